Context: an optimization exercise on an open-source flow, tuned for small area and a short achievable clock period. The choices shown serve that exercise and are no tape-out recipe. At most, simulation tests tie the RTL to the original design; equivalence was not proved. The runs stand in the order in which they began. Some may have run side by side, so a run need not build on the results above it, and the first need not be the original design. Some runs may be left out. An edit can pass the tests and still lose a function that they never use. Only the layout flow was run in runs 2 to 5, 9, 11 to 14, 18, 22, 25, 45, 49 and 50; the RTL was not checked for function there.

==> flow/run.sh <==
#!/bin/bash
# synth_recipe.tcl (not shown) runs the flow's synth.tcl, then flattens the netlist and writes it again
# the make line also repeats each setting of config.mk as NAME=value (left out here)
make -C /OpenROAD-flow-scripts/flow DESIGN_CONFIG=/design/flow/config.mk WORK_HOME=/design/flow/orfs CLKGATE_MAP_FILE= SYNTH_SCRIPT=/design/flow/synth_recipe.tcl finish
==> flow/config.mk <==
export PLATFORM = sky130hd
export DESIGN_NAME = hybrid_pwm_sd_2ndorder
export DESIGN_NICKNAME = hybrid_pwm_sd_2ndorder
export VERILOG_FILES = /design/flow/design.v
export SDC_FILE = /design/flow/constraint.sdc
export NUM_CORES = 4
export LEC_CHECK = 0
export CAP_MARGIN = 20
export CORE_MARGIN = 2
export CORE_UTILIZATION = 40
export SLEW_MARGIN = 20
==> flow/constraint.sdc <==
create_clock -name core_clock -period 11.0 [get_ports {clk}]
set_input_delay 2.2000 -clock core_clock [delete_from_list [all_inputs] [get_ports {clk}]]
set_output_delay 2.2000 -clock core_clock [all_outputs]
set_load 0.01 [all_outputs]
==> flow/design.v <==
module hybrid_pwm_sd_2ndorder #(parameter signalwidth=16)
(
	input clk,
	input reset_n,
	input [signalwidth-1:0] d,
	output q
);
reg q_reg;
wire [signalwidth-1:0] infiltered;
reg infilterena;
iirfilter # (.signalwidth(signalwidth),.cbits(2)) inputfilter
(
	.clk(clk),
	.reset_n(reset_n),
	.ena(infilterena),
	.d(d),
	.q(infiltered)
);
wire [signalwidth-1:0] outfiltered;
reg outfilterena;
iirfilter # (.signalwidth(signalwidth),.cbits(7),.immediate(1)) outputfilter
(
	.clk(clk),
	.reset_n(reset_n),
	.ena(1'b1),
	.d(q_comb ? {signalwidth{1'b1}} : {signalwidth{1'b0}}),
	.q(outfiltered)
);
reg [signalwidth-1:0] inprev;
reg [signalwidth+1:0] sigma;
reg [signalwidth+1:0] sigma2;
wire [signalwidth+1:0] sigmanext;
assign sigmanext = sigma + {2'b0,infiltered} - {2'b0,outfiltered};
reg [6:0] pwmcounter;
wire [6:0] pwmthreshold;
assign pwmthreshold = sigma2[signalwidth+1:signalwidth-5];
wire q_comb;
assign q_comb = pwmthreshold[6] ? infiltered[signalwidth-1] : (pwmcounter<pwmthreshold ? 1'b1 : 1'b0);
assign q=q_comb;
always @(posedge clk,negedge reset_n)
begin
	if(!reset_n) begin
		sigma<={signalwidth+2{1'b0}};
		sigma2<={signalwidth+2{1'b0}};
		pwmcounter<=7'b111110;
		infilterena<=1'b0;
	end else begin
		infilterena<=1'b0;
		if(pwmcounter==pwmthreshold)
			q_reg<=1'b0;
		if(pwmcounter==7'b11111)  
		begin
			inprev<=infiltered;
			infilterena<=1'b1;
			sigma<=sigmanext;
			sigma2<=sigmanext+{7'b0010000,sigma2[signalwidth-6:0]};
			if(sigma2[signalwidth+1]==1'b1)
				q_reg<=1'b0;
			else
				q_reg<=1'b1;
		end
		pwmcounter[6:5]<=2'b0;
		pwmcounter[4:0]<=pwmcounter[4:0]+5'b1;
	end
end
endmodule
module iirfilter # 
(
	parameter signalwidth = 16,
	parameter cbits = 5,	 
	parameter immediate = 0
)
(
	input clk,
	input reset_n,
	input ena,
	input [signalwidth-1:0] d,
	output [signalwidth-1:0] q
);
reg [signalwidth+cbits-1:0] acc;
wire [signalwidth+cbits-1:0] acc_new;
wire [signalwidth+cbits:0] delta = {d,{cbits{1'b0}}} - acc;
assign acc_new = acc + {{cbits{delta[signalwidth+cbits]}},delta[signalwidth+cbits-1:cbits]};
always @(posedge clk, negedge reset_n)
begin
	if(!reset_n)
	begin
		acc[signalwidth+cbits-1:0]<={{signalwidth{1'b1}},{cbits{1'b0}}};  
	end
	else if(ena)
		acc <= acc_new;  
end
assign q=immediate ? acc_new[signalwidth+cbits-1:cbits] : acc[signalwidth+cbits-1:cbits];
endmodule
==> impl_metrics.py, run 1 <==
metrics = {
    "logic_synthesis": {
        "synth_cell_type_count": 67,
        "ys_ff_latch": 84,
        "synth_top_cell_by_area": "ha_1",
        "synthTopCellsByArea": "ha_1 (17%), dfrtp_1 (15%), dfstp_2 (12%)",
        "syn_inst": 896,
        "synth.avg_cell_area_um2": 8.75,
        "yosysMostFrequentCell": "ha_1",
        "synth_common_cells": "ha_1 (107), inv_1 (101), nand2_1 (78)",
        "synth-edff-count": 0,
        "ys_seq_area_share_pct": 27.4,
        "synth_warnings": 3,
        "syn_area_mm2": 0.00784,
        "synthArstFlopShare_pct": 100,
        "netlist.area_leader.share_pct": 17.1,
        "synth_nets": 1040,
        "synth_ff_type": "dfrtp_1",
    },
    "clock_tree": {
        "clock_sinks": 84,
        "h-tree-depth": 3,
        "cts.clk_slew.worst_paths_ns": 0.06,
        "ctsResizeCount": 0,
        "cts_tree": "done",
        "clkLatencyLatePin_ns": 0.35,
        "cts-root-buf": "clkbuf_16",
        "cts_buffers": 9,
        "clockBufferDepth": 2,
        "postCtsSetupBuffers": 0,
        "ctsHoldBuffers": 0,
    },
    "timing": {
        "worstMarginPinSlew_ns": 0.974,
        "tns_ns": 0,
        "finalMaxSlewViolations": 0,
        "maxSlewHeadroom_pct": 35.1,
        "setup_viol": 0,
        "clock_skew_ns": 0.00853,
        "finalHoldViolations": 0,
        "period_share_pct": 84.4,
        "rsz0062_at_grt": "false",
        "fmax_mhz": 108,
        "period_needed_ns": 9.29,
    },
    "worst_setup_path": {
        "critical_path.slowest_cell": "a22o_1",
        "rr_worst_depth": 36,
        "critPathMostFrequentCell": "o21ai_0",
        "reg2reg_from": "pwmcounter[1]",
        "r2r_slack_ns": 1.71,
        "crit_start": "pwmcounter[1]",
        "arrival_ns": 9.50,
        "crit_path_end_kind": "flop",
        "crit_required_ns": 11.21,
        "worst_path_largest_cell_delay_ns": 0.57,
        "crit_fanout": 17,
        "reg2reg_to": "sigma2[17]",
        "crit_path_start_kind": "flop",
        "criticalPathCategory": "reg2reg",
    },
    "routing": {
        "drt-total-wl_um": 16700,
        "ant_nets": 0,
        "vias": 6108,
        "viasPerCell": 5.15,
        "drc": 0,
        "dr.pass1.iters": 4,
        "wl_per_cell_um": 14.1,
        "drt_iter0_markers": 219,
    },
    "global_routing": {
        "grt_pass1_wl_um": 29400,
        "gr-usage-all-layers_pct": 18.0,
        "antenna_found_initial": 0,
        "overflow": 0,
        "grt_max_degree": 45,
        "grt_pass1_vias": 6095,
    },
    "floorplan": {
        "coreArea_mm2": 0.0193,
        "die_x_um": 144,
        "start_util_pct": 40.5,
        "dieArea_mm2": 0.0207,
        "io_pins": 19,
        "rows": 51,
        "die_height_um": 144,
    },
    "worst_hold_path": {
        "whs_endpoint": "pwmcounter[0]",
        "holdPathStages": 1,
        "hold_start": "pwmcounter[0]",
        "hold_path_class": "reg2reg",
    },
    "final_layout": {
        "final_nets": 1060,
        "drive_above_1_share_pct": 8.58,
        "n_antenna_cell": 0,
        "areaGrowthSynthToFinish_pct": 10.2,
    },
    "placed_design": {
        "dpl.hpwl_um": 13500,
        "routabilityCongestion": 0.861,
        "portBuffers": 18,
    },
    "run_status": {
        "status": "finished clean",
    },
    "run": {
        "drv_cap": 0,
    },
}
==> worst max path at each step <==
| stage | endpoint | slack [ns] | depth (start not counted) |
|---|---|---|---|
| floorplan | sigma2[17] | 2.66 | 36 |
| global placement | sigma2[17] | 1.92 | 36 |
| detailed placement | sigma2[17] | 1.72 | 36 |
| CTS | sigma2[17] | 1.70 | 36 |
| global route | sigma2[17] | 0.83 | 37 |
| finish | sigma2[17] | 1.71 | 36 |
==> through the flow <==
stage	area [um^2]	std cells	setup WS, ns	util [%]	hold slack, ns
3_5_place_dp	8340	1170	1.72	43.2	0.472
4_1_cts	8640	1186	1.70	44.7	0.486
6_report	8640	1186	1.71	44.7	0.474
5_1_grt	8640	1186	0.834	44.7	0.517
2_1_floorplan	7840	896	2.66	-	0.434
3_3_place_gp	8320	1169	1.92	43.0	0.464
==> flip-flops by register name, summed over array words and instances, names as in the netlist <==
name,flops
sigma2,18
inputfilter.acc,18
outputfilter.acc,23
infilterena,1
pwmcounter,6
sigma,18
==> area by class of cell <==
class | count | area (um^2)
clock buffers | 12 | 246
clock inverters | 4 | 48.8
fillers | 1930 | 10700
inverters | 101 | 379
multi-input cells | 699 | 5260
flip-flops and latches | 84 | 2150
well taps | 265 | 332
repair buffers | 21 | 220
==> cell families (layout without fill, tap and decap cells) <==
kind of cell / count (synthesis) / in the layout / share of synthesized area, %
AO/OA/AOI/OAI: 248 / 248 / 20.4
XOR/XNOR: 91 / 91 / 10.2
adder cells (fa/ha/maj): 126 / 126 / 21.9
buffers and inverters: 113 / 138 / 5.41
flip-flops: 84 / 84 / 27.4
multiplexers: 4 / 4 / 0.543
other: 1 / 1 / 0.0479
AND/OR/NAND/NOR: 229 / 229 / 14.1
==> routing by layer <==
layer	up-vias	share of wire [%]	GRT usage [%]	wire [um]
met1	2861	51	25.0	8590
li1	3176	-	-	-
met3	15	2.1	2.73	348
met2	56	45	29.3	7570
met5	-	0	0	0
met4	0	1.3	4.70	222
==> worst max-delay path, delay by kind of cell (launching register included) <==
kind	cells	cell delay, ns
buffers and inverters	1	0.05
flip-flops	1	0.54
XOR/XNOR	2	0.34
AND/OR/NAND/NOR	9	1.39
adder cells (fa/ha/maj)	5	1.65
AO/OA/AOI/OAI	19	5.18
==> cells in the final DEF, fill, tap and decap left out, types with 11 or more instances in the layout <==
cell type	count
clkdlybuf4s50_1	17
xnor2_1	67
a21oi_1	66
a21o_1	21
inv_1	101
nor2b_1	12
o21bai_1	12
nand2b_1	13
o21ai_0	75
xor2_1	24
dfrtp_1	47
o21a_1	11
nand3_1	15
fa_1	19
nor3_1	19
nor2_1	50
a211oi_1	11
dfstp_2	37
ha_1	107
nand2_1	78
Power of run 1 is not shown: default switching activity piles up to over one toggle a cycle in this logic, so the estimate is an artifact.
==> run 2, diff against run 1 <==
==> flow/design.v (replaced) <==
module hybrid_pwm_sd_2ndorder #(parameter signalwidth=16)
(
	input clk,
	input reset_n,
	input [signalwidth-1:0] d,
	output q
);
reg [4:0]  pc;        
reg        q_r;       
reg [22:0] r;         
reg [17:0] acc1;      
reg [17:0] sigma;
reg [17:0] sigma2;
wire [17:0] acc1_base = acc1 - {2'b0, acc1[17:2]} - {17'b0, |acc1[1:0]};
wire [17:0] acc1_new  = acc1_base + {2'b0, d};
wire [15:0] an_hi = r[22:7] + (q_r ? ((r[6:0] == 7'd0) ? 16'd511 : 16'd512) : 16'd0);
wire [17:0] sigma_new  = sigma + {2'b0, acc1[17:2]} - {2'b0, an_hi};
wire [17:0] sigma2_new = sigma_new + {7'b0010000, sigma2[10:0]};
wire last  = (pc == 5'd31);
wire first = (pc == 5'd0);
wire [6:0] th_next  = last ? sigma2_new[17:11] : sigma2[17:11];
wire       msb_next = first ? acc1_new[17] : acc1[17];
wire [4:0] pc_next  = pc + 5'd1;
wire       q_next   = th_next[6] ? msb_next : ({1'b0, pc_next} < th_next[5:0]);
wire [22:0] r_next = r + {7'h7f, ~r[22:7]} + (q_r ? 23'h00fdff : 23'h0)
                       + {22'b0, (r[6:0] < {6'b0, 1'b1} + {6'b0, q_r})};
always @(posedge clk, negedge reset_n)
begin
	if (!reset_n) begin
		pc     <= 5'd30;
		q_r    <= 1'b0;
		r      <= 23'h7eff81;
		acc1   <= 18'h3fffc;
		sigma  <= 18'd0;
		sigma2 <= 18'd0;
	end else begin
		pc  <= pc_next;
		q_r <= q_next;
		r   <= r_next;
		if (first)
			acc1 <= acc1_new;
		if (last) begin
			sigma  <= sigma_new;
			sigma2 <= sigma2_new;
		end
	end
end
assign q = q_r;
endmodule
==> run 2 against run 1 <==
Against the previous run: non-clock buffer count down 1; worst setup slack better by 1.7 ns; die area unchanged; final area up 0.16%; clock-buffer cell count down 2; register-to-register slack better by 1.7 ns; critical endpoint is now q_r; sequential share of layout area down 0.34 points.
==> impl_metrics.py, run 2 <==
metrics = {
    "run_status": {
        "status": "finished clean",
    },
    "logic_synthesis": {
        "synth_cell_type_count": 65,
        "synth_top_cell_by_area": "ha_1",
        "netlist.area_leader.share_pct": 16.0,
        "syn_inst": 813,
        "synth_common_cells": "inv_1 (109), ha_1 (100), nand2_1 (52)",
        "synth-edff-count": 0,
        "synth.avg_cell_area_um2": 9.64,
        "synth_warnings": 1,
        "syn_area_mm2": 0.00784,
        "yosysMostFrequentCell": "inv_1",
        "synthTopCellsByArea": "ha_1 (16%), dfrtp_1 (15%), fa_1 (13%)",
        "synthArstFlopShare_pct": 100,
        "ys_seq_area_share_pct": 27.1,
        "synth_ff_type": "dfrtp_1",
        "ys_ff_latch": 83,
        "synth_nets": 981,
    },
    "worst_setup_path": {
        "critPathMostFrequentCell": "ha_1",
        "crit_fanout": 12,
        "crit_required_ns": 11.23,
        "worst_path_largest_cell_delay_ns": 0.72,
        "reg2reg_to": "q_r",
        "criticalPathCategory": "reg2reg",
        "r2r_slack_ns": 3.45,
        "rr_worst_depth": 25,
        "arrival_ns": 7.78,
        "crit_path_end_kind": "flop",
        "crit_path_start_kind": "flop",
        "reg2reg_from": "r[5]",
        "critical_path.slowest_cell": "or4b_1",
    },
    "routing": {
        "drc": 0,
        "viasPerCell": 5.03,
        "vias": 5549,
        "drt-total-wl_um": 15600,
        "dr.pass1.iters": 5,
        "wl_per_cell_um": 14.2,
        "drt_iter0_markers": 239,
        "ant_nets": 0,
    },
    "final_layout": {
        "mostFrequentLayoutCells": "inv_1 (109), ha_1 (99), nand2_1 (52)",
        "areaGrowthSynthToFinish_pct": 10.4,
        "drive_above_1_share_pct": 11.7,
        "largest_reg_flops": 23,
        "n_antenna_cell": 0,
        "final_nets": 1003,
        "layout_commonest_cell": "inv_1",
        "top_register": "r",
    },
    "floorplan": {
        "die_x_um": 144,
        "start_util_pct": 40.5,
        "coreArea_mm2": 0.0193,
        "die_height_um": 144,
        "io_pins": 19,
        "rows": 51,
        "dieArea_mm2": 0.0207,
    },
    "global_routing": {
        "antenna_found_initial": 0,
        "gr-usage-all-layers_pct": 16.6,
        "use_met2_pct": 26.7,
        "grt_max_degree": 54,
        "busiest_layer": "met2",
        "grt_pass1_wl_um": 27300,
        "grt_pass1_vias": 5554,
        "met3_usage_pct": 3.10,
        "grt_use_met1_pct": 22.9,
        "overflow": 0,
    },
    "timing": {
        "maxSlewHeadroom_pct": 29.8,
        "finalMaxSlewViolations": 0,
        "rsz0062_at_grt": "false",
        "period_share_pct": 68.6,
        "worstMarginPinSlew_ns": 1.05,
        "finalHoldViolations": 0,
        "clock_skew_ns": 0.00628,
        "setup_slack_ns": 3.45,
        "fmax_mhz": 132,
        "tns_ns": 0,
        "setup_viol": 0,
        "period_needed_ns": 7.55,
    },
    "worst_hold_path": {
        "hold_start": "sigma2[11]",
        "hold_path_class": "reg2reg",
        "whs_endpoint": "sigma2[11]",
        "holdPathStages": 2,
    },
    "run": {
        "drv_cap": 0,
    },
    "placed_design": {
        "dpl.hpwl_um": 12300,
        "routabilityCongestion": 0.825,
        "portBuffers": 18,
        "place_ws_ns": 3.53,
    },
    "clock_tree": {
        "clockBufferDepth": 2,
        "cts.clk_slew.worst_paths_ns": 0.06,
        "clkLatencyLatePin_ns": 0.35,
        "ctsResizeCount": 0,
        "clock_sinks": 83,
        "ctsHoldBuffers": 0,
        "h-tree-depth": 3,
        "cts-root-buf": "clkbuf_16",
        "cts_tree": "done",
        "postCtsSetupBuffers": 0,
        "cts_buffers": 9,
    },
}
[run 2: cell types whose count changed after synthesis, moves of 7 or more]
cell | before | now
nand2_1 | 78 | 52
inv_1 | 101 | 109
o21ai_0 | 75 | 43
mux2_2 | 2 | 20
fa_1 | 19 | 50
a21oi_1 | 66 | 50
nand2b_1 | 13 | 4
ha_1 | 107 | 100
nor2_1 | 50 | 43
xnor2_1 | 67 | 51
[run 2: critical path: cells and delay by family, from the launching register on]
| kind | cells | cell delay [ns] |
|---|---|---|
| AOI/OAI and AO/OA | 6 | 0.95 |
| xor gates and xnor gates | 4 | 0.68 |
| adders and majority gates | 5 | 1.71 |
| DFF | 1 | 0.39 |
| muxes | 1 | 0.28 |
| and+or+nand+nor | 9 | 3.38 |
[run 2: kinds of logic (layout without fill, tap and decap cells)]
logic type	after synthesis	in the layout	share of synthesized area, %
adders and majority gates	150	150	28.7
and+or+nand+nor	177	177	11.1
buffers and inverters	118	144	5.65
xor gates and xnor gates	76	76	8.88
AOI/OAI and AO/OA	185	185	15.2
DFF	83	83	27.1
muxes	24	24	3.40
[run 2: layer usage]
layer,vias up,part of all wire [%]
li1,2833,-
met2,54,46
met4,0,1.7
met5,-,0
met1,2644,50
met3,18,2.7
[run 2: cell type report]
class                           instances  area (um^2)
Sequential cell                        83         2120
Clock buffer                           10          239
Inverter                              109          409
Multi-Input combinational cell        612         5280
Fill cell                            1876        10700
Tap cell                              265          332
Clock inverter                          5         77.6
Timing Repair Buffer                   20          193
[run 2: metrics by stage]
stage / std cells / instance area, um^2 / util [%] / hold WS [ns]
CTS: 1104 / 8650 / 44.7 / 0.491
detailed placement: 1089 / 8330 / 43.1 / 0.482
global placement: 1089 / 8330 / 43.1 / 0.477
floorplan: 813 / 7840 / - / 0.437
finish: 1104 / 8650 / 44.7 / 0.490
global route: 1104 / 8650 / 44.7 / 0.516
[run 2: worst max-delay path by stage]
| stage | slack [ns] | end | from | depth (start not counted) |
|---|---|---|---|---|
| 2_1_floorplan | 3.63 | q_r | q_r | 28 |
| 3_3_place_gp | 3.63 | q_r | r[5] | 27 |
| 3_5_place_dp | 3.53 | q_r | r[5] | 25 |
| 4_1_cts | 3.46 | q_r | r[5] | 25 |
| 5_1_grt | 2.91 | q_r | r[5] | 27 |
| 6_report | 3.45 | q_r | r[5] | 25 |
Power of run 2 is left out for the same reason.
==> run 3, diff against run 2 <==
==> flow/design.v (replaced) <==
module hybrid_pwm_sd_2ndorder #(parameter signalwidth=16)
(
	input clk,
	input reset_n,
	input [signalwidth-1:0] d,
	output q
);
reg [4:0]  pc;        
reg        q_r;       
reg [22:0] r;         
reg [17:0] acc1;      
reg        m;         
reg [15:0] dreg;      
reg [6:0]  th;        
reg [17:0] s2;        
reg [10:0] ep;        
wire last  = (pc == 5'd31);
wire first = (pc == 5'd0);
wire pre   = (pc == 5'd30);
wire st1   = (pc == 5'd1);
wire st2   = (pc == 5'd2);
wire st3   = (pc == 5'd3);
wire st4   = (pc == 5'd4);
wire [16:0] lo_sum = {1'b0, acc1[15:0]} + {1'b0, d};
wire m_new = acc1[17] ^ (acc1[16] & lo_sum[16]);
wire [17:0] a_op  = st1 ? {2'b0, dreg} : ~{2'b0, acc1[17:2]};
wire        a_cin = ~st1 & ~|acc1[1:0];
wire [17:0] acc1_sum = acc1 + a_op + {17'b0, a_cin};
wire [17:0] s_op = last ? ~{2'b0, r[22:7]} :
                   st1  ? ~{7'b0, ep} :
                   st2  ?  {7'b0, ep} :
                           {2'b0, acc1[17:2]};
wire        s_cin = last | st1;
wire [17:0] s2_sum = s2 + s_op + {17'b0, s_cin};
wire [4:0] pc_next = pc + 5'd1;
wire       q_gen   = th[6] ? m : ({1'b0, pc_next} < th[5:0]);
wire       q_last  = s2_sum[17] ? m : (s2_sum[16:11] != 6'd0);
wire       q_first = th[6] ? m_new : (th[5:1] != 5'd0);
wire       q_next  = last ? q_last : first ? q_first : q_gen;
wire f = q_r & ~last;
wire p = q_gen & pre;
wire [22:0] r_next = r + {7'h7f, ~r[22:7]} + (f ? 23'h00fdff : 23'h0) + (p ? 23'h00ffff : 23'h0)
                       + {22'b0, (r[6:0] < {6'b0, 1'b1} + {6'b0, f})};
always @(posedge clk)
	dreg <= d;
always @(posedge clk, negedge reset_n)
begin
	if (!reset_n) begin
		pc   <= 5'd30;
		q_r  <= 1'b0;
		r    <= 23'h7eff81;
		acc1 <= 18'h2fffd;
		m    <= 1'b1;
		th   <= 7'd0;
		s2   <= 18'h17fff;
		ep   <= 11'd0;
	end else begin
		pc  <= pc_next;
		q_r <= q_next;
		r   <= r_next;
		if (first)
			m <= m_new;
		if (st1 | st4)
			acc1 <= acc1_sum;
		if (last | st1 | st2 | st3)
			s2 <= s2_sum;
		if (last)
			th <= s2_sum[17:11];
		if (st1)
			ep <= s2[10:0];
	end
end
assign q = q_r;
endmodule
==> run 3 against run 2 <==
Against the previous run: still clean; maximum frequency up 27%; register-to-register slack gained 1.6 ns; final cell count rose by 1.4%; synthesized cell count increased by 3.3%; critical endpoint is now r[21].
==> impl_metrics.py, run 3 <==
metrics = {
    "routing": {
        "routedLengthMet1_um": 8200,
        "wl_per_cell_um": 14.7,
        "ant_nets": 0,
        "dr.max_layer_used": "met4",
        "viasPerCell": 5.14,
        "drt_iter0_markers": 236,
        "dr_wl_met2_um": 7750,
        "dr.pass1.iters": 4,
        "vias": 5757,
        "wl_met3_um": 348,
        "drt-total-wl_um": 16500,
        "drc": 0,
    },
    "final_layout": {
        "drive_above_1_share_pct": 12.5,
        "mostFrequentLayoutCells": "a21oi_1 (87), ha_1 (85), inv_1 (79)",
        "final_cell_area_mm2": 0.00852,
        "layout_commonest_cell": "a21oi_1",
        "num-fill-cells": 1878,
        "top_regs": "r: 23 flops, acc1: 18 flops, s2: 18 flops",
        "largest_reg_flops": 23,
        "n_antenna_cell": 0,
        "final_util_pct": 45.1,
        "multiInputGateArea_mm2": 0.00489,
        "final_nets": 993,
        "areaGrowthSynthToFinish_pct": 9.79,
        "top_register": "r",
        "regArea_mm2": 0.00249,
    },
    "logic_synthesis": {
        "synth_cell_type_count": 65,
        "synth_nets": 979,
        "syn_area_mm2": 0.00776,
        "yosysMostFrequentCell": "a21oi_1",
        "synth_ff_type": "dfstp_2",
        "syn_inst": 840,
        "synthArstFlopShare_pct": 84.0,
        "ys_ff_latch": 100,
        "synth_common_cells": "a21oi_1 (87), ha_1 (85), inv_1 (79)",
        "synth_warnings": 1,
        "synthTopCellsByArea": "dfstp_2 (18%), ha_1 (14%), dfrtp_1 (10%)",
        "netlist.area_leader.share_pct": 17.9,
        "synth_top_cell_by_area": "dfstp_2",
        "ys_seq_area_share_pct": 32.1,
        "synth.avg_cell_area_um2": 9.24,
        "synth-edff-count": 0,
    },
    "placed_design": {
        "routabilityCongestion": 0.840,
        "portBuffers": 18,
        "postPlaceCellArea_mm2": 0.00823,
        "dpl.hpwl_um": 12500,
    },
    "clock_tree": {
        "cts.clk_slew.worst_paths_ns": 0.07,
        "h-tree-depth": 3,
        "ctsResizeCount": 0,
        "cts_buffers": 9,
        "clockBufferDepth": 2,
        "clkLatencyLatePin_ns": 0.37,
        "cts_tree": "done",
        "postCtsSetupBuffers": 0,
        "ctsHoldBuffers": 0,
        "clock_sinks": 100,
        "cts-root-buf": "clkbuf_16",
    },
    "timing": {
        "hold_slack_ns": 0.481,
        "finalMaxSlewViolations": 0,
        "clock_skew_ns": 0.00997,
        "maxSlewHeadroom_pct": 36.1,
        "fmax_mhz": 168,
        "rsz0062_at_grt": "false",
        "setup_viol": 0,
        "finalHoldViolations": 0,
        "period_needed_ns": 5.96,
        "worstMarginPinSlew_ns": 0.957,
        "tns_ns": 0,
        "period_share_pct": 54.2,
    },
    "worst_setup_path": {
        "criticalPathCategory": "reg2reg",
        "reg2reg_from": "pc[1]",
        "endpoint": "r[21]",
        "rr_worst_depth": 23,
        "crit_path_start_kind": "flop",
        "crit_required_ns": 11.29,
        "reg2reg_to": "r[21]",
        "r2r_slack_ns": 5.04,
        "crit_start": "pc[1]",
        "crit_path_end_kind": "flop",
        "crit_fanout": 15,
        "arrival_ns": 6.25,
    },
    "global_routing": {
        "grt_pass1_vias": 5769,
        "overflow": 0,
        "gr-usage-all-layers_pct": 17.5,
        "grt_max_degree": 60,
        "grt_pass1_wl_um": 28500,
        "antenna_found_initial": 0,
    },
    "floorplan": {
        "io_pins": 19,
        "die_x_um": 143,
        "start_util_pct": 41.1,
        "coreArea_mm2": 0.0189,
        "dieArea_mm2": 0.0205,
        "rows": 50,
        "die_height_um": 143,
    },
    "run_status": {
        "status": "finished clean",
    },
    "run": {
        "drv_cap": 0,
    },
    "worst_hold_path": {
        "hold_path_class": "reg2reg",
    },
}
[run 3: cell count changes after synthesis, sizes merged, moves of 13 or more]
cell	delta
a211oi	+13
clkbuf	+13
a21oi	+35
nand2	+24
dfrtp	-16
and3	+17
inv	-29
fa	-14
dfxtp	+16
nor2	+19
ha	-15
dfstp	+17
xnor2	-22
[run 3: routing by layer]
metal | vias up | global-route usage (%)
met5 | - | 0
met4 | 0 | 3.97
met3 | 9 | 3.62
met2 | 47 | 28.9
met1 | 2723 | 23.6
li1 | 2978 | -
[run 3: area by class of cell]
class / instances / share of cell area [%]
repair buffers: 24 / 2.61
clock inverters: 7 / 0.764
well taps: 260 / 3.82
multi-input cells: 639 / 57.4
inverters: 80 / 3.52
clock buffers: 9 / 2.64
flip-flops and latches: 100 / 29.2
[run 3: how the worst min path moves through the flow]
stage	startpoint	endpoint	slack, ns	cells after the start
after global placement	s2[14]	s2[14]	0.46	2
after detailed placement	s2[14]	s2[14]	0.47	2
after floorplan	s2[14]	s2[14]	0.45	2
after global routing	m	m	0.52	2
final	s2[14]	s2[14]	0.48	2
after CTS	s2[14]	s2[14]	0.49	2
[run 3: critical path, cell delays in order, from the launching register on]
cell and delay (ns):
dfstp_2 0.56, inv_1 0.07, ha_1 0.29, ha_1 0.27
a21boi_0 0.12, o21a_1 0.18, o21ai_0 0.15, nand2b_1 0.07
a21oi_1 0.15, o31a_1 0.15, nand3_1 0.19, inv_1 0.79
fa_1 0.55, ha_1 0.25, fa_1 0.41, a21oi_1 0.22
o211ai_1 0.16, a31oi_1 0.21, a21oi_1 0.18, a41o_1 0.30
nor3_1 0.20, o21bai_1 0.11, a21oi_1 0.18, xnor2_1 0.13
[run 3: cell families after synthesis]
| family | after synthesis | share of synthesized area (%) |
|---|---|---|
| xor gates and xnor gates | 45 | 5.27 |
| DFF | 100 | 32.1 |
| and+or+nand+nor | 228 | 13.9 |
| muxes | 16 | 2.24 |
| buffers and inverters | 101 | 4.95 |
| AOI/OAI and AO/OA | 229 | 18.6 |
| adders and majority gates | 121 | 23.0 |
[run 3: through the flow]
stage	setup WS, ns	instances
2_1_floorplan	5.79	840
3_3_place_gp	5.13	1103
3_5_place_dp	5.00	1103
4_1_cts	4.95	1119
5_1_grt	4.55	1119
6_report	5.04	1119
Power of run 3 is left out for the same reason.
==> run 4, diff against run 3 <==
==> flow/design.v (replaced) <==
module hybrid_pwm_sd_2ndorder #(parameter signalwidth=16)
(
	input clk,
	input reset_n,
	input [signalwidth-1:0] d,
	output q
);
reg [4:0]  pc;        
reg        q_r;       
reg [22:0] w;         
reg [17:0] acc1;      
reg        m;         
reg [15:0] dreg;      
reg [6:0]  th;        
reg [17:0] s2;        
reg [10:0] ep;        
wire st30 = (pc == 5'd30);
wire st31 = (pc == 5'd31);
wire st0  = (pc == 5'd0);
wire st1  = (pc == 5'd1);
wire st2  = (pc == 5'd2);
wire st3  = (pc == 5'd3);
wire st4  = (pc == 5'd4);
wire st5  = (pc == 5'd5);
wire [16:0] lo_sum = {1'b0, acc1[15:0]} + {1'b0, d};
wire m_new = acc1[17] ^ (acc1[16] & lo_sum[16]);
wire q31 = th[6] ? m : th[5];
wire use_acc = st1 | st5;
wire inv = st31 | st2 | st5;
wire [17:0] b_sel = st31 ? {2'b0, w[22:7]} :
                    st30 ? {{9{q31}}, 9'b0} :
                    st1  ? {2'b0, dreg} :
                    (st2 | st3) ? {7'b0, ep} :
                    {2'b0, acc1[17:2]};
wire [17:0] b_op = b_sel ^ {18{inv}};
wire [17:0] a_op = use_acc ? acc1 : s2;
wire cin = st30 | st2 | (st31 & (q_r | ~&w[6:0])) | (st5 & ~|acc1[1:0]);
wire [17:0] sum = a_op + b_op + {17'b0, cin};
wire [4:0] pc_next = pc + 5'd1;
wire q_gen   = th[6] ? m : ({1'b0, pc_next} < th[5:0]);
wire q_last  = sum[17] ? m : (sum[16:11] != 6'd0);
wire q_first = th[6] ? m_new : (th[5:1] != 5'd0);
wire q_next  = st31 ? q_last : st0 ? q_first : q_gen;
wire [22:0] w_next = w + {7'h7f, ~w[22:7]} + (q_r ? 23'h00fe00 : 23'h0)
                       + {22'b0, q_r ? (w[6:0] == 7'd0) : 1'b1};
always @(posedge clk)
	dreg <= d;
always @(posedge clk, negedge reset_n)
begin
	if (!reset_n) begin
		pc   <= 5'd30;
		q_r  <= 1'b0;
		w    <= 23'h7f0000;
		acc1 <= 18'h2fffd;
		m    <= 1'b1;
		th   <= 7'd0;
		s2   <= 18'h17fff;
		ep   <= 11'd0;
	end else begin
		pc  <= pc_next;
		q_r <= q_next;
		w   <= w_next;
		if (st0)
			m <= m_new;
		if (use_acc)
			acc1 <= sum;
		if (st30 | st31 | st2 | st3 | st4)
			s2 <= sum;
		if (st31)
			th <= sum[17:11];
		if (st2)
			ep <= s2[10:0];
	end
end
assign q = q_r;
endmodule
==> run 4 against run 3 <==
Against the previous run: sequential share of layout area is 4.0 points higher; final area decreased by 13%; clock skew decreased by 0.0030 ns.
==> impl_metrics.py, run 4 <==
metrics = {
    "run_status": {
        "status": "finished clean",
    },
    "worst_setup_path": {
        "crit_fanout": 53,
        "criticalPathCategory": "reg2reg",
        "crit_required_ns": 11.23,
        "path_cells": "inv_1 -> ha_1 -> or3b_2 -> buf_4 -> nor2_2 -> o21ai_0 -> a22oi_1 -> xnor2_1 -> fa_1 -> inv_1 -> fa_1 -> nor2b_1 -> o31ai_1 -> a211o_1 -> a21oi_1 -> o21a_1 -> o22ai_1 -> nor4_1 -> a211oi_2",
        "arrival_ns": 5.63,
        "critical_path.slowest_cell": "nor2_2",
        "crit_path_start_kind": "flop",
        "worst_path_largest_cell_delay_ns": 0.81,
        "crit_path_end_kind": "flop",
    },
    "floorplan": {
        "start_util_pct": 40.9,
        "coreArea_mm2": 0.0165,
        "dieArea_mm2": 0.0179,
        "rows": 47,
        "die_height_um": 134,
        "die_x_um": 134,
        "io_pins": 19,
    },
    "timing": {
        "rsz0062_at_grt": "false",
        "maxSlewHeadroom_pct": 34.5,
        "setup_viol": 0,
        "worstMarginPinSlew_ns": 0.982,
        "finalHoldViolations": 0,
        "period_share_pct": 49.1,
        "setup_slack_ns": 5.59,
        "tns_ns": 0,
        "finalMaxSlewViolations": 0,
        "fmax_mhz": 185,
        "clock_skew_ns": 0.00701,
        "period_needed_ns": 5.41,
    },
    "routing": {
        "drt_iter0_markers": 167,
        "drc": 0,
        "vias": 4986,
        "ant_nets": 0,
        "wl_per_cell_um": 17.1,
        "viasPerCell": 5.46,
        "drt-total-wl_um": 15600,
        "dr.pass1.iters": 4,
    },
    "logic_synthesis": {
        "synth-edff-count": 0,
        "syn_area_mm2": 0.00675,
        "synth_cell_type_count": 59,
        "synth_common_cells": "ha_1 (69), nand2_1 (52), o21ai_0 (51)",
        "synthTopCellsByArea": "dfstp_2 (17%), dfrtp_1 (15%), ha_1 (13%)",
        "synth_ff_type": "dfstp_2",
        "synthArstFlopShare_pct": 84.0,
        "synth.avg_cell_area_um2": 10.0,
        "synth_warnings": 1,
        "synth_top_cell_by_area": "dfstp_2",
        "synth_nets": 773,
        "ys_seq_area_share_pct": 36.7,
        "netlist.area_leader.share_pct": 17.1,
        "yosysMostFrequentCell": "ha_1",
        "ys_ff_latch": 100,
        "syn_inst": 675,
    },
    "final_layout": {
        "final_cell_area_mm2": 0.00745,
        "n_antenna_cell": 0,
        "layout_commonest_cell": "ha_1",
        "top_register": "w",
        "drive_above_1_share_pct": 16.6,
        "top_regs": "w: 23 flops, acc1: 18 flops, s2: 18 flops",
        "mostFrequentLayoutCells": "ha_1 (69), nand2_1 (52), o21ai_0 (51)",
        "largest_reg_flops": 23,
        "final_nets": 786,
        "areaGrowthSynthToFinish_pct": 10.4,
    },
    "global_routing": {
        "grt_use_met1_pct": 24.9,
        "grt_pass1_wl_um": 26000,
        "busiest_layer": "met2",
        "grt_max_degree": 54,
        "met3_usage_pct": 2.57,
        "gr-usage-all-layers_pct": 18.5,
        "use_met2_pct": 30.4,
        "grt_pass1_vias": 5026,
        "antenna_found_initial": 0,
        "overflow": 0,
    },
    "clock_tree": {
        "ctsResizeCount": 0,
        "cts_tree": "done",
        "cts_buffers": 9,
        "cts.clk_slew.worst_paths_ns": 0.06,
        "clockBufferDepth": 2,
        "postCtsSetupBuffers": 0,
        "clock_sinks": 100,
        "h-tree-depth": 3,
        "clkLatencyLatePin_ns": 0.35,
        "cts-root-buf": "clkbuf_16",
        "ctsHoldBuffers": 0,
    },
    "placed_design": {
        "place_ws_ns": 5.51,
        "postPlaceCellArea_mm2": 0.00717,
        "dpl.hpwl_um": 11700,
        "portBuffers": 18,
        "routabilityCongestion": 0.831,
    },
    "run": {
        "drv_cap": 0,
    },
    "worst_hold_path": {
        "hold_path_class": "reg2reg",
    },
}
==> run 4: changes by cell type after synthesis, moves of 12 or more <==
cell,before,now
ha_1,85,69
nor2_1,62,28
nand2_1,76,52
fa_1,36,11
a211oi_1,24,12
mux2_2,11,42
inv_1,79,40
and3_1,22,8
a22oi_1,0,12
a21oi_1,87,36
==> run 4: stage by stage <==
| step | hold WS [ns] | std cells | util [%] |
|---|---|---|---|
| 4_1_cts | 0.482 | 913 | 45.1 |
| 3_5_place_dp | 0.472 | 897 | 43.4 |
| 5_1_grt | 0.499 | 913 | 45.1 |
| 6_report | 0.477 | 913 | 45.1 |
| 2_1_floorplan | 0.452 | 675 | - |
| 3_3_place_gp | 0.468 | 897 | 43.4 |
==> run 4: kinds of logic (layout without fill, tap and decap cells) <==
| group | Yosys count | count (layout) | synth area share (%) |
|---|---|---|---|
| AO/OA/AOI/OAI | 181 | 181 | 17.3 |
| XOR/XNOR | 50 | 50 | 6.69 |
| AND/OR/NAND/NOR | 146 | 146 | 10.4 |
| multiplexers | 58 | 58 | 9.37 |
| adder cells (fa/ha/maj) | 80 | 80 | 16.0 |
| buffers and inverters | 60 | 78 | 3.50 |
| flip-flops | 100 | 100 | 36.7 |
==> run 4: worst paths after layout <==
check | startpoint | endpoint | slack [ns] | cells after the start
worst min register to register | s2[12] | s2[12] | 0.48 | 2
worst max-delay path | pc[1] | q_r | 5.59 | 19
min in group asynchronous | reset_n | s2[15] | 1.82 | 1
worst min-delay path | s2[12] | s2[12] | 0.48 | 2
worst max register to register | pc[1] | q_r | 5.59 | 19
max in group asynchronous | reset_n | ep[0] | 8.18 | 2
==> run 4: metal layers <==
metal / part of all wire (%) / vias up
met5: 0 / -
met4: 2.6 / 0
li1: - / 2469
met3: 2.9 / 21
met2: 47 / 98
met1: 48 / 2398
==> run 4: worst max-delay path, delay by kind of cell, from the launching register on <==
| family | cells | cell delay [ns] |
|---|---|---|
| AOI/OAI and AO/OA | 8 | 1.63 |
| xor gates and xnor gates | 1 | 0.18 |
| adders and majority gates | 3 | 0.77 |
| buffers and inverters | 3 | 0.45 |
| DFF | 1 | 0.38 |
| and+or+nand+nor | 4 | 1.85 |
==> run 4: cell type report <==
| class | instances | area [um^2] |
|---|---|---|
| fill | 1522 | 9070 |
| multi-input combinational | 515 | 4060 |
| sequential | 100 | 2480 |
| clock buffer | 15 | 278 |
| tap | 220 | 275 |
| timing repair buffer | 22 | 208 |
| inverter | 40 | 150 |
| clock inverter | 1 | 5.00 |
Power of run 4 is not shown: the default activity estimate is doubtful for this run.
==> run 5, diff against run 4 <==
==> flow/flow/run.sh (new file) <==
#!/bin/bash
# Standard ORFS layout (standard.sh), with timing repair asked to leave
# extra setup margin so that the layout runs well faster than the clock.
set -euo pipefail
bash standard.sh SETUP_SLACK_MARGIN=7.5 finish > flow_make.log 2>&1
==> flow/standard.sh (new file) <==
#!/bin/bash
# synth_recipe.tcl (not shown) runs the flow's synth.tcl, then flattens the netlist and writes it again
# the make line also repeats each setting of config.mk as NAME=value (left out here)
make -C /OpenROAD-flow-scripts/flow DESIGN_CONFIG=/design/flow/config.mk WORK_HOME=/design/flow/orfs CLKGATE_MAP_FILE= SYNTH_SCRIPT=/design/flow/synth_recipe.tcl "${@:-finish}"
removed: flow/run.sh
==> run 5 against run 4 <==
Against the previous run: still clean; first-iteration DRC count grew 63%; final area rose by 13%; highest routed layer unchanged; largest cell class unchanged; core utilization up 6.0 points; final cell count is 4.5% higher; critical endpoint is now acc1[16].
==> impl_metrics.py, run 5 <==
metrics = {
    "final_layout": {
        "top_register": "w",
        "num-fill-cells": 1433,
        "areaGrowthSynthToFinish_pct": 25.0,
        "largest_reg_flops": 23,
        "stdcell_count": 954,
        "final_nets": 827,
        "n_antenna_cell": 0,
        "drive_above_1_share_pct": 33.1,
        "mostFrequentLayoutCells": "nand2_1 (52), ha_1 (52), dfstp_2 (43)",
        "top_regs": "w: 23 flops, acc1: 18 flops, s2: 18 flops",
    },
    "floorplan": {
        "die_x_um": 134,
        "io_pins": 19,
        "coreArea_mm2": 0.0165,
        "dieArea_mm2": 0.0179,
        "rows": 47,
        "die_height_um": 134,
        "start_util_pct": 40.9,
    },
    "clock_tree": {
        "ctsHoldBuffers": 0,
        "cts.clk_slew.worst_paths_ns": 0.07,
        "clockBufferDepth": 2,
        "clock_sinks": 100,
        "clkLatencyLatePin_ns": 0.37,
        "cts_tree": "done",
        "cts-root-buf": "clkbuf_16",
        "h-tree-depth": 3,
        "cts_buffers": 9,
    },
    "logic_synthesis": {
        "yosysMostFrequentCell": "ha_1",
        "netlist.area_leader.share_pct": 17.1,
        "synth_top_cell_by_area": "dfstp_2",
        "synthTopCellsByArea": "dfstp_2 (17%), dfrtp_1 (15%), ha_1 (13%)",
        "synth.avg_cell_area_um2": 10.0,
        "synth_cell_type_count": 59,
        "syn_area_mm2": 0.00675,
        "synthArstFlopShare_pct": 84.0,
        "synth-edff-count": 0,
        "synth_common_cells": "ha_1 (69), nand2_1 (52), o21ai_0 (51)",
        "synth_nets": 773,
        "ys_seq_area_share_pct": 36.7,
        "synth_ff_type": "dfstp_2",
        "synth_warnings": 1,
        "ys_ff_latch": 100,
        "syn_inst": 675,
    },
    "routing": {
        "wl_per_cell_um": 18.5,
        "drt_iter0_markers": 273,
        "dr.pass1.iters": 4,
        "vias": 5301,
        "ant_nets": 0,
        "viasPerCell": 5.56,
        "drc": 0,
        "drt-total-wl_um": 17700,
    },
    "worst_hold_path": {
        "hold_start": "s2[13]",
        "hold_path_class": "reg2reg",
    },
    "timing": {
        "maxSlewHeadroom_pct": 53.4,
        "setup_viol": 0,
        "finalMaxSlewViolations": 0,
        "rsz0062_at_grt": "true",
        "clock_skew_ns": 0.0146,
        "tns_ns": 0,
        "finalHoldViolations": 0,
        "setup_slack_ns": 6.94,
        "period_share_pct": 37.0,
        "period_needed_ns": 4.06,
        "fmax_mhz": 246,
        "hold_slack_ns": 0.465,
        "worstMarginPinSlew_ns": 0.700,
    },
    "placed_design": {
        "portBuffers": 18,
        "place_inst": 897,
        "dpl.hpwl_um": 12100,
        "routabilityCongestion": 0.839,
        "place_ws_ns": 5.93,
    },
    "worst_setup_path": {
        "criticalPathCategory": "reg2reg",
        "worst_path_largest_cell_delay_ns": 0.39,
        "crit_required_ns": 11.26,
        "crit_fanout": 6,
        "arrival_ns": 4.32,
        "crit_start": "pc[1]",
        "path_cells": "inv_2 -> ha_2 -> or3b_4 -> buf_12 -> nor2_4 -> buf_4 -> nand2_1 -> o21ai_1 -> a22oi_1 -> xnor2_1 -> ha_1 -> o21a_1 -> o31ai_4 -> a211o_1 -> a21oi_2 -> o21a_1 -> o211ai_1 -> buf_4 -> mux2_2",
        "critical_path.slowest_cell": "dfstp_2",
        "reg2reg_from": "pc[1]",
        "crit_path_end_kind": "flop",
        "crit_path_start_kind": "flop",
    },
    "global_routing": {
        "grt_max_degree": 53,
        "overflow": 0,
        "grt_pass1_wl_um": 28700,
        "gr-usage-all-layers_pct": 20.7,
        "grt_pass1_vias": 5553,
        "antenna_found_initial": 0,
    },
    "run": {
        "drv_cap": 0,
    },
    "run_status": {
        "status": "finished clean",
    },
}
## run 5: final cells by class
| class | count | area (um^2) | share of cell area [%] |
|---|---|---|---|
| Clock inverter | 6 | 61.3 | 0.726 |
| Multi-Input combinational cell | 516 | 4610 | 54.6 |
| Clock buffer | 10 | 250 | 2.96 |
| Inverter | 40 | 150 | 1.78 |
| Sequential cell | 100 | 2480 | 29.4 |
| Timing Repair Buffer | 62 | 612 | 7.25 |
| Tap cell | 220 | 275 | 3.26 |
## run 5: layer usage
layer  part of all wire, %  global-route usage [%]
met1                    45                    26.4
met2                    47                    33.5
met3                   3.1                    2.91
met4                   4.3                    12.4
met5                     0                       0
## run 5: critical path: cells and delay by family (launching register included)
family / cells / cell delay (ns)
xor gates and xnor gates: 1 / 0.20
buffers and inverters: 4 / 0.59
DFF: 1 / 0.39
muxes: 1 / 0.25
adders and majority gates: 2 / 0.48
and+or+nand+nor: 3 / 0.60
AOI/OAI and AO/OA: 8 / 1.44
## run 5: final timing paths
check,depth (start not counted),endpoint,slack [ns]
min in group asynchronous,1,acc1[16],1.78
max in group asynchronous,2,ep[2],8.18
setup / recovery,19,acc1[16],6.94
setup reg to reg,19,acc1[16],6.94
hold reg to reg,2,s2[13],0.47
hold / removal,2,s2[13],0.47
## run 5: cells by family (layout without fill, tap and decap cells)
logic type,count (synthesis),count (layout),synth area share [%]
AOI/OAI and AO/OA,181,181,17.3
adders and majority gates,80,80,16.0
xor gates and xnor gates,50,50,6.69
and+or+nand+nor,146,147,10.4
muxes,58,58,9.37
buffers and inverters,60,118,3.50
DFF,100,100,36.7
## run 5: through the flow
| step | cell area, um^2 | utilization [%] |
|---|---|---|
| 2_1_floorplan | 6910 | - |
| 3_3_place_gp | 7290 | 44.1 |
| 3_5_place_dp | 7290 | 44.1 |
| 4_1_cts | 8360 | 50.6 |
| 5_1_grt | 8440 | 51.1 |
| 6_report | 8440 | 51.1 |
## run 5: what timing repair did
item,CTS,global route
endpoints found under the setup margin,52,38
buffers inserted,35,2
cloned,4,0
pin swaps,41,19
gates resized for setup,104,37
Power of run 5 is not shown: the default activity estimate is doubtful for this run.
==> run 6, diff against run 5 <==
==> flow/design.v (replaced) <==
module hybrid_pwm_sd_2ndorder #(parameter signalwidth=16)
(
	input clk,
	input reset_n,
	input [signalwidth-1:0] d,
	output q
);
reg [4:0]  pc;        
reg        q_r;       
reg [22:0] w;         
reg [17:0] acc1;      
reg        m;         
reg [15:0] dreg;      
reg [6:0]  th;        
reg [17:0] s2;        
reg [10:0] ep;        
reg        f30, f31, f0, f1, f2, f3, f4, f5;    
wire [16:0] lo_sum = {1'b0, acc1[15:0]} + {1'b0, d};
wire c16 = lo_sum[16];
wire q31 = th[6] ? m : th[5];
wire [17:0] b_oth = ({18{f30}} & {{9{q31}}, 9'b0})
                  | ({18{f1}} & {2'b0, dreg})
                  | ({18{f2 | f3}} & ({7'b0, ep} ^ {18{f2}}))
                  | ({18{f4 | f5}} & ({2'b0, acc1[17:2]} ^ {18{f5}}));
wire [17:0] b_op = f31 ? ~{2'b0, w[22:7]} : b_oth;
wire [17:0] a_op = (f1 | f5) ? acc1 : s2;
wire cin = f30 | f2 | (f31 & (q_r | ~&w[6:0])) | (f5 & ~|acc1[1:0]);
wire [17:0] sum = a_op + b_op + {17'b0, cin};
wire [4:0] pc_next = pc + 5'd1;
wire q_gen   = th[6] ? m : ({1'b0, pc_next} < th[5:0]);
wire q_last  = sum[17] ? m : (sum[16:11] != 6'd0);
wire q_oth   = f31 ? q_last : f0 ? (th[5:1] != 5'd0) : q_gen;
wire sel_m   = f0 & th[6];
wire q_c1    = sel_m ? (acc1[17] ^ acc1[16]) : q_oth;
wire q_c0    = sel_m ? acc1[17] : q_oth;
wire q_next  = c16 ? q_c1 : q_c0;
wire m_new   = c16 ? (acc1[17] ^ acc1[16]) : acc1[17];
wire [22:0] w_next = w + {7'h7f, ~w[22:7]} + (q_r ? 23'h00fe00 : 23'h0)
                       + {22'b0, q_r ? (w[6:0] == 7'd0) : 1'b1};
always @(posedge clk)
	dreg <= d;
always @(posedge clk, negedge reset_n)
begin
	if (!reset_n) begin
		pc   <= 5'd30;
		q_r  <= 1'b0;
		w    <= 23'h7f0000;
		acc1 <= 18'h2fffd;
		m    <= 1'b1;
		th   <= 7'd0;
		s2   <= 18'h17fff;
		ep   <= 11'd0;
		{f30, f31, f0, f1, f2, f3, f4, f5} <= 8'b10000000;
	end else begin
		pc  <= pc_next;
		q_r <= q_next;
		w   <= w_next;
		{f30, f31, f0, f1, f2, f3, f4, f5} <= {pc == 5'd29, f30, f31, f0, f1, f2, f3, f4};
		if (f0)
			m <= m_new;
		if (f1 | f5)
			acc1 <= sum;
		if (f30 | f31 | f2 | f3 | f4)
			s2 <= sum;
		if (f31)
			th <= sum[17:11];
		if (f2)
			ep <= s2[10:0];
	end
end
assign q = q_r;
endmodule
==> flow/run.sh (new file) <==
#!/bin/bash
# synth_recipe.tcl (not shown) runs the flow's synth.tcl, then flattens the netlist and writes it again
# the make line also repeats each setting of config.mk as NAME=value (left out here)
make -C /OpenROAD-flow-scripts/flow DESIGN_CONFIG=/design/flow/config.mk WORK_HOME=/design/flow/orfs CLKGATE_MAP_FILE= SYNTH_SCRIPT=/design/flow/synth_recipe.tcl finish
removed: flow/flow/run.sh
removed: flow/standard.sh
==> run 6 against run 5 <==
Against the previous run: non-clock buffer count decreased by 40; die area increased by 3.8%; clock-buffer cell count increased by 1; first-iteration DRC count increased by 1.8%; via count increased by 0.47%; core utilization decreased by 6.3 points; register-to-register slack got worse by 0.85 ns; hold slack got worse by 0.036 ns; critical path type unchanged; critical endpoint is now q_r.
==> impl_metrics.py, run 6 <==
metrics = {
    "clock_tree": {
        "h-tree-depth": 3,
        "ctsHoldBuffers": 0,
        "cts-root-buf": "clkbuf_16",
        "clock_sinks": 108,
        "ctsResizeCount": 0,
        "postCtsSetupBuffers": 0,
        "clkLatencyLatePin_ns": 0.36,
        "clockBufferDepth": 2,
        "cts.clk_slew.worst_paths_ns": 0.07,
        "cts_buffers": 9,
        "cts_tree": "done",
    },
    "final_layout": {
        "multiInputGateArea_mm2": 0.00404,
        "areaGrowthSynthToFinish_pct": 9.98,
        "regArea_mm2": 0.00268,
        "final_nets": 826,
        "num-fill-cells": 1631,
        "mostFrequentLayoutCells": "ha_1 (66), a21oi_1 (64), inv_1 (58), nor2_1 (58), mux2_2 (50)",
        "drive_above_1_share_pct": 17.3,
        "largest_reg_flops": 23,
        "top_regs": "w: 23 flops, acc1: 18 flops, s2: 18 flops",
        "n_antenna_cell": 0,
        "top_register": "w",
        "final_cell_area_mm2": 0.00772,
        "layout_commonest_cell": "ha_1",
    },
    "timing": {
        "finalHoldViolations": 0,
        "setup_slack_ns": 6.09,
        "clock_skew_ns": 0.00558,
        "period_share_pct": 44.6,
        "worstMarginPinSlew_ns": 0.967,
        "finalMaxSlewViolations": 0,
        "rsz0062_at_grt": "false",
        "tns_ns": 0,
        "fmax_mhz": 204,
        "maxSlewHeadroom_pct": 35.5,
        "period_needed_ns": 4.91,
        "setup_viol": 0,
    },
    "floorplan": {
        "die_x_um": 136,
        "die_height_um": 136,
        "rows": 48,
        "io_pins": 19,
        "dieArea_mm2": 0.0186,
        "start_util_pct": 40.7,
        "coreArea_mm2": 0.0172,
    },
    "worst_setup_path": {
        "crit_path_start_kind": "flop",
        "criticalPathCategory": "reg2reg",
        "arrival_ns": 5.13,
        "worst_path_largest_cell_delay_ns": 0.78,
        "crit_fanout": 22,
        "critical_path.slowest_cell": "dfrtp_1",
        "crit_start": "f5",
        "path_cells": "nand2b_1 -> a21oi_1 -> a2111oi_0 -> a21oi_1 -> fa_1 -> inv_1 -> fa_1 -> nor2b_1 -> o31a_1 -> o21bai_1 -> a2111oi_0 -> a311oi_1 -> nand3_1 -> nor4_1 -> a31oi_1",
        "crit_path_end_kind": "flop",
        "reg2reg_from": "f5",
        "crit_required_ns": 11.22,
    },
    "logic_synthesis": {
        "synth_warnings": 1,
        "synthXorXnorAreaFrac_pct": 3.87,
        "ys_seq_area_share_pct": 38.2,
        "synthArstFlopShare_pct": 85.2,
        "synth_top_family_by_area": "compound AO/OA/AOI/OAI gates",
        "synthMuxAreaShare_pct": 8.59,
        "synth_compound_area_share_pct": 18.6,
        "syn_area_mm2": 0.00702,
        "ys_ff_latch": 108,
        "yosys.area_share.simple_pct": 11.5,
        "yosysMostFrequentCell": "ha_1",
        "synth_common_cells": "ha_1 (66), a21oi_1 (64), nor2_1 (60)",
        "netlist.area_leader.share_pct": 16.8,
        "synthAdderAreaFrac_pct": 14.9,
        "syn_inst": 721,
        "synth_top_cell_by_area": "dfstp_2",
        "synth_ff_type": "dfrtp_1",
        "synth_cell_type_count": 66,
        "synth-edff-count": 0,
        "synthTopCellsByArea": "dfstp_2 (17%), dfrtp_1 (17%), ha_1 (12%)",
        "synth.avg_cell_area_um2": 9.74,
        "synth_nets": 816,
    },
    "placed_design": {
        "dpl.hpwl_um": 13000,
        "postPlaceCellArea_mm2": 0.00743,
        "routabilityCongestion": 0.903,
        "portBuffers": 18,
        "place_ws_ns": 6.20,
    },
    "run": {
        "drv_cap": 0,
    },
    "routing": {
        "wl_per_cell_um": 18.0,
        "drt_iter0_markers": 278,
        "drt-total-wl_um": 17300,
        "vias": 5326,
        "ant_nets": 0,
        "drc": 0,
        "viasPerCell": 5.54,
        "dr.pass1.iters": 5,
    },
    "global_routing": {
        "overflow": 0,
        "grt_pass1_wl_um": 28500,
        "gr-usage-all-layers_pct": 19.9,
        "grt_pass1_vias": 5420,
        "grt_max_degree": 63,
        "antenna_found_initial": 0,
    },
    "run_status": {
        "status": "finished clean",
    },
    "worst_hold_path": {
        "hold_start": "f3",
        "hold_path_class": "reg2reg",
    },
}
## run 6: changes by cell type after synthesis, moves of 7 or more
cell	previous run	this run
a21oi_1	36	64
a221oi_1	7	0
dfrtp_1	40	47
inv_1	40	58
mux2_2	42	50
mux2i_1	16	4
nand2_1	52	37
nand3_1	7	14
nor2_1	28	60
o21ai_0	51	41
xnor2_1	32	22
xor2_1	17	9
## run 6: metrics by stage
step | hold WS [ns] | cells | utilization [%]
6_report | 0.429 | 961 | 44.8
3_3_place_gp | 0.418 | 945 | 43.1
5_1_grt | 0.447 | 961 | 44.8
2_1_floorplan | 0.349 | 721 | -
3_5_place_dp | 0.412 | 945 | 43.1
4_1_cts | 0.431 | 961 | 44.8
## run 6: routing by layer
| metal | part of all wire [%] | vias to the layer above | track usage (%) | routed length (um) |
|---|---|---|---|---|
| met5 | 0 | - | 0 | 0 |
| met4 | 1.4 | 0 | 5.32 | 240 |
| met3 | 5.2 | 20 | 4.15 | 891 |
| met2 | 47 | 127 | 32.1 | 8110 |
| met1 | 46 | 2587 | 27.1 | 8010 |
| li1 | - | 2592 | - | - |
## run 6: path summary, 6_finish.rpt
kind / cells after the start / to / slack (ns)
worst min register to register: 0 / f4 / 0.43
worst max register to register: 15 / q_r / 6.09
min in group asynchronous: 1 / acc1[1] / 1.76
worst max-delay path: 15 / q_r / 6.09
worst min-delay path: 0 / f4 / 0.43
max in group asynchronous: 2 / s2[15] / 8.10
## run 6: area by class of cell
| class | instances | share of cell area [%] |
|---|---|---|
| multi-input cells | 532 | 52.3 |
| inverters | 58 | 2.82 |
| repair buffers | 22 | 2.69 |
| clock inverters | 5 | 0.551 |
| clock buffers | 11 | 3.27 |
| well taps | 225 | 3.65 |
| flip-flops and latches | 108 | 34.7 |
## run 6: cell families (layout without fill, tap and decap cells)
| logic type | after synthesis | count (layout) |
|---|---|---|
| AND/OR/NAND/NOR | 169 | 169 |
| buffers and inverters | 81 | 96 |
| flip-flops | 108 | 108 |
| multiplexers | 54 | 54 |
| AO/OA/AOI/OAI | 201 | 201 |
| adder cells (fa/ha/maj) | 77 | 77 |
| XOR/XNOR | 31 | 31 |
## run 6: worst max-delay path: cells and delay by family (launching register included)
kind,cells,cell delay [ns]
compound gates,8,2.22
simple gates,4,0.99
flops,1,0.78
fa+ha+maj,2,0.70
buf+inv,1,0.09
Power of run 6 is not shown: the default activity estimate is doubtful for this run.
==> run 7, diff against run 6 <==
==> flow/flow/run.sh (new file) <==
#!/bin/bash
# Standard ORFS layout (standard.sh), with timing repair asked to leave
# extra setup margin so that the layout runs well faster than the clock.
set -euo pipefail
bash standard.sh SETUP_SLACK_MARGIN=7.0 finish > flow_make.log 2>&1
==> flow/standard.sh (new file) <==
#!/bin/bash
# synth_recipe.tcl (not shown) runs the flow's synth.tcl, then flattens the netlist and writes it again
# the make line also repeats each setting of config.mk as NAME=value (left out here)
make -C /OpenROAD-flow-scripts/flow DESIGN_CONFIG=/design/flow/config.mk WORK_HOME=/design/flow/orfs CLKGATE_MAP_FILE= SYNTH_SCRIPT=/design/flow/synth_recipe.tcl "${@:-finish}"
removed: flow/run.sh
==> run 7 against run 6 <==
Against the previous run: clock-buffer cell count did not move; area after synthesis did not move; critical path depth fell by 6; core utilization rose by 0.94 points; final area rose by 2.1%; final cell count rose by 0.94%.
==> impl_metrics.py, run 7 <==
metrics = {
    "logic_synthesis": {
        "ys_seq_area_share_pct": 38.2,
        "ys_ff_latch": 108,
        "synthTopCellsByArea": "dfstp_2 (17%), dfrtp_1 (17%), ha_1 (12%)",
        "synth_top_cell_by_area": "dfstp_2",
        "synth_cell_type_count": 66,
        "synth_nets": 816,
        "synth.avg_cell_area_um2": 9.74,
        "synth_ff_type": "dfrtp_1",
        "syn_inst": 721,
        "synth_common_cells": "ha_1 (66), a21oi_1 (64), nor2_1 (60)",
        "syn_area_mm2": 0.00702,
        "netlist.area_leader.share_pct": 16.8,
        "synth-edff-count": 0,
        "synthArstFlopShare_pct": 85.2,
        "yosysMostFrequentCell": "ha_1",
        "synth_warnings": 1,
    },
    "final_layout": {
        "multiInputGateArea_mm2": 0.00412,
        "final_nets": 835,
        "n_antenna_cell": 0,
        "drive_above_1_share_pct": 20.5,
        "mostFrequentLayoutCells": "ha_1 (65), a21oi_1 (63), nor2_1 (58)",
        "regArea_mm2": 0.00269,
        "largest_reg_flops": 23,
        "layout_commonest_cell": "ha_1",
        "final_util_pct": 45.7,
        "top_regs": "w: 23 flops, acc1: 18 flops, s2: 18 flops",
        "num-fill-cells": 1612,
        "top_register": "w",
        "areaGrowthSynthToFinish_pct": 12.3,
    },
    "routing": {
        "drt_iter0_markers": 324,
        "dr_wl_met2_um": 8310,
        "dr.pass1.iters": 4,
        "wl_per_cell_um": 18.1,
        "vias": 5356,
        "dr.max_layer_used": "met4",
        "drt-total-wl_um": 17500,
        "drc": 0,
        "wl_met3_um": 823,
        "viasPerCell": 5.52,
        "routedLengthMet1_um": 8080,
        "ant_nets": 0,
    },
    "placed_design": {
        "dpl.hpwl_um": 13000,
        "routabilityCongestion": 0.903,
        "place_ws_ns": 6.20,
        "portBuffers": 18,
    },
    "worst_setup_path": {
        "criticalPathCategory": "in2reg",
        "crit_fanout": 2,
        "critical_path.slowest_cell": "clkdlybuf4s50_1",
        "crit_required_ns": 11.28,
        "path_cells": "clkdlybuf4s50_1 -> ha_1 -> or3_1 -> a211oi_2 -> o21bai_1 -> a22oi_2 -> xnor2_1 -> o221ai_1 -> a31oi_1",
        "crit_path_end_kind": "flop",
        "worst_path_largest_cell_delay_ns": 0.48,
        "crit_path_start_kind": "input port",
        "arrival_ns": 4.23,
    },
    "timing": {
        "tns_ns": 0,
        "worstMarginPinSlew_ns": 0.799,
        "period_needed_ns": 3.95,
        "rsz0062_at_grt": "true",
        "fmax_mhz": 253,
        "maxSlewHeadroom_pct": 46.7,
        "setup_slack_ns": 7.05,
        "finalMaxSlewViolations": 0,
        "finalHoldViolations": 0,
        "setup_viol": 0,
        "clock_skew_ns": 0.00594,
        "period_share_pct": 35.9,
    },
    "floorplan": {
        "die_height_um": 136,
        "start_util_pct": 40.7,
        "coreArea_mm2": 0.0172,
        "dieArea_mm2": 0.0186,
        "die_x_um": 136,
        "io_pins": 19,
        "rows": 48,
    },
    "clock_tree": {
        "clock_sinks": 108,
        "cts_buffers": 9,
        "cts-root-buf": "clkbuf_16",
        "ctsHoldBuffers": 0,
        "cts_tree": "done",
        "cts.clk_slew.worst_paths_ns": 0.08,
        "h-tree-depth": 3,
        "clkLatencyLatePin_ns": 0.36,
        "clockBufferDepth": 2,
    },
    "global_routing": {
        "overflow": 0,
        "grt_pass1_vias": 5467,
        "gr-usage-all-layers_pct": 20.0,
        "grt_pass1_wl_um": 28700,
        "grt_max_degree": 63,
        "antenna_found_initial": 0,
    },
    "worst_hold_path": {
        "hold_path_class": "reg2reg",
    },
    "run_status": {
        "status": "finished clean",
    },
    "run": {
        "drv_cap": 0,
    },
}
## run 7: worst max-delay path: cells and delay by family
family | cells | cell delay, ns
AOI/OAI and AO/OA | 5 | 0.82
adders and majority gates | 1 | 0.22
and+or+nand+nor | 1 | 0.34
xor gates and xnor gates | 1 | 0.16
buffers and inverters | 1 | 0.48
## run 7: cell families (layout without fill, tap and decap cells)
family	count (synthesis)	count (layout)	share of synthesized area (%)
buffers and inverters	81	105	4.37
DFF	108	108	38.2
and+or+nand+nor	169	169	11.5
xor gates and xnor gates	31	31	3.87
muxes	54	54	8.59
AOI/OAI and AO/OA	201	201	18.6
adders and majority gates	77	77	14.9
## run 7: final cells by class
cell class,instances,share of cell area [%]
clock buffers,11,3.21
clock inverters,5,0.540
inverters,58,2.81
multi-input cells,532,52.2
flip-flops and latches,108,34.1
well taps,225,3.57
repair buffers,31,3.57
## run 7: through the flow
step / hold WS (ns) / area (um^2) / std cells
final: 0.444 / 7880 / 970
after global routing: 0.452 / 7880 / 970
after CTS: 0.447 / 7800 / 964
after detailed placement: 0.412 / 7430 / 945
after global placement: 0.418 / 7430 / 945
after floorplan: 0.349 / 7020 / 721
## run 7: metal layers
metal  track usage (%)  up-vias
met5                 0        -
met2              32.3      108
li1                  -     2616
met3              4.15       22
met4              5.73        0
met1              27.1     2610
## run 7: worst paths after layout
path	start	to	slack, ns	cells after the start
max in group asynchronous	reset_n	f5	8.02	2
worst max register to register	f5	q_r	7.14	16
worst max-delay path	d[12]	q_r	7.05	9
worst min-delay path	f30	f31	0.44	0
min in group asynchronous	reset_n	acc1[1]	1.76	1
worst min register to register	f30	f31	0.44	0
## run 7: repair_timing
item | 4_1_cts | 5_1_grt
resized for setup | 17 | 9
endpoints found under the setup margin | 28 | 12
buffers inserted | 3 | 6
cloned | 0 | 0
pin swaps | 6 | 5
Power of run 7 is not shown: the default activity estimate is doubtful for this run.
==> run 8, diff against run 7 <==
==> flow/flow/run.sh (replaced) <==
#!/bin/bash
# Standard ORFS layout (standard.sh), with timing repair asked to leave
# extra setup margin so that the layout runs well faster than the clock.
set -euo pipefail
bash standard.sh SETUP_SLACK_MARGIN=8.0 finish > flow_make.log 2>&1
==> run 8 against run 7 <==
Against the previous run: still clean on timing, DRC and antenna; flip-flop and latch count did not move; final area up 18%; synthesized cell count unchanged; sequential share of layout area down 5.3 points; register-to-register slack improved by 0.34 ns; non-clock buffer count increased by 54; first-iteration DRC count increased by 21%; clock skew increased by 0.0076 ns; critical path type unchanged.
==> impl_metrics.py, run 8 <==
metrics = {
    "placed_design": {
        "dpl.hpwl_um": 13000,
        "portBuffers": 18,
        "routabilityCongestion": 0.902,
    },
    "routing": {
        "vias": 5801,
        "drt-total-wl_um": 20000,
        "dr.pass1.iters": 5,
        "ant_nets": 0,
        "wl_per_cell_um": 19.5,
        "viasPerCell": 5.66,
        "drt_iter0_markers": 392,
        "drc": 0,
    },
    "worst_setup_path": {
        "criticalPathCategory": "in2reg",
        "r2r_slack_ns": 7.48,
        "crit_path_start_kind": "input port",
        "crit_required_ns": 11.28,
        "arrival_ns": 3.91,
        "crit_path_end_kind": "flop",
        "crit_fanout": 2,
    },
    "global_routing": {
        "grt_pass1_vias": 5912,
        "grt_pass1_wl_um": 31100,
        "met3_usage_pct": 3.63,
        "grt_max_degree": 49,
        "overflow": 0,
        "antenna_found_initial": 0,
        "grt_use_met1_pct": 29.1,
        "use_met2_pct": 34.9,
        "gr-usage-all-layers_pct": 22.0,
        "busiest_layer": "met2",
    },
    "clock_tree": {
        "cts.clk_slew.worst_paths_ns": 0.07,
        "cts_buffers": 9,
        "cts-root-buf": "clkbuf_16",
        "cts_tree": "done",
        "ctsHoldBuffers": 0,
        "clkLatencyLatePin_ns": 0.36,
        "h-tree-depth": 3,
        "clock_sinks": 108,
        "clockBufferDepth": 2,
    },
    "final_layout": {
        "top_regs": "w: 23 flops, acc1: 18 flops, s2: 18 flops",
        "mostFrequentLayoutCells": "inv_1 (55), nor2_1 (49), dfstp_2 (45)",
        "num-fill-cells": 1443,
        "final_nets": 890,
        "regArea_mm2": 0.00269,
        "areaGrowthSynthToFinish_pct": 32.8,
        "multiInputGateArea_mm2": 0.00502,
        "layout_commonest_cell": "inv_1",
        "top_register": "w",
        "n_antenna_cell": 0,
        "largest_reg_flops": 23,
        "drive_above_1_share_pct": 41.4,
    },
    "floorplan": {
        "io_pins": 19,
        "coreArea_mm2": 0.0172,
        "rows": 48,
        "die_x_um": 136,
        "die_height_um": 136,
        "dieArea_mm2": 0.0186,
        "start_util_pct": 40.7,
    },
    "timing": {
        "worstMarginPinSlew_ns": 0.632,
        "rsz0062_at_grt": "true",
        "clock_skew_ns": 0.0135,
        "period_needed_ns": 3.62,
        "finalMaxSlewViolations": 0,
        "tns_ns": 0,
        "period_share_pct": 33.0,
        "maxSlewHeadroom_pct": 57.8,
        "fmax_mhz": 276,
        "finalHoldViolations": 0,
        "setup_viol": 0,
    },
    "run_status": {
        "status": "finished clean",
    },
    "logic_synthesis": {
        "ys_seq_area_share_pct": 38.2,
        "synth_warnings": 1,
        "synthTopCellsByArea": "dfstp_2 (17%), dfrtp_1 (17%), ha_1 (12%)",
        "yosysMostFrequentCell": "ha_1",
        "ys_ff_latch": 108,
        "synth_cell_type_count": 66,
        "synth_top_cell_by_area": "dfstp_2",
        "synth_common_cells": "ha_1 (66), a21oi_1 (64), nor2_1 (60)",
        "synth_nets": 816,
        "synth_ff_type": "dfrtp_1",
        "synth-edff-count": 0,
        "netlist.area_leader.share_pct": 16.8,
        "syn_inst": 721,
        "syn_area_mm2": 0.00702,
        "synthArstFlopShare_pct": 85.2,
        "synth.avg_cell_area_um2": 9.74,
    },
    "worst_hold_path": {
        "hold_path_class": "reg2reg",
    },
    "run": {
        "drv_cap": 0,
    },
}
## run 8: layer usage
metal	wire length (um)	vias up	share of wire [%]
met5	0	-	0
met1	8760	2856	44
met2	9520	161	48
met3	951	49	4.8
li1	-	2735	-
met4	784	0	3.9
## run 8: logic make-up (layout without fill, tap and decap cells)
| group | after synthesis | in the layout | share of synthesized area (%) |
|---|---|---|---|
| XOR/XNOR | 31 | 31 | 3.87 |
| buffers and inverters | 81 | 159 | 4.37 |
| multiplexers | 54 | 54 | 8.59 |
| AND/OR/NAND/NOR | 169 | 170 | 11.5 |
| adder cells (fa/ha/maj) | 77 | 77 | 14.9 |
| flip-flops | 108 | 108 | 38.2 |
| AO/OA/AOI/OAI | 201 | 201 | 18.6 |
## run 8: worst max-delay path: stages
cell      delay (ns)
buf_6           0.10
ha_4            0.21
a21o_1          0.19
a21o_1          0.18
a211oi_2        0.23
o21bai_2        0.14
a22oi_2         0.20
xnor2_2         0.16
o221ai_1        0.14
a31oi_1         0.15
## run 8: area by class of cell
type	instances	share of cell area [%]
multi-input combinational	533	53.9
sequential	108	28.8
timing repair buffer	85	8.72
tap	225	3.02
clock buffer	12	2.64
inverter	58	2.38
clock inverter	4	0.523
## run 8: through the flow
step                setup slack (ns)  cell area [um^2]  hold slack (ns)  std cells  util [%]
floorplan                       7.36              7280            0.349        721         -
global placement                6.44              7620            0.426        945      44.2
detailed placement              6.45              7620            0.397        945      44.2
CTS                             7.43              8880            0.475       1009      51.5
global route                    7.29              9320            0.494       1025      54.1
finish                          7.38              9320            0.476       1025      54.1
## run 8: final timing paths
| kind | startpoint | to | cells after the start |
|---|---|---|---|
| max in group asynchronous | reset_n | f1 | 2 |
| min in group asynchronous | reset_n | acc1[1] | 1 |
| setup reg to reg | w[4] | q_r | 14 |
| hold reg to reg | s2[16] | s2[16] | 2 |
| hold / removal | s2[16] | s2[16] | 2 |
| setup / recovery | d[9] | q_r | 10 |
## run 8: repair_timing
item / in CTS / in global routing
gates cloned: 2 / 0
resized for setup: 155 / 74
setup endpoints to repair: 56 / 95
pin swaps: 44 / 44
buffers inserted: 46 / 16
Power of run 8 is not shown: the default activity estimate is doubtful for this run.
==> run 9, diff against run 8 <==
--- a/flow/design.v
+++ b/flow/design.v
@@ -15,8 +15,8 @@
 reg [17:0] s2;        
 reg [10:0] ep;        
 reg        f30, f31, f0, f1, f2, f3, f4, f5;    
-wire [16:0] lo_sum = {1'b0, acc1[15:0]} + {1'b0, d};
-wire c16 = lo_sum[16];
+wire c16;
+carry16 u_c16 (.a(acc1[15:0]), .b(d), .c(c16));
 wire q31 = th[6] ? m : th[5];
 wire [17:0] b_oth = ({18{f30}} & {{9{q31}}, 9'b0})
                   | ({18{f1}} & {2'b0, dreg})
@@ -33,8 +33,9 @@
 wire sel_m   = f0 & th[6];
 wire q_c1    = sel_m ? (acc1[17] ^ acc1[16]) : q_oth;
 wire q_c0    = sel_m ? acc1[17] : q_oth;
-wire q_next  = c16 ? q_c1 : q_c0;
-wire m_new   = c16 ? (acc1[17] ^ acc1[16]) : acc1[17];
+wire q_next, m_new;
+mux2x u_qsel (.s(c16), .a1(q_c1), .a0(q_c0), .y(q_next));
+mux2x u_msel (.s(c16), .a1(acc1[17] ^ acc1[16]), .a0(acc1[17]), .y(m_new));
 wire [22:0] w_next = w + {7'h7f, ~w[22:7]} + (q_r ? 23'h00fe00 : 23'h0)
                        + {22'b0, q_r ? (w[6:0] == 7'd0) : 1'b1};
 always @(posedge clk)
@@ -70,3 +71,29 @@
 end
 assign q = q_r;
 endmodule
+module carry16 (input [15:0] a, input [15:0] b, output c);
+wire [15:0] g0 = a & b;
+wire [15:0] p0 = a | b;
+wire [7:0] g1, p1;
+wire [3:0] g2, p2;
+wire [1:0] g3, p3;
+genvar i;
+generate
+	for (i = 0; i < 8; i = i + 1) begin : l1
+		assign g1[i] = g0[2*i+1] | (p0[2*i+1] & g0[2*i]);
+		assign p1[i] = p0[2*i+1] & p0[2*i];
+	end
+	for (i = 0; i < 4; i = i + 1) begin : l2
+		assign g2[i] = g1[2*i+1] | (p1[2*i+1] & g1[2*i]);
+		assign p2[i] = p1[2*i+1] & p1[2*i];
+	end
+	for (i = 0; i < 2; i = i + 1) begin : l3
+		assign g3[i] = g2[2*i+1] | (p2[2*i+1] & g2[2*i]);
+		assign p3[i] = p2[2*i+1] & p2[2*i];
+	end
+endgenerate
+assign c = g3[1] | (p3[1] & g3[0]);
+endmodule
+module mux2x (input s, input a1, input a0, output y);
+assign y = s ? a1 : a0;
+endmodule
==> flow/flow/run.sh (replaced) <==
#!/bin/bash
# Standard ORFS layout (standard.sh), with timing repair asked to leave
# extra setup margin so that the layout runs well faster than the clock.
set -euo pipefail
bash standard.sh SETUP_SLACK_MARGIN=7.5 finish > flow_make.log 2>&1
--- a/flow/config.mk
+++ b/flow/config.mk
@@ -9,3 +9,4 @@
 export CORE_MARGIN = 2
 export CORE_UTILIZATION = 40
 export SLEW_MARGIN = 20
+export SYNTH_HIERARCHICAL = 1
==> run 9 against run 8 <==
Against the previous run: critical path depth grew 6; register-to-register slack lost 0.24 ns; core utilization shrank 2.9 points; sequential share of layout area grew 2.6 points; final area shrank 8.3%; final cell count shrank 3.2%; synthesized cell count shrank 3.1%; hold slack gained 0.0071 ns; largest cell class unchanged; critical path type is now reg2reg; clock skew shrank 0.0069 ns.
==> impl_metrics.py, run 9 <==
metrics = {
    "run_status": {
        "status": "finished clean",
    },
    "worst_setup_path": {
        "crit_path_end_kind": "flop",
        "crit_required_ns": 11.24,
        "critPathMostFrequentCell": "fa_2",
        "crit_buf_inv": 2,
        "crit_path_start_kind": "flop",
        "path_cells": "nor2b_1 -> buf_6 -> a2111oi_4 -> a21oi_2 -> fa_2 -> inv_2 -> fa_2 -> nor2b_2 -> o31a_1 -> o21ai_2 -> nand2_2 -> a31oi_1 -> xor2_1 -> nor4b_4 -> a211oi_2 -> mux2_4",
        "critical_path.slowest_cell": "fa_2",
        "critPathTopFamily": "compound AO/OA/AOI/OAI gates",
        "crit_fanout": 10,
        "arrival_ns": 4.00,
        "criticalPathCategory": "reg2reg",
        "worst_path_largest_cell_delay_ns": 0.41,
    },
    "timing": {
        "rsz0062_at_grt": "true",
        "period_share_pct": 34.2,
        "clock_skew_ns": 0.00657,
        "tns_ns": 0,
        "finalMaxSlewViolations": 0,
        "worstMarginPinSlew_ns": 0.628,
        "period_needed_ns": 3.76,
        "maxSlewHeadroom_pct": 58.1,
        "fmax_mhz": 266,
        "setup_viol": 0,
        "hold_slack_ns": 0.483,
        "finalHoldViolations": 0,
    },
    "final_layout": {
        "top_register": "w",
        "n_antenna_cell": 0,
        "areaGrowthSynthToFinish_pct": 24.5,
        "mostFrequentLayoutCells": "nand2_1 (52), buf_4 (52), inv_1 (51)",
        "top_regs": "w: 23 flops, acc1: 18 flops, s2: 18 flops",
        "num-fill-cells": 1484,
        "largest_reg_flops": 23,
        "final_cell_area_mm2": 0.00855,
        "stdcell_count": 992,
        "final_nets": 847,
        "drive_above_1_share_pct": 35.9,
    },
    "clock_tree": {
        "clkLatencyLatePin_ns": 0.36,
        "cts_tree": "done",
        "cts.clk_slew.worst_paths_ns": 0.08,
        "clock_sinks": 108,
        "cts-root-buf": "clkbuf_16",
        "cts_buffers": 9,
        "ctsHoldBuffers": 0,
        "h-tree-depth": 3,
        "clockBufferDepth": 2,
    },
    "global_routing": {
        "grt_pass1_vias": 5899,
        "grt_max_degree": 48,
        "grt_pass1_wl_um": 29900,
        "overflow": 0,
        "gr-usage-all-layers_pct": 21.0,
        "antenna_found_initial": 0,
    },
    "floorplan": {
        "die_height_um": 135,
        "io_pins": 19,
        "die_x_um": 135,
        "coreArea_mm2": 0.0167,
        "start_util_pct": 41.1,
        "dieArea_mm2": 0.0182,
        "rows": 47,
    },
    "logic_synthesis": {
        "synth_cell_type_count": 71,
        "synth_common_cells": "a21oi_1 (61), nand2_1 (55), inv_1 (54), o21ai_0 (54), ha_1 (51)",
        "synth_warnings": 7,
        "synth_ff_type": "dfrtp_1",
        "synth_nets": 779,
        "syn_area_mm2": 0.00687,
        "ys_ff_latch": 108,
        "synth-edff-count": 0,
        "ys_seq_area_share_pct": 39.0,
        "syn_inst": 699,
        "netlist.area_leader.share_pct": 17.2,
        "synthArstFlopShare_pct": 85.2,
        "synth.avg_cell_area_um2": 9.82,
        "yosysMostFrequentCell": "a21oi_1",
        "synth_top_cell_by_area": "dfstp_2",
        "synthTopCellsByArea": "dfstp_2 (17%), dfrtp_1 (17%), ha_1 (9.3%)",
    },
    "routing": {
        "vias": 5695,
        "dr.pass1.iters": 5,
        "drc": 0,
        "viasPerCell": 5.74,
        "wl_per_cell_um": 18.9,
        "ant_nets": 0,
        "drt-total-wl_um": 18800,
        "drt_iter0_markers": 418,
    },
    "placed_design": {
        "postPlaceCellArea_mm2": 0.00726,
        "portBuffers": 18,
        "place_inst": 921,
        "dpl.hpwl_um": 12500,
        "routabilityCongestion": 0.873,
    },
    "run": {
        "drv_cap": 0,
    },
    "worst_hold_path": {
        "hold_path_class": "reg2reg",
    },
}
## run 9: changes by cell type after synthesis, moves of 5 or more
cell / previous run / this run
a21o_1: 18 / 7
ha_1: 66 / 51
nand2_1: 37 / 55
nand2b_1: 10 / 3
nand3_1: 14 / 9
nor2_1: 60 / 43
o21ai_0: 41 / 54
o22ai_1: 0 / 7
## run 9: metrics by stage
stage / worst slack (ns) / utilization [%]
finish: 7.24 / 51.2
global route: 7.15 / 51.2
CTS: 7.35 / 49.1
detailed placement: 6.02 / 43.5
global placement: 6.27 / 43.5
floorplan: 7.31 / -
## run 9: layer usage
layer	routed length (um)	vias to the layer above	track usage, %
met3	834	39	3.57
met1	8350	2808	27.4
met4	537	0	8.22
met2	9040	173	34.9
li1	-	2675	-
met5	0	-	0
## run 9: final timing paths
check | startpoint | slack (ns) | end | depth (start not counted)
worst max-delay path | f4 | 7.24 | q_r | 16
worst min-delay path | s2[15] | 0.48 | s2[15] | 2
worst max register to register | f4 | 7.24 | q_r | 16
worst min register to register | s2[15] | 0.48 | s2[15] | 2
max in group asynchronous | reset_n | 8.09 | th[0] | 2
min in group asynchronous | reset_n | 1.84 | ep[1] | 1
## run 9: final cells by class
class                   count  area, um^2  share of cell area, %
well taps                 220         275                   3.22
flip-flops and latches    108        2690                   31.5
multi-input cells         516        4370                   51.1
clock inverters             7        82.6                  0.966
inverters                  54         211                   2.47
repair buffers             78         693                   8.11
clock buffers               9         225                   2.63
## run 9: worst register-to-register path, cell delays in order (launching register included)
cell and delay, ns:
dfrtp_1 0.38, nor2b_1 0.15, buf_6 0.16, a2111oi_4 0.39, a21oi_2 0.08, fa_2 0.42, inv_2 0.07, fa_2 0.21
nor2b_2 0.05, o31a_1 0.31, o21ai_2 0.18, nand2_2 0.12, a31oi_1 0.19, xor2_1 0.22, nor4b_4 0.32, a211oi_2 0.13
mux2_4 0.28
## run 9: logic make-up after synthesis
logic type	Yosys count	synth area share (%)
flip-flops	108	39.0
buffers and inverters	75	4.56
AO/OA/AOI/OAI	214	20.2
adder cells (fa/ha/maj)	63	12.7
XOR/XNOR	32	4.08
multiplexers	54	8.97
AND/OR/NAND/NOR	153	10.6
## run 9: what timing repair did
| action | 4_1_cts | 5_1_grt |
|---|---|---|
| setup buffers | 32 | 21 |
| setup endpoints to repair | 42 | 13 |
| pin swaps | 35 | 36 |
| gates resized for setup | 104 | 63 |
| cloned | 2 | 0 |
## run 9: per-module statistics from Yosys (local to each module, per instance)
module | times used | flops+latches
mux2x | 2 | 0
carry16 | 1 | 0
hybrid_pwm_sd_2ndorder | 1 | 108
Power of run 9 is not shown: the default activity estimate is doubtful for this run.
==> run 10, diff against run 9 <==
--- a/flow/design.v
+++ b/flow/design.v
@@ -15,8 +15,8 @@
 reg [17:0] s2;        
 reg [10:0] ep;        
 reg        f30, f31, f0, f1, f2, f3, f4, f5;    
-wire c16;
-carry16 u_c16 (.a(acc1[15:0]), .b(d), .c(c16));
+wire [16:0] lo_sum = {1'b0, acc1[15:0]} + {1'b0, d};
+wire c16 = lo_sum[16];
 wire q31 = th[6] ? m : th[5];
 wire [17:0] b_oth = ({18{f30}} & {{9{q31}}, 9'b0})
                   | ({18{f1}} & {2'b0, dreg})
@@ -33,9 +33,8 @@
 wire sel_m   = f0 & th[6];
 wire q_c1    = sel_m ? (acc1[17] ^ acc1[16]) : q_oth;
 wire q_c0    = sel_m ? acc1[17] : q_oth;
-wire q_next, m_new;
-mux2x u_qsel (.s(c16), .a1(q_c1), .a0(q_c0), .y(q_next));
-mux2x u_msel (.s(c16), .a1(acc1[17] ^ acc1[16]), .a0(acc1[17]), .y(m_new));
+wire q_next  = c16 ? q_c1 : q_c0;
+wire m_new   = c16 ? (acc1[17] ^ acc1[16]) : acc1[17];
 wire [22:0] w_next = w + {7'h7f, ~w[22:7]} + (q_r ? 23'h00fe00 : 23'h0)
                        + {22'b0, q_r ? (w[6:0] == 7'd0) : 1'b1};
 always @(posedge clk)
@@ -71,29 +70,3 @@
 end
 assign q = q_r;
 endmodule
-module carry16 (input [15:0] a, input [15:0] b, output c);
-wire [15:0] g0 = a & b;
-wire [15:0] p0 = a | b;
-wire [7:0] g1, p1;
-wire [3:0] g2, p2;
-wire [1:0] g3, p3;
-genvar i;
-generate
-	for (i = 0; i < 8; i = i + 1) begin : l1
-		assign g1[i] = g0[2*i+1] | (p0[2*i+1] & g0[2*i]);
-		assign p1[i] = p0[2*i+1] & p0[2*i];
-	end
-	for (i = 0; i < 4; i = i + 1) begin : l2
-		assign g2[i] = g1[2*i+1] | (p1[2*i+1] & g1[2*i]);
-		assign p2[i] = p1[2*i+1] & p1[2*i];
-	end
-	for (i = 0; i < 2; i = i + 1) begin : l3
-		assign g3[i] = g2[2*i+1] | (p2[2*i+1] & g2[2*i]);
-		assign p3[i] = p2[2*i+1] & p2[2*i];
-	end
-endgenerate
-assign c = g3[1] | (p3[1] & g3[0]);
-endmodule
-module mux2x (input s, input a1, input a0, output y);
-assign y = s ? a1 : a0;
-endmodule
--- a/flow/config.mk
+++ b/flow/config.mk
@@ -9,4 +9,3 @@
 export CORE_MARGIN = 2
 export CORE_UTILIZATION = 40
 export SLEW_MARGIN = 20
-export SYNTH_HIERARCHICAL = 1
==> run 10 against run 9 <==
Against the previous run: still clean on timing, DRC and antenna; first-iteration DRC count up 5.0%; maximum frequency up 4.8%; core utilization down 2.3 points; non-clock buffer count down 25; register-to-register slack better by 0.27 ns; die area up 2.2%; final cell count unchanged; sequential share of layout area up 0.47 points; critical path depth down 6; critical endpoint unchanged; highest routed layer unchanged.
==> impl_metrics.py, run 10 <==
metrics = {
    "timing": {
        "maxSlewHeadroom_pct": 55.7,
        "finalMaxSlewViolations": 0,
        "period_share_pct": 32.6,
        "setup_viol": 0,
        "clock_skew_ns": 0.00965,
        "period_needed_ns": 3.59,
        "tns_ns": 0,
        "finalHoldViolations": 0,
        "fmax_mhz": 279,
        "rsz0062_at_grt": "true",
        "worstMarginPinSlew_ns": 0.664,
    },
    "routing": {
        "ant_nets": 0,
        "vias": 5579,
        "drc": 0,
        "drt-total-wl_um": 18400,
        "drt_iter0_markers": 439,
        "wl_per_cell_um": 18.5,
        "viasPerCell": 5.62,
        "dr.pass1.iters": 6,
    },
    "logic_synthesis": {
        "synth_compound_area_share_pct": 18.6,
        "synth-edff-count": 0,
        "ys_ff_latch": 108,
        "synth.avg_cell_area_um2": 9.74,
        "synthTopCellsByArea": "dfstp_2 (17%), dfrtp_1 (17%), ha_1 (12%)",
        "synth_top_family_by_area": "compound AO/OA/AOI/OAI gates",
        "yosys.area_share.simple_pct": 11.5,
        "yosysMostFrequentCell": "ha_1",
        "synth_common_cells": "ha_1 (66), a21oi_1 (64), nor2_1 (60)",
        "synth_top_cell_by_area": "dfstp_2",
        "synth_warnings": 1,
        "syn_area_mm2": 0.00702,
        "ys_seq_area_share_pct": 38.2,
        "synthAdderAreaFrac_pct": 14.9,
        "netlist.area_leader.share_pct": 16.8,
        "synthMuxAreaShare_pct": 8.59,
        "synth_ff_type": "dfrtp_1",
        "synth_nets": 816,
        "synthArstFlopShare_pct": 85.2,
        "syn_inst": 721,
        "synthXorXnorAreaFrac_pct": 3.87,
        "synth_cell_type_count": 66,
    },
    "worst_setup_path": {
        "reg2reg_to": "q_r",
        "path_cells": "buf_4 -> ha_4 -> a31o_4 -> a21o_1 -> a21oi_2 -> o21ai_2 -> a22oi_2 -> xnor2_2 -> o221ai_2 -> a31oi_1",
        "crit_fanout": 2,
        "crit_path_start_kind": "input port",
        "crit_path_end_kind": "flop",
        "critical_path.slowest_cell": "a22oi_2",
        "crit_required_ns": 11.28,
        "critPathTopFamily": "compound AO/OA/AOI/OAI gates",
        "reg2reg_from": "f1",
        "crit_start": "d[1]",
        "criticalPathCategory": "in2reg",
        "r2r_slack_ns": 7.51,
        "crit_buf_inv": 1,
        "worst_path_largest_cell_delay_ns": 0.25,
        "path_depth": 10,
        "rr_worst_depth": 12,
        "endpoint": "q_r",
        "arrival_ns": 3.86,
    },
    "final_layout": {
        "drive_above_1_share_pct": 30.5,
        "top_register": "w",
        "num-fill-cells": 1561,
        "mostFrequentLayoutCells": "inv_1 (57), nor2_1 (57), a21oi_1 (57)",
        "multiInputGateArea_mm2": 0.00452,
        "n_antenna_cell": 0,
        "final_nets": 857,
        "regArea_mm2": 0.00269,
        "final_cell_area_mm2": 0.00843,
        "top_regs": "w: 23 flops, acc1: 18 flops, s2: 18 flops",
        "largest_reg_flops": 23,
        "areaGrowthSynthToFinish_pct": 20.0,
    },
    "run_status": {
        "status": "finished clean",
    },
    "floorplan": {
        "die_x_um": 136,
        "die_height_um": 136,
        "io_pins": 19,
        "rows": 48,
        "start_util_pct": 40.7,
        "dieArea_mm2": 0.0186,
        "coreArea_mm2": 0.0172,
    },
    "clock_tree": {
        "ctsHoldBuffers": 0,
        "cts-root-buf": "clkbuf_16",
        "clock_sinks": 108,
        "clockBufferDepth": 2,
        "cts_tree": "done",
        "cts_buffers": 9,
        "cts.clk_slew.worst_paths_ns": 0.08,
        "h-tree-depth": 3,
        "clkLatencyLatePin_ns": 0.36,
    },
    "worst_hold_path": {
        "holdPathStages": 0,
        "hold_path_class": "reg2reg",
    },
    "placed_design": {
        "postPlaceCellArea_mm2": 0.00749,
        "routabilityCongestion": 0.883,
        "portBuffers": 18,
        "dpl.hpwl_um": 12700,
    },
    "global_routing": {
        "grt_pass1_wl_um": 29500,
        "grt_pass1_vias": 5491,
        "antenna_found_initial": 0,
        "gr-usage-all-layers_pct": 20.5,
        "overflow": 0,
        "grt_max_degree": 48,
    },
    "run": {
        "drv_cap": 0,
    },
}
-- run 10: changes by cell type in the layout (fill, tap and decap cells not counted), moves of 6 or more --
cell,before,now
o22ai_1,6,0
buf_4,52,32
nand2_1,52,37
nor2_1,40,57
a21o_1,7,18
xnor2_1,23,17
ha_1,40,48
a21oi_1,50,57
ha_4,4,11
nand2b_1,2,8
inv_1,51,57
o21ai_0,45,35
-- run 10: how the worst min path moves through the flow --
stage,startpoint,endpoint,slack [ns]
CTS,f30,f31,0.46
detailed placement,f4,f5,0.42
floorplan,f1,f2,0.35
global route,f30,f31,0.46
finish,f30,f31,0.46
global placement,f4,f5,0.41
-- run 10: layout make-up --
cell class,count,share of cell area [%]
repair buffers,53,5.15
flip-flops and latches,108,31.9
multi-input cells,532,53.7
inverters,58,2.63
well taps,225,3.34
clock inverters,5,0.520
clock buffers,11,2.76
-- run 10: cells by family after synthesis --
logic type,count (synthesis)
AOI/OAI and AO/OA,201
and+or+nand+nor,169
DFF,108
buffers and inverters,81
adders and majority gates,77
muxes,54
xor gates and xnor gates,31
-- run 10: worst register-to-register path, cell delays in order (launching register included) --
cell	delay (ns)
dfrtp_4	0.61
nor2_4	0.20
buf_12	0.17
mux2_2	0.38
ha_1	0.37
a21o_1	0.20
a21oi_1	0.21
o21ai_0	0.19
a211o_1	0.33
a21oi_2	0.18
xnor2_2	0.13
nor4_2	0.28
a31oi_1	0.12
-- run 10: routing by layer --
metal	part of all wire [%]	GRT usage [%]	up-vias
met2	48	32.4	171
li1	-	-	2667
met1	46	29.4	2721
met3	5.1	2.96	20
met5	0	0	-
met4	1.4	5.79	0
-- run 10: per-stage QoR --
step | std cells | setup slack [ns] | util [%] | hold WS [ns]
after global routing | 992 | 7.34 | 48.9 | 0.464
after global placement | 945 | 6.52 | 43.5 | 0.410
after detailed placement | 945 | 6.43 | 43.5 | 0.421
final | 992 | 7.41 | 48.9 | 0.461
after CTS | 982 | 7.40 | 47.2 | 0.459
after floorplan | 721 | 7.36 | - | 0.349
-- run 10: what timing repair did --
action / CTS / global route
pin swaps: 25 / 37
resized for setup: 85 / 54
setup buffers: 21 / 9
gates cloned: 0 / 1
setup endpoints to repair: 41 / 29
Power of run 10 is not shown: the default activity estimate is doubtful for this run.
==> run 11, diff against run 10 <==
==> flow/design.v (replaced) <==
module hybrid_pwm_sd_2ndorder #(parameter signalwidth=16)
(
	input clk,
	input reset_n,
	input [signalwidth-1:0] d,
	output q
);
reg [4:0]  pc;        
reg        q_r;       
reg [22:0] w;         
reg [17:0] acc1;      
reg        m;         
reg [15:0] dreg;      
reg [6:0]  th;        
reg [17:0] s2;        
reg [10:0] ep;        
reg        f31, f0, f1, f2, f3, f4, f5;    
reg        fa;        
wire c16;
carry16 u_c16 (.a(acc1[15:0]), .b(d), .c(c16));
wire [17:0] b_oth = ({18{f1}} & {2'b0, dreg})
                  | ({18{f2 | f3}} & ({7'b0, ep} ^ {18{f2}}))
                  | ({18{f4 | f5}} & ({2'b0, acc1[17:2]} ^ {18{f5}}));
wire [7:0] wu;
wire [17:0] b_op = f31 ? ~{1'b0, wu, w[15:7]} : b_oth;
wire [17:0] a_op = fa ? acc1 : s2;
wire cin = f2 | f4 | (f31 & (q_r | ~&w[6:0])) | (f5 & ~|acc1[1:0]);
wire [17:0] sum;
add18 u_sadd (.a(a_op), .b(b_op), .ci(cin), .s(sum));
wire [4:0] pc_next = pc + 5'd1;
wire q_gen   = th[6] ? m : ({1'b0, pc_next} < th[5:0]);
wire q_last  = sum[17] ? m : (sum[16:11] != 6'd0);
wire q_oth   = f31 ? q_last : f0 ? (th[5:1] != 5'd0) : q_gen;
wire sel_m   = f0 & th[6];
wire q_c1    = sel_m ? (acc1[17] ^ acc1[16]) : q_oth;
wire q_c0    = sel_m ? acc1[17] : q_oth;
wire q_next, m_new;
mux2x u_qsel (.s(c16), .a1(q_c1), .a0(q_c0), .y(q_next));
mux2x u_msel (.s(c16), .a1(f0 ? acc1[17] ^ acc1[16] : m), .a0(f0 ? acc1[17] : m), .y(m_new));
wire [22:0] w_next;
radd u_radd (.w(w), .f(q_r), .y(w_next), .u(wu));
always @(posedge clk)
	dreg <= d;
always @(posedge clk, negedge reset_n)
begin
	if (!reset_n) begin
		pc   <= 5'd30;
		q_r  <= 1'b0;
		w    <= 23'h7f0000;
		acc1 <= 18'h2fffd;
		m    <= 1'b1;
		th   <= 7'd0;
		s2   <= 18'h18000;
		ep   <= 11'd0;
		{f31, f0, f1, f2, f3, f4, f5} <= 7'b0000000;
		fa   <= 1'b0;
	end else begin
		pc  <= pc_next;
		q_r <= q_next;
		w   <= w_next;
		{f31, f0, f1, f2, f3, f4, f5} <= {pc == 5'd30, f31, f0, f1, f2, f3, f4};
		fa  <= f0 | f4;
		m   <= m_new;
		if (fa)
			acc1 <= sum;
		if (f31 | f2 | f3 | f4)
			s2 <= sum;
		if (f31)
			th <= sum[17:11];
		if (f2)
			ep <= s2[10:0];
	end
end
assign q = q_r;
endmodule
module carry16 (input [15:0] a, input [15:0] b, output c);
wire [15:0] g0 = a & b;
wire [15:0] p0 = a | b;
wire [7:0] g1, p1;
wire [3:0] g2, p2;
wire [1:0] g3, p3;
genvar i;
generate
	for (i = 0; i < 8; i = i + 1) begin : l1
		assign g1[i] = g0[2*i+1] | (p0[2*i+1] & g0[2*i]);
		assign p1[i] = p0[2*i+1] & p0[2*i];
	end
	for (i = 0; i < 4; i = i + 1) begin : l2
		assign g2[i] = g1[2*i+1] | (p1[2*i+1] & g1[2*i]);
		assign p2[i] = p1[2*i+1] & p1[2*i];
	end
	for (i = 0; i < 2; i = i + 1) begin : l3
		assign g3[i] = g2[2*i+1] | (p2[2*i+1] & g2[2*i]);
		assign p3[i] = p2[2*i+1] & p2[2*i];
	end
endgenerate
assign c = g3[1] | (p3[1] & g3[0]);
endmodule
module mux2x (input s, input a1, input a0, output y);
assign y = s ? a1 : a0;
endmodule
module add18 (input [17:0] a, input [17:0] b, input ci, output [17:0] s);
assign s = a + b + {17'b0, ci};
endmodule
module radd (input [22:0] w, input f, output [22:0] y, output [7:0] u);
assign u = {1'b0, w[22:16]} + {7'b0, f};
wire [22:0] b = {{7{~f | u[7]}}, ~u[6:0], ~w[15:7]};
wire ci = f ? (w[6:0] == 7'd0) : 1'b1;
assign y = w + b + {22'b0, ci};
endmodule
--- a/flow/config.mk
+++ b/flow/config.mk
@@ -9,3 +9,4 @@
 export CORE_MARGIN = 2
 export CORE_UTILIZATION = 40
 export SLEW_MARGIN = 20
+export SYNTH_HIERARCHICAL = 1
==> run 11 against run 10 <==
Against the previous run: still clean; first-iteration DRC count up 0.23%; global-route usage grew 0.88 points; area after synthesis increased by 0.57%; final cell count shrank 2.4%; hold slack gained 0.022 ns; die area increased by 0.56%; sequential share of layout area shrank 0.99 points; clock skew about the same; maximum frequency down 10%.
==> impl_metrics.py, run 11 <==
metrics = {
    "run_status": {
        "status": "finished clean",
    },
    "timing": {
        "hold_slack_ns": 0.482,
        "rsz0062_at_grt": "true",
        "fmax_mhz": 251,
        "tns_ns": 0,
        "maxSlewHeadroom_pct": 37.1,
        "setup_viol": 0,
        "finalMaxSlewViolations": 0,
        "finalHoldViolations": 0,
        "period_needed_ns": 3.99,
        "worstMarginPinSlew_ns": 0.937,
        "clock_skew_ns": 0.0101,
        "period_share_pct": 36.3,
    },
    "routing": {
        "vias": 5706,
        "dr.pass1.iters": 5,
        "drc": 0,
        "drt-total-wl_um": 19400,
        "drt_iter0_markers": 440,
        "viasPerCell": 5.89,
        "wl_per_cell_um": 20.1,
        "ant_nets": 0,
    },
    "worst_setup_path": {
        "crit_fanout": 8,
        "r2r_slack_ns": 7.01,
        "crit_start": "f2",
        "crit_required_ns": 11.25,
        "arrival_ns": 4.24,
        "rr_worst_depth": 18,
        "reg2reg_from": "f2",
        "critical_path.slowest_cell": "dfrtp_2",
        "crit_path_end_kind": "flop",
        "reg2reg_to": "q_r",
        "critPathTopFamily": "compound AO/OA/AOI/OAI gates",
        "crit_buf_inv": 2,
        "criticalPathCategory": "reg2reg",
        "crit_path_start_kind": "flop",
        "worst_path_largest_cell_delay_ns": 0.46,
        "path_cells": "buf_12 -> nor2b_4 -> mux2_2 -> a2111oi_0 -> a21oi_1 -> inv_1 -> fa_2 -> fa_2 -> nand2b_4 -> a21oi_4 -> a21oi_4 -> o211ai_1 -> xor2_2 -> nor4_2 -> a21oi_1 -> a221oi_2 -> a32oi_1 -> mux2_4",
    },
    "global_routing": {
        "grt_pass1_vias": 5824,
        "overflow": 0,
        "gr-usage-all-layers_pct": 21.4,
        "grt_pass1_wl_um": 30800,
        "grt_max_degree": 52,
        "antenna_found_initial": 0,
    },
    "clock_tree": {
        "clockBufferDepth": 2,
        "cts-root-buf": "clkbuf_16",
        "ctsHoldBuffers": 0,
        "cts_tree": "done",
        "h-tree-depth": 3,
        "clock_sinks": 108,
        "cts_buffers": 9,
        "clkLatencyLatePin_ns": 0.37,
        "cts.clk_slew.worst_paths_ns": 0.08,
    },
    "floorplan": {
        "rows": 48,
        "start_util_pct": 40.8,
        "die_x_um": 137,
        "die_height_um": 137,
        "coreArea_mm2": 0.0173,
        "io_pins": 19,
        "dieArea_mm2": 0.0187,
    },
    "final_layout": {
        "final_nets": 803,
        "n_antenna_cell": 0,
        "top_register": "w",
        "layout_commonest_cell": "mux2_2",
        "top_regs": "w: 23 flops, acc1: 18 flops, s2: 18 flops",
        "drive_above_1_share_pct": 37.1,
        "num-fill-cells": 1522,
        "largest_reg_flops": 23,
        "areaGrowthSynthToFinish_pct": 22.0,
        "mostFrequentLayoutCells": "mux2_2 (70), a21oi_1 (59), dfrtp_1 (56)",
    },
    "logic_synthesis": {
        "synthArstFlopShare_pct": 85.2,
        "synth_cell_type_count": 84,
        "synth_ff_type": "dfrtp_1",
        "synth-edff-count": 0,
        "synth.avg_cell_area_um2": 10.2,
        "netlist.area_leader.share_pct": 22.0,
        "ys_seq_area_share_pct": 37.7,
        "synth_common_cells": "mux2_2 (70), a21oi_1 (68), dfrtp_1 (62)",
        "synthTopCellsByArea": "dfrtp_1 (22%), dfstp_2 (11%), mux2_2 (11%)",
        "ys_ff_latch": 108,
        "syn_area_mm2": 0.00706,
        "synth_nets": 758,
        "synth_top_cell_by_area": "dfrtp_1",
        "syn_inst": 693,
        "synth_warnings": 7,
        "yosysMostFrequentCell": "mux2_2",
    },
    "run": {
        "drv_cap": 0,
    },
    "worst_hold_path": {
        "holdPathStages": 0,
        "hold_start": "f3",
        "hold_path_class": "reg2reg",
        "whs_endpoint": "f4",
    },
    "placed_design": {
        "portBuffers": 18,
        "routabilityCongestion": 0.915,
        "dpl.hpwl_um": 13200,
    },
}
run 11: changes by cell type after synthesis, moves of 10 or more:
cell / change
ha_1: -23
inv_1: -22
mux2_2: +20
o21ai_0: -18
dfrtp_1: +15
dfstp_2: -15
nor2_1: -15
mux2_4: +12
o21ai_1: +12
a21o_1: -10
run 11: kinds of logic (layout without fill, tap and decap cells):
group	after synthesis	count (layout)	share of synthesized area, %
mux	84	84	14.0
fa+ha+maj	49	49	9.05
flops	108	108	37.7
xor+xnor	38	38	4.82
simple gates	140	141	9.92
compound gates	214	214	20.9
buf+inv	60	109	3.60
run 11: metal layers:
| layer | GRT usage, % | part of all wire (%) | vias up |
|---|---|---|---|
| met2 | 34.1 | 47 | 154 |
| met3 | 4.22 | 5.0 | 34 |
| li1 | - | - | 2680 |
| met1 | 29.1 | 46 | 2838 |
| met5 | 0 | 0 | - |
| met4 | 7.39 | 2.6 | 0 |
run 11: per-stage QoR:
stage	std cells	utilization [%]	setup WS [ns]	cell area (um^2)
2_1_floorplan	693	-	7.37	7080
3_3_place_gp	918	43.1	6.17	7460
3_5_place_dp	918	43.1	6.21	7460
4_1_cts	956	48.2	7.11	8350
5_1_grt	968	49.8	6.89	8620
6_report	968	49.8	7.01	8620
run 11: how the worst max path moves through the flow:
stage | end | slack (ns) | depth (start not counted)
after floorplan | q_r | 7.37 | 6
after global placement | q_r | 6.17 | 15
after detailed placement | q_r | 6.21 | 18
after CTS | q_r | 7.11 | 19
after global routing | q_r | 6.89 | 18
final | q_r | 7.01 | 18
run 11: Yosys stat by module (local to each module, per instance):
module	cells inside	copies in the design
mux2x	1	2
hybrid_pwm_sd_2ndorder	331	1
carry16	34	1
add18	134	1
radd	192	1
run 11: worst register-to-register path: cells and delay by family (launching register included):
family                     cells  cell delay (ns)
buffers and inverters          2             0.23
DFF                            1             0.46
xor gates and xnor gates       1             0.13
AOI/OAI and AO/OA              8             1.24
muxes                          2             0.47
and+or+nand+nor                3             0.63
adders and majority gates      2             0.74
run 11: repair_timing:
item | in CTS | in global routing
gates resized for setup | 110 | 44
pin swaps | 25 | 24
cloned | 2 | 1
setup buffers | 20 | 11
endpoints found under the setup margin | 36 | 9
run 11: layout make-up:
type	instances	area, um^2	share of cell area [%]
Clock inverter	5	66.3	0.770
Sequential cell	108	2670	31.0
Multi-Input combinational cell	526	4700	54.5
Clock buffer	11	243	2.82
Tap cell	225	282	3.27
Inverter	37	139	1.61
Timing Repair Buffer	56	523	6.07
Power of run 11 is not shown: the default activity estimate is doubtful for this run.
==> run 12, diff against run 11 <==
--- a/flow/config.mk
+++ b/flow/config.mk
@@ -5,8 +5,8 @@
 export SDC_FILE = /design/flow/constraint.sdc
 export NUM_CORES = 4
 export LEC_CHECK = 0
+export ABC_AREA = 1
 export CAP_MARGIN = 20
 export CORE_MARGIN = 2
 export CORE_UTILIZATION = 40
 export SLEW_MARGIN = 20
-export SYNTH_HIERARCHICAL = 1
==> run 12 against run 11 <==
Against the previous run: still clean; wire length shrank 1.4%; flip-flop and latch count unchanged; non-clock buffer count is 25 lower; die area decreased by 0.10%; core utilization down 3.9 points; via count grew 5.3%; area after synthesis is 0.11% lower; clock skew down 0.0018 ns; maximum frequency is 16% higher; global-route usage is 0.40 points lower; critical path type is now in2reg.
==> impl_metrics.py, run 12 <==
metrics = {
    "final_layout": {
        "n_antenna_cell": 0,
        "num-fill-cells": 1711,
        "multiInputGateArea_mm2": 0.00391,
        "top_regs": "w: 23 flops, acc1: 18 flops, s2: 18 flops",
        "stdcell_count": 1162,
        "areaGrowthSynthToFinish_pct": 12.5,
        "layout_commonest_cell": "nand2_1",
        "mostFrequentLayoutCells": "nand2_1 (219), inv_1 (102), o21ai_0 (90)",
        "final_nets": 999,
        "drive_above_1_share_pct": 15.6,
        "largest_reg_flops": 23,
        "regArea_mm2": 0.00266,
        "final_util_pct": 45.9,
        "top_register": "w",
    },
    "global_routing": {
        "gr-usage-all-layers_pct": 21.0,
        "overflow": 0,
        "grt_pass1_vias": 5457,
        "grt_max_degree": 63,
        "antenna_found_initial": 0,
        "grt_pass1_wl_um": 29800,
    },
    "logic_synthesis": {
        "netlist.area_leader.share_pct": 22.0,
        "ys_seq_area_share_pct": 37.7,
        "syn_area_mm2": 0.00705,
        "synth_common_cells": "nand2_1 (221), inv_1 (109), o21ai_0 (91)",
        "synth-edff-count": 0,
        "syn_inst": 909,
        "yosysMostFrequentCell": "nand2_1",
        "synth_warnings": 1,
        "synth_ff_type": "dfrtp_1",
        "synthArstFlopShare_pct": 85.2,
        "synth_cell_type_count": 55,
        "synthTopCellsByArea": "dfrtp_1 (22%), nand2_1 (12%), dfstp_2 (11%)",
        "synth.avg_cell_area_um2": 7.76,
        "ys_ff_latch": 108,
        "synth_top_cell_by_area": "dfrtp_1",
        "synth_nets": 976,
    },
    "placed_design": {
        "routabilityCongestion": 0.867,
        "portBuffers": 18,
        "place_ws_ns": 7.18,
        "dpl.hpwl_um": 13900,
        "place_inst": 1133,
    },
    "worst_hold_path": {
        "hold_start": "f4",
        "whs_endpoint": "f5",
        "hold_path_class": "reg2reg",
        "holdPathStages": 0,
    },
    "floorplan": {
        "rows": 48,
        "coreArea_mm2": 0.0173,
        "die_x_um": 137,
        "die_height_um": 137,
        "io_pins": 19,
        "dieArea_mm2": 0.0187,
        "start_util_pct": 40.8,
    },
    "timing": {
        "maxSlewHeadroom_pct": 44.5,
        "finalHoldViolations": 0,
        "period_needed_ns": 3.43,
        "worstMarginPinSlew_ns": 0.832,
        "fmax_mhz": 292,
        "setup_slack_ns": 7.57,
        "tns_ns": 0,
        "period_share_pct": 31.2,
        "rsz0062_at_grt": "false",
        "finalMaxSlewViolations": 0,
        "clock_skew_ns": 0.00828,
        "setup_viol": 0,
    },
    "clock_tree": {
        "cts_tree": "done",
        "cts.clk_slew.worst_paths_ns": 0.08,
        "clockBufferDepth": 2,
        "cts-root-buf": "clkbuf_16",
        "clkLatencyLatePin_ns": 0.36,
        "clock_sinks": 108,
        "h-tree-depth": 3,
        "cts_buffers": 9,
    },
    "routing": {
        "drt-total-wl_um": 19200,
        "vias": 6007,
        "ant_nets": 0,
        "wl_met3_um": 1200,
        "drt_iter0_markers": 507,
        "wl_per_cell_um": 16.5,
        "dr.pass1.iters": 5,
        "dr_wl_met2_um": 8370,
        "dr.max_layer_used": "met4",
        "viasPerCell": 5.17,
        "drc": 0,
        "routedLengthMet1_um": 9290,
    },
    "worst_setup_path": {
        "arrival_ns": 3.68,
        "reg2reg_to": "q_r",
        "rr_worst_depth": 19,
        "crit_fanout": 3,
        "reg2reg_from": "q_r",
        "r2r_slack_ns": 7.73,
        "crit_required_ns": 11.25,
        "criticalPathCategory": "in2reg",
        "crit_path_start_kind": "input port",
        "crit_path_end_kind": "flop",
    },
    "run_status": {
        "status": "finished clean",
    },
    "run": {
        "drv_cap": 0,
    },
}
run 12: cell types whose count changed after synthesis, moves of 16 or more:
| cell | delta |
|---|---|
| o21ai_0 | +68 |
| mux2_2 | -70 |
| inv_1 | +73 |
| nand2_1 | +192 |
| nand2_2 | +21 |
| a2111oi_0 | -16 |
| nand3_1 | +20 |
| a21oi_1 | -23 |
run 12: how the worst max path moves through the flow:
stage                     startpoint  endpoint  slack (ns)  cells past startpoint
after floorplan                d[15]       q_r        7.74                      8
after global placement         d[15]       q_r        7.21                      9
after detailed placement       d[15]       q_r        7.18                      9
after CTS                         f2       q_r        7.46                     19
after global routing             f31       q_r        7.48                     20
final                           d[3]       q_r        7.57                     12
run 12: kinds of logic after synthesis:
family	Yosys count	synth area share, %
simple gates	374	23.7
flops	108	37.7
fa+ha+maj	49	9.12
xor+xnor	40	5.07
compound gates	197	16.8
buf+inv	141	7.68
run 12: stage by stage:
stage	cell area [um^2]	hold slack (ns)
finish	7940	0.428
global placement	7440	0.360
floorplan	7050	0.352
detailed placement	7440	0.368
global route	7940	0.439
CTS	7780	0.382
run 12: critical path, cell delays in order:
cell,delay (ns)
clkdlybuf4s50_1,0.52
nor2_2,0.06
a21oi_1,0.11
o211ai_1,0.10
nand2_1,0.13
nand2_1,0.08
nand2_2,0.08
nand2_1,0.08
nand2_1,0.07
nand2_1,0.07
a21oi_2,0.14
a21oi_2,0.04
run 12: cell type report:
type | instances | area share (%)
flip-flops and latches | 108 | 33.6
inverters | 119 | 5.91
clock inverters | 6 | 0.993
well taps | 225 | 3.55
repair inverters | 3 | 0.221
clock buffers | 10 | 2.88
repair buffers | 31 | 3.64
multi-input cells | 660 | 49.2
run 12: metal layers:
layer | vias to the layer above | global-route usage (%)
met5 | - | 0
met2 | 161 | 31.4
met3 | 17 | 3.26
met1 | 2779 | 31.0
li1 | 3050 | -
met4 | 0 | 6.82
run 12: timing repair:
item | 4_1_cts | 5_1_grt
gates cloned | 2 | 1
hold buffers | 0 | 0
resized for setup | 5 | 21
setup endpoints to repair | 7 | 14
setup buffers | 1 | 9
pin swaps | 0 | 3
Power of run 12 is not shown: the default activity estimate is doubtful for this run.
==> run 13, diff against run 12 <==
--- a/flow/config.mk
+++ b/flow/config.mk
@@ -9,4 +9,6 @@
 export CAP_MARGIN = 20
 export CORE_MARGIN = 2
 export CORE_UTILIZATION = 40
+export CTS_BUF_LIST = sky130_fd_sc_hd__clkbuf_4 sky130_fd_sc_hd__clkbuf_8
+export CTS_CLUSTER_SIZE = 30
 export SLEW_MARGIN = 20
==> run 13 against run 12 <==
Against the previous run: wire length down 0.21%; final cell count increased by 0.26%; core utilization shrank 0.61 points; final area is 1.3% lower; first-iteration DRC count up 5.3%; flip-flop and latch count did not move; die area did not move; critical endpoint is now q.
==> impl_metrics.py, run 13 <==
metrics = {
    "logic_synthesis": {
        "synthXorXnorAreaFrac_pct": 5.07,
        "netlist.area_leader.share_pct": 22.0,
        "ys_seq_area_share_pct": 37.7,
        "synth_cell_type_count": 55,
        "ys_ff_latch": 108,
        "synth_top_cell_by_area": "dfrtp_1",
        "yosysMostFrequentCell": "nand2_1",
        "synthMuxAreaShare_pct": 0,
        "synthTopCellsByArea": "dfrtp_1 (22%), nand2_1 (12%), dfstp_2 (11%)",
        "syn_area_mm2": 0.00705,
        "synth_ff_type": "dfrtp_1",
        "synth_nets": 976,
        "synth_common_cells": "nand2_1 (221), inv_1 (109), o21ai_0 (91)",
        "synth_top_family_by_area": "simple AND/OR/NAND/NOR gates",
        "syn_inst": 909,
        "synthArstFlopShare_pct": 85.2,
        "synthAdderAreaFrac_pct": 9.12,
        "synth_warnings": 1,
        "synth-edff-count": 0,
        "yosys.area_share.simple_pct": 23.7,
        "synth_compound_area_share_pct": 16.8,
        "synth.avg_cell_area_um2": 7.76,
    },
    "routing": {
        "viasPerCell": 5.18,
        "drt_iter0_markers": 534,
        "drt-total-wl_um": 19100,
        "wl_per_cell_um": 16.4,
        "ant_nets": 0,
        "vias": 6032,
        "dr.pass1.iters": 5,
        "drc": 0,
    },
    "clock_tree": {
        "clockBufferDepth": 2,
        "cts-root-buf": "clkbuf_8",
        "h-tree-depth": 3,
        "cts.clk_slew.worst_paths_ns": 0.12,
        "clkLatencyLatePin_ns": 0.41,
        "ctsHoldBuffers": 0,
        "clock_sinks": 108,
        "cts_tree": "done",
        "cts_buffers": 9,
    },
    "final_layout": {
        "layout_commonest_cell": "nand2_1",
        "areaGrowthSynthToFinish_pct": 11.0,
        "num-fill-cells": 1728,
        "largest_reg_flops": 23,
        "drive_above_1_share_pct": 15.4,
        "multiInputGateArea_mm2": 0.00389,
        "top_regs": "w: 23 flops, acc1: 18 flops, s2: 18 flops",
        "final_util_pct": 45.3,
        "mostFrequentLayoutCells": "nand2_1 (220), inv_1 (103), o21ai_0 (90)",
        "n_antenna_cell": 0,
        "final_nets": 1002,
        "regArea_mm2": 0.00266,
        "top_register": "w",
    },
    "worst_setup_path": {
        "arrival_ns": 1.17,
        "critical_path.slowest_cell": "dfrtp_2",
        "crit_required_ns": 8.80,
        "worst_path_largest_cell_delay_ns": 0.47,
        "crit_path_end_kind": "output pin",
        "r2r_slack_ns": 7.76,
        "crit_path_start_kind": "flop",
        "critPathTopFamily": "flip-flops",
        "criticalPathCategory": "reg2out",
        "crit_fanout": 2,
        "crit_buf_inv": 1,
        "path_cells": "dlygate4sd2_1",
    },
    "global_routing": {
        "grt_max_degree": 63,
        "antenna_found_initial": 0,
        "gr-usage-all-layers_pct": 20.7,
        "grt_pass1_vias": 5387,
        "grt_pass1_wl_um": 29400,
        "overflow": 0,
    },
    "timing": {
        "finalHoldViolations": 0,
        "clock_skew_ns": 0.0188,
        "period_share_pct": 30.6,
        "fmax_mhz": 297,
        "finalMaxSlewViolations": 0,
        "period_needed_ns": 3.37,
        "maxSlewHeadroom_pct": 44.7,
        "rsz0062_at_grt": "false",
        "setup_viol": 0,
        "hold_slack_ns": 0.431,
        "worstMarginPinSlew_ns": 0.829,
        "tns_ns": 0,
    },
    "floorplan": {
        "io_pins": 19,
        "dieArea_mm2": 0.0187,
        "rows": 48,
        "start_util_pct": 40.8,
        "die_x_um": 137,
        "die_height_um": 137,
        "coreArea_mm2": 0.0173,
    },
    "placed_design": {
        "portBuffers": 18,
        "dpl.hpwl_um": 13900,
        "routabilityCongestion": 0.867,
    },
    "run_status": {
        "status": "finished clean",
    },
    "run": {
        "drv_cap": 0,
    },
    "worst_hold_path": {
        "hold_path_class": "reg2reg",
    },
}
[run 13: cell counts after synthesis]
No cell type changed its count.
[run 13: logic make-up (layout without fill, tap and decap cells)]
group / Yosys count / count (layout)
adder cells (fa/ha/maj): 49 / 49
XOR/XNOR: 40 / 40
buffers and inverters: 141 / 172
AND/OR/NAND/NOR: 374 / 374
AO/OA/AOI/OAI: 197 / 197
flip-flops: 108 / 108
[run 13: final timing paths]
| path | start | to | cells after the start |
|---|---|---|---|
| min reg2reg | f4 | f5 | 0 |
| min | f4 | f5 | 0 |
| min in group asynchronous | reset_n | w[12] | 1 |
| max in group asynchronous | reset_n | f1 | 2 |
| max reg2reg | q_r | q_r | 19 |
| max | q_r | q | 1 |
[run 13: per-layer routing]
metal	routed length (um)	vias up	track usage, %	share of wire, %
li1	-	3052	-	-
met1	9490	2809	30.4	50
met2	8360	153	31.0	44
met3	934	18	3.37	4.9
met4	341	0	7.04	1.8
met5	0	-	0	0
[run 13: through the flow]
step | cell area, um^2 | cells | setup slack, ns
floorplan | 7050 | 909 | 7.74
global placement | 7440 | 1133 | 7.21
detailed placement | 7440 | 1133 | 7.18
CTS | 7670 | 1150 | 7.38
global route | 7830 | 1165 | 7.47
finish | 7830 | 1165 | 7.63
[run 13: what timing repair did]
item                                    CTS  global route
endpoints found under the setup margin    8            23
setup buffers                             1            12
cloned                                    0             3
gates resized for setup                   5            15
pin swaps                                 0             1
[run 13: final cells by class]
| class | count | area share, % |
|---|---|---|
| timing repair buffer | 34 | 3.79 |
| multi-input combinational | 660 | 49.7 |
| clock buffer | 10 | 1.68 |
| clock inverter | 6 | 1.01 |
| inverter | 119 | 5.99 |
| sequential | 108 | 34.0 |
| tap | 225 | 3.59 |
| timing repair inverter | 3 | 0.224 |
Power of run 13 is not shown: the default activity estimate is doubtful for this run.
==> run 14, diff against run 13 <==
--- a/flow/config.mk
+++ b/flow/config.mk
@@ -8,7 +8,5 @@
 export ABC_AREA = 1
 export CAP_MARGIN = 20
 export CORE_MARGIN = 2
-export CORE_UTILIZATION = 40
-export CTS_BUF_LIST = sky130_fd_sc_hd__clkbuf_4 sky130_fd_sc_hd__clkbuf_8
-export CTS_CLUSTER_SIZE = 30
+export CORE_UTILIZATION = 65
 export SLEW_MARGIN = 20
==> run 14 against run 13 <==
Against the previous run: still clean on timing, DRC and antenna; first-iteration DRC count increased by 7.3%; area after synthesis unchanged; non-clock buffer count decreased by 1; core utilization increased by 27 points; final area decreased by 1.2%; critical path type is now in2reg; critical endpoint is now q_r; largest cell class unchanged.
==> impl_metrics.py, run 14 <==
metrics = {
    "routing": {
        "viasPerCell": 5.82,
        "drt-total-wl_um": 18600,
        "ant_nets": 0,
        "dr.pass1.iters": 7,
        "wl_per_cell_um": 17.2,
        "drt_iter0_markers": 573,
        "vias": 6279,
        "drc": 0,
    },
    "logic_synthesis": {
        "syn_inst": 909,
        "synthXorXnorAreaFrac_pct": 5.07,
        "synthArstFlopShare_pct": 85.2,
        "synthMuxAreaShare_pct": 0,
        "ys_seq_area_share_pct": 37.7,
        "syn_area_mm2": 0.00705,
        "synth_compound_area_share_pct": 16.8,
        "synth_common_cells": "nand2_1 (221), inv_1 (109), o21ai_0 (91)",
        "synth_cell_type_count": 55,
        "yosysMostFrequentCell": "nand2_1",
        "synth.avg_cell_area_um2": 7.76,
        "synth_nets": 976,
        "synth_top_cell_by_area": "dfrtp_1",
        "synth_warnings": 1,
        "synth_ff_type": "dfrtp_1",
        "netlist.area_leader.share_pct": 22.0,
        "yosys.area_share.simple_pct": 23.7,
        "synthAdderAreaFrac_pct": 9.12,
        "synth_top_family_by_area": "simple AND/OR/NAND/NOR gates",
        "synthTopCellsByArea": "dfrtp_1 (22%), nand2_1 (12%), dfstp_2 (11%)",
        "ys_ff_latch": 108,
        "synth-edff-count": 0,
    },
    "timing": {
        "worstMarginPinSlew_ns": 0.779,
        "maxSlewHeadroom_pct": 48.0,
        "period_needed_ns": 3.47,
        "finalHoldViolations": 0,
        "period_share_pct": 31.5,
        "clock_skew_ns": 0.00983,
        "finalMaxSlewViolations": 0,
        "setup_viol": 0,
        "fmax_mhz": 288,
        "tns_ns": 0,
        "rsz0062_at_grt": "false",
    },
    "floorplan": {
        "rows": 38,
        "dieArea_mm2": 0.0117,
        "coreArea_mm2": 0.0107,
        "io_pins": 19,
        "die_height_um": 108,
        "start_util_pct": 65.9,
        "die_x_um": 108,
    },
    "final_layout": {
        "top_regs": "w: 23 flops, acc1: 18 flops, s2: 18 flops",
        "areaGrowthSynthToFinish_pct": 9.72,
        "drive_above_1_share_pct": 14.9,
        "mostFrequentLayoutCells": "nand2_1 (221), inv_1 (104), o21ai_0 (90)",
        "layout_commonest_cell": "nand2_1",
        "largest_reg_flops": 23,
        "num-fill-cells": 817,
        "n_antenna_cell": 0,
        "final_nets": 1001,
        "multiInputGateArea_mm2": 0.00388,
        "regArea_mm2": 0.00266,
        "top_register": "w",
    },
    "clock_tree": {
        "cts.clk_slew.worst_paths_ns": 0.10,
        "cts-root-buf": "clkbuf_8",
        "ctsHoldBuffers": 0,
        "h-tree-depth": 3,
        "clockBufferDepth": 2,
        "clkLatencyLatePin_ns": 0.39,
        "clock_sinks": 108,
        "cts_tree": "done",
        "cts_buffers": 9,
    },
    "worst_setup_path": {
        "crit_required_ns": 11.28,
        "crit_path_end_kind": "flop",
        "crit_fanout": 2,
        "crit_path_start_kind": "input port",
        "criticalPathCategory": "in2reg",
        "arrival_ns": 3.75,
    },
    "placed_design": {
        "dpl.hpwl_um": 13400,
        "routabilityCongestion": 0.988,
        "portBuffers": 18,
    },
    "global_routing": {
        "grt_pass1_vias": 6021,
        "grt_max_degree": 58,
        "overflow": 0,
        "gr-usage-all-layers_pct": 33.2,
        "antenna_found_initial": 0,
        "grt_pass1_wl_um": 29700,
    },
    "worst_hold_path": {
        "hold_path_class": "reg2reg",
    },
    "run_status": {
        "status": "finished clean",
    },
    "run": {
        "drv_cap": 0,
    },
}
==> run 14: cell counts after synthesis <==
Identical to the previous run, type by type.
==> run 14: worst paths after layout <==
| check | slack [ns] | depth (start not counted) | to | start |
|---|---|---|---|---|
| worst max-delay path | 7.53 | 11 | q_r | d[5] |
| worst min-delay path | 0.40 | 0 | f4 | f3 |
| worst max register to register | 7.72 | 21 | q_r | f4 |
| worst min register to register | 0.40 | 0 | f4 | f3 |
| max in group asynchronous | 8.11 | 2 | q_r | reset_n |
| min in group asynchronous | 1.75 | 1 | ep[1] | reset_n |
==> run 14: area by class of cell <==
| cell class | count | share of cell area (%) |
|---|---|---|
| clock inverters | 6 | 1.12 |
| repair buffers | 33 | 4.09 |
| flip-flops and latches | 108 | 34.4 |
| clock buffers | 10 | 1.78 |
| multi-input cells | 660 | 50.1 |
| repair inverters | 3 | 0.226 |
| well taps | 140 | 2.26 |
| inverters | 119 | 6.01 |
==> run 14: kinds of logic (layout without fill, tap and decap cells) <==
group,count (synthesis),count (layout)
AOI/OAI and AO/OA,197,197
xor gates and xnor gates,40,40
adders and majority gates,49,49
buffers and inverters,141,171
DFF,108,108
and+or+nand+nor,374,374
==> run 14: metrics by stage <==
| stage | area (um^2) | setup WS, ns | hold slack [ns] | utilization (%) | std cells |
|---|---|---|---|---|---|
| after floorplan | 7050 | 7.74 | 0.352 | - | 909 |
| after global placement | 7330 | 7.24 | 0.370 | 68.6 | 1048 |
| after detailed placement | 7330 | 7.19 | 0.381 | 68.6 | 1048 |
| after CTS | 7590 | 7.42 | 0.405 | 70.9 | 1067 |
| after global routing | 7740 | 7.49 | 0.426 | 72.4 | 1079 |
| final | 7740 | 7.53 | 0.396 | 72.4 | 1079 |
==> run 14: repair_timing <==
| action | 4_1_cts | 5_1_grt |
|---|---|---|
| setup endpoints to repair | 12 | 15 |
| endpoints found under the hold margin | 0 | 0 |
| resized for setup | 5 | 16 |
| setup buffers | 1 | 11 |
| pin swaps | 0 | 2 |
| cloned | 2 | 1 |
==> run 14: critical path: stages <==
cell             delay [ns]
clkdlybuf4s50_1        0.45
inv_1                  0.09
nand2_1                0.08
nand3_1                0.08
o21ai_0                0.09
a21oi_1                0.19
nand2_1                0.13
nand2_1                0.11
nand3_1                0.12
a21oi_2                0.16
a21oi_2                0.04
==> run 14: layer usage <==
metal / GRT usage, % / up-vias / routed length, um
li1: - / 3051 / -
met1: 42.7 / 2937 / 8030
met2: 53.4 / 231 / 8500
met3: 7.59 / 60 / 1340
met4: 15.1 / 0 / 732
met5: 0 / - / 0
Power of run 14 is not shown: the default activity estimate is doubtful for this run.
==> run 15, diff against run 14 <==
--- a/flow/design.v
+++ b/flow/design.v
@@ -100,11 +100,200 @@
 assign y = s ? a1 : a0;
 endmodule
 module add18 (input [17:0] a, input [17:0] b, input ci, output [17:0] s);
-assign s = a + b + {17'b0, ci};
+add_bk18 u_add (.a(a), .b(b), .cin(ci), .s(s));
 endmodule
 module radd (input [22:0] w, input f, output [22:0] y, output [7:0] u);
 assign u = {1'b0, w[22:16]} + {7'b0, f};
 wire [22:0] b = {{7{~f | u[7]}}, ~u[6:0], ~w[15:7]};
 wire ci = f ? (w[6:0] == 7'd0) : 1'b1;
-assign y = w + b + {22'b0, ci};
-endmodule
+add_bk23 u_add (.a(w), .b(b), .cin(ci), .s(y));
+endmodule
+module add_bk23 (input [22:0] a, input [22:0] b, input cin, output [22:0] s);
+wire [22:0] p = a ^ b;
+wire g1 = (a[0] & b[0]) | (p[0] & cin);
+wire p1 = p[0] & 1'b0;
+wire g2 = (a[2] & b[2]) | (p[2] & (a[1] & b[1]));
+wire p2 = p[2] & p[1];
+wire g3 = (a[4] & b[4]) | (p[4] & (a[3] & b[3]));
+wire p3 = p[4] & p[3];
+wire g4 = (a[6] & b[6]) | (p[6] & (a[5] & b[5]));
+wire p4 = p[6] & p[5];
+wire g5 = (a[8] & b[8]) | (p[8] & (a[7] & b[7]));
+wire p5 = p[8] & p[7];
+wire g6 = (a[10] & b[10]) | (p[10] & (a[9] & b[9]));
+wire p6 = p[10] & p[9];
+wire g7 = (a[12] & b[12]) | (p[12] & (a[11] & b[11]));
+wire p7 = p[12] & p[11];
+wire g8 = (a[14] & b[14]) | (p[14] & (a[13] & b[13]));
+wire p8 = p[14] & p[13];
+wire g9 = (a[16] & b[16]) | (p[16] & (a[15] & b[15]));
+wire p9 = p[16] & p[15];
+wire g10 = (a[18] & b[18]) | (p[18] & (a[17] & b[17]));
+wire p10 = p[18] & p[17];
+wire g11 = (a[20] & b[20]) | (p[20] & (a[19] & b[19]));
+wire p11 = p[20] & p[19];
+wire g12 = (a[22] & b[22]) | (p[22] & (a[21] & b[21]));
+wire p12 = p[22] & p[21];
+wire g13 = g2 | (p2 & g1);
+wire p13 = p2 & p1;
+wire g14 = g4 | (p4 & g3);
+wire p14 = p4 & p3;
+wire g15 = g6 | (p6 & g5);
+wire p15 = p6 & p5;
+wire g16 = g8 | (p8 & g7);
+wire p16 = p8 & p7;
+wire g17 = g10 | (p10 & g9);
+wire p17 = p10 & p9;
+wire g18 = g12 | (p12 & g11);
+wire p18 = p12 & p11;
+wire g19 = g14 | (p14 & g13);
+wire p19 = p14 & p13;
+wire g20 = g16 | (p16 & g15);
+wire p20 = p16 & p15;
+wire g21 = g18 | (p18 & g17);
+wire p21 = p18 & p17;
+wire g22 = g20 | (p20 & g19);
+wire p22 = p20 & p19;
+wire g23 = g21 | (p21 & g22);
+wire p23 = p21 & p22;
+wire g24 = g15 | (p15 & g19);
+wire p24 = p15 & p19;
+wire g25 = g17 | (p17 & g22);
+wire p25 = p17 & p22;
+wire g26 = g3 | (p3 & g13);
+wire p26 = p3 & p13;
+wire g27 = g5 | (p5 & g19);
+wire p27 = p5 & p19;
+wire g28 = g7 | (p7 & g24);
+wire p28 = p7 & p24;
+wire g29 = g9 | (p9 & g22);
+wire p29 = p9 & p22;
+wire g30 = g11 | (p11 & g25);
+wire p30 = p11 & p25;
+wire g31 = (a[1] & b[1]) | (p[1] & g1);
+wire p31 = p[1] & p1;
+wire g32 = (a[3] & b[3]) | (p[3] & g13);
+wire p32 = p[3] & p13;
+wire g33 = (a[5] & b[5]) | (p[5] & g26);
+wire p33 = p[5] & p26;
+wire g34 = (a[7] & b[7]) | (p[7] & g19);
+wire p34 = p[7] & p19;
+wire g35 = (a[9] & b[9]) | (p[9] & g27);
+wire p35 = p[9] & p27;
+wire g36 = (a[11] & b[11]) | (p[11] & g24);
+wire p36 = p[11] & p24;
+wire g37 = (a[13] & b[13]) | (p[13] & g28);
+wire p37 = p[13] & p28;
+wire g38 = (a[15] & b[15]) | (p[15] & g22);
+wire p38 = p[15] & p22;
+wire g39 = (a[17] & b[17]) | (p[17] & g29);
+wire p39 = p[17] & p29;
+wire g40 = (a[19] & b[19]) | (p[19] & g25);
+wire p40 = p[19] & p25;
+wire g41 = (a[21] & b[21]) | (p[21] & g30);
+wire p41 = p[21] & p30;
+assign s[0] = p[0] ^ cin;
+assign s[1] = p[1] ^ g1;
+assign s[2] = p[2] ^ g31;
+assign s[3] = p[3] ^ g13;
+assign s[4] = p[4] ^ g32;
+assign s[5] = p[5] ^ g26;
+assign s[6] = p[6] ^ g33;
+assign s[7] = p[7] ^ g19;
+assign s[8] = p[8] ^ g34;
+assign s[9] = p[9] ^ g27;
+assign s[10] = p[10] ^ g35;
+assign s[11] = p[11] ^ g24;
+assign s[12] = p[12] ^ g36;
+assign s[13] = p[13] ^ g28;
+assign s[14] = p[14] ^ g37;
+assign s[15] = p[15] ^ g22;
+assign s[16] = p[16] ^ g38;
+assign s[17] = p[17] ^ g29;
+assign s[18] = p[18] ^ g39;
+assign s[19] = p[19] ^ g25;
+assign s[20] = p[20] ^ g40;
+assign s[21] = p[21] ^ g30;
+assign s[22] = p[22] ^ g41;
+endmodule
+module add_bk18 (input [17:0] a, input [17:0] b, input cin, output [17:0] s);
+wire [17:0] p = a ^ b;
+wire g1 = (a[0] & b[0]) | (p[0] & cin);
+wire p1 = p[0] & 1'b0;
+wire g2 = (a[2] & b[2]) | (p[2] & (a[1] & b[1]));
+wire p2 = p[2] & p[1];
+wire g3 = (a[4] & b[4]) | (p[4] & (a[3] & b[3]));
+wire p3 = p[4] & p[3];
+wire g4 = (a[6] & b[6]) | (p[6] & (a[5] & b[5]));
+wire p4 = p[6] & p[5];
+wire g5 = (a[8] & b[8]) | (p[8] & (a[7] & b[7]));
+wire p5 = p[8] & p[7];
+wire g6 = (a[10] & b[10]) | (p[10] & (a[9] & b[9]));
+wire p6 = p[10] & p[9];
+wire g7 = (a[12] & b[12]) | (p[12] & (a[11] & b[11]));
+wire p7 = p[12] & p[11];
+wire g8 = (a[14] & b[14]) | (p[14] & (a[13] & b[13]));
+wire p8 = p[14] & p[13];
+wire g9 = (a[16] & b[16]) | (p[16] & (a[15] & b[15]));
+wire p9 = p[16] & p[15];
+wire g10 = g2 | (p2 & g1);
+wire p10 = p2 & p1;
+wire g11 = g4 | (p4 & g3);
+wire p11 = p4 & p3;
+wire g12 = g6 | (p6 & g5);
+wire p12 = p6 & p5;
+wire g13 = g8 | (p8 & g7);
+wire p13 = p8 & p7;
+wire g14 = g11 | (p11 & g10);
+wire p14 = p11 & p10;
+wire g15 = g13 | (p13 & g12);
+wire p15 = p13 & p12;
+wire g16 = g15 | (p15 & g14);
+wire p16 = p15 & p14;
+wire g17 = g12 | (p12 & g14);
+wire p17 = p12 & p14;
+wire g18 = g3 | (p3 & g10);
+wire p18 = p3 & p10;
+wire g19 = g5 | (p5 & g14);
+wire p19 = p5 & p14;
+wire g20 = g7 | (p7 & g17);
+wire p20 = p7 & p17;
+wire g21 = g9 | (p9 & g16);
+wire p21 = p9 & p16;
+wire g22 = (a[1] & b[1]) | (p[1] & g1);
+wire p22 = p[1] & p1;
+wire g23 = (a[3] & b[3]) | (p[3] & g10);
+wire p23 = p[3] & p10;
+wire g24 = (a[5] & b[5]) | (p[5] & g18);
+wire p24 = p[5] & p18;
+wire g25 = (a[7] & b[7]) | (p[7] & g14);
+wire p25 = p[7] & p14;
+wire g26 = (a[9] & b[9]) | (p[9] & g19);
+wire p26 = p[9] & p19;
+wire g27 = (a[11] & b[11]) | (p[11] & g17);
+wire p27 = p[11] & p17;
+wire g28 = (a[13] & b[13]) | (p[13] & g20);
+wire p28 = p[13] & p20;
+wire g29 = (a[15] & b[15]) | (p[15] & g16);
+wire p29 = p[15] & p16;
+wire g30 = (a[17] & b[17]) | (p[17] & g21);
+wire p30 = p[17] & p21;
+assign s[0] = p[0] ^ cin;
+assign s[1] = p[1] ^ g1;
+assign s[2] = p[2] ^ g22;
+assign s[3] = p[3] ^ g10;
+assign s[4] = p[4] ^ g23;
+assign s[5] = p[5] ^ g18;
+assign s[6] = p[6] ^ g24;
+assign s[7] = p[7] ^ g14;
+assign s[8] = p[8] ^ g25;
+assign s[9] = p[9] ^ g19;
+assign s[10] = p[10] ^ g26;
+assign s[11] = p[11] ^ g17;
+assign s[12] = p[12] ^ g27;
+assign s[13] = p[13] ^ g20;
+assign s[14] = p[14] ^ g28;
+assign s[15] = p[15] ^ g16;
+assign s[16] = p[16] ^ g29;
+assign s[17] = p[17] ^ g21;
+endmodule
--- a/flow/config.mk
+++ b/flow/config.mk
@@ -8,5 +8,6 @@
 export ABC_AREA = 1
 export CAP_MARGIN = 20
 export CORE_MARGIN = 2
-export CORE_UTILIZATION = 65
+export CORE_UTILIZATION = 40
+export CTS_BUF_LIST = sky130_fd_sc_hd__clkbuf_8
 export SLEW_MARGIN = 20
==> run 15 against run 14 <==
Against the previous run: critical path type unchanged; synthesized cell count shrank 18%; first-iteration DRC count shrank 19%; register-to-register slack lost 0.11 ns; hold slack gained 0.056 ns; area after synthesis shrank 8.6%; core utilization shrank 25 points; clock skew grew 0.010 ns; clock-buffer cell count grew 1; worst setup slack gained 0.0069 ns; maximum frequency grew 0.20%; critical endpoint unchanged; flip-flop and latch count is the same; still clean.
==> impl_metrics.py, run 15 <==
metrics = {
    "floorplan": {
        "start_util_pct": 40.7,
        "die_x_um": 131,
        "dieArea_mm2": 0.0171,
        "io_pins": 19,
        "die_height_um": 131,
        "rows": 46,
        "coreArea_mm2": 0.0158,
    },
    "timing": {
        "tns_ns": 0,
        "period_needed_ns": 3.46,
        "finalHoldViolations": 0,
        "finalMaxSlewViolations": 0,
        "setup_viol": 0,
        "clock_skew_ns": 0.0199,
        "rsz0062_at_grt": "true",
        "period_share_pct": 31.5,
        "maxSlewHeadroom_pct": 45.1,
        "worstMarginPinSlew_ns": 0.823,
        "fmax_mhz": 289,
        "setup_slack_ns": 7.54,
    },
    "worst_hold_path": {
        "holdPathStages": 0,
        "hold_start": "f0",
        "whs_endpoint": "f1",
        "hold_path_class": "reg2reg",
    },
    "final_layout": {
        "largest_reg_flops": 23,
        "top_register": "w",
        "final_nets": 875,
        "n_antenna_cell": 0,
        "layout_commonest_cell": "nand2_1",
        "top_regs": "w: 23 flops, acc1: 18 flops, s2: 18 flops",
        "mostFrequentLayoutCells": "nand2_1 (161), inv_1 (100), o21ai_0 (66)",
        "areaGrowthSynthToFinish_pct": 17.2,
        "drive_above_1_share_pct": 18.4,
    },
    "clock_tree": {
        "cts.clk_slew.worst_paths_ns": 0.10,
        "clockBufferDepth": 2,
        "cts_tree": "done",
        "clock_sinks": 108,
        "h-tree-depth": 3,
        "clkLatencyLatePin_ns": 0.39,
        "cts_buffers": 9,
        "cts-root-buf": "clkbuf_8",
        "ctsHoldBuffers": 0,
    },
    "global_routing": {
        "antenna_found_initial": 0,
        "overflow": 0,
        "grt_pass1_wl_um": 26200,
        "grt_max_degree": 65,
        "grt_pass1_vias": 5166,
        "gr-usage-all-layers_pct": 20.1,
    },
    "logic_synthesis": {
        "synth_cell_type_count": 52,
        "synthAdderAreaFrac_pct": 15.1,
        "ys_seq_area_share_pct": 41.3,
        "synth_nets": 830,
        "ys_ff_latch": 108,
        "synth_warnings": 1,
        "synth_ff_type": "dfrtp_1",
        "yosys.area_share.simple_pct": 16.6,
        "synth-edff-count": 0,
        "synthXorXnorAreaFrac_pct": 3.92,
        "synth.avg_cell_area_um2": 8.63,
        "synth_common_cells": "nand2_1 (167), inv_1 (101), o21ai_0 (66)",
        "syn_inst": 747,
        "yosysMostFrequentCell": "nand2_1",
        "synthTopCellsByArea": "dfrtp_1 (24%), dfstp_2 (12%), nand2_1 (9.7%)",
        "synth_compound_area_share_pct": 15.4,
        "synth_top_cell_by_area": "dfrtp_1",
        "synth_top_family_by_area": "simple AND/OR/NAND/NOR gates",
        "synthArstFlopShare_pct": 85.2,
        "synthMuxAreaShare_pct": 0,
        "netlist.area_leader.share_pct": 24.1,
        "syn_area_mm2": 0.00645,
    },
    "placed_design": {
        "portBuffers": 18,
        "dpl.hpwl_um": 11800,
        "place_ws_ns": 6.77,
        "routabilityCongestion": 0.873,
    },
    "routing": {
        "vias": 5322,
        "ant_nets": 0,
        "drt_iter0_markers": 463,
        "wl_per_cell_um": 16.7,
        "viasPerCell": 5.25,
        "drc": 0,
        "drt-total-wl_um": 16900,
        "dr.pass1.iters": 5,
    },
    "run_status": {
        "status": "finished clean",
    },
    "worst_setup_path": {
        "rr_worst_depth": 21,
        "reg2reg_to": "q_r",
        "r2r_slack_ns": 7.61,
        "crit_path_start_kind": "input port",
        "crit_required_ns": 11.28,
        "crit_path_end_kind": "flop",
        "reg2reg_from": "w[16]",
        "crit_fanout": 3,
        "criticalPathCategory": "in2reg",
        "crit_start": "d[13]",
        "arrival_ns": 3.74,
    },
    "run": {
        "drv_cap": 0,
    },
}
## run 15: cell type report
| class | instances | area, um^2 |
|---|---|---|
| Sequential cell | 108 | 2670 |
| Inverter | 106 | 425 |
| Tap cell | 216 | 270 |
| Clock buffer | 11 | 151 |
| Clock inverter | 5 | 45.0 |
| Fill cell | 1513 | 8280 |
| Timing Repair Buffer | 54 | 475 |
| Timing Repair inverter | 2 | 21.3 |
| Multi-Input combinational cell | 511 | 3500 |
## run 15: repair_timing
action,4_1_cts,5_1_grt
gates cloned,1,1
gates resized for setup,10,56
endpoints found under the setup margin,30,10
pin swaps,0,18
setup buffers,1,32
## run 15: how the worst max path moves through the flow
stage / slack, ns / endpoint / cells past startpoint
floorplan: 7.78 / q_r / 21
global placement: 6.87 / q_r / 18
detailed placement: 6.77 / q_r / 17
CTS: 7.40 / q_r / 18
global route: 7.39 / q_r / 21
finish: 7.54 / q_r / 10
## run 15: layer usage
metal | up-vias | part of all wire [%] | track usage, %
met5 | - | 0 | 0
met4 | 0 | 2.9 | 7.88
met3 | 31 | 5.0 | 4.15
met2 | 178 | 47 | 32.5
met1 | 2574 | 45 | 26.6
li1 | 2539 | - | -
## run 15: critical path, cell delays in order
cell	delay [ns]
clkdlybuf4s50_1	0.57
nor2_1	0.08
nor3_2	0.13
o21ai_1	0.15
nor2_1	0.16
nand2_2	0.10
nand3_1	0.08
nand2_1	0.10
nor2_1	0.13
a21oi_2	0.04
## run 15: cells by family after synthesis
logic type / Yosys count
compound gates: 164
xor+xnor: 28
fa+ha+maj: 65
buf+inv: 128
flops: 108
simple gates: 254
## run 15: stage by stage
step	std cells	area (um^2)	utilization (%)	hold slack, ns
after floorplan	747	6450	-	0.352
after global placement	962	6820	43.1	0.365
after detailed placement	962	6820	43.1	0.372
after CTS	980	7050	44.6	0.396
after global routing	1013	7550	47.7	0.457
final	1013	7550	47.7	0.452
Power of run 15 is not shown: the default activity estimate is doubtful for this run.
==> run 16, diff against run 15 <==
==> flow/flow/run.sh (replaced) <==
#!/bin/bash
# Standard ORFS layout (standard.sh), with timing repair asked to leave
# extra setup margin so that the layout runs well faster than the clock,
# and small port buffers.
set -euo pipefail
bash standard.sh SETUP_SLACK_MARGIN=7.5 "BUFFER_PORTS_ARGS=-buffer_cell sky130_fd_sc_hd__buf_2" finish > flow_make.log 2>&1
==> run 16 against run 15 <==
Against the previous run: still clean on timing, DRC and antenna; final area decreased by 0.93%; clock-buffer cell count increased by 2; die area unchanged; first-iteration DRC count down 0.65%; flip-flop and latch count unchanged; hold slack worse by 0.0089 ns; clock skew shrank 0.0090 ns; sequential share of layout area grew 0.33 points; critical path depth is 11 higher; final cell count increased by 0.30%; critical path type is now reg2reg; critical endpoint unchanged.
==> impl_metrics.py, run 16 <==
metrics = {
    "logic_synthesis": {
        "netlist.area_leader.share_pct": 24.1,
        "ys_ff_latch": 108,
        "synth_nets": 830,
        "synthArstFlopShare_pct": 85.2,
        "yosysMostFrequentCell": "nand2_1",
        "synth_warnings": 1,
        "synth-edff-count": 0,
        "syn_inst": 747,
        "syn_area_mm2": 0.00645,
        "synth_ff_type": "dfrtp_1",
        "synthTopCellsByArea": "dfrtp_1 (24%), dfstp_2 (12%), nand2_1 (9.7%)",
        "synth_cell_type_count": 52,
        "ys_seq_area_share_pct": 41.3,
        "synth.avg_cell_area_um2": 8.63,
        "synth_top_cell_by_area": "dfrtp_1",
        "synth_common_cells": "nand2_1 (167), inv_1 (101), o21ai_0 (66)",
    },
    "final_layout": {
        "layout_commonest_cell": "nand2_1",
        "top_regs": "w: 23 flops, acc1: 18 flops, s2: 18 flops",
        "largest_reg_flops": 23,
        "areaGrowthSynthToFinish_pct": 16.1,
        "drive_above_1_share_pct": 20.6,
        "n_antenna_cell": 0,
        "top_register": "w",
        "mostFrequentLayoutCells": "nand2_1 (163), inv_1 (98), o21ai_0 (66)",
        "final_nets": 878,
    },
    "timing": {
        "tns_ns": 0,
        "maxSlewHeadroom_pct": 47.5,
        "fmax_mhz": 293,
        "rsz0062_at_grt": "true",
        "clock_skew_ns": 0.0109,
        "worstMarginPinSlew_ns": 0.788,
        "finalHoldViolations": 0,
        "setup_viol": 0,
        "period_needed_ns": 3.42,
        "hold_slack_ns": 0.443,
        "period_share_pct": 31.1,
        "finalMaxSlewViolations": 0,
    },
    "worst_setup_path": {
        "crit_path_start_kind": "flop",
        "crit_buf_inv": 3,
        "rr_worst_depth": 21,
        "crit_path_end_kind": "flop",
        "criticalPathCategory": "reg2reg",
        "critPathTopFamily": "simple AND/OR/NAND/NOR gates",
        "crit_fanout": 3,
        "path_depth": 21,
        "critical_path.slowest_cell": "dfstp_2",
        "worst_path_largest_cell_delay_ns": 0.57,
        "arrival_ns": 3.69,
        "path_cells": "ha_4 -> nand3_4 -> nor2_4 -> nand2_2 -> xor2_4 -> o22ai_2 -> inv_2 -> ha_4 -> nand2_4 -> nor2_4 -> inv_1 -> nor2_1 -> nand2_1 -> nand2_2 -> inv_2 -> fa_2 -> nand4_1 -> nor3_2 -> nand3_2 -> nand3_2 -> a21oi_2",
        "crit_required_ns": 11.28,
    },
    "placed_design": {
        "routabilityCongestion": 0.863,
        "dpl.hpwl_um": 11800,
        "portBuffers": 18,
    },
    "global_routing": {
        "antenna_found_initial": 0,
        "grt_max_degree": 64,
        "grt_pass1_vias": 5091,
        "gr-usage-all-layers_pct": 20.4,
        "overflow": 0,
        "grt_pass1_wl_um": 26500,
    },
    "floorplan": {
        "rows": 46,
        "die_x_um": 131,
        "coreArea_mm2": 0.0158,
        "start_util_pct": 40.7,
        "io_pins": 19,
        "dieArea_mm2": 0.0171,
        "die_height_um": 131,
    },
    "routing": {
        "viasPerCell": 5.22,
        "drt-total-wl_um": 16700,
        "drt_iter0_markers": 460,
        "ant_nets": 0,
        "wl_per_cell_um": 16.5,
        "dr.pass1.iters": 5,
        "vias": 5301,
        "drc": 0,
    },
    "clock_tree": {
        "ctsHoldBuffers": 0,
        "cts.clk_slew.worst_paths_ns": 0.10,
        "cts_tree": "done",
        "clockBufferDepth": 2,
        "h-tree-depth": 3,
        "clkLatencyLatePin_ns": 0.39,
        "clock_sinks": 108,
        "cts_buffers": 9,
        "cts-root-buf": "clkbuf_8",
    },
    "run": {
        "drv_cap": 0,
    },
    "run_status": {
        "status": "finished clean",
    },
    "worst_hold_path": {
        "hold_path_class": "reg2reg",
        "holdPathStages": 0,
    },
}
run 16: timing repair:
action	4_1_cts	5_1_grt
cloned	2	1
setup buffers	1	34
pin swaps	0	17
setup endpoints to repair	31	8
gates resized for setup	13	44
run 16: layout make-up:
class	instances	area [um^2]
fill	1520	8350
multi-input combinational	511	3500
clock buffer	13	179
clock inverter	3	12.5
timing repair inverter	3	16.3
sequential	108	2670
inverter	106	420
timing repair buffer	56	417
tap	216	270
run 16: layer usage:
layer | GRT usage (%) | share of wire [%] | vias up
met4 | 6.57 | 2.8 | 0
met2 | 33.5 | 48 | 137
met3 | 3.75 | 4.0 | 35
li1 | - | - | 2549
met1 | 27.3 | 45 | 2580
met5 | 0 | 0 | -
run 16: worst paths after layout:
kind,slack [ns],endpoint,start
max,7.58,q_r,w[16]
min,0.44,f4,f3
max reg2reg,7.58,q_r,w[16]
min reg2reg,0.44,f4,f3
max in group asynchronous,8.07,f31,reset_n
min in group asynchronous,1.73,ep[8],reset_n
run 16: cell families after synthesis:
family / share of synthesized area [%]
xor gates and xnor gates: 3.92
adders and majority gates: 15.1
buffers and inverters: 7.69
and+or+nand+nor: 16.6
AOI/OAI and AO/OA: 15.4
DFF: 41.3
run 16: metrics by stage:
stage	util (%)	setup WS (ns)	instances	cell area, um^2
global route	47.3	7.40	1016	7480
detailed placement	42.5	6.75	962	6730
finish	47.3	7.58	1016	7480
floorplan	-	7.78	747	6450
global placement	42.5	6.83	962	6730
CTS	44.3	7.50	981	7010
run 16: worst register-to-register path, cell delays in order, from the launching register on:
cell and delay [ns]:
dfstp_2 0.57, ha_4 0.16, nand3_4 0.10, nor2_4 0.14
nand2_2 0.09, xor2_4 0.17, o22ai_2 0.16, inv_2 0.07
ha_4 0.29, nand2_4 0.06, nor2_4 0.10, inv_1 0.04
nor2_1 0.07, nand2_1 0.07, nand2_2 0.09, inv_2 0.04
fa_2 0.55, nand4_1 0.11, nor3_2 0.20, nand3_2 0.09
nand3_2 0.07, a21oi_2 0.05
Power of run 16 is not shown: the default activity estimate is doubtful for this run.
==> run 17, diff against run 16 <==
--- a/flow/design.v
+++ b/flow/design.v
@@ -8,67 +8,63 @@
 reg [4:0]  pc;        
 reg        q_r;       
 reg [22:0] w;         
-reg [17:0] acc1;      
+reg [17:0] p;
+reg [17:0] r;
 reg        m;         
 reg [15:0] dreg;      
 reg [6:0]  th;        
-reg [17:0] s2;        
 reg [10:0] ep;        
-reg        f31, f0, f1, f2, f3, f4, f5;    
-reg        fa;        
+reg        f31, f0, f2, f3, f5, f7, f8;    
 wire c16;
-carry16 u_c16 (.a(acc1[15:0]), .b(d), .c(c16));
-wire [17:0] b_oth = ({18{f1}} & {2'b0, dreg})
-                  | ({18{f2 | f3}} & ({7'b0, ep} ^ {18{f2}}))
-                  | ({18{f4 | f5}} & ({2'b0, acc1[17:2]} ^ {18{f5}}));
+carry16 u_c16 (.a(p[15:0]), .b(d), .c(c16));
+wire [17:0] b_oth = ({18{f2}} & {2'b0, dreg})
+                  | ({18{f3 | f5}} & ({7'b0, ep} ^ {18{f3}}))
+                  | ({18{f7}} & {2'b0, r[17:2]})
+                  | ({18{f8}} & ~{2'b0, p[17:2]});
 wire [7:0] wu;
 wire [17:0] b_op = f31 ? ~{1'b0, wu, w[15:7]} : b_oth;
-wire [17:0] a_op = fa ? acc1 : s2;
-wire cin = f2 | f4 | (f31 & (q_r | ~&w[6:0])) | (f5 & ~|acc1[1:0]);
+wire cin = f3 | f7 | (f31 & (q_r | ~&w[6:0])) | (f8 & ~|p[1:0]);
 wire [17:0] sum;
-add18 u_sadd (.a(a_op), .b(b_op), .ci(cin), .s(sum));
+add18 u_sadd (.a(p), .b(b_op), .ci(cin), .s(sum));
 wire [4:0] pc_next = pc + 5'd1;
 wire q_gen   = th[6] ? m : ({1'b0, pc_next} < th[5:0]);
 wire q_last  = sum[17] ? m : (sum[16:11] != 6'd0);
 wire q_oth   = f31 ? q_last : f0 ? (th[5:1] != 5'd0) : q_gen;
 wire sel_m   = f0 & th[6];
-wire q_c1    = sel_m ? (acc1[17] ^ acc1[16]) : q_oth;
-wire q_c0    = sel_m ? acc1[17] : q_oth;
+wire q_c1    = sel_m ? (p[17] ^ p[16]) : q_oth;
+wire q_c0    = sel_m ? p[17] : q_oth;
 wire q_next, m_new;
 mux2x u_qsel (.s(c16), .a1(q_c1), .a0(q_c0), .y(q_next));
-mux2x u_msel (.s(c16), .a1(f0 ? acc1[17] ^ acc1[16] : m), .a0(f0 ? acc1[17] : m), .y(m_new));
+mux2x u_msel (.s(c16), .a1(f0 ? p[17] ^ p[16] : m), .a0(f0 ? p[17] : m), .y(m_new));
 wire [22:0] w_next;
 radd u_radd (.w(w), .f(q_r), .y(w_next), .u(wu));
 always @(posedge clk)
-	dreg <= d;
+	if (f0)
+		dreg <= d;
 always @(posedge clk, negedge reset_n)
 begin
 	if (!reset_n) begin
 		pc   <= 5'd30;
 		q_r  <= 1'b0;
 		w    <= 23'h7f0000;
-		acc1 <= 18'h2fffd;
+		p    <= 18'h2fffd;
+		r    <= 18'h18000;
 		m    <= 1'b1;
 		th   <= 7'd0;
-		s2   <= 18'h18000;
 		ep   <= 11'd0;
-		{f31, f0, f1, f2, f3, f4, f5} <= 7'b0000000;
-		fa   <= 1'b0;
+		{f31, f0, f2, f3, f5, f7, f8} <= 7'b0000000;
 	end else begin
 		pc  <= pc_next;
 		q_r <= q_next;
 		w   <= w_next;
-		{f31, f0, f1, f2, f3, f4, f5} <= {pc == 5'd30, f31, f0, f1, f2, f3, f4};
-		fa  <= f0 | f4;
+		p   <= r;
+		r   <= sum;
+		{f31, f0, f2, f3, f5, f7, f8} <= {pc == 5'd30, f31, pc == 5'd1, f2, pc == 5'd4, pc == 5'd6, f7};
 		m   <= m_new;
-		if (fa)
-			acc1 <= sum;
-		if (f31 | f2 | f3 | f4)
-			s2 <= sum;
 		if (f31)
 			th <= sum[17:11];
-		if (f2)
-			ep <= s2[10:0];
+		if (f3)
+			ep <= p[10:0];
 	end
 end
 assign q = q_r;
==> run 17 against run 16 <==
Against the previous run: still clean on timing, DRC and antenna; hold slack got worse by 0.080 ns; final area decreased by 8.7%; synthesized cell count decreased by 15%; critical path depth decreased by 2; via count decreased by 15%; global-route usage decreased by 1.7 points; maximum frequency decreased by 3.6%; area after synthesis decreased by 5.7%; first-iteration DRC count decreased by 30%; critical endpoint unchanged.
==> impl_metrics.py, run 17 <==
metrics = {
    "worst_setup_path": {
        "reg2reg_from": "q_r",
        "crit_path_end_kind": "flop",
        "crit_required_ns": 11.30,
        "worst_path_largest_cell_delay_ns": 0.47,
        "crit_start": "q_r",
        "reg2reg_to": "q_r",
        "criticalPathCategory": "reg2reg",
        "crit_path_start_kind": "flop",
        "r2r_slack_ns": 7.45,
        "endpoint": "q_r",
        "critical_path.slowest_cell": "dfrtp_2",
        "rr_worst_depth": 19,
        "arrival_ns": 3.84,
        "path_cells": "ha_1 -> ha_1 -> xnor2_2 -> o22ai_2 -> inv_1 -> ha_1 -> nand2_2 -> nor2_2 -> inv_1 -> nor2_1 -> nand2_1 -> nand2_2 -> inv_1 -> fa_1 -> xnor2_2 -> nor4_2 -> nand3_1 -> nand3_2 -> a21oi_2",
        "crit_fanout": 4,
    },
    "floorplan": {
        "die_height_um": 127,
        "dieArea_mm2": 0.0162,
        "die_x_um": 127,
        "io_pins": 19,
        "start_util_pct": 40.4,
        "coreArea_mm2": 0.0150,
        "rows": 45,
    },
    "run": {
        "drv_cap": 0,
    },
    "placed_design": {
        "dpl.hpwl_um": 9970,
        "portBuffers": 18,
        "postPlaceCellArea_mm2": 0.00636,
        "routabilityCongestion": 0.895,
    },
    "timing": {
        "setup_viol": 0,
        "worstMarginPinSlew_ns": 0.999,
        "period_share_pct": 32.2,
        "rsz0062_at_grt": "true",
        "finalMaxSlewViolations": 0,
        "tns_ns": 0,
        "maxSlewHeadroom_pct": 33.4,
        "period_needed_ns": 3.55,
        "fmax_mhz": 282,
        "finalHoldViolations": 0,
        "clock_skew_ns": 0.0140,
    },
    "global_routing": {
        "grt_max_degree": 47,
        "grt_pass1_vias": 4576,
        "overflow": 0,
        "antenna_found_initial": 0,
        "grt_pass1_wl_um": 23400,
        "gr-usage-all-layers_pct": 18.7,
    },
    "final_layout": {
        "n_antenna_cell": 0,
        "areaGrowthSynthToFinish_pct": 12.3,
        "top_register": "w",
        "top_regs": "w: 23 flops, p: 18 flops, r: 18 flops",
        "regArea_mm2": 0.00280,
        "largest_reg_flops": 23,
        "num-fill-cells": 1416,
        "drive_above_1_share_pct": 19.7,
        "layout_commonest_cell": "nand2_1",
        "final_nets": 756,
        "multiInputGateArea_mm2": 0.00294,
        "final_cell_area_mm2": 0.00683,
        "mostFrequentLayoutCells": "nand2_1 (110), inv_1 (92), dfrtp_1 (57)",
    },
    "clock_tree": {
        "cts_tree": "done",
        "cts_buffers": 9,
        "h-tree-depth": 3,
        "clkLatencyLatePin_ns": 0.40,
        "clockBufferDepth": 2,
        "cts.clk_slew.worst_paths_ns": 0.11,
        "cts-root-buf": "clkbuf_8",
        "clock_sinks": 107,
        "ctsHoldBuffers": 0,
    },
    "logic_synthesis": {
        "synth_warnings": 1,
        "synthArstFlopShare_pct": 85.0,
        "synth_top_cell_by_area": "dfrtp_1",
        "synth_ff_type": "dfrtp_1",
        "yosysMostFrequentCell": "nand2_1",
        "ys_ff_latch": 107,
        "synth_common_cells": "nand2_1 (111), inv_1 (94), dfrtp_1 (61)",
        "synth-edff-count": 16,
        "synth.avg_cell_area_um2": 9.61,
        "synth_nets": 718,
        "syn_area_mm2": 0.00608,
        "synth_cell_type_count": 46,
        "synthTopCellsByArea": "dfrtp_1 (25%), dfstp_2 (13%), ha_1 (9.5%)",
        "netlist.area_leader.share_pct": 25.1,
        "syn_inst": 633,
        "ys_seq_area_share_pct": 46.0,
    },
    "routing": {
        "viasPerCell": 5.19,
        "drt_iter0_markers": 323,
        "vias": 4488,
        "drt-total-wl_um": 14000,
        "ant_nets": 0,
        "drc": 0,
        "dr.pass1.iters": 5,
        "wl_per_cell_um": 16.2,
    },
    "worst_hold_path": {
        "hold_path_class": "reg2reg",
    },
    "run_status": {
        "status": "finished clean",
    },
}
run 17: logic make-up (layout without fill, tap and decap cells):
family          after synthesis  count (layout)  synth area share (%)
simple gates                202             202                  14.3
buf+inv                     109             152                  6.91
compound gates              122             122                  12.5
flops                       107             107                  46.0
fa+ha+maj                    67              67                  16.4
xor+xnor                     26              26                  3.87
run 17: how the worst min path moves through the flow:
stage	cells after the start	slack (ns)	from	end
after floorplan	0	0.33	r[1]	p[1]
after global placement	0	0.34	r[0]	p[0]
after detailed placement	0	0.34	r[1]	p[1]
after CTS	0	0.37	r[1]	p[1]
after global routing	0	0.37	r[1]	p[1]
final	0	0.36	r[1]	p[1]
run 17: final cells by class:
class	instances	share of cell area, %
inverter	96	5.51
multi-input combinational	417	43.1
tap	188	3.44
timing repair inverter	1	0.110
sequential	107	41.0
timing repair buffer	39	4.27
clock inverter	7	0.733
clock buffer	9	1.81
run 17: layer usage:
layer  vias to the layer above  track usage [%]  wire length, um
met1                      2214             25.5             6470
li1                       2162                -                -
met5                         -                0                0
met3                        19             4.44              542
met2                        93             30.0             6700
met4                         0             5.56              267
run 17: stage by stage:
step | utilization (%) | worst slack, ns | instances | hold slack [ns]
2_1_floorplan | - | 7.62 | 633 | 0.331
3_3_place_gp | 42.3 | 6.95 | 828 | 0.343
3_5_place_dp | 42.3 | 6.87 | 828 | 0.343
4_1_cts | 45.0 | 7.51 | 862 | 0.367
5_1_grt | 45.4 | 7.27 | 864 | 0.370
6_report | 45.4 | 7.45 | 864 | 0.362
run 17: what timing repair did:
| action | CTS | global route |
|---|---|---|
| gates resized for setup | 19 | 15 |
| endpoints found under the setup margin | 10 | 12 |
| gates cloned | 2 | 0 |
| pin swaps | 9 | 2 |
| setup buffers | 16 | 2 |
run 17: critical path: cells and delay by family (launching register included):
family | cells | cell delay (ns)
AOI/OAI and AO/OA | 2 | 0.33
xor gates and xnor gates | 2 | 0.39
adders and majority gates | 4 | 1.19
buffers and inverters | 3 | 0.17
DFF | 1 | 0.47
and+or+nand+nor | 8 | 0.86
Power of run 17 is not shown: the default activity estimate is doubtful for this run.
==> run 18, diff against run 17 <==
--- a/flow/design.v
+++ b/flow/design.v
@@ -14,15 +14,16 @@
 reg [15:0] dreg;      
 reg [6:0]  th;        
 reg [10:0] ep;        
-reg        f31, f0, f2, f3, f5, f7, f8;    
+reg        f31, f0, f2, f3, f5, f7, f8, f9;    
 wire c16;
 carry16 u_c16 (.a(p[15:0]), .b(d), .c(c16));
+wire q31 = th[6] ? m : th[5];
 wire [17:0] b_oth = ({18{f2}} & {2'b0, dreg})
                   | ({18{f3 | f5}} & ({7'b0, ep} ^ {18{f3}}))
                   | ({18{f7}} & {2'b0, r[17:2]})
-                  | ({18{f8}} & ~{2'b0, p[17:2]});
-wire [7:0] wu;
-wire [17:0] b_op = f31 ? ~{1'b0, wu, w[15:7]} : b_oth;
+                  | ({18{f8}} & ~{2'b0, p[17:2]})
+                  | ({18{f9 & q31}} & {9'h1ff, 9'b0});
+wire [17:0] b_op = f31 ? ~{2'b0, w[22:7]} : b_oth;
 wire cin = f3 | f7 | (f31 & (q_r | ~&w[6:0])) | (f8 & ~|p[1:0]);
 wire [17:0] sum;
 add18 u_sadd (.a(p), .b(b_op), .ci(cin), .s(sum));
@@ -37,7 +38,7 @@
 mux2x u_qsel (.s(c16), .a1(q_c1), .a0(q_c0), .y(q_next));
 mux2x u_msel (.s(c16), .a1(f0 ? p[17] ^ p[16] : m), .a0(f0 ? p[17] : m), .y(m_new));
 wire [22:0] w_next;
-radd u_radd (.w(w), .f(q_r), .y(w_next), .u(wu));
+radd u_radd (.w(w), .f(q_r), .y(w_next));
 always @(posedge clk)
 	if (f0)
 		dreg <= d;
@@ -52,14 +53,14 @@
 		m    <= 1'b1;
 		th   <= 7'd0;
 		ep   <= 11'd0;
-		{f31, f0, f2, f3, f5, f7, f8} <= 7'b0000000;
+		{f31, f0, f2, f3, f5, f7, f8, f9} <= 8'b00000000;
 	end else begin
 		pc  <= pc_next;
 		q_r <= q_next;
 		w   <= w_next;
 		p   <= r;
 		r   <= sum;
-		{f31, f0, f2, f3, f5, f7, f8} <= {pc == 5'd30, f31, pc == 5'd1, f2, pc == 5'd4, pc == 5'd6, f7};
+		{f31, f0, f2, f3, f5, f7, f8, f9} <= {pc == 5'd30, f31, pc == 5'd1, f2, pc == 5'd4, pc == 5'd6, f7, f8};
 		m   <= m_new;
 		if (f31)
 			th <= sum[17:11];
@@ -98,8 +99,8 @@
 module add18 (input [17:0] a, input [17:0] b, input ci, output [17:0] s);
 add_bk18 u_add (.a(a), .b(b), .cin(ci), .s(s));
 endmodule
-module radd (input [22:0] w, input f, output [22:0] y, output [7:0] u);
-assign u = {1'b0, w[22:16]} + {7'b0, f};
+module radd (input [22:0] w, input f, output [22:0] y);
+wire [7:0] u = {1'b0, w[22:16]} + {7'b0, f};
 wire [22:0] b = {{7{~f | u[7]}}, ~u[6:0], ~w[15:7]};
 wire ci = f ? (w[6:0] == 7'd0) : 1'b1;
 add_bk23 u_add (.a(w), .b(b), .cin(ci), .s(y));
==> run 18 against run 17 <==
Against the previous run: critical path type unchanged; still clean on timing, DRC and antenna; flip-flop and latch count is 1 higher; worst setup slack gained 0.038 ns; final area up 4.5%; global-route usage up 0.39 points; wire length grew 5.7%; core utilization up 1.9 points; final cell count rose by 1.3%; area after synthesis grew 0.49%; highest routed layer unchanged; maximum frequency increased by 1.1%; clock skew is 0.0015 ns lower; die area up 0.48%.
==> impl_metrics.py, run 18 <==
metrics = {
    "final_layout": {
        "areaGrowthSynthToFinish_pct": 16.8,
        "top_regs": "w: 23 flops, p: 18 flops, r: 18 flops",
        "drive_above_1_share_pct": 23.9,
        "final_nets": 767,
        "final_cell_area_mm2": 0.00714,
        "mostFrequentLayoutCells": "nand2_1 (121), inv_1 (82), dfrtp_1 (59)",
        "n_antenna_cell": 0,
        "top_register": "w",
        "num-fill-cells": 1419,
        "largest_reg_flops": 23,
        "layout_commonest_cell": "nand2_1",
    },
    "worst_setup_path": {
        "crit_fanout": 6,
        "critical_path.slowest_cell": "fa_2",
        "reg2reg_from": "f3",
        "rr_worst_depth": 18,
        "criticalPathCategory": "reg2reg",
        "crit_required_ns": 11.30,
        "crit_path_start_kind": "flop",
        "reg2reg_to": "q_r",
        "path_cells": "clkinv_4 -> o21ai_1 -> a2111oi_2 -> a21oi_2 -> ha_1 -> nand2_1 -> nor2_2 -> nand2_1 -> nand2_2 -> inv_2 -> o21bai_4 -> a31oi_4 -> fa_2 -> nand3b_1 -> nor4_2 -> nand3_1 -> nand3_2 -> a21oi_2",
        "r2r_slack_ns": 7.49,
        "crit_path_end_kind": "flop",
        "arrival_ns": 3.81,
        "worst_path_largest_cell_delay_ns": 0.55,
    },
    "logic_synthesis": {
        "synthArstFlopShare_pct": 85.2,
        "synthTopCellsByArea": "dfrtp_1 (25%), dfstp_2 (13%), ha_1 (9.4%)",
        "netlist.area_leader.share_pct": 25.4,
        "syn_inst": 636,
        "synth_top_cell_by_area": "dfrtp_1",
        "yosysMostFrequentCell": "nand2_1",
        "synth-edff-count": 16,
        "syn_area_mm2": 0.00611,
        "ys_ff_latch": 108,
        "synth.avg_cell_area_um2": 9.61,
        "synth_nets": 721,
        "synth_common_cells": "nand2_1 (126), inv_1 (84), dfrtp_1 (62)",
        "synth_ff_type": "dfrtp_1",
        "synth_cell_type_count": 49,
        "synth_warnings": 1,
        "ys_seq_area_share_pct": 46.2,
    },
    "clock_tree": {
        "clkLatencyLatePin_ns": 0.40,
        "cts-root-buf": "clkbuf_8",
        "cts_buffers": 9,
        "cts.clk_slew.worst_paths_ns": 0.12,
        "h-tree-depth": 3,
        "clock_sinks": 108,
        "cts_tree": "done",
        "ctsHoldBuffers": 0,
        "clockBufferDepth": 2,
    },
    "routing": {
        "ant_nets": 0,
        "viasPerCell": 5.21,
        "wl_per_cell_um": 16.9,
        "vias": 4563,
        "drc": 0,
        "drt_iter0_markers": 247,
        "dr.pass1.iters": 4,
        "drt-total-wl_um": 14800,
    },
    "floorplan": {
        "die_height_um": 128,
        "die_x_um": 128,
        "io_pins": 19,
        "start_util_pct": 40.5,
        "dieArea_mm2": 0.0163,
        "rows": 45,
        "coreArea_mm2": 0.0151,
    },
    "placed_design": {
        "routabilityCongestion": 0.907,
        "postPlaceCellArea_mm2": 0.00639,
        "dpl.hpwl_um": 10300,
        "portBuffers": 18,
    },
    "timing": {
        "tns_ns": 0,
        "setup_viol": 0,
        "worstMarginPinSlew_ns": 0.894,
        "maxSlewHeadroom_pct": 40.4,
        "period_needed_ns": 3.51,
        "period_share_pct": 31.9,
        "finalHoldViolations": 0,
        "finalMaxSlewViolations": 0,
        "fmax_mhz": 285,
        "clock_skew_ns": 0.0125,
        "rsz0062_at_grt": "true",
    },
    "global_routing": {
        "grt_pass1_vias": 4855,
        "overflow": 0,
        "gr-usage-all-layers_pct": 19.1,
        "grt_max_degree": 63,
        "grt_pass1_wl_um": 23900,
        "antenna_found_initial": 0,
    },
    "worst_hold_path": {
        "hold_start": "r[1]",
        "holdPathStages": 0,
        "hold_path_class": "reg2reg",
        "whs_endpoint": "p[1]",
    },
    "run": {
        "drv_cap": 0,
    },
    "run_status": {
        "status": "finished clean",
    },
}
==> run 18: cell types whose count changed in the layout (fill, tap and decap cells not counted), moves of 6 or more <==
cell | before | now
inv_1 | 92 | 82
nand3_1 | 26 | 17
o21ai_0 | 41 | 32
nand2_1 | 110 | 121
a21oi_1 | 31 | 25
==> run 18: kinds of logic (layout without fill, tap and decap cells) <==
family	count (synthesis)	in the layout	synth area share (%)
AOI/OAI and AO/OA	114	114	11.7
xor gates and xnor gates	27	27	3.87
adders and majority gates	67	67	16.3
buffers and inverters	102	153	6.49
DFF	108	108	46.2
and+or+nand+nor	218	218	15.5
==> run 18: final cells by class <==
cell class | count | area (um^2) | share of cell area (%)
Timing Repair inverter | 2 | 17.5 | 0.245
Sequential cell | 108 | 2830 | 39.6
Clock buffer | 9 | 124 | 1.74
Tap cell | 188 | 235 | 3.30
Inverter | 90 | 362 | 5.07
Multi-Input combinational cell | 426 | 3120 | 43.8
Timing Repair Buffer | 45 | 319 | 4.47
Clock inverter | 7 | 128 | 1.79
==> run 18: worst max path at each step <==
stage | start | to | cells after the start
global route | f3 | q_r | 19
finish | f3 | q_r | 18
floorplan | f3 | q_r | 23
detailed placement | f8 | q_r | 18
global placement | f31 | q_r | 18
CTS | f2 | q_r | 19
==> run 18: worst max-delay path, delay by kind of cell, from the launching register on <==
kind            cells  cell delay [ns]
compound gates      6             0.92
fa+ha+maj           2             0.87
buf+inv             2             0.17
flops               1             0.52
simple gates        8             0.93
==> run 18: layer usage <==
layer,track usage [%],share of wire (%)
met5,0,0
met4,7.43,2.8
met3,4.40,3.9
met2,31.2,48
met1,24.8,45
==> run 18: repair_timing <==
action | in CTS | in global routing
setup endpoints to repair | 4 | 6
buffers inserted | 10 | 15
pin swaps | 9 | 27
gates resized for setup | 21 | 58
gates cloned | 0 | 2
==> run 18: metrics by stage <==
step / cells / setup slack [ns] / utilization (%) / hold WS [ns]
2_1_floorplan: 636 / 7.63 / - / 0.331
3_3_place_gp: 832 / 7.16 / 42.4 / 0.335
3_5_place_dp: 832 / 7.04 / 42.4 / 0.335
4_1_cts: 858 / 7.51 / 45.0 / 0.360
5_1_grt: 875 / 7.31 / 47.3 / 0.385
6_report: 875 / 7.49 / 47.3 / 0.357
Power of run 18 is not shown: the default activity estimate is doubtful for this run.
==> run 19, diff against run 18 <==
--- a/flow/design.v
+++ b/flow/design.v
@@ -14,16 +14,15 @@
 reg [15:0] dreg;      
 reg [6:0]  th;        
 reg [10:0] ep;        
-reg        f31, f0, f2, f3, f5, f7, f8, f9;    
+reg        f31, f0, f2, f3, f5, f7, f8;    
 wire c16;
 carry16 u_c16 (.a(p[15:0]), .b(d), .c(c16));
-wire q31 = th[6] ? m : th[5];
 wire [17:0] b_oth = ({18{f2}} & {2'b0, dreg})
                   | ({18{f3 | f5}} & ({7'b0, ep} ^ {18{f3}}))
                   | ({18{f7}} & {2'b0, r[17:2]})
-                  | ({18{f8}} & ~{2'b0, p[17:2]})
-                  | ({18{f9 & q31}} & {9'h1ff, 9'b0});
-wire [17:0] b_op = f31 ? ~{2'b0, w[22:7]} : b_oth;
+                  | ({18{f8}} & ~{2'b0, p[17:2]});
+wire [7:0] wu;
+wire [17:0] b_op = f31 ? ~{1'b0, wu, w[15:7]} : b_oth;
 wire cin = f3 | f7 | (f31 & (q_r | ~&w[6:0])) | (f8 & ~|p[1:0]);
 wire [17:0] sum;
 add18 u_sadd (.a(p), .b(b_op), .ci(cin), .s(sum));
@@ -38,7 +37,7 @@
 mux2x u_qsel (.s(c16), .a1(q_c1), .a0(q_c0), .y(q_next));
 mux2x u_msel (.s(c16), .a1(f0 ? p[17] ^ p[16] : m), .a0(f0 ? p[17] : m), .y(m_new));
 wire [22:0] w_next;
-radd u_radd (.w(w), .f(q_r), .y(w_next));
+radd u_radd (.w(w), .f(q_r), .y(w_next), .u(wu));
 always @(posedge clk)
 	if (f0)
 		dreg <= d;
@@ -53,14 +52,14 @@
 		m    <= 1'b1;
 		th   <= 7'd0;
 		ep   <= 11'd0;
-		{f31, f0, f2, f3, f5, f7, f8, f9} <= 8'b00000000;
+		{f31, f0, f2, f3, f5, f7, f8} <= 7'b0000000;
 	end else begin
 		pc  <= pc_next;
 		q_r <= q_next;
 		w   <= w_next;
 		p   <= r;
 		r   <= sum;
-		{f31, f0, f2, f3, f5, f7, f8, f9} <= {pc == 5'd30, f31, pc == 5'd1, f2, pc == 5'd4, pc == 5'd6, f7, f8};
+		{f31, f0, f2, f3, f5, f7, f8} <= {pc == 5'd30, f31, pc == 5'd1, f2, pc == 5'd4, pc == 5'd6, f7};
 		m   <= m_new;
 		if (f31)
 			th <= sum[17:11];
@@ -99,8 +98,8 @@
 module add18 (input [17:0] a, input [17:0] b, input ci, output [17:0] s);
 add_bk18 u_add (.a(a), .b(b), .cin(ci), .s(s));
 endmodule
-module radd (input [22:0] w, input f, output [22:0] y);
-wire [7:0] u = {1'b0, w[22:16]} + {7'b0, f};
+module radd (input [22:0] w, input f, output [22:0] y, output [7:0] u);
+assign u = {1'b0, w[22:16]} + {7'b0, f};
 wire [22:0] b = {{7{~f | u[7]}}, ~u[6:0], ~w[15:7]};
 wire ci = f ? (w[6:0] == 7'd0) : 1'b1;
 add_bk23 u_add (.a(w), .b(b), .cin(ci), .s(y));
==> flow/flow/run.sh (replaced) <==
#!/bin/bash
# Standard ORFS layout (standard.sh), with timing repair asked to leave
# extra setup margin so that the layout runs well faster than the clock,
# and small port buffers.
set -euo pipefail
bash standard.sh SETUP_SLACK_MARGIN=7.2 "BUFFER_PORTS_ARGS=-buffer_cell sky130_fd_sc_hd__buf_2" finish > flow_make.log 2>&1
==> run 19 against run 18 <==
Against the previous run: still clean; clock-buffer cell count stayed put; non-clock buffer count decreased by 6; first-iteration DRC count up 4.5%; hold slack improved by 0.0057 ns; synthesized cell count decreased by 0.47%; highest routed layer unchanged.
==> impl_metrics.py, run 19 <==
metrics = {
    "clock_tree": {
        "cts_buffers": 9,
        "h-tree-depth": 3,
        "cts.clk_slew.worst_paths_ns": 0.11,
        "ctsHoldBuffers": 0,
        "clockBufferDepth": 2,
        "clkLatencyLatePin_ns": 0.40,
        "cts-root-buf": "clkbuf_8",
        "clock_sinks": 107,
        "cts_tree": "done",
    },
    "floorplan": {
        "coreArea_mm2": 0.0150,
        "rows": 45,
        "die_height_um": 127,
        "start_util_pct": 40.4,
        "dieArea_mm2": 0.0162,
        "io_pins": 19,
        "die_x_um": 127,
    },
    "routing": {
        "dr.pass1.iters": 5,
        "vias": 4460,
        "ant_nets": 0,
        "viasPerCell": 5.16,
        "wl_per_cell_um": 16.1,
        "drt_iter0_markers": 258,
        "drt-total-wl_um": 13900,
        "drc": 0,
    },
    "logic_synthesis": {
        "synthTopCellsByArea": "dfrtp_1 (25%), dfstp_2 (13%), ha_1 (9.5%)",
        "netlist.area_leader.share_pct": 25.1,
        "ys_seq_area_share_pct": 46.0,
        "synth_top_cell_by_area": "dfrtp_1",
        "synth_common_cells": "nand2_1 (111), inv_1 (94), dfrtp_1 (61)",
        "synth_ff_type": "dfrtp_1",
        "synth.avg_cell_area_um2": 9.61,
        "synth-edff-count": 16,
        "synth_cell_type_count": 46,
        "synth_warnings": 1,
        "yosysMostFrequentCell": "nand2_1",
        "synthArstFlopShare_pct": 85.0,
        "ys_ff_latch": 107,
        "synth_nets": 718,
        "syn_inst": 633,
        "syn_area_mm2": 0.00608,
    },
    "final_layout": {
        "layout_commonest_cell": "nand2_1",
        "areaGrowthSynthToFinish_pct": 11.8,
        "n_antenna_cell": 0,
        "largest_reg_flops": 23,
        "top_regs": "w: 23 flops, p: 18 flops, r: 18 flops",
        "stdcell_count": 864,
        "drive_above_1_share_pct": 19.1,
        "top_register": "w",
        "final_nets": 756,
        "mostFrequentLayoutCells": "nand2_1 (110), inv_1 (92), dfrtp_1 (57)",
    },
    "worst_setup_path": {
        "critPathTopFamily": "simple AND/OR/NAND/NOR gates",
        "crit_fanout": 7,
        "criticalPathCategory": "reg2reg",
        "worst_path_largest_cell_delay_ns": 0.58,
        "critPathMostFrequentCell": "nor2_2",
        "crit_required_ns": 11.29,
        "crit_buf_inv": 4,
        "rr_worst_depth": 22,
        "arrival_ns": 3.90,
        "crit_path_end_kind": "flop",
        "path_cells": "buf_12 -> clkinvlp_4 -> buf_6 -> o21ai_0 -> a2111oi_1 -> a21oi_1 -> ha_1 -> nand2_2 -> nor2_2 -> nand2_2 -> nand2_4 -> inv_2 -> nor2_2 -> nor2_2 -> nor2_1 -> nor2_2 -> fa_2 -> nand3_1 -> nor4_2 -> nand3_1 -> nand3_2 -> a21oi_2",
        "path_depth": 22,
        "crit_path_start_kind": "flop",
        "critical_path.slowest_cell": "fa_2",
    },
    "run": {
        "drv_cap": 0,
    },
    "timing": {
        "finalHoldViolations": 0,
        "period_needed_ns": 3.61,
        "setup_viol": 0,
        "clock_skew_ns": 0.0160,
        "maxSlewHeadroom_pct": 32.8,
        "period_share_pct": 32.8,
        "finalMaxSlewViolations": 0,
        "rsz0062_at_grt": "false",
        "tns_ns": 0,
        "worstMarginPinSlew_ns": 1.01,
        "fmax_mhz": 277,
    },
    "placed_design": {
        "routabilityCongestion": 0.895,
        "place_inst": 828,
        "portBuffers": 18,
        "dpl.hpwl_um": 9970,
    },
    "global_routing": {
        "gr-usage-all-layers_pct": 18.2,
        "grt_pass1_vias": 4433,
        "overflow": 0,
        "antenna_found_initial": 0,
        "grt_max_degree": 47,
        "grt_pass1_wl_um": 22800,
    },
    "worst_hold_path": {
        "hold_path_class": "reg2reg",
        "holdPathStages": 0,
    },
    "run_status": {
        "status": "finished clean",
    },
}
[run 19: cell types whose count changed after synthesis, sizes merged, moves of 3 or more]
cell and change:
a21oi +4, a22oi -3, clkbuf +3, inv +8
nand2 -13, nand3 +4, nor2 -4, o21ai +5
o22ai +3
[run 19: cell type report]
class	instances	area, um^2
fillers	1411	8240
well taps	188	235
flip-flops and latches	107	2800
clock buffers	9	124
multi-input cells	417	2920
repair buffers	39	284
repair inverters	1	7.51
clock inverters	7	50.0
inverters	96	373
[run 19: what timing repair did]
item                                    4_1_cts  5_1_grt
buffers inserted                              3       15
gates resized for setup                       4       25
endpoints found under the setup margin        2        3
pin swaps                                     0        8
cloned                                        1        1
[run 19: layer usage]
| layer | up-vias | part of all wire [%] | track usage, % |
|---|---|---|---|
| li1 | 2164 | - | - |
| met3 | 17 | 4.5 | 4.15 |
| met4 | 0 | 1.5 | 4.85 |
| met5 | - | 0 | 0 |
| met2 | 98 | 48 | 29.3 |
| met1 | 2181 | 46 | 25.0 |
[run 19: cell families after synthesis]
kind of cell               Yosys count  share of synthesized area, %
adders and majority gates           67                          16.4
buffers and inverters              109                          6.91
AOI/OAI and AO/OA                  122                          12.5
xor gates and xnor gates            26                          3.87
and+or+nand+nor                    202                          14.3
DFF                                107                          46.0
[run 19: worst paths after layout]
check | start | end | slack [ns]
max in group asynchronous | reset_n | f2 | 8.08
hold reg to reg | r[1] | p[1] | 0.36
setup reg to reg | f31 | q_r | 7.39
hold / removal | r[1] | p[1] | 0.36
min in group asynchronous | reset_n | w[1] | 1.80
setup / recovery | f31 | q_r | 7.39
[run 19: stage by stage]
stage / util (%) / area [um^2] / setup slack (ns) / hold slack, ns
2_1_floorplan: - / 6080 / 7.62 / 0.331
3_3_place_gp: 42.3 / 6360 / 6.95 / 0.343
3_5_place_dp: 42.3 / 6360 / 6.87 / 0.343
4_1_cts: 43.7 / 6580 / 7.23 / 0.367
5_1_grt: 45.2 / 6800 / 7.21 / 0.370
6_report: 45.2 / 6800 / 7.39 / 0.363
[run 19: worst reg2reg max path, stage by stage (launching register included)]
cell	delay [ns]
dfrtp_2	0.43
buf_12	0.14
clkinvlp_4	0.14
buf_6	0.12
o21ai_0	0.08
a2111oi_1	0.42
a21oi_1	0.08
ha_1	0.35
nand2_2	0.07
nor2_2	0.09
nand2_2	0.07
nand2_4	0.07
inv_2	0.05
nor2_2	0.10
nor2_2	0.05
nor2_1	0.13
nor2_2	0.06
fa_2	0.58
nand3_1	0.09
nor4_2	0.15
nand3_1	0.11
nand3_2	0.08
a21oi_2	0.05
Power of run 19 is not shown: the default activity estimate is doubtful for this run.
==> run 20, diff against run 19 <==
==> flow/flow/run.sh (replaced) <==
#!/bin/bash
# Standard ORFS layout (standard.sh), with timing repair asked to leave
# extra setup margin so that the layout runs well faster than the clock,
# and small port buffers.
set -euo pipefail
bash standard.sh SETUP_SLACK_MARGIN=7.8 "BUFFER_PORTS_ARGS=-buffer_cell sky130_fd_sc_hd__buf_2" finish > flow_make.log 2>&1
==> run 20 against run 19 <==
Against the previous run: still clean on timing, DRC and antenna; clock skew shrank 0.0063 ns; die area is the same; sequential share of layout area shrank 4.5 points; highest routed layer unchanged.
==> impl_metrics.py, run 20 <==
metrics = {
    "run": {
        "drv_cap": 0,
    },
    "logic_synthesis": {
        "synth_top_family_by_area": "adder cells",
        "synth_nets": 718,
        "synth_top_cell_by_area": "dfrtp_1",
        "yosysMostFrequentCell": "nand2_1",
        "synth_cell_type_count": 46,
        "ys_seq_area_share_pct": 46.0,
        "syn_area_mm2": 0.00608,
        "syn_inst": 633,
        "synthTopCellsByArea": "dfrtp_1 (25%), dfstp_2 (13%), ha_1 (9.5%)",
        "synth.avg_cell_area_um2": 9.61,
        "synth-edff-count": 16,
        "ys_ff_latch": 107,
        "synth_warnings": 1,
        "yosys.area_share.simple_pct": 14.3,
        "netlist.area_leader.share_pct": 25.1,
        "synthAdderAreaFrac_pct": 16.4,
        "synthMuxAreaShare_pct": 0,
        "synthXorXnorAreaFrac_pct": 3.87,
        "synthArstFlopShare_pct": 85.0,
        "synth_common_cells": "nand2_1 (111), inv_1 (94), dfrtp_1 (61)",
        "synth_ff_type": "dfrtp_1",
        "synth_compound_area_share_pct": 12.5,
    },
    "routing": {
        "viasPerCell": 5.35,
        "routedLengthMet1_um": 6910,
        "dr.max_layer_used": "met4",
        "wl_met3_um": 634,
        "dr.pass1.iters": 5,
        "dr_wl_met2_um": 7900,
        "drt_iter0_markers": 310,
        "wl_per_cell_um": 17.6,
        "drc": 0,
        "vias": 4823,
        "drt-total-wl_um": 15800,
        "ant_nets": 0,
    },
    "clock_tree": {
        "clockBufferDepth": 2,
        "cts.clk_slew.worst_paths_ns": 0.09,
        "clock_sinks": 107,
        "clkLatencyLatePin_ns": 0.39,
        "cts_buffers": 9,
        "cts-root-buf": "clkbuf_8",
        "ctsHoldBuffers": 0,
        "h-tree-depth": 3,
        "cts_tree": "done",
    },
    "placed_design": {
        "routabilityCongestion": 0.849,
        "place_inst": 828,
        "dpl.hpwl_um": 10300,
        "portBuffers": 18,
        "place_ws_ns": 7.11,
    },
    "worst_setup_path": {
        "crit_fanout": 8,
        "arrival_ns": 3.86,
        "crit_path_start_kind": "flop",
        "crit_required_ns": 11.28,
        "crit_path_end_kind": "flop",
        "criticalPathCategory": "reg2reg",
    },
    "final_layout": {
        "layout_commonest_cell": "nand2_1",
        "drive_above_1_share_pct": 32.5,
        "n_antenna_cell": 0,
        "final_util_pct": 50.8,
        "final_nets": 794,
        "top_register": "w",
        "stdcell_count": 902,
        "mostFrequentLayoutCells": "nand2_1 (100), inv_1 (85), dfrtp_1 (56)",
        "top_regs": "w: 23 flops, p: 18 flops, r: 18 flops",
        "areaGrowthSynthToFinish_pct": 25.7,
        "largest_reg_flops": 23,
    },
    "global_routing": {
        "grt_pass1_wl_um": 23300,
        "grt_pass1_vias": 4623,
        "antenna_found_initial": 0,
        "overflow": 0,
        "gr-usage-all-layers_pct": 18.6,
        "grt_max_degree": 48,
    },
    "floorplan": {
        "rows": 45,
        "die_x_um": 127,
        "dieArea_mm2": 0.0162,
        "io_pins": 19,
        "start_util_pct": 40.4,
        "coreArea_mm2": 0.0150,
        "die_height_um": 127,
    },
    "timing": {
        "worstMarginPinSlew_ns": 0.973,
        "fmax_mhz": 280,
        "tns_ns": 0,
        "period_needed_ns": 3.58,
        "rsz0062_at_grt": "true",
        "maxSlewHeadroom_pct": 35.2,
        "clock_skew_ns": 0.00969,
        "setup_viol": 0,
        "period_share_pct": 32.5,
        "setup_slack_ns": 7.42,
        "finalHoldViolations": 0,
        "finalMaxSlewViolations": 0,
    },
    "run_status": {
        "status": "finished clean",
    },
    "worst_hold_path": {
        "hold_path_class": "reg2reg",
    },
}
-- run 20: cell counts after synthesis --
No cell type changed its count.
-- run 20: kinds of logic after synthesis --
group | after synthesis
adder cells (fa/ha/maj) | 67
flip-flops | 107
AO/OA/AOI/OAI | 122
buffers and inverters | 109
AND/OR/NAND/NOR | 202
XOR/XNOR | 26
-- run 20: metal layers --
metal / up-vias / GRT usage, %
met5: - / 0
met2: 114 / 30.5
met3: 29 / 2.35
met1: 2423 / 25.0
met4: 0 / 7.89
li1: 2257 / -
-- run 20: worst max-delay path, stage by stage (launching register included) --
cell and delay, ns:
dfrtp_4 0.55, buf_6 0.17, buf_4 0.16, a22o_1 0.20
o22ai_1 0.18, inv_1 0.10, ha_4 0.29, nand2_2 0.07
nor2_2 0.12, inv_1 0.07, nor2_2 0.11, nand2_2 0.08
nand2_4 0.09, inv_2 0.04, fa_2 0.61, nand3_2 0.10
nor4_2 0.25, nand3_1 0.13, nand3_2 0.09, a21oi_2 0.05
-- run 20: final timing paths --
path	start	to	slack, ns	cells past startpoint
setup / recovery	f2	q_r	7.42	19
hold / removal	r[0]	p[0]	0.36	0
setup reg to reg	f2	q_r	7.42	19
hold reg to reg	r[0]	p[0]	0.36	0
max in group asynchronous	reset_n	f3	8.16	2
min in group asynchronous	reset_n	f8	1.81	1
-- run 20: metrics by stage --
stage | cell area (um^2) | hold WS [ns]
4_1_cts | 6700 | 0.361
3_5_place_dp | 6390 | 0.339
2_1_floorplan | 6130 | 0.331
6_report | 7640 | 0.364
5_1_grt | 7640 | 0.365
3_3_place_gp | 6390 | 0.342
-- run 20: final cells by class --
| cell class | instances | area (um^2) |
|---|---|---|
| clock buffer | 12 | 165 |
| clock inverter | 4 | 23.8 |
| fill | 1315 | 7390 |
| inverter | 96 | 397 |
| multi-input combinational | 417 | 3320 |
| sequential | 107 | 2810 |
| tap | 188 | 235 |
| timing repair buffer | 74 | 649 |
| timing repair inverter | 4 | 40.0 |
-- run 20: timing repair --
action                                  CTS  global route
buffers inserted                          7            45
hold endpoints to repair                  0             0
gates resized for setup                  19           119
gates cloned                              1             5
pin swaps                                 3            55
endpoints found under the setup margin   20            17
Power of run 20 is not shown: the default activity estimate is doubtful for this run.
==> run 21, diff against run 20 <==
==> flow/flow/run.sh (replaced) <==
#!/bin/bash
# Standard ORFS layout (standard.sh), with timing repair asked to leave
# extra setup margin so that the layout runs well faster than the clock,
# and small port buffers.
set -euo pipefail
bash standard.sh SETUP_SLACK_MARGIN=7.5 "BUFFER_PORTS_ARGS=-buffer_cell sky130_fd_sc_hd__buf_2" finish > flow_make.log 2>&1
--- a/flow/config.mk
+++ b/flow/config.mk
@@ -10,4 +10,5 @@
 export CORE_MARGIN = 2
 export CORE_UTILIZATION = 40
 export CTS_BUF_LIST = sky130_fd_sc_hd__clkbuf_8
+export PLACE_DENSITY = 0.8
 export SLEW_MARGIN = 20
==> run 21 against run 20 <==
Against the previous run: wire length fell by 13%; hold slack about the same; via count is 4.2% lower; global-route usage down 1.4 points; register-to-register slack about the same; synthesized cell count did not move; first-iteration DRC count fell by 0.97%; maximum frequency is 0.37% higher; largest cell class unchanged; non-clock buffer count decreased by 31; highest routed layer unchanged; die area unchanged.
==> impl_metrics.py, run 21 <==
metrics = {
    "logic_synthesis": {
        "synthArstFlopShare_pct": 85.0,
        "netlist.area_leader.share_pct": 25.1,
        "synthTopCellsByArea": "dfrtp_1 (25%), dfstp_2 (13%), ha_1 (9.5%)",
        "syn_area_mm2": 0.00608,
        "synth_cell_type_count": 46,
        "synth_common_cells": "nand2_1 (111), inv_1 (94), dfrtp_1 (61)",
        "synth_top_cell_by_area": "dfrtp_1",
        "yosysMostFrequentCell": "nand2_1",
        "synth_ff_type": "dfrtp_1",
        "ys_seq_area_share_pct": 46.0,
        "synth_nets": 718,
        "syn_inst": 633,
        "synth.avg_cell_area_um2": 9.61,
        "ys_ff_latch": 107,
        "synth_warnings": 1,
        "synth-edff-count": 16,
    },
    "timing": {
        "setup_viol": 0,
        "clock_skew_ns": 0.00800,
        "finalHoldViolations": 0,
        "fmax_mhz": 281,
        "worstMarginPinSlew_ns": 1.02,
        "period_share_pct": 32.4,
        "finalMaxSlewViolations": 0,
        "hold_slack_ns": 0.364,
        "rsz0062_at_grt": "true",
        "tns_ns": 0,
        "maxSlewHeadroom_pct": 31.8,
        "period_needed_ns": 3.56,
    },
    "final_layout": {
        "layout_commonest_cell": "nand2_1",
        "mostFrequentLayoutCells": "nand2_1 (105), inv_1 (88), dfrtp_1 (58)",
        "n_antenna_cell": 0,
        "largest_reg_flops": 23,
        "drive_above_1_share_pct": 23.7,
        "top_register": "w",
        "top_regs": "w: 23 flops, p: 18 flops, r: 18 flops",
        "stdcell_count": 868,
        "final_nets": 760,
        "areaGrowthSynthToFinish_pct": 15.7,
    },
    "routing": {
        "drt_iter0_markers": 307,
        "wl_per_cell_um": 16.0,
        "dr.pass1.iters": 5,
        "vias": 4620,
        "ant_nets": 0,
        "drt-total-wl_um": 13900,
        "drc": 0,
        "viasPerCell": 5.32,
    },
    "global_routing": {
        "gr-usage-all-layers_pct": 17.3,
        "met3_usage_pct": 2.30,
        "overflow": 0,
        "grt_max_degree": 51,
        "antenna_found_initial": 0,
        "busiest_layer": "met2",
        "use_met2_pct": 27.6,
        "grt_pass1_wl_um": 22000,
        "grt_use_met1_pct": 23.5,
        "grt_pass1_vias": 4458,
    },
    "worst_setup_path": {
        "critical_path.slowest_cell": "fa_2",
        "criticalPathCategory": "reg2reg",
        "crit_path_end_kind": "flop",
        "path_cells": "buf_12 -> clkinvlp_4 -> buf_12 -> o21ai_0 -> a2111oi_1 -> a21oi_1 -> ha_1 -> nand2_2 -> nor2_2 -> nand2_2 -> nand2_2 -> inv_2 -> nor2_2 -> nor2_2 -> nor2_1 -> nor2_1 -> fa_2 -> nand3_2 -> nor4_4 -> nand3_1 -> nand3_2 -> a21oi_2",
        "arrival_ns": 3.85,
        "crit_path_start_kind": "flop",
        "crit_buf_inv": 4,
        "critPathTopFamily": "simple AND/OR/NAND/NOR gates",
        "crit_required_ns": 11.28,
        "worst_path_largest_cell_delay_ns": 0.54,
        "crit_fanout": 6,
    },
    "floorplan": {
        "die_x_um": 127,
        "io_pins": 19,
        "dieArea_mm2": 0.0162,
        "coreArea_mm2": 0.0150,
        "start_util_pct": 40.4,
        "die_height_um": 127,
        "rows": 45,
    },
    "placed_design": {
        "portBuffers": 18,
        "dpl.hpwl_um": 9400,
        "routabilityCongestion": 0.903,
        "place_inst": 828,
    },
    "run_status": {
        "status": "finished clean",
    },
    "clock_tree": {
        "cts-root-buf": "clkbuf_8",
        "cts.clk_slew.worst_paths_ns": 0.10,
        "clockBufferDepth": 2,
        "clkLatencyLatePin_ns": 0.39,
        "h-tree-depth": 3,
        "cts_tree": "done",
        "ctsHoldBuffers": 0,
        "cts_buffers": 9,
        "clock_sinks": 107,
    },
    "run": {
        "drv_cap": 0,
    },
    "worst_hold_path": {
        "hold_path_class": "reg2reg",
    },
}
-- run 21: cell type report --
cell class | count | area [um^2]
Clock inverter | 6 | 50.0
Timing Repair Buffer | 43 | 338
Clock buffer | 10 | 138
Sequential cell | 107 | 2800
Multi-Input combinational cell | 417 | 3100
Fill cell | 1315 | 8000
Inverter | 96 | 373
Tap cell | 188 | 235
Timing Repair inverter | 1 | 7.51
-- run 21: metal layers --
| metal | share of wire [%] | up-vias |
|---|---|---|
| met3 | 5.2 | 28 |
| met1 | 44 | 2266 |
| met4 | 2.7 | 0 |
| met5 | 0 | - |
| met2 | 48 | 147 |
| li1 | - | 2179 |
-- run 21: worst paths after layout --
check / depth (start not counted) / slack, ns / from / end
max in group asynchronous: 2 / 8.19 / reset_n / f2
max reg2reg: 22 / 7.44 / f31 / q_r
min reg2reg: 0 / 0.36 / r[1] / p[1]
min: 0 / 0.36 / r[1] / p[1]
max: 22 / 7.44 / f31 / q_r
min in group asynchronous: 1 / 1.78 / reset_n / w[3]
-- run 21: logic make-up (layout without fill, tap and decap cells) --
logic type	count (synthesis)	in the layout	synth area share, %
simple gates	202	202	14.3
flops	107	107	46.0
xor+xnor	26	26	3.87
fa+ha+maj	67	67	16.4
buf+inv	109	156	6.91
compound gates	122	122	12.5
-- run 21: stage by stage --
step | setup WS, ns | utilization (%) | area (um^2)
2_1_floorplan | 7.62 | - | 6080
3_3_place_gp | 7.10 | 42.3 | 6360
3_5_place_dp | 6.92 | 42.3 | 6360
4_1_cts | 7.50 | 45.0 | 6770
5_1_grt | 7.26 | 46.8 | 7040
6_report | 7.44 | 46.8 | 7040
-- run 21: timing repair --
item	4_1_cts	5_1_grt
resized for setup	21	47
pin swaps	13	25
setup buffers	13	9
cloned	2	0
endpoints found under the setup margin	8	8
Power of run 21 is not shown: the default activity estimate is doubtful for this run.
==> run 22, diff against run 21 <==
--- a/flow/design.v
+++ b/flow/design.v
@@ -11,10 +11,11 @@
 reg [17:0] p;
 reg [17:0] r;
 reg        m;         
+reg        c16_r;     
 reg [15:0] dreg;      
 reg [6:0]  th;        
 reg [10:0] ep;        
-reg        f31, f0, f2, f3, f5, f7, f8;    
+reg        f31, f0, f1, f2, f3, f5, f7, f8;    
 wire c16;
 carry16 u_c16 (.a(p[15:0]), .b(d), .c(c16));
 wire [17:0] b_oth = ({18{f2}} & {2'b0, dreg})
@@ -27,21 +28,25 @@
 wire [17:0] sum;
 add18 u_sadd (.a(p), .b(b_op), .ci(cin), .s(sum));
 wire [4:0] pc_next = pc + 5'd1;
-wire q_gen   = th[6] ? m : ({1'b0, pc_next} < th[5:0]);
+wire m_new   = r[17] ^ (r[16] & c16_r);
+wire m_eff   = f1 ? m_new : m;
+wire q_gen   = th[6] ? m_eff : ({1'b0, pc_next} < th[5:0]);
 wire q_last  = sum[17] ? m : (sum[16:11] != 6'd0);
 wire q_oth   = f31 ? q_last : f0 ? (th[5:1] != 5'd0) : q_gen;
 wire sel_m   = f0 & th[6];
 wire q_c1    = sel_m ? (p[17] ^ p[16]) : q_oth;
 wire q_c0    = sel_m ? p[17] : q_oth;
-wire q_next, m_new;
+wire q_next;
 mux2x u_qsel (.s(c16), .a1(q_c1), .a0(q_c0), .y(q_next));
-mux2x u_msel (.s(c16), .a1(f0 ? p[17] ^ p[16] : m), .a0(f0 ? p[17] : m), .y(m_new));
 wire [22:0] w_next;
 radd u_radd (.w(w), .f(q_r), .y(w_next), .u(wu));
 always @(posedge clk)
+begin
+	c16_r <= c16;
 	if (f0)
 		dreg <= d;
-always @(posedge clk, negedge reset_n)
+end
+always @(posedge clk)
 begin
 	if (!reset_n) begin
 		pc   <= 5'd30;
@@ -52,15 +57,16 @@
 		m    <= 1'b1;
 		th   <= 7'd0;
 		ep   <= 11'd0;
-		{f31, f0, f2, f3, f5, f7, f8} <= 7'b0000000;
+		{f31, f0, f1, f2, f3, f5, f7, f8} <= 8'b00000000;
 	end else begin
 		pc  <= pc_next;
 		q_r <= q_next;
 		w   <= w_next;
 		p   <= r;
 		r   <= sum;
-		{f31, f0, f2, f3, f5, f7, f8} <= {pc == 5'd30, f31, pc == 5'd1, f2, pc == 5'd4, pc == 5'd6, f7};
-		m   <= m_new;
+		{f31, f0, f1, f2, f3, f5, f7, f8} <= {pc == 5'd30, f31, f0, f1, f2, pc == 5'd4, pc == 5'd6, f7};
+		if (f1)
+			m <= m_new;
 		if (f31)
 			th <= sum[17:11];
 		if (f3)
==> flow/flow/run.sh (replaced) <==
#!/bin/bash
# Standard ORFS layout (standard.sh) with three changes: timing repair is
# asked to leave extra setup margin so that the layout runs well faster than
# the clock, the ports get small buffers, and adders are left to ABC instead
# of being mapped to full/half-adder cells (registers are unchanged).
set -euo pipefail
bash standard.sh SETUP_SLACK_MARGIN=7.5 "BUFFER_PORTS_ARGS=-buffer_cell sky130_fd_sc_hd__buf_2" ADDER_MAP_FILE= finish > flow_make.log 2>&1
--- a/flow/config.mk
+++ b/flow/config.mk
@@ -10,5 +10,4 @@
 export CORE_MARGIN = 2
 export CORE_UTILIZATION = 40
 export CTS_BUF_LIST = sky130_fd_sc_hd__clkbuf_8
-export PLACE_DENSITY = 0.8
 export SLEW_MARGIN = 20
==> run 22 against run 21 <==
Against the previous run: worst setup slack better by 0.12 ns; critical endpoint is now q_r; die area up 2.0%; sequential share of layout area down 4.6 points; hold slack better by 0.060 ns; core utilization down 3.0 points; non-clock buffer count down 23; flip-flop and latch count up 2; final area down 5.3%; maximum frequency up 3.4%; area after synthesis up 2.0%; register-to-register slack better by 0.53 ns; first-iteration DRC count up 18%.
==> impl_metrics.py, run 22 <==
metrics = {
    "routing": {
        "drt-total-wl_um": 15300,
        "wl_met3_um": 591,
        "drc": 0,
        "vias": 5590,
        "ant_nets": 0,
        "dr.max_layer_used": "met4",
        "dr.pass1.iters": 6,
        "routedLengthMet1_um": 7300,
        "viasPerCell": 4.91,
        "dr_wl_met2_um": 7250,
        "drt_iter0_markers": 361,
        "wl_per_cell_um": 13.4,
    },
    "timing": {
        "period_needed_ns": 3.44,
        "finalMaxSlewViolations": 0,
        "rsz0062_at_grt": "true",
        "maxSlewHeadroom_pct": 44.4,
        "fmax_mhz": 290,
        "setup_viol": 0,
        "finalHoldViolations": 0,
        "tns_ns": 0,
        "period_share_pct": 31.3,
        "setup_slack_ns": 7.56,
        "clock_skew_ns": 0.0145,
        "worstMarginPinSlew_ns": 0.832,
    },
    "worst_hold_path": {
        "whs_endpoint": "p[0]",
        "hold_start": "r[0]",
        "holdPathStages": 1,
        "hold_path_class": "reg2reg",
    },
    "logic_synthesis": {
        "synth_common_cells": "nand2_1 (287), inv_1 (121), nor2_1 (101)",
        "yosysMostFrequentCell": "nand2_1",
        "syn_inst": 941,
        "synthArstFlopShare_pct": 0,
        "synth_cell_type_count": 53,
        "synth.avg_cell_area_um2": 6.59,
        "synth_ff_type": "dfxtp_1",
        "syn_area_mm2": 0.00620,
        "synthTopCellsByArea": "dfxtp_1 (30%), nand2_1 (17%), edfxtp_1 (7.7%)",
        "ys_seq_area_share_pct": 37.7,
        "synth_warnings": 1,
        "synth_nets": 959,
        "ys_ff_latch": 109,
        "synth_top_cell_by_area": "dfxtp_1",
        "synth-edff-count": 16,
        "netlist.area_leader.share_pct": 30.0,
    },
    "placed_design": {
        "dpl.hpwl_um": 11000,
        "place_ws_ns": 6.98,
        "postPlaceCellArea_mm2": 0.00640,
        "portBuffers": 18,
        "routabilityCongestion": 0.837,
    },
    "clock_tree": {
        "cts-root-buf": "clkbuf_8",
        "ctsHoldBuffers": 0,
        "cts_tree": "done",
        "h-tree-depth": 3,
        "clockBufferDepth": 2,
        "cts_buffers": 9,
        "cts.clk_slew.worst_paths_ns": 0.11,
        "clock_sinks": 109,
        "clkLatencyLatePin_ns": 0.40,
        "postCtsSetupBuffers": 0,
    },
    "final_layout": {
        "final_cell_area_mm2": 0.00666,
        "layout_commonest_cell": "nand2_1",
        "areaGrowthSynthToFinish_pct": 7.40,
        "top_regs": "w: 23 flops, p: 18 flops, r: 18 flops",
        "num-fill-cells": 1627,
        "mostFrequentLayoutCells": "nand2_1 (286), inv_1 (121), nor2_1 (100)",
        "drive_above_1_share_pct": 11.9,
        "largest_reg_flops": 23,
        "n_antenna_cell": 0,
        "multiInputGateArea_mm2": 0.00324,
        "final_util_pct": 43.8,
        "final_nets": 964,
        "top_register": "w",
        "regArea_mm2": 0.00234,
    },
    "worst_setup_path": {
        "reg2reg_to": "q_r",
        "crit_buf_inv": 1,
        "r2r_slack_ns": 7.97,
        "crit_path_end_kind": "flop",
        "critPathTopFamily": "compound AO/OA/AOI/OAI gates",
        "crit_required_ns": 11.34,
        "crit_path_start_kind": "input port",
        "criticalPathCategory": "in2reg",
        "reg2reg_from": "f31",
        "worst_path_largest_cell_delay_ns": 0.26,
        "path_cells": "buf_8 -> nor2_4 -> o211ai_1 -> o221ai_1 -> nand2_1 -> a21oi_2 -> o31ai_4 -> nand2_1 -> nand2_1 -> nand2_1 -> nand2_1 -> nand2_1 -> xor2_1 -> nand3_1 -> nand2_1 -> a21oi_1",
        "rr_worst_depth": 22,
        "arrival_ns": 3.78,
        "crit_fanout": 3,
        "critPathMostFrequentCell": "nand2_1",
        "critical_path.slowest_cell": "o31ai_4",
    },
    "global_routing": {
        "gr-usage-all-layers_pct": 19.5,
        "grt_pass1_wl_um": 25300,
        "overflow": 0,
        "grt_max_degree": 55,
        "grt_pass1_vias": 5220,
        "antenna_found_initial": 0,
    },
    "run": {
        "drv_cap": 0,
    },
    "run_status": {
        "status": "finished clean",
    },
    "floorplan": {
        "dieArea_mm2": 0.0165,
        "start_util_pct": 40.8,
        "die_x_um": 129,
        "coreArea_mm2": 0.0152,
        "rows": 45,
        "io_pins": 19,
        "die_height_um": 129,
    },
}
## run 22: changes by cell type in the layout (fill, tap and decap cells not counted), sizes merged, moves of 9 or more
cell / before / now
a2111oi: 9 / 0
a21oi: 34 / 54
buf: 42 / 19
dfrtp: 61 / 0
dfstp: 30 / 0
dfxtp: 0 / 93
fa: 21 / 0
ha: 46 / 0
inv: 94 / 133
nand2: 122 / 310
nand3: 28 / 66
nor2: 39 / 106
or2: 0 / 18
## run 22: cell families after synthesis
kind of cell | after synthesis | share of synthesized area, %
and+or+nand+nor | 525 | 37.1
AOI/OAI and AO/OA | 138 | 13.0
DFF | 109 | 37.7
buffers and inverters | 157 | 10.4
xor gates and xnor gates | 12 | 1.69
## run 22: stage by stage
step / std cells / hold WS (ns)
final: 1138 / 0.424
after global routing: 1138 / 0.448
after CTS: 1138 / 0.425
after detailed placement: 1123 / 0.400
after global placement: 1123 / 0.400
after floorplan: 941 / 0.390
## run 22: final cells by class
cell class,count,share of cell area [%]
flip-flops and latches,109,35.2
inverters,131,7.49
repair buffers,20,1.86
clock buffers,9,1.86
well taps,188,3.53
multi-input cells,675,48.6
clock inverters,6,1.43
## run 22: per-layer routing
metal  vias to the layer above  GRT usage, %
met5                         -             0
met4                         0          4.16
met3                         7          3.99
met2                        80          33.7
met1                      2507          25.2
li1                       2996             -
## run 22: how the worst max path moves through the flow
stage | start | endpoint | slack (ns) | cells after the start
floorplan | d[0] | q_r | 7.51 | 15
global placement | d[0] | q_r | 6.98 | 16
detailed placement | d[0] | q_r | 6.98 | 16
CTS | d[0] | q_r | 7.51 | 16
global route | d[1] | q_r | 7.41 | 16
finish | d[1] | q_r | 7.56 | 16
## run 22: repair_timing
| item | CTS | global route |
|---|---|---|
| gates cloned | 0 | 0 |
| resized for setup | 1 | 10 |
| endpoints found under the hold margin | 0 | 0 |
| pin swaps | 0 | 5 |
| setup endpoints to repair | 1 | 20 |
## run 22: worst register-to-register path, cell delays in order, from the launching register on
cell     delay (ns)
dfxtp_1        0.33
buf_4          0.36
inv_1          0.36
nand2_1        0.16
nor2_1         0.05
nand2_1        0.07
nand3_1        0.16
nand3_2        0.14
nand2_1        0.07
nand2_1        0.08
nand2_1        0.08
nand2_1        0.08
nand2_2        0.09
nand2_1        0.10
nand2_1        0.07
nand2_1        0.09
nand2_1        0.05
nand2_1        0.07
nand2_1        0.09
nor3_1         0.19
nand4_1        0.10
nand3_1        0.08
a21oi_1        0.06
Power of run 22 is not shown: the default activity estimate is doubtful for this run.
==> run 23, diff against run 22 <==
--- a/flow/design.v
+++ b/flow/design.v
@@ -11,11 +11,10 @@
 reg [17:0] p;
 reg [17:0] r;
 reg        m;         
-reg        c16_r;     
 reg [15:0] dreg;      
 reg [6:0]  th;        
 reg [10:0] ep;        
-reg        f31, f0, f1, f2, f3, f5, f7, f8;    
+reg        f31, f0, f2, f3, f5, f7, f8;    
 wire c16;
 carry16 u_c16 (.a(p[15:0]), .b(d), .c(c16));
 wire [17:0] b_oth = ({18{f2}} & {2'b0, dreg})
@@ -28,24 +27,20 @@
 wire [17:0] sum;
 add18 u_sadd (.a(p), .b(b_op), .ci(cin), .s(sum));
 wire [4:0] pc_next = pc + 5'd1;
-wire m_new   = r[17] ^ (r[16] & c16_r);
-wire m_eff   = f1 ? m_new : m;
-wire q_gen   = th[6] ? m_eff : ({1'b0, pc_next} < th[5:0]);
+wire q_gen   = th[6] ? m : ({1'b0, pc_next} < th[5:0]);
 wire q_last  = sum[17] ? m : (sum[16:11] != 6'd0);
 wire q_oth   = f31 ? q_last : f0 ? (th[5:1] != 5'd0) : q_gen;
 wire sel_m   = f0 & th[6];
 wire q_c1    = sel_m ? (p[17] ^ p[16]) : q_oth;
 wire q_c0    = sel_m ? p[17] : q_oth;
-wire q_next;
+wire q_next, m_new;
 mux2x u_qsel (.s(c16), .a1(q_c1), .a0(q_c0), .y(q_next));
+mux2x u_msel (.s(c16), .a1(f0 ? p[17] ^ p[16] : m), .a0(f0 ? p[17] : m), .y(m_new));
 wire [22:0] w_next;
 radd u_radd (.w(w), .f(q_r), .y(w_next), .u(wu));
 always @(posedge clk)
-begin
-	c16_r <= c16;
 	if (f0)
 		dreg <= d;
-end
 always @(posedge clk)
 begin
 	if (!reset_n) begin
@@ -57,16 +52,15 @@
 		m    <= 1'b1;
 		th   <= 7'd0;
 		ep   <= 11'd0;
-		{f31, f0, f1, f2, f3, f5, f7, f8} <= 8'b00000000;
+		{f31, f0, f2, f3, f5, f7, f8} <= 7'b0000000;
 	end else begin
 		pc  <= pc_next;
 		q_r <= q_next;
 		w   <= w_next;
 		p   <= r;
 		r   <= sum;
-		{f31, f0, f1, f2, f3, f5, f7, f8} <= {pc == 5'd30, f31, f0, f1, f2, pc == 5'd4, pc == 5'd6, f7};
-		if (f1)
-			m <= m_new;
+		{f31, f0, f2, f3, f5, f7, f8} <= {pc == 5'd30, f31, pc == 5'd1, f2, pc == 5'd4, pc == 5'd6, f7};
+		m   <= m_new;
 		if (f31)
 			th <= sum[17:11];
 		if (f3)
==> flow/flow/run.sh (replaced) <==
#!/bin/bash
# Standard ORFS layout (standard.sh), with timing repair asked to leave
# extra setup margin so that the layout runs well faster than the clock,
# and small port buffers.
set -euo pipefail
bash standard.sh SETUP_SLACK_MARGIN=7.5 "BUFFER_PORTS_ARGS=-buffer_cell sky130_fd_sc_hd__buf_2" finish > flow_make.log 2>&1
==> run 23 against run 22 <==
Against the previous run: critical endpoint is now r[16]; register-to-register slack got worse by 0.32 ns; maximum frequency rose by 2.4%; clock-buffer cell count rose by 3; core utilization rose by 2.5 points; flip-flop and latch count fell by 2.
==> impl_metrics.py, run 23 <==
metrics = {
    "run_status": {
        "status": "finished clean",
    },
    "logic_synthesis": {
        "synthTopCellsByArea": "dfxtp_1 (30%), ha_1 (9.5%), nand2_1 (8.2%)",
        "ys_ff_latch": 107,
        "synth_common_cells": "nand2_1 (132), inv_1 (97), dfxtp_1 (91)",
        "synth.avg_cell_area_um2": 8.27,
        "synthArstFlopShare_pct": 0,
        "syn_area_mm2": 0.00603,
        "syn_inst": 729,
        "synth-edff-count": 16,
        "netlist.area_leader.share_pct": 30.2,
        "synth_cell_type_count": 44,
        "synth_ff_type": "dfxtp_1",
        "synth_nets": 814,
        "ys_seq_area_share_pct": 38.2,
        "synth_warnings": 1,
        "synth_top_cell_by_area": "dfxtp_1",
        "yosysMostFrequentCell": "nand2_1",
    },
    "routing": {
        "dr.pass1.iters": 4,
        "viasPerCell": 5.16,
        "drt-total-wl_um": 14600,
        "vias": 4840,
        "drt_iter0_markers": 290,
        "wl_per_cell_um": 15.6,
        "drc": 0,
        "ant_nets": 0,
    },
    "placed_design": {
        "routabilityCongestion": 0.860,
        "dpl.hpwl_um": 10400,
        "portBuffers": 18,
    },
    "final_layout": {
        "final_nets": 834,
        "n_antenna_cell": 0,
        "top_regs": "w: 23 flops, p: 18 flops, r: 18 flops",
        "top_register": "w",
        "largest_reg_flops": 23,
        "mostFrequentLayoutCells": "nand2_1 (130), inv_1 (95), dfxtp_1 (83)",
        "layout_commonest_cell": "nand2_1",
        "areaGrowthSynthToFinish_pct": 12.5,
        "drive_above_1_share_pct": 17.8,
    },
    "worst_setup_path": {
        "criticalPathCategory": "in2reg",
        "crit_fanout": 33,
        "critPathTopFamily": "buffers and inverters",
        "worst_path_largest_cell_delay_ns": 0.39,
        "crit_path_start_kind": "input port",
        "arrival_ns": 3.64,
        "rr_worst_depth": 19,
        "crit_required_ns": 11.28,
        "crit_path_end_kind": "flop",
        "reg2reg_to": "q_r",
        "critical_path.slowest_cell": "clkinvlp_4",
        "r2r_slack_ns": 7.65,
        "critPathMostFrequentCell": "buf_4",
        "path_cells": "buf_4 -> clkinvlp_4 -> buf_4 -> or2_2",
        "crit_buf_inv": 3,
        "reg2reg_from": "q_r",
    },
    "clock_tree": {
        "ctsHoldBuffers": 0,
        "h-tree-depth": 3,
        "cts_buffers": 9,
        "cts.clk_slew.worst_paths_ns": 0.10,
        "clockBufferDepth": 2,
        "cts-root-buf": "clkbuf_8",
        "cts_tree": "done",
        "clock_sinks": 107,
        "clkLatencyLatePin_ns": 0.39,
    },
    "floorplan": {
        "die_x_um": 127,
        "coreArea_mm2": 0.0146,
        "die_height_um": 127,
        "io_pins": 19,
        "rows": 44,
        "start_util_pct": 41.2,
        "dieArea_mm2": 0.0161,
    },
    "global_routing": {
        "gr-usage-all-layers_pct": 19.1,
        "antenna_found_initial": 0,
        "grt_max_degree": 34,
        "overflow": 0,
        "grt_pass1_wl_um": 24400,
        "grt_pass1_vias": 4859,
    },
    "timing": {
        "period_needed_ns": 3.36,
        "clock_skew_ns": 0.00564,
        "fmax_mhz": 297,
        "finalMaxSlewViolations": 0,
        "setup_viol": 0,
        "tns_ns": 0,
        "worstMarginPinSlew_ns": 1.04,
        "period_share_pct": 30.6,
        "maxSlewHeadroom_pct": 30.8,
        "rsz0062_at_grt": "true",
        "finalHoldViolations": 0,
    },
    "worst_hold_path": {
        "hold_path_class": "reg2reg",
        "whs_endpoint": "p[0]",
        "holdPathStages": 1,
        "hold_start": "r[0]",
    },
    "run": {
        "drv_cap": 0,
    },
}
[run 23: cell count changes after synthesis, sizes merged, moves of 8 or more]
| cell | delta |
|---|---|
| clkbuf | +8 |
| inv | -29 |
| xnor2 | +10 |
| nand2 | -167 |
| nor2 | -47 |
| fa | +21 |
| o211ai | +10 |
| ha | +46 |
| nand3 | -22 |
| buf | -11 |
| o21ai | -29 |
[run 23: kinds of logic after synthesis]
| kind of cell | after synthesis | synth area share, % |
|---|---|---|
| AO/OA/AOI/OAI | 129 | 13.2 |
| XOR/XNOR | 24 | 3.80 |
| adder cells (fa/ha/maj) | 67 | 16.5 |
| buffers and inverters | 126 | 8.05 |
| flip-flops | 107 | 38.2 |
| AND/OR/NAND/NOR | 276 | 20.2 |
[run 23: worst register-to-register path, delay by kind of cell, from the launching register on]
kind            cells  cell delay (ns)
fa+ha+maj           4             1.26
simple gates        9             0.93
flops               1             0.38
compound gates      2             0.28
buf+inv             3             0.20
xor+xnor            1             0.18
[run 23: timing repair]
action / CTS / global route
buffers inserted: 0 / 8
resized for setup: 10 / 50
endpoints found under the setup margin: 40 / 10
pin swaps: 0 / 11
cloned: 1 / 1
[run 23: routing by layer]
metal / global-route usage, % / vias to the layer above / routed length, um
met5: 0 / - / 0
met4: 5.69 / 0 / 297
met3: 4.39 / 21 / 514
met2: 32.0 / 69 / 7120
met1: 24.9 / 2318 / 6690
li1: - / 2432 / -
[run 23: worst max path at each step]
| stage | start | endpoint | slack [ns] | cells after the start |
|---|---|---|---|---|
| 6_report | reset_n | r[16] | 7.64 | 4 |
| 5_1_grt | w[16] | q_r | 7.42 | 22 |
| 4_1_cts | f8 | q_r | 7.38 | 22 |
| 3_5_place_dp | reset_n | pc[3] | 6.76 | 4 |
| 3_3_place_gp | reset_n | pc[3] | 6.81 | 4 |
| 2_1_floorplan | f31 | q_r | 7.73 | 21 |
[run 23: area by class of cell]
| cell class | count | area [um^2] |
|---|---|---|
| fill | 1465 | 7860 |
| multi-input combinational | 496 | 3390 |
| sequential | 107 | 2320 |
| inverter | 103 | 417 |
| tap | 184 | 230 |
| timing repair buffer | 31 | 224 |
| clock buffer | 12 | 165 |
| clock inverter | 4 | 32.5 |
| timing repair inverter | 1 | 5.00 |
[run 23: metrics by stage]
step	std cells	cell area [um^2]	util, %	setup slack (ns)	hold WS, ns
6_report	938	6780	46.3	7.64	0.425
4_1_cts	929	6520	44.5	7.38	0.427
3_5_place_dp	912	6280	42.9	6.76	0.398
5_1_grt	938	6780	46.3	7.42	0.450
3_3_place_gp	912	6280	42.9	6.81	0.397
2_1_floorplan	729	6030	-	7.73	0.388
Power of run 23 is not shown: the default activity estimate is doubtful for this run.
==> run 24, diff against run 23 <==
==> flow/design.v (replaced) <==
module hybrid_pwm_sd_2ndorder #(parameter signalwidth=16)
(
	input clk,
	input reset_n,
	input [signalwidth-1:0] d,
	output q
);
reg [4:0]  pc;        
reg        q_r;       
reg [22:0] w;         
reg [17:0] p;
reg [17:0] r;
reg        m;         
reg        c16_r;     
reg [15:0] dreg;      
reg [6:0]  th;        
reg [10:0] ep;        
reg        f31, f0, f1, f2, f3, f5, f7, f8;    
wire c16;
carry16 u_c16 (.a(p[15:0]), .b(d), .c(c16));
wire [17:0] b_oth = ({18{f2}} & {2'b0, dreg})
                  | ({18{f3 | f5}} & ({7'b0, ep} ^ {18{f3}}))
                  | ({18{f7}} & {2'b0, r[17:2]})
                  | ({18{f8}} & ~{2'b0, p[17:2]});
wire [7:0] wu;
wire [17:0] b_op = f31 ? ~{1'b0, wu, w[15:7]} : b_oth;
wire cin = f3 | f7 | (f31 & (q_r | ~&w[6:0])) | (f8 & ~|p[1:0]);
wire [17:0] sum;
wire [17:0] sa_p = p ^ b_op;
wire [17:0] sa_g = p & b_op;
wire sa_g1 = sa_g[0] | (sa_p[0] & cin);
wire sa_p1 = sa_p[0] & 1'b0;
wire sa_g2 = sa_g[2] | (sa_p[2] & sa_g[1]);
wire sa_p2 = sa_p[2] & sa_p[1];
wire sa_g3 = sa_g[4] | (sa_p[4] & sa_g[3]);
wire sa_p3 = sa_p[4] & sa_p[3];
wire sa_g4 = sa_g[6] | (sa_p[6] & sa_g[5]);
wire sa_p4 = sa_p[6] & sa_p[5];
wire sa_g5 = sa_g[8] | (sa_p[8] & sa_g[7]);
wire sa_p5 = sa_p[8] & sa_p[7];
wire sa_g6 = sa_g[10] | (sa_p[10] & sa_g[9]);
wire sa_p6 = sa_p[10] & sa_p[9];
wire sa_g7 = sa_g[12] | (sa_p[12] & sa_g[11]);
wire sa_p7 = sa_p[12] & sa_p[11];
wire sa_g8 = sa_g[14] | (sa_p[14] & sa_g[13]);
wire sa_p8 = sa_p[14] & sa_p[13];
wire sa_g9 = sa_g[16] | (sa_p[16] & sa_g[15]);
wire sa_p9 = sa_p[16] & sa_p[15];
wire sa_g10 = sa_g2 | (sa_p2 & sa_g1);
wire sa_p10 = sa_p2 & sa_p1;
wire sa_g11 = sa_g4 | (sa_p4 & sa_g3);
wire sa_p11 = sa_p4 & sa_p3;
wire sa_g12 = sa_g6 | (sa_p6 & sa_g5);
wire sa_p12 = sa_p6 & sa_p5;
wire sa_g13 = sa_g8 | (sa_p8 & sa_g7);
wire sa_p13 = sa_p8 & sa_p7;
wire sa_g14 = sa_g11 | (sa_p11 & sa_g10);
wire sa_p14 = sa_p11 & sa_p10;
wire sa_g15 = sa_g13 | (sa_p13 & sa_g12);
wire sa_p15 = sa_p13 & sa_p12;
wire sa_g16 = sa_g15 | (sa_p15 & sa_g14);
wire sa_p16 = sa_p15 & sa_p14;
wire sa_g17 = sa_g12 | (sa_p12 & sa_g14);
wire sa_p17 = sa_p12 & sa_p14;
wire sa_g18 = sa_g3 | (sa_p3 & sa_g10);
wire sa_p18 = sa_p3 & sa_p10;
wire sa_g19 = sa_g5 | (sa_p5 & sa_g14);
wire sa_p19 = sa_p5 & sa_p14;
wire sa_g20 = sa_g7 | (sa_p7 & sa_g17);
wire sa_p20 = sa_p7 & sa_p17;
wire sa_g21 = sa_g9 | (sa_p9 & sa_g16);
wire sa_p21 = sa_p9 & sa_p16;
wire sa_g22 = sa_g[1] | (sa_p[1] & sa_g1);
wire sa_p22 = sa_p[1] & sa_p1;
wire sa_g23 = sa_g[3] | (sa_p[3] & sa_g10);
wire sa_p23 = sa_p[3] & sa_p10;
wire sa_g24 = sa_g[5] | (sa_p[5] & sa_g18);
wire sa_p24 = sa_p[5] & sa_p18;
wire sa_g25 = sa_g[7] | (sa_p[7] & sa_g14);
wire sa_p25 = sa_p[7] & sa_p14;
wire sa_g26 = sa_g[9] | (sa_p[9] & sa_g19);
wire sa_p26 = sa_p[9] & sa_p19;
wire sa_g27 = sa_g[11] | (sa_p[11] & sa_g17);
wire sa_p27 = sa_p[11] & sa_p17;
wire sa_g28 = sa_g[13] | (sa_p[13] & sa_g20);
wire sa_p28 = sa_p[13] & sa_p20;
wire sa_g29 = sa_g[15] | (sa_p[15] & sa_g16);
wire sa_p29 = sa_p[15] & sa_p16;
wire sa_g30 = sa_g[17] | (sa_p[17] & sa_g21);
wire sa_p30 = sa_p[17] & sa_p21;
assign sum = sa_p ^ {sa_g21, sa_g29, sa_g16, sa_g28, sa_g20, sa_g27, sa_g17, sa_g26, sa_g19, sa_g25, sa_g14, sa_g24, sa_g18, sa_g23, sa_g10, sa_g22, sa_g1, cin};
wire [4:0] pc_next = pc + 5'd1;
wire m_new   = r[17] ^ (r[16] & c16_r);
wire m_eff   = f1 ? m_new : m;
wire q_gen   = th[6] ? m_eff : ({1'b0, pc_next} < th[5:0]);
wire q_last  = sum[17] ? m : (sum[16:11] != 6'd0);
wire q_oth   = f31 ? q_last : f0 ? (th[5:1] != 5'd0) : q_gen;
wire sel_m   = f0 & th[6];
wire q_c1    = sel_m ? (p[17] ^ p[16]) : q_oth;
wire q_c0    = sel_m ? p[17] : q_oth;
wire q_next;
mux2x u_qsel (.s(c16), .a1(q_c1), .a0(q_c0), .y(q_next));
wire [22:0] w_next;
assign wu = {1'b0, w[22:16]} + {7'b0, q_r};
wire [22:0] wb = {{7{~q_r | wu[7]}}, ~wu[6:0], ~w[15:7]};
wire wci = q_r ? (w[6:0] == 7'd0) : 1'b1;
wire [22:0] wa_p = w ^ wb;
wire [22:0] wa_g = w & wb;
wire wa_g1 = wa_g[0] | (wa_p[0] & wci);
wire wa_p1 = wa_p[0] & 1'b0;
wire wa_g2 = wa_g[2] | (wa_p[2] & wa_g[1]);
wire wa_p2 = wa_p[2] & wa_p[1];
wire wa_g3 = wa_g[4] | (wa_p[4] & wa_g[3]);
wire wa_p3 = wa_p[4] & wa_p[3];
wire wa_g4 = wa_g[6] | (wa_p[6] & wa_g[5]);
wire wa_p4 = wa_p[6] & wa_p[5];
wire wa_g5 = wa_g[8] | (wa_p[8] & wa_g[7]);
wire wa_p5 = wa_p[8] & wa_p[7];
wire wa_g6 = wa_g[10] | (wa_p[10] & wa_g[9]);
wire wa_p6 = wa_p[10] & wa_p[9];
wire wa_g7 = wa_g[12] | (wa_p[12] & wa_g[11]);
wire wa_p7 = wa_p[12] & wa_p[11];
wire wa_g8 = wa_g[14] | (wa_p[14] & wa_g[13]);
wire wa_p8 = wa_p[14] & wa_p[13];
wire wa_g9 = wa_g[16] | (wa_p[16] & wa_g[15]);
wire wa_p9 = wa_p[16] & wa_p[15];
wire wa_g10 = wa_g[18] | (wa_p[18] & wa_g[17]);
wire wa_p10 = wa_p[18] & wa_p[17];
wire wa_g11 = wa_g[20] | (wa_p[20] & wa_g[19]);
wire wa_p11 = wa_p[20] & wa_p[19];
wire wa_g12 = wa_g[22] | (wa_p[22] & wa_g[21]);
wire wa_p12 = wa_p[22] & wa_p[21];
wire wa_g13 = wa_g2 | (wa_p2 & wa_g1);
wire wa_p13 = wa_p2 & wa_p1;
wire wa_g14 = wa_g4 | (wa_p4 & wa_g3);
wire wa_p14 = wa_p4 & wa_p3;
wire wa_g15 = wa_g6 | (wa_p6 & wa_g5);
wire wa_p15 = wa_p6 & wa_p5;
wire wa_g16 = wa_g8 | (wa_p8 & wa_g7);
wire wa_p16 = wa_p8 & wa_p7;
wire wa_g17 = wa_g10 | (wa_p10 & wa_g9);
wire wa_p17 = wa_p10 & wa_p9;
wire wa_g18 = wa_g12 | (wa_p12 & wa_g11);
wire wa_p18 = wa_p12 & wa_p11;
wire wa_g19 = wa_g14 | (wa_p14 & wa_g13);
wire wa_p19 = wa_p14 & wa_p13;
wire wa_g20 = wa_g16 | (wa_p16 & wa_g15);
wire wa_p20 = wa_p16 & wa_p15;
wire wa_g21 = wa_g18 | (wa_p18 & wa_g17);
wire wa_p21 = wa_p18 & wa_p17;
wire wa_g22 = wa_g20 | (wa_p20 & wa_g19);
wire wa_p22 = wa_p20 & wa_p19;
wire wa_g23 = wa_g21 | (wa_p21 & wa_g22);
wire wa_p23 = wa_p21 & wa_p22;
wire wa_g24 = wa_g15 | (wa_p15 & wa_g19);
wire wa_p24 = wa_p15 & wa_p19;
wire wa_g25 = wa_g17 | (wa_p17 & wa_g22);
wire wa_p25 = wa_p17 & wa_p22;
wire wa_g26 = wa_g3 | (wa_p3 & wa_g13);
wire wa_p26 = wa_p3 & wa_p13;
wire wa_g27 = wa_g5 | (wa_p5 & wa_g19);
wire wa_p27 = wa_p5 & wa_p19;
wire wa_g28 = wa_g7 | (wa_p7 & wa_g24);
wire wa_p28 = wa_p7 & wa_p24;
wire wa_g29 = wa_g9 | (wa_p9 & wa_g22);
wire wa_p29 = wa_p9 & wa_p22;
wire wa_g30 = wa_g11 | (wa_p11 & wa_g25);
wire wa_p30 = wa_p11 & wa_p25;
wire wa_g31 = wa_g[1] | (wa_p[1] & wa_g1);
wire wa_p31 = wa_p[1] & wa_p1;
wire wa_g32 = wa_g[3] | (wa_p[3] & wa_g13);
wire wa_p32 = wa_p[3] & wa_p13;
wire wa_g33 = wa_g[5] | (wa_p[5] & wa_g26);
wire wa_p33 = wa_p[5] & wa_p26;
wire wa_g34 = wa_g[7] | (wa_p[7] & wa_g19);
wire wa_p34 = wa_p[7] & wa_p19;
wire wa_g35 = wa_g[9] | (wa_p[9] & wa_g27);
wire wa_p35 = wa_p[9] & wa_p27;
wire wa_g36 = wa_g[11] | (wa_p[11] & wa_g24);
wire wa_p36 = wa_p[11] & wa_p24;
wire wa_g37 = wa_g[13] | (wa_p[13] & wa_g28);
wire wa_p37 = wa_p[13] & wa_p28;
wire wa_g38 = wa_g[15] | (wa_p[15] & wa_g22);
wire wa_p38 = wa_p[15] & wa_p22;
wire wa_g39 = wa_g[17] | (wa_p[17] & wa_g29);
wire wa_p39 = wa_p[17] & wa_p29;
wire wa_g40 = wa_g[19] | (wa_p[19] & wa_g25);
wire wa_p40 = wa_p[19] & wa_p25;
wire wa_g41 = wa_g[21] | (wa_p[21] & wa_g30);
wire wa_p41 = wa_p[21] & wa_p30;
assign w_next = wa_p ^ {wa_g41, wa_g30, wa_g40, wa_g25, wa_g39, wa_g29, wa_g38, wa_g22, wa_g37, wa_g28, wa_g36, wa_g24, wa_g35, wa_g27, wa_g34, wa_g19, wa_g33, wa_g26, wa_g32, wa_g13, wa_g31, wa_g1, wci};
always @(posedge clk)
begin
	c16_r <= c16;
	if (f0)
		dreg <= d;
end
always @(posedge clk)
begin
	if (!reset_n) begin
		pc   <= 5'd30;
		q_r  <= 1'b0;
		w    <= 23'h7f0000;
		p    <= 18'h2fffd;
		r    <= 18'h18000;
		m    <= 1'b1;
		th   <= 7'd0;
		ep   <= 11'd0;
		{f31, f0, f1, f2, f3, f5, f7, f8} <= 8'b00000000;
	end else begin
		pc  <= pc_next;
		q_r <= q_next;
		w   <= w_next;
		p   <= r;
		r   <= sum;
		{f31, f0, f1, f2, f3, f5, f7, f8} <= {pc == 5'd30, f31, f0, f1, f2, pc == 5'd4, pc == 5'd6, f7};
		if (f1)
			m <= m_new;
		if (f31)
			th <= sum[17:11];
		if (f3)
			ep <= p[10:0];
	end
end
assign q = q_r;
endmodule
module carry16 (input [15:0] a, input [15:0] b, output c);
wire [15:0] g0 = a & b;
wire [15:0] p0 = a | b;
wire [7:0] g1, p1;
wire [3:0] g2, p2;
wire [1:0] g3, p3;
genvar i;
generate
	for (i = 0; i < 8; i = i + 1) begin : l1
		assign g1[i] = g0[2*i+1] | (p0[2*i+1] & g0[2*i]);
		assign p1[i] = p0[2*i+1] & p0[2*i];
	end
	for (i = 0; i < 4; i = i + 1) begin : l2
		assign g2[i] = g1[2*i+1] | (p1[2*i+1] & g1[2*i]);
		assign p2[i] = p1[2*i+1] & p1[2*i];
	end
	for (i = 0; i < 2; i = i + 1) begin : l3
		assign g3[i] = g2[2*i+1] | (p2[2*i+1] & g2[2*i]);
		assign p3[i] = p2[2*i+1] & p2[2*i];
	end
endgenerate
assign c = g3[1] | (p3[1] & g3[0]);
endmodule
module mux2x (input s, input a1, input a0, output y);
assign y = s ? a1 : a0;
endmodule
==> flow/flow/run.sh (replaced) <==
#!/bin/bash
# Standard ORFS layout (standard.sh) with three changes: timing repair is
# asked to leave extra setup margin so that the layout runs well faster than
# the clock, the ports get small buffers, and adders are left to ABC instead
# of being mapped to full/half-adder cells (registers are unchanged).
set -euo pipefail
bash standard.sh SETUP_SLACK_MARGIN=7.5 "BUFFER_PORTS_ARGS=-buffer_cell sky130_fd_sc_hd__buf_2" ADDER_MAP_FILE= finish > flow_make.log 2>&1
--- a/flow/config.mk
+++ b/flow/config.mk
@@ -11,3 +11,4 @@
 export CORE_UTILIZATION = 40
 export CTS_BUF_LIST = sky130_fd_sc_hd__clkbuf_8
 export SLEW_MARGIN = 20
+export SYNTH_HIERARCHICAL = 1
==> run 24 against run 23 <==
Against the previous run: maximum frequency is 1.3% lower; non-clock buffer count is 8 lower; flip-flop and latch count is 2 higher; worst setup slack worse by 0.045 ns; largest cell class unchanged; sequential share of layout area is 0.34 points higher; clock-buffer cell count is 3 lower; first-iteration DRC count is 20% higher; die area is 4.6% higher; critical path type is now reg2out; synthesized cell count is 33% higher.
==> impl_metrics.py, run 24 <==
metrics = {
    "logic_synthesis": {
        "synth_nets": 987,
        "synthTopCellsByArea": "dfxtp_1 (29%), nand2_1 (18%), edfxtp_1 (7.6%)",
        "syn_area_mm2": 0.00632,
        "ys_seq_area_share_pct": 37.1,
        "synthArstFlopShare_pct": 0,
        "synth_top_family_by_area": "simple AND/OR/NAND/NOR gates",
        "ys_ff_latch": 109,
        "yosys.area_share.simple_pct": 39.2,
        "synth_warnings": 7,
        "netlist.area_leader.share_pct": 29.5,
        "synthXorXnorAreaFrac_pct": 1.37,
        "synth_cell_type_count": 52,
        "synth_compound_area_share_pct": 11.6,
        "syn_inst": 969,
        "synth_common_cells": "nand2_1 (301), inv_1 (126), nor2_1 (109)",
        "synth_ff_type": "dfxtp_1",
        "synthAdderAreaFrac_pct": 0,
        "yosysMostFrequentCell": "nand2_1",
        "synth-edff-count": 16,
        "synth.avg_cell_area_um2": 6.52,
        "synth_top_cell_by_area": "dfxtp_1",
        "synthMuxAreaShare_pct": 0,
    },
    "clock_tree": {
        "cts_tree": "done",
        "cts_buffers": 9,
        "clock_sinks": 109,
        "clkLatencyLatePin_ns": 0.40,
        "h-tree-depth": 3,
        "cts-root-buf": "clkbuf_8",
        "cts.clk_slew.worst_paths_ns": 0.10,
        "ctsHoldBuffers": 0,
        "ctsResizeCount": 0,
        "postCtsSetupBuffers": 0,
        "clockBufferDepth": 2,
    },
    "run_status": {
        "status": "finished clean",
    },
    "routing": {
        "wl_per_cell_um": 12.9,
        "drt-total-wl_um": 15500,
        "ant_nets": 0,
        "dr_wl_met2_um": 6780,
        "viasPerCell": 4.78,
        "drt_iter0_markers": 348,
        "routedLengthMet1_um": 7890,
        "dr.pass1.iters": 4,
        "drc": 0,
        "vias": 5712,
        "dr.max_layer_used": "met4",
        "wl_met3_um": 596,
    },
    "timing": {
        "finalHoldViolations": 0,
        "rsz0062_at_grt": "true",
        "worstMarginPinSlew_ns": 0.469,
        "finalMaxSlewViolations": 0,
        "setup_viol": 0,
        "period_needed_ns": 3.41,
        "fmax_mhz": 293,
        "period_share_pct": 31.0,
        "tns_ns": 0,
        "hold_slack_ns": 0.433,
        "clock_skew_ns": 0.0160,
        "maxSlewHeadroom_pct": 68.7,
    },
    "final_layout": {
        "num-fill-cells": 1673,
        "multiInputGateArea_mm2": 0.00329,
        "drive_above_1_share_pct": 12.0,
        "top_register": "w",
        "final_nets": 997,
        "layout_commonest_cell": "nand2_1",
        "final_util_pct": 44.3,
        "areaGrowthSynthToFinish_pct": 7.35,
        "top_regs": "w: 23 flops, p: 18 flops, r: 18 flops",
        "mostFrequentLayoutCells": "nand2_1 (301), inv_1 (127), nor2_1 (109)",
        "regArea_mm2": 0.00235,
        "n_antenna_cell": 0,
        "largest_reg_flops": 23,
    },
    "placed_design": {
        "routabilityCongestion": 0.818,
        "portBuffers": 18,
        "dpl.hpwl_um": 11200,
    },
    "worst_setup_path": {
        "crit_path_end_kind": "output pin",
        "criticalPathCategory": "reg2out",
        "crit_required_ns": 8.80,
        "critical_path.slowest_cell": "dfxtp_1",
        "crit_fanout": 7,
        "worst_path_largest_cell_delay_ns": 0.59,
        "critPathTopFamily": "flip-flops",
        "crit_buf_inv": 1,
        "crit_path_start_kind": "flop",
        "path_cells": "buf_2",
        "arrival_ns": 1.21,
    },
    "floorplan": {
        "die_height_um": 130,
        "io_pins": 19,
        "start_util_pct": 41.3,
        "dieArea_mm2": 0.0168,
        "coreArea_mm2": 0.0153,
        "rows": 45,
        "die_x_um": 130,
    },
    "global_routing": {
        "grt_max_degree": 53,
        "grt_pass1_vias": 5361,
        "antenna_found_initial": 0,
        "grt_pass1_wl_um": 25700,
        "overflow": 0,
        "gr-usage-all-layers_pct": 19.5,
    },
    "run": {
        "drv_cap": 0,
    },
    "worst_hold_path": {
        "hold_path_class": "reg2reg",
    },
}
-- run 24: cell count changes after synthesis, moves of 8 or more --
cell      delta
ha_1        -46
o211ai_1     -9
nand4_1     +10
clkbuf_1     -8
nand2_2     +13
o21ai_0     +12
nand3_1     +17
xnor2_1     -11
nand2_1    +169
inv_1       +29
nor3_1       +9
nor2_1      +52
fa_1        -21
-- run 24: kinds of logic after synthesis --
| group | after synthesis |
|---|---|
| AOI/OAI and AO/OA | 126 |
| xor gates and xnor gates | 9 |
| buffers and inverters | 163 |
| DFF | 109 |
| and+or+nand+nor | 562 |
-- run 24: worst paths after layout --
kind,cells past startpoint,slack [ns],end,startpoint
worst max-delay path,1,7.59,q,q_r
worst min-delay path,1,0.43,p[0],r[0]
worst max register to register,29,7.93,q_r,f3
worst min register to register,1,0.43,p[0],r[0]
-- run 24: metal layers --
layer / up-vias / track usage (%)
met5: - / 0
met4: 0 / 5.06
met3: 14 / 4.26
met2: 77 / 32.2
met1: 2524 / 25.9
li1: 3097 / -
-- run 24: modules after synthesis (local to each module, per instance) --
module                  copies in the design  area [um^2]  cells inside
hybrid_pwm_sd_2ndorder                     1         6030           904
mux2x                                      1         15.0             4
carry16                                    1          270            61
-- run 24: final cells by class --
type | instances | area share (%)
well taps | 211 | 3.89
clock inverters | 7 | 1.46
inverters | 139 | 7.75
repair buffers | 23 | 1.94
multi-input cells | 697 | 48.6
clock buffers | 9 | 1.83
flip-flops and latches | 109 | 34.6
-- run 24: per-stage QoR --
step	worst slack, ns	instance area (um^2)	std cells
floorplan	7.96	6320	969
global placement	7.14	6550	1179
detailed placement	7.09	6550	1179
CTS	7.52	6780	1195
global route	7.43	6780	1195
finish	7.59	6780	1195
Power of run 24 is not shown: the default activity estimate is doubtful for this run.
==> run 25, diff against run 24 <==
==> flow/design.v: back to that of run 22 <==
==> flow/flow/run.sh (replaced) <==
#!/bin/bash
# Standard ORFS layout (standard.sh) with three changes: timing repair after
# placement is asked to leave extra setup margin so that the layout runs well
# faster than the clock, the ports get small buffers, and adders are left to
# ABC instead of being mapped to full/half-adder cells (registers unchanged).
set -euo pipefail
opts=("BUFFER_PORTS_ARGS=-buffer_cell sky130_fd_sc_hd__buf_2" ADDER_MAP_FILE=)
bash standard.sh "${opts[@]}" floorplan > flow_make_fp.log 2>&1
bash standard.sh SETUP_SLACK_MARGIN=7.5 "${opts[@]}" finish > flow_make.log 2>&1
--- a/flow/config.mk
+++ b/flow/config.mk
@@ -11,4 +11,3 @@
 export CORE_UTILIZATION = 40
 export CTS_BUF_LIST = sky130_fd_sc_hd__clkbuf_8
 export SLEW_MARGIN = 20
-export SYNTH_HIERARCHICAL = 1
==> run 25 against run 24 <==
Against the previous run: still clean; clock skew down 0.0015 ns; sequential share of layout area grew 0.60 points; first-iteration DRC count increased by 3.7%; critical path type is now in2reg; highest routed layer unchanged.
==> impl_metrics.py, run 25 <==
metrics = {
    "run_status": {
        "status": "finished clean",
    },
    "logic_synthesis": {
        "synth-edff-count": 16,
        "synth_common_cells": "nand2_1 (287), inv_1 (121), nor2_1 (101)",
        "synthArstFlopShare_pct": 0,
        "yosysMostFrequentCell": "nand2_1",
        "synthTopCellsByArea": "dfxtp_1 (30%), nand2_1 (17%), edfxtp_1 (7.7%)",
        "netlist.area_leader.share_pct": 30.0,
        "ys_seq_area_share_pct": 37.7,
        "synth_top_cell_by_area": "dfxtp_1",
        "syn_inst": 941,
        "synth.avg_cell_area_um2": 6.59,
        "synth_cell_type_count": 53,
        "synth_ff_type": "dfxtp_1",
        "synth_nets": 959,
        "ys_ff_latch": 109,
        "synth_warnings": 1,
        "syn_area_mm2": 0.00620,
    },
    "timing": {
        "fmax_mhz": 290,
        "tns_ns": 0,
        "worstMarginPinSlew_ns": 0.832,
        "finalMaxSlewViolations": 0,
        "hold_slack_ns": 0.424,
        "setup_viol": 0,
        "period_share_pct": 31.3,
        "period_needed_ns": 3.44,
        "finalHoldViolations": 0,
        "setup_slack_ns": 7.56,
        "maxSlewHeadroom_pct": 44.4,
        "clock_skew_ns": 0.0145,
        "rsz0062_at_grt": "true",
    },
    "floorplan": {
        "start_util_pct": 40.8,
        "die_height_um": 129,
        "rows": 45,
        "coreArea_mm2": 0.0152,
        "die_x_um": 129,
        "dieArea_mm2": 0.0165,
        "io_pins": 19,
    },
    "final_layout": {
        "drive_above_1_share_pct": 11.9,
        "largest_reg_flops": 23,
        "final_util_pct": 43.8,
        "mostFrequentLayoutCells": "nand2_1 (286), inv_1 (121), nor2_1 (100)",
        "n_antenna_cell": 0,
        "layout_commonest_cell": "nand2_1",
        "top_register": "w",
        "areaGrowthSynthToFinish_pct": 7.40,
        "top_regs": "w: 23 flops, p: 18 flops, r: 18 flops",
        "final_nets": 964,
    },
    "placed_design": {
        "place_ws_ns": 6.98,
        "dpl.hpwl_um": 11000,
        "routabilityCongestion": 0.837,
        "portBuffers": 18,
    },
    "routing": {
        "dr.pass1.iters": 6,
        "wl_per_cell_um": 13.4,
        "viasPerCell": 4.91,
        "ant_nets": 0,
        "vias": 5590,
        "drt_iter0_markers": 361,
        "drc": 0,
        "drt-total-wl_um": 15300,
    },
    "worst_setup_path": {
        "critical_path.slowest_cell": "o31ai_4",
        "crit_fanout": 3,
        "crit_required_ns": 11.34,
        "path_cells": "buf_8 -> nor2_4 -> o211ai_1 -> o221ai_1 -> nand2_1 -> a21oi_2 -> o31ai_4 -> nand2_1 -> nand2_1 -> nand2_1 -> nand2_1 -> nand2_1 -> xor2_1 -> nand3_1 -> nand2_1 -> a21oi_1",
        "criticalPathCategory": "in2reg",
        "crit_path_start_kind": "input port",
        "critPathMostFrequentCell": "nand2_1",
        "worst_path_largest_cell_delay_ns": 0.26,
        "arrival_ns": 3.78,
        "critPathTopFamily": "compound AO/OA/AOI/OAI gates",
        "crit_buf_inv": 1,
        "crit_path_end_kind": "flop",
    },
    "global_routing": {
        "overflow": 0,
        "gr-usage-all-layers_pct": 19.5,
        "grt_pass1_vias": 5220,
        "grt_pass1_wl_um": 25300,
        "grt_max_degree": 55,
        "antenna_found_initial": 0,
    },
    "clock_tree": {
        "cts-root-buf": "clkbuf_8",
        "h-tree-depth": 3,
        "clkLatencyLatePin_ns": 0.40,
        "clock_sinks": 109,
        "cts_buffers": 9,
        "postCtsSetupBuffers": 0,
        "cts_tree": "done",
        "cts.clk_slew.worst_paths_ns": 0.11,
        "clockBufferDepth": 2,
        "ctsHoldBuffers": 0,
    },
    "run": {
        "drv_cap": 0,
    },
    "worst_hold_path": {
        "hold_path_class": "reg2reg",
    },
}
run 25: cell count changes in the layout (fill, tap and decap cells not counted), moves of 5 or more:
cell     delta
nand4_1     -5
nand2_1    -15
o21ai_0    +12
a21oi_1     +5
nor2_1      -9
inv_1       -6
run 25: stage by stage:
| step | area (um^2) | instances |
|---|---|---|
| floorplan | 6200 | 941 |
| global placement | 6400 | 1123 |
| detailed placement | 6400 | 1123 |
| CTS | 6620 | 1138 |
| global route | 6660 | 1138 |
| finish | 6660 | 1138 |
run 25: cell type report:
cell class	instances	area, um^2
Inverter	131	499
Timing Repair Buffer	20	124
Clock buffer	9	124
Sequential cell	109	2340
Multi-Input combinational cell	675	3240
Clock inverter	6	95.1
Fill cell	1627	8540
Tap cell	188	235
run 25: path summary, 6_finish.rpt:
kind	startpoint	end	slack [ns]	depth (start not counted)
setup / recovery	d[1]	q_r	7.56	16
hold / removal	r[0]	p[0]	0.42	1
setup reg to reg	f31	q_r	7.97	22
hold reg to reg	r[0]	p[0]	0.42	1
run 25: repair_timing:
item	CTS	global route
cloned	0	0
pin swaps	0	5
gates resized for setup	1	10
setup endpoints to repair	1	20
run 25: per-layer routing:
| layer | part of all wire [%] | up-vias | GRT usage [%] | wire length [um] |
|---|---|---|---|---|
| li1 | - | 2996 | - | - |
| met1 | 48 | 2507 | 25.2 | 7300 |
| met2 | 47 | 80 | 33.7 | 7250 |
| met3 | 3.9 | 7 | 3.99 | 591 |
| met4 | 0.79 | 0 | 4.16 | 121 |
| met5 | 0 | - | 0 | 0 |
run 25: logic make-up after synthesis:
kind of cell | Yosys count | synth area share (%)
and+or+nand+nor | 525 | 37.1
xor gates and xnor gates | 12 | 1.69
buffers and inverters | 157 | 10.4
DFF | 109 | 37.7
AOI/OAI and AO/OA | 138 | 13.0
Power of run 25 is not shown: the default activity estimate is doubtful for this run.
==> run 26, diff against run 25 <==
==> flow/design.v: back to that of run 24 <==
==> flow/flow/run.sh (replaced) <==
#!/bin/bash
# Standard ORFS layout (standard.sh) with three changes: timing repair is
# asked to leave extra setup margin so that the layout runs well faster than
# the clock, the ports get small buffers, and adders are left to ABC instead
# of being mapped to full/half-adder cells (registers are unchanged).
set -euo pipefail
bash standard.sh SETUP_SLACK_MARGIN=7.7 "BUFFER_PORTS_ARGS=-buffer_cell sky130_fd_sc_hd__buf_2" ADDER_MAP_FILE= finish > flow_make.log 2>&1
--- a/flow/config.mk
+++ b/flow/config.mk
@@ -11,3 +11,4 @@
 export CORE_UTILIZATION = 40
 export CTS_BUF_LIST = sky130_fd_sc_hd__clkbuf_8
 export SLEW_MARGIN = 20
+export SYNTH_HIERARCHICAL = 1
==> run 26 against run 25 <==
Against the previous run: still clean; final area up 3.2%; wire length up 1.6%; first-iteration DRC count down 6.9%; via count up 2.1%; global-route usage about the same.
==> impl_metrics.py, run 26 <==
metrics = {
    "clock_tree": {
        "cts.clk_slew.worst_paths_ns": 0.11,
        "ctsHoldBuffers": 0,
        "cts_buffers": 9,
        "clkLatencyLatePin_ns": 0.40,
        "clockBufferDepth": 2,
        "cts_tree": "done",
        "clock_sinks": 109,
        "cts-root-buf": "clkbuf_8",
        "h-tree-depth": 3,
    },
    "worst_setup_path": {
        "crit_required_ns": 8.80,
        "critical_path.slowest_cell": "dfxtp_2",
        "reg2reg_from": "q_r",
        "crit_path_start_kind": "flop",
        "crit_path_end_kind": "output pin",
        "criticalPathCategory": "reg2out",
        "worst_path_largest_cell_delay_ns": 0.48,
        "arrival_ns": 1.07,
        "path_depth": 1,
        "r2r_slack_ns": 8.08,
        "path_cells": "buf_2",
        "crit_start": "q_r",
        "endpoint": "q",
        "rr_worst_depth": 25,
        "crit_buf_inv": 1,
        "reg2reg_to": "q_r",
        "crit_fanout": 7,
        "critPathTopFamily": "flip-flops",
    },
    "run": {
        "drv_cap": 0,
    },
    "floorplan": {
        "dieArea_mm2": 0.0168,
        "die_height_um": 130,
        "io_pins": 19,
        "start_util_pct": 41.3,
        "coreArea_mm2": 0.0153,
        "rows": 45,
        "die_x_um": 130,
    },
    "timing": {
        "fmax_mhz": 306,
        "finalMaxSlewViolations": 0,
        "maxSlewHeadroom_pct": 70.3,
        "tns_ns": 0,
        "rsz0062_at_grt": "true",
        "period_share_pct": 29.7,
        "hold_slack_ns": 0.425,
        "setup_viol": 0,
        "period_needed_ns": 3.27,
        "worstMarginPinSlew_ns": 0.444,
        "clock_skew_ns": 0.0152,
        "finalHoldViolations": 0,
    },
    "logic_synthesis": {
        "synthArstFlopShare_pct": 0,
        "synth_top_cell_by_area": "dfxtp_1",
        "synthTopCellsByArea": "dfxtp_1 (29%), nand2_1 (18%), edfxtp_1 (7.6%)",
        "netlist.area_leader.share_pct": 29.5,
        "synth.avg_cell_area_um2": 6.52,
        "synth_warnings": 7,
        "synth_nets": 987,
        "ys_seq_area_share_pct": 37.1,
        "yosysMostFrequentCell": "nand2_1",
        "syn_area_mm2": 0.00632,
        "synth-edff-count": 16,
        "synth_cell_type_count": 52,
        "syn_inst": 969,
        "synth_common_cells": "nand2_1 (301), inv_1 (126), nor2_1 (109)",
        "ys_ff_latch": 109,
        "synth_ff_type": "dfxtp_1",
    },
    "routing": {
        "ant_nets": 0,
        "viasPerCell": 4.75,
        "drt_iter0_markers": 336,
        "dr.pass1.iters": 5,
        "vias": 5710,
        "drc": 0,
        "drt-total-wl_um": 15500,
        "wl_per_cell_um": 12.9,
    },
    "global_routing": {
        "grt_max_degree": 53,
        "grt_pass1_vias": 5365,
        "antenna_found_initial": 0,
        "overflow": 0,
        "grt_pass1_wl_um": 25700,
        "gr-usage-all-layers_pct": 19.5,
    },
    "final_layout": {
        "top_register": "w",
        "n_antenna_cell": 0,
        "layout_commonest_cell": "nand2_1",
        "drive_above_1_share_pct": 13.0,
        "final_util_pct": 44.9,
        "final_nets": 1003,
        "largest_reg_flops": 23,
        "mostFrequentLayoutCells": "nand2_1 (300), inv_1 (126), nor2_1 (109)",
        "top_regs": "w: 23 flops, p: 18 flops, r: 18 flops",
        "areaGrowthSynthToFinish_pct": 8.79,
    },
    "placed_design": {
        "routabilityCongestion": 0.818,
        "dpl.hpwl_um": 11200,
        "portBuffers": 18,
    },
    "worst_hold_path": {
        "hold_start": "r[0]",
        "hold_path_class": "reg2reg",
    },
    "run_status": {
        "status": "finished clean",
    },
}
run 26: cell types whose count changed after synthesis, moves of 4 or more:
cell / delta
a21oi_1: -6
buf_2: -4
inv_1: +5
nand2_1: +14
nand4_1: +5
nor2_1: +8
o21ai_0: -12
run 26: worst min-delay path by stage:
stage	end	slack, ns	cells past startpoint
final	p[0]	0.43	1
after global routing	p[0]	0.45	1
after CTS	p[0]	0.43	1
after detailed placement	p[0]	0.41	1
after global placement	p[0]	0.41	1
after floorplan	p[1]	0.39	2
run 26: cell families after synthesis:
| family | count (synthesis) | synth area share [%] |
|---|---|---|
| xor gates and xnor gates | 9 | 1.37 |
| DFF | 109 | 37.1 |
| buffers and inverters | 163 | 10.8 |
| AOI/OAI and AO/OA | 126 | 11.6 |
| and+or+nand+nor | 562 | 39.2 |
run 26: Yosys stat by module, one instance, submodules excluded:
module,copies in the design,cell area (um^2),flip-flops and latches
carry16,1,270,0
mux2x,1,15.0,0
hybrid_pwm_sd_2ndorder,1,6030,109
run 26: area by class of cell:
cell class                      instances  area, um^2
Multi-Input combinational cell        697        3300
Fill cell                            1663        8440
Clock inverter                          7        98.8
Tap cell                              211         264
Clock buffer                            9         124
Sequential cell                       109        2360
Inverter                              139         539
Timing Repair Buffer                   29         195
run 26: metal layers:
layer / vias up / wire (um) / GRT usage (%) / part of all wire, %
li1: 3105 / - / - / -
met1: 2516 / 7940 / 26.0 / 51
met2: 77 / 6880 / 32.1 / 44
met3: 12 / 510 / 4.26 / 3.3
met4: 0 / 187 / 5.06 / 1.2
met5: - / 0 / 0 / 0
run 26: timing repair:
| action | 4_1_cts | 5_1_grt |
|---|---|---|
| gates resized for setup | 2 | 18 |
| setup endpoints to repair | 16 | 15 |
| setup buffers | 0 | 6 |
run 26: through the flow:
stage / setup WS [ns] / std cells / area (um^2)
final: 7.73 / 1201 / 6880
after global routing: 7.69 / 1201 / 6880
after CTS: 7.70 / 1195 / 6780
after detailed placement: 7.09 / 1179 / 6550
after global placement: 7.14 / 1179 / 6550
after floorplan: 7.96 / 969 / 6320
Power of run 26 is not shown: the default activity estimate is doubtful for this run.
==> run 27, diff against run 26 <==
==> flow/flow/run.sh (replaced) <==
#!/bin/bash
# Standard ORFS layout (standard.sh) with three changes: timing repair is
# asked to leave extra setup margin so that the layout runs well faster than
# the clock, the ports get small buffers, and adders are left to ABC instead
# of being mapped to full/half-adder cells (registers are unchanged).
set -euo pipefail
bash standard.sh SETUP_SLACK_MARGIN=7.9 "BUFFER_PORTS_ARGS=-buffer_cell sky130_fd_sc_hd__buf_2" ADDER_MAP_FILE= finish > flow_make.log 2>&1
==> run 27 against run 26 <==
Against the previous run: maximum frequency grew 5.6%; clock skew shrank 0.0012 ns; area after synthesis is the same; non-clock buffer count grew 8; highest routed layer unchanged; synthesized cell count is the same; wire length grew 2.2%; final cell count grew 0.67%; first-iteration DRC count shrank 14%; worst setup slack gained 0.17 ns.
==> impl_metrics.py, run 27 <==
metrics = {
    "run_status": {
        "status": "finished clean",
    },
    "logic_synthesis": {
        "synth.avg_cell_area_um2": 6.52,
        "synthTopCellsByArea": "dfxtp_1 (29%), nand2_1 (18%), edfxtp_1 (7.6%)",
        "synth_warnings": 7,
        "yosysMostFrequentCell": "nand2_1",
        "syn_area_mm2": 0.00632,
        "synth_top_cell_by_area": "dfxtp_1",
        "synthArstFlopShare_pct": 0,
        "ys_seq_area_share_pct": 37.1,
        "synth_ff_type": "dfxtp_1",
        "synth_nets": 987,
        "synth-edff-count": 16,
        "synth_cell_type_count": 52,
        "netlist.area_leader.share_pct": 29.5,
        "ys_ff_latch": 109,
        "syn_inst": 969,
        "synth_common_cells": "nand2_1 (301), inv_1 (126), nor2_1 (109)",
    },
    "placed_design": {
        "portBuffers": 18,
        "dpl.hpwl_um": 11200,
        "routabilityCongestion": 0.818,
        "place_ws_ns": 7.09,
        "place_inst": 1179,
    },
    "floorplan": {
        "dieArea_mm2": 0.0168,
        "die_x_um": 130,
        "die_height_um": 130,
        "start_util_pct": 41.3,
        "rows": 45,
        "io_pins": 19,
        "coreArea_mm2": 0.0153,
    },
    "routing": {
        "drt_iter0_markers": 288,
        "drc": 0,
        "drt-total-wl_um": 15900,
        "vias": 5782,
        "ant_nets": 0,
        "viasPerCell": 4.78,
        "wl_per_cell_um": 13.1,
        "dr.pass1.iters": 5,
    },
    "timing": {
        "clock_skew_ns": 0.0140,
        "period_share_pct": 28.1,
        "worstMarginPinSlew_ns": 0.372,
        "setup_slack_ns": 7.91,
        "period_needed_ns": 3.09,
        "finalHoldViolations": 0,
        "hold_slack_ns": 0.426,
        "maxSlewHeadroom_pct": 75.0,
        "tns_ns": 0,
        "rsz0062_at_grt": "true",
        "finalMaxSlewViolations": 0,
        "fmax_mhz": 323,
        "setup_viol": 0,
    },
    "worst_setup_path": {
        "crit_fanout": 2,
        "rr_worst_depth": 26,
        "crit_path_start_kind": "flop",
        "crit_buf_inv": 1,
        "crit_path_end_kind": "output pin",
        "worst_path_largest_cell_delay_ns": 0.38,
        "crit_required_ns": 8.80,
        "arrival_ns": 0.89,
        "path_depth": 1,
        "critical_path.slowest_cell": "dfxtp_4",
        "critPathTopFamily": "flip-flops",
        "r2r_slack_ns": 8.15,
        "path_cells": "buf_6",
        "criticalPathCategory": "reg2out",
    },
    "clock_tree": {
        "cts_tree": "done",
        "cts_buffers": 9,
        "clockBufferDepth": 2,
        "h-tree-depth": 3,
        "cts.clk_slew.worst_paths_ns": 0.11,
        "clkLatencyLatePin_ns": 0.39,
        "ctsHoldBuffers": 0,
        "cts-root-buf": "clkbuf_8",
        "clock_sinks": 109,
    },
    "worst_hold_path": {
        "holdPathStages": 1,
        "hold_path_class": "reg2reg",
    },
    "final_layout": {
        "drive_above_1_share_pct": 16.9,
        "largest_reg_flops": 23,
        "top_regs": "w: 23 flops, p: 18 flops, r: 18 flops",
        "final_nets": 1011,
        "areaGrowthSynthToFinish_pct": 12.9,
        "num-fill-cells": 1641,
        "mostFrequentLayoutCells": "nand2_1 (282), inv_1 (124), nor2_1 (108)",
        "top_register": "w",
        "stdcell_count": 1209,
        "n_antenna_cell": 0,
        "layout_commonest_cell": "nand2_1",
    },
    "global_routing": {
        "gr-usage-all-layers_pct": 19.5,
        "grt_pass1_vias": 5389,
        "overflow": 0,
        "grt_pass1_wl_um": 25800,
        "antenna_found_initial": 0,
        "grt_max_degree": 53,
    },
    "run": {
        "drv_cap": 0,
    },
}
-- run 27: what timing repair did --
action | 4_1_cts | 5_1_grt
buffers inserted | 2 | 12
gates cloned | 0 | 0
resized for setup | 8 | 67
setup endpoints to repair | 34 | 17
pin swaps | 0 | 20
-- run 27: modules after synthesis (local to each module, per instance) --
module,cells,copies in the design
hybrid_pwm_sd_2ndorder,904,1
carry16,61,1
mux2x,4,1
-- run 27: cells by family after synthesis --
group | share of synthesized area [%]
compound gates | 11.6
xor+xnor | 1.37
buf+inv | 10.8
flops | 37.1
simple gates | 39.2
-- run 27: area by class of cell --
class                   instances  area [um^2]  area share [%]
clock buffers                   9          124            1.74
clock inverters                 7         98.8            1.39
multi-input cells             697         3450            48.4
well taps                     211          264            3.70
repair buffers                 37          284            3.98
inverters                     139          551            7.72
flip-flops and latches        109         2360            33.1
-- run 27: per-stage QoR --
stage / cell area [um^2] / util [%]
detailed placement: 6550 / 42.8
global route: 7130 / 46.6
CTS: 6810 / 44.5
floorplan: 6320 / -
finish: 7130 / 46.6
global placement: 6550 / 42.8
-- run 27: worst paths after layout --
check / start / end
max reg2reg: q_r / q_r
min: r[0] / p[0]
min reg2reg: r[0] / p[0]
max: q_r / q
-- run 27: routing by layer --
| metal | vias up | track usage [%] | routed length (um) |
|---|---|---|---|
| met2 | 73 | 32.4 | 7210 |
| met5 | - | 0 | 0 |
| met3 | 15 | 4.26 | 552 |
| met1 | 2575 | 25.9 | 7860 |
| li1 | 3119 | - | - |
| met4 | 0 | 5.06 | 235 |
Power of run 27 is not shown: the default activity estimate is doubtful for this run.
==> run 28, diff against run 27 <==
==> flow/flow/run.sh (replaced) <==
#!/bin/bash
# Standard ORFS layout (standard.sh) with these changes:
#  - synthesis is standard.sh's, except that ABC maps the top module with a
#    delay target (flow/synth.tcl, flow/abc_top.script); registers unchanged;
#  - adders are left to ABC instead of full/half-adder cells;
#  - timing repair is asked to leave extra setup margin, so that the layout
#    runs well faster than the clock;
#  - the ports get small buffers.
# make's output goes to flow_make.log; each step's log is under orfs/logs.
set -euo pipefail
export FLOW_FLOW_DIR="$(pwd)/flow"
bash standard.sh "SYNTH_SCRIPT=$FLOW_FLOW_DIR/synth.tcl" ADDER_MAP_FILE= \
  SETUP_SLACK_MARGIN=7.5 "BUFFER_PORTS_ARGS=-buffer_cell sky130_fd_sc_hd__buf_2" \
  finish > flow_make.log 2>&1
==> flow/flow/abc_top.script (new file) <==
strash
dch
map -D 2500
topo
stime -c
buffer -c
upsize -c
dnsize -c
==> flow/flow/synth.tcl (new file) <==
# synth_recipe.tcl (standard.sh's synthesis script) with one change: ABC maps
# the top module with abc_top.script (the flow's area script, given a delay
# target) and the input-side carry tree (carry16, mux2x) with the flow's own
# script. Registers and names are those of the standard synthesis.
proc synth {args} { yosys synth -nofsm -noshare {*}$args }
proc abc {args} {
  set i [lsearch -exact $args -script]
  set rest $args
  lset rest [expr {$i + 1}] $::env(FLOW_FLOW_DIR)/abc_top.script
  yosys abc {*}$args carry16 mux2x
  yosys abc {*}$rest hybrid_pwm_sd_2ndorder
}
source $::env(SCRIPTS_DIR)/synth.tcl
# left out here: clear keep_hierarchy, flatten, clean up, hide names made inside functions, write 1_2_yosys.v
==> run 28 against run 27 <==
Against the previous run: critical path type is now reg2reg; register-to-register slack worse by 0.57 ns; hold slack worse by 0.019 ns; die area is 7.4% lower; final cell count decreased by 14%; via count fell by 10%.
==> impl_metrics.py, run 28 <==
metrics = {
    "routing": {
        "wl_met3_um": 449,
        "dr_wl_met2_um": 6690,
        "wl_per_cell_um": 14.2,
        "drc": 0,
        "viasPerCell": 4.98,
        "ant_nets": 0,
        "routedLengthMet1_um": 7530,
        "vias": 5185,
        "drt_iter0_markers": 351,
        "dr.max_layer_used": "met4",
        "dr.pass1.iters": 4,
        "drt-total-wl_um": 14800,
    },
    "worst_setup_path": {
        "crit_start": "f3",
        "criticalPathCategory": "reg2reg",
        "crit_required_ns": 11.27,
        "critical_path.slowest_cell": "dfxtp_4",
        "crit_path_end_kind": "flop",
        "reg2reg_from": "f3",
        "path_cells": "clkinv_8 -> o2111ai_4 -> o21ai_4 -> xor2_2 -> nand2_1 -> o21ai_2 -> nand2_1 -> o21ai_2 -> a21oi_2 -> nor4_2 -> or2_4 -> nand2_2 -> nand2_4 -> nand2_2 -> a31oi_4 -> a21oi_2 -> xor2_1 -> nand4_1 -> a32oi_2 -> o21ai_1 -> nand2_1 -> nand2_1 -> inv_1 -> nor2_1",
        "worst_path_largest_cell_delay_ns": 0.44,
        "critPathMostFrequentCell": "nand2_1",
        "crit_path_start_kind": "flop",
        "crit_fanout": 13,
        "arrival_ns": 3.69,
    },
    "placed_design": {
        "dpl.hpwl_um": 10300,
        "postPlaceCellArea_mm2": 0.00607,
        "routabilityCongestion": 0.810,
        "portBuffers": 18,
    },
    "clock_tree": {
        "clock_sinks": 109,
        "cts_buffers": 9,
        "cts_tree": "done",
        "ctsHoldBuffers": 0,
        "h-tree-depth": 3,
        "cts.clk_slew.worst_paths_ns": 0.10,
        "clkLatencyLatePin_ns": 0.39,
        "clockBufferDepth": 2,
        "cts-root-buf": "clkbuf_8",
    },
    "timing": {
        "hold_slack_ns": 0.407,
        "rsz0062_at_grt": "true",
        "worstMarginPinSlew_ns": 1.02,
        "finalMaxSlewViolations": 0,
        "tns_ns": 0,
        "clock_skew_ns": 0.00807,
        "maxSlewHeadroom_pct": 31.6,
        "period_needed_ns": 3.42,
        "fmax_mhz": 292,
        "setup_viol": 0,
        "period_share_pct": 31.1,
        "finalHoldViolations": 0,
    },
    "final_layout": {
        "final_cell_area_mm2": 0.00660,
        "areaGrowthSynthToFinish_pct": 13.1,
        "layout_commonest_cell": "nor2_1",
        "drive_above_1_share_pct": 17.0,
        "n_antenna_cell": 0,
        "mostFrequentLayoutCells": "nor2_1 (143), nand2_1 (135), inv_1 (106)",
        "final_nets": 871,
        "top_regs": "w: 23 flops, p: 18 flops, r: 18 flops",
        "top_register": "w",
        "largest_reg_flops": 23,
    },
    "logic_synthesis": {
        "yosysMostFrequentCell": "nor2_1",
        "synthMuxAreaShare_pct": 0,
        "synthTopCellsByArea": "dfxtp_1 (32%), nor2_1 (9.5%), nand2_1 (8.7%)",
        "synth_compound_area_share_pct": 21.0,
        "synth_top_family_by_area": "simple AND/OR/NAND/NOR gates",
        "ys_ff_latch": 109,
        "synthArstFlopShare_pct": 0,
        "synth_nets": 843,
        "netlist.area_leader.share_pct": 31.9,
        "synthAdderAreaFrac_pct": 0,
        "synthXorXnorAreaFrac_pct": 3.28,
        "yosys.area_share.simple_pct": 26.3,
        "syn_inst": 825,
        "synth_common_cells": "nor2_1 (148), nand2_1 (136), inv_1 (107)",
        "syn_area_mm2": 0.00584,
        "synth_cell_type_count": 52,
        "synth_warnings": 7,
        "synth.avg_cell_area_um2": 7.08,
        "synth_top_cell_by_area": "dfxtp_1",
        "ys_seq_area_share_pct": 40.1,
        "synth_ff_type": "dfxtp_1",
        "synth-edff-count": 16,
    },
    "floorplan": {
        "coreArea_mm2": 0.0144,
        "start_util_pct": 40.6,
        "die_x_um": 125,
        "io_pins": 19,
        "rows": 44,
        "dieArea_mm2": 0.0156,
        "die_height_um": 125,
    },
    "run_status": {
        "status": "finished clean",
    },
    "worst_hold_path": {
        "hold_path_class": "reg2reg",
        "hold_start": "r[1]",
    },
    "global_routing": {
        "grt_max_degree": 44,
        "gr-usage-all-layers_pct": 18.8,
        "grt_pass1_wl_um": 23600,
        "antenna_found_initial": 0,
        "overflow": 0,
        "grt_pass1_vias": 4714,
    },
    "run": {
        "drv_cap": 0,
    },
}
## run 28: worst paths after layout
kind          end  slack (ns)  cells past startpoint
min reg2reg  p[1]        0.41                      2
min          p[1]        0.41                      2
max           q_r        7.58                     24
max reg2reg   q_r        7.58                     24
## run 28: modules after synthesis, one instance, submodules excluded
module | times used | flops+latches | cells
carry16 | 1 | 0 | 61
mux2x | 1 | 0 | 4
hybrid_pwm_sd_2ndorder | 1 | 109 | 760
## run 28: what timing repair did
action                     CTS  global route
pin swaps                    0            12
gates cloned                 1             2
setup endpoints to repair   15             3
gates resized for setup      8            36
buffers inserted             1            17
## run 28: layout make-up
class / instances / area [um^2]
well taps: 184 / 230
multi-input cells: 575 / 3050
clock buffers: 11 / 151
clock inverters: 5 / 57.6
repair buffers: 39 / 278
repair inverters: 2 / 16.3
inverters: 117 / 455
fillers: 1434 / 7770
flip-flops and latches: 109 / 2370
## run 28: kinds of logic (layout without fill, tap and decap cells)
kind of cell              Yosys count  in the layout
and+or+nand+nor                   360            360
AOI/OAI and AO/OA                 194            194
buffers and inverters             141            174
DFF                               109            109
xor gates and xnor gates           21             21
## run 28: critical path, delay by kind of cell (launching register included)
kind                   cells  cell delay [ns]
AND/OR/NAND/NOR           11             1.02
flip-flops                 1             0.44
buffers and inverters      2             0.16
AO/OA/AOI/OAI              9             1.20
XOR/XNOR                   2             0.45
## run 28: stage by stage
step / instances / utilization, % / worst slack (ns)
finish: 1042 / 45.9 / 7.58
global placement: 1005 / 42.2 / 7.04
detailed placement: 1005 / 42.2 / 7.00
floorplan: 825 / - / 7.95
global route: 1042 / 45.9 / 7.37
CTS: 1023 / 43.9 / 7.45
## run 28: metal layers
metal,vias up,global-route usage (%)
li1,2743,-
met1,2363,26.5
met2,73,29.4
met3,6,4.17
met4,0,4.58
met5,-,0
Power of run 28 is not shown: the default activity estimate is doubtful for this run.
==> run 29, diff against run 28 <==
--- a/flow/flow/run.sh
+++ b/flow/flow/run.sh
@@ -10,5 +10,5 @@
 set -euo pipefail
 export FLOW_FLOW_DIR="$(pwd)/flow"
 bash standard.sh "SYNTH_SCRIPT=$FLOW_FLOW_DIR/synth.tcl" ADDER_MAP_FILE= \
-  SETUP_SLACK_MARGIN=7.5 "BUFFER_PORTS_ARGS=-buffer_cell sky130_fd_sc_hd__buf_2" \
+  SETUP_SLACK_MARGIN=7.9 "BUFFER_PORTS_ARGS=-buffer_cell sky130_fd_sc_hd__buf_2" \
   finish > flow_make.log 2>&1
==> run 29 against run 28 <==
Against the previous run: core utilization grew 1.8 points; wire length increased by 2.6%; via count is 1.6% higher; clock-buffer cell count unchanged; non-clock buffer count up 19; critical path depth grew 2; final area up 3.9%; critical endpoint unchanged.
==> impl_metrics.py, run 29 <==
metrics = {
    "run_status": {
        "status": "finished clean",
    },
    "routing": {
        "drt-total-wl_um": 15200,
        "drt_iter0_markers": 412,
        "drc": 0,
        "vias": 5270,
        "viasPerCell": 4.97,
        "dr.max_layer_used": "met4",
        "wl_per_cell_um": 14.3,
        "wl_met3_um": 545,
        "routedLengthMet1_um": 7520,
        "dr.pass1.iters": 5,
        "ant_nets": 0,
        "dr_wl_met2_um": 6850,
    },
    "worst_setup_path": {
        "crit_required_ns": 11.28,
        "crit_path_start_kind": "flop",
        "crit_path_end_kind": "flop",
        "critical_path.slowest_cell": "dfxtp_2",
        "critPathMostFrequentCell": "nand2_1",
        "crit_fanout": 13,
        "reg2reg_from": "f31",
        "criticalPathCategory": "reg2reg",
        "arrival_ns": 3.56,
        "crit_start": "f31",
        "worst_path_largest_cell_delay_ns": 0.35,
    },
    "global_routing": {
        "grt_pass1_vias": 4910,
        "grt_pass1_wl_um": 24700,
        "antenna_found_initial": 0,
        "gr-usage-all-layers_pct": 19.8,
        "grt_max_degree": 44,
        "overflow": 0,
    },
    "timing": {
        "finalHoldViolations": 0,
        "hold_slack_ns": 0.407,
        "rsz0062_at_grt": "true",
        "period_share_pct": 29.8,
        "setup_slack_ns": 7.72,
        "period_needed_ns": 3.28,
        "fmax_mhz": 305,
        "clock_skew_ns": 0.0127,
        "worstMarginPinSlew_ns": 1.04,
        "finalMaxSlewViolations": 0,
        "setup_viol": 0,
        "maxSlewHeadroom_pct": 30.3,
        "tns_ns": 0,
    },
    "logic_synthesis": {
        "synth_ff_type": "dfxtp_1",
        "synth_nets": 843,
        "ys_ff_latch": 109,
        "synth-edff-count": 16,
        "netlist.area_leader.share_pct": 31.9,
        "synthTopCellsByArea": "dfxtp_1 (32%), nor2_1 (9.5%), nand2_1 (8.7%)",
        "synthMuxAreaShare_pct": 0,
        "syn_inst": 825,
        "synth.avg_cell_area_um2": 7.08,
        "synthXorXnorAreaFrac_pct": 3.28,
        "synthAdderAreaFrac_pct": 0,
        "synth_cell_type_count": 52,
        "yosys.area_share.simple_pct": 26.3,
        "synth_warnings": 7,
        "ys_seq_area_share_pct": 40.1,
        "synth_top_cell_by_area": "dfxtp_1",
        "yosysMostFrequentCell": "nor2_1",
        "syn_area_mm2": 0.00584,
        "synth_common_cells": "nor2_1 (148), nand2_1 (136), inv_1 (107)",
        "synth_compound_area_share_pct": 21.0,
        "synthArstFlopShare_pct": 0,
        "synth_top_family_by_area": "simple AND/OR/NAND/NOR gates",
    },
    "placed_design": {
        "routabilityCongestion": 0.810,
        "place_ws_ns": 7.00,
        "dpl.hpwl_um": 10300,
        "portBuffers": 18,
    },
    "final_layout": {
        "areaGrowthSynthToFinish_pct": 17.5,
        "top_regs": "w: 23 flops, p: 18 flops, r: 18 flops",
        "top_register": "w",
        "largest_reg_flops": 23,
        "drive_above_1_share_pct": 20.2,
        "mostFrequentLayoutCells": "nor2_1 (141), nand2_1 (134), inv_1 (106)",
        "final_util_pct": 47.8,
        "layout_commonest_cell": "nor2_1",
        "final_nets": 890,
        "num-fill-cells": 1414,
        "n_antenna_cell": 0,
    },
    "run": {
        "drv_cap": 0,
    },
    "floorplan": {
        "die_x_um": 125,
        "rows": 44,
        "die_height_um": 125,
        "dieArea_mm2": 0.0156,
        "io_pins": 19,
        "coreArea_mm2": 0.0144,
        "start_util_pct": 40.6,
    },
    "clock_tree": {
        "clock_sinks": 109,
        "cts_buffers": 9,
        "clockBufferDepth": 2,
        "clkLatencyLatePin_ns": 0.40,
        "cts-root-buf": "clkbuf_8",
        "cts_tree": "done",
        "cts.clk_slew.worst_paths_ns": 0.10,
        "ctsHoldBuffers": 0,
        "h-tree-depth": 3,
    },
    "worst_hold_path": {
        "hold_start": "r[1]",
        "hold_path_class": "reg2reg",
    },
}
run 29: cell counts after synthesis:
No cell type changed its count.
run 29: per-module statistics from Yosys, one instance, submodules excluded:
module	flops+latches	cells	times used	area (um^2)
mux2x	0	4	1	15.0
hybrid_pwm_sd_2ndorder	109	760	1	5550
carry16	0	61	1	270
run 29: area by class of cell:
| cell class | instances | area, um^2 | area share (%) |
|---|---|---|---|
| multi-input cells | 575 | 3120 | 45.4 |
| flip-flops and latches | 109 | 2370 | 34.6 |
| repair buffers | 58 | 460 | 6.71 |
| inverters | 117 | 455 | 6.64 |
| well taps | 184 | 230 | 3.36 |
| clock buffers | 11 | 151 | 2.21 |
| clock inverters | 5 | 57.6 | 0.839 |
| repair inverters | 2 | 16.3 | 0.237 |
run 29: worst max-delay path, delay by kind of cell, from the launching register on:
| family | cells | cell delay, ns |
|---|---|---|
| AO/OA/AOI/OAI | 10 | 1.16 |
| XOR/XNOR | 1 | 0.16 |
| buffers and inverters | 2 | 0.21 |
| flip-flops | 1 | 0.35 |
| AND/OR/NAND/NOR | 13 | 1.27 |
run 29: metrics by stage:
step | cell area (um^2) | cells
global route | 6860 | 1061
floorplan | 5840 | 825
finish | 6860 | 1061
global placement | 6070 | 1005
CTS | 6640 | 1044
detailed placement | 6070 | 1005
run 29: cell families after synthesis:
kind of cell           after synthesis
AO/OA/AOI/OAI                      194
XOR/XNOR                            21
buffers and inverters              141
flip-flops                         109
AND/OR/NAND/NOR                    360
run 29: worst paths after layout:
kind                to  slack (ns)  cells past startpoint
setup / recovery   q_r        7.72                     26
hold reg to reg   p[1]        0.41                      2
hold / removal    p[1]        0.41                      2
setup reg to reg   q_r        7.72                     26
run 29: timing repair:
action	CTS	global route
buffers inserted	20	17
gates resized for setup	42	26
endpoints found under the setup margin	57	21
pin swaps	10	11
cloned	3	0
run 29: per-layer routing:
layer / GRT usage, % / up-vias
met3: 4.68 / 19
met5: 0 / -
met4: 5.29 / 0
met2: 31.4 / 92
met1: 27.0 / 2383
li1: - / 2776
Power of run 29 is not shown: the default activity estimate is doubtful for this run.
==> run 30, diff against run 29 <==
==> flow/flow/run.sh (replaced) <==
#!/bin/bash
# Standard ORFS layout (standard.sh) with three changes: timing repair is
# asked to leave extra setup margin so that the layout runs well faster than
# the clock, the ports get small buffers, and adders are left to ABC instead
# of being mapped to full/half-adder cells (registers are unchanged).
set -euo pipefail
bash standard.sh SETUP_SLACK_MARGIN=8.3 "BUFFER_PORTS_ARGS=-buffer_cell sky130_fd_sc_hd__buf_2" ADDER_MAP_FILE= finish > flow_make.log 2>&1
removed: flow/flow/abc_top.script
removed: flow/flow/synth.tcl
==> run 30 against run 29 <==
Against the previous run: global-route usage decreased by 0.57 points; wire length increased by 5.3%; final area increased by 6.8%.
==> impl_metrics.py, run 30 <==
metrics = {
    "global_routing": {
        "gr-usage-all-layers_pct": 19.2,
        "antenna_found_initial": 0,
        "grt_max_degree": 53,
        "grt_pass1_wl_um": 25300,
        "overflow": 0,
        "grt_pass1_vias": 5203,
    },
    "final_layout": {
        "n_antenna_cell": 0,
        "largest_reg_flops": 23,
        "top_regs": "w: 23 flops, p: 18 flops, r: 18 flops",
        "drive_above_1_share_pct": 18.8,
        "final_nets": 1012,
        "layout_commonest_cell": "nand2_1",
        "mostFrequentLayoutCells": "nand2_1 (279), inv_1 (123), nor2_1 (104)",
        "top_register": "w",
        "areaGrowthSynthToFinish_pct": 16.0,
    },
    "placed_design": {
        "dpl.hpwl_um": 11100,
        "routabilityCongestion": 0.861,
        "portBuffers": 18,
    },
    "worst_setup_path": {
        "path_cells": "buf_6",
        "critical_path.slowest_cell": "dfxtp_4",
        "worst_path_largest_cell_delay_ns": 0.38,
        "crit_required_ns": 8.80,
        "crit_buf_inv": 1,
        "crit_path_start_kind": "flop",
        "crit_path_end_kind": "output pin",
        "arrival_ns": 0.89,
        "critPathTopFamily": "flip-flops",
        "crit_fanout": 2,
        "criticalPathCategory": "reg2out",
    },
    "logic_synthesis": {
        "synth_ff_type": "dfxtp_1",
        "synth_cell_type_count": 52,
        "synthArstFlopShare_pct": 0,
        "synthTopCellsByArea": "dfxtp_1 (29%), nand2_1 (18%), edfxtp_1 (7.6%)",
        "ys_ff_latch": 109,
        "yosysMostFrequentCell": "nand2_1",
        "syn_inst": 969,
        "synth_nets": 987,
        "synth_top_cell_by_area": "dfxtp_1",
        "syn_area_mm2": 0.00632,
        "synth.avg_cell_area_um2": 6.52,
        "synth_common_cells": "nand2_1 (301), inv_1 (126), nor2_1 (109)",
        "synth_warnings": 7,
        "synth-edff-count": 16,
        "ys_seq_area_share_pct": 37.1,
        "netlist.area_leader.share_pct": 29.5,
    },
    "timing": {
        "finalHoldViolations": 0,
        "setup_viol": 0,
        "worstMarginPinSlew_ns": 0.469,
        "tns_ns": 0,
        "maxSlewHeadroom_pct": 68.5,
        "period_needed_ns": 3.09,
        "rsz0062_at_grt": "true",
        "finalMaxSlewViolations": 0,
        "period_share_pct": 28.1,
        "fmax_mhz": 324,
        "clock_skew_ns": 0.0109,
    },
    "floorplan": {
        "start_util_pct": 41.3,
        "coreArea_mm2": 0.0153,
        "die_height_um": 130,
        "io_pins": 19,
        "dieArea_mm2": 0.0168,
        "die_x_um": 130,
        "rows": 45,
    },
    "clock_tree": {
        "cts_buffers": 9,
        "clkLatencyLatePin_ns": 0.40,
        "cts-root-buf": "clkbuf_8",
        "cts_tree": "done",
        "ctsHoldBuffers": 0,
        "h-tree-depth": 3,
        "clockBufferDepth": 2,
        "clock_sinks": 109,
        "cts.clk_slew.worst_paths_ns": 0.10,
    },
    "routing": {
        "drt_iter0_markers": 381,
        "drc": 0,
        "vias": 5861,
        "drt-total-wl_um": 16000,
        "wl_per_cell_um": 13.2,
        "ant_nets": 0,
        "dr.pass1.iters": 5,
        "viasPerCell": 4.84,
    },
    "run_status": {
        "status": "finished clean",
    },
    "worst_hold_path": {
        "hold_path_class": "reg2reg",
    },
    "run": {
        "drv_cap": 0,
    },
}
## run 30: cell count changes after synthesis, moves of 16 or more
cell and change:
nand2_1 +165, nor2_1 -39, nand3_1 +35, o21ai_0 -23
inv_1 +19, nand2_2 +17, a22oi_1 -16
## run 30: cell families (layout without fill, tap and decap cells)
kind of cell              Yosys count  in the layout  share of synthesized area (%)
AOI/OAI and AO/OA                 126            126                           11.6
and+or+nand+nor                   562            562                           39.2
buffers and inverters             163            193                           10.8
xor gates and xnor gates            9              9                           1.37
DFF                               109            109                           37.1
## run 30: routing by layer
layer  routed length (um)  GRT usage (%)
met5                    0              0
met4                  393           7.65
met3                  591           2.67
met2                 7050           30.2
met1                 7950           26.7
## run 30: through the flow
step / worst slack, ns / utilization [%] / instances / hold WS, ns / instance area (um^2)
2_1_floorplan: 8.00 / - / 969 / 0.390 / 6480
3_3_place_gp: 7.26 / 43.2 / 1178 / 0.404 / 6610
4_1_cts: 7.89 / 45.1 / 1196 / 0.430 / 6910
6_report: 7.91 / 47.9 / 1210 / 0.426 / 7330
3_5_place_dp: 7.24 / 43.2 / 1178 / 0.401 / 6610
5_1_grt: 7.89 / 47.9 / 1210 / 0.455 / 7330
## run 30: area by class of cell
type | instances | area (um^2)
Clock buffer | 10 | 138
Timing Repair Buffer | 38 | 333
Inverter | 139 | 543
Tap cell | 211 | 264
Clock inverter | 6 | 108
Multi-Input combinational cell | 697 | 3590
Sequential cell | 109 | 2360
Fill cell | 1576 | 7990
## run 30: timing repair
item                                    CTS  global route
pin swaps                                 0            21
resized for setup                        13            80
setup buffers                             2            13
hold endpoints to repair                  0             0
gates cloned                              0             1
endpoints found under the setup margin   94            37
## run 30: path summary, 6_finish.rpt
path	cells past startpoint	endpoint	slack [ns]	start
max	1	q	7.91	q_r
min	2	p[1]	0.43	r[1]
max reg2reg	27	q_r	8.14	q_r
min reg2reg	2	p[1]	0.43	r[1]
## run 30: per-module statistics from Yosys, one instance, submodules excluded
| module | cells | flip-flops and latches |
|---|---|---|
| hybrid_pwm_sd_2ndorder | 904 | 109 |
| carry16 | 61 | 0 |
| mux2x | 4 | 0 |
Power of run 30 is not shown: the default activity estimate is doubtful for this run.
==> run 31, diff against run 30 <==
==> flow/flow/run.sh (replaced) <==
#!/bin/bash
# Standard ORFS layout (standard.sh) with three changes: timing repair is
# asked to leave extra setup margin so that the layout runs well faster than
# the clock, the ports get small buffers, and adders are left to ABC instead
# of being mapped to full/half-adder cells (registers are unchanged).
set -euo pipefail
bash standard.sh SETUP_SLACK_MARGIN=8.1 "BUFFER_PORTS_ARGS=-buffer_cell sky130_fd_sc_hd__buf_2" ADDER_MAP_FILE= finish > flow_make.log 2>&1
==> run 31 against run 30 <==
Against the previous run: final cell count decreased by 0.41%; clock skew decreased by 0.00065 ns; non-clock buffer count is 6 lower; core utilization down 2.2 points; first-iteration DRC count up 2.6%; critical endpoint unchanged.
==> impl_metrics.py, run 31 <==
metrics = {
    "logic_synthesis": {
        "synth_cell_type_count": 52,
        "netlist.area_leader.share_pct": 29.5,
        "syn_area_mm2": 0.00632,
        "synthArstFlopShare_pct": 0,
        "synth_top_cell_by_area": "dfxtp_1",
        "synth.avg_cell_area_um2": 6.52,
        "synth_nets": 987,
        "ys_ff_latch": 109,
        "synth_ff_type": "dfxtp_1",
        "yosysMostFrequentCell": "nand2_1",
        "synth_warnings": 7,
        "syn_inst": 969,
        "ys_seq_area_share_pct": 37.1,
        "synth-edff-count": 16,
        "synthTopCellsByArea": "dfxtp_1 (29%), nand2_1 (18%), edfxtp_1 (7.6%)",
        "synth_common_cells": "nand2_1 (301), inv_1 (126), nor2_1 (109)",
    },
    "worst_setup_path": {
        "critical_path.slowest_cell": "dfxtp_4",
        "path_cells": "buf_6",
        "reg2reg_from": "q_r",
        "crit_fanout": 2,
        "crit_path_end_kind": "output pin",
        "crit_path_start_kind": "flop",
        "path_depth": 1,
        "crit_start": "q_r",
        "critPathTopFamily": "flip-flops",
        "r2r_slack_ns": 8.15,
        "rr_worst_depth": 23,
        "crit_buf_inv": 1,
        "arrival_ns": 0.90,
        "crit_required_ns": 8.80,
        "endpoint": "q",
        "reg2reg_to": "q_r",
        "criticalPathCategory": "reg2out",
        "worst_path_largest_cell_delay_ns": 0.38,
    },
    "worst_hold_path": {
        "hold_path_class": "reg2reg",
    },
    "placed_design": {
        "dpl.hpwl_um": 11000,
        "place_ws_ns": 7.26,
        "portBuffers": 18,
        "routabilityCongestion": 0.898,
    },
    "timing": {
        "period_needed_ns": 3.10,
        "tns_ns": 0,
        "fmax_mhz": 323,
        "worstMarginPinSlew_ns": 0.562,
        "maxSlewHeadroom_pct": 62.5,
        "finalHoldViolations": 0,
        "setup_viol": 0,
        "rsz0062_at_grt": "true",
        "period_share_pct": 28.2,
        "clock_skew_ns": 0.0103,
        "setup_slack_ns": 7.90,
        "finalMaxSlewViolations": 0,
    },
    "clock_tree": {
        "clkLatencyLatePin_ns": 0.40,
        "cts_tree": "done",
        "ctsHoldBuffers": 0,
        "cts.clk_slew.worst_paths_ns": 0.10,
        "cts_buffers": 9,
        "h-tree-depth": 3,
        "cts-root-buf": "clkbuf_8",
        "clockBufferDepth": 2,
        "clock_sinks": 109,
    },
    "run": {
        "drv_cap": 0,
    },
    "routing": {
        "drt_iter0_markers": 391,
        "viasPerCell": 4.85,
        "wl_per_cell_um": 13.0,
        "ant_nets": 0,
        "drt-total-wl_um": 15600,
        "dr.pass1.iters": 5,
        "vias": 5840,
        "drc": 0,
    },
    "floorplan": {
        "dieArea_mm2": 0.0168,
        "rows": 45,
        "io_pins": 19,
        "die_height_um": 130,
        "coreArea_mm2": 0.0153,
        "start_util_pct": 41.3,
        "die_x_um": 130,
    },
    "run_status": {
        "status": "finished clean",
    },
    "global_routing": {
        "grt_pass1_vias": 5081,
        "grt_max_degree": 53,
        "gr-usage-all-layers_pct": 19.1,
        "overflow": 0,
        "antenna_found_initial": 0,
        "grt_pass1_wl_um": 25200,
    },
    "final_layout": {
        "top_register": "w",
        "final_nets": 1007,
        "n_antenna_cell": 0,
        "layout_commonest_cell": "nand2_1",
        "drive_above_1_share_pct": 15.5,
        "areaGrowthSynthToFinish_pct": 10.6,
        "top_regs": "w: 23 flops, p: 18 flops, r: 18 flops",
        "largest_reg_flops": 23,
        "mostFrequentLayoutCells": "nand2_1 (291), inv_1 (125), nor2_1 (106)",
    },
}
==> run 31: cell counts after synthesis <==
Identical to the previous run, type by type.
==> run 31: worst min path at each step <==
stage	to	start	depth (start not counted)	slack (ns)
detailed placement	p[0]	r[0]	1	0.40
finish	p[0]	r[0]	1	0.42
CTS	p[0]	r[0]	1	0.43
global placement	p[0]	r[0]	1	0.39
global route	p[0]	r[0]	1	0.44
floorplan	p[1]	r[1]	2	0.39
==> run 31: logic make-up (layout without fill, tap and decap cells) <==
group / after synthesis / count (layout) / share of synthesized area (%)
and+or+nand+nor: 562 / 562 / 39.2
buffers and inverters: 163 / 188 / 10.8
AOI/OAI and AO/OA: 126 / 126 / 11.6
DFF: 109 / 109 / 37.1
xor gates and xnor gates: 9 / 9 / 1.37
==> run 31: modules after synthesis, one instance, submodules excluded <==
module	times used	cells	flops+latches	area (um^2)
hybrid_pwm_sd_2ndorder	1	904	109	6030
carry16	1	61	0	270
mux2x	1	4	0	15.0
==> run 31: timing repair <==
action | CTS | global route
endpoints found under the setup margin | 51 | 11
setup buffers | 1 | 8
resized for setup | 13 | 40
pin swaps | 0 | 2
cloned | 0 | 2
==> run 31: layout make-up <==
type	count	area (um^2)
Sequential cell	109	2370
Fill cell	1617	8330
Inverter	139	537
Clock inverter	6	38.8
Tap cell	211	264
Clock buffer	10	138
Timing Repair inverter	1	5.00
Multi-Input combinational cell	697	3370
Timing Repair Buffer	32	263
==> run 31: per-layer routing <==
| metal | up-vias | global-route usage, % | part of all wire (%) |
|---|---|---|---|
| met2 | 75 | 29.9 | 44 |
| met4 | 0 | 6.33 | 1.4 |
| met5 | - | 0 | 0 |
| met1 | 2619 | 27.0 | 51 |
| met3 | 18 | 3.08 | 3.1 |
| li1 | 3128 | - | - |
==> run 31: per-stage QoR <==
stage	std cells	util (%)	area, um^2	hold WS, ns
after global placement	1177	42.7	6540	0.395
after floorplan	969	-	6340	0.390
after CTS	1194	44.1	6760	0.426
final	1205	45.6	6990	0.422
after global routing	1205	45.6	6990	0.445
after detailed placement	1177	42.7	6540	0.401
Power of run 31 is not shown: the default activity estimate is doubtful for this run.
==> run 32, diff against run 31 <==
--- a/flow/config.mk
+++ b/flow/config.mk
@@ -12,3 +12,4 @@
 export CTS_BUF_LIST = sky130_fd_sc_hd__clkbuf_8
 export SLEW_MARGIN = 20
 export SYNTH_HIERARCHICAL = 1
+export TNS_END_PERCENT = 0
==> run 32 against run 31 <==
Against the previous run: flip-flop and latch count did not move; area after synthesis did not move; worst setup slack improved by 0.022 ns; die area did not move; core utilization rose by 0.12 points; synthesized cell count did not move; wire length fell by 0.29%; critical endpoint unchanged.
==> impl_metrics.py, run 32 <==
metrics = {
    "final_layout": {
        "multiInputGateArea_mm2": 0.00337,
        "regArea_mm2": 0.00236,
        "mostFrequentLayoutCells": "nand2_1 (291), inv_1 (125), nor2_1 (108)",
        "drive_above_1_share_pct": 15.4,
        "largest_reg_flops": 23,
        "top_regs": "w: 23 flops, p: 18 flops, r: 18 flops",
        "layout_commonest_cell": "nand2_1",
        "final_util_pct": 45.8,
        "num-fill-cells": 1596,
        "final_nets": 1009,
        "top_register": "w",
        "n_antenna_cell": 0,
        "areaGrowthSynthToFinish_pct": 10.9,
    },
    "clock_tree": {
        "cts_buffers": 9,
        "clockBufferDepth": 2,
        "ctsHoldBuffers": 0,
        "clock_sinks": 109,
        "cts-root-buf": "clkbuf_8",
        "clkLatencyLatePin_ns": 0.38,
        "cts.clk_slew.worst_paths_ns": 0.10,
        "h-tree-depth": 3,
        "cts_tree": "done",
    },
    "logic_synthesis": {
        "synth-edff-count": 16,
        "ys_seq_area_share_pct": 37.1,
        "syn_area_mm2": 0.00632,
        "synth_nets": 987,
        "synth_top_cell_by_area": "dfxtp_1",
        "synth_cell_type_count": 52,
        "synthTopCellsByArea": "dfxtp_1 (29%), nand2_1 (18%), edfxtp_1 (7.6%)",
        "netlist.area_leader.share_pct": 29.5,
        "syn_inst": 969,
        "synth_common_cells": "nand2_1 (301), inv_1 (126), nor2_1 (109)",
        "synth_ff_type": "dfxtp_1",
        "ys_ff_latch": 109,
        "yosysMostFrequentCell": "nand2_1",
        "synth_warnings": 7,
        "synthArstFlopShare_pct": 0,
        "synth.avg_cell_area_um2": 6.52,
    },
    "timing": {
        "setup_viol": 0,
        "period_needed_ns": 3.07,
        "finalMaxSlewViolations": 0,
        "worstMarginPinSlew_ns": 0.427,
        "finalHoldViolations": 0,
        "maxSlewHeadroom_pct": 71.3,
        "clock_skew_ns": 0.0139,
        "setup_slack_ns": 7.93,
        "rsz0062_at_grt": "true",
        "fmax_mhz": 325,
        "period_share_pct": 28.0,
        "tns_ns": 0,
    },
    "worst_setup_path": {
        "critPathTopFamily": "flip-flops",
        "crit_fanout": 2,
        "crit_path_end_kind": "output pin",
        "crit_start": "q_r",
        "path_cells": "buf_6",
        "crit_required_ns": 8.80,
        "reg2reg_from": "q_r",
        "crit_path_start_kind": "flop",
        "critical_path.slowest_cell": "dfxtp_4",
        "worst_path_largest_cell_delay_ns": 0.38,
        "arrival_ns": 0.87,
        "criticalPathCategory": "reg2out",
        "crit_buf_inv": 1,
    },
    "run_status": {
        "status": "finished clean",
    },
    "global_routing": {
        "grt_pass1_wl_um": 25100,
        "overflow": 0,
        "met3_usage_pct": 2.71,
        "use_met2_pct": 29.7,
        "gr-usage-all-layers_pct": 18.9,
        "busiest_layer": "met2",
        "grt_max_degree": 53,
        "grt_pass1_vias": 5120,
        "grt_use_met1_pct": 26.6,
        "antenna_found_initial": 0,
    },
    "placed_design": {
        "routabilityCongestion": 0.850,
        "portBuffers": 18,
        "dpl.hpwl_um": 11300,
        "place_ws_ns": 7.32,
    },
    "floorplan": {
        "die_height_um": 130,
        "io_pins": 19,
        "coreArea_mm2": 0.0153,
        "rows": 45,
        "dieArea_mm2": 0.0168,
        "die_x_um": 130,
        "start_util_pct": 41.3,
    },
    "routing": {
        "drt_iter0_markers": 433,
        "viasPerCell": 4.82,
        "vias": 5819,
        "dr.pass1.iters": 5,
        "ant_nets": 0,
        "wl_per_cell_um": 12.9,
        "drc": 0,
        "drt-total-wl_um": 15600,
    },
    "worst_hold_path": {
        "hold_start": "r[0]",
        "hold_path_class": "reg2reg",
    },
    "run": {
        "drv_cap": 0,
    },
}
## run 32: cell counts after synthesis
Identical to the previous run, type by type.
## run 32: per-stage QoR
stage               std cells  area [um^2]  hold slack (ns)
finish                   1207         7010            0.423
global route             1207         7010            0.457
CTS                      1197         6820            0.430
detailed placement       1180         6560            0.408
global placement         1180         6560            0.403
floorplan                 969         6320            0.390
## run 32: worst paths after layout
| kind | slack [ns] | endpoint | cells after the start |
|---|---|---|---|
| max | 7.93 | q | 1 |
| min reg2reg | 0.42 | p[0] | 1 |
| max reg2reg | 8.11 | q_r | 26 |
| min | 0.42 | p[0] | 1 |
## run 32: repair_timing
item	CTS	global route
pin swaps	0	6
buffers inserted	1	9
setup endpoints to repair	49	47
resized for setup	8	39
gates cloned	0	1
## run 32: layout make-up
type	instances	area share, %
multi-input combinational	697	48.0
timing repair buffer	34	3.66
timing repair inverter	1	0.0714
clock buffer	11	2.16
clock inverter	5	1.05
inverter	139	7.61
sequential	109	33.7
tap	211	3.77
## run 32: metal layers
| metal | wire length (um) | share of wire [%] |
|---|---|---|
| met5 | 0 | 0 |
| met1 | 8030 | 52 |
| met2 | 6750 | 43 |
| met4 | 274 | 1.8 |
| met3 | 534 | 3.4 |
## run 32: Yosys stat by module, one instance, submodules excluded
module | cell area [um^2] | cells inside | flops+latches | copies in the design
mux2x | 15.0 | 4 | 0 | 1
carry16 | 270 | 61 | 0 | 1
hybrid_pwm_sd_2ndorder | 6030 | 904 | 109 | 1
## run 32: cells by family after synthesis
family	Yosys count	synth area share [%]
and+or+nand+nor	562	39.2
buffers and inverters	163	10.8
AOI/OAI and AO/OA	126	11.6
DFF	109	37.1
xor gates and xnor gates	9	1.37
Power of run 32 is not shown: the default activity estimate is doubtful for this run.
==> run 33, diff against run 32 <==
==> flow/flow/run.sh (replaced) <==
#!/bin/bash
# Standard ORFS layout (standard.sh) with these changes:
#  - synthesis is standard.sh's, except that ABC maps the top module with a
#    delay target (flow/synth.tcl, flow/abc_top.script); registers unchanged;
#  - adders are left to ABC instead of full/half-adder cells;
#  - timing repair is asked to leave extra setup margin, so that the layout
#    runs well faster than the clock;
#  - the ports get small buffers.
# make's output goes to flow_make.log; each step's log is under orfs/logs.
set -euo pipefail
export FLOW_FLOW_DIR="$(pwd)/flow"
bash standard.sh "SYNTH_SCRIPT=$FLOW_FLOW_DIR/synth.tcl" ADDER_MAP_FILE= \
  SETUP_SLACK_MARGIN=8.0 "BUFFER_PORTS_ARGS=-buffer_cell sky130_fd_sc_hd__buf_2" \
  finish > flow_make.log 2>&1
==> flow/flow/abc_top.script (new file) <==
strash
dch
map -D 2000
topo
stime -c
buffer -c
upsize -c
dnsize -c
==> flow/flow/synth.tcl (new file) <==
# synth_recipe.tcl (standard.sh's synthesis script) with one change: ABC maps
# the top module with abc_top.script (the flow's area script, given a delay
# target) and the input-side carry tree (carry16, mux2x) with the flow's own
# script. Registers and names are those of the standard synthesis.
proc synth {args} { yosys synth -nofsm -noshare {*}$args }
proc abc {args} {
  set i [lsearch -exact $args -script]
  set rest $args
  lset rest [expr {$i + 1}] $::env(FLOW_FLOW_DIR)/abc_top.script
  yosys abc {*}$args carry16 mux2x
  yosys abc {*}$rest hybrid_pwm_sd_2ndorder
}
source $::env(SCRIPTS_DIR)/synth.tcl
# left out here: clear keep_hierarchy, flatten, clean up, hide names made inside functions, write 1_2_yosys.v
--- a/flow/config.mk
+++ b/flow/config.mk
@@ -12,4 +12,3 @@
 export CTS_BUF_LIST = sky130_fd_sc_hd__clkbuf_8
 export SLEW_MARGIN = 20
 export SYNTH_HIERARCHICAL = 1
-export TNS_END_PERCENT = 0
==> run 33 against run 32 <==
Against the previous run: wire length increased by 2.2%; clock skew decreased by 0.0022 ns; hold slack got worse by 0.017 ns; maximum frequency decreased by 0.84%; area after synthesis decreased by 5.0%; sequential share of layout area decreased by 0.97 points; flip-flop and latch count unchanged; critical path depth unchanged; first-iteration DRC count decreased by 35%; critical path type unchanged.
==> impl_metrics.py, run 33 <==
metrics = {
    "worst_setup_path": {
        "crit_required_ns": 8.80,
        "r2r_slack_ns": 7.92,
        "reg2reg_from": "f31",
        "path_cells": "buf_6",
        "crit_path_start_kind": "flop",
        "rr_worst_depth": 23,
        "path_depth": 1,
        "crit_fanout": 5,
        "criticalPathCategory": "reg2out",
        "critPathTopFamily": "flip-flops",
        "critical_path.slowest_cell": "dfxtp_4",
        "crit_buf_inv": 1,
        "worst_path_largest_cell_delay_ns": 0.40,
        "crit_path_end_kind": "output pin",
        "arrival_ns": 0.90,
        "reg2reg_to": "q_r",
    },
    "logic_synthesis": {
        "synth_warnings": 7,
        "ys_ff_latch": 109,
        "synth.avg_cell_area_um2": 7.13,
        "synthArstFlopShare_pct": 0,
        "yosysMostFrequentCell": "nor2_1",
        "synthTopCellsByArea": "dfxtp_1 (31%), nor2_1 (9.4%), nand2_1 (8.5%)",
        "synth_nets": 860,
        "synth_top_cell_by_area": "dfxtp_1",
        "synth-edff-count": 16,
        "synth_ff_type": "dfxtp_1",
        "ys_seq_area_share_pct": 39.0,
        "netlist.area_leader.share_pct": 31.0,
        "synth_cell_type_count": 62,
        "syn_inst": 842,
        "synth_common_cells": "nor2_1 (150), nand2_1 (136), inv_1 (95)",
        "syn_area_mm2": 0.00601,
    },
    "clock_tree": {
        "cts.clk_slew.worst_paths_ns": 0.09,
        "clockBufferDepth": 2,
        "clock_sinks": 109,
        "h-tree-depth": 3,
        "clkLatencyLatePin_ns": 0.40,
        "cts-root-buf": "clkbuf_8",
        "cts_tree": "done",
        "cts_buffers": 9,
    },
    "worst_hold_path": {
        "whs_endpoint": "p[1]",
        "hold_start": "r[1]",
        "hold_path_class": "reg2reg",
        "holdPathStages": 2,
    },
    "floorplan": {
        "io_pins": 19,
        "dieArea_mm2": 0.0160,
        "rows": 44,
        "coreArea_mm2": 0.0146,
        "start_util_pct": 41.2,
        "die_height_um": 127,
        "die_x_um": 127,
    },
    "routing": {
        "viasPerCell": 5.12,
        "drt_iter0_markers": 282,
        "dr.pass1.iters": 4,
        "ant_nets": 0,
        "vias": 5617,
        "drc": 0,
        "drt-total-wl_um": 15900,
        "wl_per_cell_um": 14.5,
    },
    "final_layout": {
        "layout_commonest_cell": "nor2_1",
        "top_regs": "w: 23 flops, p: 18 flops, r: 18 flops",
        "num-fill-cells": 1433,
        "mostFrequentLayoutCells": "nor2_1 (144), nand2_1 (128), inv_1 (98)",
        "top_register": "w",
        "final_nets": 926,
        "drive_above_1_share_pct": 24.3,
        "largest_reg_flops": 23,
        "stdcell_count": 1097,
        "areaGrowthSynthToFinish_pct": 20.6,
        "n_antenna_cell": 0,
    },
    "placed_design": {
        "place_inst": 1024,
        "place_ws_ns": 6.57,
        "portBuffers": 18,
        "dpl.hpwl_um": 10400,
        "routabilityCongestion": 0.864,
    },
    "timing": {
        "period_needed_ns": 3.10,
        "maxSlewHeadroom_pct": 70.9,
        "clock_skew_ns": 0.0117,
        "period_share_pct": 28.2,
        "rsz0062_at_grt": "true",
        "fmax_mhz": 322,
        "finalHoldViolations": 0,
        "setup_slack_ns": 7.90,
        "worstMarginPinSlew_ns": 0.435,
        "setup_viol": 0,
        "finalMaxSlewViolations": 0,
        "tns_ns": 0,
    },
    "global_routing": {
        "gr-usage-all-layers_pct": 19.8,
        "grt_pass1_vias": 5033,
        "overflow": 0,
        "grt_pass1_wl_um": 25000,
        "grt_max_degree": 41,
        "antenna_found_initial": 0,
    },
    "run": {
        "drv_cap": 0,
    },
    "run_status": {
        "status": "finished clean",
    },
}
==> run 33: cells by family after synthesis <==
family                    after synthesis  share of synthesized area [%]
DFF                                   109                           39.0
buffers and inverters                 129                           8.94
AOI/OAI and AO/OA                     198                           20.6
xor gates and xnor gates               18                           2.88
and+or+nand+nor                       388                           28.6
==> run 33: final cells by class <==
type / instances / area [um^2] / area share, %
inverters: 104 / 423 / 5.84
multi-input cells: 604 / 3380 / 46.7
clock buffers: 10 / 138 / 1.90
well taps: 184 / 230 / 3.18
repair inverters: 2 / 16.3 / 0.225
repair buffers: 78 / 639 / 8.83
clock inverters: 6 / 48.8 / 0.674
flip-flops and latches: 109 / 2370 / 32.7
==> run 33: Yosys stat by module (local to each module, per instance) <==
module | flip-flops and latches | cells
mux2x | 0 | 4
hybrid_pwm_sd_2ndorder | 109 | 777
carry16 | 0 | 61
==> run 33: tightest hold or removal path, cell delays in order, from the launching register on <==
cell     delay, ns
dfxtp_1       0.31
inv_1         0.04
nor2_1        0.03
==> run 33: timing repair <==
item / in CTS / in global routing
buffers inserted: 32 / 22
hold endpoints to repair: 0 / 0
pin swaps: 26 / 22
hold buffers: 0 / 0
setup endpoints to repair: 62 / 22
cloned: 3 / 0
resized for setup: 71 / 30
==> run 33: worst max-delay path by stage <==
stage	startpoint	endpoint
6_report	q_r	q
3_5_place_dp	reset_n	p[13]
3_3_place_gp	reset_n	p[15]
2_1_floorplan	d[5]	q_r
4_1_cts	q_r	q
5_1_grt	f31	q_r
==> run 33: metrics by stage <==
| step | area (um^2) | hold slack, ns | util, % |
|---|---|---|---|
| 2_1_floorplan | 6010 | 0.388 | - |
| 3_3_place_gp | 6220 | 0.395 | 42.6 |
| 3_5_place_dp | 6220 | 0.395 | 42.6 |
| 4_1_cts | 6970 | 0.408 | 47.8 |
| 5_1_grt | 7240 | 0.429 | 49.6 |
| 6_report | 7240 | 0.406 | 49.6 |
==> run 33: routing by layer <==
metal	track usage (%)	vias to the layer above	routed length (um)
met1	27.0	2600	7750
met5	0	-	0
met3	2.78	18	525
met2	31.8	88	7390
met4	7.56	0	275
li1	-	2911	-
Power of run 33 is not shown: the default activity estimate is doubtful for this run.
==> run 34, diff against run 33 <==
==> flow/flow/run.sh (replaced) <==
#!/bin/bash
# Standard ORFS layout (standard.sh) with three changes: timing repair is
# asked to leave extra setup margin so that the layout runs well faster than
# the clock, the ports get small buffers, and adders are left to ABC instead
# of being mapped to full/half-adder cells (registers are unchanged).
set -euo pipefail
bash standard.sh SETUP_SLACK_MARGIN=8.1 "BUFFER_PORTS_ARGS=-buffer_cell sky130_fd_sc_hd__buf_2" ADDER_MAP_FILE= finish > flow_make.log 2>&1
--- a/flow/config.mk
+++ b/flow/config.mk
@@ -5,7 +5,7 @@
 export SDC_FILE = /design/flow/constraint.sdc
 export NUM_CORES = 4
 export LEC_CHECK = 0
-export ABC_AREA = 1
+export ABC_AREA = 0
 export CAP_MARGIN = 20
 export CORE_MARGIN = 2
 export CORE_UTILIZATION = 40
removed: flow/flow/abc_top.script
removed: flow/flow/synth.tcl
==> run 34 against run 33 <==
Against the previous run: via count increased by 6.3%; sequential share of layout area decreased by 3.4 points; clock skew increased by 0.0039 ns.
==> impl_metrics.py, run 34 <==
metrics = {
    "clock_tree": {
        "cts-root-buf": "clkbuf_8",
        "clockBufferDepth": 2,
        "ctsHoldBuffers": 0,
        "cts_buffers": 9,
        "cts.clk_slew.worst_paths_ns": 0.10,
        "clock_sinks": 109,
        "cts_tree": "done",
        "h-tree-depth": 3,
        "clkLatencyLatePin_ns": 0.39,
    },
    "worst_setup_path": {
        "critPathTopFamily": "simple AND/OR/NAND/NOR gates",
        "crit_buf_inv": 1,
        "arrival_ns": 3.84,
        "criticalPathCategory": "in2reg",
        "worst_path_largest_cell_delay_ns": 0.37,
        "crit_fanout": 2,
        "reg2reg_to": "q_r",
        "path_cells": "buf_6 -> or2_1 -> maj3_2 -> a21oi_4 -> nor4_4 -> or3_4 -> mux2_4 -> and2_1",
        "rr_worst_depth": 15,
        "crit_required_ns": 11.29,
        "crit_path_end_kind": "flop",
        "reg2reg_from": "f8",
        "r2r_slack_ns": 7.56,
        "critical_path.slowest_cell": "or3_4",
        "crit_path_start_kind": "input port",
    },
    "timing": {
        "maxSlewHeadroom_pct": 58.8,
        "fmax_mhz": 282,
        "clock_skew_ns": 0.0156,
        "period_needed_ns": 3.54,
        "setup_viol": 0,
        "period_share_pct": 32.2,
        "worstMarginPinSlew_ns": 0.617,
        "rsz0062_at_grt": "true",
        "tns_ns": 0,
        "finalMaxSlewViolations": 0,
        "setup_slack_ns": 7.46,
        "finalHoldViolations": 0,
    },
    "final_layout": {
        "final_cell_area_mm2": 0.00825,
        "layout_commonest_cell": "nor2_1",
        "num-fill-cells": 1472,
        "drive_above_1_share_pct": 29.1,
        "final_nets": 844,
        "top_regs": "w: 23 flops, p: 18 flops, r: 18 flops",
        "top_register": "w",
        "n_antenna_cell": 0,
        "areaGrowthSynthToFinish_pct": 24.8,
        "final_util_pct": 51.5,
        "largest_reg_flops": 23,
        "mostFrequentLayoutCells": "nor2_1 (76), dfxtp_1 (65), buf_4 (65)",
    },
    "global_routing": {
        "grt_pass1_wl_um": 28800,
        "busiest_layer": "met2",
        "antenna_found_initial": 0,
        "gr-usage-all-layers_pct": 20.5,
        "met3_usage_pct": 3.56,
        "grt_max_degree": 47,
        "use_met2_pct": 33.6,
        "grt_use_met1_pct": 26.4,
        "overflow": 0,
        "grt_pass1_vias": 5576,
    },
    "placed_design": {
        "dpl.hpwl_um": 11900,
        "routabilityCongestion": 0.940,
        "postPlaceCellArea_mm2": 0.00679,
        "place_ws_ns": 6.74,
        "portBuffers": 18,
    },
    "logic_synthesis": {
        "synth-edff-count": 16,
        "synth_nets": 785,
        "syn_area_mm2": 0.00661,
        "synth.avg_cell_area_um2": 8.62,
        "ys_seq_area_share_pct": 35.4,
        "yosysMostFrequentCell": "dfxtp_1",
        "synth_ff_type": "dfxtp_1",
        "synth_cell_type_count": 81,
        "syn_inst": 767,
        "synthArstFlopShare_pct": 0,
        "synth_top_cell_by_area": "dfxtp_1",
        "ys_ff_latch": 109,
        "synth_common_cells": "dfxtp_1 (93), nor2_1 (79), nand2_1 (55)",
        "netlist.area_leader.share_pct": 28.2,
        "synthTopCellsByArea": "dfxtp_1 (28%), edfxtp_1 (7.3%), xnor2_1 (6.9%)",
        "synth_warnings": 7,
    },
    "worst_hold_path": {
        "holdPathStages": 1,
        "hold_path_class": "reg2reg",
        "whs_endpoint": "p[0]",
        "hold_start": "r[0]",
    },
    "run": {
        "drv_cap": 0,
    },
    "floorplan": {
        "start_util_pct": 41.3,
        "dieArea_mm2": 0.0176,
        "die_height_um": 133,
        "coreArea_mm2": 0.0160,
        "die_x_um": 133,
        "io_pins": 19,
        "rows": 46,
    },
    "routing": {
        "drt-total-wl_um": 19000,
        "ant_nets": 0,
        "drc": 0,
        "dr.pass1.iters": 6,
        "drt_iter0_markers": 411,
        "wl_per_cell_um": 18.2,
        "vias": 5971,
        "viasPerCell": 5.70,
    },
    "run_status": {
        "status": "finished clean",
    },
}
==> run 34: how the worst max path moves through the flow <==
stage	from	end	slack, ns	depth (start not counted)
finish	d[5]	q_r	7.46	8
global route	f8	q_r	7.40	15
CTS	d[5]	q_r	7.41	8
detailed placement	reset_n	f5	6.74	5
global placement	reset_n	f7	6.91	5
floorplan	d[5]	q_r	7.29	7
==> run 34: layer usage <==
metal	part of all wire [%]	vias to the layer above
met3	4.6	35
met2	48	167
met1	45	2885
met4	3.0	0
met5	0	-
li1	-	2884
==> run 34: timing repair <==
action / 4_1_cts / 5_1_grt
gates cloned: 0 / 1
endpoints found under the hold margin: 0 / 0
buffers inserted: 38 / 33
pin swaps: 19 / 45
setup endpoints to repair: 64 / 32
gates resized for setup: 89 / 62
==> run 34: Yosys stat by module, one instance, submodules excluded <==
module	copies in the design	flops+latches	cells	area [um^2]
mux2x	1	0	1	15.0
hybrid_pwm_sd_2ndorder	1	109	732	6380
carry16	1	0	34	210
==> run 34: logic make-up (layout without fill, tap and decap cells) <==
logic type	after synthesis	in the layout	synth area share, %
AND/OR/NAND/NOR	256	256	19.5
buffers and inverters	76	140	5.30
AO/OA/AOI/OAI	203	203	22.1
multiplexers	24	24	3.92
adder cells (fa/ha/maj)	25	25	3.98
XOR/XNOR	74	74	9.81
flip-flops	109	109	35.4
==> run 34: cell type report <==
type | count | area, um^2 | share of cell area, %
flip-flops and latches | 109 | 2410 | 29.3
well taps | 216 | 270 | 3.28
clock buffers | 9 | 124 | 1.50
inverters | 31 | 130 | 1.58
repair buffers | 93 | 758 | 9.19
clock inverters | 7 | 121 | 1.47
multi-input cells | 582 | 4430 | 53.7
==> run 34: metrics by stage <==
step / cells / hold WS [ns]
3_5_place_dp: 959 / 0.396
4_1_cts: 1013 / 0.419
2_1_floorplan: 767 / 0.386
3_3_place_gp: 959 / 0.392
6_report: 1047 / 0.415
5_1_grt: 1047 / 0.438
Power of run 34 is not shown: the default activity estimate is doubtful for this run.
==> run 35, diff against run 34 <==
--- a/flow/design.v
+++ b/flow/design.v
@@ -7,6 +7,7 @@
 );
 reg [4:0]  pc;        
 reg        q_r;       
+reg        q_o;       
 reg [22:0] w;         
 reg [17:0] p;
 reg [17:0] r;
@@ -200,6 +201,7 @@
 	if (!reset_n) begin
 		pc   <= 5'd30;
 		q_r  <= 1'b0;
+		q_o  <= 1'b1;
 		w    <= 23'h7f0000;
 		p    <= 18'h2fffd;
 		r    <= 18'h18000;
@@ -210,6 +212,7 @@
 	end else begin
 		pc  <= pc_next;
 		q_r <= q_next;
+		q_o <= q_next;
 		w   <= w_next;
 		p   <= r;
 		r   <= sum;
@@ -222,7 +225,7 @@
 			ep <= p[10:0];
 	end
 end
-assign q = q_r;
+assign q = q_o;
 endmodule
 module carry16 (input [15:0] a, input [15:0] b, output c);
 wire [15:0] g0 = a & b;
==> flow/flow/run.sh (replaced) <==
#!/bin/bash
# Standard ORFS layout (standard.sh) with three changes: timing repair is
# asked to leave extra setup margin so that the layout runs well faster than
# the clock, the ports get small buffers, and adders are left to ABC instead
# of being mapped to full/half-adder cells (registers are unchanged).
set -euo pipefail
bash standard.sh SETUP_SLACK_MARGIN=8.3 "BUFFER_PORTS_ARGS=-buffer_cell sky130_fd_sc_hd__buf_2" ADDER_MAP_FILE= finish > flow_make.log 2>&1
--- a/flow/config.mk
+++ b/flow/config.mk
@@ -5,7 +5,7 @@
 export SDC_FILE = /design/flow/constraint.sdc
 export NUM_CORES = 4
 export LEC_CHECK = 0
-export ABC_AREA = 0
+export ABC_AREA = 1
 export CAP_MARGIN = 20
 export CORE_MARGIN = 2
 export CORE_UTILIZATION = 40
==> run 35 against run 34 <==
Against the previous run: still clean on timing, DRC and antenna; flip-flop and latch count grew 1; global-route usage decreased by 0.89 points; wire length is 14% lower; first-iteration DRC count down 16%; critical endpoint is now q; largest cell class unchanged; highest routed layer unchanged.
==> impl_metrics.py, run 35 <==
metrics = {
    "logic_synthesis": {
        "yosysMostFrequentCell": "nand2_1",
        "syn_inst": 972,
        "synth_cell_type_count": 49,
        "synth_warnings": 7,
        "synth_ff_type": "dfxtp_1",
        "synth_common_cells": "nand2_1 (312), inv_1 (122), nor2_1 (108)",
        "synth_nets": 990,
        "ys_seq_area_share_pct": 37.5,
        "synthTopCellsByArea": "dfxtp_1 (30%), nand2_1 (19%), edfxtp_1 (7.6%)",
        "syn_area_mm2": 0.00629,
        "synth_top_cell_by_area": "dfxtp_1",
        "synth.avg_cell_area_um2": 6.47,
        "netlist.area_leader.share_pct": 29.9,
        "ys_ff_latch": 110,
        "synthArstFlopShare_pct": 0,
        "synth-edff-count": 16,
    },
    "worst_setup_path": {
        "path_cells": "buf_6",
        "arrival_ns": 0.83,
        "crit_path_end_kind": "output pin",
        "critical_path.slowest_cell": "dfxtp_2",
        "critPathTopFamily": "flip-flops",
        "crit_buf_inv": 1,
        "r2r_slack_ns": 8.23,
        "rr_worst_depth": 24,
        "crit_fanout": 1,
        "criticalPathCategory": "reg2out",
        "crit_required_ns": 8.80,
        "crit_path_start_kind": "flop",
        "reg2reg_from": "q_r",
        "reg2reg_to": "q_o",
        "worst_path_largest_cell_delay_ns": 0.34,
    },
    "floorplan": {
        "io_pins": 19,
        "start_util_pct": 41.1,
        "rows": 45,
        "die_x_um": 129,
        "coreArea_mm2": 0.0153,
        "dieArea_mm2": 0.0167,
        "die_height_um": 129,
    },
    "timing": {
        "clock_skew_ns": 0.00949,
        "period_needed_ns": 3.03,
        "tns_ns": 0,
        "period_share_pct": 27.6,
        "setup_viol": 0,
        "finalMaxSlewViolations": 0,
        "worstMarginPinSlew_ns": 1.09,
        "maxSlewHeadroom_pct": 26.9,
        "rsz0062_at_grt": "true",
        "fmax_mhz": 330,
        "finalHoldViolations": 0,
    },
    "routing": {
        "ant_nets": 0,
        "wl_per_cell_um": 13.4,
        "vias": 5892,
        "drt-total-wl_um": 16300,
        "drt_iter0_markers": 344,
        "dr.pass1.iters": 5,
        "drc": 0,
        "viasPerCell": 4.83,
    },
    "placed_design": {
        "routabilityCongestion": 0.892,
        "portBuffers": 18,
        "postPlaceCellArea_mm2": 0.00660,
        "dpl.hpwl_um": 11200,
    },
    "final_layout": {
        "largest_reg_flops": 23,
        "final_nets": 1022,
        "mostFrequentLayoutCells": "nand2_1 (296), inv_1 (122), nor2_1 (99)",
        "top_regs": "w: 23 flops, p: 18 flops, r: 18 flops",
        "areaGrowthSynthToFinish_pct": 16.7,
        "final_cell_area_mm2": 0.00734,
        "top_register": "w",
        "drive_above_1_share_pct": 18.7,
        "num-fill-cells": 1595,
        "layout_commonest_cell": "nand2_1",
        "n_antenna_cell": 0,
    },
    "clock_tree": {
        "ctsHoldBuffers": 0,
        "cts_tree": "done",
        "clock_sinks": 110,
        "cts-root-buf": "clkbuf_8",
        "cts_buffers": 9,
        "clockBufferDepth": 2,
        "cts.clk_slew.worst_paths_ns": 0.10,
        "clkLatencyLatePin_ns": 0.39,
        "h-tree-depth": 3,
    },
    "global_routing": {
        "grt_pass1_vias": 5239,
        "grt_pass1_wl_um": 25600,
        "antenna_found_initial": 0,
        "overflow": 0,
        "gr-usage-all-layers_pct": 19.6,
        "grt_max_degree": 41,
    },
    "worst_hold_path": {
        "hold_path_class": "reg2reg",
        "hold_start": "r[1]",
        "whs_endpoint": "p[1]",
        "holdPathStages": 2,
    },
    "run": {
        "drv_cap": 0,
    },
    "run_status": {
        "status": "finished clean",
    },
}
[run 35: changes by cell type after synthesis, moves of 15 or more]
cell,delta
nand2_1,+257
inv_1,+94
xnor2_1,-49
nand3_1,+46
nor2_1,+29
nand2b_1,-26
mux2i_1,-21
xor2_1,-18
and2_1,-17
maj3_1,-15
nand2_2,+15
[run 35: how the worst max path moves through the flow]
stage | startpoint | endpoint | slack, ns | depth (start not counted)
after global placement | d[5] | q_o | 7.48 | 12
after global routing | q_o | q | 7.93 | 1
after detailed placement | d[5] | q_o | 7.48 | 12
final | q_o | q | 7.97 | 1
after floorplan | d[5] | q_o | 7.97 | 11
after CTS | q_o | q | 7.94 | 1
[run 35: kinds of logic (layout without fill, tap and decap cells)]
kind of cell	Yosys count	in the layout	synth area share, %
XOR/XNOR	8	8	1.23
flip-flops	110	110	37.5
AO/OA/AOI/OAI	126	126	11.7
buffers and inverters	163	200	10.5
AND/OR/NAND/NOR	565	565	39.1
[run 35: timing repair]
item                       in CTS  in global routing
pin swaps                       4                 12
resized for setup              21                 71
setup endpoints to repair      72                 39
setup buffers                   0                 21
gates cloned                    1                  2
[run 35: final cells by class]
type                    count  area, um^2  area share, %
flip-flops and latches    110        2390           32.6
clock inverters             6        85.1           1.16
clock buffers              10         138           1.87
well taps                 211         264           3.60
multi-input cells         699        3500           47.7
repair buffers             44         394           5.37
repair inverters            1        8.76          0.119
inverters                 139         554           7.55
[run 35: through the flow]
stage	util, %	hold slack (ns)	worst slack (ns)	std cells
final	47.9	0.420	7.97	1220
after global routing	47.9	0.439	7.93	1220
after CTS	45.2	0.424	7.94	1197
after detailed placement	43.1	0.399	7.48	1180
after global placement	43.1	0.399	7.48	1180
after floorplan	-	0.390	7.97	972
[run 35: Yosys stat by module (local to each module, per instance)]
module	times used	cells	flip-flops and latches
hybrid_pwm_sd_2ndorder	1	907	110
mux2x	1	4	0
carry16	1	61	0
[run 35: layer usage]
layer  track usage [%]  part of all wire, %
met1              26.6                   50
met2              32.2                   45
met3              3.30                  3.7
met4              5.31                 0.84
met5                 0                    0
[run 35: tightest hold or removal path, stage by stage, from the launching register on]
cell     delay [ns]
dfxtp_1        0.32
nand2_1        0.04
inv_1          0.04
Power of run 35 is not shown: the default activity estimate is doubtful for this run.
==> run 36, diff against run 35 <==
==> flow/flow/run.sh (replaced) <==
#!/bin/bash
# Standard ORFS layout (standard.sh) with three changes: timing repair is
# asked to leave extra setup margin so that the layout runs well faster than
# the clock, the ports get small buffers, and adders are left to ABC instead
# of being mapped to full/half-adder cells (registers are unchanged).
set -euo pipefail
bash standard.sh SETUP_SLACK_MARGIN=8.1 "BUFFER_PORTS_ARGS=-buffer_cell sky130_fd_sc_hd__buf_2" ADDER_MAP_FILE= finish > flow_make.log 2>&1
==> run 36 against run 35 <==
Against the previous run: still clean; clock-buffer cell count stayed put; register-to-register slack worse by 0.10 ns; first-iteration DRC count is 22% higher; hold slack better by 0.0070 ns; worst setup slack better by 0.0017 ns; final cell count is 0.25% lower; area after synthesis stayed put; non-clock buffer count is 3 lower; synthesized cell count stayed put; maximum frequency hardly changed; flip-flop and latch count stayed put; core utilization is 0.16 points higher; critical endpoint unchanged; largest cell class unchanged; highest routed layer unchanged.
==> impl_metrics.py, run 36 <==
metrics = {
    "logic_synthesis": {
        "yosysMostFrequentCell": "nand2_1",
        "synth_ff_type": "dfxtp_1",
        "synthArstFlopShare_pct": 0,
        "synthMuxAreaShare_pct": 0,
        "synth.avg_cell_area_um2": 6.47,
        "ys_ff_latch": 110,
        "synthXorXnorAreaFrac_pct": 1.23,
        "synth_top_family_by_area": "simple AND/OR/NAND/NOR gates",
        "synth_common_cells": "nand2_1 (312), inv_1 (122), nor2_1 (108)",
        "yosys.area_share.simple_pct": 39.1,
        "synth_warnings": 7,
        "synth_compound_area_share_pct": 11.7,
        "syn_area_mm2": 0.00629,
        "synthTopCellsByArea": "dfxtp_1 (30%), nand2_1 (19%), edfxtp_1 (7.6%)",
        "syn_inst": 972,
        "synth_top_cell_by_area": "dfxtp_1",
        "synth_nets": 990,
        "synthAdderAreaFrac_pct": 0,
        "netlist.area_leader.share_pct": 29.9,
        "synth-edff-count": 16,
        "synth_cell_type_count": 49,
        "ys_seq_area_share_pct": 37.5,
    },
    "global_routing": {
        "grt_max_degree": 54,
        "antenna_found_initial": 0,
        "grt_pass1_vias": 5139,
        "gr-usage-all-layers_pct": 18.8,
        "overflow": 0,
        "grt_pass1_wl_um": 24600,
    },
    "worst_setup_path": {
        "critical_path.slowest_cell": "dfxtp_2",
        "criticalPathCategory": "reg2out",
        "worst_path_largest_cell_delay_ns": 0.33,
        "arrival_ns": 0.83,
        "path_depth": 1,
        "crit_path_start_kind": "flop",
        "critPathTopFamily": "flip-flops",
        "rr_worst_depth": 22,
        "crit_fanout": 1,
        "path_cells": "buf_6",
        "crit_path_end_kind": "output pin",
        "crit_required_ns": 8.80,
        "crit_buf_inv": 1,
    },
    "clock_tree": {
        "clockBufferDepth": 2,
        "h-tree-depth": 3,
        "ctsHoldBuffers": 0,
        "clock_sinks": 110,
        "cts_buffers": 9,
        "cts.clk_slew.worst_paths_ns": 0.10,
        "cts_tree": "done",
        "cts-root-buf": "clkbuf_8",
        "clkLatencyLatePin_ns": 0.39,
    },
    "placed_design": {
        "dpl.hpwl_um": 10900,
        "routabilityCongestion": 0.867,
        "portBuffers": 18,
    },
    "routing": {
        "dr_wl_met2_um": 7060,
        "dr.pass1.iters": 5,
        "routedLengthMet1_um": 7700,
        "drt-total-wl_um": 15600,
        "viasPerCell": 4.84,
        "wl_met3_um": 642,
        "drt_iter0_markers": 418,
        "vias": 5894,
        "ant_nets": 0,
        "wl_per_cell_um": 12.9,
        "drc": 0,
        "dr.max_layer_used": "met4",
    },
    "floorplan": {
        "die_height_um": 129,
        "coreArea_mm2": 0.0153,
        "io_pins": 19,
        "start_util_pct": 41.1,
        "rows": 45,
        "dieArea_mm2": 0.0167,
        "die_x_um": 129,
    },
    "final_layout": {
        "mostFrequentLayoutCells": "nand2_1 (272), inv_1 (119), nor2_1 (103)",
        "top_regs": "w: 23 flops, p: 18 flops, r: 18 flops",
        "drive_above_1_share_pct": 19.8,
        "top_register": "w",
        "n_antenna_cell": 0,
        "largest_reg_flops": 23,
        "final_nets": 1019,
        "areaGrowthSynthToFinish_pct": 17.1,
        "layout_commonest_cell": "nand2_1",
    },
    "timing": {
        "period_share_pct": 27.5,
        "maxSlewHeadroom_pct": 73.7,
        "clock_skew_ns": 0.0101,
        "finalMaxSlewViolations": 0,
        "period_needed_ns": 3.03,
        "fmax_mhz": 330,
        "finalHoldViolations": 0,
        "rsz0062_at_grt": "true",
        "tns_ns": 0,
        "setup_viol": 0,
        "worstMarginPinSlew_ns": 0.391,
    },
    "run": {
        "drv_cap": 0,
    },
    "worst_hold_path": {
        "holdPathStages": 1,
        "hold_path_class": "reg2reg",
    },
    "run_status": {
        "status": "finished clean",
    },
}
run 36: worst paths after layout:
path | from | to | slack [ns]
max | q_o | q | 7.97
min | r[0] | p[0] | 0.43
max reg2reg | f3 | q_o | 8.13
min reg2reg | r[0] | p[0] | 0.43
run 36: area by class of cell:
type                    instances  area (um^2)
clock buffers                  10          138
clock inverters                 6          131
fillers                      1602         7950
inverters                     139          561
multi-input cells             699         3530
flip-flops and latches        110         2390
well taps                     211          264
repair buffers                 41          348
repair inverters                1         11.3
run 36: cells by family (layout without fill, tap and decap cells):
group | Yosys count | after routing
buf+inv | 163 | 197
compound gates | 126 | 126
simple gates | 565 | 565
xor+xnor | 8 | 8
flops | 110 | 110
run 36: per-layer routing:
layer	GRT usage, %	up-vias
met5	0	-
met4	6.64	0
met3	2.31	13
met2	30.5	95
met1	25.8	2640
li1	-	3146
run 36: repair_timing:
item                                    in CTS  in global routing
pin swaps                                    6                 44
gates resized for setup                     29                 89
endpoints found under the setup margin      46                 14
buffers inserted                             7                 11
gates cloned                                 0                  2
run 36: stage by stage:
step	setup slack, ns	hold slack [ns]	cell area (um^2)	utilization (%)	instances
3_3_place_gp	7.26	0.404	6540	42.7	1181
2_1_floorplan	7.95	0.390	6310	-	972
5_1_grt	7.88	0.439	7370	48.1	1217
3_5_place_dp	7.26	0.405	6540	42.7	1181
4_1_cts	7.93	0.430	6940	45.3	1204
6_report	7.97	0.427	7370	48.1	1217
run 36: Yosys stat by module (local to each module, per instance):
| module | times used | cell area (um^2) |
|---|---|---|
| hybrid_pwm_sd_2ndorder | 1 | 6010 |
| carry16 | 1 | 270 |
| mux2x | 1 | 15.0 |
Power of run 36 is not shown: the default activity estimate is doubtful for this run.
==> run 37, diff against run 36 <==
--- a/flow/design.v
+++ b/flow/design.v
@@ -7,7 +7,6 @@
 );
 reg [4:0]  pc;        
 reg        q_r;       
-reg        q_o;       
 reg [22:0] w;         
 reg [17:0] p;
 reg [17:0] r;
@@ -201,7 +200,6 @@
 	if (!reset_n) begin
 		pc   <= 5'd30;
 		q_r  <= 1'b0;
-		q_o  <= 1'b1;
 		w    <= 23'h7f0000;
 		p    <= 18'h2fffd;
 		r    <= 18'h18000;
@@ -212,7 +210,6 @@
 	end else begin
 		pc  <= pc_next;
 		q_r <= q_next;
-		q_o <= q_next;
 		w   <= w_next;
 		p   <= r;
 		r   <= sum;
@@ -225,7 +222,7 @@
 			ep <= p[10:0];
 	end
 end
-assign q = q_o;
+assign q = q_r;
 endmodule
 module carry16 (input [15:0] a, input [15:0] b, output c);
 wire [15:0] g0 = a & b;
--- a/flow/config.mk
+++ b/flow/config.mk
@@ -8,7 +8,7 @@
 export ABC_AREA = 1
 export CAP_MARGIN = 20
 export CORE_MARGIN = 2
-export CORE_UTILIZATION = 40
+export CORE_UTILIZATION = 60
 export CTS_BUF_LIST = sky130_fd_sc_hd__clkbuf_8
 export SLEW_MARGIN = 20
 export SYNTH_HIERARCHICAL = 1
==> run 37 against run 36 <==
Against the previous run: clock-buffer cell count unchanged; hold slack about the same; maximum frequency decreased by 1.2%; die area decreased by 32%; highest routed layer unchanged.
==> impl_metrics.py, run 37 <==
metrics = {
    "run_status": {
        "status": "finished clean",
    },
    "logic_synthesis": {
        "netlist.area_leader.share_pct": 29.5,
        "syn_area_mm2": 0.00632,
        "ys_seq_area_share_pct": 37.1,
        "synthArstFlopShare_pct": 0,
        "synth_warnings": 7,
        "synth_cell_type_count": 52,
        "ys_ff_latch": 109,
        "synth.avg_cell_area_um2": 6.52,
        "synth_common_cells": "nand2_1 (301), inv_1 (126), nor2_1 (109)",
        "yosysMostFrequentCell": "nand2_1",
        "synthTopCellsByArea": "dfxtp_1 (29%), nand2_1 (18%), edfxtp_1 (7.6%)",
        "synth_nets": 987,
        "synth_top_cell_by_area": "dfxtp_1",
        "syn_inst": 969,
        "synth_ff_type": "dfxtp_1",
        "synth-edff-count": 16,
    },
    "final_layout": {
        "top_regs": "w: 23 flops, p: 18 flops, r: 18 flops",
        "drive_above_1_share_pct": 16.9,
        "top_register": "w",
        "mostFrequentLayoutCells": "nand2_1 (284), inv_1 (124), nor2_1 (107)",
        "final_cell_area_mm2": 0.00702,
        "n_antenna_cell": 0,
        "largest_reg_flops": 23,
        "areaGrowthSynthToFinish_pct": 11.1,
        "layout_commonest_cell": "nand2_1",
        "final_nets": 1013,
    },
    "worst_setup_path": {
        "crit_path_start_kind": "flop",
        "crit_path_end_kind": "output pin",
        "critPathTopFamily": "flip-flops",
        "path_cells": "buf_6",
        "crit_required_ns": 8.80,
        "r2r_slack_ns": 8.05,
        "crit_buf_inv": 1,
        "criticalPathCategory": "reg2out",
        "worst_path_largest_cell_delay_ns": 0.37,
        "crit_fanout": 2,
        "arrival_ns": 0.87,
        "reg2reg_from": "f31",
        "critical_path.slowest_cell": "dfxtp_4",
        "crit_start": "q_r",
    },
    "clock_tree": {
        "h-tree-depth": 3,
        "clockBufferDepth": 2,
        "cts_tree": "done",
        "clkLatencyLatePin_ns": 0.38,
        "cts-root-buf": "clkbuf_8",
        "clock_sinks": 109,
        "ctsHoldBuffers": 0,
        "cts_buffers": 9,
        "cts.clk_slew.worst_paths_ns": 0.10,
    },
    "placed_design": {
        "dpl.hpwl_um": 11000,
        "postPlaceCellArea_mm2": 0.00643,
        "portBuffers": 18,
        "routabilityCongestion": 0.933,
    },
    "timing": {
        "clock_skew_ns": 0.00867,
        "fmax_mhz": 326,
        "period_share_pct": 27.9,
        "period_needed_ns": 3.07,
        "hold_slack_ns": 0.427,
        "tns_ns": 0,
        "finalHoldViolations": 0,
        "finalMaxSlewViolations": 0,
        "setup_viol": 0,
        "worstMarginPinSlew_ns": 1.05,
        "rsz0062_at_grt": "true",
        "maxSlewHeadroom_pct": 29.8,
    },
    "floorplan": {
        "coreArea_mm2": 0.0103,
        "dieArea_mm2": 0.0114,
        "die_height_um": 107,
        "die_x_um": 107,
        "rows": 37,
        "io_pins": 19,
        "start_util_pct": 61.5,
    },
    "routing": {
        "ant_nets": 0,
        "drt-total-wl_um": 15900,
        "drc": 0,
        "viasPerCell": 5.40,
        "drt_iter0_markers": 513,
        "wl_per_cell_um": 14.0,
        "dr.pass1.iters": 8,
        "vias": 6139,
    },
    "global_routing": {
        "overflow": 0,
        "grt_pass1_vias": 5729,
        "gr-usage-all-layers_pct": 28.0,
        "grt_pass1_wl_um": 25400,
        "antenna_found_initial": 0,
        "grt_max_degree": 53,
    },
    "worst_hold_path": {
        "hold_start": "r[0]",
        "hold_path_class": "reg2reg",
    },
    "run": {
        "drv_cap": 0,
    },
}
==> run 37: cell type report <==
| class | instances | area, um^2 |
|---|---|---|
| clock buffers | 10 | 138 |
| well taps | 136 | 170 |
| inverters | 139 | 541 |
| flip-flops and latches | 109 | 2370 |
| multi-input cells | 697 | 3440 |
| clock inverters | 6 | 37.5 |
| fillers | 916 | 3260 |
| repair buffers | 39 | 327 |
==> run 37: cells by family (layout without fill, tap and decap cells) <==
| kind of cell | count (synthesis) | after routing | share of synthesized area (%) |
|---|---|---|---|
| buffers and inverters | 163 | 194 | 10.8 |
| AOI/OAI and AO/OA | 126 | 126 | 11.6 |
| DFF | 109 | 109 | 37.1 |
| xor gates and xnor gates | 9 | 9 | 1.37 |
| and+or+nand+nor | 562 | 562 | 39.2 |
==> run 37: path summary, 6_finish.rpt <==
path | end | cells past startpoint
setup / recovery | q | 1
hold / removal | p[0] | 1
setup reg to reg | q_r | 26
hold reg to reg | p[0] | 1
==> run 37: repair_timing <==
| action | 4_1_cts | 5_1_grt |
|---|---|---|
| resized for setup | 26 | 44 |
| endpoints found under the setup margin | 67 | 17 |
| endpoints found under the hold margin | 0 | 0 |
| pin swaps | 1 | 13 |
| setup buffers | 5 | 13 |
| gates cloned | 1 | 1 |
==> run 37: stage by stage <==
stage                     setup slack, ns  cells  util (%)
final                                7.93   1136      68.3
after floorplan                      8.00    969         -
after detailed placement             6.95   1100      62.6
after global routing                 7.85   1136      68.3
after global placement               7.00   1100      62.6
after CTS                            7.92   1122      65.7
==> run 37: per-layer routing <==
metal	track usage [%]	share of wire (%)
met1	35.0	44
met2	48.2	47
met3	5.23	6.3
met4	10.3	2.2
met5	0	0
==> run 37: per-module statistics from Yosys, one instance, submodules excluded <==
module / cell area, um^2 / cells inside / flip-flops and latches / times used
carry16: 270 / 61 / 0 / 1
hybrid_pwm_sd_2ndorder: 6030 / 904 / 109 / 1
mux2x: 15.0 / 4 / 0 / 1
Power of run 37 is not shown: the default activity estimate is doubtful for this run.
==> run 38, diff against run 37 <==
--- a/flow/config.mk
+++ b/flow/config.mk
@@ -8,7 +8,8 @@
 export ABC_AREA = 1
 export CAP_MARGIN = 20
 export CORE_MARGIN = 2
-export CORE_UTILIZATION = 60
+export CORE_UTILIZATION = 40
 export CTS_BUF_LIST = sky130_fd_sc_hd__clkbuf_8
+export GPL_TIMING_DRIVEN = 0
 export SLEW_MARGIN = 20
 export SYNTH_HIERARCHICAL = 1
==> run 38 against run 37 <==
Against the previous run: critical path type unchanged; final cell count up 7.3%; via count down 4.5%; worst setup slack worse by 0.11 ns; wire length increased by 3.1%; non-clock buffer count is 8 higher; flip-flop and latch count unchanged; area after synthesis stayed put.
==> impl_metrics.py, run 38 <==
metrics = {
    "clock_tree": {
        "clockBufferDepth": 2,
        "cts.clk_slew.worst_paths_ns": 0.10,
        "ctsHoldBuffers": 0,
        "cts_buffers": 9,
        "clock_sinks": 109,
        "cts-root-buf": "clkbuf_8",
        "h-tree-depth": 3,
        "cts_tree": "done",
        "clkLatencyLatePin_ns": 0.38,
    },
    "routing": {
        "drt_iter0_markers": 285,
        "wl_per_cell_um": 13.5,
        "vias": 5864,
        "dr.pass1.iters": 5,
        "drc": 0,
        "drt-total-wl_um": 16400,
        "ant_nets": 0,
        "viasPerCell": 4.81,
    },
    "worst_setup_path": {
        "crit_fanout": 2,
        "critical_path.slowest_cell": "dfxtp_4",
        "crit_path_end_kind": "output pin",
        "criticalPathCategory": "reg2out",
        "arrival_ns": 0.98,
        "worst_path_largest_cell_delay_ns": 0.37,
        "crit_required_ns": 8.80,
        "path_cells": "buf_12 -> buf_6",
        "critPathTopFamily": "flip-flops",
        "crit_path_start_kind": "flop",
        "crit_buf_inv": 2,
    },
    "logic_synthesis": {
        "synth_nets": 987,
        "syn_area_mm2": 0.00632,
        "netlist.area_leader.share_pct": 29.5,
        "ys_seq_area_share_pct": 37.1,
        "synth_cell_type_count": 52,
        "synthArstFlopShare_pct": 0,
        "synth_top_cell_by_area": "dfxtp_1",
        "syn_inst": 969,
        "synth-edff-count": 16,
        "synthTopCellsByArea": "dfxtp_1 (29%), nand2_1 (18%), edfxtp_1 (7.6%)",
        "synth_common_cells": "nand2_1 (301), inv_1 (126), nor2_1 (109)",
        "ys_ff_latch": 109,
        "synth.avg_cell_area_um2": 6.52,
        "synth_ff_type": "dfxtp_1",
        "synth_warnings": 7,
        "yosysMostFrequentCell": "nand2_1",
    },
    "final_layout": {
        "final_cell_area_mm2": 0.00709,
        "drive_above_1_share_pct": 16.0,
        "num-fill-cells": 1652,
        "layout_commonest_cell": "nand2_1",
        "top_regs": "w: 23 flops, p: 18 flops, r: 18 flops",
        "final_util_pct": 46.3,
        "largest_reg_flops": 23,
        "mostFrequentLayoutCells": "nand2_1 (288), inv_1 (125), nor2_1 (107)",
        "n_antenna_cell": 0,
        "areaGrowthSynthToFinish_pct": 12.2,
        "top_register": "w",
        "final_nets": 1021,
    },
    "floorplan": {
        "io_pins": 19,
        "coreArea_mm2": 0.0153,
        "rows": 45,
        "start_util_pct": 41.3,
        "die_height_um": 130,
        "dieArea_mm2": 0.0168,
        "die_x_um": 130,
    },
    "timing": {
        "clock_skew_ns": 0.00945,
        "tns_ns": 0,
        "finalHoldViolations": 0,
        "period_needed_ns": 3.18,
        "worstMarginPinSlew_ns": 0.705,
        "fmax_mhz": 315,
        "setup_slack_ns": 7.82,
        "rsz0062_at_grt": "true",
        "setup_viol": 0,
        "period_share_pct": 28.9,
        "maxSlewHeadroom_pct": 53.0,
        "finalMaxSlewViolations": 0,
    },
    "placed_design": {
        "routabilityCongestion": 0.842,
        "postPlaceCellArea_mm2": 0.00669,
        "place_ws_ns": 7.58,
        "portBuffers": 17,
        "dpl.hpwl_um": 12300,
    },
    "run": {
        "drv_cap": 0,
    },
    "global_routing": {
        "grt_max_degree": 22,
        "gr-usage-all-layers_pct": 20.4,
        "antenna_found_initial": 0,
        "grt_pass1_vias": 5363,
        "overflow": 0,
        "grt_pass1_wl_um": 26500,
    },
    "worst_hold_path": {
        "hold_path_class": "reg2reg",
    },
    "run_status": {
        "status": "finished clean",
    },
}
-- run 38: changes by cell type in the layout (fill, tap and decap cells not counted), sizes merged --
cell,before,now
clkbuf,11,24
buf,37,33
bufbuf,1,0
bufinv,0,1
clkinv,4,5
clkinvlp,1,0
inv,140,139
-- run 38: routing by layer --
metal  vias up  track usage [%]  wire length [um]
met5         -                0                 0
met4         0             4.68               225
met3        16             3.81               580
met2        83             34.2              7560
met1      2625             27.3              8040
li1       3140                -                 -
-- run 38: timing repair --
action,in CTS,in global routing
endpoints found under the setup margin,2,11
buffers inserted,2,4
resized for setup,21,28
pin swaps,3,6
-- run 38: layout make-up --
class | count | area (um^2) | share of cell area [%]
repair buffers | 23 | 153 | 2.15
well taps | 211 | 264 | 3.72
plain buffers | 24 | 190 | 2.68
inverters | 139 | 527 | 7.43
clock inverters | 6 | 53.8 | 0.759
clock buffers | 10 | 138 | 1.94
flip-flops and latches | 109 | 2350 | 33.2
multi-input cells | 697 | 3410 | 48.1
-- run 38: path summary, 6_finish.rpt --
| kind | endpoint | cells past startpoint | slack (ns) | start |
|---|---|---|---|---|
| setup reg to reg | q_r | 27 | 8.07 | q_r |
| setup / recovery | q | 2 | 7.82 | q_r |
| hold / removal | p[0] | 1 | 0.42 | r[0] |
| hold reg to reg | p[0] | 1 | 0.42 | r[0] |
-- run 38: cells by family after synthesis --
logic type	synth area share, %
buffers and inverters	10.8
XOR/XNOR	1.37
AND/OR/NAND/NOR	39.2
AO/OA/AOI/OAI	11.6
flip-flops	37.1
-- run 38: Yosys stat by module (local to each module, per instance) --
module | cells inside | flip-flops and latches | times used
hybrid_pwm_sd_2ndorder | 904 | 109 | 1
carry16 | 61 | 0 | 1
mux2x | 4 | 0 | 1
-- run 38: worst reg2reg max path: stages (launching register included) --
cell	delay, ns
dfxtp_4	0.38
buf_6	0.13
nand2_2	0.08
nor2_4	0.14
buf_4	0.14
nand4_4	0.13
inv_4	0.12
nand2_4	0.07
nand3_4	0.09
nand2_2	0.06
nand2_2	0.07
nand2_2	0.06
inv_1	0.08
nand2_2	0.07
nor2_4	0.14
nand3_2	0.10
nand3_1	0.10
nand2_1	0.08
nor3_1	0.21
nand4_1	0.11
nand2_1	0.08
nand2_1	0.06
nand2_2	0.07
nand2_1	0.05
nand2_1	0.06
nand2_1	0.05
nand2_1	0.05
inv_1	0.05
-- run 38: through the flow --
step	hold slack (ns)	std cells
4_1_cts	0.425	1215
3_5_place_dp	0.399	1197
6_report	0.420	1219
5_1_grt	0.441	1219
3_3_place_gp	0.393	1197
2_1_floorplan	0.390	969
Power of run 38 is not shown: the default activity estimate is doubtful for this run.
==> run 39, diff against run 38 <==
==> flow/flow/run.sh (replaced) <==
#!/bin/bash
# Standard ORFS layout (standard.sh) with three changes: timing repair is
# asked to leave extra setup margin so that the layout runs well faster than
# the clock, the ports get small buffers, and adders are left to ABC instead
# of being mapped to full/half-adder cells (registers are unchanged).
set -euo pipefail
bash standard.sh SETUP_SLACK_MARGIN=8.0 "BUFFER_PORTS_ARGS=-buffer_cell sky130_fd_sc_hd__buf_2" ADDER_MAP_FILE= finish > flow_make.log 2>&1
--- a/flow/config.mk
+++ b/flow/config.mk
@@ -10,6 +10,5 @@
 export CORE_MARGIN = 2
 export CORE_UTILIZATION = 40
 export CTS_BUF_LIST = sky130_fd_sc_hd__clkbuf_8
-export GPL_TIMING_DRIVEN = 0
 export SLEW_MARGIN = 20
 export SYNTH_HIERARCHICAL = 1
==> run 39 against run 38 <==
Against the previous run: largest cell class unchanged; highest routed layer unchanged; core utilization increased by 0.42 points; hold slack improved by 0.010 ns; worst setup slack improved by 0.084 ns; sequential share of layout area decreased by 0.21 points; register-to-register slack improved by 0.04 ns; global-route usage decreased by 0.93 points; flip-flop and latch count unchanged.
==> impl_metrics.py, run 39 <==
metrics = {
    "timing": {
        "finalMaxSlewViolations": 0,
        "worstMarginPinSlew_ns": 0.402,
        "period_needed_ns": 3.09,
        "period_share_pct": 28.1,
        "clock_skew_ns": 0.0123,
        "maxSlewHeadroom_pct": 72.9,
        "hold_slack_ns": 0.430,
        "tns_ns": 0,
        "rsz0062_at_grt": "true",
        "fmax_mhz": 323,
        "finalHoldViolations": 0,
        "setup_viol": 0,
    },
    "worst_setup_path": {
        "path_cells": "buf_6",
        "worst_path_largest_cell_delay_ns": 0.38,
        "endpoint": "q",
        "criticalPathCategory": "reg2out",
        "crit_path_end_kind": "output pin",
        "rr_worst_depth": 29,
        "crit_fanout": 2,
        "path_depth": 1,
        "crit_required_ns": 8.80,
        "critical_path.slowest_cell": "dfxtp_4",
        "r2r_slack_ns": 8.11,
        "arrival_ns": 0.89,
        "reg2reg_from": "q_r",
        "reg2reg_to": "q_r",
        "critPathTopFamily": "flip-flops",
        "crit_buf_inv": 1,
        "crit_path_start_kind": "flop",
        "crit_start": "q_r",
    },
    "routing": {
        "dr.pass1.iters": 5,
        "viasPerCell": 4.80,
        "wl_per_cell_um": 13.1,
        "ant_nets": 0,
        "drc": 0,
        "drt_iter0_markers": 300,
        "drt-total-wl_um": 15900,
        "vias": 5826,
    },
    "clock_tree": {
        "cts_tree": "done",
        "clockBufferDepth": 2,
        "clkLatencyLatePin_ns": 0.39,
        "cts.clk_slew.worst_paths_ns": 0.11,
        "cts-root-buf": "clkbuf_8",
        "h-tree-depth": 3,
        "clock_sinks": 109,
        "cts_buffers": 9,
    },
    "final_layout": {
        "num-fill-cells": 1612,
        "top_regs": "w: 23 flops, p: 18 flops, r: 18 flops",
        "mostFrequentLayoutCells": "nand2_1 (288), inv_1 (123), nor2_1 (108)",
        "areaGrowthSynthToFinish_pct": 13.2,
        "largest_reg_flops": 23,
        "drive_above_1_share_pct": 16.6,
        "layout_commonest_cell": "nand2_1",
        "n_antenna_cell": 0,
        "final_cell_area_mm2": 0.00716,
        "stdcell_count": 1215,
        "top_register": "w",
        "final_nets": 1017,
    },
    "worst_hold_path": {
        "hold_start": "r[0]",
        "hold_path_class": "reg2reg",
    },
    "logic_synthesis": {
        "synth_cell_type_count": 52,
        "ys_seq_area_share_pct": 37.1,
        "synth.avg_cell_area_um2": 6.52,
        "synthTopCellsByArea": "dfxtp_1 (29%), nand2_1 (18%), edfxtp_1 (7.6%)",
        "syn_inst": 969,
        "synth_common_cells": "nand2_1 (301), inv_1 (126), nor2_1 (109)",
        "yosysMostFrequentCell": "nand2_1",
        "syn_area_mm2": 0.00632,
        "synth_nets": 987,
        "ys_ff_latch": 109,
        "synth_ff_type": "dfxtp_1",
        "synth_warnings": 7,
        "synthArstFlopShare_pct": 0,
        "netlist.area_leader.share_pct": 29.5,
        "synth_top_cell_by_area": "dfxtp_1",
        "synth-edff-count": 16,
    },
    "global_routing": {
        "overflow": 0,
        "grt_pass1_vias": 5313,
        "grt_pass1_wl_um": 25700,
        "antenna_found_initial": 0,
        "grt_max_degree": 53,
        "gr-usage-all-layers_pct": 19.4,
    },
    "run_status": {
        "status": "finished clean",
    },
    "floorplan": {
        "die_height_um": 130,
        "rows": 45,
        "start_util_pct": 41.3,
        "coreArea_mm2": 0.0153,
        "io_pins": 19,
        "die_x_um": 130,
        "dieArea_mm2": 0.0168,
    },
    "placed_design": {
        "portBuffers": 18,
        "postPlaceCellArea_mm2": 0.00656,
        "dpl.hpwl_um": 11100,
        "routabilityCongestion": 0.821,
        "place_inst": 1180,
    },
    "run": {
        "drv_cap": 0,
    },
}
run 39: cell types whose count changed in the layout (fill, tap and decap cells not counted), sizes merged:
cell | before | now
buf | 33 | 42
clkinv | 5 | 4
clkbuf | 24 | 10
clkinvlp | 0 | 2
run 39: worst min path at each step:
stage | to | slack [ns] | depth (start not counted)
floorplan | p[1] | 0.39 | 2
global placement | p[0] | 0.41 | 1
detailed placement | p[1] | 0.40 | 2
CTS | p[1] | 0.44 | 2
global route | p[0] | 0.44 | 1
finish | p[0] | 0.43 | 1
run 39: final cells by class:
type	instances	area (um^2)	share of cell area, %
multi-input cells	697	3420	47.8
flip-flops and latches	109	2360	33.0
inverters	139	551	7.69
repair buffers	43	354	4.95
well taps	211	264	3.69
clock buffers	9	124	1.73
clock inverters	7	78.8	1.10
run 39: timing repair:
action	CTS	global route
pin swaps	0	12
cloned	0	1
endpoints found under the setup margin	37	18
hold buffers	0	0
buffers inserted	2	16
gates resized for setup	14	54
run 39: Yosys stat by module, one instance, submodules excluded:
| module | cells | area, um^2 | times used | flip-flops and latches |
|---|---|---|---|---|
| hybrid_pwm_sd_2ndorder | 904 | 6030 | 1 | 109 |
| carry16 | 61 | 270 | 1 | 0 |
| mux2x | 4 | 15.0 | 1 | 0 |
run 39: per-layer routing:
| layer | GRT usage, % | wire length, um | vias up |
|---|---|---|---|
| met5 | 0 | 0 | - |
| met4 | 4.43 | 163 | 0 |
| li1 | - | - | 3143 |
| met2 | 31.6 | 7140 | 82 |
| met3 | 3.85 | 566 | 12 |
| met1 | 26.8 | 8000 | 2589 |
run 39: cells by family (layout without fill, tap and decap cells):
kind of cell,count (synthesis),after routing,synth area share (%)
AOI/OAI and AO/OA,126,126,11.6
xor gates and xnor gates,9,9,1.37
and+or+nand+nor,562,562,39.2
DFF,109,109,37.1
buffers and inverters,163,198,10.8
run 39: per-stage QoR:
stage          utilization (%)  worst slack [ns]
2_1_floorplan                -              7.98
3_3_place_gp              42.8              7.11
3_5_place_dp              42.8              7.08
4_1_cts                   44.5              7.89
5_1_grt                   46.7              7.81
6_report                  46.7              7.91
Power of run 39 is not shown: the default activity estimate is doubtful for this run.
==> run 40, diff against run 39 <==
--- a/flow/config.mk
+++ b/flow/config.mk
@@ -12,3 +12,4 @@
 export CTS_BUF_LIST = sky130_fd_sc_hd__clkbuf_8
 export SLEW_MARGIN = 20
 export SYNTH_HIERARCHICAL = 1
+export TNS_END_PERCENT = 0
==> run 40 against run 39 <==
Against the previous run: hold slack lost 0.0013 ns; critical path type unchanged; via count rose by 0.21%; first-iteration DRC count increased by 12%.
==> impl_metrics.py, run 40 <==
metrics = {
    "run_status": {
        "status": "finished clean",
    },
    "routing": {
        "drt-total-wl_um": 15600,
        "vias": 5838,
        "drc": 0,
        "wl_per_cell_um": 12.9,
        "ant_nets": 0,
        "viasPerCell": 4.80,
        "dr.pass1.iters": 7,
        "drt_iter0_markers": 335,
    },
    "timing": {
        "clock_skew_ns": 0.0123,
        "fmax_mhz": 323,
        "maxSlewHeadroom_pct": 72.9,
        "finalHoldViolations": 0,
        "period_needed_ns": 3.10,
        "worstMarginPinSlew_ns": 0.405,
        "tns_ns": 0,
        "finalMaxSlewViolations": 0,
        "rsz0062_at_grt": "true",
        "hold_slack_ns": 0.429,
        "setup_viol": 0,
        "period_share_pct": 28.2,
    },
    "clock_tree": {
        "h-tree-depth": 3,
        "clkLatencyLatePin_ns": 0.40,
        "cts_buffers": 9,
        "cts.clk_slew.worst_paths_ns": 0.11,
        "clock_sinks": 109,
        "cts-root-buf": "clkbuf_8",
        "ctsHoldBuffers": 0,
        "clockBufferDepth": 2,
        "cts_tree": "done",
    },
    "floorplan": {
        "rows": 45,
        "die_x_um": 130,
        "coreArea_mm2": 0.0153,
        "io_pins": 19,
        "dieArea_mm2": 0.0168,
        "start_util_pct": 41.3,
        "die_height_um": 130,
    },
    "logic_synthesis": {
        "synth.avg_cell_area_um2": 6.52,
        "yosysMostFrequentCell": "nand2_1",
        "synthTopCellsByArea": "dfxtp_1 (29%), nand2_1 (18%), edfxtp_1 (7.6%)",
        "syn_inst": 969,
        "syn_area_mm2": 0.00632,
        "netlist.area_leader.share_pct": 29.5,
        "ys_ff_latch": 109,
        "synth_common_cells": "nand2_1 (301), inv_1 (126), nor2_1 (109)",
        "synth_ff_type": "dfxtp_1",
        "synth-edff-count": 16,
        "ys_seq_area_share_pct": 37.1,
        "synth_warnings": 7,
        "synth_cell_type_count": 52,
        "synth_top_cell_by_area": "dfxtp_1",
        "synthArstFlopShare_pct": 0,
        "synth_nets": 987,
    },
    "worst_setup_path": {
        "arrival_ns": 0.90,
        "crit_buf_inv": 1,
        "criticalPathCategory": "reg2out",
        "critical_path.slowest_cell": "dfxtp_4",
        "crit_required_ns": 8.80,
        "crit_path_end_kind": "output pin",
        "crit_fanout": 2,
        "path_cells": "buf_6",
        "crit_path_start_kind": "flop",
        "critPathTopFamily": "flip-flops",
        "worst_path_largest_cell_delay_ns": 0.38,
    },
    "final_layout": {
        "layout_commonest_cell": "nand2_1",
        "multiInputGateArea_mm2": 0.00342,
        "top_regs": "w: 23 flops, p: 18 flops, r: 18 flops",
        "mostFrequentLayoutCells": "nand2_1 (285), inv_1 (123), nor2_1 (108)",
        "num-fill-cells": 1614,
        "n_antenna_cell": 0,
        "areaGrowthSynthToFinish_pct": 12.9,
        "top_register": "w",
        "drive_above_1_share_pct": 16.8,
        "final_nets": 1017,
        "regArea_mm2": 0.00236,
        "largest_reg_flops": 23,
    },
    "global_routing": {
        "overflow": 0,
        "grt_max_degree": 53,
        "grt_pass1_vias": 5301,
        "antenna_found_initial": 0,
        "gr-usage-all-layers_pct": 19.4,
        "grt_pass1_wl_um": 25700,
    },
    "placed_design": {
        "portBuffers": 18,
        "dpl.hpwl_um": 11100,
        "routabilityCongestion": 0.821,
    },
    "worst_hold_path": {
        "hold_path_class": "reg2reg",
    },
    "run": {
        "drv_cap": 0,
    },
}
==> run 40: cell families after synthesis <==
kind of cell,synth area share [%]
compound gates,11.6
xor+xnor,1.37
buf+inv,10.8
flops,37.1
simple gates,39.2
==> run 40: modules after synthesis, one instance, submodules excluded <==
| module | cell area, um^2 | copies in the design |
|---|---|---|
| hybrid_pwm_sd_2ndorder | 6030 | 1 |
| carry16 | 270 | 1 |
| mux2x | 15.0 | 1 |
==> run 40: final timing paths <==
kind,start,endpoint,slack [ns],depth (start not counted)
hold / removal,r[0],p[0],0.43,1
setup reg to reg,q_r,q_r,8.09,29
hold reg to reg,r[0],p[0],0.43,1
setup / recovery,q_r,q,7.90,1
==> run 40: area by class of cell <==
class	count	area share [%]
clock buffers	9	1.74
clock inverters	7	1.10
inverters	139	7.71
multi-input cells	697	47.9
flip-flops and latches	109	33.1
well taps	211	3.70
repair buffers	43	4.72
==> run 40: repair_timing <==
item,CTS,global route
setup endpoints to repair,37,26
buffers inserted,2,17
pin swaps,0,15
gates cloned,0,0
resized for setup,8,63
==> run 40: metrics by stage <==
stage / std cells / setup WS [ns] / cell area [um^2] / util [%]
after global placement: 1180 / 7.11 / 6560 / 42.8
after floorplan: 969 / 7.98 / 6320 / -
final: 1215 / 7.90 / 7140 / 46.6
after global routing: 1215 / 7.84 / 7140 / 46.6
after detailed placement: 1180 / 7.08 / 6560 / 42.8
after CTS: 1198 / 7.89 / 6800 / 44.4
==> run 40: routing by layer <==
layer	GRT usage, %	up-vias	part of all wire (%)
li1	-	3138	-
met1	26.7	2602	50
met3	3.85	14	3.2
met2	31.6	84	45
met5	0	-	0
met4	4.43	0	1.2
Power of run 40 is not shown: the default activity estimate is doubtful for this run.
==> run 41, diff against run 40 <==
--- a/flow/design.v
+++ b/flow/design.v
@@ -7,6 +7,7 @@
 );
 reg [4:0]  pc;        
 reg        q_r;       
+reg        q_o;       
 reg [22:0] w;         
 reg [17:0] p;
 reg [17:0] r;
@@ -200,6 +201,7 @@
 	if (!reset_n) begin
 		pc   <= 5'd30;
 		q_r  <= 1'b0;
+		q_o  <= 1'b1;
 		w    <= 23'h7f0000;
 		p    <= 18'h2fffd;
 		r    <= 18'h18000;
@@ -210,6 +212,7 @@
 	end else begin
 		pc  <= pc_next;
 		q_r <= q_next;
+		q_o <= q_next;
 		w   <= w_next;
 		p   <= r;
 		r   <= sum;
@@ -222,7 +225,7 @@
 			ep <= p[10:0];
 	end
 end
-assign q = q_r;
+assign q = q_o;
 endmodule
 module carry16 (input [15:0] a, input [15:0] b, output c);
 wire [15:0] g0 = a & b;
--- a/flow/config.mk
+++ b/flow/config.mk
@@ -12,4 +12,3 @@
 export CTS_BUF_LIST = sky130_fd_sc_hd__clkbuf_8
 export SLEW_MARGIN = 20
 export SYNTH_HIERARCHICAL = 1
-export TNS_END_PERCENT = 0
==> run 41 against run 40 <==
Against the previous run: still clean; flip-flop and latch count increased by 1; maximum frequency increased by 2.1%; hold slack got worse by 0.0093 ns; final area increased by 1.1%; via count increased by 0.82%; die area decreased by 0.42%; core utilization increased by 0.51 points; sequential share of layout area about the same; non-clock buffer count increased by 3; first-iteration DRC count increased by 6.3%; wire length increased by 3.0%; register-to-register slack improved by 0.04 ns; highest routed layer unchanged.
==> impl_metrics.py, run 41 <==
metrics = {
    "run_status": {
        "status": "finished clean",
    },
    "global_routing": {
        "grt_pass1_vias": 5152,
        "grt_pass1_wl_um": 24800,
        "gr-usage-all-layers_pct": 18.8,
        "antenna_found_initial": 0,
        "grt_max_degree": 54,
        "overflow": 0,
    },
    "routing": {
        "viasPerCell": 4.82,
        "vias": 5886,
        "drt-total-wl_um": 16100,
        "ant_nets": 0,
        "drc": 0,
        "drt_iter0_markers": 356,
        "dr.pass1.iters": 5,
        "wl_per_cell_um": 13.2,
    },
    "logic_synthesis": {
        "synthArstFlopShare_pct": 0,
        "ys_ff_latch": 110,
        "yosysMostFrequentCell": "nand2_1",
        "synth_common_cells": "nand2_1 (312), inv_1 (122), nor2_1 (108)",
        "synthTopCellsByArea": "dfxtp_1 (30%), nand2_1 (19%), edfxtp_1 (7.6%)",
        "syn_inst": 972,
        "synth_warnings": 7,
        "ys_seq_area_share_pct": 37.5,
        "syn_area_mm2": 0.00629,
        "synth-edff-count": 16,
        "synth.avg_cell_area_um2": 6.47,
        "synth_cell_type_count": 49,
        "synth_nets": 990,
        "synth_top_cell_by_area": "dfxtp_1",
        "synth_ff_type": "dfxtp_1",
        "netlist.area_leader.share_pct": 29.9,
    },
    "clock_tree": {
        "h-tree-depth": 3,
        "clkLatencyLatePin_ns": 0.40,
        "clockBufferDepth": 2,
        "clock_sinks": 110,
        "cts_tree": "done",
        "cts.clk_slew.worst_paths_ns": 0.11,
        "cts_buffers": 9,
        "cts-root-buf": "clkbuf_8",
    },
    "placed_design": {
        "postPlaceCellArea_mm2": 0.00654,
        "place_inst": 1181,
        "portBuffers": 18,
        "dpl.hpwl_um": 11000,
        "routabilityCongestion": 0.819,
    },
    "worst_setup_path": {
        "crit_fanout": 1,
        "crit_buf_inv": 1,
        "critical_path.slowest_cell": "dfxtp_1",
        "crit_required_ns": 8.80,
        "crit_path_end_kind": "output pin",
        "reg2reg_from": "q_r",
        "arrival_ns": 0.83,
        "path_cells": "buf_2",
        "critPathTopFamily": "flip-flops",
        "r2r_slack_ns": 8.13,
        "criticalPathCategory": "reg2out",
        "crit_path_start_kind": "flop",
        "worst_path_largest_cell_delay_ns": 0.32,
        "crit_start": "q_o",
    },
    "floorplan": {
        "start_util_pct": 41.1,
        "coreArea_mm2": 0.0153,
        "die_x_um": 129,
        "dieArea_mm2": 0.0167,
        "io_pins": 19,
        "die_height_um": 129,
        "rows": 45,
    },
    "timing": {
        "maxSlewHeadroom_pct": 74.6,
        "clock_skew_ns": 0.0183,
        "rsz0062_at_grt": "true",
        "tns_ns": 0,
        "period_needed_ns": 3.03,
        "finalMaxSlewViolations": 0,
        "worstMarginPinSlew_ns": 0.381,
        "finalHoldViolations": 0,
        "setup_viol": 0,
        "fmax_mhz": 330,
        "hold_slack_ns": 0.419,
        "period_share_pct": 27.6,
    },
    "final_layout": {
        "multiInputGateArea_mm2": 0.00347,
        "top_register": "w",
        "areaGrowthSynthToFinish_pct": 14.7,
        "final_cell_area_mm2": 0.00722,
        "drive_above_1_share_pct": 18.7,
        "largest_reg_flops": 23,
        "n_antenna_cell": 0,
        "layout_commonest_cell": "nand2_1",
        "mostFrequentLayoutCells": "nand2_1 (280), inv_1 (124), nor2_1 (103)",
        "num-fill-cells": 1615,
        "final_nets": 1024,
        "stdcell_count": 1222,
        "regArea_mm2": 0.00239,
        "top_regs": "w: 23 flops, p: 18 flops, r: 18 flops",
    },
    "run": {
        "drv_cap": 0,
    },
    "worst_hold_path": {
        "hold_path_class": "reg2reg",
        "hold_start": "r[0]",
    },
}
==> run 41: changes by cell type after synthesis, moves of 3 or more <==
cell / previous run / this run
nand2_2: 23 / 15
nand3_1: 58 / 61
inv_1: 126 / 122
nand2_1: 301 / 312
inv_2: 10 / 15
buf_2: 4 / 7
==> run 41: path summary, 6_finish.rpt <==
| check | end | depth (start not counted) |
|---|---|---|
| max reg2reg | q_o | 22 |
| min reg2reg | p[0] | 1 |
| min | p[0] | 1 |
| max | q | 1 |
==> run 41: area by class of cell <==
cell class	instances	area share, %
clock buffers	10	1.91
clock inverters	6	0.347
inverters	139	7.63
multi-input cells	699	48.1
flip-flops and latches	110	33.2
well taps	211	3.66
repair buffers	46	5.12
repair inverters	1	0.121
==> run 41: layer usage <==
metal	wire length [um]	share of wire (%)	GRT usage [%]	up-vias
met2	7370	46	30.8	82
met1	8050	50	25.5	2644
met4	200	1.2	6.64	0
met3	488	3.0	2.60	13
li1	-	-	-	3147
met5	0	0	0	-
==> run 41: what timing repair did <==
item,CTS,global route
hold buffers,0,0
buffers inserted,3,20
resized for setup,23,72
gates cloned,0,2
pin swaps,0,32
endpoints found under the hold margin,0,0
setup endpoints to repair,48,3
==> run 41: kinds of logic after synthesis <==
| group | Yosys count | share of synthesized area [%] |
|---|---|---|
| buf+inv | 163 | 10.5 |
| flops | 110 | 37.5 |
| simple gates | 565 | 39.1 |
| compound gates | 126 | 11.7 |
| xor+xnor | 8 | 1.23 |
==> run 41: Yosys stat by module (local to each module, per instance) <==
module                  copies in the design  area (um^2)  flops+latches  cells
mux2x                                      1         15.0              0      4
carry16                                    1          270              0     61
hybrid_pwm_sd_2ndorder                     1         6010            110    907
==> run 41: through the flow <==
stage | setup WS [ns] | util (%)
2_1_floorplan | 7.95 | -
3_3_place_gp | 7.05 | 42.7
3_5_place_dp | 7.03 | 42.7
4_1_cts | 7.95 | 44.3
5_1_grt | 7.91 | 47.1
6_report | 7.97 | 47.1
Power of run 41 is not shown: the default activity estimate is doubtful for this run.
==> run 42, diff against run 41 <==
==> flow/flow/run.sh (replaced) <==
#!/bin/bash
# Standard ORFS layout (standard.sh) with three changes: timing repair is
# asked to leave extra setup margin so that the layout runs well faster than
# the clock, the ports get small buffers, and adders are left to ABC instead
# of being mapped to full/half-adder cells (registers are unchanged).
set -euo pipefail
bash standard.sh SETUP_SLACK_MARGIN=8.2 "BUFFER_PORTS_ARGS=-buffer_cell sky130_fd_sc_hd__buf_2" ADDER_MAP_FILE= finish > flow_make.log 2>&1
==> run 42 against run 41 <==
Against the previous run: sequential share of layout area up 0.76 points; critical path depth unchanged; hold slack better by 0.0061 ns; first-iteration DRC count up 36%; worst setup slack improved by 0.0037 ns; register-to-register slack gained 0.11 ns; wire length shrank 2.1%; area after synthesis unchanged; non-clock buffer count decreased by 16; flip-flop and latch count unchanged; maximum frequency grew 0.12%.
==> impl_metrics.py, run 42 <==
metrics = {
    "run_status": {
        "status": "finished clean",
    },
    "timing": {
        "maxSlewHeadroom_pct": 72.8,
        "worstMarginPinSlew_ns": 0.408,
        "fmax_mhz": 330,
        "tns_ns": 0,
        "rsz0062_at_grt": "true",
        "setup_viol": 0,
        "period_share_pct": 27.5,
        "clock_skew_ns": 0.0109,
        "finalMaxSlewViolations": 0,
        "finalHoldViolations": 0,
        "period_needed_ns": 3.03,
    },
    "routing": {
        "viasPerCell": 4.79,
        "drc": 0,
        "wl_per_cell_um": 13.1,
        "drt_iter0_markers": 484,
        "drt-total-wl_um": 15800,
        "vias": 5774,
        "ant_nets": 0,
        "dr.pass1.iters": 5,
    },
    "global_routing": {
        "antenna_found_initial": 0,
        "overflow": 0,
        "grt_pass1_vias": 5082,
        "gr-usage-all-layers_pct": 18.9,
        "grt_max_degree": 54,
        "grt_pass1_wl_um": 24900,
    },
    "logic_synthesis": {
        "synth_nets": 990,
        "synth_ff_type": "dfxtp_1",
        "syn_inst": 972,
        "ys_ff_latch": 110,
        "yosysMostFrequentCell": "nand2_1",
        "ys_seq_area_share_pct": 37.5,
        "syn_area_mm2": 0.00629,
        "synth_cell_type_count": 49,
        "synth_top_cell_by_area": "dfxtp_1",
        "synthTopCellsByArea": "dfxtp_1 (30%), nand2_1 (19%), edfxtp_1 (7.6%)",
        "synth_common_cells": "nand2_1 (312), inv_1 (122), nor2_1 (108)",
        "netlist.area_leader.share_pct": 29.9,
        "synth-edff-count": 16,
        "synth.avg_cell_area_um2": 6.47,
        "synthArstFlopShare_pct": 0,
        "synth_warnings": 7,
    },
    "worst_setup_path": {
        "r2r_slack_ns": 8.24,
        "criticalPathCategory": "reg2out",
        "path_cells": "buf_6",
        "crit_path_end_kind": "output pin",
        "reg2reg_to": "q_o",
        "reg2reg_from": "f3",
        "crit_buf_inv": 1,
        "worst_path_largest_cell_delay_ns": 0.33,
        "critPathTopFamily": "flip-flops",
        "arrival_ns": 0.83,
        "crit_required_ns": 8.80,
        "crit_path_start_kind": "flop",
        "rr_worst_depth": 27,
        "crit_fanout": 1,
        "critical_path.slowest_cell": "dfxtp_2",
    },
    "final_layout": {
        "layout_commonest_cell": "nand2_1",
        "num-fill-cells": 1605,
        "drive_above_1_share_pct": 15.5,
        "mostFrequentLayoutCells": "nand2_1 (296), inv_1 (124), nor2_1 (103)",
        "areaGrowthSynthToFinish_pct": 12.1,
        "n_antenna_cell": 0,
        "top_regs": "w: 23 flops, p: 18 flops, r: 18 flops",
        "final_nets": 1007,
        "largest_reg_flops": 23,
        "stdcell_count": 1205,
        "top_register": "w",
    },
    "floorplan": {
        "start_util_pct": 41.1,
        "rows": 45,
        "io_pins": 19,
        "coreArea_mm2": 0.0153,
        "die_height_um": 129,
        "dieArea_mm2": 0.0167,
        "die_x_um": 129,
    },
    "clock_tree": {
        "ctsHoldBuffers": 0,
        "clkLatencyLatePin_ns": 0.39,
        "clock_sinks": 110,
        "cts-root-buf": "clkbuf_8",
        "cts_buffers": 9,
        "cts.clk_slew.worst_paths_ns": 0.09,
        "clockBufferDepth": 2,
        "h-tree-depth": 3,
        "cts_tree": "done",
    },
    "worst_hold_path": {
        "hold_path_class": "reg2reg",
        "holdPathStages": 2,
        "whs_endpoint": "p[1]",
        "hold_start": "r[1]",
    },
    "placed_design": {
        "routabilityCongestion": 0.846,
        "dpl.hpwl_um": 11200,
        "portBuffers": 18,
        "place_inst": 1180,
    },
    "run": {
        "drv_cap": 0,
    },
}
## run 42: cell types whose count changed in the layout (fill, tap and decap cells not counted), moves of 13 or more
cell,change
buf_4,-15
nand2_2,-13
nand2_1,+16
or2_2,-16
or2_4,+16
## run 42: logic make-up (layout without fill, tap and decap cells)
kind of cell / count (synthesis) / in the layout / synth area share (%)
DFF: 110 / 110 / 37.5
and+or+nand+nor: 565 / 565 / 39.1
buffers and inverters: 163 / 185 / 10.5
xor gates and xnor gates: 8 / 8 / 1.23
AOI/OAI and AO/OA: 126 / 126 / 11.7
## run 42: timing repair
item	4_1_cts	5_1_grt
buffers inserted	0	7
cloned	0	2
setup endpoints to repair	54	11
gates resized for setup	18	50
pin swaps	2	12
## run 42: per-stage QoR
step | hold slack (ns) | util [%] | cell area, um^2 | worst slack (ns)
detailed placement | 0.410 | 42.9 | 6580 | 7.46
global placement | 0.411 | 42.9 | 6580 | 7.44
floorplan | 0.390 | - | 6380 | 7.96
global route | 0.456 | 46.1 | 7050 | 7.93
CTS | 0.433 | 44.4 | 6800 | 7.95
finish | 0.425 | 46.1 | 7050 | 7.97
## run 42: per-module statistics from Yosys (local to each module, per instance)
module                  flops+latches  area (um^2)
mux2x                               0         15.0
carry16                             0          270
hybrid_pwm_sd_2ndorder            110         6010
## run 42: worst max path at each step
stage,from,cells past startpoint,to
6_report,q_o,1,q
5_1_grt,f31,29,q_o
4_1_cts,q_o,1,q
3_5_place_dp,d[5],12,q_o
3_3_place_gp,reset_n,4,f31
2_1_floorplan,d[5],11,q_o
## run 42: layer usage
| layer | track usage, % | vias to the layer above | share of wire [%] |
|---|---|---|---|
| li1 | - | 3118 | - |
| met1 | 26.3 | 2560 | 52 |
| met2 | 30.2 | 82 | 44 |
| met3 | 3.18 | 14 | 2.9 |
| met4 | 5.76 | 0 | 1.4 |
| met5 | 0 | - | 0 |
## run 42: tightest hold or removal path, cell delays in order, from the launching register on
cell	delay, ns
dfxtp_1	0.32
nand2_1	0.05
inv_1	0.04
## run 42: cell type report
cell class / instances / area, um^2 / share of cell area, %
Tap cell: 211 / 264 / 3.74
Timing Repair Buffer: 30 / 253 / 3.58
Clock inverter: 5 / 20.0 / 0.284
Sequential cell: 110 / 2390 / 33.9
Multi-Input combinational cell: 699 / 3430 / 48.7
Inverter: 139 / 542 / 7.68
Clock buffer: 11 / 151 / 2.15
Power of run 42 is not shown: the default activity estimate is doubtful for this run.
==> run 43, diff against run 42 <==
==> flow/flow/run.sh (replaced) <==
#!/bin/bash
# Standard ORFS layout (standard.sh) with three changes: timing repair is
# asked to leave extra setup margin so that the layout runs well faster than
# the clock, the ports get small buffers, and adders are left to ABC instead
# of being mapped to full/half-adder cells (registers are unchanged).
set -euo pipefail
bash standard.sh SETUP_SLACK_MARGIN=8.2 SETUP_MOVE_SEQUENCE=unbuffer,sizeup,swap "BUFFER_PORTS_ARGS=-buffer_cell sky130_fd_sc_hd__buf_2" ADDER_MAP_FILE= finish > flow_make.log 2>&1
==> run 43 against run 42 <==
Against the previous run: core utilization shrank 0.40 points; flip-flop and latch count is the same; maximum frequency decreased by 0.19%; global-route usage is the same; first-iteration DRC count fell by 5.8%; via count increased by 0.59%; critical path depth unchanged; die area unchanged; final area shrank 0.87%; synthesized cell count is the same; non-clock buffer count shrank 9; hold slack improved by 0.0015 ns.
==> impl_metrics.py, run 43 <==
metrics = {
    "run_status": {
        "status": "finished clean",
    },
    "logic_synthesis": {
        "synthTopCellsByArea": "dfxtp_1 (30%), nand2_1 (19%), edfxtp_1 (7.6%)",
        "netlist.area_leader.share_pct": 29.9,
        "synth.avg_cell_area_um2": 6.47,
        "synth_nets": 990,
        "synth_top_family_by_area": "simple AND/OR/NAND/NOR gates",
        "synthAdderAreaFrac_pct": 0,
        "ys_ff_latch": 110,
        "synth_top_cell_by_area": "dfxtp_1",
        "synth_warnings": 7,
        "synthArstFlopShare_pct": 0,
        "ys_seq_area_share_pct": 37.5,
        "synth_ff_type": "dfxtp_1",
        "synth_compound_area_share_pct": 11.7,
        "synthXorXnorAreaFrac_pct": 1.23,
        "yosys.area_share.simple_pct": 39.1,
        "synthMuxAreaShare_pct": 0,
        "syn_inst": 972,
        "syn_area_mm2": 0.00629,
        "synth_cell_type_count": 49,
        "synth-edff-count": 16,
        "synth_common_cells": "nand2_1 (312), inv_1 (122), nor2_1 (108)",
        "yosysMostFrequentCell": "nand2_1",
    },
    "final_layout": {
        "n_antenna_cell": 0,
        "areaGrowthSynthToFinish_pct": 11.1,
        "mostFrequentLayoutCells": "nand2_1 (285), inv_1 (125), nor2_1 (102)",
        "final_nets": 998,
        "num-fill-cells": 1627,
        "multiInputGateArea_mm2": 0.00349,
        "top_register": "w",
        "final_cell_area_mm2": 0.00699,
        "regArea_mm2": 0.00238,
        "largest_reg_flops": 23,
        "drive_above_1_share_pct": 15.5,
        "stdcell_count": 1196,
        "top_regs": "w: 23 flops, p: 18 flops, r: 18 flops",
        "layout_commonest_cell": "nand2_1",
    },
    "floorplan": {
        "start_util_pct": 41.1,
        "die_x_um": 129,
        "rows": 45,
        "dieArea_mm2": 0.0167,
        "io_pins": 19,
        "die_height_um": 129,
        "coreArea_mm2": 0.0153,
    },
    "worst_setup_path": {
        "arrival_ns": 0.84,
        "critical_path.slowest_cell": "dfxtp_2",
        "crit_fanout": 1,
        "crit_path_start_kind": "flop",
        "crit_required_ns": 8.80,
        "path_cells": "buf_6",
        "critPathTopFamily": "flip-flops",
        "worst_path_largest_cell_delay_ns": 0.33,
        "r2r_slack_ns": 8.04,
        "criticalPathCategory": "reg2out",
        "crit_path_end_kind": "output pin",
        "crit_buf_inv": 1,
    },
    "global_routing": {
        "overflow": 0,
        "grt_pass1_wl_um": 24900,
        "gr-usage-all-layers_pct": 18.9,
        "use_met2_pct": 30.2,
        "grt_pass1_vias": 5082,
        "antenna_found_initial": 0,
        "grt_use_met1_pct": 26.3,
        "grt_max_degree": 54,
        "busiest_layer": "met2",
        "met3_usage_pct": 3.18,
    },
    "routing": {
        "drt_iter0_markers": 456,
        "drc": 0,
        "ant_nets": 0,
        "dr.pass1.iters": 5,
        "drt-total-wl_um": 15600,
        "wl_per_cell_um": 13.0,
        "viasPerCell": 4.86,
        "vias": 5808,
    },
    "timing": {
        "worstMarginPinSlew_ns": 0.391,
        "maxSlewHeadroom_pct": 73.7,
        "finalHoldViolations": 0,
        "period_share_pct": 27.6,
        "rsz0062_at_grt": "true",
        "setup_viol": 0,
        "fmax_mhz": 329,
        "clock_skew_ns": 0.00850,
        "period_needed_ns": 3.04,
        "finalMaxSlewViolations": 0,
        "tns_ns": 0,
    },
    "placed_design": {
        "postPlaceCellArea_mm2": 0.00658,
        "portBuffers": 18,
        "dpl.hpwl_um": 11200,
        "place_inst": 1180,
        "routabilityCongestion": 0.846,
    },
    "clock_tree": {
        "cts_buffers": 9,
        "cts_tree": "done",
        "clkLatencyLatePin_ns": 0.39,
        "ctsHoldBuffers": 0,
        "clockBufferDepth": 2,
        "cts-root-buf": "clkbuf_8",
        "clock_sinks": 110,
        "h-tree-depth": 3,
        "cts.clk_slew.worst_paths_ns": 0.10,
    },
    "run": {
        "drv_cap": 0,
    },
    "worst_hold_path": {
        "hold_path_class": "reg2reg",
    },
}
==> run 43: Yosys stat by module, one instance, submodules excluded <==
module | copies in the design | cell area [um^2] | flip-flops and latches
hybrid_pwm_sd_2ndorder | 1 | 6010 | 110
mux2x | 1 | 15.0 | 0
carry16 | 1 | 270 | 0
==> run 43: final timing paths <==
path | cells after the start | startpoint | endpoint
max reg2reg | 29 | f3 | q_o
min reg2reg | 2 | r[1] | p[1]
min | 2 | r[1] | p[1]
max | 1 | q_o | q
==> run 43: cells by family (layout without fill, tap and decap cells) <==
| kind of cell | count (synthesis) | after routing |
|---|---|---|
| xor gates and xnor gates | 8 | 8 |
| and+or+nand+nor | 565 | 565 |
| AOI/OAI and AO/OA | 126 | 126 |
| DFF | 110 | 110 |
| buffers and inverters | 163 | 176 |
==> run 43: area by class of cell <==
type | count | share of cell area [%]
clock buffers | 11 | 2.16
flip-flops and latches | 110 | 34.1
inverters | 139 | 7.75
repair buffers | 21 | 2.06
clock inverters | 5 | 0.286
well taps | 211 | 3.78
multi-input cells | 699 | 49.9
==> run 43: what timing repair did <==
action	CTS	global route
buffers inserted	0	0
pin swaps	2	29
resized for setup	18	56
endpoints found under the setup margin	54	11
==> run 43: through the flow <==
| step | setup WS, ns | hold slack [ns] | utilization [%] |
|---|---|---|---|
| 2_1_floorplan | 7.96 | 0.390 | - |
| 3_3_place_gp | 7.44 | 0.411 | 42.9 |
| 3_5_place_dp | 7.46 | 0.410 | 42.9 |
| 4_1_cts | 7.95 | 0.433 | 44.4 |
| 5_1_grt | 7.78 | 0.456 | 45.7 |
| 6_report | 7.96 | 0.427 | 45.7 |
==> run 43: per-layer routing <==
metal | vias up | wire, um
met1 | 2610 | 7960
li1 | 3101 | -
met4 | 0 | 224
met5 | - | 0
met3 | 16 | 508
met2 | 81 | 6880
Power of run 43 is not shown: the default activity estimate is doubtful for this run.
==> run 44, diff against run 43 <==
==> flow/flow/run.sh (replaced) <==
#!/bin/bash
# Standard ORFS layout (standard.sh) with three changes: timing repair is
# asked to leave extra setup margin so that the layout runs well faster than
# the clock, the ports get small buffers, and adders are left to ABC instead
# of being mapped to full/half-adder cells (registers are unchanged).
set -euo pipefail
bash standard.sh SETUP_SLACK_MARGIN=8.2 SKIP_GATE_CLONING=1 "BUFFER_PORTS_ARGS=-buffer_cell sky130_fd_sc_hd__buf_2" ADDER_MAP_FILE= finish > flow_make.log 2>&1
==> run 44 against run 43 <==
Against the previous run: still clean; wire length increased by 1.7%; critical path depth unchanged; via count about the same.
==> impl_metrics.py, run 44 <==
metrics = {
    "logic_synthesis": {
        "synthXorXnorAreaFrac_pct": 1.23,
        "synth_warnings": 7,
        "synthArstFlopShare_pct": 0,
        "synth_nets": 990,
        "synth_common_cells": "nand2_1 (312), inv_1 (122), nor2_1 (108)",
        "synth_cell_type_count": 49,
        "yosysMostFrequentCell": "nand2_1",
        "syn_area_mm2": 0.00629,
        "syn_inst": 972,
        "ys_seq_area_share_pct": 37.5,
        "synthAdderAreaFrac_pct": 0,
        "synth-edff-count": 16,
        "synth_compound_area_share_pct": 11.7,
        "synth_top_cell_by_area": "dfxtp_1",
        "ys_ff_latch": 110,
        "yosys.area_share.simple_pct": 39.1,
        "netlist.area_leader.share_pct": 29.9,
        "synthMuxAreaShare_pct": 0,
        "synth_top_family_by_area": "simple AND/OR/NAND/NOR gates",
        "synth.avg_cell_area_um2": 6.47,
        "synth_ff_type": "dfxtp_1",
        "synthTopCellsByArea": "dfxtp_1 (30%), nand2_1 (19%), edfxtp_1 (7.6%)",
    },
    "placed_design": {
        "routabilityCongestion": 0.846,
        "dpl.hpwl_um": 11200,
        "place_ws_ns": 7.46,
        "place_inst": 1180,
        "portBuffers": 18,
    },
    "floorplan": {
        "dieArea_mm2": 0.0167,
        "rows": 45,
        "die_x_um": 129,
        "coreArea_mm2": 0.0153,
        "die_height_um": 129,
        "start_util_pct": 41.1,
        "io_pins": 19,
    },
    "routing": {
        "ant_nets": 0,
        "wl_per_cell_um": 13.1,
        "drt_iter0_markers": 482,
        "drc": 0,
        "dr.pass1.iters": 5,
        "viasPerCell": 4.82,
        "drt-total-wl_um": 15800,
        "vias": 5807,
    },
    "global_routing": {
        "gr-usage-all-layers_pct": 18.9,
        "grt_max_degree": 54,
        "antenna_found_initial": 0,
        "grt_pass1_vias": 5082,
        "grt_pass1_wl_um": 24900,
        "overflow": 0,
    },
    "clock_tree": {
        "cts_buffers": 9,
        "cts-root-buf": "clkbuf_8",
        "clockBufferDepth": 2,
        "cts.clk_slew.worst_paths_ns": 0.09,
        "clkLatencyLatePin_ns": 0.39,
        "clock_sinks": 110,
        "h-tree-depth": 3,
        "ctsHoldBuffers": 0,
        "cts_tree": "done",
    },
    "timing": {
        "finalMaxSlewViolations": 0,
        "setup_viol": 0,
        "worstMarginPinSlew_ns": 0.388,
        "hold_slack_ns": 0.425,
        "rsz0062_at_grt": "true",
        "period_needed_ns": 3.03,
        "clock_skew_ns": 0.00922,
        "maxSlewHeadroom_pct": 73.8,
        "tns_ns": 0,
        "fmax_mhz": 330,
        "finalHoldViolations": 0,
        "setup_slack_ns": 7.97,
        "period_share_pct": 27.6,
    },
    "worst_hold_path": {
        "hold_path_class": "reg2reg",
    },
    "final_layout": {
        "stdcell_count": 1206,
        "top_register": "w",
        "n_antenna_cell": 0,
        "drive_above_1_share_pct": 15.7,
        "largest_reg_flops": 23,
        "mostFrequentLayoutCells": "nand2_1 (296), inv_1 (124), nor2_1 (103)",
        "final_nets": 1008,
        "areaGrowthSynthToFinish_pct": 12.1,
        "layout_commonest_cell": "nand2_1",
        "top_regs": "w: 23 flops, p: 18 flops, r: 18 flops",
        "num-fill-cells": 1605,
    },
    "worst_setup_path": {
        "path_cells": "buf_6",
        "crit_required_ns": 8.80,
        "crit_buf_inv": 1,
        "critPathTopFamily": "flip-flops",
        "critical_path.slowest_cell": "dfxtp_2",
        "arrival_ns": 0.83,
        "worst_path_largest_cell_delay_ns": 0.33,
        "crit_path_end_kind": "output pin",
        "criticalPathCategory": "reg2out",
        "crit_fanout": 1,
        "crit_path_start_kind": "flop",
    },
    "run": {
        "drv_cap": 0,
    },
    "run_status": {
        "status": "finished clean",
    },
}
-- run 44: changes by cell type in the layout (fill, tap and decap cells not counted), moves of 2 or more --
cell     previous run  this run
dfxtp_4             4         7
nand2_1           285       296
nand2_2            34        29
nand3_2            13        11
dfxtp_1            86        82
nor2_2              8         6
nand2_4             8         3
buf_4               1         9
-- run 44: worst min-delay path: stages (launching register included) --
cell and delay [ns]:
dfxtp_1 0.32, nand2_1 0.05, inv_1 0.04
-- run 44: path summary, 6_finish.rpt --
path | start | end | slack, ns | depth (start not counted)
max | q_o | q | 7.97 | 1
max reg2reg | f2 | q_o | 8.18 | 26
min reg2reg | r[1] | p[1] | 0.43 | 2
min | r[1] | p[1] | 0.43 | 2
-- run 44: metrics by stage --
| step | cell area [um^2] | utilization [%] |
|---|---|---|
| after floorplan | 6380 | - |
| after global placement | 6580 | 42.9 |
| after detailed placement | 6580 | 42.9 |
| after CTS | 6800 | 44.4 |
| after global routing | 7050 | 46.1 |
| final | 7050 | 46.1 |
-- run 44: cell families (layout without fill, tap and decap cells) --
| logic type | count (synthesis) | after routing |
|---|---|---|
| AND/OR/NAND/NOR | 565 | 565 |
| buffers and inverters | 163 | 186 |
| AO/OA/AOI/OAI | 126 | 126 |
| flip-flops | 110 | 110 |
| XOR/XNOR | 8 | 8 |
-- run 44: what timing repair did --
| action | 4_1_cts | 5_1_grt |
|---|---|---|
| gates resized for setup | 18 | 51 |
| pin swaps | 2 | 12 |
| endpoints found under the setup margin | 54 | 11 |
| setup buffers | 0 | 10 |
-- run 44: area by class of cell --
type	instances	area [um^2]	share of cell area (%)
Multi-Input combinational cell	699	3440	48.7
Sequential cell	110	2390	33.9
Inverter	139	542	7.68
Tap cell	211	264	3.74
Timing Repair Buffer	31	245	3.48
Clock buffer	11	151	2.15
Clock inverter	5	20.0	0.284
-- run 44: per-module statistics from Yosys, one instance, submodules excluded --
| module | area [um^2] | cells inside | flops+latches | times used |
|---|---|---|---|---|
| carry16 | 270 | 61 | 0 | 1 |
| mux2x | 15.0 | 4 | 0 | 1 |
| hybrid_pwm_sd_2ndorder | 6010 | 907 | 110 | 1 |
-- run 44: layer usage --
metal | GRT usage [%] | up-vias | wire [um] | share of wire [%]
met4 | 5.76 | 0 | 220 | 1.4
met3 | 3.18 | 14 | 482 | 3.0
met1 | 26.3 | 2586 | 8150 | 51
met5 | 0 | - | 0 | 0
met2 | 30.2 | 87 | 7000 | 44
li1 | - | 3120 | - | -
Power of run 44 is not shown: the default activity estimate is doubtful for this run.
==> run 45, diff against run 44 <==
--- a/flow/design.v
+++ b/flow/design.v
@@ -200,8 +200,7 @@
 begin
 	if (!reset_n) begin
 		pc   <= 5'd30;
-		q_r  <= 1'b0;
-		q_o  <= 1'b1;
+		q_o  <= 1'b0;
 		w    <= 23'h7f0000;
 		p    <= 18'h2fffd;
 		r    <= 18'h18000;
@@ -211,7 +210,6 @@
 		{f31, f0, f1, f2, f3, f5, f7, f8} <= 8'b00000000;
 	end else begin
 		pc  <= pc_next;
-		q_r <= q_next;
 		q_o <= q_next;
 		w   <= w_next;
 		p   <= r;
@@ -225,6 +223,11 @@
 			ep <= p[10:0];
 	end
 end
+always @(posedge clk, negedge reset_n)
+	if (!reset_n)
+		q_r <= 1'b0;
+	else
+		q_r <= q_next;
 assign q = q_o;
 endmodule
 module carry16 (input [15:0] a, input [15:0] b, output c);
==> flow/flow/run.sh (replaced) <==
#!/bin/bash
# Standard ORFS layout (standard.sh) with three changes: timing repair is
# asked to leave extra setup margin so that the layout runs well faster than
# the clock, the ports get small buffers, and adders are left to ABC instead
# of being mapped to full/half-adder cells (registers are unchanged).
set -euo pipefail
bash standard.sh SETUP_SLACK_MARGIN=8.2 "BUFFER_PORTS_ARGS=-buffer_cell sky130_fd_sc_hd__buf_2" ADDER_MAP_FILE= finish > flow_make.log 2>&1
==> run 45 against run 44 <==
Against the previous run: critical path depth unchanged; critical endpoint unchanged; register-to-register slack worse by 0.09 ns; final area increased by 1.9%; still clean; critical path type unchanged; area after synthesis fell by 0.14%; core utilization up 1.1 points; final cell count up 1.6%; global-route usage rose by 0.79 points.
==> impl_metrics.py, run 45 <==
metrics = {
    "final_layout": {
        "drive_above_1_share_pct": 16.7,
        "largest_reg_flops": 23,
        "stdcell_count": 1225,
        "layout_commonest_cell": "nand2_1",
        "top_register": "w",
        "top_regs": "w: 23 flops, p: 18 flops, r: 18 flops",
        "n_antenna_cell": 0,
        "final_util_pct": 47.1,
        "final_nets": 1027,
        "areaGrowthSynthToFinish_pct": 14.4,
        "mostFrequentLayoutCells": "nand2_1 (302), inv_1 (130), nor2_1 (101)",
    },
    "logic_synthesis": {
        "yosysMostFrequentCell": "nand2_1",
        "synth_top_cell_by_area": "dfxtp_1",
        "synth_common_cells": "nand2_1 (328), inv_1 (130), nor2_1 (107)",
        "synthArstFlopShare_pct": 0.909,
        "synth.avg_cell_area_um2": 6.46,
        "synthTopCellsByArea": "dfxtp_1 (30%), nand2_1 (20%), inv_1 (7.8%)",
        "netlist.area_leader.share_pct": 29.6,
        "synth_ff_type": "dfxtp_1",
        "synth_cell_type_count": 50,
        "synth-edff-count": 16,
        "syn_area_mm2": 0.00628,
        "ys_seq_area_share_pct": 37.7,
        "syn_inst": 973,
        "synth_warnings": 7,
        "synth_nets": 991,
        "ys_ff_latch": 110,
    },
    "worst_setup_path": {
        "crit_fanout": 1,
        "r2r_slack_ns": 8.09,
        "arrival_ns": 0.81,
        "crit_required_ns": 8.80,
        "path_cells": "buf_2",
        "crit_path_start_kind": "flop",
        "crit_path_end_kind": "output pin",
        "crit_buf_inv": 1,
        "worst_path_largest_cell_delay_ns": 0.30,
        "critPathTopFamily": "flip-flops",
        "critical_path.slowest_cell": "dfxtp_1",
        "criticalPathCategory": "reg2out",
    },
    "routing": {
        "wl_per_cell_um": 13.1,
        "drt-total-wl_um": 16100,
        "drc": 0,
        "ant_nets": 0,
        "viasPerCell": 4.81,
        "drt_iter0_markers": 437,
        "vias": 5897,
        "dr.pass1.iters": 5,
    },
    "global_routing": {
        "antenna_found_initial": 0,
        "grt_use_met1_pct": 27.5,
        "busiest_layer": "met2",
        "grt_pass1_wl_um": 25500,
        "gr-usage-all-layers_pct": 19.7,
        "grt_max_degree": 40,
        "overflow": 0,
        "met3_usage_pct": 3.30,
        "use_met2_pct": 31.2,
        "grt_pass1_vias": 5195,
    },
    "timing": {
        "maxSlewHeadroom_pct": 35.0,
        "tns_ns": 0,
        "setup_viol": 0,
        "worstMarginPinSlew_ns": 0.974,
        "period_share_pct": 27.4,
        "finalMaxSlewViolations": 0,
        "clock_skew_ns": 0.0209,
        "period_needed_ns": 3.01,
        "finalHoldViolations": 0,
        "fmax_mhz": 332,
        "rsz0062_at_grt": "true",
    },
    "clock_tree": {
        "clock_sinks": 110,
        "clockBufferDepth": 2,
        "cts_buffers": 9,
        "h-tree-depth": 3,
        "cts.clk_slew.worst_paths_ns": 0.10,
        "cts_tree": "done",
        "cts-root-buf": "clkbuf_8",
        "clkLatencyLatePin_ns": 0.40,
        "ctsHoldBuffers": 0,
    },
    "placed_design": {
        "place_inst": 1183,
        "portBuffers": 18,
        "dpl.hpwl_um": 11000,
        "routabilityCongestion": 0.835,
    },
    "floorplan": {
        "start_util_pct": 41.2,
        "die_height_um": 129,
        "coreArea_mm2": 0.0153,
        "die_x_um": 129,
        "dieArea_mm2": 0.0167,
        "io_pins": 19,
        "rows": 45,
    },
    "run_status": {
        "status": "finished clean",
    },
    "worst_hold_path": {
        "hold_path_class": "reg2reg",
    },
    "run": {
        "drv_cap": 0,
    },
}
run 45: timing repair:
item | in CTS | in global routing
setup buffers | 6 | 17
resized for setup | 25 | 55
pin swaps | 1 | 33
setup endpoints to repair | 56 | 7
cloned | 3 | 0
run 45: logic make-up after synthesis:
group	count (synthesis)	share of synthesized area [%]
AOI/OAI and AO/OA	117	10.6
DFF	110	37.7
and+or+nand+nor	575	39.4
buffers and inverters	157	10.1
xor gates and xnor gates	14	2.25
run 45: path summary, 6_finish.rpt:
check / from / endpoint / cells past startpoint
worst min register to register: r[0] / p[0] / 1
max in group asynchronous: reset_n / q_r / 2
worst max-delay path: q_o / q / 1
min in group asynchronous: reset_n / q_r / 2
worst min-delay path: r[0] / p[0] / 1
worst max register to register: f3 / q_o / 28
run 45: through the flow:
| stage | cell area [um^2] | hold WS [ns] | setup slack (ns) |
|---|---|---|---|
| 3_5_place_dp | 6540 | 0.402 | 7.15 |
| 3_3_place_gp | 6540 | 0.394 | 7.16 |
| 5_1_grt | 7190 | 0.432 | 7.87 |
| 6_report | 7190 | 0.419 | 7.99 |
| 4_1_cts | 6900 | 0.423 | 7.95 |
| 2_1_floorplan | 6300 | 0.390 | 7.98 |
run 45: final cells by class:
| cell class | count | area (um^2) |
|---|---|---|
| clock inverter | 7 | 35.0 |
| timing repair buffer | 47 | 427 |
| fill | 1570 | 8070 |
| clock buffer | 9 | 124 |
| sequential | 110 | 2390 |
| inverter | 134 | 523 |
| multi-input combinational | 706 | 3420 |
| timing repair inverter | 1 | 8.76 |
| tap | 211 | 264 |
run 45: routing by layer:
| metal | vias up | share of wire [%] |
|---|---|---|
| met2 | 97 | 44 |
| met1 | 2640 | 50 |
| met5 | - | 0 |
| met4 | 0 | 2.0 |
| met3 | 21 | 3.9 |
| li1 | 3139 | - |
run 45: Yosys stat by module, one instance, submodules excluded:
module,flops+latches,cells,cell area [um^2]
carry16,0,61,270
hybrid_pwm_sd_2ndorder,110,908,6000
mux2x,0,4,15.0
Power of run 45 is not shown: the default activity estimate is doubtful for this run.
==> run 46, diff against run 45 <==
--- a/flow/design.v
+++ b/flow/design.v
@@ -200,7 +200,8 @@
 begin
 	if (!reset_n) begin
 		pc   <= 5'd30;
-		q_o  <= 1'b0;
+		q_r  <= 1'b0;
+		q_o  <= 1'b1;
 		w    <= 23'h7f0000;
 		p    <= 18'h2fffd;
 		r    <= 18'h18000;
@@ -210,6 +211,7 @@
 		{f31, f0, f1, f2, f3, f5, f7, f8} <= 8'b00000000;
 	end else begin
 		pc  <= pc_next;
+		q_r <= q_next;
 		q_o <= q_next;
 		w   <= w_next;
 		p   <= r;
@@ -223,11 +225,6 @@
 			ep <= p[10:0];
 	end
 end
-always @(posedge clk, negedge reset_n)
-	if (!reset_n)
-		q_r <= 1'b0;
-	else
-		q_r <= q_next;
 assign q = q_o;
 endmodule
 module carry16 (input [15:0] a, input [15:0] b, output c);
==> flow/flow/run.sh (replaced) <==
#!/bin/bash
# Layout: the standard ORFS flow (standard.sh) with these changes:
#  - adders are left to ABC instead of being mapped to full/half-adder cells
#    (ADDER_MAP_FILE empty); registers are those of the standard synthesis;
#  - timing repair is asked to leave 8.2 ns of setup margin, so that the
#    layout runs well faster than the 11 ns clock (the SDC is unchanged);
set -euo pipefail
bash standard.sh SETUP_SLACK_MARGIN=8.2 "BUFFER_PORTS_ARGS=-buffer_cell sky130_fd_sc_hd__buf_2" ADDER_MAP_FILE= finish > flow_make.log 2>&1
==> run 46 against run 45 <==
Against the previous run: still clean on timing, DRC and antenna; area after synthesis rose by 0.14%; hold slack better by 0.0061 ns; first-iteration DRC count is 11% higher; worst setup slack got worse by 0.016 ns; global-route usage fell by 0.79 points.
==> impl_metrics.py, run 46 <==
metrics = {
    "final_layout": {
        "mostFrequentLayoutCells": "nand2_1 (296), inv_1 (124), nor2_1 (103)",
        "stdcell_count": 1205,
        "drive_above_1_share_pct": 15.5,
        "top_regs": "w: 23 flops, p: 18 flops, r: 18 flops",
        "layout_commonest_cell": "nand2_1",
        "top_register": "w",
        "final_nets": 1007,
        "areaGrowthSynthToFinish_pct": 12.1,
        "n_antenna_cell": 0,
        "largest_reg_flops": 23,
        "num-fill-cells": 1605,
    },
    "worst_setup_path": {
        "crit_fanout": 1,
        "worst_path_largest_cell_delay_ns": 0.33,
        "path_cells": "buf_6",
        "critPathTopFamily": "flip-flops",
        "crit_buf_inv": 1,
        "arrival_ns": 0.83,
        "crit_path_start_kind": "flop",
        "critical_path.slowest_cell": "dfxtp_2",
        "crit_required_ns": 8.80,
        "crit_path_end_kind": "output pin",
        "criticalPathCategory": "reg2out",
    },
    "logic_synthesis": {
        "syn_inst": 972,
        "yosysMostFrequentCell": "nand2_1",
        "synth_top_cell_by_area": "dfxtp_1",
        "synth-edff-count": 16,
        "synth_common_cells": "nand2_1 (312), inv_1 (122), nor2_1 (108)",
        "synth_nets": 990,
        "synthTopCellsByArea": "dfxtp_1 (30%), nand2_1 (19%), edfxtp_1 (7.6%)",
        "ys_ff_latch": 110,
        "synthArstFlopShare_pct": 0,
        "synth.avg_cell_area_um2": 6.47,
        "netlist.area_leader.share_pct": 29.9,
        "synth_ff_type": "dfxtp_1",
        "syn_area_mm2": 0.00629,
        "ys_seq_area_share_pct": 37.5,
        "synth_cell_type_count": 49,
        "synth_warnings": 7,
    },
    "clock_tree": {
        "cts.clk_slew.worst_paths_ns": 0.09,
        "ctsHoldBuffers": 0,
        "clockBufferDepth": 2,
        "cts_buffers": 9,
        "clock_sinks": 110,
        "cts_tree": "done",
        "cts-root-buf": "clkbuf_8",
        "h-tree-depth": 3,
        "clkLatencyLatePin_ns": 0.39,
    },
    "run_status": {
        "status": "finished clean",
    },
    "timing": {
        "rsz0062_at_grt": "true",
        "finalMaxSlewViolations": 0,
        "setup_viol": 0,
        "clock_skew_ns": 0.0109,
        "worstMarginPinSlew_ns": 0.408,
        "fmax_mhz": 330,
        "period_share_pct": 27.5,
        "period_needed_ns": 3.03,
        "tns_ns": 0,
        "hold_slack_ns": 0.425,
        "finalHoldViolations": 0,
        "maxSlewHeadroom_pct": 72.8,
    },
    "routing": {
        "drc": 0,
        "drt_iter0_markers": 484,
        "ant_nets": 0,
        "vias": 5774,
        "drt-total-wl_um": 15800,
        "viasPerCell": 4.79,
        "dr.pass1.iters": 5,
        "wl_per_cell_um": 13.1,
    },
    "global_routing": {
        "grt_pass1_wl_um": 24900,
        "overflow": 0,
        "met3_usage_pct": 3.18,
        "busiest_layer": "met2",
        "use_met2_pct": 30.2,
        "grt_pass1_vias": 5082,
        "grt_max_degree": 54,
        "grt_use_met1_pct": 26.3,
        "antenna_found_initial": 0,
        "gr-usage-all-layers_pct": 18.9,
    },
    "run": {
        "drv_cap": 0,
    },
    "placed_design": {
        "place_inst": 1180,
        "portBuffers": 18,
        "routabilityCongestion": 0.846,
        "dpl.hpwl_um": 11200,
    },
    "floorplan": {
        "die_height_um": 129,
        "dieArea_mm2": 0.0167,
        "die_x_um": 129,
        "rows": 45,
        "io_pins": 19,
        "coreArea_mm2": 0.0153,
        "start_util_pct": 41.1,
    },
    "worst_hold_path": {
        "hold_path_class": "reg2reg",
    },
}
run 46: changes by cell type after synthesis, sizes merged, moves of 2 or more:
cell / previous run / this run
nand3: 63 / 70
o211ai: 6 / 10
nor2: 116 / 113
o2111ai: 1 / 5
inv: 134 / 138
a31oi: 3 / 5
nand2: 337 / 328
nand4: 16 / 14
xor2: 10 / 5
run 46: per-module statistics from Yosys (local to each module, per instance):
module                  cell area (um^2)  cells  times used
mux2x                               15.0      4           1
hybrid_pwm_sd_2ndorder              6010    907           1
carry16                              270     61           1
run 46: logic make-up (layout without fill, tap and decap cells):
family / count (synthesis) / in the layout / synth area share, %
compound gates: 126 / 126 / 11.7
buf+inv: 163 / 185 / 10.5
simple gates: 565 / 565 / 39.1
xor+xnor: 8 / 8 / 1.23
flops: 110 / 110 / 37.5
run 46: worst paths after layout:
check / start / to / slack (ns) / depth (start not counted)
setup reg to reg: f3 / q_o / 8.24 / 27
hold / removal: r[1] / p[1] / 0.43 / 2
setup / recovery: q_o / q / 7.97 / 1
hold reg to reg: r[1] / p[1] / 0.43 / 2
run 46: final cells by class:
class                      instances  area (um^2)  area share, %
multi-input combinational        699         3430           48.7
inverter                         139          542           7.68
timing repair buffer              30          253           3.58
clock buffer                      11          151           2.15
sequential                       110         2390           33.9
tap                              211          264           3.74
clock inverter                     5         20.0          0.284
run 46: repair_timing:
action,in CTS,in global routing
gates resized for setup,18,50
cloned,0,2
buffers inserted,0,7
pin swaps,2,12
setup endpoints to repair,54,11
run 46: metrics by stage:
stage / area [um^2] / worst slack, ns / utilization, %
floorplan: 6380 / 7.96 / -
global placement: 6580 / 7.44 / 42.9
detailed placement: 6580 / 7.46 / 42.9
CTS: 6800 / 7.95 / 44.4
global route: 7050 / 7.93 / 46.1
finish: 7050 / 7.97 / 46.1
run 46: per-layer routing:
metal | routed length, um | vias up
met1 | 8210 | 2560
met4 | 221 | 0
li1 | - | 3118
met5 | 0 | -
met2 | 6890 | 82
met3 | 454 | 14
Power of run 46 is not shown: the default activity estimate is doubtful for this run.
==> run 47, diff against run 46 <==
--- a/flow/config.mk
+++ b/flow/config.mk
@@ -12,3 +12,4 @@
 export CTS_BUF_LIST = sky130_fd_sc_hd__clkbuf_8
 export SLEW_MARGIN = 20
 export SYNTH_HIERARCHICAL = 1
+export TNS_END_PERCENT = 0
==> run 47 against run 46 <==
Against the previous run: area after synthesis stayed put; flip-flop and latch count is the same; non-clock buffer count up 16; highest routed layer unchanged; core utilization is 1.0 points higher; first-iteration DRC count shrank 30%; die area did not move; register-to-register slack worse by 0.11 ns; synthesized cell count unchanged; worst setup slack got worse by 0.0038 ns; clock-buffer cell count decreased by 1; clock skew is 0.0088 ns higher; hold slack worse by 0.0062 ns.
==> impl_metrics.py, run 47 <==
metrics = {
    "run_status": {
        "status": "finished clean",
    },
    "timing": {
        "period_share_pct": 27.6,
        "rsz0062_at_grt": "true",
        "fmax_mhz": 330,
        "setup_viol": 0,
        "tns_ns": 0,
        "worstMarginPinSlew_ns": 0.380,
        "finalMaxSlewViolations": 0,
        "clock_skew_ns": 0.0197,
        "maxSlewHeadroom_pct": 74.6,
        "period_needed_ns": 3.03,
        "finalHoldViolations": 0,
    },
    "worst_setup_path": {
        "crit_required_ns": 8.80,
        "path_cells": "buf_2",
        "crit_buf_inv": 1,
        "crit_fanout": 1,
        "rr_worst_depth": 22,
        "worst_path_largest_cell_delay_ns": 0.32,
        "arrival_ns": 0.83,
        "critical_path.slowest_cell": "dfxtp_1",
        "crit_path_end_kind": "output pin",
        "crit_path_start_kind": "flop",
        "path_depth": 1,
        "criticalPathCategory": "reg2out",
        "critPathTopFamily": "flip-flops",
    },
    "clock_tree": {
        "clockBufferDepth": 2,
        "cts_tree": "done",
        "clock_sinks": 110,
        "clkLatencyLatePin_ns": 0.40,
        "cts_buffers": 9,
        "cts-root-buf": "clkbuf_8",
        "cts.clk_slew.worst_paths_ns": 0.10,
        "h-tree-depth": 3,
    },
    "floorplan": {
        "coreArea_mm2": 0.0153,
        "dieArea_mm2": 0.0167,
        "die_x_um": 129,
        "die_height_um": 129,
        "io_pins": 19,
        "rows": 45,
        "start_util_pct": 41.1,
    },
    "placed_design": {
        "portBuffers": 18,
        "dpl.hpwl_um": 11000,
        "routabilityCongestion": 0.819,
    },
    "routing": {
        "drt-total-wl_um": 16100,
        "viasPerCell": 4.80,
        "drt_iter0_markers": 340,
        "wl_per_cell_um": 13.2,
        "drc": 0,
        "ant_nets": 0,
        "vias": 5870,
        "dr.pass1.iters": 5,
    },
    "logic_synthesis": {
        "synth_cell_type_count": 49,
        "syn_inst": 972,
        "ys_seq_area_share_pct": 37.5,
        "synthArstFlopShare_pct": 0,
        "synth_top_cell_by_area": "dfxtp_1",
        "synth-edff-count": 16,
        "netlist.area_leader.share_pct": 29.9,
        "synthAdderAreaFrac_pct": 0,
        "ys_ff_latch": 110,
        "yosys.area_share.simple_pct": 39.1,
        "yosysMostFrequentCell": "nand2_1",
        "synth_warnings": 7,
        "synthXorXnorAreaFrac_pct": 1.23,
        "synth_top_family_by_area": "simple AND/OR/NAND/NOR gates",
        "synth.avg_cell_area_um2": 6.47,
        "synth_nets": 990,
        "synth_compound_area_share_pct": 11.7,
        "synthMuxAreaShare_pct": 0,
        "synthTopCellsByArea": "dfxtp_1 (30%), nand2_1 (19%), edfxtp_1 (7.6%)",
        "syn_area_mm2": 0.00629,
        "synth_common_cells": "nand2_1 (312), inv_1 (122), nor2_1 (108)",
        "synth_ff_type": "dfxtp_1",
    },
    "global_routing": {
        "gr-usage-all-layers_pct": 18.8,
        "grt_max_degree": 54,
        "overflow": 0,
        "grt_pass1_vias": 5152,
        "antenna_found_initial": 0,
        "grt_pass1_wl_um": 24800,
    },
    "run": {
        "drv_cap": 0,
    },
    "final_layout": {
        "top_register": "w",
        "n_antenna_cell": 0,
        "largest_reg_flops": 23,
        "final_nets": 1024,
        "drive_above_1_share_pct": 18.5,
        "areaGrowthSynthToFinish_pct": 14.5,
        "mostFrequentLayoutCells": "nand2_1 (281), inv_1 (125), nor2_1 (103)",
        "top_regs": "w: 23 flops, p: 18 flops, r: 18 flops",
        "layout_commonest_cell": "nand2_1",
    },
    "worst_hold_path": {
        "holdPathStages": 1,
        "hold_path_class": "reg2reg",
    },
}
-- run 47: cell counts after synthesis --
Identical to the previous run, type by type.
-- run 47: final timing paths --
kind / startpoint / end / slack, ns
hold / removal: r[0] / p[0] / 0.42
setup reg to reg: q_r / q_o / 8.13
hold reg to reg: r[0] / p[0] / 0.42
setup / recovery: q_o / q / 7.97
-- run 47: repair_timing --
item                                    in CTS  in global routing
hold buffers                                 0                  0
cloned                                       0                  2
pin swaps                                    0                 31
gates resized for setup                     19                 73
endpoints found under the setup margin      55                 49
setup buffers                                3                 20
-- run 47: per-stage QoR --
stage               utilization (%)  instances  setup WS, ns  hold slack [ns]  instance area (um^2)
floorplan                         -        972          7.95            0.390                  6290
global placement               42.7       1181          7.05            0.394                  6540
detailed placement             42.7       1181          7.03            0.400                  6540
CTS                            44.2       1200          7.95            0.422                  6770
global route                   47.1       1222          7.90            0.449                  7210
finish                         47.1       1222          7.97            0.419                  7210
-- run 47: per-layer routing --
metal | GRT usage, % | wire length [um] | up-vias | share of wire [%]
met1 | 25.5 | 8070 | 2634 | 50
met3 | 2.60 | 517 | 13 | 3.2
met4 | 6.64 | 155 | 0 | 0.96
met2 | 30.8 | 7370 | 76 | 46
li1 | - | - | 3147 | -
met5 | 0 | 0 | - | 0
-- run 47: logic make-up after synthesis --
kind of cell | count (synthesis)
compound gates | 126
xor+xnor | 8
buf+inv | 163
flops | 110
simple gates | 565
-- run 47: area by class of cell --
type | count | area (um^2)
Clock buffer | 10 | 138
Clock inverter | 6 | 25.0
Fill cell | 1617 | 8110
Inverter | 139 | 551
Multi-Input combinational cell | 699 | 3470
Sequential cell | 110 | 2390
Tap cell | 211 | 264
Timing Repair Buffer | 46 | 363
Timing Repair inverter | 1 | 8.76
-- run 47: per-module statistics from Yosys, one instance, submodules excluded --
module                  copies in the design  flops+latches  cells inside  cell area, um^2
carry16                                    1              0            61              270
mux2x                                      1              0             4             15.0
hybrid_pwm_sd_2ndorder                     1            110           907             6010
Power of run 47 is not shown: the default activity estimate is doubtful for this run.
==> run 48, diff against run 47 <==
--- a/flow/config.mk
+++ b/flow/config.mk
@@ -8,8 +8,7 @@
 export ABC_AREA = 1
 export CAP_MARGIN = 20
 export CORE_MARGIN = 2
-export CORE_UTILIZATION = 40
+export CORE_UTILIZATION = 50
 export CTS_BUF_LIST = sky130_fd_sc_hd__clkbuf_8
 export SLEW_MARGIN = 20
 export SYNTH_HIERARCHICAL = 1
-export TNS_END_PERCENT = 0
==> run 48 against run 47 <==
Against the previous run: wire length up 6.4%; flip-flop and latch count unchanged; area after synthesis unchanged; clock-buffer cell count up 1; sequential share of layout area down 1.5 points; global-route usage up 5.4 points; maximum frequency up 0.30%; critical path depth unchanged; final area up 5.0%; die area down 19%.
==> impl_metrics.py, run 48 <==
metrics = {
    "worst_setup_path": {
        "criticalPathCategory": "reg2out",
        "crit_required_ns": 8.80,
        "arrival_ns": 0.83,
        "crit_path_start_kind": "flop",
        "crit_path_end_kind": "output pin",
        "crit_buf_inv": 1,
        "path_cells": "buf_2",
        "critPathTopFamily": "flip-flops",
        "worst_path_largest_cell_delay_ns": 0.31,
        "crit_fanout": 1,
        "critical_path.slowest_cell": "dfxtp_1",
    },
    "logic_synthesis": {
        "synth_top_family_by_area": "simple AND/OR/NAND/NOR gates",
        "yosysMostFrequentCell": "nand2_1",
        "synth_top_cell_by_area": "dfxtp_1",
        "synth-edff-count": 16,
        "synth_common_cells": "nand2_1 (312), inv_1 (122), nor2_1 (108)",
        "ys_seq_area_share_pct": 37.5,
        "synthMuxAreaShare_pct": 0,
        "synth_ff_type": "dfxtp_1",
        "syn_area_mm2": 0.00629,
        "synthTopCellsByArea": "dfxtp_1 (30%), nand2_1 (19%), edfxtp_1 (7.6%)",
        "yosys.area_share.simple_pct": 39.1,
        "synthArstFlopShare_pct": 0,
        "syn_inst": 972,
        "synth_compound_area_share_pct": 11.7,
        "synth.avg_cell_area_um2": 6.47,
        "synthXorXnorAreaFrac_pct": 1.23,
        "synthAdderAreaFrac_pct": 0,
        "synth_cell_type_count": 49,
        "netlist.area_leader.share_pct": 29.9,
        "synth_nets": 990,
        "ys_ff_latch": 110,
        "synth_warnings": 7,
    },
    "floorplan": {
        "die_height_um": 116,
        "rows": 40,
        "start_util_pct": 51.7,
        "dieArea_mm2": 0.0135,
        "io_pins": 19,
        "die_x_um": 116,
        "coreArea_mm2": 0.0122,
    },
    "routing": {
        "ant_nets": 0,
        "drt-total-wl_um": 17100,
        "vias": 6137,
        "drc": 0,
        "dr.pass1.iters": 5,
        "drt_iter0_markers": 442,
        "wl_per_cell_um": 14.4,
        "viasPerCell": 5.17,
    },
    "final_layout": {
        "areaGrowthSynthToFinish_pct": 20.2,
        "top_register": "w",
        "num-fill-cells": 1118,
        "mostFrequentLayoutCells": "nand2_1 (259), inv_1 (117), nor2_1 (94)",
        "final_util_pct": 62.2,
        "final_nets": 1032,
        "largest_reg_flops": 23,
        "layout_commonest_cell": "nand2_1",
        "top_regs": "w: 23 flops, p: 18 flops, r: 18 flops",
        "drive_above_1_share_pct": 24.5,
        "n_antenna_cell": 0,
    },
    "clock_tree": {
        "cts.clk_slew.worst_paths_ns": 0.11,
        "clockBufferDepth": 2,
        "cts_buffers": 9,
        "cts-root-buf": "clkbuf_8",
        "clkLatencyLatePin_ns": 0.39,
        "cts_tree": "done",
        "h-tree-depth": 3,
        "clock_sinks": 110,
    },
    "timing": {
        "worstMarginPinSlew_ns": 1.09,
        "tns_ns": 0,
        "hold_slack_ns": 0.436,
        "fmax_mhz": 331,
        "period_share_pct": 27.5,
        "clock_skew_ns": 0.0172,
        "maxSlewHeadroom_pct": 27.2,
        "period_needed_ns": 3.03,
        "finalMaxSlewViolations": 0,
        "setup_slack_ns": 7.97,
        "setup_viol": 0,
        "rsz0062_at_grt": "true",
        "finalHoldViolations": 0,
    },
    "global_routing": {
        "gr-usage-all-layers_pct": 24.2,
        "antenna_found_initial": 0,
        "grt_pass1_vias": 5485,
        "overflow": 0,
        "grt_max_degree": 54,
        "grt_pass1_wl_um": 25500,
    },
    "worst_hold_path": {
        "hold_path_class": "reg2reg",
    },
    "placed_design": {
        "dpl.hpwl_um": 11300,
        "routabilityCongestion": 0.842,
        "portBuffers": 18,
        "place_ws_ns": 7.22,
    },
    "run": {
        "drv_cap": 0,
    },
    "run_status": {
        "status": "finished clean",
    },
}
run 48: cell families after synthesis:
| family | after synthesis |
|---|---|
| AO/OA/AOI/OAI | 126 |
| flip-flops | 110 |
| XOR/XNOR | 8 |
| buffers and inverters | 163 |
| AND/OR/NAND/NOR | 565 |
run 48: final timing paths:
check             start  endpoint  slack [ns]  cells after the start
hold reg to reg    r[0]      p[0]        0.44                      1
setup reg to reg     f3       q_o        8.15                     29
hold / removal     r[0]      p[0]        0.44                      1
setup / recovery    q_o         q        7.97                      1
run 48: area by class of cell:
| type | count | area [um^2] | area share, % |
|---|---|---|---|
| Tap cell | 168 | 210 | 2.78 |
| Inverter | 139 | 549 | 7.26 |
| Clock buffer | 11 | 151 | 2.00 |
| Timing Repair Buffer | 53 | 439 | 5.81 |
| Sequential cell | 110 | 2400 | 31.7 |
| Multi-Input combinational cell | 699 | 3750 | 49.5 |
| Clock inverter | 5 | 41.3 | 0.546 |
| Timing Repair inverter | 2 | 27.5 | 0.364 |
run 48: Yosys stat by module, one instance, submodules excluded:
module / copies in the design / cells / cell area, um^2 / flip-flops and latches
carry16: 1 / 61 / 270 / 0
hybrid_pwm_sd_2ndorder: 1 / 907 / 6010 / 110
mux2x: 1 / 4 / 15.0 / 0
run 48: timing repair:
| item | in CTS | in global routing |
|---|---|---|
| cloned | 0 | 3 |
| resized for setup | 34 | 138 |
| hold buffers | 0 | 0 |
| endpoints found under the setup margin | 95 | 26 |
| pin swaps | 11 | 66 |
| setup buffers | 4 | 29 |
run 48: worst reg2reg max path, delay by kind of cell, from the launching register on:
family / cells / cell delay, ns
AND/OR/NAND/NOR: 26 / 1.98
buffers and inverters: 3 / 0.32
flip-flops: 1 / 0.45
run 48: per-layer routing:
layer / GRT usage, % / vias to the layer above / wire length (um)
met2: 42.6 / 124 / 8320
met1: 30.3 / 2820 / 7850
met5: 0 / - / 0
met3: 4.26 / 25 / 617
met4: 7.86 / 0 / 355
li1: - / 3168 / -
run 48: through the flow:
step,instance area (um^2),instances
after detailed placement,6510,1135
after floorplan,6380,972
after CTS,6810,1155
after global placement,6510,1135
after global routing,7560,1187
final,7560,1187
Power of run 48 is not shown: the default activity estimate is doubtful for this run.
==> run 49, diff against run 48 <==
--- a/flow/design.v
+++ b/flow/design.v
@@ -12,7 +12,6 @@
 reg [17:0] p;
 reg [17:0] r;
 reg        m;         
-reg        c16_r;     
 reg [15:0] dreg;      
 reg [6:0]  th;        
 reg [10:0] ep;        
@@ -91,11 +90,10 @@
 wire sa_p30 = sa_p[17] & sa_p21;
 assign sum = sa_p ^ {sa_g21, sa_g29, sa_g16, sa_g28, sa_g20, sa_g27, sa_g17, sa_g26, sa_g19, sa_g25, sa_g14, sa_g24, sa_g18, sa_g23, sa_g10, sa_g22, sa_g1, cin};
 wire [4:0] pc_next = pc + 5'd1;
-wire m_new   = r[17] ^ (r[16] & c16_r);
-wire m_eff   = f1 ? m_new : m;
+wire m_eff   = (f1 | f2) ? q_r : m;
 wire q_gen   = th[6] ? m_eff : ({1'b0, pc_next} < th[5:0]);
 wire q_last  = sum[17] ? m : (sum[16:11] != 6'd0);
-wire q_oth   = f31 ? q_last : f0 ? (th[5:1] != 5'd0) : q_gen;
+wire q_oth   = f31 ? q_last : q_gen;
 wire sel_m   = f0 & th[6];
 wire q_c1    = sel_m ? (p[17] ^ p[16]) : q_oth;
 wire q_c0    = sel_m ? p[17] : q_oth;
@@ -192,7 +190,6 @@
 assign w_next = wa_p ^ {wa_g41, wa_g30, wa_g40, wa_g25, wa_g39, wa_g29, wa_g38, wa_g22, wa_g37, wa_g28, wa_g36, wa_g24, wa_g35, wa_g27, wa_g34, wa_g19, wa_g33, wa_g26, wa_g32, wa_g13, wa_g31, wa_g1, wci};
 always @(posedge clk)
 begin
-	c16_r <= c16;
 	if (f0)
 		dreg <= d;
 end
@@ -217,8 +214,8 @@
 		p   <= r;
 		r   <= sum;
 		{f31, f0, f1, f2, f3, f5, f7, f8} <= {pc == 5'd30, f31, f0, f1, f2, pc == 5'd4, pc == 5'd6, f7};
-		if (f1)
-			m <= m_new;
+		if (f2)
+			m <= sum[17];
 		if (f31)
 			th <= sum[17:11];
 		if (f3)
--- a/flow/config.mk
+++ b/flow/config.mk
@@ -8,7 +8,7 @@
 export ABC_AREA = 1
 export CAP_MARGIN = 20
 export CORE_MARGIN = 2
-export CORE_UTILIZATION = 50
+export CORE_UTILIZATION = 40
 export CTS_BUF_LIST = sky130_fd_sc_hd__clkbuf_8
 export SLEW_MARGIN = 20
 export SYNTH_HIERARCHICAL = 1
==> run 49 against run 48 <==
Against the previous run: via count fell by 3.9%; die area increased by 23%; non-clock buffer count down 5; global-route usage shrank 4.8 points; critical path depth unchanged; maximum frequency increased by 0.27%; worst setup slack better by 0.0082 ns; area after synthesis is 0.52% lower; synthesized cell count fell by 0.72%; final area fell by 3.9%; first-iteration DRC count decreased by 36%; largest cell class unchanged.
==> impl_metrics.py, run 49 <==
metrics = {
    "floorplan": {
        "rows": 45,
        "die_x_um": 129,
        "io_pins": 19,
        "die_height_um": 129,
        "coreArea_mm2": 0.0153,
        "start_util_pct": 41.0,
        "dieArea_mm2": 0.0167,
    },
    "clock_tree": {
        "h-tree-depth": 3,
        "clockBufferDepth": 2,
        "cts_buffers": 9,
        "cts.clk_slew.worst_paths_ns": 0.10,
        "cts_tree": "done",
        "ctsHoldBuffers": 0,
        "cts-root-buf": "clkbuf_8",
        "clock_sinks": 109,
        "clkLatencyLatePin_ns": 0.39,
    },
    "logic_synthesis": {
        "synth_top_cell_by_area": "dfxtp_1",
        "syn_inst": 965,
        "synth-edff-count": 16,
        "ys_ff_latch": 109,
        "netlist.area_leader.share_pct": 29.7,
        "synthArstFlopShare_pct": 0,
        "synthTopCellsByArea": "dfxtp_1 (30%), nand2_1 (18%), edfxtp_1 (7.7%)",
        "synth_common_cells": "nand2_1 (293), inv_1 (127), nor2_1 (121)",
        "syn_area_mm2": 0.00626,
        "synth_cell_type_count": 52,
        "yosysMostFrequentCell": "nand2_1",
        "synth.avg_cell_area_um2": 6.49,
        "synth_nets": 983,
        "synth_ff_type": "dfxtp_1",
        "ys_seq_area_share_pct": 37.4,
        "synth_warnings": 7,
    },
    "worst_setup_path": {
        "arrival_ns": 0.82,
        "critPathTopFamily": "flip-flops",
        "crit_path_end_kind": "output pin",
        "critical_path.slowest_cell": "dfxtp_1",
        "criticalPathCategory": "reg2out",
        "path_cells": "buf_2",
        "crit_required_ns": 8.80,
        "crit_buf_inv": 1,
        "crit_fanout": 1,
        "crit_path_start_kind": "flop",
        "worst_path_largest_cell_delay_ns": 0.31,
    },
    "final_layout": {
        "top_regs": "w: 23 flops, p: 18 flops, r: 18 flops",
        "final_nets": 1019,
        "n_antenna_cell": 0,
        "mostFrequentLayoutCells": "nand2_1 (263), inv_1 (127), nor2_1 (118)",
        "drive_above_1_share_pct": 19.5,
        "top_register": "w",
        "final_util_pct": 47.7,
        "largest_reg_flops": 23,
        "areaGrowthSynthToFinish_pct": 16.2,
        "layout_commonest_cell": "nand2_1",
    },
    "timing": {
        "rsz0062_at_grt": "true",
        "period_needed_ns": 3.02,
        "period_share_pct": 27.4,
        "setup_viol": 0,
        "clock_skew_ns": 0.0126,
        "fmax_mhz": 331,
        "maxSlewHeadroom_pct": 58.4,
        "finalHoldViolations": 0,
        "worstMarginPinSlew_ns": 0.624,
        "finalMaxSlewViolations": 0,
        "tns_ns": 0,
    },
    "run_status": {
        "status": "finished clean",
    },
    "routing": {
        "drc": 0,
        "ant_nets": 0,
        "drt_iter0_markers": 284,
        "vias": 5899,
        "wl_per_cell_um": 13.4,
        "dr.pass1.iters": 5,
        "viasPerCell": 4.85,
        "drt-total-wl_um": 16400,
    },
    "global_routing": {
        "grt_pass1_wl_um": 25400,
        "gr-usage-all-layers_pct": 19.5,
        "grt_max_degree": 38,
        "overflow": 0,
        "antenna_found_initial": 0,
        "grt_pass1_vias": 5258,
    },
    "placed_design": {
        "portBuffers": 18,
        "routabilityCongestion": 0.850,
        "dpl.hpwl_um": 10700,
    },
    "run": {
        "drv_cap": 0,
    },
    "worst_hold_path": {
        "hold_path_class": "reg2reg",
    },
}
## run 49: what timing repair did
item,in CTS,in global routing
buffers inserted,5,20
pin swaps,8,22
cloned,2,2
endpoints found under the setup margin,53,19
resized for setup,32,71
## run 49: cell type report
cell class,instances,area [um^2]
multi-input combinational,694,3480
fill,1547,7990
inverter,138,549
sequential,109,2370
tap,211,264
clock buffer,9,124
timing repair inverter,1,8.76
timing repair buffer,48,422
clock inverter,7,45.0
## run 49: through the flow
| stage | hold slack [ns] | cells | setup WS [ns] | instance area, um^2 |
|---|---|---|---|---|
| final | 0.423 | 1217 | 7.98 | 7270 |
| after global routing | 0.445 | 1217 | 7.91 | 7270 |
| after CTS | 0.425 | 1195 | 7.95 | 6860 |
| after detailed placement | 0.399 | 1172 | 6.98 | 6500 |
| after global placement | 0.393 | 1172 | 6.99 | 6500 |
| after floorplan | 0.390 | 965 | 7.97 | 6280 |
## run 49: per-layer routing
layer  up-vias  GRT usage [%]  wire length [um]
met5         -              0                 0
met3         5           3.88               707
met4         0           3.96                99
met2       119           32.7              7710
met1      2649           26.2              7840
li1       3126              -                 -
## run 49: final timing paths
path | depth (start not counted) | start | end | slack, ns
setup / recovery | 1 | q_o | q | 7.98
hold / removal | 1 | r[0] | p[0] | 0.42
setup reg to reg | 27 | q_r | q_o | 8.13
hold reg to reg | 1 | r[0] | p[0] | 0.42
## run 49: cell families after synthesis
family | count (synthesis) | share of synthesized area, %
buf+inv | 162 | 10.4
simple gates | 553 | 38.8
fa+ha+maj | 1 | 0.180
compound gates | 132 | 12.0
xor+xnor | 8 | 1.12
flops | 109 | 37.4
## run 49: per-module statistics from Yosys (local to each module, per instance)
module | flops+latches | times used | cells inside | cell area (um^2)
carry16 | 0 | 1 | 61 | 270
hybrid_pwm_sd_2ndorder | 109 | 1 | 900 | 5970
mux2x | 0 | 1 | 4 | 15.0
Power of run 49 is not shown: the default activity estimate is doubtful for this run.
==> run 50, diff against run 49 <==
==> flow/flow/run.sh (replaced) <==
#!/bin/bash
# Layout: the standard ORFS flow (standard.sh) with these changes:
#  - adders are left to ABC instead of being mapped to full/half-adder cells
#    (ADDER_MAP_FILE empty); registers are those of the standard synthesis;
#  - timing repair is asked to leave 8.1 ns of setup margin, so that the
#    layout runs well faster than the 11 ns clock (the SDC is unchanged);
set -euo pipefail
bash standard.sh SETUP_SLACK_MARGIN=8.1 "BUFFER_PORTS_ARGS=-buffer_cell sky130_fd_sc_hd__buf_2" ADDER_MAP_FILE= finish > flow_make.log 2>&1
==> run 50 against run 49 <==
Against the previous run: critical endpoint unchanged; global-route usage is 0.13 points lower; final cell count is 0.41% higher; clock skew is 0.0019 ns higher; critical path type unchanged; largest cell class unchanged; hold slack worse by 0.0066 ns.
==> impl_metrics.py, run 50 <==
metrics = {
    "logic_synthesis": {
        "ys_seq_area_share_pct": 37.4,
        "synth_ff_type": "dfxtp_1",
        "yosysMostFrequentCell": "nand2_1",
        "synth-edff-count": 16,
        "syn_area_mm2": 0.00626,
        "netlist.area_leader.share_pct": 29.7,
        "synthTopCellsByArea": "dfxtp_1 (30%), nand2_1 (18%), edfxtp_1 (7.7%)",
        "synth_top_cell_by_area": "dfxtp_1",
        "synthArstFlopShare_pct": 0,
        "ys_ff_latch": 109,
        "synth.avg_cell_area_um2": 6.49,
        "synth_nets": 983,
        "syn_inst": 965,
        "synth_cell_type_count": 52,
        "synth_common_cells": "nand2_1 (293), inv_1 (127), nor2_1 (121)",
        "synth_warnings": 7,
    },
    "global_routing": {
        "grt_max_degree": 30,
        "gr-usage-all-layers_pct": 19.3,
        "grt_pass1_vias": 5189,
        "antenna_found_initial": 0,
        "grt_pass1_wl_um": 25300,
        "overflow": 0,
    },
    "final_layout": {
        "areaGrowthSynthToFinish_pct": 18.2,
        "largest_reg_flops": 23,
        "top_register": "w",
        "final_nets": 1024,
        "top_regs": "w: 23 flops, p: 18 flops, r: 18 flops",
        "drive_above_1_share_pct": 21.1,
        "mostFrequentLayoutCells": "nand2_1 (263), inv_1 (124), nor2_1 (116)",
        "n_antenna_cell": 0,
        "layout_commonest_cell": "nand2_1",
    },
    "clock_tree": {
        "h-tree-depth": 3,
        "ctsHoldBuffers": 0,
        "cts_tree": "done",
        "cts.clk_slew.worst_paths_ns": 0.10,
        "clkLatencyLatePin_ns": 0.38,
        "clockBufferDepth": 2,
        "cts-root-buf": "clkbuf_8",
        "cts_buffers": 9,
        "clock_sinks": 109,
    },
    "timing": {
        "worstMarginPinSlew_ns": 1.08,
        "fmax_mhz": 331,
        "period_share_pct": 27.5,
        "finalHoldViolations": 0,
        "tns_ns": 0,
        "maxSlewHeadroom_pct": 27.6,
        "finalMaxSlewViolations": 0,
        "clock_skew_ns": 0.0145,
        "rsz0062_at_grt": "true",
        "period_needed_ns": 3.02,
        "setup_viol": 0,
    },
    "worst_setup_path": {
        "crit_required_ns": 8.80,
        "path_cells": "buf_6",
        "reg2reg_from": "q_r",
        "r2r_slack_ns": 8.13,
        "crit_buf_inv": 1,
        "criticalPathCategory": "reg2out",
        "crit_path_start_kind": "flop",
        "reg2reg_to": "q_o",
        "critPathTopFamily": "flip-flops",
        "critical_path.slowest_cell": "dfxtp_2",
        "worst_path_largest_cell_delay_ns": 0.33,
        "rr_worst_depth": 26,
        "crit_path_end_kind": "output pin",
        "arrival_ns": 0.82,
        "crit_fanout": 1,
    },
    "routing": {
        "drc": 0,
        "viasPerCell": 4.82,
        "drt_iter0_markers": 325,
        "ant_nets": 0,
        "dr.pass1.iters": 4,
        "wl_per_cell_um": 13.4,
        "vias": 5896,
        "drt-total-wl_um": 16400,
    },
    "floorplan": {
        "start_util_pct": 41.0,
        "coreArea_mm2": 0.0153,
        "rows": 45,
        "io_pins": 19,
        "dieArea_mm2": 0.0167,
        "die_x_um": 129,
        "die_height_um": 129,
    },
    "placed_design": {
        "dpl.hpwl_um": 10900,
        "portBuffers": 18,
        "routabilityCongestion": 0.842,
    },
    "worst_hold_path": {
        "whs_endpoint": "f2",
        "holdPathStages": 2,
        "hold_start": "f1",
        "hold_path_class": "reg2reg",
    },
    "run_status": {
        "status": "finished clean",
    },
    "run": {
        "drv_cap": 0,
    },
}
==> run 50: layout make-up <==
type / count / area (um^2)
clock buffers: 9 / 124
well taps: 211 / 264
inverters: 138 / 552
clock inverters: 7 / 35.0
fillers: 1533 / 7860
repair inverters: 1 / 8.76
multi-input cells: 694 / 3580
repair buffers: 53 / 455
flip-flops and latches: 109 / 2380
==> run 50: metrics by stage <==
step / hold WS, ns / setup WS [ns] / instance area [um^2] / instances / util, %
after floorplan: 0.390 / 7.97 / 6270 / 965 / -
after global placement: 0.394 / 7.08 / 6500 / 1173 / 42.6
after detailed placement: 0.404 / 7.05 / 6500 / 1173 / 42.6
after CTS: 0.420 / 7.96 / 6820 / 1196 / 44.7
after global routing: 0.433 / 7.90 / 7400 / 1222 / 48.5
final: 0.417 / 7.98 / 7400 / 1222 / 48.5
==> run 50: worst max-delay path by stage <==
stage            start   end  slack [ns]  depth (start not counted)
6_report           q_o     q        7.98                          1
5_1_grt            q_r   q_o        7.90                         27
4_1_cts            q_o     q        7.96                          1
3_5_place_dp   reset_n  p[8]        7.05                          5
3_3_place_gp   reset_n  p[6]        7.08                          5
2_1_floorplan     d[5]   q_o        7.97                         11
==> run 50: routing by layer <==
| layer | track usage [%] | up-vias | part of all wire, % | wire length (um) |
|---|---|---|---|---|
| met5 | 0 | - | 0 | 0 |
| met4 | 4.09 | 0 | 1.6 | 259 |
| met3 | 3.96 | 17 | 3.4 | 555 |
| met2 | 32.3 | 84 | 47 | 7660 |
| met1 | 26.0 | 2660 | 48 | 7920 |
| li1 | - | 3135 | - | - |
==> run 50: kinds of logic (layout without fill, tap and decap cells) <==
group | after synthesis | after routing | share of synthesized area (%)
xor gates and xnor gates | 8 | 8 | 1.12
buffers and inverters | 162 | 208 | 10.4
AOI/OAI and AO/OA | 132 | 132 | 12.0
adders and majority gates | 1 | 1 | 0.180
and+or+nand+nor | 553 | 553 | 38.8
DFF | 109 | 109 | 37.4
==> run 50: modules after synthesis (local to each module, per instance) <==
module | flops+latches | cells inside | cell area [um^2]
mux2x | 0 | 4 | 15.0
carry16 | 0 | 61 | 270
hybrid_pwm_sd_2ndorder | 109 | 900 | 5970
==> run 50: timing repair <==
| item | in CTS | in global routing |
|---|---|---|
| pin swaps | 4 | 43 |
| gates cloned | 1 | 2 |
| gates resized for setup | 29 | 104 |
| setup endpoints to repair | 49 | 26 |
| buffers inserted | 6 | 24 |
Power of run 50 is not shown: the default activity estimate is doubtful for this run.

what the ideal ports hide:
How much do the figures lean on ideal ports? The routed layouts below were timed once more, with nothing changed but the port constraints.
Step 1 assumes that a clkbuf_16 drives the clock port and a buf_2 every other input.
Step 2, shift: input delay + t, output delay - t, t = (earliest + latest rising clock arrival at the registers) / 2. This alone moves slack from input paths to output paths.
Slacks: ideal ports / drivers / drivers and shift; pairs: ideal ports / drivers.
| run | t, ns | setup slack, ns | worst setup path after step 2 | slew at the worst register clock pin (ns) | worst slew at a driven data input, ns |
|---|---|---|---|---|---|
| run 1 | 0.388 | 1.713 / 1.713 / 1.713 | register to register | 0.06 / 0.06 | 0.06 |
| run 2 | 0.389 | 3.450 / 3.450 / 3.450 | register to register | 0.07 / 0.07 | 0.04 |
| run 3 | 0.405 | 5.036 / 5.036 / 5.036 | register to register | 0.08 / 0.08 | 0.03 |
| run 4 | 0.387 | 5.594 / 5.594 / 5.594 | register to register | 0.07 / 0.07 | 0.03 |
| run 5 | 0.402 | 6.935 / 6.935 / 6.928 | input to register | 0.07 / 0.07 | 0.04 |
| run 6 | 0.399 | 6.090 / 6.090 / 6.090 | register to register | 0.08 / 0.08 | 0.04 |
| run 7 | 0.401 | 7.055 / 7.075 / 6.674 | input to register | 0.08 / 0.08 | 0.04 |
| run 8 | 0.400 | 7.375 / 7.383 / 6.983 | input to register | 0.08 / 0.08 | 0.05 |
| run 9 | 0.394 | 7.240 / 7.240 / 6.972 | input to register | 0.08 / 0.08 | 0.06 |
| run 10 | 0.397 | 7.411 / 7.429 / 7.032 | input to register | 0.08 / 0.08 | 0.03 |
| run 11 | 0.404 | 7.011 / 7.011 / 7.011 | register to register | 0.08 / 0.08 | 0.05 |
| run 12 | 0.397 | 7.570 / 7.586 / 7.189 | input to register | 0.08 / 0.08 | 0.04 |
| run 13 | 0.434 | 7.632 / 7.594 / 7.214 | input to register | 0.12 / 0.12 | 0.04 |
| run 14 | 0.418 | 7.532 / 7.538 / 7.120 | input to register | 0.10 / 0.10 | 0.03 |
| run 15 | 0.423 | 7.539 / 7.520 / 7.097 | input to register | 0.10 / 0.10 | 0.06 |
| run 16 | 0.422 | 7.583 / 7.583 / 7.388 | input to register | 0.10 / 0.10 | 0.06 |
| run 17 | 0.431 | 7.455 / 7.455 / 7.420 | input to register | 0.11 / 0.11 | 0.03 |
| run 18 | 0.434 | 7.493 / 7.493 / 7.493 | register to register | 0.12 / 0.12 | 0.03 |
| run 19 | 0.427 | 7.394 / 7.394 / 7.394 | register to register | 0.11 / 0.11 | 0.03 |
| run 20 | 0.425 | 7.425 / 7.425 / 7.425 | register to register | 0.10 / 0.10 | 0.04 |
| run 21 | 0.425 | 7.438 / 7.438 / 7.317 | input to register | 0.10 / 0.10 | 0.04 |
| run 22 | 0.431 | 7.556 / 7.543 / 7.112 | input to register | 0.11 / 0.11 | 0.05 |
| run 23 | 0.416 | 7.637 / 7.647 / 7.231 | input to register | 0.10 / 0.10 | 0.04 |
| run 24 | 0.425 | 7.592 / 7.555 / 7.265 | input to register | 0.11 / 0.11 | 0.03 |
| run 25 | 0.431 | 7.556 / 7.543 / 7.112 | input to register | 0.11 / 0.11 | 0.05 |
| run 26 | 0.426 | 7.734 / 7.696 / 7.429 | input to register | 0.11 / 0.11 | 0.03 |
| run 27 | 0.425 | 7.907 / 7.869 / 7.606 | input to register | 0.11 / 0.11 | 0.03 |
| run 28 | 0.421 | 7.580 / 7.580 / 7.328 | input to register | 0.10 / 0.10 | 0.03 |
| run 29 | 0.428 | 7.719 / 7.719 / 7.526 | input to register | 0.11 / 0.11 | 0.04 |
| run 30 | 0.429 | 7.912 / 7.873 / 7.621 | input to register | 0.11 / 0.11 | 0.06 |
| run 31 | 0.434 | 7.903 / 7.865 / 7.596 | input to register | 0.11 / 0.11 | 0.03 |
| run 32 | 0.406 | 7.925 / 7.890 / 7.645 | input to register | 0.10 / 0.10 | 0.03 |
| run 33 | 0.432 | 7.899 / 7.860 / 7.618 | input to register | 0.10 / 0.10 | 0.05 |
| run 34 | 0.424 | 7.456 / 7.462 / 7.038 | input to register | 0.11 / 0.11 | 0.06 |
| run 35 | 0.421 | 7.969 / 7.930 / 7.571 | input to register | 0.10 / 0.10 | 0.04 |
| run 36 | 0.425 | 7.971 / 7.932 / 7.596 | input to register | 0.11 / 0.11 | 0.05 |
| run 37 | 0.409 | 7.934 / 7.897 / 7.656 | input to register | 0.10 / 0.10 | 0.05 |
| run 38 | 0.413 | 7.823 / 7.789 / 7.681 | input to register | 0.10 / 0.10 | 0.03 |
| run 39 | 0.425 | 7.908 / 7.869 / 7.613 | input to register | 0.11 / 0.11 | 0.03 |
| run 40 | 0.429 | 7.903 / 7.864 / 7.598 | input to register | 0.11 / 0.11 | 0.03 |
| run 41 | 0.426 | 7.966 / 7.927 / 7.627 | input to register | 0.11 / 0.11 | 0.04 |
| run 42 | 0.417 | 7.970 / 7.935 / 7.614 | input to register | 0.10 / 0.10 | 0.04 |
| run 43 | 0.419 | 7.964 / 7.930 / 7.588 | input to register | 0.10 / 0.10 | 0.03 |
| run 44 | 0.417 | 7.969 / 7.934 / 7.605 | input to register | 0.10 / 0.10 | 0.04 |
| run 45 | 0.427 | 7.986 / 7.946 / 7.591 | input to register | 0.11 / 0.11 | 0.03 |
| run 46 | 0.417 | 7.970 / 7.935 / 7.614 | input to register | 0.10 / 0.10 | 0.04 |
| run 47 | 0.428 | 7.966 / 7.926 / 7.626 | input to register | 0.11 / 0.11 | 0.03 |
| run 48 | 0.421 | 7.975 / 7.939 / 7.635 | input to register | 0.11 / 0.11 | 0.06 |
| run 49 | 0.422 | 7.983 / 7.946 / 7.624 | input to register | 0.11 / 0.11 | 0.04 |
| run 50 | 0.413 | 7.977 / 7.940 / 7.658 | input to register | 0.10 / 0.10 | 0.03 |
After both steps every run listed still meets setup and hold.
